This is an optimization exercise on Yosys and OpenROAD, whose aim is small area, not a production implementation. At most, simulation tests tie the RTL to the original design; equivalence was not proved. Runs are listed by start time; runs that overlapped did not see each other's results, and the first one shown may already differ from the original design. Not every run is shown, and edits may drop behaviour that the tests do not exercise. No functional check of the RTL was part of runs 3 and 4.

$ cat design/flow/config.mk
export PLATFORM = sky130hd
export DESIGN_NAME = motor1stab
export DESIGN_NICKNAME = motor1stab
export VERILOG_FILES = /design/flow/design.v
export SDC_FILE = /design/flow/constraint.sdc
export NUM_CORES = 4
export LEC_CHECK = 0
export CAP_MARGIN = 20
export CORE_MARGIN = 2
export CORE_UTILIZATION = 40
export SLEW_MARGIN = 20
$ cat design/flow/constraint.sdc
create_clock -name core_clock -period 40.0 [get_ports {clk}]
set_input_delay 8.0000 -clock core_clock [delete_from_list [all_inputs] [get_ports {clk}]]
set_output_delay 8.0000 -clock core_clock [all_outputs]
set_load 0.01 [all_outputs]
$ cat design/flow/design.v
module motor1stab(clk, rst,
m1in, m2in, m3in, m4in, ch6ratio, ch3ratio,
m1ratio,m2ratio,m3ratio,m4ratio);
input [10:0] m1in, m2in, m3in, m4in,  ch6ratio, ch3ratio;
input clk,rst;
output [10:0] m1ratio,m2ratio,m3ratio,m4ratio;
reg [10:0] m1ratio,m2ratio,m3ratio,m4ratio;
reg [31:0] counter;
reg [31:0] tempcounter;
reg [31:0] seconds;		
reg[3:0]S;	 
reg[3:0]NS;  
reg[31:0]count1;
reg[16:0]count2;
reg[16:0]count3;
reg[16:0]count4;
reg[16:0]count5;
reg[16:0]cnt1;
reg[16:0]cnt2;
reg[16:0]cnt3;
reg[16:0]cnt4;
reg[16:0]cnt5;
reg[16:0]cnt6;
reg[16:0]cnt7;
reg[16:0]cnt8;
reg [16:0] second;
reg [10:0] tempm1;
reg [10:0] tempm2;
reg [10:0] tempm3;
reg [10:0] tempm4;
reg [10:0] m1dif;
reg [10:0] m2dif;
reg [10:0] m3dif;
reg [10:0] m4dif;
reg [10:0] m1dif1;
reg [10:0] m2dif1;
reg [10:0] m3dif1;
reg [10:0] m4dif1;
reg [10:0] m1dif2;
reg [10:0] m2dif2;
reg [10:0] m3dif2;
reg [10:0] m4dif2;
reg [10:0] m1dif3;
reg [10:0] m2dif3;
reg [10:0] m3dif3;
reg [10:0] m4dif3;
reg [10:0] tempch6;
reg [10:0] tempx;
reg [10:0] tempy;
reg [10:0] tempz;
reg [10:0] m1deri;
reg [10:0] m2deri;
reg [10:0] m3deri;		 
reg [10:0] m4deri;
reg [10:0] m1deri2;
reg [10:0] m2deri2;	 
reg [10:0] m3deri2;
reg [10:0] m4deri2;
reg [12:0] m2avg;
reg [12:0] m3avg;
parameter	
			START					= 4'd0,
			GETMOTOR2 			= 4'd2,
			GETMOTOR3 			= 4'd3,
			ADJUSTMOTOR1		= 4'd4,
			ADJUSTMOTOR2		= 4'd5;			
always @(posedge clk or negedge rst)
if (rst == 1'b0)
begin
	NS <= START;
	cnt1 <= 17'd0;
	cnt2 <= 17'd0;
end
else
begin
	case(S)
		START:
			begin
			cnt1<=second;
			cnt2<=second;
				NS <= GETMOTOR2;
		end
		GETMOTOR2:
		begin
		cnt1 <= seconds;
		cnt2 <= 31'd0;
				if (((m1dif3!=m1dif2)||(m2dif3!=m2dif2)||(m2dif3!=m2dif2)||(m2dif3!=m2dif2))||(seconds>(cnt1+1)))
				NS <= ADJUSTMOTOR1;
		end
		GETMOTOR3:
		begin
		cnt2 <= seconds;
		cnt1 <= 31'd0;
				if ((m1dif3!=m1dif2)||(m2dif3!=m2dif2)||(m2dif3!=m2dif2)||(m2dif3!=m2dif2)||(seconds>(cnt2+1)))
				NS <= ADJUSTMOTOR2;	
		end
		ADJUSTMOTOR1:
		begin
			NS <= GETMOTOR3;	
		end
		ADJUSTMOTOR2:
		begin
			NS <= GETMOTOR2;	
		end
		default:
		begin
		NS <= START;
		end
	endcase
end
always @(posedge clk or negedge rst)
begin
	if (rst == 1'b0)
	begin
		S <= START;
		counter <= 32'd0;
		second <= 32'd0;
		tempcounter <= 32'd0;
		seconds <= 32'd0;
	end
	else
	begin
		S <= NS;		
counter <= counter +1;
if (counter == (32'd50000))
begin						
tempcounter <= 32'd0;
seconds <= seconds + 1'b1;
counter <= 32'b0;	
end
end
end
reg [10:0] m1dif2_q;
reg [10:0] m2dif2_q;
reg [10:0] m3dif2_q;
reg [10:0] m4dif2_q;
reg [10:0] m1dif3_q;
reg [10:0] m2dif3_q;
reg [10:0] m3dif3_q;
reg [10:0] m4dif3_q;
reg [10:0] m1deri_q;
reg [10:0] m2deri_q;
reg [10:0] m3deri_q;
reg [10:0] m4deri_q;
reg [10:0] m1deri2_q;
reg [10:0] m2deri2_q;
reg [10:0] m3deri2_q;
reg [10:0] m4deri2_q;
reg [10:0] m1ratio_q;
reg [10:0] m2ratio_q;
reg [10:0] m3ratio_q;
reg [10:0] m4ratio_q;
reg [12:0] m2avg_q;
reg [12:0] m3avg_q;
always @(posedge clk or negedge rst)
if (rst == 1'b0)
begin
	m1dif2_q <= 11'd0;
	m2dif2_q <= 11'd0;
	m3dif2_q <= 11'd0;
	m4dif2_q <= 11'd0;
	m1dif3_q <= 11'd0;
	m2dif3_q <= 11'd0;
	m3dif3_q <= 11'd0;
	m4dif3_q <= 11'd0;
	m1deri_q <= 11'd0;
	m2deri_q <= 11'd0;
	m3deri_q <= 11'd0;
	m4deri_q <= 11'd0;
	m1deri2_q <= 11'd0;
	m2deri2_q <= 11'd0;
	m3deri2_q <= 11'd0;
	m4deri2_q <= 11'd0;
	m1ratio_q <= 11'd0;
	m2ratio_q <= 11'd0;
	m3ratio_q <= 11'd0;
	m4ratio_q <= 11'd0;
	m2avg_q <= 13'd0;
	m3avg_q <= 13'd0;
end
else
begin
	m1dif2_q <= m1dif2;
	m2dif2_q <= m2dif2;
	m3dif2_q <= m3dif2;
	m4dif2_q <= m4dif2;
	m1dif3_q <= m1dif3;
	m2dif3_q <= m2dif3;
	m3dif3_q <= m3dif3;
	m4dif3_q <= m4dif3;
	m1deri_q <= m1deri;
	m2deri_q <= m2deri;
	m3deri_q <= m3deri;
	m4deri_q <= m4deri;
	m1deri2_q <= m1deri2;
	m2deri2_q <= m2deri2;
	m3deri2_q <= m3deri2;
	m4deri2_q <= m4deri2;
	m1ratio_q <= m1ratio;
	m2ratio_q <= m2ratio;
	m3ratio_q <= m3ratio;
	m4ratio_q <= m4ratio;
	m2avg_q <= m2avg;
	m3avg_q <= m3avg;
end
always @(*)
begin
m1dif2 = m1dif2_q;
m2dif2 = m2dif2_q;
m3dif2 = m3dif2_q;
m4dif2 = m4dif2_q;
m1dif3 = m1dif3_q;
m2dif3 = m2dif3_q;
m3dif3 = m3dif3_q;
m4dif3 = m4dif3_q;
m1deri = m1deri_q;
m2deri = m2deri_q;
m3deri = m3deri_q;
m4deri = m4deri_q;
m1deri2 = m1deri2_q;
m2deri2 = m2deri2_q;
m3deri2 = m3deri2_q;
m4deri2 = m4deri2_q;
m1ratio = m1ratio_q;
m2ratio = m2ratio_q;
m3ratio = m3ratio_q;
m4ratio = m4ratio_q;
m2avg = m2avg_q;
m3avg = m3avg_q;
case (S)
	START:
		begin
m1dif3 = m1in;
m2dif3 = m2in;
m3dif3 = m3in;
m4dif3 = m4in;
		end
		GETMOTOR2:
		begin		
m1dif2 = m1in;
m2dif2 = m2in;
m3dif2 = m3in;
m4dif2 = m4in;
m1deri = (m1dif3-m1dif2);
m2deri = (m2dif3-m2dif2);
m3deri = (m3dif3-m3dif2);
m4deri = (m4dif3-m4dif2);				
		end
	GETMOTOR3:
		begin
m1dif3 = m1in;
m2dif3 = m2in;
m3dif3 = m3in;
m4dif3 = m4in;
m1deri2 = (m1dif2-m1dif3);
m2deri2 = (m2dif2-m2dif3);
m3deri2 = (m3dif2-m3dif3);
m4deri2 = (m4dif2-m4dif3);		
		end
	ADJUSTMOTOR1:
		begin
		if (ch3ratio<50)
		begin
		m1ratio = 0;
		m2ratio = 0;
		m3ratio = 0;
		m4ratio = 0;
		end
		else
		begin
		m2avg = ((m1dif2+m2dif2+m3dif2+m4dif2)/4);
		if ((m1dif2>m2avg)&&(m1deri>0))
		m1ratio = (m1in-((m1deri*ch6ratio)/50));
		else
		m1ratio = m1in;
		if ((m2dif2>m2avg)&&(m2deri>0))
		m2ratio = (m2in-((m2deri*ch6ratio)/50));
		else
		m2ratio = m2in;
		if ((m3dif2>m2avg)&&(m3deri>0))
		m3ratio = (m3in-((m3deri*ch6ratio)/50));
		else
		m3ratio = m3in;
		if ((m4dif2>m2avg)&&(m4deri>0))
		m4ratio = (m4in-((m4deri*ch6ratio)/50));
		else
		m4ratio = m4in;
		end
		end
		ADJUSTMOTOR2:
		begin
		if (ch3ratio<50)
		begin
		m1ratio = 0;
		m2ratio = 0;
		m3ratio = 0;
		m4ratio = 0;
		end
		else
		begin
		m3avg = ((m1dif3+m2dif3+m3dif3+m4dif3)/4);
		if ((m1dif3>m3avg)&&(m1deri2>0))
		m1ratio = (m1in-((m1deri2*ch6ratio)/50));
		else
		m1ratio = m1in;
		if ((m2dif3>m3avg)&&(m2deri2>0))
		m2ratio = (m2in-((m2deri2*ch6ratio)/50));
		else
		m2ratio = m2in;
		if ((m3dif3>m3avg)&&(m3deri2>0))
		m3ratio = (m3in-((m3deri2*ch6ratio)/50));
		else
		m3ratio = m3in;
		if ((m4dif3>m3avg)&&(m4deri2>0))
		m4ratio = (m4in-((m4deri2*ch6ratio)/50));
		else
		m4ratio = m4in;
		end
		end
	endcase
end
endmodule
$ cat design/flow/run.sh
#!/bin/bash
# synth_recipe.tcl (not shown) runs the flow's synth.tcl, then flattens the netlist and writes it again
# the make line also repeats each setting of config.mk as NAME=value (left out here)
make -C /OpenROAD-flow-scripts/flow DESIGN_CONFIG=/design/flow/config.mk WORK_HOME=/design/flow/orfs CLKGATE_MAP_FILE= SYNTH_SCRIPT=/design/flow/synth_recipe.tcl finish
==> results of run 1 <==
registers in the layout, summed over array words and instances, names as in the netlist, 17 cells and up:
name	flops
cnt1	17
counter	32
seconds	32
cnt2	17
kinds of logic after synthesis:
logic type                 synth area share, %
DFF                                      9.658
adders and majority gates                28.76
AOI/OAI and AO/OA                        25.11
xor gates and xnor gates                 6.282
muxes                                    2.544
buffers and inverters                    6.535
and+or+nand+nor                          21.11
cells in the mapped netlist (58+ instances only):
library cell	instances	area share, %
and2_1	637	4.7
o31ai_1	72	0.64
clkbuf_1	411	1.8
a211oi_1	129	1.2
fa_1	700	17
o211ai_1	155	1.4
dfrtp_1	324	9.7
nand2_1	1094	4.9
a31oi_1	113	0.84
nor3_1	211	1.3
mux2i_1	114	1.4
a21o_1	308	2.8
xor2_1	220	2.3
or2_2	59	0.44
o21a_1	83	0.74
and3_1	121	0.90
a211o_1	65	0.68
or3_1	66	0.49
o22ai_1	60	0.45
mux2_2	81	1.1
o21bai_1	58	0.52
nor2b_1	78	0.58
ha_1	787	12
nor2_1	513	2.3
inv_1	955	4.3
nand3_1	266	1.6
a21oi_1	475	2.8
nor4_1	93	0.69
o21ai_0	590	3.5
nand4_1	93	0.69
xnor2_1	359	3.7
nand2b_1	108	0.80
critical path, delay by kind of cell:
| kind | cells | cell delay (ns) |
|---|---|---|
| XOR/XNOR | 4 | 1.92 |
| buffers and inverters | 6 | 1.79 |
| adder cells (fa/ha/maj) | 9 | 3.74 |
| multiplexers | 1 | 0.67 |
| AO/OA/AOI/OAI | 36 | 10.93 |
| AND/OR/NAND/NOR | 11 | 2.79 |
layout make-up:
class / instances / area [µm²]
inverters: 962 / 3611
fillers: 20960 / 120500
flip-flops and latches: 324 / 8109
diodes: 10 / 25.02
clock inverters: 15 / 250.2
well taps: 2805 / 3510
multi-input cells: 8797 / 70460
clock buffers: 55 / 1107
repair buffers: 177 / 1584
per-stage QoR:
stage               setup WS (ns)  instances  hold WS, ns  utilization, %
floorplan                   7.171      10560       0.3486               -
global placement            2.786      13060       0.3530           41.71
detailed placement          2.456      13060       0.3588           41.72
CTS                         2.377      13130       0.3549           42.37
global route               0.5059      13140       0.3686           42.38
finish                      2.067      13150       0.3527           42.39
routing by layer:
layer	wire length [µm]	global-route usage [%]
met1	111900	30.87
met2	114400	37.73
met3	12000	2.456
met4	8252	6.833
met5	105	0
worst max-delay path by stage:
stage / end / cells past startpoint
CTS: m4ratio[10] / 67
floorplan: m2ratio[10] / 72
finish: m4ratio[10] / 67
global placement: m1ratio[10] / 68
detailed placement: m4ratio[10] / 67
global route: m4ratio[10] / 67
==> results.txt, run 1 <==
count of endpoints failing setup in the final report=0; Die W=462.1 µm; routability cong.=0.9099; register-to-register path setup slack=18.80 ns; share of cells above drive strength 1=4.695%; clock period minus worst slack=37.93 ns; unrepaired setup endpoints after global routing=no; wire length of the first global-routing pass=403,500 µm; launch point of the critical path=ch6ratio[7]; gate count of the mapped netlist=10,560; final period utilization=94.83%; total non-filler cell area in the finished layout=88,660 µm²; cell chosen for the clock root=clkbuf_16; PostCTS Resize Cnt=0; cell area after synthesis=83,950 µm²; antenna violations before repair=21; half-perimeter wire length of the detailed placement result=193,800 µm; area of the core=209,200 µm²; instance area at placement=87,250 µm²; CTS tree=done; synthesis-to-finish area growth=5.607%; outcome=finished clean; clock-pin slew reported for the worst setup and hold paths after clock tree synthesis=0.06 ns; Worst Hold Endpoint=S[0]; average cell area after synthesis=7.949 µm²; combined global-route utilization of all metal layers=22.69%; number of enable flip-flop cells after synthesis=0; die area=213,600 µm²; kind of path behind the tightest hold check=reg2reg; count of synthesis-stage warnings from yosys=1; count of pins on the block boundary=112; Top cell by count, worst path=fa_1; end of the worst register-to-register path=m4ratio_q[10]; maximum number of pins on one net before global-route repair=111; Final Routed Wirelength=246,700 µm; number of distinct library cell variants in the gate-level netlist after synthesis=136; launch point of the worst reg-to-reg path=m4deri_q[9]; ANT nets after route=0; Die H=462.1 µm; Worst Path Arrival=29.93 ns; H-tree lvl count=2; flip-flop and latch count after synthesis=324; max-slew headroom at the worst pin=24.61%; ratio of routed vias to standard cells=5.936; CP required=32.00 ns; Initial Util=40.14%; average wire length per cell after detail routing=18.77 µm; summed negative setup slack over all endpoints=0 ns; CP startpoint kind=input port; gr ovfl total=0; Net Count, Synth=12,120; number of post-CTS setup repair buffers=0; initial drt markers=5,710; number of hold-slack violations in the final timing report=0; Crit Path Category=in2out; Achievable Freq=26.36 MHz; number of buffers created by CTS=40; vias in the first global route=75,780; Port-buffer cells=110; DR vias=78,030; proportion of register bits with asynchronous set or reset after synthesis=100.0%; number of detailed-route iterations in the first pass=7; category of the worst setup path capture point=output pin; clk sink count=324; Crit path largest cell delay=0.85 ns; max-cap violations=0; Least-Margin Pin Slew=1.119 ns; final layout net count=11,860; hold_buf cts=0; Fin Clk Skew=0.03853 ns; worst-case reg-to-reg path depth=64; maximum net fanout on the critical path=43; maximum count of clock buffers along a single path=3; Slowest cell on crit path=xnor2_2; top library cells by usage in the layout, fill and taps aside=nand2_1 (1,092), inv_1 (955), ha_1 (787), fa_1 (700), and2_1 (637); sequential fraction of the synthesis area=9.658%; most common cell after layout, fill and taps aside=nand2_1; row count=168; fin. max-slew vios=0; startpoint of the tightest hold check path=NS[0]; number of cells on the worst hold path=0; flip-flop cell with the highest count after synthesis=dfrtp_1; worst skew pair latency=0.61 ns; post-route DRC violation count=0
Power of run 1 is not shown: default switching activity piles up to over one toggle a cycle in this logic, so the estimate is an artifact.
==> inputs of run 2 (changes only) <==
==> design/flow/design.v (replaced) <==
module motor1stab(clk, rst,
m1in, m2in, m3in, m4in, ch6ratio, ch3ratio,
m1ratio,m2ratio,m3ratio,m4ratio);
input [10:0] m1in, m2in, m3in, m4in,  ch6ratio, ch3ratio;
input clk,rst;
output [10:0] m1ratio,m2ratio,m3ratio,m4ratio;
localparam P0 = 3'b000,   
           P1 = 3'b001,   
           AA = 3'b010,   
           AB = 3'b011,   
           WF = 3'b100,   
           WS = 3'b101,   
           GB = 3'b110;   
localparam [16:0] LFSR_END = 17'h151ae;
reg [2:0] ph;
reg [16:0] lfsr;
reg sec2;
reg [10:0] a1, a2, a3, a4;    
reg [10:0] b1, b2, b3, b4;    
reg [10:0] r1, r2, r3, r4;    
wire neq = (m1in != b1) || (m2in != b2);
always @(posedge clk or negedge rst)
if (!rst) begin
	ph <= P0;
	lfsr <= 17'd0;
	sec2 <= 1'b0;
end else begin
	lfsr <= {lfsr[15:0], ~(lfsr[16] ^ lfsr[13])};
	if (lfsr == LFSR_END) sec2 <= 1'b1;
	case (ph)
	P0: ph <= P1;
	P1: ph <= WF;
	WF: ph <= (neq || sec2) ? GB : WS;
	WS: ph <= neq ? GB : WS;
	GB: ph <= AA;
	AA: ph <= AB;
	AB: ph <= WF;
	default: ph <= P0;
	endcase
end
wire cap_a = ph[2];
wire adj   = ~ph[2] & ph[1];
wire ld_b  = ~ph[2] & (~ph[1] | ph[0]);
always @(posedge clk) begin
	if (cap_a) begin
		a1 <= m1in; a2 <= m2in; a3 <= m3in; a4 <= m4in;
	end
	if (ld_b) begin
		b1 <= ph[1] ? a1 : m1in;
		b2 <= ph[1] ? a2 : m2in;
		b3 <= ph[1] ? a3 : m3in;
		b4 <= ph[1] ? a4 : m4in;
	end
end
wire gt1, gt2, gt3, gt4;
wire [10:0] d1, d2, d3, d4;
wire [11:0] cp, cp3;
wire [4:0] w0, w1, w2, w3, w4;
wire t1 = ch6ratio[3] ^ ch6ratio[0];
wire t2 = ch6ratio[3] & ch6ratio[0];
wire t3 = ch6ratio[4] ^ ch6ratio[1] ^ t2;
wire t4 = (ch6ratio[4] & ch6ratio[1]) | (t2 & (ch6ratio[4] ^ ch6ratio[1]));
wire t5 = ch6ratio[5] ^ ch6ratio[2] ^ ch6ratio[0];
wire t6 = (ch6ratio[5] & ch6ratio[2]) | (ch6ratio[0] & (ch6ratio[5] ^ ch6ratio[2]));
wire t7 = t5 ^ t4;
wire t8 = t5 & t4;
wire t9 = ch6ratio[6] ^ ch6ratio[3] ^ ch6ratio[1];
wire t10 = (ch6ratio[6] & ch6ratio[3]) | (ch6ratio[1] & (ch6ratio[6] ^ ch6ratio[3]));
wire t11 = t6 ^ t9 ^ t8;
wire t12 = (t6 & t9) | (t8 & (t6 ^ t9));
wire t13 = ch6ratio[7] ^ ch6ratio[4] ^ ch6ratio[2];
wire t14 = (ch6ratio[7] & ch6ratio[4]) | (ch6ratio[2] & (ch6ratio[7] ^ ch6ratio[4]));
wire t15 = t10 ^ t13 ^ t12;
wire t16 = (t10 & t13) | (t12 & (t10 ^ t13));
wire t17 = ch6ratio[8] ^ ch6ratio[5] ^ ch6ratio[3];
wire t18 = (ch6ratio[8] & ch6ratio[5]) | (ch6ratio[3] & (ch6ratio[8] ^ ch6ratio[5]));
wire t19 = t14 ^ t17 ^ t16;
wire t20 = (t14 & t17) | (t16 & (t14 ^ t17));
wire t21 = ch6ratio[9] ^ ch6ratio[6] ^ ch6ratio[4];
wire t22 = (ch6ratio[9] & ch6ratio[6]) | (ch6ratio[4] & (ch6ratio[9] ^ ch6ratio[6]));
wire t23 = t18 ^ t21 ^ t20;
wire t24 = (t18 & t21) | (t20 & (t18 ^ t21));
wire t25 = ch6ratio[10] ^ ch6ratio[7] ^ ch6ratio[5];
wire t26 = (ch6ratio[10] & ch6ratio[7]) | (ch6ratio[5] & (ch6ratio[10] ^ ch6ratio[7]));
wire t27 = ch6ratio[0] ^ t22 ^ t25;
wire t28 = (ch6ratio[0] & t22) | (t25 & (ch6ratio[0] ^ t22));
wire t29 = t27 ^ t24;
wire t30 = t27 & t24;
wire t31 = ch6ratio[8] ^ ch6ratio[6] ^ ch6ratio[1];
wire t32 = t26 ^ t31 ^ t28;
wire t33 = t32 ^ t30;
wire t34 = ch6ratio[0] ^ ch6ratio[1];
wire t35 = ch6ratio[0] & ch6ratio[1];
wire t36 = ch6ratio[1] ^ ch6ratio[2] ^ t35;
wire t37 = (ch6ratio[1] & ch6ratio[2]) | (t35 & (ch6ratio[1] ^ ch6ratio[2]));
wire t38 = ch6ratio[2] ^ t1 ^ t37;
wire t39 = (ch6ratio[2] & t1) | (t37 & (ch6ratio[2] ^ t1));
wire t40 = t1 ^ t3 ^ t39;
wire t41 = (t1 & t3) | (t39 & (t1 ^ t3));
wire t42 = t3 ^ t7 ^ t41;
wire t43 = (t3 & t7) | (t41 & (t3 ^ t7));
wire t44 = t7 ^ t11 ^ t43;
wire t45 = (t7 & t11) | (t43 & (t7 ^ t11));
wire t46 = t11 ^ t15 ^ t45;
wire t47 = (t11 & t15) | (t45 & (t11 ^ t15));
wire t48 = t15 ^ t19 ^ t47;
wire t49 = (t15 & t19) | (t47 & (t15 ^ t19));
wire t50 = t19 ^ t23 ^ t49;
wire t51 = (t19 & t23) | (t49 & (t19 ^ t23));
wire t52 = t23 ^ t29 ^ t51;
wire t53 = (t23 & t29) | (t51 & (t23 ^ t29));
wire t54 = t29 ^ t33 ^ t53;
wire t55 = ch6ratio[0] ^ ch6ratio[5] ^ ch6ratio[7];
wire t56 = (ch6ratio[0] & ch6ratio[5]) | (ch6ratio[7] & (ch6ratio[0] ^ ch6ratio[5]));
wire t57 = ch6ratio[1] ^ ch6ratio[5] ^ ch6ratio[6];
wire t58 = (ch6ratio[1] & ch6ratio[5]) | (ch6ratio[6] & (ch6ratio[1] ^ ch6ratio[5]));
wire t59 = ch6ratio[7] ^ ch6ratio[8] ^ t56;
wire t60 = (ch6ratio[7] & ch6ratio[8]) | (t56 & (ch6ratio[7] ^ ch6ratio[8]));
wire t61 = t57 ^ t59;
wire t62 = t57 & t59;
wire t63 = ch6ratio[2] ^ ch6ratio[5] ^ ch6ratio[6];
wire t64 = (ch6ratio[2] & ch6ratio[5]) | (ch6ratio[6] & (ch6ratio[2] ^ ch6ratio[5]));
wire t65 = ch6ratio[8] ^ ch6ratio[9] ^ t58;
wire t66 = (ch6ratio[8] & ch6ratio[9]) | (t58 & (ch6ratio[8] ^ ch6ratio[9]));
wire t67 = t63 ^ t60 ^ t65;
wire t68 = (t63 & t60) | (t65 & (t63 ^ t60));
wire t69 = t62 ^ t67;
wire t70 = t62 & t67;
wire t71 = ch6ratio[3] ^ ch6ratio[6] ^ ch6ratio[9];
wire t72 = (ch6ratio[3] & ch6ratio[6]) | (ch6ratio[9] & (ch6ratio[3] ^ ch6ratio[6]));
wire t73 = ch6ratio[10] ^ t64 ^ t71;
wire t74 = (ch6ratio[10] & t64) | (t71 & (ch6ratio[10] ^ t64));
wire t75 = t66 ^ t73 ^ t68;
wire t76 = (t66 & t73) | (t68 & (t66 ^ t73));
wire t77 = t70 ^ t75;
wire t78 = t70 & t75;
wire t79 = ch6ratio[4] ^ ch6ratio[10] ^ t72;
wire t80 = (ch6ratio[4] & ch6ratio[10]) | (t72 & (ch6ratio[4] ^ ch6ratio[10]));
wire t81 = t74 ^ t79 ^ t76;
wire t82 = (t74 & t79) | (t76 & (t74 ^ t79));
wire t83 = t78 ^ t81;
wire t84 = t78 & t81;
wire t85 = t80 ^ t82 ^ t84;
wire t86 = (t80 & t82) | (t84 & (t80 ^ t82));
wire t87 = t86 | (t85 & t83 & (t77 | t69 | t61));
wire t88 = t87 & ~t61;
wire t89 = t87 & t61;
wire t90 = t69 ^ t88;
wire t91 = t69 & t88;
wire t92 = t77 ^ t88 ^ t91;
wire t93 = (t77 & t88) | (t91 & (t77 ^ t88));
wire t94 = t89 | t93;
wire t95 = t83 ^ t94;
wire t96 = t83 & t94;
wire t97 = t85 ^ t96;
wire t98 = t61 ^ t87;
wire t99 = t97 | (t95 & t92 & (t90 | t98 | t55));
wire t100 = t99 & ~t55;
wire t101 = t99 & t55;
wire t102 = t98 ^ t100;
wire t103 = t98 & t100;
wire t104 = t90 ^ t100 ^ t103;
wire t105 = (t90 & t100) | (t103 & (t90 ^ t100));
wire t106 = t101 | t105;
wire t107 = t92 ^ t106;
wire t108 = t92 & t106;
wire t109 = t95 ^ t108;
wire t110 = t55 ^ t99;
wire t111 = t109 | (t107 & t104 & (t102 | t110 | 1'b0));
wire t112 = t111 & ~1'b0;
wire t113 = t111 & 1'b0;
wire t114 = t110 ^ t112;
wire t115 = t110 & t112;
wire t116 = t102 ^ t112 ^ t115;
wire t117 = (t102 & t112) | (t115 & (t102 ^ t112));
wire t118 = t113 | t117;
wire t119 = t104 ^ t118;
wire t120 = t104 & t118;
wire t121 = t107 ^ t120;
wire t122 = 1'b0 ^ t111;
wire t123 = t121 | (t119 & t116 & (t114 | t122 | 1'b0));
wire t124 = t123 & ~1'b0;
wire t125 = t123 & 1'b0;
wire t126 = t122 ^ t124;
wire t127 = t122 & t124;
wire t128 = t114 ^ t124 ^ t127;
wire t129 = (t114 & t124) | (t127 & (t114 ^ t124));
wire t130 = t125 | t129;
wire t131 = t116 ^ t130;
wire t132 = t116 & t130;
wire t133 = t119 ^ t132;
wire t134 = 1'b0 ^ t123;
wire t135 = t133 | (t131 & t128 & (t126 | t134 | 1'b0));
wire t136 = t135 & ~1'b0;
wire t137 = t135 & 1'b0;
wire t138 = t134 ^ t136;
wire t139 = t134 & t136;
wire t140 = t126 ^ t136 ^ t139;
wire t141 = (t126 & t136) | (t139 & (t126 ^ t136));
wire t142 = t137 | t141;
wire t143 = t128 ^ t142;
wire t144 = t128 & t142;
wire t145 = t131 ^ t144;
wire t146 = 1'b0 ^ t135;
wire t147 = t145 | (t143 & t140 & (t138 | t146 | 1'b0));
wire t148 = t147 & ~1'b0;
wire t149 = t147 & 1'b0;
wire t150 = t146 ^ t148;
wire t151 = t146 & t148;
wire t152 = t138 ^ t148 ^ t151;
wire t153 = (t138 & t148) | (t151 & (t138 ^ t148));
wire t154 = t149 | t153;
wire t155 = t140 ^ t154;
wire t156 = t140 & t154;
wire t157 = t143 ^ t156;
wire t158 = 1'b0 ^ t147;
wire t159 = a1[0] ^ a2[0] ^ a3[0];
wire t160 = (a1[0] & a2[0]) | (a3[0] & (a1[0] ^ a2[0]));
wire t161 = a4[0] ^ t159;
wire t162 = a4[0] & t159;
wire t163 = a1[1] ^ a2[1] ^ a3[1];
wire t164 = (a1[1] & a2[1]) | (a3[1] & (a1[1] ^ a2[1]));
wire t165 = a4[1] ^ t160 ^ t163;
wire t166 = (a4[1] & t160) | (t163 & (a4[1] ^ t160));
wire t167 = t162 ^ t165;
wire t168 = t162 & t165;
wire t169 = a1[2] ^ a2[2] ^ a3[2];
wire t170 = (a1[2] & a2[2]) | (a3[2] & (a1[2] ^ a2[2]));
wire t171 = a4[2] ^ t164 ^ t169;
wire t172 = (a4[2] & t164) | (t169 & (a4[2] ^ t164));
wire t173 = t166 ^ t171 ^ t168;
wire t174 = (t166 & t171) | (t168 & (t166 ^ t171));
wire t175 = a1[3] ^ a2[3] ^ a3[3];
wire t176 = (a1[3] & a2[3]) | (a3[3] & (a1[3] ^ a2[3]));
wire t177 = a4[3] ^ t170 ^ t175;
wire t178 = (a4[3] & t170) | (t175 & (a4[3] ^ t170));
wire t179 = t172 ^ t177 ^ t174;
wire t180 = (t172 & t177) | (t174 & (t172 ^ t177));
wire t181 = a1[4] ^ a2[4] ^ a3[4];
wire t182 = (a1[4] & a2[4]) | (a3[4] & (a1[4] ^ a2[4]));
wire t183 = a4[4] ^ t176 ^ t181;
wire t184 = (a4[4] & t176) | (t181 & (a4[4] ^ t176));
wire t185 = t178 ^ t183 ^ t180;
wire t186 = (t178 & t183) | (t180 & (t178 ^ t183));
wire t187 = a1[5] ^ a2[5] ^ a3[5];
wire t188 = (a1[5] & a2[5]) | (a3[5] & (a1[5] ^ a2[5]));
wire t189 = a4[5] ^ t182 ^ t187;
wire t190 = (a4[5] & t182) | (t187 & (a4[5] ^ t182));
wire t191 = t184 ^ t189 ^ t186;
wire t192 = (t184 & t189) | (t186 & (t184 ^ t189));
wire t193 = a1[6] ^ a2[6] ^ a3[6];
wire t194 = (a1[6] & a2[6]) | (a3[6] & (a1[6] ^ a2[6]));
wire t195 = a4[6] ^ t188 ^ t193;
wire t196 = (a4[6] & t188) | (t193 & (a4[6] ^ t188));
wire t197 = t190 ^ t195 ^ t192;
wire t198 = (t190 & t195) | (t192 & (t190 ^ t195));
wire t199 = a1[7] ^ a2[7] ^ a3[7];
wire t200 = (a1[7] & a2[7]) | (a3[7] & (a1[7] ^ a2[7]));
wire t201 = a4[7] ^ t194 ^ t199;
wire t202 = (a4[7] & t194) | (t199 & (a4[7] ^ t194));
wire t203 = t196 ^ t201 ^ t198;
wire t204 = (t196 & t201) | (t198 & (t196 ^ t201));
wire t205 = a1[8] ^ a2[8] ^ a3[8];
wire t206 = (a1[8] & a2[8]) | (a3[8] & (a1[8] ^ a2[8]));
wire t207 = a4[8] ^ t200 ^ t205;
wire t208 = (a4[8] & t200) | (t205 & (a4[8] ^ t200));
wire t209 = t202 ^ t207 ^ t204;
wire t210 = (t202 & t207) | (t204 & (t202 ^ t207));
wire t211 = a1[9] ^ a2[9] ^ a3[9];
wire t212 = (a1[9] & a2[9]) | (a3[9] & (a1[9] ^ a2[9]));
wire t213 = a4[9] ^ t206 ^ t211;
wire t214 = (a4[9] & t206) | (t211 & (a4[9] ^ t206));
wire t215 = t208 ^ t213 ^ t210;
wire t216 = (t208 & t213) | (t210 & (t208 ^ t213));
wire t217 = a1[10] ^ a2[10] ^ a3[10];
wire t218 = (a1[10] & a2[10]) | (a3[10] & (a1[10] ^ a2[10]));
wire t219 = a4[10] ^ t212 ^ t217;
wire t220 = (a4[10] & t212) | (t217 & (a4[10] ^ t212));
wire t221 = t214 ^ t219 ^ t216;
wire t222 = (t214 & t219) | (t216 & (t214 ^ t219));
wire t223 = t218 ^ t220 ^ t222;
wire t224 = (t218 & t220) | (t222 & (t218 ^ t220));
wire t225 = (~t173 & a1[0]) | (~(t173 ^ a1[0]) & 1'b0);
wire t226 = (~t179 & a1[1]) | (~(t179 ^ a1[1]) & t225);
wire t227 = (~t185 & a1[2]) | (~(t185 ^ a1[2]) & t226);
wire t228 = (~t191 & a1[3]) | (~(t191 ^ a1[3]) & t227);
wire t229 = (~t197 & a1[4]) | (~(t197 ^ a1[4]) & t228);
wire t230 = (~t203 & a1[5]) | (~(t203 ^ a1[5]) & t229);
wire t231 = (~t209 & a1[6]) | (~(t209 ^ a1[6]) & t230);
wire t232 = (~t215 & a1[7]) | (~(t215 ^ a1[7]) & t231);
wire t233 = (~t221 & a1[8]) | (~(t221 ^ a1[8]) & t232);
wire t234 = (~t223 & a1[9]) | (~(t223 ^ a1[9]) & t233);
wire t235 = (~t224 & a1[10]) | (~(t224 ^ a1[10]) & t234);
assign gt1 = t235;
wire t236 = (~t173 & a2[0]) | (~(t173 ^ a2[0]) & 1'b0);
wire t237 = (~t179 & a2[1]) | (~(t179 ^ a2[1]) & t236);
wire t238 = (~t185 & a2[2]) | (~(t185 ^ a2[2]) & t237);
wire t239 = (~t191 & a2[3]) | (~(t191 ^ a2[3]) & t238);
wire t240 = (~t197 & a2[4]) | (~(t197 ^ a2[4]) & t239);
wire t241 = (~t203 & a2[5]) | (~(t203 ^ a2[5]) & t240);
wire t242 = (~t209 & a2[6]) | (~(t209 ^ a2[6]) & t241);
wire t243 = (~t215 & a2[7]) | (~(t215 ^ a2[7]) & t242);
wire t244 = (~t221 & a2[8]) | (~(t221 ^ a2[8]) & t243);
wire t245 = (~t223 & a2[9]) | (~(t223 ^ a2[9]) & t244);
wire t246 = (~t224 & a2[10]) | (~(t224 ^ a2[10]) & t245);
assign gt2 = t246;
wire t247 = (~t173 & a3[0]) | (~(t173 ^ a3[0]) & 1'b0);
wire t248 = (~t179 & a3[1]) | (~(t179 ^ a3[1]) & t247);
wire t249 = (~t185 & a3[2]) | (~(t185 ^ a3[2]) & t248);
wire t250 = (~t191 & a3[3]) | (~(t191 ^ a3[3]) & t249);
wire t251 = (~t197 & a3[4]) | (~(t197 ^ a3[4]) & t250);
wire t252 = (~t203 & a3[5]) | (~(t203 ^ a3[5]) & t251);
wire t253 = (~t209 & a3[6]) | (~(t209 ^ a3[6]) & t252);
wire t254 = (~t215 & a3[7]) | (~(t215 ^ a3[7]) & t253);
wire t255 = (~t221 & a3[8]) | (~(t221 ^ a3[8]) & t254);
wire t256 = (~t223 & a3[9]) | (~(t223 ^ a3[9]) & t255);
wire t257 = (~t224 & a3[10]) | (~(t224 ^ a3[10]) & t256);
assign gt3 = t257;
wire t258 = (~t173 & a4[0]) | (~(t173 ^ a4[0]) & 1'b0);
wire t259 = (~t179 & a4[1]) | (~(t179 ^ a4[1]) & t258);
wire t260 = (~t185 & a4[2]) | (~(t185 ^ a4[2]) & t259);
wire t261 = (~t191 & a4[3]) | (~(t191 ^ a4[3]) & t260);
wire t262 = (~t197 & a4[4]) | (~(t197 ^ a4[4]) & t261);
wire t263 = (~t203 & a4[5]) | (~(t203 ^ a4[5]) & t262);
wire t264 = (~t209 & a4[6]) | (~(t209 ^ a4[6]) & t263);
wire t265 = (~t215 & a4[7]) | (~(t215 ^ a4[7]) & t264);
wire t266 = (~t221 & a4[8]) | (~(t221 ^ a4[8]) & t265);
wire t267 = (~t223 & a4[9]) | (~(t223 ^ a4[9]) & t266);
wire t268 = (~t224 & a4[10]) | (~(t224 ^ a4[10]) & t267);
assign gt4 = t268;
wire t269 = ~a1[0];
wire t270 = ~a1[1];
wire t271 = ~a1[2];
wire t272 = ~a1[3];
wire t273 = ~a1[4];
wire t274 = ~a1[5];
wire t275 = ~a1[6];
wire t276 = ~a1[7];
wire t277 = ~a1[8];
wire t278 = ~a1[9];
wire t279 = ~a1[10];
wire t280 = ~b1[0];
wire t281 = t269 ^ t280;
wire t282 = t269 & t280;
wire t283 = b1[1] ^ t270 ^ b1[0];
wire t284 = (b1[1] & t270) | (b1[0] & (b1[1] ^ t270));
wire t285 = t282 ^ t283;
wire t286 = t282 & t283;
wire t287 = b1[2] ^ t271 ^ t284;
wire t288 = (b1[2] & t271) | (t284 & (b1[2] ^ t271));
wire t289 = t286 ^ t287;
wire t290 = t286 & t287;
wire t291 = b1[3] ^ t272 ^ t288;
wire t292 = (b1[3] & t272) | (t288 & (b1[3] ^ t272));
wire t293 = t290 ^ t291;
wire t294 = t290 & t291;
wire t295 = b1[4] ^ t273 ^ t292;
wire t296 = (b1[4] & t273) | (t292 & (b1[4] ^ t273));
wire t297 = t294 ^ t295;
wire t298 = t294 & t295;
wire t299 = b1[5] ^ t274 ^ t296;
wire t300 = (b1[5] & t274) | (t296 & (b1[5] ^ t274));
wire t301 = t298 ^ t299;
wire t302 = t298 & t299;
wire t303 = b1[6] ^ t275 ^ t300;
wire t304 = (b1[6] & t275) | (t300 & (b1[6] ^ t275));
wire t305 = t302 ^ t303;
wire t306 = t302 & t303;
wire t307 = b1[7] ^ t276 ^ t304;
wire t308 = (b1[7] & t276) | (t304 & (b1[7] ^ t276));
wire t309 = t306 ^ t307;
wire t310 = t306 & t307;
wire t311 = b1[8] ^ t277 ^ t308;
wire t312 = (b1[8] & t277) | (t308 & (b1[8] ^ t277));
wire t313 = t310 ^ t311;
wire t314 = t310 & t311;
wire t315 = b1[9] ^ t278 ^ t312;
wire t316 = (b1[9] & t278) | (t312 & (b1[9] ^ t278));
wire t317 = t314 ^ t315;
wire t318 = t314 & t315;
wire t319 = b1[10] ^ t279 ^ t316;
wire t320 = t318 ^ t319;
assign d1 = {t320, t317, t313, t309, t305, t301, t297, t293, t289, t285, t281};
wire t321 = ~a2[0];
wire t322 = ~a2[1];
wire t323 = ~a2[2];
wire t324 = ~a2[3];
wire t325 = ~a2[4];
wire t326 = ~a2[5];
wire t327 = ~a2[6];
wire t328 = ~a2[7];
wire t329 = ~a2[8];
wire t330 = ~a2[9];
wire t331 = ~a2[10];
wire t332 = ~b2[0];
wire t333 = t321 ^ t332;
wire t334 = t321 & t332;
wire t335 = b2[1] ^ t322 ^ b2[0];
wire t336 = (b2[1] & t322) | (b2[0] & (b2[1] ^ t322));
wire t337 = t334 ^ t335;
wire t338 = t334 & t335;
wire t339 = b2[2] ^ t323 ^ t336;
wire t340 = (b2[2] & t323) | (t336 & (b2[2] ^ t323));
wire t341 = t338 ^ t339;
wire t342 = t338 & t339;
wire t343 = b2[3] ^ t324 ^ t340;
wire t344 = (b2[3] & t324) | (t340 & (b2[3] ^ t324));
wire t345 = t342 ^ t343;
wire t346 = t342 & t343;
wire t347 = b2[4] ^ t325 ^ t344;
wire t348 = (b2[4] & t325) | (t344 & (b2[4] ^ t325));
wire t349 = t346 ^ t347;
wire t350 = t346 & t347;
wire t351 = b2[5] ^ t326 ^ t348;
wire t352 = (b2[5] & t326) | (t348 & (b2[5] ^ t326));
wire t353 = t350 ^ t351;
wire t354 = t350 & t351;
wire t355 = b2[6] ^ t327 ^ t352;
wire t356 = (b2[6] & t327) | (t352 & (b2[6] ^ t327));
wire t357 = t354 ^ t355;
wire t358 = t354 & t355;
wire t359 = b2[7] ^ t328 ^ t356;
wire t360 = (b2[7] & t328) | (t356 & (b2[7] ^ t328));
wire t361 = t358 ^ t359;
wire t362 = t358 & t359;
wire t363 = b2[8] ^ t329 ^ t360;
wire t364 = (b2[8] & t329) | (t360 & (b2[8] ^ t329));
wire t365 = t362 ^ t363;
wire t366 = t362 & t363;
wire t367 = b2[9] ^ t330 ^ t364;
wire t368 = (b2[9] & t330) | (t364 & (b2[9] ^ t330));
wire t369 = t366 ^ t367;
wire t370 = t366 & t367;
wire t371 = b2[10] ^ t331 ^ t368;
wire t372 = t370 ^ t371;
assign d2 = {t372, t369, t365, t361, t357, t353, t349, t345, t341, t337, t333};
wire t373 = ~a3[0];
wire t374 = ~a3[1];
wire t375 = ~a3[2];
wire t376 = ~a3[3];
wire t377 = ~a3[4];
wire t378 = ~a3[5];
wire t379 = ~a3[6];
wire t380 = ~a3[7];
wire t381 = ~a3[8];
wire t382 = ~a3[9];
wire t383 = ~a3[10];
wire t384 = ~b3[0];
wire t385 = t373 ^ t384;
wire t386 = t373 & t384;
wire t387 = b3[1] ^ t374 ^ b3[0];
wire t388 = (b3[1] & t374) | (b3[0] & (b3[1] ^ t374));
wire t389 = t386 ^ t387;
wire t390 = t386 & t387;
wire t391 = b3[2] ^ t375 ^ t388;
wire t392 = (b3[2] & t375) | (t388 & (b3[2] ^ t375));
wire t393 = t390 ^ t391;
wire t394 = t390 & t391;
wire t395 = b3[3] ^ t376 ^ t392;
wire t396 = (b3[3] & t376) | (t392 & (b3[3] ^ t376));
wire t397 = t394 ^ t395;
wire t398 = t394 & t395;
wire t399 = b3[4] ^ t377 ^ t396;
wire t400 = (b3[4] & t377) | (t396 & (b3[4] ^ t377));
wire t401 = t398 ^ t399;
wire t402 = t398 & t399;
wire t403 = b3[5] ^ t378 ^ t400;
wire t404 = (b3[5] & t378) | (t400 & (b3[5] ^ t378));
wire t405 = t402 ^ t403;
wire t406 = t402 & t403;
wire t407 = b3[6] ^ t379 ^ t404;
wire t408 = (b3[6] & t379) | (t404 & (b3[6] ^ t379));
wire t409 = t406 ^ t407;
wire t410 = t406 & t407;
wire t411 = b3[7] ^ t380 ^ t408;
wire t412 = (b3[7] & t380) | (t408 & (b3[7] ^ t380));
wire t413 = t410 ^ t411;
wire t414 = t410 & t411;
wire t415 = b3[8] ^ t381 ^ t412;
wire t416 = (b3[8] & t381) | (t412 & (b3[8] ^ t381));
wire t417 = t414 ^ t415;
wire t418 = t414 & t415;
wire t419 = b3[9] ^ t382 ^ t416;
wire t420 = (b3[9] & t382) | (t416 & (b3[9] ^ t382));
wire t421 = t418 ^ t419;
wire t422 = t418 & t419;
wire t423 = b3[10] ^ t383 ^ t420;
wire t424 = t422 ^ t423;
assign d3 = {t424, t421, t417, t413, t409, t405, t401, t397, t393, t389, t385};
wire t425 = ~a4[0];
wire t426 = ~a4[1];
wire t427 = ~a4[2];
wire t428 = ~a4[3];
wire t429 = ~a4[4];
wire t430 = ~a4[5];
wire t431 = ~a4[6];
wire t432 = ~a4[7];
wire t433 = ~a4[8];
wire t434 = ~a4[9];
wire t435 = ~a4[10];
wire t436 = ~b4[0];
wire t437 = t425 ^ t436;
wire t438 = t425 & t436;
wire t439 = b4[1] ^ t426 ^ b4[0];
wire t440 = (b4[1] & t426) | (b4[0] & (b4[1] ^ t426));
wire t441 = t438 ^ t439;
wire t442 = t438 & t439;
wire t443 = b4[2] ^ t427 ^ t440;
wire t444 = (b4[2] & t427) | (t440 & (b4[2] ^ t427));
wire t445 = t442 ^ t443;
wire t446 = t442 & t443;
wire t447 = b4[3] ^ t428 ^ t444;
wire t448 = (b4[3] & t428) | (t444 & (b4[3] ^ t428));
wire t449 = t446 ^ t447;
wire t450 = t446 & t447;
wire t451 = b4[4] ^ t429 ^ t448;
wire t452 = (b4[4] & t429) | (t448 & (b4[4] ^ t429));
wire t453 = t450 ^ t451;
wire t454 = t450 & t451;
wire t455 = b4[5] ^ t430 ^ t452;
wire t456 = (b4[5] & t430) | (t452 & (b4[5] ^ t430));
wire t457 = t454 ^ t455;
wire t458 = t454 & t455;
wire t459 = b4[6] ^ t431 ^ t456;
wire t460 = (b4[6] & t431) | (t456 & (b4[6] ^ t431));
wire t461 = t458 ^ t459;
wire t462 = t458 & t459;
wire t463 = b4[7] ^ t432 ^ t460;
wire t464 = (b4[7] & t432) | (t460 & (b4[7] ^ t432));
wire t465 = t462 ^ t463;
wire t466 = t462 & t463;
wire t467 = b4[8] ^ t433 ^ t464;
wire t468 = (b4[8] & t433) | (t464 & (b4[8] ^ t433));
wire t469 = t466 ^ t467;
wire t470 = t466 & t467;
wire t471 = b4[9] ^ t434 ^ t468;
wire t472 = (b4[9] & t434) | (t468 & (b4[9] ^ t434));
wire t473 = t470 ^ t471;
wire t474 = t470 & t471;
wire t475 = b4[10] ^ t435 ^ t472;
wire t476 = t474 ^ t475;
assign d4 = {t476, t473, t469, t465, t461, t457, t453, t449, t445, t441, t437};
assign cp = {t33, t29, t23, t19, t15, t11, t7, t3, t1, ch6ratio[2], ch6ratio[1], ch6ratio[0]};
assign cp3 = {t54, t52, t50, t48, t46, t44, t42, t40, t38, t36, t34, ch6ratio[0]};
assign w0 = {t109, t107, t104, t102, t110};
assign w1 = {t121, t119, t116, t114, t122};
assign w2 = {t133, t131, t128, t126, t134};
assign w3 = {t145, t143, t140, t138, t146};
assign w4 = {t157, t155, t152, t150, t158};
wire act1 = gt1 & (|d1);
wire act2 = gt2 & (|d2);
wire act3 = gt3 & (|d3);
wire act4 = gt4 & (|d4);
wire s12 = act1 & act2;
wire [10:0] u1d = act1 ? d1 : d2;
wire [10:0] u2d = s12 ? d2 : d3;
wire [10:0] u3d = act4 ? d4 : d3;
wire [10:0] u1m = act1 ? m1in : m2in;
wire [10:0] u2m = s12 ? m2in : m3in;
wire [10:0] u3m = act4 ? m4in : m3in;
wire [10:0] u1o, u2o, u3o;
dunit u1 (.d(u1d), .m(u1m), .cp(cp), .cp3(cp3), .w0(w0), .w1(w1), .w2(w2), .w3(w3), .w4(w4), .c0(ch6ratio[0]), .o(u1o));
dunit u2 (.d(u2d), .m(u2m), .cp(cp), .cp3(cp3), .w0(w0), .w1(w1), .w2(w2), .w3(w3), .w4(w4), .c0(ch6ratio[0]), .o(u2o));
dunit u3 (.d(u3d), .m(u3m), .cp(cp), .cp3(cp3), .w0(w0), .w1(w1), .w2(w2), .w3(w3), .w4(w4), .c0(ch6ratio[0]), .o(u3o));
wire [10:0] o1 = u1o;
wire [10:0] o2 = act1 ? u2o : u1o;
wire [10:0] o3 = s12 ? u3o : u2o;
wire [10:0] o4 = u3o;
wire off = ch3ratio < 11'd50;
wire [10:0] n1 = off ? 11'd0 : act1 ? o1 : m1in;
wire [10:0] n2 = off ? 11'd0 : act2 ? o2 : m2in;
wire [10:0] n3 = off ? 11'd0 : act3 ? o3 : m3in;
wire [10:0] n4 = off ? 11'd0 : act4 ? o4 : m4in;
assign m1ratio = adj ? n1 : r1;
assign m2ratio = adj ? n2 : r2;
assign m3ratio = adj ? n3 : r3;
assign m4ratio = adj ? n4 : r4;
always @(posedge clk or negedge rst)
if (!rst) begin
	r1 <= 11'd0; r2 <= 11'd0; r3 <= 11'd0; r4 <= 11'd0;
end else begin
	r1 <= m1ratio; r2 <= m2ratio; r3 <= m3ratio; r4 <= m4ratio;
end
endmodule
module dunit(d, m, cp, cp3, w0, w1, w2, w3, w4, c0, o);
input [10:0] d;
input [10:0] m;
input [11:0] cp;
input [11:0] cp3;
input [4:0] w0;
input [4:0] w1;
input [4:0] w2;
input [4:0] w3;
input [4:0] w4;
input [0:0] c0;
output [10:0] o;
wire n1 = d[0] ^ d[5] ^ d[7];
wire n2 = (d[0] & d[5]) | (d[7] & (d[0] ^ d[5]));
wire n3 = d[1] ^ d[5] ^ d[6];
wire n4 = (d[1] & d[5]) | (d[6] & (d[1] ^ d[5]));
wire n5 = d[7] ^ d[8] ^ n2;
wire n6 = (d[7] & d[8]) | (n2 & (d[7] ^ d[8]));
wire n7 = n3 ^ n5;
wire n8 = n3 & n5;
wire n9 = d[2] ^ d[5] ^ d[6];
wire n10 = (d[2] & d[5]) | (d[6] & (d[2] ^ d[5]));
wire n11 = d[8] ^ d[9] ^ n4;
wire n12 = (d[8] & d[9]) | (n4 & (d[8] ^ d[9]));
wire n13 = n9 ^ n6 ^ n11;
wire n14 = (n9 & n6) | (n11 & (n9 ^ n6));
wire n15 = n8 ^ n13;
wire n16 = n8 & n13;
wire n17 = d[3] ^ d[6] ^ d[9];
wire n18 = (d[3] & d[6]) | (d[9] & (d[3] ^ d[6]));
wire n19 = d[10] ^ n10 ^ n17;
wire n20 = (d[10] & n10) | (n17 & (d[10] ^ n10));
wire n21 = n12 ^ n19 ^ n14;
wire n22 = (n12 & n19) | (n14 & (n12 ^ n19));
wire n23 = n16 ^ n21;
wire n24 = n16 & n21;
wire n25 = d[4] ^ d[10] ^ n18;
wire n26 = (d[4] & d[10]) | (n18 & (d[4] ^ d[10]));
wire n27 = n20 ^ n25 ^ n22;
wire n28 = (n20 & n25) | (n22 & (n20 ^ n25));
wire n29 = n24 ^ n27;
wire n30 = n24 & n27;
wire n31 = n26 ^ n28 ^ n30;
wire n32 = (n26 & n28) | (n30 & (n26 ^ n28));
wire n33 = n32 | (n31 & n29 & (n23 | n15 | n7));
wire n34 = n33 & ~n7;
wire n35 = n33 & n7;
wire n36 = n15 ^ n34;
wire n37 = n15 & n34;
wire n38 = n23 ^ n34 ^ n37;
wire n39 = (n23 & n34) | (n37 & (n23 ^ n34));
wire n40 = n35 | n39;
wire n41 = n29 ^ n40;
wire n42 = n29 & n40;
wire n43 = n31 ^ n42;
wire n44 = n7 ^ n33;
wire n45 = n43 | (n41 & n38 & (n36 | n44 | n1));
wire n46 = n45 & ~n1;
wire n47 = n45 & n1;
wire n48 = n44 ^ n46;
wire n49 = n44 & n46;
wire n50 = n36 ^ n46 ^ n49;
wire n51 = (n36 & n46) | (n49 & (n36 ^ n46));
wire n52 = n47 | n51;
wire n53 = n38 ^ n52;
wire n54 = n38 & n52;
wire n55 = n41 ^ n54;
wire n56 = n1 ^ n45;
wire n57 = n56 & w0[0];
wire n58 = n56 & w0[1];
wire n59 = n56 & w0[2];
wire n60 = n56 & w0[3];
wire n61 = n56 & w0[4];
wire n62 = n48 & w1[0];
wire n63 = n48 & w1[1];
wire n64 = n48 & w1[2];
wire n65 = n48 & w1[3];
wire n66 = n48 & w1[4];
wire n67 = n50 & w2[0];
wire n68 = n50 & w2[1];
wire n69 = n50 & w2[2];
wire n70 = n50 & w2[3];
wire n71 = n50 & w2[4];
wire n72 = n53 & w3[0];
wire n73 = n53 & w3[1];
wire n74 = n53 & w3[2];
wire n75 = n53 & w3[3];
wire n76 = n53 & w3[4];
wire n77 = n55 & w4[0];
wire n78 = n55 & w4[1];
wire n79 = n55 & w4[2];
wire n80 = n55 & w4[3];
wire n81 = n55 & w4[4];
wire n82 = n57 ^ n62 ^ n67;
wire n83 = (n57 & n62) | (n67 & (n57 ^ n62));
wire n84 = n72 ^ n77 ^ n82;
wire n85 = (n72 & n77) | (n82 & (n72 ^ n77));
wire n86 = n58 ^ n63 ^ n68;
wire n87 = (n58 & n63) | (n68 & (n58 ^ n63));
wire n88 = n73 ^ n78 ^ n83;
wire n89 = (n73 & n78) | (n83 & (n73 ^ n78));
wire n90 = n86 ^ n85 ^ n88;
wire n91 = (n86 & n85) | (n88 & (n86 ^ n85));
wire n92 = n59 ^ n64 ^ n69;
wire n93 = (n59 & n64) | (n69 & (n59 ^ n64));
wire n94 = n74 ^ n79 ^ n87;
wire n95 = (n74 & n79) | (n87 & (n74 ^ n79));
wire n96 = n92 ^ n89 ^ n94;
wire n97 = (n92 & n89) | (n94 & (n92 ^ n89));
wire n98 = n91 ^ n96;
wire n99 = n91 & n96;
wire n100 = n60 ^ n65 ^ n70;
wire n101 = (n60 & n65) | (n70 & (n60 ^ n65));
wire n102 = n75 ^ n80 ^ n93;
wire n103 = (n75 & n80) | (n93 & (n75 ^ n80));
wire n104 = n100 ^ n95 ^ n102;
wire n105 = (n100 & n95) | (n102 & (n100 ^ n95));
wire n106 = n97 ^ n104 ^ n99;
wire n107 = (n97 & n104) | (n99 & (n97 ^ n104));
wire n108 = n61 ^ n66 ^ n71;
wire n109 = (n61 & n66) | (n71 & (n61 ^ n66));
wire n110 = n76 ^ n81 ^ n101;
wire n111 = (n76 & n81) | (n101 & (n76 ^ n81));
wire n112 = n108 ^ n103 ^ n110;
wire n113 = (n108 & n103) | (n110 & (n108 ^ n103));
wire n114 = n105 ^ n112 ^ n107;
wire n115 = (n105 & n112) | (n107 & (n105 ^ n112));
wire n116 = n109 ^ n111 ^ n113;
wire n117 = (n109 & n111) | (n113 & (n109 ^ n111));
wire n118 = n116 ^ n115;
wire n119 = n116 & n115;
wire n120 = n117 ^ n119;
wire n121 = n120 | (n118 & n114 & (n106 | n98 | n90));
wire n122 = n121 & ~n90;
wire n123 = n121 & n90;
wire n124 = n98 ^ n122;
wire n125 = n98 & n122;
wire n126 = n106 ^ n122 ^ n125;
wire n127 = (n106 & n122) | (n125 & (n106 ^ n122));
wire n128 = n123 | n127;
wire n129 = n114 ^ n128;
wire n130 = n114 & n128;
wire n131 = n118 ^ n130;
wire n132 = n90 ^ n121;
wire n133 = n131 | (n129 & n126 & (n124 | n132 | n84));
wire n134 = n133 & ~n84;
wire n135 = n133 & n84;
wire n136 = n132 ^ n134;
wire n137 = n132 & n134;
wire n138 = n124 ^ n134 ^ n137;
wire n139 = (n124 & n134) | (n137 & (n124 ^ n134));
wire n140 = n135 | n139;
wire n141 = n126 ^ n140;
wire n142 = n126 & n140;
wire n143 = n129 ^ n142;
wire n144 = n84 ^ n133;
wire n145 = (d[0] & c0) ^ n144;
wire n146 = (1'b0 & ~d[0] & ~d[1] & ~d[2]) | (~1'b0 & d[0] & ~d[1] & ~d[2]) | (1'b0 & ~d[0] & d[1] & d[2]) | (~1'b0 & d[0] & d[1] & d[2]);
wire n147 = (1'b0 & d[0] & ~d[1] & ~d[2]) | (~1'b0 & ~d[0] & d[1] & ~d[2]) | (1'b0 & d[0] & ~d[1] & d[2]) | (~1'b0 & ~d[0] & d[1] & d[2]);
wire n148 = (1'b0 & ~d[0] & d[1] & ~d[2]) | (~1'b0 & d[0] & d[1] & ~d[2]) | (1'b0 & ~d[0] & ~d[1] & d[2]) | (~1'b0 & d[0] & ~d[1] & d[2]);
wire n149 = (1'b0 & d[0] & d[1] & ~d[2]) | (~1'b0 & ~d[0] & ~d[1] & d[2]);
wire n150 = (1'b0 & ~d[0] & ~d[1] & ~d[2]) | (~1'b0 & d[0] & ~d[1] & ~d[2]) | (1'b0 & d[0] & ~d[1] & ~d[2]) | (~1'b0 & ~d[0] & d[1] & ~d[2]) | (1'b0 & ~d[0] & d[1] & ~d[2]) | (~1'b0 & d[0] & d[1] & ~d[2]) | (1'b0 & d[0] & d[1] & ~d[2]);
wire n151 = (d[2] & ~d[3] & ~d[4] & ~d[5]) | (~d[2] & d[3] & ~d[4] & ~d[5]) | (d[2] & ~d[3] & d[4] & d[5]) | (~d[2] & d[3] & d[4] & d[5]);
wire n152 = (d[2] & d[3] & ~d[4] & ~d[5]) | (~d[2] & ~d[3] & d[4] & ~d[5]) | (d[2] & d[3] & ~d[4] & d[5]) | (~d[2] & ~d[3] & d[4] & d[5]);
wire n153 = (d[2] & ~d[3] & d[4] & ~d[5]) | (~d[2] & d[3] & d[4] & ~d[5]) | (d[2] & ~d[3] & ~d[4] & d[5]) | (~d[2] & d[3] & ~d[4] & d[5]);
wire n154 = (d[2] & d[3] & d[4] & ~d[5]) | (~d[2] & ~d[3] & ~d[4] & d[5]);
wire n155 = (d[2] & ~d[3] & ~d[4] & ~d[5]) | (~d[2] & d[3] & ~d[4] & ~d[5]) | (d[2] & d[3] & ~d[4] & ~d[5]) | (~d[2] & ~d[3] & d[4] & ~d[5]) | (d[2] & ~d[3] & d[4] & ~d[5]) | (~d[2] & d[3] & d[4] & ~d[5]) | (d[2] & d[3] & d[4] & ~d[5]);
wire n156 = (d[5] & ~d[6] & ~d[7] & ~d[8]) | (~d[5] & d[6] & ~d[7] & ~d[8]) | (d[5] & ~d[6] & d[7] & d[8]) | (~d[5] & d[6] & d[7] & d[8]);
wire n157 = (d[5] & d[6] & ~d[7] & ~d[8]) | (~d[5] & ~d[6] & d[7] & ~d[8]) | (d[5] & d[6] & ~d[7] & d[8]) | (~d[5] & ~d[6] & d[7] & d[8]);
wire n158 = (d[5] & ~d[6] & d[7] & ~d[8]) | (~d[5] & d[6] & d[7] & ~d[8]) | (d[5] & ~d[6] & ~d[7] & d[8]) | (~d[5] & d[6] & ~d[7] & d[8]);
wire n159 = (d[5] & d[6] & d[7] & ~d[8]) | (~d[5] & ~d[6] & ~d[7] & d[8]);
wire n160 = (d[5] & ~d[6] & ~d[7] & ~d[8]) | (~d[5] & d[6] & ~d[7] & ~d[8]) | (d[5] & d[6] & ~d[7] & ~d[8]) | (~d[5] & ~d[6] & d[7] & ~d[8]) | (d[5] & ~d[6] & d[7] & ~d[8]) | (~d[5] & d[6] & d[7] & ~d[8]) | (d[5] & d[6] & d[7] & ~d[8]);
wire n161 = (d[8] & ~d[9] & ~d[10] & ~1'b0) | (~d[8] & d[9] & ~d[10] & ~1'b0) | (d[8] & ~d[9] & d[10] & 1'b0) | (~d[8] & d[9] & d[10] & 1'b0);
wire n162 = (d[8] & d[9] & ~d[10] & ~1'b0) | (~d[8] & ~d[9] & d[10] & ~1'b0) | (d[8] & d[9] & ~d[10] & 1'b0) | (~d[8] & ~d[9] & d[10] & 1'b0);
wire n163 = (d[8] & ~d[9] & d[10] & ~1'b0) | (~d[8] & d[9] & d[10] & ~1'b0) | (d[8] & ~d[9] & ~d[10] & 1'b0) | (~d[8] & d[9] & ~d[10] & 1'b0);
wire n164 = (d[8] & d[9] & d[10] & ~1'b0) | (~d[8] & ~d[9] & ~d[10] & 1'b0);
wire n165 = (d[8] & ~d[9] & ~d[10] & ~1'b0) | (~d[8] & d[9] & ~d[10] & ~1'b0) | (d[8] & d[9] & ~d[10] & ~1'b0) | (~d[8] & ~d[9] & d[10] & ~1'b0) | (d[8] & ~d[9] & d[10] & ~1'b0) | (~d[8] & d[9] & d[10] & ~1'b0) | (d[8] & d[9] & d[10] & ~1'b0);
wire n166 = ((n146 & cp[0]) | (n148 & cp3[0])) ^ n150;
wire n167 = ((n146 & cp[1]) | (n147 & cp[0]) | (n148 & cp3[1])) ^ n150;
wire n168 = ((n146 & cp[2]) | (n147 & cp[1]) | (n148 & cp3[2]) | (n149 & cp[0])) ^ n150;
wire n169 = ((n146 & cp[3]) | (n147 & cp[2]) | (n148 & cp3[3]) | (n149 & cp[1])) ^ n150;
wire n170 = ((n146 & cp[4]) | (n147 & cp[3]) | (n148 & cp3[4]) | (n149 & cp[2])) ^ n150;
wire n171 = ((n146 & cp[5]) | (n147 & cp[4]) | (n148 & cp3[5]) | (n149 & cp[3])) ^ n150;
wire n172 = ((n146 & cp[6]) | (n147 & cp[5]) | (n148 & cp3[6]) | (n149 & cp[4])) ^ n150;
wire n173 = ((n146 & cp[7]) | (n147 & cp[6]) | (n148 & cp3[7]) | (n149 & cp[5])) ^ n150;
wire n174 = ((n146 & cp[8]) | (n147 & cp[7]) | (n148 & cp3[8]) | (n149 & cp[6])) ^ n150;
wire n175 = ((n146 & cp[9]) | (n147 & cp[8]) | (n148 & cp3[9]) | (n149 & cp[7])) ^ n150;
wire n176 = ((n146 & cp[10]) | (n147 & cp[9]) | (n148 & cp3[10]) | (n149 & cp[8])) ^ n150;
wire n177 = ((n146 & cp[11]) | (n147 & cp[10]) | (n148 & cp3[11]) | (n149 & cp[9])) ^ n150;
wire n178 = ((n151 & cp[0]) | (n153 & cp3[0])) ^ n155;
wire n179 = ((n151 & cp[1]) | (n152 & cp[0]) | (n153 & cp3[1])) ^ n155;
wire n180 = ((n151 & cp[2]) | (n152 & cp[1]) | (n153 & cp3[2]) | (n154 & cp[0])) ^ n155;
wire n181 = ((n151 & cp[3]) | (n152 & cp[2]) | (n153 & cp3[3]) | (n154 & cp[1])) ^ n155;
wire n182 = ((n151 & cp[4]) | (n152 & cp[3]) | (n153 & cp3[4]) | (n154 & cp[2])) ^ n155;
wire n183 = ((n151 & cp[5]) | (n152 & cp[4]) | (n153 & cp3[5]) | (n154 & cp[3])) ^ n155;
wire n184 = ((n151 & cp[6]) | (n152 & cp[5]) | (n153 & cp3[6]) | (n154 & cp[4])) ^ n155;
wire n185 = ((n151 & cp[7]) | (n152 & cp[6]) | (n153 & cp3[7]) | (n154 & cp[5])) ^ n155;
wire n186 = ((n151 & cp[8]) | (n152 & cp[7]) | (n153 & cp3[8]) | (n154 & cp[6])) ^ n155;
wire n187 = ((n156 & cp[0]) | (n158 & cp3[0])) ^ n160;
wire n188 = ((n156 & cp[1]) | (n157 & cp[0]) | (n158 & cp3[1])) ^ n160;
wire n189 = ((n156 & cp[2]) | (n157 & cp[1]) | (n158 & cp3[2]) | (n159 & cp[0])) ^ n160;
wire n190 = ((n156 & cp[3]) | (n157 & cp[2]) | (n158 & cp3[3]) | (n159 & cp[1])) ^ n160;
wire n191 = ((n156 & cp[4]) | (n157 & cp[3]) | (n158 & cp3[4]) | (n159 & cp[2])) ^ n160;
wire n192 = ((n156 & cp[5]) | (n157 & cp[4]) | (n158 & cp3[5]) | (n159 & cp[3])) ^ n160;
wire n193 = ((n161 & cp[0]) | (n163 & cp3[0])) ^ n165;
wire n194 = ((n161 & cp[1]) | (n162 & cp[0]) | (n163 & cp3[1])) ^ n165;
wire n195 = ((n161 & cp[2]) | (n162 & cp[1]) | (n163 & cp3[2]) | (n164 & cp[0])) ^ n165;
wire n196 = n144 ^ n145 ^ n166;
wire n197 = (n144 & n145) | (n166 & (n144 ^ n145));
wire n198 = n150 ^ n196;
wire n199 = n150 & n196;
wire n200 = m[0] ^ n136 ^ n167;
wire n201 = (m[0] & n136) | (n167 & (m[0] ^ n136));
wire n202 = n197 ^ n200 ^ n199;
wire n203 = (n197 & n200) | (n199 & (n197 ^ n200));
wire n204 = m[1] ^ n138 ^ n168;
wire n205 = (m[1] & n138) | (n168 & (m[1] ^ n138));
wire n206 = n201 ^ n204 ^ n203;
wire n207 = (n201 & n204) | (n203 & (n201 ^ n204));
wire n208 = m[2] ^ n141 ^ n144;
wire n209 = (m[2] & n141) | (n144 & (m[2] ^ n141));
wire n210 = n169 ^ n178 ^ n155;
wire n211 = (n169 & n178) | (n155 & (n169 ^ n178));
wire n212 = n205 ^ n208 ^ n210;
wire n213 = (n205 & n208) | (n210 & (n205 ^ n208));
wire n214 = n212 ^ n207;
wire n215 = n212 & n207;
wire n216 = m[3] ^ n143 ^ n136;
wire n217 = (m[3] & n143) | (n136 & (m[3] ^ n143));
wire n218 = n170 ^ n179 ^ n209;
wire n219 = (n170 & n179) | (n209 & (n170 ^ n179));
wire n220 = n211 ^ n216 ^ n213;
wire n221 = (n211 & n216) | (n213 & (n211 ^ n216));
wire n222 = n218 ^ n220 ^ n215;
wire n223 = (n218 & n220) | (n215 & (n218 ^ n220));
wire n224 = m[4] ^ n138 ^ n144;
wire n225 = (m[4] & n138) | (n144 & (m[4] ^ n138));
wire n226 = n171 ^ n180 ^ n217;
wire n227 = (n171 & n180) | (n217 & (n171 ^ n180));
wire n228 = n224 ^ n219 ^ n226;
wire n229 = (n224 & n219) | (n226 & (n224 ^ n219));
wire n230 = n221 ^ n228 ^ n223;
wire n231 = (n221 & n228) | (n223 & (n221 ^ n228));
wire n232 = m[5] ^ n141 ^ n136;
wire n233 = (m[5] & n141) | (n136 & (m[5] ^ n141));
wire n234 = n172 ^ n181 ^ n187;
wire n235 = (n172 & n181) | (n187 & (n172 ^ n181));
wire n236 = n160 ^ n225 ^ n232;
wire n237 = (n160 & n225) | (n232 & (n160 ^ n225));
wire n238 = n234 ^ n227 ^ n236;
wire n239 = (n234 & n227) | (n236 & (n234 ^ n227));
wire n240 = n229 ^ n238 ^ n231;
wire n241 = (n229 & n238) | (n231 & (n229 ^ n238));
wire n242 = m[6] ^ n143 ^ n138;
wire n243 = (m[6] & n143) | (n138 & (m[6] ^ n143));
wire n244 = n173 ^ n182 ^ n188;
wire n245 = (n173 & n182) | (n188 & (n173 ^ n182));
wire n246 = n233 ^ n235 ^ n242;
wire n247 = (n233 & n235) | (n242 & (n233 ^ n235));
wire n248 = n244 ^ n237 ^ n246;
wire n249 = (n244 & n237) | (n246 & (n244 ^ n237));
wire n250 = n239 ^ n248 ^ n241;
wire n251 = (n239 & n248) | (n241 & (n239 ^ n248));
wire n252 = m[7] ^ n141 ^ n174;
wire n253 = (m[7] & n141) | (n174 & (m[7] ^ n141));
wire n254 = n183 ^ n189 ^ n243;
wire n255 = (n183 & n189) | (n243 & (n183 ^ n189));
wire n256 = n245 ^ n252 ^ n247;
wire n257 = (n245 & n252) | (n247 & (n245 ^ n252));
wire n258 = n254 ^ n249 ^ n256;
wire n259 = (n254 & n249) | (n256 & (n254 ^ n249));
wire n260 = n258 ^ n251;
wire n261 = n258 & n251;
wire n262 = m[8] ^ n143 ^ n175;
wire n263 = (m[8] & n143) | (n175 & (m[8] ^ n143));
wire n264 = n184 ^ n190 ^ n193;
wire n265 = (n184 & n190) | (n193 & (n184 ^ n190));
wire n266 = n165 ^ n253 ^ n262;
wire n267 = (n165 & n253) | (n262 & (n165 ^ n253));
wire n268 = n264 ^ n255 ^ n266;
wire n269 = (n264 & n255) | (n266 & (n264 ^ n255));
wire n270 = n257 ^ n268 ^ n259;
wire n271 = (n257 & n268) | (n259 & (n257 ^ n268));
wire n272 = n270 ^ n261;
wire n273 = n270 & n261;
wire n274 = m[9] ^ n144 ^ n176;
wire n275 = (m[9] & n144) | (n176 & (m[9] ^ n144));
wire n276 = n185 ^ n191 ^ n194;
wire n277 = (n185 & n191) | (n194 & (n185 ^ n191));
wire n278 = n263 ^ n265 ^ n274;
wire n279 = (n263 & n265) | (n274 & (n263 ^ n265));
wire n280 = n276 ^ n267 ^ n278;
wire n281 = (n276 & n267) | (n278 & (n276 ^ n267));
wire n282 = n269 ^ n280 ^ n271;
wire n283 = (n269 & n280) | (n271 & (n269 ^ n280));
wire n284 = n282 ^ n273;
wire n285 = n282 & n273;
wire n286 = m[10] ^ n136 ^ n145;
wire n287 = n177 ^ n186 ^ n192;
wire n288 = n195 ^ n275 ^ n277;
wire n289 = n286 ^ n287 ^ n279;
wire n290 = n288 ^ n281 ^ n289;
wire n291 = n290 ^ n283 ^ n285;
assign o = {n291, n284, n272, n260, n250, n240, n230, n222, n214, n206, n202};
endmodule
==> results.txt, run 2 <==
post-route DRC violation count=0; H-tree lvl count=4; maximum number of pins on one net before global-route repair=66; kind of path behind the tightest hold check=reg2reg; cell with the most instances after synthesis=inv_1; startpoint of the tightest hold check path=lfsr[8]; most common cell after layout, fill and taps aside=inv_1; ANT nets after route=0; count of pins on the block boundary=112; Net Count, Synth=2,960; Port-buffer cells=110; Yosys top cell area share=27.27%; top library cells by usage in the layout, fill and taps aside=inv_1 (364), fa_1 (317), nand2_1 (223), ha_1 (199), xnor2_1 (111); number of distinct library cell variants in the gate-level netlist after synthesis=88; Crit Path Category=in2out; CTS tree=done; flip-flop cell with the highest count after synthesis=edfxtp_1; number of cells on the worst hold path=0; initial drt markers=1,768; hold_buf cts=0; clock period minus worst slack=38.86 ns; Top cell by count, worst path=ha_1; routability cong.=0.9522; maximum net fanout on the critical path=7; cell type with the largest total area after synthesis=fa_1; flip-flop and latch count after synthesis=153; Final Routed Wirelength=73,010 µm; most flop-heavy register=lfsr; top cells by count, synth=inv_1 (364), fa_1 (317), nand2_1 (223); number of antenna repair diodes=0; count of endpoints failing setup in the final report=0; summed negative setup slack over all endpoints=0 ns; average wire length per cell after detail routing=22.67 µm; DR vias=17,860; Slowest cell on crit path=clkdlybuf4s50_1; combined global-route utilization of all metal layers=24.84%; worst skew pair latency=0.45 ns; Initial Util=40.42%; category of the worst setup path capture point=output pin; Achievable Freq=25.73 MHz; final worst hold slack=0.3680 ns; wire length of the first global-routing pass=111,800 µm; proportion of register bits with asynchronous set or reset after synthesis=42.48%; outcome=finished clean; CP startpoint kind=input port; die area=60,130 µm²; worst-case reg-to-reg path depth=98; final layout net count=3,026; share of cells above drive strength 1=7.128%; count of synthesis-stage warnings from yosys=1; CP required=32.00 ns; number of detailed-route iterations in the first pass=8; max FFs per register=17; number of enable flip-flop cells after synthesis=88; number of hold-slack violations in the final timing report=0; gate count of the mapped netlist=2,376; Die W=245.2 µm; ratio of routed vias to standard cells=5.545; row count=88; clk sink count=153; register-to-register path setup slack=14.27 ns; sequential fraction of the synthesis area=18.34%; area of the core=57,590 µm²; vias in the first global route=18,590; maximum count of clock buffers along a single path=2; Crit path largest cell delay=0.59 ns; number of buffers created by CTS=17; largest cells by area after synthesis=fa_1 (27%), edfxtp_1 (11%), ha_1 (11%), dfrtp_1 (7.0%), inv_1 (5.9%); average cell area after synthesis=9.796 µm²; unrepaired setup endpoints after global routing=no; half-perimeter wire length of the detailed placement result=60,270 µm; Setup WS pre-CTS=0.1134 ns; final period utilization=97.15%; launch point of the worst reg-to-reg path=a1[1]; Die H=245.2 µm; Least-Margin Pin Slew=1.054 ns; max-cap violations=0; cell chosen for the clock root=clkbuf_16; antenna violations before repair=0; max-slew headroom at the worst pin=29.71%; least setup slack across all paths after layout=1.139 ns; Fin Clk Skew=0.008069 ns; Worst Path Arrival=30.86 ns; Worst Hold Endpoint=lfsr[9]; cell area after synthesis=23,270 µm²; gr ovfl total=0; end of the worst register-to-register path=r2[10]; clock-pin slew reported for the worst setup and hold paths after clock tree synthesis=0.07 ns; synthesis-to-finish area growth=10.79%; fin. max-slew vios=0
-- run 2: changes by cell type in the layout (fill, tap and decap cells not counted), moves of 383 or more --
cell,previous run,this run
fa_1,700,317
and2_1,637,44
inv_1,955,364
o21ai_0,590,109
nand2_1,1092,223
nor2_1,512,110
ha_1,787,199
-- run 2: final cells by class --
type | instances | area (µm²)
Tap cell | 765 | 957.2
Fill cell | 5459 | 31800
Multi-Input combinational cell | 1764 | 17320
Inverter | 367 | 1379
Clock inverter | 14 | 115.1
Timing Repair Buffer | 139 | 1319
Sequential cell | 153 | 4272
Clock buffer | 18 | 429.2
-- run 2: repair_timing --
| action | 4_1_cts | 5_1_grt |
|---|---|---|
| setup endpoints to repair | 0 | 6 |
| hold endpoints to repair | 0 | 0 |
| buffers inserted | 0 | 2 |
| gates resized for setup | 0 | 13 |
-- run 2: cell families after synthesis --
logic type	Yosys count	share of synthesized area, %
XOR/XNOR	197	7.720
flip-flops	153	18.34
buffers and inverters	459	7.585
AND/OR/NAND/NOR	507	10.04
adder cells (fa/ha/maj)	516	37.96
AO/OA/AOI/OAI	384	10.99
multiplexers	160	7.365
-- run 2: worst max-delay path by stage --
stage           startpoint          end  slack, ns
6_report       ch6ratio[9]  m3ratio[10]       1.14
5_1_grt        ch6ratio[9]  m3ratio[10]       0.05
4_1_cts        ch6ratio[6]  m4ratio[10]       0.05
3_5_place_dp   ch6ratio[6]  m4ratio[10]       0.11
3_3_place_gp   ch6ratio[6]  m4ratio[10]       0.50
2_1_floorplan  ch6ratio[3]  m4ratio[10]       3.21
-- run 2: routing by layer --
metal,vias to the layer above,routed length [µm],global-route usage (%)
li1,8051,-,-
met1,9063,30280,32.55
met2,626,35630,42.10
met3,115,4103,2.591
met4,0,3005,9.828
met5,-,0,0
-- run 2: stage by stage --
stage	instance area [µm²]	instances	utilization [%]
2_1_floorplan	23270	2376	-
3_3_place_gp	25170	3186	43.70
3_5_place_dp	25170	3186	43.70
4_1_cts	25710	3218	44.65
5_1_grt	25790	3220	44.78
6_report	25790	3220	44.78
-- run 2: worst max-delay path: cells and delay by family --
| family | cells | cell delay (ns) |
|---|---|---|
| AO/OA/AOI/OAI | 9 | 1.37 |
| XOR/XNOR | 8 | 1.58 |
| AND/OR/NAND/NOR | 10 | 1.83 |
| multiplexers | 1 | 0.39 |
| buffers and inverters | 14 | 2.17 |
| adder cells (fa/ha/maj) | 49 | 15.49 |
Power of run 2 is left out for the same reason.
==> inputs of run 3 (changes only) <==
==> design/flow/design.v (replaced) <==
module motor1stab(clk, rst,
m1in, m2in, m3in, m4in, ch6ratio, ch3ratio,
m1ratio,m2ratio,m3ratio,m4ratio);
input [10:0] m1in, m2in, m3in, m4in,  ch6ratio, ch3ratio;
input clk,rst;
output [10:0] m1ratio,m2ratio,m3ratio,m4ratio;
localparam P0 = 3'b000,   
           P1 = 3'b001,   
           AA = 3'b010,   
           AB = 3'b011,   
           WF = 3'b100,   
           WS = 3'b101,   
           GB = 3'b110;   
localparam [16:0] LFSR_END = 17'h151ae;
reg [2:0] ph;
reg [16:0] lfsr;
reg sec2;
reg [10:0] a1, a2, a3, a4;    
reg [10:0] b1, b2, b3, b4;    
reg [10:0] r1, r2, r3, r4;    
wire first = (ph == WF);
wire [10:0] x1 = first ? a1 : b1;
wire [10:0] x2 = first ? a2 : b2;
wire neq = (m1in != x1) || (m2in != x2);
always @(posedge clk or negedge rst)
if (!rst) begin
	ph <= P0;
	lfsr <= 17'd0;
	sec2 <= 1'b0;
end else begin
	lfsr <= {lfsr[15:0], ~(lfsr[16] ^ lfsr[13])};
	if (lfsr == LFSR_END) sec2 <= 1'b1;
	case (ph)
	P0: ph <= P1;
	P1: ph <= WF;
	WF: ph <= (neq || sec2) ? GB : WS;
	WS: ph <= neq ? GB : WS;
	GB: ph <= AA;
	AA: ph <= AB;
	AB: ph <= WF;
	default: ph <= P0;
	endcase
end
wire cap_a = ph[2] | ~ph[1];    
wire adj   = ~ph[2] & ph[1];
always @(posedge clk) begin
	if (cap_a) begin
		a1 <= m1in; a2 <= m2in; a3 <= m3in; a4 <= m4in;
	end
	if (first) begin
		b1 <= a1; b2 <= a2; b3 <= a3; b4 <= a4;
	end
end
wire gt1, gt2, gt3, gt4;
wire [10:0] d1, d2, d3, d4;
wire [11:0] cp, cp3;
wire [4:0] w0, w1, w2, w3, w4;
wire t1 = ch6ratio[3] ^ ch6ratio[0];
wire t2 = ch6ratio[3] & ch6ratio[0];
wire t3 = ch6ratio[4] ^ ch6ratio[1] ^ t2;
wire t4 = (ch6ratio[4] & ch6ratio[1]) | (t2 & (ch6ratio[4] ^ ch6ratio[1]));
wire t5 = ch6ratio[5] ^ ch6ratio[2] ^ ch6ratio[0];
wire t6 = (ch6ratio[5] & ch6ratio[2]) | (ch6ratio[0] & (ch6ratio[5] ^ ch6ratio[2]));
wire t7 = t5 ^ t4;
wire t8 = t5 & t4;
wire t9 = ch6ratio[6] ^ ch6ratio[3] ^ ch6ratio[1];
wire t10 = (ch6ratio[6] & ch6ratio[3]) | (ch6ratio[1] & (ch6ratio[6] ^ ch6ratio[3]));
wire t11 = t6 ^ t9 ^ t8;
wire t12 = (t6 & t9) | (t8 & (t6 ^ t9));
wire t13 = ch6ratio[7] ^ ch6ratio[4] ^ ch6ratio[2];
wire t14 = (ch6ratio[7] & ch6ratio[4]) | (ch6ratio[2] & (ch6ratio[7] ^ ch6ratio[4]));
wire t15 = t10 ^ t13 ^ t12;
wire t16 = (t10 & t13) | (t12 & (t10 ^ t13));
wire t17 = ch6ratio[8] ^ ch6ratio[5] ^ ch6ratio[3];
wire t18 = (ch6ratio[8] & ch6ratio[5]) | (ch6ratio[3] & (ch6ratio[8] ^ ch6ratio[5]));
wire t19 = t14 ^ t17 ^ t16;
wire t20 = (t14 & t17) | (t16 & (t14 ^ t17));
wire t21 = ch6ratio[9] ^ ch6ratio[6] ^ ch6ratio[4];
wire t22 = (ch6ratio[9] & ch6ratio[6]) | (ch6ratio[4] & (ch6ratio[9] ^ ch6ratio[6]));
wire t23 = t18 ^ t21 ^ t20;
wire t24 = (t18 & t21) | (t20 & (t18 ^ t21));
wire t25 = ch6ratio[10] ^ ch6ratio[7] ^ ch6ratio[5];
wire t26 = (ch6ratio[10] & ch6ratio[7]) | (ch6ratio[5] & (ch6ratio[10] ^ ch6ratio[7]));
wire t27 = ch6ratio[0] ^ t22 ^ t25;
wire t28 = (ch6ratio[0] & t22) | (t25 & (ch6ratio[0] ^ t22));
wire t29 = t27 ^ t24;
wire t30 = t27 & t24;
wire t31 = ch6ratio[8] ^ ch6ratio[6] ^ ch6ratio[1];
wire t32 = t31 ^ t26 ^ t28;
wire t33 = t32 ^ t30;
wire t34 = ~ch6ratio[0];
wire t35 = ~ch6ratio[1];
wire t36 = ~ch6ratio[2];
wire t37 = ~ch6ratio[3];
wire t38 = ~ch6ratio[4];
wire t39 = ~ch6ratio[5];
wire t40 = ~ch6ratio[6];
wire t41 = ~ch6ratio[7];
wire t42 = ~ch6ratio[8];
wire t43 = ~ch6ratio[9];
wire t44 = ~ch6ratio[10];
wire t45 = ~ch6ratio[0];
wire t46 = ~ch6ratio[1];
wire t47 = ~ch6ratio[2];
wire t48 = ~ch6ratio[3];
wire t49 = ~ch6ratio[4];
wire t50 = ~ch6ratio[5];
wire t51 = ~ch6ratio[6];
wire t52 = ~ch6ratio[7];
wire t53 = ~ch6ratio[8];
wire t54 = ~ch6ratio[9];
wire t55 = ~ch6ratio[0];
wire t56 = ~ch6ratio[1];
wire t57 = ~t34;
wire t58 = t35 ^ t34;
wire t59 = t35 & t34;
wire t60 = ~(t36 ^ t45);
wire t61 = t36 | t45;
wire t62 = t59 ^ t60;
wire t63 = t59 & t60;
wire t64 = t37 ^ t46 ^ t61;
wire t65 = (t37 & t46) | (t61 & (t37 ^ t46));
wire t66 = t63 ^ t64;
wire t67 = t63 & t64;
wire t68 = t38 ^ t47 ^ t65;
wire t69 = (t38 & t47) | (t65 & (t38 ^ t47));
wire t70 = t67 ^ t68;
wire t71 = t67 & t68;
wire t72 = t39 ^ t48 ^ t69;
wire t73 = (t39 & t48) | (t69 & (t39 ^ t48));
wire t74 = t71 ^ t72;
wire t75 = t71 & t72;
wire t76 = t40 ^ t49 ^ t73;
wire t77 = (t40 & t49) | (t73 & (t40 ^ t49));
wire t78 = t75 ^ t76;
wire t79 = t75 & t76;
wire t80 = ch6ratio[0] ^ t41 ^ t50;
wire t81 = (ch6ratio[0] & t41) | (t50 & (ch6ratio[0] ^ t41));
wire t82 = t80 ^ t77 ^ t79;
wire t83 = (t80 & t77) | (t79 & (t80 ^ t77));
wire t84 = ch6ratio[1] ^ t42 ^ t51;
wire t85 = (ch6ratio[1] & t42) | (t51 & (ch6ratio[1] ^ t42));
wire t86 = t81 ^ t84 ^ t83;
wire t87 = (t81 & t84) | (t83 & (t81 ^ t84));
wire t88 = ch6ratio[2] ^ t43 ^ t52;
wire t89 = (ch6ratio[2] & t43) | (t52 & (ch6ratio[2] ^ t43));
wire t90 = t85 ^ t88 ^ t87;
wire t91 = (t85 & t88) | (t87 & (t85 ^ t88));
wire t92 = ~(ch6ratio[3] ^ t44);
wire t93 = ch6ratio[3] | t44;
wire t94 = t53 ^ t55 ^ t89;
wire t95 = (t53 & t55) | (t89 & (t53 ^ t55));
wire t96 = t92 ^ t94 ^ t91;
wire t97 = (t92 & t94) | (t91 & (t92 ^ t94));
wire t98 = ch6ratio[4] ^ 1'b1 ^ t54;
wire t99 = t56 ^ t98 ^ t93;
wire t100 = t99 ^ t95 ^ t97;
wire t101 = ch6ratio[0] ^ ch6ratio[5] ^ ch6ratio[7];
wire t102 = (ch6ratio[0] & ch6ratio[5]) | (ch6ratio[7] & (ch6ratio[0] ^ ch6ratio[5]));
wire t103 = ch6ratio[1] ^ ch6ratio[5] ^ ch6ratio[6];
wire t104 = (ch6ratio[1] & ch6ratio[5]) | (ch6ratio[6] & (ch6ratio[1] ^ ch6ratio[5]));
wire t105 = ch6ratio[7] ^ ch6ratio[8] ^ t102;
wire t106 = (ch6ratio[7] & ch6ratio[8]) | (t102 & (ch6ratio[7] ^ ch6ratio[8]));
wire t107 = t103 ^ t105;
wire t108 = t103 & t105;
wire t109 = ch6ratio[2] ^ ch6ratio[5] ^ ch6ratio[6];
wire t110 = (ch6ratio[2] & ch6ratio[5]) | (ch6ratio[6] & (ch6ratio[2] ^ ch6ratio[5]));
wire t111 = ch6ratio[8] ^ ch6ratio[9] ^ t104;
wire t112 = (ch6ratio[8] & ch6ratio[9]) | (t104 & (ch6ratio[8] ^ ch6ratio[9]));
wire t113 = t109 ^ t106 ^ t111;
wire t114 = (t109 & t106) | (t111 & (t109 ^ t106));
wire t115 = t108 ^ t113;
wire t116 = t108 & t113;
wire t117 = ch6ratio[3] ^ ch6ratio[6] ^ ch6ratio[9];
wire t118 = (ch6ratio[3] & ch6ratio[6]) | (ch6ratio[9] & (ch6ratio[3] ^ ch6ratio[6]));
wire t119 = ch6ratio[10] ^ t110 ^ t117;
wire t120 = (ch6ratio[10] & t110) | (t117 & (ch6ratio[10] ^ t110));
wire t121 = t112 ^ t119 ^ t114;
wire t122 = (t112 & t119) | (t114 & (t112 ^ t119));
wire t123 = t116 ^ t121;
wire t124 = t116 & t121;
wire t125 = ch6ratio[4] ^ ch6ratio[10] ^ t118;
wire t126 = (ch6ratio[4] & ch6ratio[10]) | (t118 & (ch6ratio[4] ^ ch6ratio[10]));
wire t127 = t120 ^ t125 ^ t122;
wire t128 = (t120 & t125) | (t122 & (t120 ^ t125));
wire t129 = t124 ^ t127;
wire t130 = t124 & t127;
wire t131 = t126 ^ t128 ^ t130;
wire t132 = (t126 & t128) | (t130 & (t126 ^ t128));
wire t133 = t132 | (t131 & t129 & (t123 | t115 | t107));
wire t134 = t133 & ~t107;
wire t135 = t133 & t107;
wire t136 = t115 ^ t134;
wire t137 = t115 & t134;
wire t138 = t123 ^ t134 ^ t137;
wire t139 = (t123 & t134) | (t137 & (t123 ^ t134));
wire t140 = t135 | t139;
wire t141 = t129 ^ t140;
wire t142 = t129 & t140;
wire t143 = t131 ^ t142;
wire t144 = t107 ^ t133;
wire t145 = t143 | (t141 & t138 & (t136 | t144 | t101));
wire t146 = t145 & ~t101;
wire t147 = t145 & t101;
wire t148 = t144 ^ t146;
wire t149 = t144 & t146;
wire t150 = t136 ^ t146 ^ t149;
wire t151 = (t136 & t146) | (t149 & (t136 ^ t146));
wire t152 = t147 | t151;
wire t153 = t138 ^ t152;
wire t154 = t138 & t152;
wire t155 = t141 ^ t154;
wire t156 = t101 ^ t145;
wire t157 = (t155) | (t156 & t150 & t153) | (t148 & t150 & t153);
wire t158 = (~t156 & t155) | (t156 & ~t150 & ~t155) | (t156 & ~t153 & ~t155) | (~t156 & t148 & t150 & t153);
wire t159 = (t156 & t148) | (~t156 & ~t148 & t155) | (t148 & ~t150 & ~t155) | (t148 & ~t153 & ~t155);
wire t160 = (t150 & ~t153 & ~t155) | (t156 & ~t150 & t155) | (~t156 & ~t148 & t150) | (t148 & ~t150 & t155);
wire t161 = (~t150 & t153) | (t156 & t150 & t155) | (~t156 & ~t148 & t153) | (t148 & t150 & t155);
wire t162 = (~t150 & t153) | (t150 & t155) | (t156 & t148 & t155) | (~t156 & ~t148 & t153) | (t156 & t148 & t150 & ~t153);
wire t163 = (t153 & ~t155) | (~t148 & ~t150 & ~t153 & t155) | (~t156 & t148 & ~t150 & t155) | (t156 & t148 & t150 & ~t155);
wire t164 = (~t156 & t153) | (~t156 & t155) | (t156 & ~t150 & ~t153 & ~t155) | (t156 & ~t148 & ~t153 & ~t155);
wire t165 = (~t156 & t148 & ~t150 & ~t155) | (~t156 & t148 & t150 & ~t153) | (t156 & t148 & t150 & t153) | (t148 & ~t150 & ~t153 & ~t155) | (t156 & ~t148 & t150 & t155) | (t156 & ~t148 & ~t150 & t153) | (~t156 & ~t148 & ~t150 & ~t153 & t155);
wire t166 = (~t156 & t150 & ~t153 & ~t155) | (t153 & t155) | (~t156 & t148 & ~t150 & t155) | (t156 & t148 & t150 & t155) | (~t156 & ~t148 & t150 & t153) | (t156 & ~t148 & ~t150 & t155) | (t156 & t148 & ~t150 & t153) | (~t148 & t150 & ~t153 & ~t155);
wire t167 = (~t148 & ~t150 & t155) | (t148 & ~t150 & t153) | (t148 & t150 & t155) | (~t156 & t150 & ~t153 & ~t155) | (~t156 & ~t150 & t155) | (~t156 & ~t148 & t150 & t153) | (~t148 & t150 & ~t153 & ~t155);
wire t168 = (t150 & ~t153 & ~t155) | (~t150 & ~t153 & t155) | (~t148 & t150 & ~t153) | (~t148 & ~t150 & t153 & ~t155);
wire t169 = (t150 & ~t155) | (t153 & ~t155);
wire t170 = (t156 & ~t150 & ~t153 & ~t155) | (t156 & t148 & t150 & t155) | (t156 & ~t148 & ~t150 & t155) | (t156 & t148 & ~t150 & t153) | (~t156 & ~t148 & t150 & t155) | (t156 & ~t148 & ~t153 & ~t155) | (~t156 & t148 & t150 & t153) | (~t156 & ~t148 & ~t150 & t153 & ~t155);
wire t171 = (~t156 & t148 & ~t150 & ~t153) | (t153 & t155) | (t156 & t148 & t150 & t153) | (~t156 & ~t148 & t150 & t153) | (t148 & ~t150 & ~t153 & ~t155) | (~t156 & t148 & ~t153 & ~t155) | (t156 & ~t148 & t150 & t155) | (t156 & ~t148 & ~t150 & t153);
wire t172 = (~t148 & ~t150 & t153) | (t156 & t148 & t153) | (~t156 & t148 & ~t150 & ~t153) | (t156 & ~t148 & t150 & ~t153) | (~t156 & ~t148 & t153) | (t148 & ~t150 & ~t153 & ~t155) | (~t156 & t148 & ~t153 & ~t155);
wire t173 = (t156 & ~t148 & t155) | (t148 & t150 & t155) | (~t156 & t148 & ~t150 & ~t155) | (~t148 & ~t150 & t153 & ~t155) | (t156 & t148 & t150 & t153) | (~t148 & ~t150 & ~t153 & t155) | (t148 & ~t150 & ~t153 & ~t155) | (~t156 & ~t148 & t150 & ~t153 & ~t155);
wire t174 = (t150 & ~t153 & ~t155) | (t148 & ~t150 & ~t153) | (~t150 & ~t153 & t155) | (~t156 & ~t148 & ~t153 & t155) | (t156 & t148 & t150 & t153);
wire t175 = (t156 & t150 & t153) | (~t156 & t148 & t153) | (t153 & t155) | (~t156 & t148 & ~t150 & t155) | (t156 & ~t148 & t150 & t155) | (t156 & t148 & t150 & ~t155) | (~t156 & ~t148 & t150 & ~t153 & ~t155);
wire t176 = (t156 & ~t148 & ~t150) | (~t156 & t150 & t153) | (t156 & ~t150 & ~t153 & ~t155) | (t156 & t148 & t150 & t155) | (~t156 & t148 & t150 & ~t155) | (~t156 & ~t148 & t150 & t155);
wire t177 = a1[0] ^ a2[0] ^ a3[0];
wire t178 = (a1[0] & a2[0]) | (a3[0] & (a1[0] ^ a2[0]));
wire t179 = a4[0] ^ t177;
wire t180 = a4[0] & t177;
wire t181 = a1[1] ^ a2[1] ^ a3[1];
wire t182 = (a1[1] & a2[1]) | (a3[1] & (a1[1] ^ a2[1]));
wire t183 = a4[1] ^ t178 ^ t181;
wire t184 = (a4[1] & t178) | (t181 & (a4[1] ^ t178));
wire t185 = t180 ^ t183;
wire t186 = t180 & t183;
wire t187 = a1[2] ^ a2[2] ^ a3[2];
wire t188 = (a1[2] & a2[2]) | (a3[2] & (a1[2] ^ a2[2]));
wire t189 = a4[2] ^ t182 ^ t187;
wire t190 = (a4[2] & t182) | (t187 & (a4[2] ^ t182));
wire t191 = t184 ^ t189 ^ t186;
wire t192 = (t184 & t189) | (t186 & (t184 ^ t189));
wire t193 = a1[3] ^ a2[3] ^ a3[3];
wire t194 = (a1[3] & a2[3]) | (a3[3] & (a1[3] ^ a2[3]));
wire t195 = a4[3] ^ t188 ^ t193;
wire t196 = (a4[3] & t188) | (t193 & (a4[3] ^ t188));
wire t197 = t190 ^ t195 ^ t192;
wire t198 = (t190 & t195) | (t192 & (t190 ^ t195));
wire t199 = a1[4] ^ a2[4] ^ a3[4];
wire t200 = (a1[4] & a2[4]) | (a3[4] & (a1[4] ^ a2[4]));
wire t201 = a4[4] ^ t194 ^ t199;
wire t202 = (a4[4] & t194) | (t199 & (a4[4] ^ t194));
wire t203 = t196 ^ t201 ^ t198;
wire t204 = (t196 & t201) | (t198 & (t196 ^ t201));
wire t205 = a1[5] ^ a2[5] ^ a3[5];
wire t206 = (a1[5] & a2[5]) | (a3[5] & (a1[5] ^ a2[5]));
wire t207 = a4[5] ^ t200 ^ t205;
wire t208 = (a4[5] & t200) | (t205 & (a4[5] ^ t200));
wire t209 = t202 ^ t207 ^ t204;
wire t210 = (t202 & t207) | (t204 & (t202 ^ t207));
wire t211 = a1[6] ^ a2[6] ^ a3[6];
wire t212 = (a1[6] & a2[6]) | (a3[6] & (a1[6] ^ a2[6]));
wire t213 = a4[6] ^ t206 ^ t211;
wire t214 = (a4[6] & t206) | (t211 & (a4[6] ^ t206));
wire t215 = t208 ^ t213 ^ t210;
wire t216 = (t208 & t213) | (t210 & (t208 ^ t213));
wire t217 = a1[7] ^ a2[7] ^ a3[7];
wire t218 = (a1[7] & a2[7]) | (a3[7] & (a1[7] ^ a2[7]));
wire t219 = a4[7] ^ t212 ^ t217;
wire t220 = (a4[7] & t212) | (t217 & (a4[7] ^ t212));
wire t221 = t214 ^ t219 ^ t216;
wire t222 = (t214 & t219) | (t216 & (t214 ^ t219));
wire t223 = a1[8] ^ a2[8] ^ a3[8];
wire t224 = (a1[8] & a2[8]) | (a3[8] & (a1[8] ^ a2[8]));
wire t225 = a4[8] ^ t218 ^ t223;
wire t226 = (a4[8] & t218) | (t223 & (a4[8] ^ t218));
wire t227 = t220 ^ t225 ^ t222;
wire t228 = (t220 & t225) | (t222 & (t220 ^ t225));
wire t229 = a1[9] ^ a2[9] ^ a3[9];
wire t230 = (a1[9] & a2[9]) | (a3[9] & (a1[9] ^ a2[9]));
wire t231 = a4[9] ^ t224 ^ t229;
wire t232 = (a4[9] & t224) | (t229 & (a4[9] ^ t224));
wire t233 = t226 ^ t231 ^ t228;
wire t234 = (t226 & t231) | (t228 & (t226 ^ t231));
wire t235 = a1[10] ^ a2[10] ^ a3[10];
wire t236 = (a1[10] & a2[10]) | (a3[10] & (a1[10] ^ a2[10]));
wire t237 = a4[10] ^ t230 ^ t235;
wire t238 = (a4[10] & t230) | (t235 & (a4[10] ^ t230));
wire t239 = t232 ^ t237 ^ t234;
wire t240 = (t232 & t237) | (t234 & (t232 ^ t237));
wire t241 = t236 ^ t238 ^ t240;
wire t242 = (t236 & t238) | (t240 & (t236 ^ t238));
wire t243 = (a1[0] & ~t191) | (a1[0] & 1'b0) | (~t191 & 1'b0);
wire t244 = (a1[1] & ~t197) | (a1[1] & t243) | (~t197 & t243);
wire t245 = (a1[2] & ~t203) | (a1[2] & t244) | (~t203 & t244);
wire t246 = (a1[3] & ~t209) | (a1[3] & t245) | (~t209 & t245);
wire t247 = (a1[4] & ~t215) | (a1[4] & t246) | (~t215 & t246);
wire t248 = (a1[5] & ~t221) | (a1[5] & t247) | (~t221 & t247);
wire t249 = (a1[6] & ~t227) | (a1[6] & t248) | (~t227 & t248);
wire t250 = (a1[7] & ~t233) | (a1[7] & t249) | (~t233 & t249);
wire t251 = (a1[8] & ~t239) | (a1[8] & t250) | (~t239 & t250);
wire t252 = (a1[9] & ~t241) | (a1[9] & t251) | (~t241 & t251);
wire t253 = (a1[10] & ~t242) | (a1[10] & t252) | (~t242 & t252);
assign gt1 = t253;
wire t254 = (a2[0] & ~t191) | (a2[0] & 1'b0) | (~t191 & 1'b0);
wire t255 = (a2[1] & ~t197) | (a2[1] & t254) | (~t197 & t254);
wire t256 = (a2[2] & ~t203) | (a2[2] & t255) | (~t203 & t255);
wire t257 = (a2[3] & ~t209) | (a2[3] & t256) | (~t209 & t256);
wire t258 = (a2[4] & ~t215) | (a2[4] & t257) | (~t215 & t257);
wire t259 = (a2[5] & ~t221) | (a2[5] & t258) | (~t221 & t258);
wire t260 = (a2[6] & ~t227) | (a2[6] & t259) | (~t227 & t259);
wire t261 = (a2[7] & ~t233) | (a2[7] & t260) | (~t233 & t260);
wire t262 = (a2[8] & ~t239) | (a2[8] & t261) | (~t239 & t261);
wire t263 = (a2[9] & ~t241) | (a2[9] & t262) | (~t241 & t262);
wire t264 = (a2[10] & ~t242) | (a2[10] & t263) | (~t242 & t263);
assign gt2 = t264;
wire t265 = (a3[0] & ~t191) | (a3[0] & 1'b0) | (~t191 & 1'b0);
wire t266 = (a3[1] & ~t197) | (a3[1] & t265) | (~t197 & t265);
wire t267 = (a3[2] & ~t203) | (a3[2] & t266) | (~t203 & t266);
wire t268 = (a3[3] & ~t209) | (a3[3] & t267) | (~t209 & t267);
wire t269 = (a3[4] & ~t215) | (a3[4] & t268) | (~t215 & t268);
wire t270 = (a3[5] & ~t221) | (a3[5] & t269) | (~t221 & t269);
wire t271 = (a3[6] & ~t227) | (a3[6] & t270) | (~t227 & t270);
wire t272 = (a3[7] & ~t233) | (a3[7] & t271) | (~t233 & t271);
wire t273 = (a3[8] & ~t239) | (a3[8] & t272) | (~t239 & t272);
wire t274 = (a3[9] & ~t241) | (a3[9] & t273) | (~t241 & t273);
wire t275 = (a3[10] & ~t242) | (a3[10] & t274) | (~t242 & t274);
assign gt3 = t275;
wire t276 = (a4[0] & ~t191) | (a4[0] & 1'b0) | (~t191 & 1'b0);
wire t277 = (a4[1] & ~t197) | (a4[1] & t276) | (~t197 & t276);
wire t278 = (a4[2] & ~t203) | (a4[2] & t277) | (~t203 & t277);
wire t279 = (a4[3] & ~t209) | (a4[3] & t278) | (~t209 & t278);
wire t280 = (a4[4] & ~t215) | (a4[4] & t279) | (~t215 & t279);
wire t281 = (a4[5] & ~t221) | (a4[5] & t280) | (~t221 & t280);
wire t282 = (a4[6] & ~t227) | (a4[6] & t281) | (~t227 & t281);
wire t283 = (a4[7] & ~t233) | (a4[7] & t282) | (~t233 & t282);
wire t284 = (a4[8] & ~t239) | (a4[8] & t283) | (~t239 & t283);
wire t285 = (a4[9] & ~t241) | (a4[9] & t284) | (~t241 & t284);
wire t286 = (a4[10] & ~t242) | (a4[10] & t285) | (~t242 & t285);
assign gt4 = t286;
wire t287 = ~a1[0];
wire t288 = ~a1[1];
wire t289 = ~a1[2];
wire t290 = ~a1[3];
wire t291 = ~a1[4];
wire t292 = ~a1[5];
wire t293 = ~a1[6];
wire t294 = ~a1[7];
wire t295 = ~a1[8];
wire t296 = ~a1[9];
wire t297 = ~a1[10];
wire t298 = ~(b1[0] ^ t287);
wire t299 = b1[0] | t287;
wire t300 = b1[1] ^ t288 ^ t299;
wire t301 = (b1[1] & t288) | (t299 & (b1[1] ^ t288));
wire t302 = b1[2] ^ t289 ^ t301;
wire t303 = (b1[2] & t289) | (t301 & (b1[2] ^ t289));
wire t304 = b1[3] ^ t290 ^ t303;
wire t305 = (b1[3] & t290) | (t303 & (b1[3] ^ t290));
wire t306 = b1[4] ^ t291 ^ t305;
wire t307 = (b1[4] & t291) | (t305 & (b1[4] ^ t291));
wire t308 = b1[5] ^ t292 ^ t307;
wire t309 = (b1[5] & t292) | (t307 & (b1[5] ^ t292));
wire t310 = b1[6] ^ t293 ^ t309;
wire t311 = (b1[6] & t293) | (t309 & (b1[6] ^ t293));
wire t312 = b1[7] ^ t294 ^ t311;
wire t313 = (b1[7] & t294) | (t311 & (b1[7] ^ t294));
wire t314 = b1[8] ^ t295 ^ t313;
wire t315 = (b1[8] & t295) | (t313 & (b1[8] ^ t295));
wire t316 = b1[9] ^ t296 ^ t315;
wire t317 = (b1[9] & t296) | (t315 & (b1[9] ^ t296));
wire t318 = b1[10] ^ t297 ^ t317;
assign d1 = {t318, t316, t314, t312, t310, t308, t306, t304, t302, t300, t298};
wire t319 = ~a2[0];
wire t320 = ~a2[1];
wire t321 = ~a2[2];
wire t322 = ~a2[3];
wire t323 = ~a2[4];
wire t324 = ~a2[5];
wire t325 = ~a2[6];
wire t326 = ~a2[7];
wire t327 = ~a2[8];
wire t328 = ~a2[9];
wire t329 = ~a2[10];
wire t330 = ~(b2[0] ^ t319);
wire t331 = b2[0] | t319;
wire t332 = b2[1] ^ t320 ^ t331;
wire t333 = (b2[1] & t320) | (t331 & (b2[1] ^ t320));
wire t334 = b2[2] ^ t321 ^ t333;
wire t335 = (b2[2] & t321) | (t333 & (b2[2] ^ t321));
wire t336 = b2[3] ^ t322 ^ t335;
wire t337 = (b2[3] & t322) | (t335 & (b2[3] ^ t322));
wire t338 = b2[4] ^ t323 ^ t337;
wire t339 = (b2[4] & t323) | (t337 & (b2[4] ^ t323));
wire t340 = b2[5] ^ t324 ^ t339;
wire t341 = (b2[5] & t324) | (t339 & (b2[5] ^ t324));
wire t342 = b2[6] ^ t325 ^ t341;
wire t343 = (b2[6] & t325) | (t341 & (b2[6] ^ t325));
wire t344 = b2[7] ^ t326 ^ t343;
wire t345 = (b2[7] & t326) | (t343 & (b2[7] ^ t326));
wire t346 = b2[8] ^ t327 ^ t345;
wire t347 = (b2[8] & t327) | (t345 & (b2[8] ^ t327));
wire t348 = b2[9] ^ t328 ^ t347;
wire t349 = (b2[9] & t328) | (t347 & (b2[9] ^ t328));
wire t350 = b2[10] ^ t329 ^ t349;
assign d2 = {t350, t348, t346, t344, t342, t340, t338, t336, t334, t332, t330};
wire t351 = ~a3[0];
wire t352 = ~a3[1];
wire t353 = ~a3[2];
wire t354 = ~a3[3];
wire t355 = ~a3[4];
wire t356 = ~a3[5];
wire t357 = ~a3[6];
wire t358 = ~a3[7];
wire t359 = ~a3[8];
wire t360 = ~a3[9];
wire t361 = ~a3[10];
wire t362 = ~(b3[0] ^ t351);
wire t363 = b3[0] | t351;
wire t364 = b3[1] ^ t352 ^ t363;
wire t365 = (b3[1] & t352) | (t363 & (b3[1] ^ t352));
wire t366 = b3[2] ^ t353 ^ t365;
wire t367 = (b3[2] & t353) | (t365 & (b3[2] ^ t353));
wire t368 = b3[3] ^ t354 ^ t367;
wire t369 = (b3[3] & t354) | (t367 & (b3[3] ^ t354));
wire t370 = b3[4] ^ t355 ^ t369;
wire t371 = (b3[4] & t355) | (t369 & (b3[4] ^ t355));
wire t372 = b3[5] ^ t356 ^ t371;
wire t373 = (b3[5] & t356) | (t371 & (b3[5] ^ t356));
wire t374 = b3[6] ^ t357 ^ t373;
wire t375 = (b3[6] & t357) | (t373 & (b3[6] ^ t357));
wire t376 = b3[7] ^ t358 ^ t375;
wire t377 = (b3[7] & t358) | (t375 & (b3[7] ^ t358));
wire t378 = b3[8] ^ t359 ^ t377;
wire t379 = (b3[8] & t359) | (t377 & (b3[8] ^ t359));
wire t380 = b3[9] ^ t360 ^ t379;
wire t381 = (b3[9] & t360) | (t379 & (b3[9] ^ t360));
wire t382 = b3[10] ^ t361 ^ t381;
assign d3 = {t382, t380, t378, t376, t374, t372, t370, t368, t366, t364, t362};
wire t383 = ~a4[0];
wire t384 = ~a4[1];
wire t385 = ~a4[2];
wire t386 = ~a4[3];
wire t387 = ~a4[4];
wire t388 = ~a4[5];
wire t389 = ~a4[6];
wire t390 = ~a4[7];
wire t391 = ~a4[8];
wire t392 = ~a4[9];
wire t393 = ~a4[10];
wire t394 = ~(b4[0] ^ t383);
wire t395 = b4[0] | t383;
wire t396 = b4[1] ^ t384 ^ t395;
wire t397 = (b4[1] & t384) | (t395 & (b4[1] ^ t384));
wire t398 = b4[2] ^ t385 ^ t397;
wire t399 = (b4[2] & t385) | (t397 & (b4[2] ^ t385));
wire t400 = b4[3] ^ t386 ^ t399;
wire t401 = (b4[3] & t386) | (t399 & (b4[3] ^ t386));
wire t402 = b4[4] ^ t387 ^ t401;
wire t403 = (b4[4] & t387) | (t401 & (b4[4] ^ t387));
wire t404 = b4[5] ^ t388 ^ t403;
wire t405 = (b4[5] & t388) | (t403 & (b4[5] ^ t388));
wire t406 = b4[6] ^ t389 ^ t405;
wire t407 = (b4[6] & t389) | (t405 & (b4[6] ^ t389));
wire t408 = b4[7] ^ t390 ^ t407;
wire t409 = (b4[7] & t390) | (t407 & (b4[7] ^ t390));
wire t410 = b4[8] ^ t391 ^ t409;
wire t411 = (b4[8] & t391) | (t409 & (b4[8] ^ t391));
wire t412 = b4[9] ^ t392 ^ t411;
wire t413 = (b4[9] & t392) | (t411 & (b4[9] ^ t392));
wire t414 = b4[10] ^ t393 ^ t413;
assign d4 = {t414, t412, t410, t408, t406, t404, t402, t400, t398, t396, t394};
assign cp = {t33, t29, t23, t19, t15, t11, t7, t3, t1, ch6ratio[2], ch6ratio[1], ch6ratio[0]};
assign cp3 = {t100, t96, t90, t86, t82, t78, t74, t70, t66, t62, t58, t57};
assign w0 = {t155, t153, t150, t148, t156};
assign w1 = {t161, t160, t159, t158, t157};
assign w2 = {t166, t165, t164, t163, t162};
assign w3 = {t171, t170, t169, t168, t167};
assign w4 = {t176, t175, t174, t173, t172};
wire act1 = gt1 & (|d1);
wire act2 = gt2 & (|d2);
wire act3 = gt3 & (|d3);
wire act4 = gt4 & (|d4);
wire s12 = act1 & act2;
wire [10:0] u1d = act1 ? d1 : d2;
wire [10:0] u2d = s12 ? d2 : d3;
wire [10:0] u3d = act4 ? d4 : d3;
wire [10:0] u1m = act1 ? m1in : m2in;
wire [10:0] u2m = s12 ? m2in : m3in;
wire [10:0] u3m = act4 ? m4in : m3in;
wire [10:0] u1o, u2o, u3o;
dunit u1 (.d(u1d), .m(u1m), .cp(cp), .cp3(cp3), .w0(w0), .w1(w1), .w2(w2), .w3(w3), .w4(w4), .c0(ch6ratio[0]), .o(u1o));
dunit u2 (.d(u2d), .m(u2m), .cp(cp), .cp3(cp3), .w0(w0), .w1(w1), .w2(w2), .w3(w3), .w4(w4), .c0(ch6ratio[0]), .o(u2o));
dunit u3 (.d(u3d), .m(u3m), .cp(cp), .cp3(cp3), .w0(w0), .w1(w1), .w2(w2), .w3(w3), .w4(w4), .c0(ch6ratio[0]), .o(u3o));
wire [10:0] o1 = u1o;
wire [10:0] o2 = act1 ? u2o : u1o;
wire [10:0] o3 = s12 ? u3o : u2o;
wire [10:0] o4 = u3o;
wire off = ch3ratio < 11'd50;
wire [10:0] n1 = off ? 11'd0 : act1 ? o1 : m1in;
wire [10:0] n2 = off ? 11'd0 : act2 ? o2 : m2in;
wire [10:0] n3 = off ? 11'd0 : act3 ? o3 : m3in;
wire [10:0] n4 = off ? 11'd0 : act4 ? o4 : m4in;
assign m1ratio = adj ? n1 : r1;
assign m2ratio = adj ? n2 : r2;
assign m3ratio = adj ? n3 : r3;
assign m4ratio = adj ? n4 : r4;
always @(posedge clk or negedge rst)
if (!rst) begin
	r1 <= 11'd0; r2 <= 11'd0; r3 <= 11'd0; r4 <= 11'd0;
end else begin
	r1 <= m1ratio; r2 <= m2ratio; r3 <= m3ratio; r4 <= m4ratio;
end
endmodule
module dunit(d, m, cp, cp3, w0, w1, w2, w3, w4, c0, o);
input [10:0] d;
input [10:0] m;
input [11:0] cp;
input [11:0] cp3;
input [4:0] w0;
input [4:0] w1;
input [4:0] w2;
input [4:0] w3;
input [4:0] w4;
input [0:0] c0;
output [10:0] o;
wire n1 = d[0] ^ d[5] ^ d[7];
wire n2 = (d[0] & d[5]) | (d[7] & (d[0] ^ d[5]));
wire n3 = d[1] ^ d[5] ^ d[6];
wire n4 = (d[1] & d[5]) | (d[6] & (d[1] ^ d[5]));
wire n5 = d[7] ^ d[8] ^ n2;
wire n6 = (d[7] & d[8]) | (n2 & (d[7] ^ d[8]));
wire n7 = n3 ^ n5;
wire n8 = n3 & n5;
wire n9 = d[2] ^ d[5] ^ d[6];
wire n10 = (d[2] & d[5]) | (d[6] & (d[2] ^ d[5]));
wire n11 = d[8] ^ d[9] ^ n4;
wire n12 = (d[8] & d[9]) | (n4 & (d[8] ^ d[9]));
wire n13 = n9 ^ n6 ^ n11;
wire n14 = (n9 & n6) | (n11 & (n9 ^ n6));
wire n15 = n8 ^ n13;
wire n16 = n8 & n13;
wire n17 = d[3] ^ d[6] ^ d[9];
wire n18 = (d[3] & d[6]) | (d[9] & (d[3] ^ d[6]));
wire n19 = d[10] ^ n10 ^ n17;
wire n20 = (d[10] & n10) | (n17 & (d[10] ^ n10));
wire n21 = n12 ^ n19 ^ n14;
wire n22 = (n12 & n19) | (n14 & (n12 ^ n19));
wire n23 = n16 ^ n21;
wire n24 = n16 & n21;
wire n25 = d[4] ^ d[10] ^ n18;
wire n26 = (d[4] & d[10]) | (n18 & (d[4] ^ d[10]));
wire n27 = n20 ^ n25 ^ n22;
wire n28 = (n20 & n25) | (n22 & (n20 ^ n25));
wire n29 = n24 ^ n27;
wire n30 = n24 & n27;
wire n31 = n26 ^ n28 ^ n30;
wire n32 = (n26 & n28) | (n30 & (n26 ^ n28));
wire n33 = n32 | (n31 & n29 & (n23 | n15 | n7));
wire n34 = n33 & ~n7;
wire n35 = n33 & n7;
wire n36 = n15 ^ n34;
wire n37 = n15 & n34;
wire n38 = n23 ^ n34 ^ n37;
wire n39 = (n23 & n34) | (n37 & (n23 ^ n34));
wire n40 = n35 | n39;
wire n41 = n29 ^ n40;
wire n42 = n29 & n40;
wire n43 = n31 ^ n42;
wire n44 = n7 ^ n33;
wire n45 = n43 | (n41 & n38 & (n36 | n44 | n1));
wire n46 = n45 & ~n1;
wire n47 = n45 & n1;
wire n48 = n44 ^ n46;
wire n49 = n44 & n46;
wire n50 = n36 ^ n46 ^ n49;
wire n51 = (n36 & n46) | (n49 & (n36 ^ n46));
wire n52 = n47 | n51;
wire n53 = n38 ^ n52;
wire n54 = n38 & n52;
wire n55 = n41 ^ n54;
wire n56 = n1 ^ n45;
wire n57 = n56 & w0[0];
wire n58 = n56 & w0[1];
wire n59 = n56 & w0[2];
wire n60 = n56 & w0[3];
wire n61 = n56 & w0[4];
wire n62 = n48 & w1[0];
wire n63 = n48 & w1[1];
wire n64 = n48 & w1[2];
wire n65 = n48 & w1[3];
wire n66 = n48 & w1[4];
wire n67 = n50 & w2[0];
wire n68 = n50 & w2[1];
wire n69 = n50 & w2[2];
wire n70 = n50 & w2[3];
wire n71 = n50 & w2[4];
wire n72 = n53 & w3[0];
wire n73 = n53 & w3[1];
wire n74 = n53 & w3[2];
wire n75 = n53 & w3[3];
wire n76 = n53 & w3[4];
wire n77 = n55 & w4[0];
wire n78 = n55 & w4[1];
wire n79 = n55 & w4[2];
wire n80 = n55 & w4[3];
wire n81 = n55 & w4[4];
wire n82 = n57 ^ n62 ^ n67;
wire n83 = (n57 & n62) | (n67 & (n57 ^ n62));
wire n84 = n72 ^ n82 ^ n77;
wire n85 = (n72 & n82) | (n77 & (n72 ^ n82));
wire n86 = n58 ^ n63 ^ n68;
wire n87 = (n58 & n63) | (n68 & (n58 ^ n63));
wire n88 = n73 ^ n83 ^ n86;
wire n89 = (n73 & n83) | (n86 & (n73 ^ n83));
wire n90 = n78 ^ n88 ^ n85;
wire n91 = (n78 & n88) | (n85 & (n78 ^ n88));
wire n92 = n59 ^ n64 ^ n69;
wire n93 = (n59 & n64) | (n69 & (n59 ^ n64));
wire n94 = n74 ^ n87 ^ n92;
wire n95 = (n74 & n87) | (n92 & (n74 ^ n87));
wire n96 = n79 ^ n89 ^ n94;
wire n97 = (n79 & n89) | (n94 & (n79 ^ n89));
wire n98 = n96 ^ n91;
wire n99 = n96 & n91;
wire n100 = n60 ^ n65 ^ n70;
wire n101 = (n60 & n65) | (n70 & (n60 ^ n65));
wire n102 = n75 ^ n93 ^ n100;
wire n103 = (n75 & n93) | (n100 & (n75 ^ n93));
wire n104 = n80 ^ n95 ^ n102;
wire n105 = (n80 & n95) | (n102 & (n80 ^ n95));
wire n106 = n97 ^ n104 ^ n99;
wire n107 = (n97 & n104) | (n99 & (n97 ^ n104));
wire n108 = n61 ^ n66 ^ n71;
wire n109 = (n61 & n66) | (n71 & (n61 ^ n66));
wire n110 = n76 ^ n101 ^ n108;
wire n111 = (n76 & n101) | (n108 & (n76 ^ n101));
wire n112 = n81 ^ n103 ^ n110;
wire n113 = (n81 & n103) | (n110 & (n81 ^ n103));
wire n114 = n105 ^ n112 ^ n107;
wire n115 = (n105 & n112) | (n107 & (n105 ^ n112));
wire n116 = n109 ^ n111 ^ n113;
wire n117 = (n109 & n111) | (n113 & (n109 ^ n111));
wire n118 = n116 ^ n115;
wire n119 = n116 & n115;
wire n120 = n117 ^ n119;
wire n121 = n120 | (n118 & n114 & (n106 | n98 | n90));
wire n122 = n121 & ~n90;
wire n123 = n121 & n90;
wire n124 = n98 ^ n122;
wire n125 = n98 & n122;
wire n126 = n106 ^ n122 ^ n125;
wire n127 = (n106 & n122) | (n125 & (n106 ^ n122));
wire n128 = n123 | n127;
wire n129 = n114 ^ n128;
wire n130 = n114 & n128;
wire n131 = n118 ^ n130;
wire n132 = n90 ^ n121;
wire n133 = n131 | (n129 & n126 & (n124 | n132 | n84));
wire n134 = n133 & ~n84;
wire n135 = n133 & n84;
wire n136 = n132 ^ n134;
wire n137 = n132 & n134;
wire n138 = n124 ^ n134 ^ n137;
wire n139 = (n124 & n134) | (n137 & (n124 ^ n134));
wire n140 = n135 | n139;
wire n141 = n126 ^ n140;
wire n142 = n126 & n140;
wire n143 = n129 ^ n142;
wire n144 = n84 ^ n133;
wire n145 = (d[0] & c0) ^ n144;
wire n146 = (1'b0 & ~d[0] & ~d[1] & ~d[2]) | (~1'b0 & d[0] & ~d[1] & ~d[2]) | (1'b0 & ~d[0] & d[1] & d[2]) | (~1'b0 & d[0] & d[1] & d[2]);
wire n147 = (1'b0 & d[0] & ~d[1] & ~d[2]) | (~1'b0 & ~d[0] & d[1] & ~d[2]) | (1'b0 & d[0] & ~d[1] & d[2]) | (~1'b0 & ~d[0] & d[1] & d[2]);
wire n148 = (1'b0 & ~d[0] & d[1] & ~d[2]) | (~1'b0 & d[0] & d[1] & ~d[2]) | (1'b0 & ~d[0] & ~d[1] & d[2]) | (~1'b0 & d[0] & ~d[1] & d[2]);
wire n149 = (1'b0 & d[0] & d[1] & ~d[2]) | (~1'b0 & ~d[0] & ~d[1] & d[2]);
wire n150 = (1'b0 & ~d[0] & ~d[1] & ~d[2]) | (~1'b0 & d[0] & ~d[1] & ~d[2]) | (1'b0 & d[0] & ~d[1] & ~d[2]) | (~1'b0 & ~d[0] & d[1] & ~d[2]) | (1'b0 & ~d[0] & d[1] & ~d[2]) | (~1'b0 & d[0] & d[1] & ~d[2]) | (1'b0 & d[0] & d[1] & ~d[2]);
wire n151 = (d[2] & ~d[3] & ~d[4] & ~d[5]) | (~d[2] & d[3] & ~d[4] & ~d[5]) | (d[2] & ~d[3] & d[4] & d[5]) | (~d[2] & d[3] & d[4] & d[5]);
wire n152 = (d[2] & d[3] & ~d[4] & ~d[5]) | (~d[2] & ~d[3] & d[4] & ~d[5]) | (d[2] & d[3] & ~d[4] & d[5]) | (~d[2] & ~d[3] & d[4] & d[5]);
wire n153 = (d[2] & ~d[3] & d[4] & ~d[5]) | (~d[2] & d[3] & d[4] & ~d[5]) | (d[2] & ~d[3] & ~d[4] & d[5]) | (~d[2] & d[3] & ~d[4] & d[5]);
wire n154 = (d[2] & d[3] & d[4] & ~d[5]) | (~d[2] & ~d[3] & ~d[4] & d[5]);
wire n155 = (d[2] & ~d[3] & ~d[4] & ~d[5]) | (~d[2] & d[3] & ~d[4] & ~d[5]) | (d[2] & d[3] & ~d[4] & ~d[5]) | (~d[2] & ~d[3] & d[4] & ~d[5]) | (d[2] & ~d[3] & d[4] & ~d[5]) | (~d[2] & d[3] & d[4] & ~d[5]) | (d[2] & d[3] & d[4] & ~d[5]);
wire n156 = (d[5] & ~d[6] & ~d[7] & ~d[8]) | (~d[5] & d[6] & ~d[7] & ~d[8]) | (d[5] & ~d[6] & d[7] & d[8]) | (~d[5] & d[6] & d[7] & d[8]);
wire n157 = (d[5] & d[6] & ~d[7] & ~d[8]) | (~d[5] & ~d[6] & d[7] & ~d[8]) | (d[5] & d[6] & ~d[7] & d[8]) | (~d[5] & ~d[6] & d[7] & d[8]);
wire n158 = (d[5] & ~d[6] & d[7] & ~d[8]) | (~d[5] & d[6] & d[7] & ~d[8]) | (d[5] & ~d[6] & ~d[7] & d[8]) | (~d[5] & d[6] & ~d[7] & d[8]);
wire n159 = (d[5] & d[6] & d[7] & ~d[8]) | (~d[5] & ~d[6] & ~d[7] & d[8]);
wire n160 = (d[5] & ~d[6] & ~d[7] & ~d[8]) | (~d[5] & d[6] & ~d[7] & ~d[8]) | (d[5] & d[6] & ~d[7] & ~d[8]) | (~d[5] & ~d[6] & d[7] & ~d[8]) | (d[5] & ~d[6] & d[7] & ~d[8]) | (~d[5] & d[6] & d[7] & ~d[8]) | (d[5] & d[6] & d[7] & ~d[8]);
wire n161 = (d[8] & ~d[9] & ~d[10] & ~1'b0) | (~d[8] & d[9] & ~d[10] & ~1'b0) | (d[8] & ~d[9] & d[10] & 1'b0) | (~d[8] & d[9] & d[10] & 1'b0);
wire n162 = (d[8] & d[9] & ~d[10] & ~1'b0) | (~d[8] & ~d[9] & d[10] & ~1'b0) | (d[8] & d[9] & ~d[10] & 1'b0) | (~d[8] & ~d[9] & d[10] & 1'b0);
wire n163 = (d[8] & ~d[9] & d[10] & ~1'b0) | (~d[8] & d[9] & d[10] & ~1'b0) | (d[8] & ~d[9] & ~d[10] & 1'b0) | (~d[8] & d[9] & ~d[10] & 1'b0);
wire n164 = (d[8] & d[9] & d[10] & ~1'b0) | (~d[8] & ~d[9] & ~d[10] & 1'b0);
wire n165 = (d[8] & ~d[9] & ~d[10] & ~1'b0) | (~d[8] & d[9] & ~d[10] & ~1'b0) | (d[8] & d[9] & ~d[10] & ~1'b0) | (~d[8] & ~d[9] & d[10] & ~1'b0) | (d[8] & ~d[9] & d[10] & ~1'b0) | (~d[8] & d[9] & d[10] & ~1'b0) | (d[8] & d[9] & d[10] & ~1'b0);
wire n166 = ((n146 & cp[0]) | (n148 & cp3[0])) ^ n150;
wire n167 = ((n146 & cp[1]) | (n147 & cp[0]) | (n148 & cp3[1])) ^ n150;
wire n168 = ((n146 & cp[2]) | (n147 & cp[1]) | (n148 & cp3[2]) | (n149 & cp[0])) ^ n150;
wire n169 = ((n146 & cp[3]) | (n147 & cp[2]) | (n148 & cp3[3]) | (n149 & cp[1])) ^ n150;
wire n170 = ((n146 & cp[4]) | (n147 & cp[3]) | (n148 & cp3[4]) | (n149 & cp[2])) ^ n150;
wire n171 = ((n146 & cp[5]) | (n147 & cp[4]) | (n148 & cp3[5]) | (n149 & cp[3])) ^ n150;
wire n172 = ((n146 & cp[6]) | (n147 & cp[5]) | (n148 & cp3[6]) | (n149 & cp[4])) ^ n150;
wire n173 = ((n146 & cp[7]) | (n147 & cp[6]) | (n148 & cp3[7]) | (n149 & cp[5])) ^ n150;
wire n174 = ((n146 & cp[8]) | (n147 & cp[7]) | (n148 & cp3[8]) | (n149 & cp[6])) ^ n150;
wire n175 = ((n146 & cp[9]) | (n147 & cp[8]) | (n148 & cp3[9]) | (n149 & cp[7])) ^ n150;
wire n176 = ((n146 & cp[10]) | (n147 & cp[9]) | (n148 & cp3[10]) | (n149 & cp[8])) ^ n150;
wire n177 = ((n146 & cp[11]) | (n147 & cp[10]) | (n148 & cp3[11]) | (n149 & cp[9])) ^ n150;
wire n178 = ((n151 & cp[0]) | (n153 & cp3[0])) ^ n155;
wire n179 = ((n151 & cp[1]) | (n152 & cp[0]) | (n153 & cp3[1])) ^ n155;
wire n180 = ((n151 & cp[2]) | (n152 & cp[1]) | (n153 & cp3[2]) | (n154 & cp[0])) ^ n155;
wire n181 = ((n151 & cp[3]) | (n152 & cp[2]) | (n153 & cp3[3]) | (n154 & cp[1])) ^ n155;
wire n182 = ((n151 & cp[4]) | (n152 & cp[3]) | (n153 & cp3[4]) | (n154 & cp[2])) ^ n155;
wire n183 = ((n151 & cp[5]) | (n152 & cp[4]) | (n153 & cp3[5]) | (n154 & cp[3])) ^ n155;
wire n184 = ((n151 & cp[6]) | (n152 & cp[5]) | (n153 & cp3[6]) | (n154 & cp[4])) ^ n155;
wire n185 = ((n151 & cp[7]) | (n152 & cp[6]) | (n153 & cp3[7]) | (n154 & cp[5])) ^ n155;
wire n186 = ((n151 & cp[8]) | (n152 & cp[7]) | (n153 & cp3[8]) | (n154 & cp[6])) ^ n155;
wire n187 = ((n156 & cp[0]) | (n158 & cp3[0])) ^ n160;
wire n188 = ((n156 & cp[1]) | (n157 & cp[0]) | (n158 & cp3[1])) ^ n160;
wire n189 = ((n156 & cp[2]) | (n157 & cp[1]) | (n158 & cp3[2]) | (n159 & cp[0])) ^ n160;
wire n190 = ((n156 & cp[3]) | (n157 & cp[2]) | (n158 & cp3[3]) | (n159 & cp[1])) ^ n160;
wire n191 = ((n156 & cp[4]) | (n157 & cp[3]) | (n158 & cp3[4]) | (n159 & cp[2])) ^ n160;
wire n192 = ((n156 & cp[5]) | (n157 & cp[4]) | (n158 & cp3[5]) | (n159 & cp[3])) ^ n160;
wire n193 = ((n161 & cp[0]) | (n163 & cp3[0])) ^ n165;
wire n194 = ((n161 & cp[1]) | (n162 & cp[0]) | (n163 & cp3[1])) ^ n165;
wire n195 = ((n161 & cp[2]) | (n162 & cp[1]) | (n163 & cp3[2]) | (n164 & cp[0])) ^ n165;
wire n196 = n150 ^ n166 ^ n144;
wire n197 = (n150 & n166) | (n144 & (n150 ^ n166));
wire n198 = n145 ^ n196;
wire n199 = n145 & n196;
wire n200 = m[0] ^ n167 ^ n136;
wire n201 = (m[0] & n167) | (n136 & (m[0] ^ n167));
wire n202 = n197 ^ n199 ^ n200;
wire n203 = (n197 & n199) | (n200 & (n197 ^ n199));
wire n204 = m[1] ^ n168 ^ n138;
wire n205 = (m[1] & n168) | (n138 & (m[1] ^ n168));
wire n206 = n201 ^ n204 ^ n203;
wire n207 = (n201 & n204) | (n203 & (n201 ^ n204));
wire n208 = m[2] ^ n155 ^ n169;
wire n209 = (m[2] & n155) | (n169 & (m[2] ^ n155));
wire n210 = n178 ^ n208 ^ n144;
wire n211 = (n178 & n208) | (n144 & (n178 ^ n208));
wire n212 = n210 ^ n141 ^ n205;
wire n213 = (n210 & n141) | (n205 & (n210 ^ n141));
wire n214 = n212 ^ n207;
wire n215 = n212 & n207;
wire n216 = m[3] ^ n170 ^ n179;
wire n217 = (m[3] & n170) | (n179 & (m[3] ^ n170));
wire n218 = n209 ^ n216 ^ n136;
wire n219 = (n209 & n216) | (n136 & (n209 ^ n216));
wire n220 = n211 ^ n218 ^ n143;
wire n221 = (n211 & n218) | (n143 & (n211 ^ n218));
wire n222 = n213 ^ n220 ^ n215;
wire n223 = (n213 & n220) | (n215 & (n213 ^ n220));
wire n224 = m[4] ^ n171 ^ n180;
wire n225 = (m[4] & n171) | (n180 & (m[4] ^ n171));
wire n226 = n217 ^ n224 ^ n144;
wire n227 = (n217 & n224) | (n144 & (n217 ^ n224));
wire n228 = n138 ^ n226 ^ n219;
wire n229 = (n138 & n226) | (n219 & (n138 ^ n226));
wire n230 = n228 ^ n221 ^ n223;
wire n231 = (n228 & n221) | (n223 & (n228 ^ n221));
wire n232 = m[5] ^ n160 ^ n172;
wire n233 = (m[5] & n160) | (n172 & (m[5] ^ n160));
wire n234 = n181 ^ n187 ^ n225;
wire n235 = (n181 & n187) | (n225 & (n181 ^ n187));
wire n236 = n232 ^ n234 ^ n136;
wire n237 = (n232 & n234) | (n136 & (n232 ^ n234));
wire n238 = n227 ^ n236 ^ n141;
wire n239 = (n227 & n236) | (n141 & (n227 ^ n236));
wire n240 = n229 ^ n238 ^ n231;
wire n241 = (n229 & n238) | (n231 & (n229 ^ n238));
wire n242 = m[6] ^ n173 ^ n182;
wire n243 = (m[6] & n173) | (n182 & (m[6] ^ n173));
wire n244 = n188 ^ n233 ^ n242;
wire n245 = (n188 & n233) | (n242 & (n188 ^ n233));
wire n246 = n235 ^ n244 ^ n138;
wire n247 = (n235 & n244) | (n138 & (n235 ^ n244));
wire n248 = n237 ^ n246 ^ n143;
wire n249 = (n237 & n246) | (n143 & (n237 ^ n246));
wire n250 = n239 ^ n248 ^ n241;
wire n251 = (n239 & n248) | (n241 & (n239 ^ n248));
wire n252 = m[7] ^ n174 ^ n183;
wire n253 = (m[7] & n174) | (n183 & (m[7] ^ n174));
wire n254 = n189 ^ n243 ^ n252;
wire n255 = (n189 & n243) | (n252 & (n189 ^ n243));
wire n256 = n245 ^ n254 ^ n141;
wire n257 = (n245 & n254) | (n141 & (n245 ^ n254));
wire n258 = n247 ^ n256 ^ n249;
wire n259 = (n247 & n256) | (n249 & (n247 ^ n256));
wire n260 = n258 ^ n251;
wire n261 = n258 & n251;
wire n262 = m[8] ^ n165 ^ n175;
wire n263 = (m[8] & n165) | (n175 & (m[8] ^ n165));
wire n264 = n184 ^ n190 ^ n193;
wire n265 = (n184 & n190) | (n193 & (n184 ^ n190));
wire n266 = n253 ^ n262 ^ n264;
wire n267 = (n253 & n262) | (n264 & (n253 ^ n262));
wire n268 = n255 ^ n266 ^ n143;
wire n269 = (n255 & n266) | (n143 & (n255 ^ n266));
wire n270 = n257 ^ n268 ^ n259;
wire n271 = (n257 & n268) | (n259 & (n257 ^ n268));
wire n272 = n270 ^ n261;
wire n273 = n270 & n261;
wire n274 = m[9] ^ n176 ^ n185;
wire n275 = (m[9] & n176) | (n185 & (m[9] ^ n176));
wire n276 = n191 ^ n194 ^ n263;
wire n277 = (n191 & n194) | (n263 & (n191 ^ n194));
wire n278 = n265 ^ n274 ^ n267;
wire n279 = (n265 & n274) | (n267 & (n265 ^ n274));
wire n280 = n276 ^ n278 ^ n144;
wire n281 = (n276 & n278) | (n144 & (n276 ^ n278));
wire n282 = n280 ^ n269 ^ n271;
wire n283 = (n280 & n269) | (n271 & (n280 ^ n269));
wire n284 = n282 ^ n273;
wire n285 = n282 & n273;
wire n286 = m[10] ^ n177 ^ n186;
wire n287 = n192 ^ n195 ^ n286;
wire n288 = n275 ^ n287 ^ n277;
wire n289 = n288 ^ n279 ^ n136;
wire n290 = n145 ^ n281 ^ n289;
wire n291 = n290 ^ n283 ^ n285;
assign o = {n291, n284, n272, n260, n250, n240, n230, n222, n214, n206, n202};
endmodule
==> results.txt, run 3 <==
area of the core=57,920 µm²; final period utilization=89.88%; cell chosen for the clock root=clkbuf_16; max-cap violations=0; average wire length per cell after detail routing=22.59 µm; row count=88; gr ovfl total=0; unrepaired setup endpoints after global routing=no; initial drt markers=1,726; clock period minus worst slack=35.95 ns; Top cell by count, worst path=fa_1; Initial Util=40.67%; number of post-CTS setup repair buffers=0; Slowest cell on crit path=clkdlybuf4s50_1; H-tree lvl count=4; CP startpoint kind=input port; cell with the most instances after synthesis=nand2_1; Fin Clk Skew=0.01657 ns; average cell area after synthesis=8.864 µm²; vias in the first global route=19,650; top library cells by usage in the layout, fill and taps aside=nand2_1 (351), inv_1 (343), fa_1 (316), o21ai_0 (182), a21oi_1 (150); routability cong.=0.8825; number of antenna repair diodes=0; max-slew headroom at the worst pin=30.49%; flip-flop cell with the highest count after synthesis=edfxtp_1; antenna violations before repair=1; count of synthesis-stage warnings from yosys=1; largest cells by area after synthesis=fa_1 (27%), edfxtp_1 (8.4%), dfrtp_1 (6.9%), ha_1 (6.7%), nand2_1 (5.6%); maximum number of pins on one net before global-route repair=66; Achievable Freq=27.82 MHz; sequential fraction of the synthesis area=17.19%; category of cells accounting for the largest share of critical-path delay=adder cells; number of hold-slack violations in the final timing report=0; number of enable flip-flop cells after synthesis=66; maximum net fanout on the critical path=19; die area=60,840 µm²; synthesis-to-finish area growth=9.902%; Die W=246.7 µm; summed negative setup slack over all endpoints=0 ns; CTS tree=done; Crit path largest cell delay=0.78 ns; met2 layer usage reported by global route=43.15%; number of buffers created by CTS=17; cell type with the largest total area after synthesis=fa_1; share of cells above drive strength 1=6.136%; top cells by count, synth=nand2_1 (351), inv_1 (343), fa_1 (316); cell area after synthesis=23,550 µm²; Net Count, Synth=3,167; outcome=finished clean; DR vias=19,620; maximum count of clock buffers along a single path=2; half-perimeter wire length of the detailed placement result=62,530 µm; met1 usage in global routing=35.24%; final layout net count=3,186; combined global-route utilization of all metal layers=25.98%; Least-Margin Pin Slew=1.032 ns; global routing's busiest layer=met2; CP required=32.00 ns; Buffers & Inverters on Critical Path=8; PostCTS Resize Cnt=0; most common cell after layout, fill and taps aside=nand2_1; worst skew pair latency=0.46 ns; fin. max-slew vios=0; Worst Path Arrival=27.95 ns; ANT nets after route=0; Final Instance Count excl. Fillers=3,454; flip-flop and latch count after synthesis=153; count of endpoints failing setup in the final report=0; clock-pin slew reported for the worst setup and hold paths after clock tree synthesis=0.07 ns; category of the worst setup path capture point=output pin; Die H=246.7 µm; number of detailed-route iterations in the first pass=7; kind of path behind the tightest hold check=reg2reg; final core area utilization=44.69%; Crit Path Category=in2out; post-route DRC violation count=0; hold_buf cts=0; Yosys top cell area share=26.86%; number of fill cells=5,692; ratio of routed vias to standard cells=5.680; number of distinct library cell variants in the gate-level netlist after synthesis=96; met3 track demand over resource in global routing=2.442%; Final Routed Wirelength=78,030 µm; placed cell count=3,422; Port-buffer cells=110; proportion of register bits with asynchronous set or reset after synthesis=42.48%; wire length of the first global-routing pass=118,900 µm; max FFs per register=17; count of pins on the block boundary=112; clk sink count=153; most flop-heavy register=lfsr; gate count of the mapped netlist=2,657
==> run 3: cell types whose count changed after synthesis, moves of 23 or more <==
cell and change:
nand2_1 +128, o21ai_0 +73, o22ai_1 +25, a21oi_1 +54
nor2b_1 +23, clkbuf_1 +52, ha_1 -73
==> run 3: area by class of cell <==
type	instances	area, µm²	share of cell area, %
Clock buffer	17	425.4	1.643
Multi-Input combinational cell	2007	17650	68.17
Inverter	353	1325	5.119
Sequential cell	153	4049	15.64
Tap cell	765	957.2	3.698
Clock inverter	15	130.1	0.5027
Timing Repair Buffer	144	1351	5.220
==> run 3: through the flow <==
step / area [µm²] / worst slack, ns / hold WS (ns)
after global routing: 25880 / 2.951 / 0.3863
after floorplan: 23550 / 6.285 / 0.3454
after CTS: 25880 / 3.936 / 0.3824
final: 25880 / 4.049 / 0.3779
after detailed placement: 25330 / 3.958 / 0.3625
after global placement: 25330 / 4.308 / 0.3575
==> run 3: cell families after synthesis <==
kind of cell               count (synthesis)  synth area share, %
and+or+nand+nor                          705                13.66
adders and majority gates                452                33.98
AOI/OAI and AO/OA                        574                15.72
muxes                                    117                5.249
xor gates and xnor gates                 159                6.184
buffers and inverters                    497                8.011
DFF                                      153                17.19
==> run 3: path summary, 6_finish.rpt <==
check                             from  depth (start not counted)  slack (ns)     endpoint
max                        ch6ratio[5]                         72        4.05  m3ratio[10]
min                            lfsr[5]                          0        0.38      lfsr[6]
max reg2reg                      a1[1]                         91       14.18       r3[10]
min reg2reg                    lfsr[5]                          0        0.38      lfsr[6]
max in group asynchronous          rst                          2       31.64        r4[4]
min in group asynchronous          rst                          2        7.74      lfsr[0]
==> run 3: per-layer routing <==
layer	part of all wire [%]	wire, µm
met1	43	33450
met2	48	37670
met3	5.2	4078
met4	3.6	2832
met5	0	0
Power of run 3 is left out for the same reason.
==> inputs of run 4 (changes only) <==
--- a/design/flow/config.mk
+++ b/design/flow/config.mk
@@ -6,6 +6,8 @@
 export NUM_CORES = 4
 export LEC_CHECK = 0
+export ABC_AREA = 1
 export CAP_MARGIN = 20
 export CORE_MARGIN = 2
-export CORE_UTILIZATION = 40
+export CORE_UTILIZATION = 55
+export CTS_BUF_LIST = sky130_fd_sc_hd__clkbuf_8
 export SLEW_MARGIN = 20
==> results.txt, run 4 <==
final worst hold slack=0.3843 ns; launch point of the worst reg-to-reg path=a1[1]; kind of path behind the tightest hold check=reg2reg; Fin Clk Skew=0.01706 ns; count of pins on the block boundary=112; Top cell by count, worst path=fa_1; placed cell count=3,385; most common cell after layout, fill and taps aside=nand2_1; simple-gate share of the synthesized area=19.69%; row count=74; DR vias=19,760; gate count of the mapped netlist=2,799; wire length of the first global-routing pass=112,600 µm; average wire length per cell after detail routing=21.62 µm; max FFs per register=17; Buffers & Inverters on Critical Path=12; launch point of the critical path=ch6ratio[1]; area of the core=40,740 µm²; ANT nets after route=0; proportion of register bits with asynchronous set or reset after synthesis=42.48%; gr ovfl total=0; flip-flop cell with the highest count after synthesis=edfxtp_1; CP startpoint kind=input port; endpoint of the worst setup timing path=m2ratio[10]; synthesis-to-finish area growth=8.499%; antenna violations before repair=0; top library cells by usage in the layout, fill and taps aside=nand2_1 (628), inv_1 (543), fa_1 (316), o21ai_0 (172), nand3_1 (131); Port-buffer cells=110; Final Instance Count excl. Fillers=3,418; Final Routed Wirelength=73,890 µm; combined global-route utilization of all metal layers=34.41%; worst-case reg-to-reg path depth=104; average cell area after synthesis=8.099 µm²; number of distinct library cell variants in the gate-level netlist after synthesis=61; share of cells above drive strength 1=5.061%; maximum net fanout on the critical path=25; cell with the most instances after synthesis=nand2_1; logic depth of the worst setup path including buffers=84; least setup slack across all paths after layout=4.408 ns; cell chosen for the clock root=clkbuf_8; number of post-CTS setup repair buffers=0; PostCTS Resize Cnt=0; number of detailed-route iterations in the first pass=6; maximum count of clock buffers along a single path=2; routability cong.=1.001; number of enable flip-flop cells after synthesis=66; CTS tree=done; initial drt markers=1,897; Net Count, Synth=3,309; post-route DRC violation count=0; clk sink count=153; Die H=207.0 µm; area share of xor/xnor cells in the synthesized design=5.171%; max-cap violations=0; most flop-heavy register=lfsr; combinational family with the most area after synthesis=adder cells; synthesized-area fraction occupied by ao, oa, aoi and oai cells=11.50%; Crit path largest cell delay=0.62 ns; largest cells by area after synthesis=fa_1 (28%), nand2_1 (10%), inv_1 (9.0%), edfxtp_1 (8.7%), dfrtp_1 (7.2%); Die W=207.0 µm; cell type with the largest total area after synthesis=fa_1; clock-pin slew reported for the worst setup and hold paths after clock tree synthesis=0.10 ns; Achievable Freq=28.10 MHz; area share of fa/ha/maj cells after synthesis=34.86%; maximum number of pins on one net before global-route repair=67; Yosys top cell area share=27.90%; final period utilization=88.98%; number of buffers created by CTS=17; max-slew headroom at the worst pin=31.87%; Setup WS pre-CTS=4.284 ns; storage element area=4049 µm²; category of cells accounting for the largest share of critical-path delay=adder cells; number of hold-slack violations in the final timing report=0; Crit Path Category=in2out; worst skew pair latency=0.50 ns; Slowest cell on crit path=xor2_1; final layout net count=3,382; top cells by count, synth=nand2_1 (628), inv_1 (543), fa_1 (316); register-to-register path setup slack=15.52 ns; Worst Path Arrival=27.59 ns; ratio of routed vias to standard cells=5.781; hold_buf cts=0; cell area after synthesis=22,670 µm²; Least-Margin Pin Slew=1.011 ns; vias in the first global route=19,640; count of synthesis-stage warnings from yosys=1; category of the worst setup path capture point=output pin; sequential fraction of the synthesis area=17.86%; half-perimeter wire length of the detailed placement result=61,360 µm; outcome=finished clean; CP required=32.00 ns; number of fill cells=3,784; count of endpoints failing setup in the final report=0; total area of multi-input combinational cells=16,150 µm²; unrepaired setup endpoints after global routing=no; clock period minus worst slack=35.59 ns; flip-flop and latch count after synthesis=153; end of the worst register-to-register path=r3[10]; H-tree lvl count=4; fin. max-slew vios=0; share of synthesized area spent on multiplexers=0%; Initial Util=55.65%; summed negative setup slack over all endpoints=0 ns; die area=42,860 µm²
==> run 4: cell count changes in the layout (fill, tap and decap cells not counted), sizes merged, moves of 39 or more <==
| cell | change |
|---|---|
| nand2 | +331 |
| a21oi | -104 |
| mux2 | -39 |
| mux2i | -78 |
| xnor2 | -55 |
| inv | +203 |
| nand3 | +100 |
==> run 4: final cells by class <==
cell class	count	area share [%]
clock inverters	15	0.6002
well taps	532	2.706
multi-input cells	2012	65.66
inverters	558	8.541
flip-flops and latches	153	16.46
clock buffers	17	0.9512
diodes	1	0.01017
repair buffers	130	5.066
==> run 4: cells by family (layout without fill, tap and decap cells) <==
logic type / count (synthesis) / after routing
other: 0 / 1
adder cells (fa/ha/maj): 442 / 442
AND/OR/NAND/NOR: 1023 / 1023
buffers and inverters: 634 / 720
AO/OA/AOI/OAI: 414 / 414
XOR/XNOR: 133 / 133
flip-flops: 153 / 153
==> run 4: how the worst min path moves through the flow <==
stage,startpoint,endpoint,slack [ns],cells past startpoint
floorplan,lfsr[14],lfsr[15],0.35,0
global placement,lfsr[14],lfsr[15],0.36,0
detailed placement,lfsr[0],lfsr[1],0.36,0
CTS,lfsr[0],lfsr[1],0.39,0
global route,lfsr[0],lfsr[1],0.39,0
finish,lfsr[0],lfsr[1],0.38,0
==> run 4: per-layer routing <==
metal  vias up  track usage [%]  part of all wire, %
met2       952            57.29                   48
met5         -                0                    0
met3       201            4.821                  7.9
met1      9622            44.82                   39
li1       8985                -                    -
met4         0            15.47                  5.2
==> run 4: metrics by stage <==
| stage | area, µm² | utilization (%) |
|---|---|---|
| after floorplan | 22670 | - |
| after global placement | 24210 | 59.43 |
| after detailed placement | 24210 | 59.43 |
| after CTS | 24590 | 60.37 |
| after global routing | 24590 | 60.37 |
| final | 24600 | 60.38 |
Power of run 4 is left out for the same reason.
==> inputs of run 5 (changes only) <==
==> design/flow/design.v (replaced) <==
module motor1stab(clk, rst,
m1in, m2in, m3in, m4in, ch6ratio, ch3ratio,
m1ratio,m2ratio,m3ratio,m4ratio);
input [10:0] m1in, m2in, m3in, m4in,  ch6ratio, ch3ratio;
input clk,rst;
output [10:0] m1ratio,m2ratio,m3ratio,m4ratio;
localparam P0 = 3'b000,   
           P1 = 3'b001,   
           AA = 3'b010,   
           AB = 3'b011,   
           WF = 3'b100,   
           WS = 3'b101,   
           GB = 3'b110;   
localparam [16:0] LFSR_END = 17'h151ae;
reg [2:0] ph;
reg [16:0] lfsr;
reg sec2;
reg [10:0] a1, a2, a3, a4;    
reg [10:0] b1, b2, b3, b4;    
reg [10:0] r1, r2, r3, r4;    
wire first = (ph == WF);
wire [10:0] x1 = first ? a1 : b1;
wire [10:0] x2 = first ? a2 : b2;
wire neq = (m1in != x1) || (m2in != x2);
always @(posedge clk or negedge rst)
if (!rst) begin
	ph <= P0;
	lfsr <= 17'd0;
	sec2 <= 1'b0;
end else begin
	lfsr <= {lfsr[15:0], ~(lfsr[16] ^ lfsr[13])};
	if (lfsr == LFSR_END) sec2 <= 1'b1;
	case (ph)
	P0: ph <= P1;
	P1: ph <= WF;
	WF: ph <= (neq || sec2) ? GB : WS;
	WS: ph <= neq ? GB : WS;
	GB: ph <= AA;
	AA: ph <= AB;
	AB: ph <= WF;
	default: ph <= P0;
	endcase
end
wire cap_a = ph[2] | ~ph[1];    
wire adj   = ~ph[2] & ph[1];
always @(posedge clk) begin
	if (cap_a) begin
		a1 <= m1in; a2 <= m2in; a3 <= m3in; a4 <= m4in;
	end
	if (first) begin
		b1 <= a1; b2 <= a2; b3 <= a3; b4 <= a4;
	end
end
wire gt1, gt2, gt3, gt4;
wire [10:0] d1, d2, d3, d4;
wire [11:0] cp, cp3;
wire [4:0] w0, w1, w2, w3, w4;
wire t1 = ch6ratio[3] ^ ch6ratio[0];
wire t2 = ch6ratio[3] & ch6ratio[0];
wire t3 = ch6ratio[4] ^ ch6ratio[1] ^ t2;
wire t4 = (ch6ratio[4] & ch6ratio[1]) | (t2 & (ch6ratio[4] ^ ch6ratio[1]));
wire t5 = ch6ratio[5] ^ ch6ratio[2] ^ ch6ratio[0];
wire t6 = (ch6ratio[5] & ch6ratio[2]) | (ch6ratio[0] & (ch6ratio[5] ^ ch6ratio[2]));
wire t7 = t5 ^ t4;
wire t8 = t5 & t4;
wire t9 = ch6ratio[6] ^ ch6ratio[3] ^ ch6ratio[1];
wire t10 = (ch6ratio[6] & ch6ratio[3]) | (ch6ratio[1] & (ch6ratio[6] ^ ch6ratio[3]));
wire t11 = t6 ^ t9 ^ t8;
wire t12 = (t6 & t9) | (t8 & (t6 ^ t9));
wire t13 = ch6ratio[7] ^ ch6ratio[4] ^ ch6ratio[2];
wire t14 = (ch6ratio[7] & ch6ratio[4]) | (ch6ratio[2] & (ch6ratio[7] ^ ch6ratio[4]));
wire t15 = t10 ^ t13 ^ t12;
wire t16 = (t10 & t13) | (t12 & (t10 ^ t13));
wire t17 = ch6ratio[8] ^ ch6ratio[5] ^ ch6ratio[3];
wire t18 = (ch6ratio[8] & ch6ratio[5]) | (ch6ratio[3] & (ch6ratio[8] ^ ch6ratio[5]));
wire t19 = t14 ^ t17 ^ t16;
wire t20 = (t14 & t17) | (t16 & (t14 ^ t17));
wire t21 = ch6ratio[9] ^ ch6ratio[6] ^ ch6ratio[4];
wire t22 = (ch6ratio[9] & ch6ratio[6]) | (ch6ratio[4] & (ch6ratio[9] ^ ch6ratio[6]));
wire t23 = t18 ^ t21 ^ t20;
wire t24 = (t18 & t21) | (t20 & (t18 ^ t21));
wire t25 = ch6ratio[10] ^ ch6ratio[7] ^ ch6ratio[5];
wire t26 = (ch6ratio[10] & ch6ratio[7]) | (ch6ratio[5] & (ch6ratio[10] ^ ch6ratio[7]));
wire t27 = ch6ratio[0] ^ t22 ^ t25;
wire t28 = (ch6ratio[0] & t22) | (t25 & (ch6ratio[0] ^ t22));
wire t29 = t27 ^ t24;
wire t30 = t27 & t24;
wire t31 = ch6ratio[8] ^ ch6ratio[6] ^ ch6ratio[1];
wire t32 = t26 ^ t31 ^ t28;
wire t33 = t32 ^ t30;
wire t34 = ch6ratio[0] ^ ch6ratio[1];
wire t35 = ch6ratio[0] & ch6ratio[1];
wire t36 = ch6ratio[1] ^ ch6ratio[2] ^ t35;
wire t37 = (ch6ratio[1] & ch6ratio[2]) | (t35 & (ch6ratio[1] ^ ch6ratio[2]));
wire t38 = ch6ratio[2] ^ t1 ^ t37;
wire t39 = (ch6ratio[2] & t1) | (t37 & (ch6ratio[2] ^ t1));
wire t40 = t1 ^ t3 ^ t39;
wire t41 = (t1 & t3) | (t39 & (t1 ^ t3));
wire t42 = t3 ^ t7 ^ t41;
wire t43 = (t3 & t7) | (t41 & (t3 ^ t7));
wire t44 = t7 ^ t11 ^ t43;
wire t45 = (t7 & t11) | (t43 & (t7 ^ t11));
wire t46 = t11 ^ t15 ^ t45;
wire t47 = (t11 & t15) | (t45 & (t11 ^ t15));
wire t48 = t15 ^ t19 ^ t47;
wire t49 = (t15 & t19) | (t47 & (t15 ^ t19));
wire t50 = t19 ^ t23 ^ t49;
wire t51 = (t19 & t23) | (t49 & (t19 ^ t23));
wire t52 = t23 ^ t29 ^ t51;
wire t53 = (t23 & t29) | (t51 & (t23 ^ t29));
wire t54 = t29 ^ t33 ^ t53;
wire t55 = ch6ratio[0] ^ ch6ratio[5] ^ ch6ratio[7];
wire t56 = (ch6ratio[0] & ch6ratio[5]) | (ch6ratio[7] & (ch6ratio[0] ^ ch6ratio[5]));
wire t57 = ch6ratio[1] ^ ch6ratio[5] ^ ch6ratio[6];
wire t58 = (ch6ratio[1] & ch6ratio[5]) | (ch6ratio[6] & (ch6ratio[1] ^ ch6ratio[5]));
wire t59 = ch6ratio[7] ^ ch6ratio[8] ^ t56;
wire t60 = (ch6ratio[7] & ch6ratio[8]) | (t56 & (ch6ratio[7] ^ ch6ratio[8]));
wire t61 = t57 ^ t59;
wire t62 = t57 & t59;
wire t63 = ch6ratio[2] ^ ch6ratio[5] ^ ch6ratio[6];
wire t64 = (ch6ratio[2] & ch6ratio[5]) | (ch6ratio[6] & (ch6ratio[2] ^ ch6ratio[5]));
wire t65 = ch6ratio[8] ^ ch6ratio[9] ^ t58;
wire t66 = (ch6ratio[8] & ch6ratio[9]) | (t58 & (ch6ratio[8] ^ ch6ratio[9]));
wire t67 = t63 ^ t60 ^ t65;
wire t68 = (t63 & t60) | (t65 & (t63 ^ t60));
wire t69 = t62 ^ t67;
wire t70 = t62 & t67;
wire t71 = ch6ratio[3] ^ ch6ratio[6] ^ ch6ratio[9];
wire t72 = (ch6ratio[3] & ch6ratio[6]) | (ch6ratio[9] & (ch6ratio[3] ^ ch6ratio[6]));
wire t73 = ch6ratio[10] ^ t64 ^ t71;
wire t74 = (ch6ratio[10] & t64) | (t71 & (ch6ratio[10] ^ t64));
wire t75 = t66 ^ t73 ^ t68;
wire t76 = (t66 & t73) | (t68 & (t66 ^ t73));
wire t77 = t70 ^ t75;
wire t78 = t70 & t75;
wire t79 = ch6ratio[4] ^ ch6ratio[10] ^ t72;
wire t80 = (ch6ratio[4] & ch6ratio[10]) | (t72 & (ch6ratio[4] ^ ch6ratio[10]));
wire t81 = t74 ^ t79 ^ t76;
wire t82 = (t74 & t79) | (t76 & (t74 ^ t79));
wire t83 = t78 ^ t81;
wire t84 = t78 & t81;
wire t85 = t80 ^ t82 ^ t84;
wire t86 = (t80 & t82) | (t84 & (t80 ^ t82));
wire t87 = t86 | (t85 & t83 & (t77 | t69 | t61));
wire t88 = t87 & ~t61;
wire t89 = t87 & t61;
wire t90 = t69 ^ t88;
wire t91 = t69 & t88;
wire t92 = t77 ^ t88 ^ t91;
wire t93 = (t77 & t88) | (t91 & (t77 ^ t88));
wire t94 = t89 | t93;
wire t95 = t83 ^ t94;
wire t96 = t83 & t94;
wire t97 = t85 ^ t96;
wire t98 = t61 ^ t87;
wire t99 = t97 | (t95 & t92 & (t90 | t98 | t55));
wire t100 = t99 & ~t55;
wire t101 = t99 & t55;
wire t102 = t98 ^ t100;
wire t103 = t98 & t100;
wire t104 = t90 ^ t100 ^ t103;
wire t105 = (t90 & t100) | (t103 & (t90 ^ t100));
wire t106 = t101 | t105;
wire t107 = t92 ^ t106;
wire t108 = t92 & t106;
wire t109 = t95 ^ t108;
wire t110 = t55 ^ t99;
wire t111 = t109 | (t107 & t104 & (t102 | t110 | 1'b0));
wire t112 = t111 & ~1'b0;
wire t113 = t111 & 1'b0;
wire t114 = t110 ^ t112;
wire t115 = t110 & t112;
wire t116 = t102 ^ t112 ^ t115;
wire t117 = (t102 & t112) | (t115 & (t102 ^ t112));
wire t118 = t113 | t117;
wire t119 = t104 ^ t118;
wire t120 = t104 & t118;
wire t121 = t107 ^ t120;
wire t122 = 1'b0 ^ t111;
wire t123 = t121 | (t119 & t116 & (t114 | t122 | 1'b0));
wire t124 = t123 & ~1'b0;
wire t125 = t123 & 1'b0;
wire t126 = t122 ^ t124;
wire t127 = t122 & t124;
wire t128 = t114 ^ t124 ^ t127;
wire t129 = (t114 & t124) | (t127 & (t114 ^ t124));
wire t130 = t125 | t129;
wire t131 = t116 ^ t130;
wire t132 = t116 & t130;
wire t133 = t119 ^ t132;
wire t134 = 1'b0 ^ t123;
wire t135 = t133 | (t131 & t128 & (t126 | t134 | 1'b0));
wire t136 = t135 & ~1'b0;
wire t137 = t135 & 1'b0;
wire t138 = t134 ^ t136;
wire t139 = t134 & t136;
wire t140 = t126 ^ t136 ^ t139;
wire t141 = (t126 & t136) | (t139 & (t126 ^ t136));
wire t142 = t137 | t141;
wire t143 = t128 ^ t142;
wire t144 = t128 & t142;
wire t145 = t131 ^ t144;
wire t146 = 1'b0 ^ t135;
wire t147 = t145 | (t143 & t140 & (t138 | t146 | 1'b0));
wire t148 = t147 & ~1'b0;
wire t149 = t147 & 1'b0;
wire t150 = t146 ^ t148;
wire t151 = t146 & t148;
wire t152 = t138 ^ t148 ^ t151;
wire t153 = (t138 & t148) | (t151 & (t138 ^ t148));
wire t154 = t149 | t153;
wire t155 = t140 ^ t154;
wire t156 = t140 & t154;
wire t157 = t143 ^ t156;
wire t158 = 1'b0 ^ t147;
wire t159 = a1[0] ^ a2[0] ^ a3[0];
wire t160 = (a1[0] & a2[0]) | (a3[0] & (a1[0] ^ a2[0]));
wire t161 = a4[0] ^ t159;
wire t162 = a4[0] & t159;
wire t163 = a1[1] ^ a2[1] ^ a3[1];
wire t164 = (a1[1] & a2[1]) | (a3[1] & (a1[1] ^ a2[1]));
wire t165 = a4[1] ^ t160 ^ t163;
wire t166 = (a4[1] & t160) | (t163 & (a4[1] ^ t160));
wire t167 = t162 ^ t165;
wire t168 = t162 & t165;
wire t169 = a1[2] ^ a2[2] ^ a3[2];
wire t170 = (a1[2] & a2[2]) | (a3[2] & (a1[2] ^ a2[2]));
wire t171 = a4[2] ^ t164 ^ t169;
wire t172 = (a4[2] & t164) | (t169 & (a4[2] ^ t164));
wire t173 = t166 ^ t171 ^ t168;
wire t174 = (t166 & t171) | (t168 & (t166 ^ t171));
wire t175 = a1[3] ^ a2[3] ^ a3[3];
wire t176 = (a1[3] & a2[3]) | (a3[3] & (a1[3] ^ a2[3]));
wire t177 = a4[3] ^ t170 ^ t175;
wire t178 = (a4[3] & t170) | (t175 & (a4[3] ^ t170));
wire t179 = t172 ^ t177 ^ t174;
wire t180 = (t172 & t177) | (t174 & (t172 ^ t177));
wire t181 = a1[4] ^ a2[4] ^ a3[4];
wire t182 = (a1[4] & a2[4]) | (a3[4] & (a1[4] ^ a2[4]));
wire t183 = a4[4] ^ t176 ^ t181;
wire t184 = (a4[4] & t176) | (t181 & (a4[4] ^ t176));
wire t185 = t178 ^ t183 ^ t180;
wire t186 = (t178 & t183) | (t180 & (t178 ^ t183));
wire t187 = a1[5] ^ a2[5] ^ a3[5];
wire t188 = (a1[5] & a2[5]) | (a3[5] & (a1[5] ^ a2[5]));
wire t189 = a4[5] ^ t182 ^ t187;
wire t190 = (a4[5] & t182) | (t187 & (a4[5] ^ t182));
wire t191 = t184 ^ t189 ^ t186;
wire t192 = (t184 & t189) | (t186 & (t184 ^ t189));
wire t193 = a1[6] ^ a2[6] ^ a3[6];
wire t194 = (a1[6] & a2[6]) | (a3[6] & (a1[6] ^ a2[6]));
wire t195 = a4[6] ^ t188 ^ t193;
wire t196 = (a4[6] & t188) | (t193 & (a4[6] ^ t188));
wire t197 = t190 ^ t195 ^ t192;
wire t198 = (t190 & t195) | (t192 & (t190 ^ t195));
wire t199 = a1[7] ^ a2[7] ^ a3[7];
wire t200 = (a1[7] & a2[7]) | (a3[7] & (a1[7] ^ a2[7]));
wire t201 = a4[7] ^ t194 ^ t199;
wire t202 = (a4[7] & t194) | (t199 & (a4[7] ^ t194));
wire t203 = t196 ^ t201 ^ t198;
wire t204 = (t196 & t201) | (t198 & (t196 ^ t201));
wire t205 = a1[8] ^ a2[8] ^ a3[8];
wire t206 = (a1[8] & a2[8]) | (a3[8] & (a1[8] ^ a2[8]));
wire t207 = a4[8] ^ t200 ^ t205;
wire t208 = (a4[8] & t200) | (t205 & (a4[8] ^ t200));
wire t209 = t202 ^ t207 ^ t204;
wire t210 = (t202 & t207) | (t204 & (t202 ^ t207));
wire t211 = a1[9] ^ a2[9] ^ a3[9];
wire t212 = (a1[9] & a2[9]) | (a3[9] & (a1[9] ^ a2[9]));
wire t213 = a4[9] ^ t206 ^ t211;
wire t214 = (a4[9] & t206) | (t211 & (a4[9] ^ t206));
wire t215 = t208 ^ t213 ^ t210;
wire t216 = (t208 & t213) | (t210 & (t208 ^ t213));
wire t217 = a1[10] ^ a2[10] ^ a3[10];
wire t218 = (a1[10] & a2[10]) | (a3[10] & (a1[10] ^ a2[10]));
wire t219 = a4[10] ^ t212 ^ t217;
wire t220 = (a4[10] & t212) | (t217 & (a4[10] ^ t212));
wire t221 = t214 ^ t219 ^ t216;
wire t222 = (t214 & t219) | (t216 & (t214 ^ t219));
wire t223 = t218 ^ t220 ^ t222;
wire t224 = (t218 & t220) | (t222 & (t218 ^ t220));
wire t225 = (a1[0] & ~t173) | (a1[0] & 1'b0) | (~t173 & 1'b0);
wire t226 = (a1[1] & ~t179) | (a1[1] & t225) | (~t179 & t225);
wire t227 = (a1[2] & ~t185) | (a1[2] & t226) | (~t185 & t226);
wire t228 = (a1[3] & ~t191) | (a1[3] & t227) | (~t191 & t227);
wire t229 = (a1[4] & ~t197) | (a1[4] & t228) | (~t197 & t228);
wire t230 = (a1[5] & ~t203) | (a1[5] & t229) | (~t203 & t229);
wire t231 = (a1[6] & ~t209) | (a1[6] & t230) | (~t209 & t230);
wire t232 = (a1[7] & ~t215) | (a1[7] & t231) | (~t215 & t231);
wire t233 = (a1[8] & ~t221) | (a1[8] & t232) | (~t221 & t232);
wire t234 = (a1[9] & ~t223) | (a1[9] & t233) | (~t223 & t233);
wire t235 = (a1[10] & ~t224) | (a1[10] & t234) | (~t224 & t234);
assign gt1 = t235;
wire t236 = (a2[0] & ~t173) | (a2[0] & 1'b0) | (~t173 & 1'b0);
wire t237 = (a2[1] & ~t179) | (a2[1] & t236) | (~t179 & t236);
wire t238 = (a2[2] & ~t185) | (a2[2] & t237) | (~t185 & t237);
wire t239 = (a2[3] & ~t191) | (a2[3] & t238) | (~t191 & t238);
wire t240 = (a2[4] & ~t197) | (a2[4] & t239) | (~t197 & t239);
wire t241 = (a2[5] & ~t203) | (a2[5] & t240) | (~t203 & t240);
wire t242 = (a2[6] & ~t209) | (a2[6] & t241) | (~t209 & t241);
wire t243 = (a2[7] & ~t215) | (a2[7] & t242) | (~t215 & t242);
wire t244 = (a2[8] & ~t221) | (a2[8] & t243) | (~t221 & t243);
wire t245 = (a2[9] & ~t223) | (a2[9] & t244) | (~t223 & t244);
wire t246 = (a2[10] & ~t224) | (a2[10] & t245) | (~t224 & t245);
assign gt2 = t246;
wire t247 = (a3[0] & ~t173) | (a3[0] & 1'b0) | (~t173 & 1'b0);
wire t248 = (a3[1] & ~t179) | (a3[1] & t247) | (~t179 & t247);
wire t249 = (a3[2] & ~t185) | (a3[2] & t248) | (~t185 & t248);
wire t250 = (a3[3] & ~t191) | (a3[3] & t249) | (~t191 & t249);
wire t251 = (a3[4] & ~t197) | (a3[4] & t250) | (~t197 & t250);
wire t252 = (a3[5] & ~t203) | (a3[5] & t251) | (~t203 & t251);
wire t253 = (a3[6] & ~t209) | (a3[6] & t252) | (~t209 & t252);
wire t254 = (a3[7] & ~t215) | (a3[7] & t253) | (~t215 & t253);
wire t255 = (a3[8] & ~t221) | (a3[8] & t254) | (~t221 & t254);
wire t256 = (a3[9] & ~t223) | (a3[9] & t255) | (~t223 & t255);
wire t257 = (a3[10] & ~t224) | (a3[10] & t256) | (~t224 & t256);
assign gt3 = t257;
wire t258 = (a4[0] & ~t173) | (a4[0] & 1'b0) | (~t173 & 1'b0);
wire t259 = (a4[1] & ~t179) | (a4[1] & t258) | (~t179 & t258);
wire t260 = (a4[2] & ~t185) | (a4[2] & t259) | (~t185 & t259);
wire t261 = (a4[3] & ~t191) | (a4[3] & t260) | (~t191 & t260);
wire t262 = (a4[4] & ~t197) | (a4[4] & t261) | (~t197 & t261);
wire t263 = (a4[5] & ~t203) | (a4[5] & t262) | (~t203 & t262);
wire t264 = (a4[6] & ~t209) | (a4[6] & t263) | (~t209 & t263);
wire t265 = (a4[7] & ~t215) | (a4[7] & t264) | (~t215 & t264);
wire t266 = (a4[8] & ~t221) | (a4[8] & t265) | (~t221 & t265);
wire t267 = (a4[9] & ~t223) | (a4[9] & t266) | (~t223 & t266);
wire t268 = (a4[10] & ~t224) | (a4[10] & t267) | (~t224 & t267);
assign gt4 = t268;
wire t269 = ~a1[0];
wire t270 = ~a1[1];
wire t271 = ~a1[2];
wire t272 = ~a1[3];
wire t273 = ~a1[4];
wire t274 = ~a1[5];
wire t275 = ~a1[6];
wire t276 = ~a1[7];
wire t277 = ~a1[8];
wire t278 = ~a1[9];
wire t279 = ~a1[10];
wire t280 = ~(b1[0] ^ t269);
wire t281 = b1[0] | t269;
wire t282 = b1[1] ^ t270 ^ t281;
wire t283 = (b1[1] & t270) | (t281 & (b1[1] ^ t270));
wire t284 = b1[2] ^ t271 ^ t283;
wire t285 = (b1[2] & t271) | (t283 & (b1[2] ^ t271));
wire t286 = b1[3] ^ t272 ^ t285;
wire t287 = (b1[3] & t272) | (t285 & (b1[3] ^ t272));
wire t288 = b1[4] ^ t273 ^ t287;
wire t289 = (b1[4] & t273) | (t287 & (b1[4] ^ t273));
wire t290 = b1[5] ^ t274 ^ t289;
wire t291 = (b1[5] & t274) | (t289 & (b1[5] ^ t274));
wire t292 = b1[6] ^ t275 ^ t291;
wire t293 = (b1[6] & t275) | (t291 & (b1[6] ^ t275));
wire t294 = b1[7] ^ t276 ^ t293;
wire t295 = (b1[7] & t276) | (t293 & (b1[7] ^ t276));
wire t296 = b1[8] ^ t277 ^ t295;
wire t297 = (b1[8] & t277) | (t295 & (b1[8] ^ t277));
wire t298 = b1[9] ^ t278 ^ t297;
wire t299 = (b1[9] & t278) | (t297 & (b1[9] ^ t278));
wire t300 = b1[10] ^ t279 ^ t299;
assign d1 = {t300, t298, t296, t294, t292, t290, t288, t286, t284, t282, t280};
wire t301 = ~a2[0];
wire t302 = ~a2[1];
wire t303 = ~a2[2];
wire t304 = ~a2[3];
wire t305 = ~a2[4];
wire t306 = ~a2[5];
wire t307 = ~a2[6];
wire t308 = ~a2[7];
wire t309 = ~a2[8];
wire t310 = ~a2[9];
wire t311 = ~a2[10];
wire t312 = ~(b2[0] ^ t301);
wire t313 = b2[0] | t301;
wire t314 = b2[1] ^ t302 ^ t313;
wire t315 = (b2[1] & t302) | (t313 & (b2[1] ^ t302));
wire t316 = b2[2] ^ t303 ^ t315;
wire t317 = (b2[2] & t303) | (t315 & (b2[2] ^ t303));
wire t318 = b2[3] ^ t304 ^ t317;
wire t319 = (b2[3] & t304) | (t317 & (b2[3] ^ t304));
wire t320 = b2[4] ^ t305 ^ t319;
wire t321 = (b2[4] & t305) | (t319 & (b2[4] ^ t305));
wire t322 = b2[5] ^ t306 ^ t321;
wire t323 = (b2[5] & t306) | (t321 & (b2[5] ^ t306));
wire t324 = b2[6] ^ t307 ^ t323;
wire t325 = (b2[6] & t307) | (t323 & (b2[6] ^ t307));
wire t326 = b2[7] ^ t308 ^ t325;
wire t327 = (b2[7] & t308) | (t325 & (b2[7] ^ t308));
wire t328 = b2[8] ^ t309 ^ t327;
wire t329 = (b2[8] & t309) | (t327 & (b2[8] ^ t309));
wire t330 = b2[9] ^ t310 ^ t329;
wire t331 = (b2[9] & t310) | (t329 & (b2[9] ^ t310));
wire t332 = b2[10] ^ t311 ^ t331;
assign d2 = {t332, t330, t328, t326, t324, t322, t320, t318, t316, t314, t312};
wire t333 = ~a3[0];
wire t334 = ~a3[1];
wire t335 = ~a3[2];
wire t336 = ~a3[3];
wire t337 = ~a3[4];
wire t338 = ~a3[5];
wire t339 = ~a3[6];
wire t340 = ~a3[7];
wire t341 = ~a3[8];
wire t342 = ~a3[9];
wire t343 = ~a3[10];
wire t344 = ~(b3[0] ^ t333);
wire t345 = b3[0] | t333;
wire t346 = b3[1] ^ t334 ^ t345;
wire t347 = (b3[1] & t334) | (t345 & (b3[1] ^ t334));
wire t348 = b3[2] ^ t335 ^ t347;
wire t349 = (b3[2] & t335) | (t347 & (b3[2] ^ t335));
wire t350 = b3[3] ^ t336 ^ t349;
wire t351 = (b3[3] & t336) | (t349 & (b3[3] ^ t336));
wire t352 = b3[4] ^ t337 ^ t351;
wire t353 = (b3[4] & t337) | (t351 & (b3[4] ^ t337));
wire t354 = b3[5] ^ t338 ^ t353;
wire t355 = (b3[5] & t338) | (t353 & (b3[5] ^ t338));
wire t356 = b3[6] ^ t339 ^ t355;
wire t357 = (b3[6] & t339) | (t355 & (b3[6] ^ t339));
wire t358 = b3[7] ^ t340 ^ t357;
wire t359 = (b3[7] & t340) | (t357 & (b3[7] ^ t340));
wire t360 = b3[8] ^ t341 ^ t359;
wire t361 = (b3[8] & t341) | (t359 & (b3[8] ^ t341));
wire t362 = b3[9] ^ t342 ^ t361;
wire t363 = (b3[9] & t342) | (t361 & (b3[9] ^ t342));
wire t364 = b3[10] ^ t343 ^ t363;
assign d3 = {t364, t362, t360, t358, t356, t354, t352, t350, t348, t346, t344};
wire t365 = ~a4[0];
wire t366 = ~a4[1];
wire t367 = ~a4[2];
wire t368 = ~a4[3];
wire t369 = ~a4[4];
wire t370 = ~a4[5];
wire t371 = ~a4[6];
wire t372 = ~a4[7];
wire t373 = ~a4[8];
wire t374 = ~a4[9];
wire t375 = ~a4[10];
wire t376 = ~(b4[0] ^ t365);
wire t377 = b4[0] | t365;
wire t378 = b4[1] ^ t366 ^ t377;
wire t379 = (b4[1] & t366) | (t377 & (b4[1] ^ t366));
wire t380 = b4[2] ^ t367 ^ t379;
wire t381 = (b4[2] & t367) | (t379 & (b4[2] ^ t367));
wire t382 = b4[3] ^ t368 ^ t381;
wire t383 = (b4[3] & t368) | (t381 & (b4[3] ^ t368));
wire t384 = b4[4] ^ t369 ^ t383;
wire t385 = (b4[4] & t369) | (t383 & (b4[4] ^ t369));
wire t386 = b4[5] ^ t370 ^ t385;
wire t387 = (b4[5] & t370) | (t385 & (b4[5] ^ t370));
wire t388 = b4[6] ^ t371 ^ t387;
wire t389 = (b4[6] & t371) | (t387 & (b4[6] ^ t371));
wire t390 = b4[7] ^ t372 ^ t389;
wire t391 = (b4[7] & t372) | (t389 & (b4[7] ^ t372));
wire t392 = b4[8] ^ t373 ^ t391;
wire t393 = (b4[8] & t373) | (t391 & (b4[8] ^ t373));
wire t394 = b4[9] ^ t374 ^ t393;
wire t395 = (b4[9] & t374) | (t393 & (b4[9] ^ t374));
wire t396 = b4[10] ^ t375 ^ t395;
assign d4 = {t396, t394, t392, t390, t388, t386, t384, t382, t380, t378, t376};
assign cp = {t33, t29, t23, t19, t15, t11, t7, t3, t1, ch6ratio[2], ch6ratio[1], ch6ratio[0]};
assign cp3 = {t54, t52, t50, t48, t46, t44, t42, t40, t38, t36, t34, ch6ratio[0]};
assign w0 = {t109, t107, t104, t102, t110};
assign w1 = {t121, t119, t116, t114, t122};
assign w2 = {t133, t131, t128, t126, t134};
assign w3 = {t145, t143, t140, t138, t146};
assign w4 = {t157, t155, t152, t150, t158};
wire act1 = gt1 & (|d1);
wire act2 = gt2 & (|d2);
wire act3 = gt3 & (|d3);
wire act4 = gt4 & (|d4);
wire s12 = act1 & act2;
wire [10:0] u1d = act1 ? d1 : d2;
wire [10:0] u2d = s12 ? d2 : d3;
wire [10:0] u3d = act4 ? d4 : d3;
wire [10:0] u1m = act1 ? m1in : m2in;
wire [10:0] u2m = s12 ? m2in : m3in;
wire [10:0] u3m = act4 ? m4in : m3in;
wire [10:0] u1o, u2o, u3o;
dunit u1 (.d(u1d), .m(u1m), .cp(cp), .cp3(cp3), .w0(w0), .w1(w1), .w2(w2), .w3(w3), .w4(w4), .c0(ch6ratio[0]), .o(u1o));
dunit u2 (.d(u2d), .m(u2m), .cp(cp), .cp3(cp3), .w0(w0), .w1(w1), .w2(w2), .w3(w3), .w4(w4), .c0(ch6ratio[0]), .o(u2o));
dunit u3 (.d(u3d), .m(u3m), .cp(cp), .cp3(cp3), .w0(w0), .w1(w1), .w2(w2), .w3(w3), .w4(w4), .c0(ch6ratio[0]), .o(u3o));
wire [10:0] o1 = u1o;
wire [10:0] o2 = act1 ? u2o : u1o;
wire [10:0] o3 = s12 ? u3o : u2o;
wire [10:0] o4 = u3o;
wire off = ch3ratio < 11'd50;
wire [10:0] n1 = off ? 11'd0 : act1 ? o1 : m1in;
wire [10:0] n2 = off ? 11'd0 : act2 ? o2 : m2in;
wire [10:0] n3 = off ? 11'd0 : act3 ? o3 : m3in;
wire [10:0] n4 = off ? 11'd0 : act4 ? o4 : m4in;
assign m1ratio = adj ? n1 : r1;
assign m2ratio = adj ? n2 : r2;
assign m3ratio = adj ? n3 : r3;
assign m4ratio = adj ? n4 : r4;
always @(posedge clk or negedge rst)
if (!rst) begin
	r1 <= 11'd0; r2 <= 11'd0; r3 <= 11'd0; r4 <= 11'd0;
end else begin
	r1 <= m1ratio; r2 <= m2ratio; r3 <= m3ratio; r4 <= m4ratio;
end
endmodule
module dunit(d, m, cp, cp3, w0, w1, w2, w3, w4, c0, o);
input [10:0] d;
input [10:0] m;
input [11:0] cp;
input [11:0] cp3;
input [4:0] w0;
input [4:0] w1;
input [4:0] w2;
input [4:0] w3;
input [4:0] w4;
input [0:0] c0;
output [10:0] o;
wire n1 = d[0] ^ d[5] ^ d[7];
wire n2 = (d[0] & d[5]) | (d[7] & (d[0] ^ d[5]));
wire n3 = d[1] ^ d[5] ^ d[6];
wire n4 = (d[1] & d[5]) | (d[6] & (d[1] ^ d[5]));
wire n5 = d[7] ^ d[8] ^ n2;
wire n6 = (d[7] & d[8]) | (n2 & (d[7] ^ d[8]));
wire n7 = n3 ^ n5;
wire n8 = n3 & n5;
wire n9 = d[2] ^ d[5] ^ d[6];
wire n10 = (d[2] & d[5]) | (d[6] & (d[2] ^ d[5]));
wire n11 = d[8] ^ d[9] ^ n4;
wire n12 = (d[8] & d[9]) | (n4 & (d[8] ^ d[9]));
wire n13 = n9 ^ n6 ^ n11;
wire n14 = (n9 & n6) | (n11 & (n9 ^ n6));
wire n15 = n8 ^ n13;
wire n16 = n8 & n13;
wire n17 = d[3] ^ d[6] ^ d[9];
wire n18 = (d[3] & d[6]) | (d[9] & (d[3] ^ d[6]));
wire n19 = d[10] ^ n10 ^ n17;
wire n20 = (d[10] & n10) | (n17 & (d[10] ^ n10));
wire n21 = n12 ^ n19 ^ n14;
wire n22 = (n12 & n19) | (n14 & (n12 ^ n19));
wire n23 = n16 ^ n21;
wire n24 = n16 & n21;
wire n25 = d[4] ^ d[10] ^ n18;
wire n26 = (d[4] & d[10]) | (n18 & (d[4] ^ d[10]));
wire n27 = n20 ^ n25 ^ n22;
wire n28 = (n20 & n25) | (n22 & (n20 ^ n25));
wire n29 = n24 ^ n27;
wire n30 = n24 & n27;
wire n31 = n26 ^ n28 ^ n30;
wire n32 = (n26 & n28) | (n30 & (n26 ^ n28));
wire n33 = n32 | (n31 & n29 & (n23 | n15 | n7));
wire n34 = n33 & ~n7;
wire n35 = n33 & n7;
wire n36 = n15 ^ n34;
wire n37 = n15 & n34;
wire n38 = n23 ^ n34 ^ n37;
wire n39 = (n23 & n34) | (n37 & (n23 ^ n34));
wire n40 = n35 | n39;
wire n41 = n29 ^ n40;
wire n42 = n29 & n40;
wire n43 = n31 ^ n42;
wire n44 = n7 ^ n33;
wire n45 = n43 | (n41 & n38 & (n36 | n44 | n1));
wire n46 = n45 & ~n1;
wire n47 = n45 & n1;
wire n48 = n44 ^ n46;
wire n49 = n44 & n46;
wire n50 = n36 ^ n46 ^ n49;
wire n51 = (n36 & n46) | (n49 & (n36 ^ n46));
wire n52 = n47 | n51;
wire n53 = n38 ^ n52;
wire n54 = n38 & n52;
wire n55 = n41 ^ n54;
wire n56 = n1 ^ n45;
wire n57 = n56 & w0[0];
wire n58 = n56 & w0[1];
wire n59 = n56 & w0[2];
wire n60 = n56 & w0[3];
wire n61 = n56 & w0[4];
wire n62 = n48 & w1[0];
wire n63 = n48 & w1[1];
wire n64 = n48 & w1[2];
wire n65 = n48 & w1[3];
wire n66 = n48 & w1[4];
wire n67 = n50 & w2[0];
wire n68 = n50 & w2[1];
wire n69 = n50 & w2[2];
wire n70 = n50 & w2[3];
wire n71 = n50 & w2[4];
wire n72 = n53 & w3[0];
wire n73 = n53 & w3[1];
wire n74 = n53 & w3[2];
wire n75 = n53 & w3[3];
wire n76 = n53 & w3[4];
wire n77 = n55 & w4[0];
wire n78 = n55 & w4[1];
wire n79 = n55 & w4[2];
wire n80 = n55 & w4[3];
wire n81 = n55 & w4[4];
wire n82 = n57 ^ n62 ^ n67;
wire n83 = (n57 & n62) | (n67 & (n57 ^ n62));
wire n84 = n72 ^ n77 ^ n82;
wire n85 = (n72 & n77) | (n82 & (n72 ^ n77));
wire n86 = n58 ^ n63 ^ n68;
wire n87 = (n58 & n63) | (n68 & (n58 ^ n63));
wire n88 = n73 ^ n78 ^ n83;
wire n89 = (n73 & n78) | (n83 & (n73 ^ n78));
wire n90 = n86 ^ n85 ^ n88;
wire n91 = (n86 & n85) | (n88 & (n86 ^ n85));
wire n92 = n59 ^ n64 ^ n69;
wire n93 = (n59 & n64) | (n69 & (n59 ^ n64));
wire n94 = n74 ^ n79 ^ n87;
wire n95 = (n74 & n79) | (n87 & (n74 ^ n79));
wire n96 = n92 ^ n89 ^ n94;
wire n97 = (n92 & n89) | (n94 & (n92 ^ n89));
wire n98 = n91 ^ n96;
wire n99 = n91 & n96;
wire n100 = n60 ^ n65 ^ n70;
wire n101 = (n60 & n65) | (n70 & (n60 ^ n65));
wire n102 = n75 ^ n80 ^ n93;
wire n103 = (n75 & n80) | (n93 & (n75 ^ n80));
wire n104 = n100 ^ n95 ^ n102;
wire n105 = (n100 & n95) | (n102 & (n100 ^ n95));
wire n106 = n97 ^ n104 ^ n99;
wire n107 = (n97 & n104) | (n99 & (n97 ^ n104));
wire n108 = n61 ^ n66 ^ n71;
wire n109 = (n61 & n66) | (n71 & (n61 ^ n66));
wire n110 = n76 ^ n81 ^ n101;
wire n111 = (n76 & n81) | (n101 & (n76 ^ n81));
wire n112 = n108 ^ n103 ^ n110;
wire n113 = (n108 & n103) | (n110 & (n108 ^ n103));
wire n114 = n105 ^ n112 ^ n107;
wire n115 = (n105 & n112) | (n107 & (n105 ^ n112));
wire n116 = n109 ^ n111 ^ n113;
wire n117 = (n109 & n111) | (n113 & (n109 ^ n111));
wire n118 = n116 ^ n115;
wire n119 = n116 & n115;
wire n120 = n117 ^ n119;
wire n121 = n120 | (n118 & n114 & (n106 | n98 | n90));
wire n122 = n121 & ~n90;
wire n123 = n121 & n90;
wire n124 = n98 ^ n122;
wire n125 = n98 & n122;
wire n126 = n106 ^ n122 ^ n125;
wire n127 = (n106 & n122) | (n125 & (n106 ^ n122));
wire n128 = n123 | n127;
wire n129 = n114 ^ n128;
wire n130 = n114 & n128;
wire n131 = n118 ^ n130;
wire n132 = n90 ^ n121;
wire n133 = n131 | (n129 & n126 & (n124 | n132 | n84));
wire n134 = n133 & ~n84;
wire n135 = n133 & n84;
wire n136 = n132 ^ n134;
wire n137 = n132 & n134;
wire n138 = n124 ^ n134 ^ n137;
wire n139 = (n124 & n134) | (n137 & (n124 ^ n134));
wire n140 = n135 | n139;
wire n141 = n126 ^ n140;
wire n142 = n126 & n140;
wire n143 = n129 ^ n142;
wire n144 = n84 ^ n133;
wire n145 = (d[0] & c0) ^ n144;
wire n146 = (1'b0 & ~d[0] & ~d[1] & ~d[2]) | (~1'b0 & d[0] & ~d[1] & ~d[2]) | (1'b0 & ~d[0] & d[1] & d[2]) | (~1'b0 & d[0] & d[1] & d[2]);
wire n147 = (1'b0 & d[0] & ~d[1] & ~d[2]) | (~1'b0 & ~d[0] & d[1] & ~d[2]) | (1'b0 & d[0] & ~d[1] & d[2]) | (~1'b0 & ~d[0] & d[1] & d[2]);
wire n148 = (1'b0 & ~d[0] & d[1] & ~d[2]) | (~1'b0 & d[0] & d[1] & ~d[2]) | (1'b0 & ~d[0] & ~d[1] & d[2]) | (~1'b0 & d[0] & ~d[1] & d[2]);
wire n149 = (1'b0 & d[0] & d[1] & ~d[2]) | (~1'b0 & ~d[0] & ~d[1] & d[2]);
wire n150 = (1'b0 & ~d[0] & ~d[1] & ~d[2]) | (~1'b0 & d[0] & ~d[1] & ~d[2]) | (1'b0 & d[0] & ~d[1] & ~d[2]) | (~1'b0 & ~d[0] & d[1] & ~d[2]) | (1'b0 & ~d[0] & d[1] & ~d[2]) | (~1'b0 & d[0] & d[1] & ~d[2]) | (1'b0 & d[0] & d[1] & ~d[2]);
wire n151 = (d[2] & ~d[3] & ~d[4] & ~d[5]) | (~d[2] & d[3] & ~d[4] & ~d[5]) | (d[2] & ~d[3] & d[4] & d[5]) | (~d[2] & d[3] & d[4] & d[5]);
wire n152 = (d[2] & d[3] & ~d[4] & ~d[5]) | (~d[2] & ~d[3] & d[4] & ~d[5]) | (d[2] & d[3] & ~d[4] & d[5]) | (~d[2] & ~d[3] & d[4] & d[5]);
wire n153 = (d[2] & ~d[3] & d[4] & ~d[5]) | (~d[2] & d[3] & d[4] & ~d[5]) | (d[2] & ~d[3] & ~d[4] & d[5]) | (~d[2] & d[3] & ~d[4] & d[5]);
wire n154 = (d[2] & d[3] & d[4] & ~d[5]) | (~d[2] & ~d[3] & ~d[4] & d[5]);
wire n155 = (d[2] & ~d[3] & ~d[4] & ~d[5]) | (~d[2] & d[3] & ~d[4] & ~d[5]) | (d[2] & d[3] & ~d[4] & ~d[5]) | (~d[2] & ~d[3] & d[4] & ~d[5]) | (d[2] & ~d[3] & d[4] & ~d[5]) | (~d[2] & d[3] & d[4] & ~d[5]) | (d[2] & d[3] & d[4] & ~d[5]);
wire n156 = (d[5] & ~d[6] & ~d[7] & ~d[8]) | (~d[5] & d[6] & ~d[7] & ~d[8]) | (d[5] & ~d[6] & d[7] & d[8]) | (~d[5] & d[6] & d[7] & d[8]);
wire n157 = (d[5] & d[6] & ~d[7] & ~d[8]) | (~d[5] & ~d[6] & d[7] & ~d[8]) | (d[5] & d[6] & ~d[7] & d[8]) | (~d[5] & ~d[6] & d[7] & d[8]);
wire n158 = (d[5] & ~d[6] & d[7] & ~d[8]) | (~d[5] & d[6] & d[7] & ~d[8]) | (d[5] & ~d[6] & ~d[7] & d[8]) | (~d[5] & d[6] & ~d[7] & d[8]);
wire n159 = (d[5] & d[6] & d[7] & ~d[8]) | (~d[5] & ~d[6] & ~d[7] & d[8]);
wire n160 = (d[5] & ~d[6] & ~d[7] & ~d[8]) | (~d[5] & d[6] & ~d[7] & ~d[8]) | (d[5] & d[6] & ~d[7] & ~d[8]) | (~d[5] & ~d[6] & d[7] & ~d[8]) | (d[5] & ~d[6] & d[7] & ~d[8]) | (~d[5] & d[6] & d[7] & ~d[8]) | (d[5] & d[6] & d[7] & ~d[8]);
wire n161 = (d[8] & ~d[9] & ~d[10] & ~1'b0) | (~d[8] & d[9] & ~d[10] & ~1'b0) | (d[8] & ~d[9] & d[10] & 1'b0) | (~d[8] & d[9] & d[10] & 1'b0);
wire n162 = (d[8] & d[9] & ~d[10] & ~1'b0) | (~d[8] & ~d[9] & d[10] & ~1'b0) | (d[8] & d[9] & ~d[10] & 1'b0) | (~d[8] & ~d[9] & d[10] & 1'b0);
wire n163 = (d[8] & ~d[9] & d[10] & ~1'b0) | (~d[8] & d[9] & d[10] & ~1'b0) | (d[8] & ~d[9] & ~d[10] & 1'b0) | (~d[8] & d[9] & ~d[10] & 1'b0);
wire n164 = (d[8] & d[9] & d[10] & ~1'b0) | (~d[8] & ~d[9] & ~d[10] & 1'b0);
wire n165 = (d[8] & ~d[9] & ~d[10] & ~1'b0) | (~d[8] & d[9] & ~d[10] & ~1'b0) | (d[8] & d[9] & ~d[10] & ~1'b0) | (~d[8] & ~d[9] & d[10] & ~1'b0) | (d[8] & ~d[9] & d[10] & ~1'b0) | (~d[8] & d[9] & d[10] & ~1'b0) | (d[8] & d[9] & d[10] & ~1'b0);
wire n166 = ((n146 & cp[0]) | (n148 & cp3[0])) ^ n150;
wire n167 = ((n146 & cp[1]) | (n147 & cp[0]) | (n148 & cp3[1])) ^ n150;
wire n168 = ((n146 & cp[2]) | (n147 & cp[1]) | (n148 & cp3[2]) | (n149 & cp[0])) ^ n150;
wire n169 = ((n146 & cp[3]) | (n147 & cp[2]) | (n148 & cp3[3]) | (n149 & cp[1])) ^ n150;
wire n170 = ((n146 & cp[4]) | (n147 & cp[3]) | (n148 & cp3[4]) | (n149 & cp[2])) ^ n150;
wire n171 = ((n146 & cp[5]) | (n147 & cp[4]) | (n148 & cp3[5]) | (n149 & cp[3])) ^ n150;
wire n172 = ((n146 & cp[6]) | (n147 & cp[5]) | (n148 & cp3[6]) | (n149 & cp[4])) ^ n150;
wire n173 = ((n146 & cp[7]) | (n147 & cp[6]) | (n148 & cp3[7]) | (n149 & cp[5])) ^ n150;
wire n174 = ((n146 & cp[8]) | (n147 & cp[7]) | (n148 & cp3[8]) | (n149 & cp[6])) ^ n150;
wire n175 = ((n146 & cp[9]) | (n147 & cp[8]) | (n148 & cp3[9]) | (n149 & cp[7])) ^ n150;
wire n176 = ((n146 & cp[10]) | (n147 & cp[9]) | (n148 & cp3[10]) | (n149 & cp[8])) ^ n150;
wire n177 = ((n146 & cp[11]) | (n147 & cp[10]) | (n148 & cp3[11]) | (n149 & cp[9])) ^ n150;
wire n178 = ((n151 & cp[0]) | (n153 & cp3[0])) ^ n155;
wire n179 = ((n151 & cp[1]) | (n152 & cp[0]) | (n153 & cp3[1])) ^ n155;
wire n180 = ((n151 & cp[2]) | (n152 & cp[1]) | (n153 & cp3[2]) | (n154 & cp[0])) ^ n155;
wire n181 = ((n151 & cp[3]) | (n152 & cp[2]) | (n153 & cp3[3]) | (n154 & cp[1])) ^ n155;
wire n182 = ((n151 & cp[4]) | (n152 & cp[3]) | (n153 & cp3[4]) | (n154 & cp[2])) ^ n155;
wire n183 = ((n151 & cp[5]) | (n152 & cp[4]) | (n153 & cp3[5]) | (n154 & cp[3])) ^ n155;
wire n184 = ((n151 & cp[6]) | (n152 & cp[5]) | (n153 & cp3[6]) | (n154 & cp[4])) ^ n155;
wire n185 = ((n151 & cp[7]) | (n152 & cp[6]) | (n153 & cp3[7]) | (n154 & cp[5])) ^ n155;
wire n186 = ((n151 & cp[8]) | (n152 & cp[7]) | (n153 & cp3[8]) | (n154 & cp[6])) ^ n155;
wire n187 = ((n156 & cp[0]) | (n158 & cp3[0])) ^ n160;
wire n188 = ((n156 & cp[1]) | (n157 & cp[0]) | (n158 & cp3[1])) ^ n160;
wire n189 = ((n156 & cp[2]) | (n157 & cp[1]) | (n158 & cp3[2]) | (n159 & cp[0])) ^ n160;
wire n190 = ((n156 & cp[3]) | (n157 & cp[2]) | (n158 & cp3[3]) | (n159 & cp[1])) ^ n160;
wire n191 = ((n156 & cp[4]) | (n157 & cp[3]) | (n158 & cp3[4]) | (n159 & cp[2])) ^ n160;
wire n192 = ((n156 & cp[5]) | (n157 & cp[4]) | (n158 & cp3[5]) | (n159 & cp[3])) ^ n160;
wire n193 = ((n161 & cp[0]) | (n163 & cp3[0])) ^ n165;
wire n194 = ((n161 & cp[1]) | (n162 & cp[0]) | (n163 & cp3[1])) ^ n165;
wire n195 = ((n161 & cp[2]) | (n162 & cp[1]) | (n163 & cp3[2]) | (n164 & cp[0])) ^ n165;
wire n196 = n144 ^ n145 ^ n166;
wire n197 = (n144 & n145) | (n166 & (n144 ^ n145));
wire n198 = n150 ^ n196;
wire n199 = n150 & n196;
wire n200 = m[0] ^ n136 ^ n167;
wire n201 = (m[0] & n136) | (n167 & (m[0] ^ n136));
wire n202 = n197 ^ n200 ^ n199;
wire n203 = (n197 & n200) | (n199 & (n197 ^ n200));
wire n204 = m[1] ^ n138 ^ n168;
wire n205 = (m[1] & n138) | (n168 & (m[1] ^ n138));
wire n206 = n201 ^ n204 ^ n203;
wire n207 = (n201 & n204) | (n203 & (n201 ^ n204));
wire n208 = m[2] ^ n141 ^ n144;
wire n209 = (m[2] & n141) | (n144 & (m[2] ^ n141));
wire n210 = n169 ^ n178 ^ n155;
wire n211 = (n169 & n178) | (n155 & (n169 ^ n178));
wire n212 = n205 ^ n208 ^ n210;
wire n213 = (n205 & n208) | (n210 & (n205 ^ n208));
wire n214 = n212 ^ n207;
wire n215 = n212 & n207;
wire n216 = m[3] ^ n143 ^ n136;
wire n217 = (m[3] & n143) | (n136 & (m[3] ^ n143));
wire n218 = n170 ^ n179 ^ n209;
wire n219 = (n170 & n179) | (n209 & (n170 ^ n179));
wire n220 = n211 ^ n216 ^ n213;
wire n221 = (n211 & n216) | (n213 & (n211 ^ n216));
wire n222 = n218 ^ n220 ^ n215;
wire n223 = (n218 & n220) | (n215 & (n218 ^ n220));
wire n224 = m[4] ^ n138 ^ n144;
wire n225 = (m[4] & n138) | (n144 & (m[4] ^ n138));
wire n226 = n171 ^ n180 ^ n217;
wire n227 = (n171 & n180) | (n217 & (n171 ^ n180));
wire n228 = n224 ^ n219 ^ n226;
wire n229 = (n224 & n219) | (n226 & (n224 ^ n219));
wire n230 = n221 ^ n228 ^ n223;
wire n231 = (n221 & n228) | (n223 & (n221 ^ n228));
wire n232 = m[5] ^ n141 ^ n136;
wire n233 = (m[5] & n141) | (n136 & (m[5] ^ n141));
wire n234 = n172 ^ n181 ^ n187;
wire n235 = (n172 & n181) | (n187 & (n172 ^ n181));
wire n236 = n160 ^ n225 ^ n232;
wire n237 = (n160 & n225) | (n232 & (n160 ^ n225));
wire n238 = n234 ^ n227 ^ n236;
wire n239 = (n234 & n227) | (n236 & (n234 ^ n227));
wire n240 = n229 ^ n238 ^ n231;
wire n241 = (n229 & n238) | (n231 & (n229 ^ n238));
wire n242 = m[6] ^ n143 ^ n138;
wire n243 = (m[6] & n143) | (n138 & (m[6] ^ n143));
wire n244 = n173 ^ n182 ^ n188;
wire n245 = (n173 & n182) | (n188 & (n173 ^ n182));
wire n246 = n233 ^ n235 ^ n242;
wire n247 = (n233 & n235) | (n242 & (n233 ^ n235));
wire n248 = n244 ^ n237 ^ n246;
wire n249 = (n244 & n237) | (n246 & (n244 ^ n237));
wire n250 = n239 ^ n248 ^ n241;
wire n251 = (n239 & n248) | (n241 & (n239 ^ n248));
wire n252 = m[7] ^ n141 ^ n174;
wire n253 = (m[7] & n141) | (n174 & (m[7] ^ n141));
wire n254 = n183 ^ n189 ^ n243;
wire n255 = (n183 & n189) | (n243 & (n183 ^ n189));
wire n256 = n245 ^ n252 ^ n247;
wire n257 = (n245 & n252) | (n247 & (n245 ^ n252));
wire n258 = n254 ^ n249 ^ n256;
wire n259 = (n254 & n249) | (n256 & (n254 ^ n249));
wire n260 = n258 ^ n251;
wire n261 = n258 & n251;
wire n262 = m[8] ^ n143 ^ n175;
wire n263 = (m[8] & n143) | (n175 & (m[8] ^ n143));
wire n264 = n184 ^ n190 ^ n193;
wire n265 = (n184 & n190) | (n193 & (n184 ^ n190));
wire n266 = n165 ^ n253 ^ n262;
wire n267 = (n165 & n253) | (n262 & (n165 ^ n253));
wire n268 = n264 ^ n255 ^ n266;
wire n269 = (n264 & n255) | (n266 & (n264 ^ n255));
wire n270 = n257 ^ n268 ^ n259;
wire n271 = (n257 & n268) | (n259 & (n257 ^ n268));
wire n272 = n270 ^ n261;
wire n273 = n270 & n261;
wire n274 = m[9] ^ n144 ^ n176;
wire n275 = (m[9] & n144) | (n176 & (m[9] ^ n144));
wire n276 = n185 ^ n191 ^ n194;
wire n277 = (n185 & n191) | (n194 & (n185 ^ n191));
wire n278 = n263 ^ n265 ^ n274;
wire n279 = (n263 & n265) | (n274 & (n263 ^ n265));
wire n280 = n276 ^ n267 ^ n278;
wire n281 = (n276 & n267) | (n278 & (n276 ^ n267));
wire n282 = n269 ^ n280 ^ n271;
wire n283 = (n269 & n280) | (n271 & (n269 ^ n280));
wire n284 = n282 ^ n273;
wire n285 = n282 & n273;
wire n286 = m[10] ^ n136 ^ n145;
wire n287 = n177 ^ n186 ^ n192;
wire n288 = n195 ^ n275 ^ n277;
wire n289 = n286 ^ n287 ^ n279;
wire n290 = n288 ^ n281 ^ n289;
wire n291 = n290 ^ n283 ^ n285;
assign o = {n291, n284, n272, n260, n250, n240, n230, n222, n214, n206, n202};
endmodule
--- a/design/flow/config.mk
+++ b/design/flow/config.mk
@@ -6,8 +6,6 @@
 export NUM_CORES = 4
 export LEC_CHECK = 0
-export ABC_AREA = 1
 export CAP_MARGIN = 20
 export CORE_MARGIN = 2
-export CORE_UTILIZATION = 55
-export CTS_BUF_LIST = sky130_fd_sc_hd__clkbuf_8
+export CORE_UTILIZATION = 40
 export SLEW_MARGIN = 20
==> results.txt, run 5 <==
outcome=finished clean; launch point of the worst reg-to-reg path=a1[1]; Die H=238.2 µm; share of cells above drive strength 1=6.898%; Crit path largest cell delay=0.58 ns; final worst hold slack=0.3683 ns; row count=85; number of antenna repair diodes=0; number of detailed-route iterations in the first pass=8; number of buffers created by CTS=17; gr ovfl total=0; top layer in use=met4; die area=56,720 µm²; H-tree lvl count=4; flip-flop cell with the highest count after synthesis=edfxtp_1; category of the worst setup path capture point=output pin; end of the worst register-to-register path=r3[10]; Slowest cell on crit path=clkdlybuf4s50_1; gate count of the mapped netlist=2,283; wire length of the first global-routing pass=106,600 µm; proportion of register bits with asynchronous set or reset after synthesis=42.48%; Initial Util=40.60%; max-cap violations=0; most common cell after layout, fill and taps aside=inv_1; register-to-register path setup slack=14.33 ns; synthesis-to-finish area growth=11.54%; cell with the most instances after synthesis=inv_1; number of cells on the worst hold path=0; maximum net fanout on the critical path=7; Final Routed Wirelength=69,920 µm; Worst Hold Endpoint=lfsr[9]; worst skew pair latency=0.45 ns; Top cell by count, worst path=fa_1; Yosys top cell area share=28.93%; total non-filler cell area in the finished layout=24,460 µm²; sequential fraction of the synthesis area=18.46%; fin. max-slew vios=0; flip-flop and latch count after synthesis=153; area of the core=54,030 µm²; CTS tree=done; cell type with the largest total area after synthesis=fa_1; Die W=238.2 µm; Crit Path Category=in2out; largest cells by area after synthesis=fa_1 (29%), edfxtp_1 (9.0%), dfrtp_1 (7.4%), ha_1 (7.0%), inv_1 (5.9%); clk sink count=153; Net Count, Synth=2,791; vias in the first global route=17,710; Achievable Freq=25.76 MHz; CP required=32.00 ns; Port-buffer cells=110; number of hold-slack violations in the final timing report=0; Worst Path Arrival=30.81 ns; routed length on met2=33,950 µm; kind of path behind the tightest hold check=reg2reg; ANT nets after route=0; initial drt markers=1,314; ratio of routed vias to standard cells=5.585; count of endpoints failing setup in the final report=0; worst-case reg-to-reg path depth=96; combined global-route utilization of all metal layers=25.09%; post-route DRC violation count=0; clock period minus worst slack=38.81 ns; number of distinct library cell variants in the gate-level netlist after synthesis=84; maximum count of clock buffers along a single path=2; Fin Clk Skew=0.01633 ns; cell area after synthesis=21,930 µm²; count of pins on the block boundary=112; cell chosen for the clock root=clkbuf_16; top cells by count, synth=inv_1 (345), fa_1 (317), nand2_1 (236); hold_buf cts=0; average cell area after synthesis=9.607 µm²; half-perimeter wire length of the detailed placement result=57,510 µm; final period utilization=97.04%; most flop-heavy register=lfsr; CP startpoint kind=input port; met3 wire length=4303 µm; average wire length per cell after detail routing=22.86 µm; number of enable flip-flop cells after synthesis=66; max-slew headroom at the worst pin=27.15%; clock-pin slew reported for the worst setup and hold paths after clock tree synthesis=0.07 ns; wire length on met1=28,740 µm; antenna violations before repair=1; final layout net count=2,858; Least-Margin Pin Slew=1.089 ns; top library cells by usage in the layout, fill and taps aside=inv_1 (345), fa_1 (317), nand2_1 (236), ha_1 (121), xnor2_1 (105); count of synthesis-stage warnings from yosys=1; startpoint of the tightest hold check path=lfsr[8]; max FFs per register=17; instance area at placement=23,780 µm²; maximum number of pins on one net before global-route repair=66; DR vias=17,090; routability cong.=0.9260
[run 5: cells by family (layout without fill, tap and decap cells)]
kind of cell	Yosys count	count (layout)	share of synthesized area [%]
AO/OA/AOI/OAI	373	373	11.72
XOR/XNOR	190	190	7.776
adder cells (fa/ha/maj)	452	452	36.53
buffers and inverters	452	532	7.833
flip-flops	153	153	18.46
multiplexers	141	141	6.663
AND/OR/NAND/NOR	522	522	11.01
[run 5: how the worst max path moves through the flow]
stage	from	depth (start not counted)	to
after CTS	ch6ratio[5]	95	m3ratio[10]
after global placement	ch6ratio[5]	95	m3ratio[10]
after global routing	ch6ratio[1]	94	m3ratio[10]
after detailed placement	ch6ratio[5]	95	m3ratio[10]
final	ch6ratio[9]	93	m3ratio[10]
after floorplan	ch6ratio[3]	87	m1ratio[10]
[run 5: stage by stage]
step	std cells	util, %	setup TNS, ns	worst slack (ns)
after global placement	3024	44.02	0	0.5975
final	3059	45.28	0	1.186
after detailed placement	3024	44.02	0	0.05457
after global routing	3059	45.28	-0.008750	-0.008750
after CTS	3056	45.09	0	0.1220
after floorplan	2283	-	0	3.218
[run 5: repair_timing]
action,in CTS,in global routing
setup endpoints to repair,1,4
pin swaps,0,7
buffers inserted,0,2
gates resized for setup,1,16
hold endpoints to repair,0,0
[run 5: critical path, delay by kind of cell]
| family | cells | cell delay (ns) |
|---|---|---|
| adders and majority gates | 49 | 15.19 |
| AOI/OAI and AO/OA | 9 | 1.47 |
| and+or+nand+nor | 9 | 1.60 |
| buffers and inverters | 14 | 2.25 |
| muxes | 1 | 0.12 |
| xor gates and xnor gates | 11 | 2.19 |
[run 5: layout make-up]
type | count | area [µm²]
clock inverters | 13 | 120.1
multi-input cells | 1678 | 16250
well taps | 696 | 870.8
repair buffers | 143 | 1376
inverters | 357 | 1340
flip-flops and latches | 153 | 4049
clock buffers | 19 | 452.9
fillers | 5172 | 29560
[run 5: per-layer routing]
metal	global-route usage, %	vias up
met5	0	-
li1	-	7677
met1	33.08	8659
met3	2.973	106
met2	42.23	643
met4	9.773	0
Power of run 5 is left out for the same reason.
==> inputs of run 6 (changes only) <==
==> design/flow/flow/run.sh (new file) <==
#!/bin/bash
# Own layout flow: the standard layout (standard.sh) with one change: synthesis
# maps the logic with an area-oriented ABC script (flow/abc_area.script, used as
# ORFS's abc_area.script with ABC_AREA=1) instead of ORFS's speed script.
# Yosys's own steps, and so the registers, are those of the standard synthesis.
set -euo pipefail
here=$(pwd)
rm -rf "$here/scripts_local"
cp -r "$FLOW_HOME/scripts" "$here/scripts_local"
cp "$here/flow/abc_area.script" "$here/scripts_local/abc_area.script"
bash standard.sh SCRIPTS_DIR="$here/scripts_local" ABC_AREA=1 synth > "$here/flow_synth.log" 2>&1
bash standard.sh finish > "$here/flow_finish.log" 2>&1
==> design/flow/flow/abc_area.script (new file) <==
strash
dch -f
map -a
topo
==> design/flow/standard.sh (new file) <==
#!/bin/bash
# synth_recipe.tcl (not shown) runs the flow's synth.tcl, then flattens the netlist and writes it again
# the make line also repeats each setting of config.mk as NAME=value (left out here)
make -C /OpenROAD-flow-scripts/flow DESIGN_CONFIG=/design/flow/config.mk WORK_HOME=/design/flow/orfs CLKGATE_MAP_FILE= SYNTH_SCRIPT=/design/flow/synth_recipe.tcl "${@:-finish}"
removed: design/flow/run.sh
==> results.txt, run 6 <==
post-route DRC violation count=0; final layout net count=2,898; combined global-route utilization of all metal layers=24.51%; final core area utilization=46.16%; count of synthesis-stage warnings from yosys=1; max FFs per register=17; Achievable Freq=25.81 MHz; top cells by count, synth=clkinv_1 (470), fa_1 (317), nand2_1 (253); cell with the most instances after synthesis=clkinv_1; antenna violations before repair=0; Least-Margin Pin Slew=1.217 ns; number of distinct library cell variants in the gate-level netlist after synthesis=41; number of detailed-route iterations in the first pass=6; most common cell after layout, fill and taps aside=clkinv_1; Die H=229.7 µm; hold_buf cts=0; Worst Path Arrival=30.75 ns; instance area at placement=22,550 µm²; clk sink count=153; H-tree lvl count=4; register-to-register path setup slack=14.11 ns; end of the worst register-to-register path=r3[9]; flip-flop and latch count after synthesis=153; worst-case reg-to-reg path depth=91; Fin Clk Skew=0.01329 ns; average wire length per cell after detail routing=20.65 µm; DR vias=16,530; Die W=229.7 µm; Port-buffer cells=110; cell area after synthesis=20,370 µm²; die area=52,740 µm²; proportion of register bits with asynchronous set or reset after synthesis=42.48%; number of fill cells=4,870; clock period minus worst slack=38.75 ns; launch point of the critical path=ch6ratio[9]; cell chosen for the clock root=clkbuf_16; number of post-CTS setup repair buffers=0; Buffers & Inverters on Critical Path=20; CTS tree=done; worst skew pair latency=0.46 ns; fin. max-slew vios=0; initial drt markers=1,425; Net Count, Synth=2,741; endpoint of the worst setup timing path=m3ratio[8]; sequential fraction of the synthesis area=19.88%; CP startpoint kind=input port; max-cap violations=0; ANT nets after route=0; Crit Path Category=in2out; Slowest cell on crit path=clkdlybuf4s50_1; maximum number of pins on one net before global-route repair=70; wire length of the first global-routing pass=98,150 µm; count of endpoints failing setup in the final report=0; total non-filler cell area in the finished layout=23,160 µm²; Initial Util=40.60%; launch point of the worst reg-to-reg path=a1[1]; maximum net fanout on the critical path=6; flip-flop cell with the highest count after synthesis=edfxtp_1; area of the core=50,170 µm²; kind of path behind the tightest hold check=reg2reg; gr ovfl total=0; logic depth of the worst setup path including buffers=93; ratio of routed vias to standard cells=5.377; Final Routed Wirelength=63,490 µm; category of cells accounting for the largest share of critical-path delay=adder cells; number of buffers created by CTS=17; row count=82; maximum count of clock buffers along a single path=2; CP required=32.00 ns; vias in the first global route=16,860; average cell area after synthesis=9.121 µm²; number of hold-slack violations in the final timing report=0; number of enable flip-flop cells after synthesis=66; outcome=finished clean; synthesis-to-finish area growth=13.71%; PostCTS Resize Cnt=0; count of pins on the block boundary=112; largest cells by area after synthesis=fa_1 (31%), edfxtp_1 (9.7%), clkinv_1 (8.7%), dfrtp_1 (8.0%), ha_1 (7.6%); half-perimeter wire length of the detailed placement result=52,410 µm; summed negative setup slack over all endpoints=0 ns; clock-pin slew reported for the worst setup and hold paths after clock tree synthesis=0.07 ns; Yosys top cell area share=31.16%; routability cong.=0.9462; unrepaired setup endpoints after global routing=no; category of the worst setup path capture point=output pin; cell type with the largest total area after synthesis=fa_1; share of cells above drive strength 1=4.869%; top library cells by usage in the layout, fill and taps aside=clkinv_1 (468), fa_1 (317), nand2_1 (253), nor2_1 (179), o21ai_0 (168); Crit path largest cell delay=0.61 ns; gate count of the mapped netlist=2,233; most flop-heavy register=lfsr; final period utilization=96.87%; max-slew headroom at the worst pin=17.98%; number of antenna repair diodes=0
run 6: changes by cell type in the layout (fill, tap and decap cells not counted), moves of 43 or more:
cell and delta:
a22oi_1 +50, clkinv_1 +463, nor2_1 +82, inv_1 -345
o21ai_0 +81, xnor2_1 -61, and2_1 -43, mux2i_1 -95
run 6: worst register-to-register path: cells and delay by family (launching register included):
family          cells  cell delay, ns
buf+inv            18            2.95
xor+xnor            2            0.44
fa+ha+maj          51           17.57
flops               1            0.40
compound gates     11            3.01
simple gates        9            1.40
run 6: worst min-delay path by stage:
stage	cells past startpoint	end	startpoint	slack [ns]
5_1_grt	0	lfsr[15]	lfsr[14]	0.39
6_report	0	lfsr[12]	lfsr[11]	0.37
4_1_cts	0	lfsr[12]	lfsr[11]	0.37
2_1_floorplan	0	lfsr[12]	lfsr[11]	0.35
3_3_place_gp	0	lfsr[12]	lfsr[11]	0.36
3_5_place_dp	0	lfsr[12]	lfsr[11]	0.36
run 6: layout make-up:
type	instances	area, µm²	share of cell area (%)
sequential	153	4049	17.48
tap	672	840.8	3.631
clock buffer	17	425.4	1.837
clock inverter	15	147.6	0.6375
timing repair buffer	138	1314	5.673
inverter	470	1769	7.640
multi-input combinational	1610	14610	63.10
run 6: layer usage:
metal  vias to the layer above  wire [µm]  GRT usage (%)  share of wire [%]
li1                       7607          -              -                  -
met1                      8262      26900          32.71                 42
met2                       564      31290          41.74                 49
met3                       100       3379          2.617                5.3
met4                         0       1923          7.955                3.0
met5                         -          0              0                  0
run 6: kinds of logic after synthesis:
kind of cell,synth area share (%)
AO/OA/AOI/OAI,14.11
XOR/XNOR,7.182
adder cells (fa/ha/maj),39.11
buffers and inverters,8.662
flip-flops,19.88
multiplexers,0.2949
AND/OR/NAND/NOR,10.77
run 6: stage by stage:
stage	std cells	hold slack [ns]	setup slack [ns]
after floorplan	2233	0.3454	3.649
after global placement	3043	0.3574	0.8266
after detailed placement	3043	0.3591	0.5171
after CTS	3075	0.3746	0.4846
after global routing	3075	0.3882	0.03139
final	3075	0.3695	1.251
Power of run 6 is left out for the same reason.
==> inputs of run 7 (changes only) <==
==> design/flow/flow/run.sh (replaced) <==
#!/bin/bash
# Own layout flow: the standard layout (standard.sh) with two changes: synthesis
# maps the logic with an area-oriented ABC script (flow/abc_area.script, used as
# ORFS's abc_area.script with ABC_AREA=1) instead of ORFS's speed script.
# Yosys's own steps, and so the registers, are those of the standard synthesis.
# The port buffers are sky130_fd_sc_hd__buf_1 cells.
set -euo pipefail
here=$(pwd)
rm -rf "$here/scripts_local"
cp -r "$FLOW_HOME/scripts" "$here/scripts_local"
cp "$here/flow/abc_area.script" "$here/scripts_local/abc_area.script"
bash standard.sh SCRIPTS_DIR="$here/scripts_local" ABC_AREA=1 synth > "$here/flow_synth.log" 2>&1
export BUFFER_PORTS_ARGS="-buffer_cell sky130_fd_sc_hd__buf_1"
bash standard.sh finish > "$here/flow_finish.log" 2>&1
==> results.txt, run 7 <==
count of pins on the block boundary=112; Slowest cell on crit path=fa_1; number of antenna repair diodes=0; number of detailed-route iterations in the first pass=6; ANT nets after route=0; outcome=finished clean; CP required=32.00 ns; cell area after synthesis=20,370 µm²; category of the worst setup path capture point=output pin; launch point of the worst reg-to-reg path=a1[1]; flip-flop cell with the highest count after synthesis=edfxtp_1; area of the core=50,170 µm²; flip-flop and latch count after synthesis=153; number of distinct library cell variants in the gate-level netlist after synthesis=41; Initial Util=40.60%; CP startpoint kind=input port; maximum net fanout on the critical path=6; Final Routed Wirelength=63,430 µm; top library cells by usage in the layout, fill and taps aside=clkinv_1 (469), fa_1 (317), nand2_1 (253), nor2_1 (179), o21ai_0 (171); max-slew headroom at the worst pin=20.14%; worst-case reg-to-reg path depth=91; Net Count, Synth=2,741; post-route DRC violation count=0; share of synthesized area spent on multiplexers=0.2949%; row count=82; largest cells by area after synthesis=fa_1 (31%), edfxtp_1 (9.7%), clkinv_1 (8.7%), dfrtp_1 (8.0%), ha_1 (7.6%); Port-buffer cells=110; Crit path largest cell delay=0.55 ns; die area=52,740 µm²; sequential fraction of the synthesis area=19.88%; top cells by count, synth=clkinv_1 (470), fa_1 (317), nand2_1 (253); final worst hold slack=0.3728 ns; average wire length per cell after detail routing=20.64 µm; gr ovfl total=0; count of synthesis-stage warnings from yosys=1; Crit Path Category=in2out; register-to-register path setup slack=14.10 ns; Achievable Freq=25.81 MHz; maximum count of clock buffers along a single path=2; area share of fa/ha/maj cells after synthesis=39.11%; number of fill cells=4,924; wire length of the first global-routing pass=99,590 µm; Worst Path Arrival=30.75 ns; final period utilization=96.87%; worst skew pair latency=0.45 ns; most flop-heavy register=lfsr; Fin Clk Skew=0.01234 ns; clk sink count=153; share of cells above drive strength 1=4.621%; average cell area after synthesis=9.121 µm²; number of enable flip-flop cells after synthesis=66; number of hold-slack violations in the final timing report=0; vias in the first global route=17,230; kind of path behind the tightest hold check=reg2reg; simple-gate share of the synthesized area=10.77%; unrepaired setup endpoints after global routing=no; Top cell by count, worst path=ha_1; DR vias=16,620; final layout net count=2,897; combinational family with the most area after synthesis=adder cells; combined global-route utilization of all metal layers=24.74%; Die H=229.7 µm; clock-pin slew reported for the worst setup and hold paths after clock tree synthesis=0.07 ns; proportion of register bits with asynchronous set or reset after synthesis=42.48%; H-tree lvl count=4; Die W=229.7 µm; max FFs per register=17; hold_buf cts=0; number of cells on the worst hold path=0; startpoint of the tightest hold check path=lfsr[11]; number of buffers created by CTS=17; Worst Hold Endpoint=lfsr[12]; synthesis-to-finish area growth=10.23%; cell chosen for the clock root=clkbuf_16; synthesized-area fraction occupied by ao, oa, aoi and oai cells=14.10%; area share of xor/xnor cells in the synthesized design=7.181%; antenna violations before repair=0; cell with the most instances after synthesis=clkinv_1; max-cap violations=0; half-perimeter wire length of the detailed placement result=52,390 µm; maximum number of pins on one net before global-route repair=67; count of endpoints failing setup in the final report=0; clock period minus worst slack=38.75 ns; Least-Margin Pin Slew=1.185 ns; initial drt markers=1,444; end of the worst register-to-register path=r2[10]; routability cong.=0.9601; fin. max-slew vios=0; Yosys top cell area share=31.16%; cell type with the largest total area after synthesis=fa_1; summed negative setup slack over all endpoints=0 ns; gate count of the mapped netlist=2,233; most common cell after layout, fill and taps aside=clkinv_1; CTS tree=done; ratio of routed vias to standard cells=5.405
==> run 7: cell counts after synthesis <==
Identical to the previous run, type by type.
==> run 7: worst max-delay path: cells and delay by family <==
| family | cells | cell delay (ns) |
|---|---|---|
| AOI/OAI and AO/OA | 7 | 1.16 |
| xor gates and xnor gates | 4 | 1.53 |
| adders and majority gates | 49 | 15.56 |
| buffers and inverters | 17 | 2.33 |
| and+or+nand+nor | 12 | 2.17 |
==> run 7: final cells by class <==
cell class / count / area, µm² / area share [%]
clock buffer: 22 / 508.0 / 2.263
clock inverter: 10 / 73.82 / 0.3288
inverter: 470 / 1765 / 7.863
sequential: 153 / 4049 / 18.03
timing repair buffer: 137 / 616.8 / 2.747
tap: 672 / 840.8 / 3.745
multi-input combinational: 1610 / 14600 / 65.02
==> run 7: worst max-delay path by stage <==
| stage | start | endpoint |
|---|---|---|
| 6_report | ch6ratio[6] | m2ratio[10] |
| 5_1_grt | ch6ratio[6] | m2ratio[10] |
| 4_1_cts | ch6ratio[6] | m2ratio[10] |
| 3_5_place_dp | ch6ratio[6] | m2ratio[10] |
| 3_3_place_gp | ch6ratio[6] | m2ratio[10] |
| 2_1_floorplan | ch6ratio[3] | m3ratio[10] |
==> run 7: metrics by stage <==
stage               std cells  worst slack, ns  util, %  instance area, µm²
global route             3074         0.001865    44.75               22450
CTS                      3074            1.024    44.74               22440
detailed placement       3042            1.057    43.58               21860
global placement         3042            1.338    43.58               21860
floorplan                2233            3.649        -               20370
finish                   3074            1.250    44.75               22450
==> run 7: routing by layer <==
metal  GRT usage, %  vias up  part of all wire (%)
met5              0        -                     0
met4          8.989        0                   3.3
met3          2.840      106                   5.7
met2          42.54      616                    49
met1          32.17     8294                    42
li1               -     7599                     -
==> run 7: cells by family (layout without fill, tap and decap cells) <==
kind of cell             count (synthesis)  count (layout)
XOR/XNOR                               167             167
AO/OA/AOI/OAI                          461             461
buffers and inverters                  470             639
flip-flops                             153             153
AND/OR/NAND/NOR                        528             528
multiplexers                             6               6
adder cells (fa/ha/maj)                448             448
==> run 7: what timing repair did <==
item                                    CTS  global route
buffers inserted                          0             0
endpoints found under the setup margin    0             4
gates resized for setup                   0             1
Power of run 7 is left out for the same reason.
==> inputs of run 8 (changes only) <==
--- a/design/flow/config.mk
+++ b/design/flow/config.mk
@@ -8,4 +8,6 @@
 export CAP_MARGIN = 20
 export CORE_MARGIN = 2
-export CORE_UTILIZATION = 40
+export CORE_UTILIZATION = 55
+export CTS_BUF_LIST = sky130_fd_sc_hd__clkbuf_8
+export CTS_CLUSTER_SIZE = 30
 export SLEW_MARGIN = 20
==> results.txt, run 8 <==
number of distinct library cell variants in the gate-level netlist after synthesis=41; Fin Clk Skew=0.01887 ns; Top cell by count, worst path=ha_1; max FFs per register=17; worst skew pair latency=0.49 ns; kind of path behind the tightest hold check=reg2reg; die area=38,590 µm²; category of cells accounting for the largest share of critical-path delay=adder cells; Buffers & Inverters on Critical Path=18; Least-Margin Pin Slew=1.198 ns; cell type with the largest total area after synthesis=fa_1; Crit path largest cell delay=0.55 ns; H-tree lvl count=4; sequential fraction of the synthesis area=19.88%; maximum number of pins on one net before global-route repair=67; CTS tree=done; row count=70; clk sink count=153; category of the worst setup path capture point=output pin; DR vias=16,610; gr ovfl total=0; clock-pin slew reported for the worst setup and hold paths after clock tree synthesis=0.08 ns; synthesis-to-finish area growth=7.722%; maximum net fanout on the critical path=6; share of cells above drive strength 1=4.379%; CP required=32.00 ns; hold_buf cts=0; flip-flop and latch count after synthesis=153; outcome=finished clean; largest cells by area after synthesis=fa_1 (31%), edfxtp_1 (9.7%), clkinv_1 (8.7%), dfrtp_1 (8.0%), ha_1 (7.6%); top library cells by usage in the layout, fill and taps aside=clkinv_1 (471), fa_1 (317), nand2_1 (253), nor2_1 (179), o21ai_0 (172); Yosys top cell area share=31.16%; maximum count of clock buffers along a single path=2; Initial Util=55.77%; unrepaired setup endpoints after global routing=no; initial drt markers=1,379; cell chosen for the clock root=clkbuf_8; Die W=196.4 µm; post-route DRC violation count=0; Final Routed Wirelength=61,260 µm; gate count of the mapped netlist=2,233; Port-buffer cells=110; Die H=196.4 µm; combined global-route utilization of all metal layers=32.98%; most common cell after layout, fill and taps aside=clkinv_1; ANT nets after route=0; count of endpoints failing setup in the final report=0; clock period minus worst slack=38.73 ns; flip-flop cell with the highest count after synthesis=edfxtp_1; antenna violations before repair=0; count of synthesis-stage warnings from yosys=1; number of hold-slack violations in the final timing report=0; Slowest cell on crit path=fa_1; ratio of routed vias to standard cells=5.797; fin. max-slew vios=0; count of pins on the block boundary=112; wire length of the first global-routing pass=95,410 µm; Worst Path Arrival=30.73 ns; routability cong.=0.9446; number of antenna repair diodes=0; average wire length per cell after detail routing=21.38 µm; number of detailed-route iterations in the first pass=6; proportion of register bits with asynchronous set or reset after synthesis=42.48%; Achievable Freq=25.82 MHz; summed negative setup slack over all endpoints=0 ns; most flop-heavy register=lfsr; Net Count, Synth=2,741; final layout net count=2,893; max-slew headroom at the worst pin=19.31%; cell with the most instances after synthesis=clkinv_1; max-cap violations=0; final period utilization=96.83%; cell area after synthesis=20,370 µm²; vias in the first global route=16,800; top cells by count, synth=clkinv_1 (470), fa_1 (317), nand2_1 (253); area of the core=36,520 µm²; average cell area after synthesis=9.121 µm²; number of buffers created by CTS=17; CP startpoint kind=input port; number of post-CTS setup repair buffers=0; half-perimeter wire length of the detailed placement result=50,620 µm; Crit Path Category=in2out; number of enable flip-flop cells after synthesis=66; PostCTS Resize Cnt=0
==> run 8: final timing paths <==
kind,from,to,slack [ns],cells after the start
worst min-delay path,lfsr[0],lfsr[1],0.38,0
worst max register to register,a1[1],r2[10],14.43,91
min in group asynchronous,rst,r4[3],7.67,2
worst min register to register,lfsr[0],lfsr[1],0.38,0
worst max-delay path,ch6ratio[6],m2ratio[10],1.27,91
max in group asynchronous,rst,r1[3],31.64,2
==> run 8: layout make-up <==
type / instances / area, µm²
Clock buffer: 17 / 234.0
Clock inverter: 15 / 128.9
Fill cell: 3343 / 14580
Inverter: 470 / 1765
Multi-Input combinational cell: 1610 / 14590
Sequential cell: 153 / 4049
Tap cell: 468 / 585.6
Timing Repair Buffer: 133 / 586.8
==> run 8: cells by family after synthesis <==
group / Yosys count / share of synthesized area (%)
simple gates: 528 / 10.77
buf+inv: 470 / 8.662
mux: 6 / 0.2949
compound gates: 461 / 14.11
xor+xnor: 167 / 7.182
fa+ha+maj: 448 / 39.11
flops: 153 / 19.88
==> run 8: per-stage QoR <==
step / instance area, µm² / util, % / instances / setup slack [ns] / hold WS (ns)
2_1_floorplan: 20370 / - / 2233 / 3.649 / 0.3454
6_report: 21940 / 60.07 / 2866 / 1.269 / 0.3815
3_5_place_dp: 21580 / 59.08 / 2834 / 1.170 / 0.3610
5_1_grt: 21940 / 60.07 / 2866 / 0.04489 / 0.3954
4_1_cts: 21940 / 60.07 / 2866 / 1.124 / 0.3837
3_3_place_gp: 21580 / 59.08 / 2834 / 1.523 / 0.3576
==> run 8: worst register-to-register path, delay by kind of cell, from the launching register on <==
kind                     cells  cell delay, ns
XOR/XNOR                     4            0.82
flip-flops                   1            0.42
buffers and inverters       19            2.97
AO/OA/AOI/OAI                9            3.02
AND/OR/NAND/NOR              9            1.45
adder cells (fa/ha/maj)     50           16.82
==> run 8: per-layer routing <==
metal	global-route usage [%]	up-vias	part of all wire [%]
li1	-	7574	-
met1	43.51	8249	41
met2	56.61	669	50
met3	2.823	122	5.7
met4	13.24	0	3.9
met5	0	-	0
Power of run 8 is left out for the same reason.
==> inputs of run 9 (changes only) <==
==> design/flow/flow/run.sh (replaced) <==
#!/bin/bash
# Own layout flow: the standard layout (standard.sh) with three changes:
#  - synthesis runs synth_recipe.tcl with its synth wrapper replaced by
#    flow/synth_proc.tcl: the full/half adders are extracted before synth's
#    abc -fast instead of after it (same passes otherwise, same registers);
#  - the logic is mapped with an area-oriented ABC script (flow/abc_area.script,
#    used as ORFS's abc_area.script with ABC_AREA=1);
#  - the port buffers are sky130_fd_sc_hd__buf_1 cells.
# Each step's output goes to its own log file in this folder.
set -euo pipefail
here=$(pwd)
rm -rf "$here/scripts_local"
cp -r "$FLOW_HOME/scripts" "$here/scripts_local"
cp "$here/flow/abc_area.script" "$here/scripts_local/abc_area.script"
first='proc synth {args} { yosys synth -nofsm -noshare {*}$args }'
if [[ "$(head -1 synth_recipe.tcl)" != "$first" ]]; then
  echo "synth_recipe.tcl does not start with the expected synth wrapper" >&2
  exit 1
fi
{ cat "$here/flow/synth_proc.tcl"; tail -n +2 synth_recipe.tcl; } > "$here/own_synth.tcl"
bash standard.sh SCRIPTS_DIR="$here/scripts_local" ABC_AREA=1 SYNTH_SCRIPT="$here/own_synth.tcl" synth > "$here/flow_synth.log" 2>&1
export BUFFER_PORTS_ARGS="-buffer_cell sky130_fd_sc_hd__buf_1"
bash standard.sh finish > "$here/flow_finish.log" 2>&1
==> design/flow/flow/synth_proc.tcl (new file) <==
# Replaces the first line of synth_recipe.tcl (its synth wrapper). Same synth -nofsm
# -noshare, except that the fine stage extracts the full and half adders (as ORFS's
# synth.tcl does later) before synth's own abc -fast, so that the adder structure of
# the RTL reaches the adder cells. Registers are not touched by this step.
proc synth {args} {
  set i [lsearch -exact $args "fine:"]
  if { $i > 0 && [lindex $args [expr {$i - 1}]] == "-run" } {
    # the fine stage of synth, with the full adders extracted before abc -fast
    set rest [lreplace $args [expr {$i - 1}] $i]
    set top [lindex $rest [expr {[lsearch -exact $rest "-top"] + 1}]]
    set extra {}
    set j [lsearch -exact $rest "-extra-map"]
    if { $j >= 0 } { set extra [list -map [lindex $rest [expr {$j + 1}]]] }
    yosys opt -fast -full
    yosys memory_map
    yosys opt -full
    yosys techmap -map +/techmap.v {*}$extra
    yosys opt -fast
    yosys extract_fa
    yosys techmap -map $::env(ADDER_MAP_FILE)
    yosys techmap
    yosys opt -fast
    yosys abc -fast
    yosys opt -fast
    yosys synth -nofsm -noshare -run check: {*}$rest
  } else {
    yosys synth -nofsm -noshare {*}$args
  }
}
--- a/design/flow/config.mk
+++ b/design/flow/config.mk
@@ -8,6 +8,4 @@
 export CAP_MARGIN = 20
 export CORE_MARGIN = 2
-export CORE_UTILIZATION = 55
-export CTS_BUF_LIST = sky130_fd_sc_hd__clkbuf_8
-export CTS_CLUSTER_SIZE = 30
+export CORE_UTILIZATION = 40
 export SLEW_MARGIN = 20
==> results.txt, run 9 <==
count of pins on the block boundary=112; category of cells accounting for the largest share of critical-path delay=adder cells; flip-flop and latch count after synthesis=153; placed cell count=2,848; Yosys top cell area share=33.05%; routability cong.=0.9682; cell area after synthesis=19,690 µm²; clock period minus worst slack=38.72 ns; Port-buffer cells=110; number of post-CTS setup repair buffers=0; category of the worst setup path capture point=output pin; row count=81; worst skew pair latency=0.44 ns; top cells by count, synth=fa_1 (325), nand2_1 (284), clkinv_1 (258); final period utilization=96.81%; antenna violations before repair=0; Die W=225.8 µm; gr ovfl total=0; wire length of the first global-routing pass=95,120 µm; CTS tree=done; final layout net count=2,720; hold_buf cts=0; max-cap violations=0; count of synthesis-stage warnings from yosys=1; Worst Path Arrival=30.72 ns; Buffers & Inverters on Critical Path=7; max FFs per register=17; Final Routed Wirelength=60,750 µm; maximum net fanout on the critical path=6; CP startpoint kind=input port; number of detailed-route iterations in the first pass=7; Crit path largest cell delay=0.53 ns; average wire length per cell after detail routing=21.09 µm; Top cell by count, worst path=fa_1; share of cells above drive strength 1=5.190%; PostCTS Resize Cnt=0; maximum count of clock buffers along a single path=2; combined global-route utilization of all metal layers=24.76%; ANT nets after route=0; sequential fraction of the synthesis area=20.57%; most flop-heavy register=lfsr; Least-Margin Pin Slew=1.154 ns; synthesis-to-finish area growth=10.95%; number of buffers created by CTS=17; area of the core=48,750 µm²; vias in the first global route=16,340; Achievable Freq=25.82 MHz; clk sink count=153; gate count of the mapped netlist=2,041; Initial Util=40.38%; most common cell after layout, fill and taps aside=fa_1; H-tree lvl count=4; number of fill cells=4,751; clock-pin slew reported for the worst setup and hold paths after clock tree synthesis=0.07 ns; flip-flop cell with the highest count after synthesis=edfxtp_1; ratio of routed vias to standard cells=5.459; Slowest cell on crit path=fa_1; max-slew headroom at the worst pin=22.22%; number of distinct library cell variants in the gate-level netlist after synthesis=42; average cell area after synthesis=9.645 µm²; half-perimeter wire length of the detailed placement result=50,020 µm; largest cells by area after synthesis=fa_1 (33%), edfxtp_1 (10%), dfrtp_1 (8.3%), ha_1 (7.9%), nand2_1 (5.4%); number of enable flip-flop cells after synthesis=66; Crit Path Category=in2out; cell chosen for the clock root=clkbuf_16; number of antenna repair diodes=0; unrepaired setup endpoints after global routing=no; fin. max-slew vios=0; proportion of register bits with asynchronous set or reset after synthesis=42.48%; cell with the most instances after synthesis=fa_1; DR vias=15,720; post-route DRC violation count=0; outcome=finished clean; summed negative setup slack over all endpoints=0 ns; die area=51,000 µm²; Net Count, Synth=2,558; top library cells by usage in the layout, fill and taps aside=fa_1 (325), nand2_1 (284), clkinv_1 (257), nor2_1 (192), o21ai_0 (180); Fin Clk Skew=0.01191 ns; Final Instance Count excl. Fillers=2,880; CP required=32.00 ns; maximum number of pins on one net before global-route repair=66; Die H=225.8 µm; number of hold-slack violations in the final timing report=0; count of endpoints failing setup in the final report=0; cell type with the largest total area after synthesis=fa_1; initial drt markers=1,146; kind of path behind the tightest hold check=reg2reg
-- run 9: worst register-to-register path: cells and delay by family (launching register included) --
family | cells | cell delay (ns)
fa+ha+maj | 52 | 19.88
compound gates | 10 | 2.27
simple gates | 11 | 2.00
buf+inv | 5 | 1.99
xor+xnor | 4 | 0.93
flops | 1 | 0.51
-- run 9: cell type report --
cell class / count / area, µm² / area share (%)
Timing Repair Buffer: 143 / 661.9 / 3.031
Inverter: 258 / 968.4 / 4.434
Clock buffer: 17 / 425.4 / 1.948
Sequential cell: 153 / 4049 / 18.54
Clock inverter: 15 / 150.1 / 0.6875
Multi-Input combinational cell: 1630 / 14750 / 67.56
Tap cell: 664 / 830.8 / 3.804
-- run 9: metrics by stage --
step           hold slack [ns]  utilization (%)  cell area, µm²  setup slack, ns
2_1_floorplan           0.3454                -           19690            2.703
3_3_place_gp            0.3562            43.50           21210            1.070
3_5_place_dp            0.3611            43.50           21210           0.6080
4_1_cts                 0.3804            44.68           21780           0.5636
5_1_grt                 0.3919            44.80           21840          0.02461
6_report                0.3793            44.80           21840            1.276
-- run 9: cells by family after synthesis --
| kind of cell | Yosys count | synth area share, % |
|---|---|---|
| xor+xnor | 166 | 7.386 |
| compound gates | 440 | 13.72 |
| flops | 153 | 20.57 |
| simple gates | 557 | 11.55 |
| buf+inv | 258 | 4.920 |
| fa+ha+maj | 466 | 41.80 |
| mux | 1 | 0.05720 |
-- run 9: metal layers --
metal  track usage (%)  wire length [µm]  vias to the layer above
met5                 0                 0                        -
met4             9.592              2394                        0
met3             3.747              3751                      111
met2             41.33             29540                      558
met1             32.43             25060                     7882
li1                  -                 -                     7170
-- run 9: path summary, 6_finish.rpt --
kind / slack (ns) / cells past startpoint / startpoint / end
max: 1.28 / 83 / ch6ratio[5] / m3ratio[10]
min: 0.38 / 0 / lfsr[15] / lfsr[16]
max reg2reg: 12.34 / 82 / a1[1] / r3[10]
min reg2reg: 0.38 / 0 / lfsr[15] / lfsr[16]
max in group asynchronous: 31.63 / 2 / rst / r4[4]
min in group asynchronous: 7.77 / 2 / rst / lfsr[16]
Power of run 9 is left out for the same reason.
==> inputs of run 10 (changes only) <==
--- a/design/flow/config.mk
+++ b/design/flow/config.mk
@@ -8,4 +8,6 @@
 export CAP_MARGIN = 20
 export CORE_MARGIN = 2
-export CORE_UTILIZATION = 40
+export CORE_UTILIZATION = 70
+export CTS_BUF_LIST = sky130_fd_sc_hd__clkbuf_8
+export CTS_CLUSTER_SIZE = 30
 export SLEW_MARGIN = 20
==> results.txt, run 10 <==
top library cells by usage in the layout, fill and taps aside=fa_1 (325), nand2_1 (284), clkinv_1 (257), nor2_1 (192), o21ai_0 (179); area share of xor/xnor cells in the synthesized design=7.386%; Initial Util=71.05%; combinational family with the most area after synthesis=adder cells; Slowest cell on crit path=fa_1; CP startpoint kind=input port; Final Routed Wirelength=58,460 µm; Worst Path Arrival=30.91 ns; maximum count of clock buffers along a single path=2; Achievable Freq=25.70 MHz; sequential fraction of the synthesis area=20.57%; cell with the most instances after synthesis=fa_1; average wire length per cell after detail routing=22.55 µm; share of synthesized area spent on multiplexers=0.05720%; clock-pin slew reported for the worst setup and hold paths after clock tree synthesis=0.08 ns; number of distinct library cell variants in the gate-level netlist after synthesis=42; wire length of the first global-routing pass=91,060 µm; antenna violations before repair=1; vias in the first global route=17,200; worst skew pair latency=0.48 ns; most flop-heavy register=lfsr; ratio of routed vias to standard cells=6.336; area share of fa/ha/maj cells after synthesis=41.80%; share of cells above drive strength 1=4.923%; cell chosen for the clock root=clkbuf_8; half-perimeter wire length of the detailed placement result=47,170 µm; number of fill cells=1,985; clock period minus worst slack=38.91 ns; Die W=171.7 µm; maximum number of pins on one net before global-route repair=66; synthesis-to-finish area growth=8.117%; average cell area after synthesis=9.645 µm²; outcome=finished clean; count of synthesis-stage warnings from yosys=1; total non-filler cell area in the finished layout=21,280 µm²; gr ovfl total=0; routability cong.=0.9509; number of detailed-route iterations in the first pass=8; number of hold-slack violations in the final timing report=0; Port-buffer cells=110; CTS tree=done; initial drt markers=1,795; kind of path behind the tightest hold check=reg2reg; CP required=32.00 ns; flip-flop cell with the highest count after synthesis=edfxtp_1; H-tree lvl count=4; flip-flop and latch count after synthesis=153; number of enable flip-flop cells after synthesis=66; Least-Margin Pin Slew=1.178 ns; number of antenna repair diodes=0; most common cell after layout, fill and taps aside=fa_1; DR vias=16,420; synthesized-area fraction occupied by ao, oa, aoi and oai cells=13.72%; max-cap violations=0; combined global-route utilization of all metal layers=41.53%; summed negative setup slack over all endpoints=0 ns; instance area at placement=20,830 µm²; Crit Path Category=in2out; cell area after synthesis=19,690 µm²; proportion of register bits with asynchronous set or reset after synthesis=42.48%; Fin Clk Skew=0.01458 ns; final period utilization=97.29%; gate count of the mapped netlist=2,041; row count=61; count of pins on the block boundary=112; register-to-register path setup slack=12.41 ns; count of endpoints failing setup in the final report=0; Net Count, Synth=2,558; top cells by count, synth=fa_1 (325), nand2_1 (284), clkinv_1 (258); final worst hold slack=0.3783 ns; ANT nets after route=0; simple-gate share of the synthesized area=11.55%; Crit path largest cell delay=0.52 ns; final layout net count=2,718; max FFs per register=17; cell type with the largest total area after synthesis=fa_1; Top cell by count, worst path=fa_1; max-slew headroom at the worst pin=20.67%; number of buffers created by CTS=17; largest cells by area after synthesis=fa_1 (33%), edfxtp_1 (10%), dfrtp_1 (8.3%), ha_1 (7.9%), nand2_1 (5.4%); die area=29,480 µm²; area of the core=27,710 µm²; Die H=171.7 µm; fin. max-slew vios=0; post-route DRC violation count=0; category of the worst setup path capture point=output pin; unrepaired setup endpoints after global routing=no; clk sink count=153; maximum net fanout on the critical path=6; Yosys top cell area share=33.05%
## run 10: path summary, 6_finish.rpt
path                             start          end  cells past startpoint
setup / recovery           ch6ratio[5]  m3ratio[10]                     81
hold / removal                lfsr[14]     lfsr[15]                      0
setup reg to reg                 a1[1]       r3[10]                     81
hold reg to reg               lfsr[14]     lfsr[15]                      0
max in group asynchronous          rst        r4[6]                      2
min in group asynchronous          rst     lfsr[14]                      2
## run 10: kinds of logic (layout without fill, tap and decap cells)
kind of cell | after synthesis | count (layout)
AND/OR/NAND/NOR | 557 | 557
adder cells (fa/ha/maj) | 466 | 466
AO/OA/AOI/OAI | 440 | 440
buffers and inverters | 258 | 431
XOR/XNOR | 166 | 166
flip-flops | 153 | 153
multiplexers | 1 | 1
## run 10: metal layers
layer	wire length, µm	global-route usage [%]
met1	21300	52.35
met4	3764	24.61
met5	12	0
met2	28020	68.22
met3	5361	6.535
## run 10: layout make-up
type	count	area [µm²]	area share [%]
sequential	153	4049	19.02
clock buffer	19	261.5	1.229
multi-input combinational	1630	14740	69.24
tap	378	473.0	2.222
inverter	258	968.4	4.550
clock inverter	13	148.9	0.6996
timing repair buffer	141	646.9	3.039
## run 10: metrics by stage
stage          std cells  util, %  worst slack, ns
3_3_place_gp        2560    75.19           0.9942
4_1_cts             2592    76.67           0.5491
2_1_floorplan       2041        -            2.703
5_1_grt             2592    76.82          0.02031
3_5_place_dp        2560    75.19           0.5629
6_report            2592    76.82            1.085
## run 10: worst max-delay path: cells and delay by family
family          cells  cell delay [ns]
simple gates       10             1.88
buf+inv             8             1.42
fa+ha+maj          49            16.84
xor+xnor            4             0.75
compound gates     10             1.96
## run 10: what timing repair did
item	4_1_cts	5_1_grt
hold buffers	0	0
buffers inserted	0	0
endpoints found under the setup margin	0	9
resized for setup	0	6
Power of run 10 is left out for the same reason.
==> inputs of run 11 (changes only) <==
==> design/flow/design.v (replaced) <==
module motor1stab(clk, rst,
m1in, m2in, m3in, m4in, ch6ratio, ch3ratio,
m1ratio,m2ratio,m3ratio,m4ratio);
input [10:0] m1in, m2in, m3in, m4in,  ch6ratio, ch3ratio;
input clk,rst;
output [10:0] m1ratio,m2ratio,m3ratio,m4ratio;
localparam P0 = 3'b000,   
           P1 = 3'b001,   
           AA = 3'b010,   
           AB = 3'b011,   
           WF = 3'b100,   
           WS = 3'b101,   
           GB = 3'b110;   
localparam [16:0] LFSR_END = 17'h151ae;
reg [2:0] ph;
reg [16:0] lfsr;
reg sec2;
reg [10:0] a1, a2, a3, a4;    
reg [10:0] b1, b2, b3, b4;    
reg [10:0] r1, r2, r3, r4;    
wire first = (ph == WF);
wire [10:0] x1 = first ? a1 : b1;
wire [10:0] x2 = first ? a2 : b2;
wire neq = (m1in != x1) || (m2in != x2);
always @(posedge clk or negedge rst)
if (!rst) begin
	ph <= P0;
	lfsr <= 17'd0;
	sec2 <= 1'b0;
end else begin
	lfsr <= {lfsr[15:0], ~(lfsr[16] ^ lfsr[13])};
	if (lfsr == LFSR_END) sec2 <= 1'b1;
	case (ph)
	P0: ph <= P1;
	P1: ph <= WF;
	WF: ph <= (neq || sec2) ? GB : WS;
	WS: ph <= neq ? GB : WS;
	GB: ph <= AA;
	AA: ph <= AB;
	AB: ph <= WF;
	default: ph <= P0;
	endcase
end
wire cap_a = ph[2] | ~ph[1];    
wire adj   = ~ph[2] & ph[1];
always @(posedge clk) begin
	if (cap_a) begin
		a1 <= m1in; a2 <= m2in; a3 <= m3in; a4 <= m4in;
	end
	if (first) begin
		b1 <= a1; b2 <= a2; b3 <= a3; b4 <= a4;
	end
end
wire gt1, gt2, gt3, gt4;
wire [10:0] d1, d2, d3, d4;
wire [11:0] cp, cp3;
wire [4:0] w0, w1, w2, w3, w4;
wire t1 = ch6ratio[3] ^ ch6ratio[0];
wire t2 = ch6ratio[3] & ch6ratio[0];
wire t3 = ch6ratio[4] ^ ch6ratio[1] ^ t2;
wire t4 = (ch6ratio[4] & ch6ratio[1]) | (t2 & (ch6ratio[4] ^ ch6ratio[1]));
wire t5 = ch6ratio[5] ^ ch6ratio[2] ^ ch6ratio[0];
wire t6 = (ch6ratio[5] & ch6ratio[2]) | (ch6ratio[0] & (ch6ratio[5] ^ ch6ratio[2]));
wire t7 = t5 ^ t4;
wire t8 = t5 & t4;
wire t9 = ch6ratio[6] ^ ch6ratio[3] ^ ch6ratio[1];
wire t10 = (ch6ratio[6] & ch6ratio[3]) | (ch6ratio[1] & (ch6ratio[6] ^ ch6ratio[3]));
wire t11 = t6 ^ t9 ^ t8;
wire t12 = (t6 & t9) | (t8 & (t6 ^ t9));
wire t13 = ch6ratio[7] ^ ch6ratio[4] ^ ch6ratio[2];
wire t14 = (ch6ratio[7] & ch6ratio[4]) | (ch6ratio[2] & (ch6ratio[7] ^ ch6ratio[4]));
wire t15 = t10 ^ t13 ^ t12;
wire t16 = (t10 & t13) | (t12 & (t10 ^ t13));
wire t17 = ch6ratio[8] ^ ch6ratio[5] ^ ch6ratio[3];
wire t18 = (ch6ratio[8] & ch6ratio[5]) | (ch6ratio[3] & (ch6ratio[8] ^ ch6ratio[5]));
wire t19 = t14 ^ t17 ^ t16;
wire t20 = (t14 & t17) | (t16 & (t14 ^ t17));
wire t21 = ch6ratio[9] ^ ch6ratio[6] ^ ch6ratio[4];
wire t22 = (ch6ratio[9] & ch6ratio[6]) | (ch6ratio[4] & (ch6ratio[9] ^ ch6ratio[6]));
wire t23 = t18 ^ t21 ^ t20;
wire t24 = (t18 & t21) | (t20 & (t18 ^ t21));
wire t25 = ch6ratio[10] ^ ch6ratio[7] ^ ch6ratio[5];
wire t26 = (ch6ratio[10] & ch6ratio[7]) | (ch6ratio[5] & (ch6ratio[10] ^ ch6ratio[7]));
wire t27 = ch6ratio[0] ^ t22 ^ t25;
wire t28 = (ch6ratio[0] & t22) | (t25 & (ch6ratio[0] ^ t22));
wire t29 = t27 ^ t24;
wire t30 = t27 & t24;
wire t31 = ch6ratio[8] ^ ch6ratio[6] ^ ch6ratio[1];
wire t32 = t26 ^ t31 ^ t28;
wire t33 = t32 ^ t30;
wire t34 = ch6ratio[0] ^ ch6ratio[1];
wire t35 = ch6ratio[0] & ch6ratio[1];
wire t36 = ch6ratio[1] ^ ch6ratio[2] ^ t35;
wire t37 = (ch6ratio[1] & ch6ratio[2]) | (t35 & (ch6ratio[1] ^ ch6ratio[2]));
wire t38 = ch6ratio[2] ^ t1 ^ t37;
wire t39 = (ch6ratio[2] & t1) | (t37 & (ch6ratio[2] ^ t1));
wire t40 = t1 ^ t3 ^ t39;
wire t41 = (t1 & t3) | (t39 & (t1 ^ t3));
wire t42 = t3 ^ t7 ^ t41;
wire t43 = (t3 & t7) | (t41 & (t3 ^ t7));
wire t44 = t7 ^ t11 ^ t43;
wire t45 = (t7 & t11) | (t43 & (t7 ^ t11));
wire t46 = t11 ^ t15 ^ t45;
wire t47 = (t11 & t15) | (t45 & (t11 ^ t15));
wire t48 = t15 ^ t19 ^ t47;
wire t49 = (t15 & t19) | (t47 & (t15 ^ t19));
wire t50 = t19 ^ t23 ^ t49;
wire t51 = (t19 & t23) | (t49 & (t19 ^ t23));
wire t52 = t23 ^ t29 ^ t51;
wire t53 = (t23 & t29) | (t51 & (t23 ^ t29));
wire t54 = t29 ^ t33 ^ t53;
wire t55 = ~ch6ratio[5];
wire t56 = ~ch6ratio[10];
wire t57 = ch6ratio[0] ^ ch6ratio[7] ^ t56;
wire t58 = (ch6ratio[0] & ch6ratio[7]) | (t56 & (ch6ratio[0] ^ ch6ratio[7]));
wire t59 = ch6ratio[1] ^ t55 ^ ch6ratio[6];
wire t60 = (ch6ratio[1] & t55) | (ch6ratio[6] & (ch6ratio[1] ^ t55));
wire t61 = ~(ch6ratio[7] ^ ch6ratio[8]);
wire t62 = ch6ratio[7] | ch6ratio[8];
wire t63 = t58 ^ t59 ^ t61;
wire t64 = (t58 & t59) | (t61 & (t58 ^ t59));
wire t65 = ch6ratio[2] ^ ch6ratio[6] ^ ch6ratio[8];
wire t66 = (ch6ratio[2] & ch6ratio[6]) | (ch6ratio[8] & (ch6ratio[2] ^ ch6ratio[6]));
wire t67 = ~(ch6ratio[9] ^ t60);
wire t68 = ch6ratio[9] | t60;
wire t69 = t62 ^ t65 ^ t64;
wire t70 = (t62 & t65) | (t64 & (t62 ^ t65));
wire t71 = t67 ^ t69;
wire t72 = t67 & t69;
wire t73 = ch6ratio[3] ^ ch6ratio[6] ^ ch6ratio[9];
wire t74 = (ch6ratio[3] & ch6ratio[6]) | (ch6ratio[9] & (ch6ratio[3] ^ ch6ratio[6]));
wire t75 = t66 ^ t73 ^ t68;
wire t76 = (t66 & t73) | (t68 & (t66 ^ t73));
wire t77 = t70 ^ t75 ^ t72;
wire t78 = (t70 & t75) | (t72 & (t70 ^ t75));
wire t79 = ch6ratio[4] ^ t55 ^ t74;
wire t80 = (ch6ratio[4] & t55) | (t74 & (ch6ratio[4] ^ t55));
wire t81 = t79 ^ t76 ^ t78;
wire t82 = (t79 & t76) | (t78 & (t79 ^ t76));
wire t83 = t80 ^ t82;
wire t84 = t80 & t82;
wire t85 = t84 | (t83 & t81 & (t77 | t71 | t63));
wire t86 = t85 & ~t63;
wire t87 = t85 & t63;
wire t88 = t71 ^ t86;
wire t89 = t71 & t86;
wire t90 = t77 ^ t86 ^ t89;
wire t91 = (t77 & t86) | (t89 & (t77 ^ t86));
wire t92 = t87 | t91;
wire t93 = t81 ^ t92;
wire t94 = t81 & t92;
wire t95 = t83 ^ t94;
wire t96 = t63 ^ t85;
wire t97 = t95 | (t93 & t90 & (t88 | t96 | t57));
wire t98 = t97 & ~t57;
wire t99 = t97 & t57;
wire t100 = t96 ^ t98;
wire t101 = t96 & t98;
wire t102 = t88 ^ t98 ^ t101;
wire t103 = (t88 & t98) | (t101 & (t88 ^ t98));
wire t104 = t99 | t103;
wire t105 = t90 ^ t104;
wire t106 = t90 & t104;
wire t107 = t93 ^ t106;
wire t108 = t57 ^ t97;
wire t109 = t107 | (t105 & t102 & (t100 | t108 | 1'b0));
wire t110 = t109 & ~1'b0;
wire t111 = t109 & 1'b0;
wire t112 = t108 ^ t110;
wire t113 = t108 & t110;
wire t114 = t100 ^ t110 ^ t113;
wire t115 = (t100 & t110) | (t113 & (t100 ^ t110));
wire t116 = t111 | t115;
wire t117 = t102 ^ t116;
wire t118 = t102 & t116;
wire t119 = t105 ^ t118;
wire t120 = 1'b0 ^ t109;
wire t121 = t119 | (t117 & t114 & (t112 | t120 | 1'b0));
wire t122 = t121 & ~1'b0;
wire t123 = t121 & 1'b0;
wire t124 = t120 ^ t122;
wire t125 = t120 & t122;
wire t126 = t112 ^ t122 ^ t125;
wire t127 = (t112 & t122) | (t125 & (t112 ^ t122));
wire t128 = t123 | t127;
wire t129 = t114 ^ t128;
wire t130 = t114 & t128;
wire t131 = t117 ^ t130;
wire t132 = 1'b0 ^ t121;
wire t133 = t131 | (t129 & t126 & (t124 | t132 | 1'b0));
wire t134 = t133 & ~1'b0;
wire t135 = t133 & 1'b0;
wire t136 = t132 ^ t134;
wire t137 = t132 & t134;
wire t138 = t124 ^ t134 ^ t137;
wire t139 = (t124 & t134) | (t137 & (t124 ^ t134));
wire t140 = t135 | t139;
wire t141 = t126 ^ t140;
wire t142 = t126 & t140;
wire t143 = t129 ^ t142;
wire t144 = 1'b0 ^ t133;
wire t145 = t143 | (t141 & t138 & (t136 | t144 | 1'b0));
wire t146 = t145 & ~1'b0;
wire t147 = t145 & 1'b0;
wire t148 = t144 ^ t146;
wire t149 = t144 & t146;
wire t150 = t136 ^ t146 ^ t149;
wire t151 = (t136 & t146) | (t149 & (t136 ^ t146));
wire t152 = t147 | t151;
wire t153 = t138 ^ t152;
wire t154 = t138 & t152;
wire t155 = t141 ^ t154;
wire t156 = 1'b0 ^ t145;
wire t157 = a1[0] ^ a2[0] ^ a3[0];
wire t158 = (a1[0] & a2[0]) | (a3[0] & (a1[0] ^ a2[0]));
wire t159 = a4[0] ^ t157;
wire t160 = a4[0] & t157;
wire t161 = a1[1] ^ a2[1] ^ a3[1];
wire t162 = (a1[1] & a2[1]) | (a3[1] & (a1[1] ^ a2[1]));
wire t163 = a4[1] ^ t158 ^ t161;
wire t164 = (a4[1] & t158) | (t161 & (a4[1] ^ t158));
wire t165 = t160 ^ t163;
wire t166 = t160 & t163;
wire t167 = a1[2] ^ a2[2] ^ a3[2];
wire t168 = (a1[2] & a2[2]) | (a3[2] & (a1[2] ^ a2[2]));
wire t169 = a4[2] ^ t162 ^ t167;
wire t170 = (a4[2] & t162) | (t167 & (a4[2] ^ t162));
wire t171 = t164 ^ t169 ^ t166;
wire t172 = (t164 & t169) | (t166 & (t164 ^ t169));
wire t173 = a1[3] ^ a2[3] ^ a3[3];
wire t174 = (a1[3] & a2[3]) | (a3[3] & (a1[3] ^ a2[3]));
wire t175 = a4[3] ^ t168 ^ t173;
wire t176 = (a4[3] & t168) | (t173 & (a4[3] ^ t168));
wire t177 = t170 ^ t175 ^ t172;
wire t178 = (t170 & t175) | (t172 & (t170 ^ t175));
wire t179 = a1[4] ^ a2[4] ^ a3[4];
wire t180 = (a1[4] & a2[4]) | (a3[4] & (a1[4] ^ a2[4]));
wire t181 = a4[4] ^ t174 ^ t179;
wire t182 = (a4[4] & t174) | (t179 & (a4[4] ^ t174));
wire t183 = t176 ^ t181 ^ t178;
wire t184 = (t176 & t181) | (t178 & (t176 ^ t181));
wire t185 = a1[5] ^ a2[5] ^ a3[5];
wire t186 = (a1[5] & a2[5]) | (a3[5] & (a1[5] ^ a2[5]));
wire t187 = a4[5] ^ t180 ^ t185;
wire t188 = (a4[5] & t180) | (t185 & (a4[5] ^ t180));
wire t189 = t182 ^ t187 ^ t184;
wire t190 = (t182 & t187) | (t184 & (t182 ^ t187));
wire t191 = a1[6] ^ a2[6] ^ a3[6];
wire t192 = (a1[6] & a2[6]) | (a3[6] & (a1[6] ^ a2[6]));
wire t193 = a4[6] ^ t186 ^ t191;
wire t194 = (a4[6] & t186) | (t191 & (a4[6] ^ t186));
wire t195 = t188 ^ t193 ^ t190;
wire t196 = (t188 & t193) | (t190 & (t188 ^ t193));
wire t197 = a1[7] ^ a2[7] ^ a3[7];
wire t198 = (a1[7] & a2[7]) | (a3[7] & (a1[7] ^ a2[7]));
wire t199 = a4[7] ^ t192 ^ t197;
wire t200 = (a4[7] & t192) | (t197 & (a4[7] ^ t192));
wire t201 = t194 ^ t199 ^ t196;
wire t202 = (t194 & t199) | (t196 & (t194 ^ t199));
wire t203 = a1[8] ^ a2[8] ^ a3[8];
wire t204 = (a1[8] & a2[8]) | (a3[8] & (a1[8] ^ a2[8]));
wire t205 = a4[8] ^ t198 ^ t203;
wire t206 = (a4[8] & t198) | (t203 & (a4[8] ^ t198));
wire t207 = t200 ^ t205 ^ t202;
wire t208 = (t200 & t205) | (t202 & (t200 ^ t205));
wire t209 = a1[9] ^ a2[9] ^ a3[9];
wire t210 = (a1[9] & a2[9]) | (a3[9] & (a1[9] ^ a2[9]));
wire t211 = a4[9] ^ t204 ^ t209;
wire t212 = (a4[9] & t204) | (t209 & (a4[9] ^ t204));
wire t213 = t206 ^ t211 ^ t208;
wire t214 = (t206 & t211) | (t208 & (t206 ^ t211));
wire t215 = a1[10] ^ a2[10] ^ a3[10];
wire t216 = (a1[10] & a2[10]) | (a3[10] & (a1[10] ^ a2[10]));
wire t217 = a4[10] ^ t210 ^ t215;
wire t218 = (a4[10] & t210) | (t215 & (a4[10] ^ t210));
wire t219 = t212 ^ t217 ^ t214;
wire t220 = (t212 & t217) | (t214 & (t212 ^ t217));
wire t221 = t216 ^ t218 ^ t220;
wire t222 = (t216 & t218) | (t220 & (t216 ^ t218));
wire t223 = (a1[0] & ~t171) | (a1[0] & 1'b0) | (~t171 & 1'b0);
wire t224 = (a1[1] & ~t177) | (a1[1] & t223) | (~t177 & t223);
wire t225 = (a1[2] & ~t183) | (a1[2] & t224) | (~t183 & t224);
wire t226 = (a1[3] & ~t189) | (a1[3] & t225) | (~t189 & t225);
wire t227 = (a1[4] & ~t195) | (a1[4] & t226) | (~t195 & t226);
wire t228 = (a1[5] & ~t201) | (a1[5] & t227) | (~t201 & t227);
wire t229 = (a1[6] & ~t207) | (a1[6] & t228) | (~t207 & t228);
wire t230 = (a1[7] & ~t213) | (a1[7] & t229) | (~t213 & t229);
wire t231 = (a1[8] & ~t219) | (a1[8] & t230) | (~t219 & t230);
wire t232 = (a1[9] & ~t221) | (a1[9] & t231) | (~t221 & t231);
wire t233 = (a1[10] & ~t222) | (a1[10] & t232) | (~t222 & t232);
assign gt1 = t233;
wire t234 = (a2[0] & ~t171) | (a2[0] & 1'b0) | (~t171 & 1'b0);
wire t235 = (a2[1] & ~t177) | (a2[1] & t234) | (~t177 & t234);
wire t236 = (a2[2] & ~t183) | (a2[2] & t235) | (~t183 & t235);
wire t237 = (a2[3] & ~t189) | (a2[3] & t236) | (~t189 & t236);
wire t238 = (a2[4] & ~t195) | (a2[4] & t237) | (~t195 & t237);
wire t239 = (a2[5] & ~t201) | (a2[5] & t238) | (~t201 & t238);
wire t240 = (a2[6] & ~t207) | (a2[6] & t239) | (~t207 & t239);
wire t241 = (a2[7] & ~t213) | (a2[7] & t240) | (~t213 & t240);
wire t242 = (a2[8] & ~t219) | (a2[8] & t241) | (~t219 & t241);
wire t243 = (a2[9] & ~t221) | (a2[9] & t242) | (~t221 & t242);
wire t244 = (a2[10] & ~t222) | (a2[10] & t243) | (~t222 & t243);
assign gt2 = t244;
wire t245 = (a3[0] & ~t171) | (a3[0] & 1'b0) | (~t171 & 1'b0);
wire t246 = (a3[1] & ~t177) | (a3[1] & t245) | (~t177 & t245);
wire t247 = (a3[2] & ~t183) | (a3[2] & t246) | (~t183 & t246);
wire t248 = (a3[3] & ~t189) | (a3[3] & t247) | (~t189 & t247);
wire t249 = (a3[4] & ~t195) | (a3[4] & t248) | (~t195 & t248);
wire t250 = (a3[5] & ~t201) | (a3[5] & t249) | (~t201 & t249);
wire t251 = (a3[6] & ~t207) | (a3[6] & t250) | (~t207 & t250);
wire t252 = (a3[7] & ~t213) | (a3[7] & t251) | (~t213 & t251);
wire t253 = (a3[8] & ~t219) | (a3[8] & t252) | (~t219 & t252);
wire t254 = (a3[9] & ~t221) | (a3[9] & t253) | (~t221 & t253);
wire t255 = (a3[10] & ~t222) | (a3[10] & t254) | (~t222 & t254);
assign gt3 = t255;
wire t256 = (a4[0] & ~t171) | (a4[0] & 1'b0) | (~t171 & 1'b0);
wire t257 = (a4[1] & ~t177) | (a4[1] & t256) | (~t177 & t256);
wire t258 = (a4[2] & ~t183) | (a4[2] & t257) | (~t183 & t257);
wire t259 = (a4[3] & ~t189) | (a4[3] & t258) | (~t189 & t258);
wire t260 = (a4[4] & ~t195) | (a4[4] & t259) | (~t195 & t259);
wire t261 = (a4[5] & ~t201) | (a4[5] & t260) | (~t201 & t260);
wire t262 = (a4[6] & ~t207) | (a4[6] & t261) | (~t207 & t261);
wire t263 = (a4[7] & ~t213) | (a4[7] & t262) | (~t213 & t262);
wire t264 = (a4[8] & ~t219) | (a4[8] & t263) | (~t219 & t263);
wire t265 = (a4[9] & ~t221) | (a4[9] & t264) | (~t221 & t264);
wire t266 = (a4[10] & ~t222) | (a4[10] & t265) | (~t222 & t265);
assign gt4 = t266;
wire t267 = ~a1[0];
wire t268 = ~a1[1];
wire t269 = ~a1[2];
wire t270 = ~a1[3];
wire t271 = ~a1[4];
wire t272 = ~a1[5];
wire t273 = ~a1[6];
wire t274 = ~a1[7];
wire t275 = ~a1[8];
wire t276 = ~a1[9];
wire t277 = ~a1[10];
wire t278 = ~(b1[0] ^ t267);
wire t279 = b1[0] | t267;
wire t280 = b1[1] ^ t268 ^ t279;
wire t281 = (b1[1] & t268) | (t279 & (b1[1] ^ t268));
wire t282 = b1[2] ^ t269 ^ t281;
wire t283 = (b1[2] & t269) | (t281 & (b1[2] ^ t269));
wire t284 = b1[3] ^ t270 ^ t283;
wire t285 = (b1[3] & t270) | (t283 & (b1[3] ^ t270));
wire t286 = b1[4] ^ t271 ^ t285;
wire t287 = (b1[4] & t271) | (t285 & (b1[4] ^ t271));
wire t288 = b1[5] ^ t272 ^ t287;
wire t289 = (b1[5] & t272) | (t287 & (b1[5] ^ t272));
wire t290 = b1[6] ^ t273 ^ t289;
wire t291 = (b1[6] & t273) | (t289 & (b1[6] ^ t273));
wire t292 = b1[7] ^ t274 ^ t291;
wire t293 = (b1[7] & t274) | (t291 & (b1[7] ^ t274));
wire t294 = b1[8] ^ t275 ^ t293;
wire t295 = (b1[8] & t275) | (t293 & (b1[8] ^ t275));
wire t296 = b1[9] ^ t276 ^ t295;
wire t297 = (b1[9] & t276) | (t295 & (b1[9] ^ t276));
wire t298 = b1[10] ^ t277 ^ t297;
assign d1 = {t298, t296, t294, t292, t290, t288, t286, t284, t282, t280, t278};
wire t299 = ~a2[0];
wire t300 = ~a2[1];
wire t301 = ~a2[2];
wire t302 = ~a2[3];
wire t303 = ~a2[4];
wire t304 = ~a2[5];
wire t305 = ~a2[6];
wire t306 = ~a2[7];
wire t307 = ~a2[8];
wire t308 = ~a2[9];
wire t309 = ~a2[10];
wire t310 = ~(b2[0] ^ t299);
wire t311 = b2[0] | t299;
wire t312 = b2[1] ^ t300 ^ t311;
wire t313 = (b2[1] & t300) | (t311 & (b2[1] ^ t300));
wire t314 = b2[2] ^ t301 ^ t313;
wire t315 = (b2[2] & t301) | (t313 & (b2[2] ^ t301));
wire t316 = b2[3] ^ t302 ^ t315;
wire t317 = (b2[3] & t302) | (t315 & (b2[3] ^ t302));
wire t318 = b2[4] ^ t303 ^ t317;
wire t319 = (b2[4] & t303) | (t317 & (b2[4] ^ t303));
wire t320 = b2[5] ^ t304 ^ t319;
wire t321 = (b2[5] & t304) | (t319 & (b2[5] ^ t304));
wire t322 = b2[6] ^ t305 ^ t321;
wire t323 = (b2[6] & t305) | (t321 & (b2[6] ^ t305));
wire t324 = b2[7] ^ t306 ^ t323;
wire t325 = (b2[7] & t306) | (t323 & (b2[7] ^ t306));
wire t326 = b2[8] ^ t307 ^ t325;
wire t327 = (b2[8] & t307) | (t325 & (b2[8] ^ t307));
wire t328 = b2[9] ^ t308 ^ t327;
wire t329 = (b2[9] & t308) | (t327 & (b2[9] ^ t308));
wire t330 = b2[10] ^ t309 ^ t329;
assign d2 = {t330, t328, t326, t324, t322, t320, t318, t316, t314, t312, t310};
wire t331 = ~a3[0];
wire t332 = ~a3[1];
wire t333 = ~a3[2];
wire t334 = ~a3[3];
wire t335 = ~a3[4];
wire t336 = ~a3[5];
wire t337 = ~a3[6];
wire t338 = ~a3[7];
wire t339 = ~a3[8];
wire t340 = ~a3[9];
wire t341 = ~a3[10];
wire t342 = ~(b3[0] ^ t331);
wire t343 = b3[0] | t331;
wire t344 = b3[1] ^ t332 ^ t343;
wire t345 = (b3[1] & t332) | (t343 & (b3[1] ^ t332));
wire t346 = b3[2] ^ t333 ^ t345;
wire t347 = (b3[2] & t333) | (t345 & (b3[2] ^ t333));
wire t348 = b3[3] ^ t334 ^ t347;
wire t349 = (b3[3] & t334) | (t347 & (b3[3] ^ t334));
wire t350 = b3[4] ^ t335 ^ t349;
wire t351 = (b3[4] & t335) | (t349 & (b3[4] ^ t335));
wire t352 = b3[5] ^ t336 ^ t351;
wire t353 = (b3[5] & t336) | (t351 & (b3[5] ^ t336));
wire t354 = b3[6] ^ t337 ^ t353;
wire t355 = (b3[6] & t337) | (t353 & (b3[6] ^ t337));
wire t356 = b3[7] ^ t338 ^ t355;
wire t357 = (b3[7] & t338) | (t355 & (b3[7] ^ t338));
wire t358 = b3[8] ^ t339 ^ t357;
wire t359 = (b3[8] & t339) | (t357 & (b3[8] ^ t339));
wire t360 = b3[9] ^ t340 ^ t359;
wire t361 = (b3[9] & t340) | (t359 & (b3[9] ^ t340));
wire t362 = b3[10] ^ t341 ^ t361;
assign d3 = {t362, t360, t358, t356, t354, t352, t350, t348, t346, t344, t342};
wire t363 = ~a4[0];
wire t364 = ~a4[1];
wire t365 = ~a4[2];
wire t366 = ~a4[3];
wire t367 = ~a4[4];
wire t368 = ~a4[5];
wire t369 = ~a4[6];
wire t370 = ~a4[7];
wire t371 = ~a4[8];
wire t372 = ~a4[9];
wire t373 = ~a4[10];
wire t374 = ~(b4[0] ^ t363);
wire t375 = b4[0] | t363;
wire t376 = b4[1] ^ t364 ^ t375;
wire t377 = (b4[1] & t364) | (t375 & (b4[1] ^ t364));
wire t378 = b4[2] ^ t365 ^ t377;
wire t379 = (b4[2] & t365) | (t377 & (b4[2] ^ t365));
wire t380 = b4[3] ^ t366 ^ t379;
wire t381 = (b4[3] & t366) | (t379 & (b4[3] ^ t366));
wire t382 = b4[4] ^ t367 ^ t381;
wire t383 = (b4[4] & t367) | (t381 & (b4[4] ^ t367));
wire t384 = b4[5] ^ t368 ^ t383;
wire t385 = (b4[5] & t368) | (t383 & (b4[5] ^ t368));
wire t386 = b4[6] ^ t369 ^ t385;
wire t387 = (b4[6] & t369) | (t385 & (b4[6] ^ t369));
wire t388 = b4[7] ^ t370 ^ t387;
wire t389 = (b4[7] & t370) | (t387 & (b4[7] ^ t370));
wire t390 = b4[8] ^ t371 ^ t389;
wire t391 = (b4[8] & t371) | (t389 & (b4[8] ^ t371));
wire t392 = b4[9] ^ t372 ^ t391;
wire t393 = (b4[9] & t372) | (t391 & (b4[9] ^ t372));
wire t394 = b4[10] ^ t373 ^ t393;
assign d4 = {t394, t392, t390, t388, t386, t384, t382, t380, t378, t376, t374};
assign cp = {t33, t29, t23, t19, t15, t11, t7, t3, t1, ch6ratio[2], ch6ratio[1], ch6ratio[0]};
assign cp3 = {t54, t52, t50, t48, t46, t44, t42, t40, t38, t36, t34, ch6ratio[0]};
assign w0 = {t107, t105, t102, t100, t108};
assign w1 = {t119, t117, t114, t112, t120};
assign w2 = {t131, t129, t126, t124, t132};
assign w3 = {t143, t141, t138, t136, t144};
assign w4 = {t155, t153, t150, t148, t156};
wire act1 = gt1 & (|d1);
wire act2 = gt2 & (|d2);
wire act3 = gt3 & (|d3);
wire act4 = gt4 & (|d4);
wire s12 = act1 & act2;
wire [10:0] u1d = act1 ? d1 : d2;
wire [10:0] u2d = s12 ? d2 : d3;
wire [10:0] u3d = act4 ? d4 : d3;
wire [10:0] u1m = act1 ? m1in : m2in;
wire [10:0] u2m = s12 ? m2in : m3in;
wire [10:0] u3m = act4 ? m4in : m3in;
wire [10:0] u1o, u2o, u3o;
dunit u1 (.d(u1d), .m(u1m), .cp(cp), .cp3(cp3), .w0(w0), .w1(w1), .w2(w2), .w3(w3), .w4(w4), .c0(ch6ratio[0]), .o(u1o));
dunit u2 (.d(u2d), .m(u2m), .cp(cp), .cp3(cp3), .w0(w0), .w1(w1), .w2(w2), .w3(w3), .w4(w4), .c0(ch6ratio[0]), .o(u2o));
dunit u3 (.d(u3d), .m(u3m), .cp(cp), .cp3(cp3), .w0(w0), .w1(w1), .w2(w2), .w3(w3), .w4(w4), .c0(ch6ratio[0]), .o(u3o));
wire [10:0] o1 = u1o;
wire [10:0] o2 = act1 ? u2o : u1o;
wire [10:0] o3 = s12 ? u3o : u2o;
wire [10:0] o4 = u3o;
wire off = ch3ratio < 11'd50;
wire [10:0] n1 = off ? 11'd0 : act1 ? o1 : m1in;
wire [10:0] n2 = off ? 11'd0 : act2 ? o2 : m2in;
wire [10:0] n3 = off ? 11'd0 : act3 ? o3 : m3in;
wire [10:0] n4 = off ? 11'd0 : act4 ? o4 : m4in;
assign m1ratio = adj ? n1 : r1;
assign m2ratio = adj ? n2 : r2;
assign m3ratio = adj ? n3 : r3;
assign m4ratio = adj ? n4 : r4;
always @(posedge clk or negedge rst)
if (!rst) begin
	r1 <= 11'd0; r2 <= 11'd0; r3 <= 11'd0; r4 <= 11'd0;
end else begin
	r1 <= m1ratio; r2 <= m2ratio; r3 <= m3ratio; r4 <= m4ratio;
end
endmodule
module dunit(d, m, cp, cp3, w0, w1, w2, w3, w4, c0, o);
input [10:0] d;
input [10:0] m;
input [11:0] cp;
input [11:0] cp3;
input [4:0] w0;
input [4:0] w1;
input [4:0] w2;
input [4:0] w3;
input [4:0] w4;
input [0:0] c0;
output [10:0] o;
wire n1 = ~d[5];
wire n2 = ~d[10];
wire n3 = d[0] ^ d[7] ^ n2;
wire n4 = (d[0] & d[7]) | (n2 & (d[0] ^ d[7]));
wire n5 = d[1] ^ n1 ^ d[6];
wire n6 = (d[1] & n1) | (d[6] & (d[1] ^ n1));
wire n7 = ~(d[7] ^ d[8]);
wire n8 = d[7] | d[8];
wire n9 = n4 ^ n5 ^ n7;
wire n10 = (n4 & n5) | (n7 & (n4 ^ n5));
wire n11 = d[2] ^ d[6] ^ d[8];
wire n12 = (d[2] & d[6]) | (d[8] & (d[2] ^ d[6]));
wire n13 = ~(d[9] ^ n6);
wire n14 = d[9] | n6;
wire n15 = n8 ^ n11 ^ n10;
wire n16 = (n8 & n11) | (n10 & (n8 ^ n11));
wire n17 = n13 ^ n15;
wire n18 = n13 & n15;
wire n19 = d[3] ^ d[6] ^ d[9];
wire n20 = (d[3] & d[6]) | (d[9] & (d[3] ^ d[6]));
wire n21 = n12 ^ n19 ^ n14;
wire n22 = (n12 & n19) | (n14 & (n12 ^ n19));
wire n23 = n16 ^ n21 ^ n18;
wire n24 = (n16 & n21) | (n18 & (n16 ^ n21));
wire n25 = d[4] ^ n1 ^ n20;
wire n26 = (d[4] & n1) | (n20 & (d[4] ^ n1));
wire n27 = n25 ^ n22 ^ n24;
wire n28 = (n25 & n22) | (n24 & (n25 ^ n22));
wire n29 = n26 ^ n28;
wire n30 = n26 & n28;
wire n31 = n30 | (n29 & n27 & (n23 | n17 | n9));
wire n32 = n31 & ~n9;
wire n33 = n31 & n9;
wire n34 = n17 ^ n32;
wire n35 = n17 & n32;
wire n36 = n23 ^ n32 ^ n35;
wire n37 = (n23 & n32) | (n35 & (n23 ^ n32));
wire n38 = n33 | n37;
wire n39 = n27 ^ n38;
wire n40 = n27 & n38;
wire n41 = n29 ^ n40;
wire n42 = n9 ^ n31;
wire n43 = n41 | (n39 & n36 & (n34 | n42 | n3));
wire n44 = n43 & ~n3;
wire n45 = n43 & n3;
wire n46 = n42 ^ n44;
wire n47 = n42 & n44;
wire n48 = n34 ^ n44 ^ n47;
wire n49 = (n34 & n44) | (n47 & (n34 ^ n44));
wire n50 = n45 | n49;
wire n51 = n36 ^ n50;
wire n52 = n36 & n50;
wire n53 = n39 ^ n52;
wire n54 = n3 ^ n43;
wire n55 = n54 & w0[0];
wire n56 = n54 & w0[1];
wire n57 = n54 & w0[2];
wire n58 = n54 & w0[3];
wire n59 = n54 & w0[4];
wire n60 = n46 & w1[0];
wire n61 = n46 & w1[1];
wire n62 = n46 & w1[2];
wire n63 = n46 & w1[3];
wire n64 = n46 & w1[4];
wire n65 = n48 & w2[0];
wire n66 = n48 & w2[1];
wire n67 = n48 & w2[2];
wire n68 = n48 & w2[3];
wire n69 = n48 & w2[4];
wire n70 = n51 & w3[0];
wire n71 = n51 & w3[1];
wire n72 = n51 & w3[2];
wire n73 = n51 & w3[3];
wire n74 = n51 & w3[4];
wire n75 = n53 & w4[0];
wire n76 = n53 & w4[1];
wire n77 = n53 & w4[2];
wire n78 = n53 & w4[3];
wire n79 = n53 & w4[4];
wire n80 = n55 ^ n60 ^ n65;
wire n81 = (n55 & n60) | (n65 & (n55 ^ n60));
wire n82 = n70 ^ n75 ^ n80;
wire n83 = (n70 & n75) | (n80 & (n70 ^ n75));
wire n84 = n56 ^ n61 ^ n66;
wire n85 = (n56 & n61) | (n66 & (n56 ^ n61));
wire n86 = n71 ^ n76 ^ n81;
wire n87 = (n71 & n76) | (n81 & (n71 ^ n76));
wire n88 = n84 ^ n83 ^ n86;
wire n89 = (n84 & n83) | (n86 & (n84 ^ n83));
wire n90 = n57 ^ n62 ^ n67;
wire n91 = (n57 & n62) | (n67 & (n57 ^ n62));
wire n92 = n72 ^ n77 ^ n85;
wire n93 = (n72 & n77) | (n85 & (n72 ^ n77));
wire n94 = n90 ^ n87 ^ n92;
wire n95 = (n90 & n87) | (n92 & (n90 ^ n87));
wire n96 = n89 ^ n94;
wire n97 = n89 & n94;
wire n98 = n58 ^ n63 ^ n68;
wire n99 = (n58 & n63) | (n68 & (n58 ^ n63));
wire n100 = n73 ^ n78 ^ n91;
wire n101 = (n73 & n78) | (n91 & (n73 ^ n78));
wire n102 = n98 ^ n93 ^ n100;
wire n103 = (n98 & n93) | (n100 & (n98 ^ n93));
wire n104 = n95 ^ n102 ^ n97;
wire n105 = (n95 & n102) | (n97 & (n95 ^ n102));
wire n106 = n59 ^ n64 ^ n69;
wire n107 = (n59 & n64) | (n69 & (n59 ^ n64));
wire n108 = n74 ^ n79 ^ n99;
wire n109 = (n74 & n79) | (n99 & (n74 ^ n79));
wire n110 = n106 ^ n101 ^ n108;
wire n111 = (n106 & n101) | (n108 & (n106 ^ n101));
wire n112 = n103 ^ n110 ^ n105;
wire n113 = (n103 & n110) | (n105 & (n103 ^ n110));
wire n114 = n107 ^ n109 ^ n111;
wire n115 = (n107 & n109) | (n111 & (n107 ^ n109));
wire n116 = n114 ^ n113;
wire n117 = n114 & n113;
wire n118 = n115 ^ n117;
wire n119 = n118 | (n116 & n112 & (n104 | n96 | n88));
wire n120 = n119 & ~n88;
wire n121 = n119 & n88;
wire n122 = n96 ^ n120;
wire n123 = n96 & n120;
wire n124 = n104 ^ n120 ^ n123;
wire n125 = (n104 & n120) | (n123 & (n104 ^ n120));
wire n126 = n121 | n125;
wire n127 = n112 ^ n126;
wire n128 = n112 & n126;
wire n129 = n116 ^ n128;
wire n130 = n88 ^ n119;
wire n131 = n129 | (n127 & n124 & (n122 | n130 | n82));
wire n132 = n131 & ~n82;
wire n133 = n131 & n82;
wire n134 = n130 ^ n132;
wire n135 = n130 & n132;
wire n136 = n122 ^ n132 ^ n135;
wire n137 = (n122 & n132) | (n135 & (n122 ^ n132));
wire n138 = n133 | n137;
wire n139 = n124 ^ n138;
wire n140 = n124 & n138;
wire n141 = n127 ^ n140;
wire n142 = n82 ^ n131;
wire n143 = (d[0] & c0) ^ n142;
wire n144 = (1'b0 & ~d[0] & ~d[1] & ~d[2]) | (~1'b0 & d[0] & ~d[1] & ~d[2]) | (1'b0 & ~d[0] & d[1] & d[2]) | (~1'b0 & d[0] & d[1] & d[2]);
wire n145 = (1'b0 & d[0] & ~d[1] & ~d[2]) | (~1'b0 & ~d[0] & d[1] & ~d[2]) | (1'b0 & d[0] & ~d[1] & d[2]) | (~1'b0 & ~d[0] & d[1] & d[2]);
wire n146 = (1'b0 & ~d[0] & d[1] & ~d[2]) | (~1'b0 & d[0] & d[1] & ~d[2]) | (1'b0 & ~d[0] & ~d[1] & d[2]) | (~1'b0 & d[0] & ~d[1] & d[2]);
wire n147 = (1'b0 & d[0] & d[1] & ~d[2]) | (~1'b0 & ~d[0] & ~d[1] & d[2]);
wire n148 = (1'b0 & ~d[0] & ~d[1] & ~d[2]) | (~1'b0 & d[0] & ~d[1] & ~d[2]) | (1'b0 & d[0] & ~d[1] & ~d[2]) | (~1'b0 & ~d[0] & d[1] & ~d[2]) | (1'b0 & ~d[0] & d[1] & ~d[2]) | (~1'b0 & d[0] & d[1] & ~d[2]) | (1'b0 & d[0] & d[1] & ~d[2]);
wire n149 = (d[2] & ~d[3] & ~d[4] & ~d[5]) | (~d[2] & d[3] & ~d[4] & ~d[5]) | (d[2] & ~d[3] & d[4] & d[5]) | (~d[2] & d[3] & d[4] & d[5]);
wire n150 = (d[2] & d[3] & ~d[4] & ~d[5]) | (~d[2] & ~d[3] & d[4] & ~d[5]) | (d[2] & d[3] & ~d[4] & d[5]) | (~d[2] & ~d[3] & d[4] & d[5]);
wire n151 = (d[2] & ~d[3] & d[4] & ~d[5]) | (~d[2] & d[3] & d[4] & ~d[5]) | (d[2] & ~d[3] & ~d[4] & d[5]) | (~d[2] & d[3] & ~d[4] & d[5]);
wire n152 = (d[2] & d[3] & d[4] & ~d[5]) | (~d[2] & ~d[3] & ~d[4] & d[5]);
wire n153 = (d[2] & ~d[3] & ~d[4] & ~d[5]) | (~d[2] & d[3] & ~d[4] & ~d[5]) | (d[2] & d[3] & ~d[4] & ~d[5]) | (~d[2] & ~d[3] & d[4] & ~d[5]) | (d[2] & ~d[3] & d[4] & ~d[5]) | (~d[2] & d[3] & d[4] & ~d[5]) | (d[2] & d[3] & d[4] & ~d[5]);
wire n154 = (d[5] & ~d[6] & ~d[7] & ~d[8]) | (~d[5] & d[6] & ~d[7] & ~d[8]) | (d[5] & ~d[6] & d[7] & d[8]) | (~d[5] & d[6] & d[7] & d[8]);
wire n155 = (d[5] & d[6] & ~d[7] & ~d[8]) | (~d[5] & ~d[6] & d[7] & ~d[8]) | (d[5] & d[6] & ~d[7] & d[8]) | (~d[5] & ~d[6] & d[7] & d[8]);
wire n156 = (d[5] & ~d[6] & d[7] & ~d[8]) | (~d[5] & d[6] & d[7] & ~d[8]) | (d[5] & ~d[6] & ~d[7] & d[8]) | (~d[5] & d[6] & ~d[7] & d[8]);
wire n157 = (d[5] & d[6] & d[7] & ~d[8]) | (~d[5] & ~d[6] & ~d[7] & d[8]);
wire n158 = (d[5] & ~d[6] & ~d[7] & ~d[8]) | (~d[5] & d[6] & ~d[7] & ~d[8]) | (d[5] & d[6] & ~d[7] & ~d[8]) | (~d[5] & ~d[6] & d[7] & ~d[8]) | (d[5] & ~d[6] & d[7] & ~d[8]) | (~d[5] & d[6] & d[7] & ~d[8]) | (d[5] & d[6] & d[7] & ~d[8]);
wire n159 = (d[8] & ~d[9] & ~d[10] & ~1'b0) | (~d[8] & d[9] & ~d[10] & ~1'b0) | (d[8] & ~d[9] & d[10] & 1'b0) | (~d[8] & d[9] & d[10] & 1'b0);
wire n160 = (d[8] & d[9] & ~d[10] & ~1'b0) | (~d[8] & ~d[9] & d[10] & ~1'b0) | (d[8] & d[9] & ~d[10] & 1'b0) | (~d[8] & ~d[9] & d[10] & 1'b0);
wire n161 = (d[8] & ~d[9] & d[10] & ~1'b0) | (~d[8] & d[9] & d[10] & ~1'b0) | (d[8] & ~d[9] & ~d[10] & 1'b0) | (~d[8] & d[9] & ~d[10] & 1'b0);
wire n162 = (d[8] & d[9] & d[10] & ~1'b0) | (~d[8] & ~d[9] & ~d[10] & 1'b0);
wire n163 = (d[8] & ~d[9] & ~d[10] & ~1'b0) | (~d[8] & d[9] & ~d[10] & ~1'b0) | (d[8] & d[9] & ~d[10] & ~1'b0) | (~d[8] & ~d[9] & d[10] & ~1'b0) | (d[8] & ~d[9] & d[10] & ~1'b0) | (~d[8] & d[9] & d[10] & ~1'b0) | (d[8] & d[9] & d[10] & ~1'b0);
wire n164 = ((n144 & cp[0]) | (n146 & cp3[0])) ^ n148;
wire n165 = ((n144 & cp[1]) | (n145 & cp[0]) | (n146 & cp3[1])) ^ n148;
wire n166 = ((n144 & cp[2]) | (n145 & cp[1]) | (n146 & cp3[2]) | (n147 & cp[0])) ^ n148;
wire n167 = ((n144 & cp[3]) | (n145 & cp[2]) | (n146 & cp3[3]) | (n147 & cp[1])) ^ n148;
wire n168 = ((n144 & cp[4]) | (n145 & cp[3]) | (n146 & cp3[4]) | (n147 & cp[2])) ^ n148;
wire n169 = ((n144 & cp[5]) | (n145 & cp[4]) | (n146 & cp3[5]) | (n147 & cp[3])) ^ n148;
wire n170 = ((n144 & cp[6]) | (n145 & cp[5]) | (n146 & cp3[6]) | (n147 & cp[4])) ^ n148;
wire n171 = ((n144 & cp[7]) | (n145 & cp[6]) | (n146 & cp3[7]) | (n147 & cp[5])) ^ n148;
wire n172 = ((n144 & cp[8]) | (n145 & cp[7]) | (n146 & cp3[8]) | (n147 & cp[6])) ^ n148;
wire n173 = ((n144 & cp[9]) | (n145 & cp[8]) | (n146 & cp3[9]) | (n147 & cp[7])) ^ n148;
wire n174 = ((n144 & cp[10]) | (n145 & cp[9]) | (n146 & cp3[10]) | (n147 & cp[8])) ^ n148;
wire n175 = ((n144 & cp[11]) | (n145 & cp[10]) | (n146 & cp3[11]) | (n147 & cp[9])) ^ n148;
wire n176 = ((n149 & cp[0]) | (n151 & cp3[0])) ^ n153;
wire n177 = ((n149 & cp[1]) | (n150 & cp[0]) | (n151 & cp3[1])) ^ n153;
wire n178 = ((n149 & cp[2]) | (n150 & cp[1]) | (n151 & cp3[2]) | (n152 & cp[0])) ^ n153;
wire n179 = ((n149 & cp[3]) | (n150 & cp[2]) | (n151 & cp3[3]) | (n152 & cp[1])) ^ n153;
wire n180 = ((n149 & cp[4]) | (n150 & cp[3]) | (n151 & cp3[4]) | (n152 & cp[2])) ^ n153;
wire n181 = ((n149 & cp[5]) | (n150 & cp[4]) | (n151 & cp3[5]) | (n152 & cp[3])) ^ n153;
wire n182 = ((n149 & cp[6]) | (n150 & cp[5]) | (n151 & cp3[6]) | (n152 & cp[4])) ^ n153;
wire n183 = ((n149 & cp[7]) | (n150 & cp[6]) | (n151 & cp3[7]) | (n152 & cp[5])) ^ n153;
wire n184 = ((n149 & cp[8]) | (n150 & cp[7]) | (n151 & cp3[8]) | (n152 & cp[6])) ^ n153;
wire n185 = ((n154 & cp[0]) | (n156 & cp3[0])) ^ n158;
wire n186 = ((n154 & cp[1]) | (n155 & cp[0]) | (n156 & cp3[1])) ^ n158;
wire n187 = ((n154 & cp[2]) | (n155 & cp[1]) | (n156 & cp3[2]) | (n157 & cp[0])) ^ n158;
wire n188 = ((n154 & cp[3]) | (n155 & cp[2]) | (n156 & cp3[3]) | (n157 & cp[1])) ^ n158;
wire n189 = ((n154 & cp[4]) | (n155 & cp[3]) | (n156 & cp3[4]) | (n157 & cp[2])) ^ n158;
wire n190 = ((n154 & cp[5]) | (n155 & cp[4]) | (n156 & cp3[5]) | (n157 & cp[3])) ^ n158;
wire n191 = ((n159 & cp[0]) | (n161 & cp3[0])) ^ n163;
wire n192 = ((n159 & cp[1]) | (n160 & cp[0]) | (n161 & cp3[1])) ^ n163;
wire n193 = ((n159 & cp[2]) | (n160 & cp[1]) | (n161 & cp3[2]) | (n162 & cp[0])) ^ n163;
wire n194 = n142 ^ n143 ^ n164;
wire n195 = (n142 & n143) | (n164 & (n142 ^ n143));
wire n196 = n148 ^ n194;
wire n197 = n148 & n194;
wire n198 = m[0] ^ n134 ^ n165;
wire n199 = (m[0] & n134) | (n165 & (m[0] ^ n134));
wire n200 = n195 ^ n198 ^ n197;
wire n201 = (n195 & n198) | (n197 & (n195 ^ n198));
wire n202 = m[1] ^ n136 ^ n166;
wire n203 = (m[1] & n136) | (n166 & (m[1] ^ n136));
wire n204 = n199 ^ n202 ^ n201;
wire n205 = (n199 & n202) | (n201 & (n199 ^ n202));
wire n206 = m[2] ^ n139 ^ n142;
wire n207 = (m[2] & n139) | (n142 & (m[2] ^ n139));
wire n208 = n167 ^ n176 ^ n153;
wire n209 = (n167 & n176) | (n153 & (n167 ^ n176));
wire n210 = n203 ^ n206 ^ n208;
wire n211 = (n203 & n206) | (n208 & (n203 ^ n206));
wire n212 = n210 ^ n205;
wire n213 = n210 & n205;
wire n214 = m[3] ^ n141 ^ n134;
wire n215 = (m[3] & n141) | (n134 & (m[3] ^ n141));
wire n216 = n168 ^ n177 ^ n207;
wire n217 = (n168 & n177) | (n207 & (n168 ^ n177));
wire n218 = n209 ^ n214 ^ n211;
wire n219 = (n209 & n214) | (n211 & (n209 ^ n214));
wire n220 = n216 ^ n218 ^ n213;
wire n221 = (n216 & n218) | (n213 & (n216 ^ n218));
wire n222 = m[4] ^ n136 ^ n142;
wire n223 = (m[4] & n136) | (n142 & (m[4] ^ n136));
wire n224 = n169 ^ n178 ^ n215;
wire n225 = (n169 & n178) | (n215 & (n169 ^ n178));
wire n226 = n222 ^ n217 ^ n224;
wire n227 = (n222 & n217) | (n224 & (n222 ^ n217));
wire n228 = n219 ^ n226 ^ n221;
wire n229 = (n219 & n226) | (n221 & (n219 ^ n226));
wire n230 = m[5] ^ n139 ^ n134;
wire n231 = (m[5] & n139) | (n134 & (m[5] ^ n139));
wire n232 = n170 ^ n179 ^ n185;
wire n233 = (n170 & n179) | (n185 & (n170 ^ n179));
wire n234 = n158 ^ n223 ^ n230;
wire n235 = (n158 & n223) | (n230 & (n158 ^ n223));
wire n236 = n232 ^ n225 ^ n234;
wire n237 = (n232 & n225) | (n234 & (n232 ^ n225));
wire n238 = n227 ^ n236 ^ n229;
wire n239 = (n227 & n236) | (n229 & (n227 ^ n236));
wire n240 = m[6] ^ n141 ^ n136;
wire n241 = (m[6] & n141) | (n136 & (m[6] ^ n141));
wire n242 = n171 ^ n180 ^ n186;
wire n243 = (n171 & n180) | (n186 & (n171 ^ n180));
wire n244 = n231 ^ n233 ^ n240;
wire n245 = (n231 & n233) | (n240 & (n231 ^ n233));
wire n246 = n242 ^ n235 ^ n244;
wire n247 = (n242 & n235) | (n244 & (n242 ^ n235));
wire n248 = n237 ^ n246 ^ n239;
wire n249 = (n237 & n246) | (n239 & (n237 ^ n246));
wire n250 = m[7] ^ n139 ^ n172;
wire n251 = (m[7] & n139) | (n172 & (m[7] ^ n139));
wire n252 = n181 ^ n187 ^ n241;
wire n253 = (n181 & n187) | (n241 & (n181 ^ n187));
wire n254 = n243 ^ n250 ^ n245;
wire n255 = (n243 & n250) | (n245 & (n243 ^ n250));
wire n256 = n252 ^ n247 ^ n254;
wire n257 = (n252 & n247) | (n254 & (n252 ^ n247));
wire n258 = n256 ^ n249;
wire n259 = n256 & n249;
wire n260 = m[8] ^ n141 ^ n173;
wire n261 = (m[8] & n141) | (n173 & (m[8] ^ n141));
wire n262 = n182 ^ n188 ^ n191;
wire n263 = (n182 & n188) | (n191 & (n182 ^ n188));
wire n264 = n163 ^ n251 ^ n260;
wire n265 = (n163 & n251) | (n260 & (n163 ^ n251));
wire n266 = n262 ^ n253 ^ n264;
wire n267 = (n262 & n253) | (n264 & (n262 ^ n253));
wire n268 = n255 ^ n266 ^ n257;
wire n269 = (n255 & n266) | (n257 & (n255 ^ n266));
wire n270 = n268 ^ n259;
wire n271 = n268 & n259;
wire n272 = m[9] ^ n142 ^ n174;
wire n273 = (m[9] & n142) | (n174 & (m[9] ^ n142));
wire n274 = n183 ^ n189 ^ n192;
wire n275 = (n183 & n189) | (n192 & (n183 ^ n189));
wire n276 = n261 ^ n263 ^ n272;
wire n277 = (n261 & n263) | (n272 & (n261 ^ n263));
wire n278 = n274 ^ n265 ^ n276;
wire n279 = (n274 & n265) | (n276 & (n274 ^ n265));
wire n280 = n267 ^ n278 ^ n269;
wire n281 = (n267 & n278) | (n269 & (n267 ^ n278));
wire n282 = n280 ^ n271;
wire n283 = n280 & n271;
wire n284 = m[10] ^ n134 ^ n143;
wire n285 = n175 ^ n184 ^ n190;
wire n286 = n193 ^ n273 ^ n275;
wire n287 = n284 ^ n285 ^ n277;
wire n288 = n286 ^ n279 ^ n287;
wire n289 = n288 ^ n281 ^ n283;
assign o = {n289, n282, n270, n258, n248, n238, n228, n220, n212, n204, n200};
endmodule
==> results.txt, run 11 <==
outcome=finished clean; initial drt markers=1,847; row count=61; wire length of the first global-routing pass=88,200 µm; DR vias=16,130; H-tree lvl count=4; die area=29,250 µm²; vias in the first global route=16,410; Port-buffer cells=110; CP required=32.00 ns; number of detailed-route iterations in the first pass=7; gr ovfl total=0; combined global-route utilization of all metal layers=40.46%; Initial Util=70.69%; cell chosen for the clock root=clkbuf_8; maximum number of pins on one net before global-route repair=66; share of cells above drive strength 1=5.190%; total non-filler cell area in the finished layout=21,080 µm²; clock period minus worst slack=39.02 ns; Buffers & Inverters on Critical Path=12; Worst Path Arrival=31.02 ns; largest cells by area after synthesis=fa_1 (32%), edfxtp_1 (10%), dfrtp_1 (8.3%), ha_1 (7.2%), clkinv_1 (5.7%); top library cells by usage in the layout, fill and taps aside=fa_1 (317), clkinv_1 (291), nand2_1 (267), nor2_1 (213), o21ai_0 (177); average wire length per cell after detail routing=21.65 µm; category of the worst setup path capture point=output pin; Final Routed Wirelength=56,570 µm; max FFs per register=17; most common cell after layout, fill and taps aside=fa_1; flip-flop and latch count after synthesis=153; count of synthesis-stage warnings from yosys=1; number of distinct library cell variants in the gate-level netlist after synthesis=39; Crit path largest cell delay=0.55 ns; hold_buf cts=0; sequential fraction of the synthesis area=20.73%; number of buffers created by CTS=17; average cell area after synthesis=9.471 µm²; flip-flop cell with the highest count after synthesis=edfxtp_1; most flop-heavy register=lfsr; synthesis-to-finish area growth=7.957%; ratio of routed vias to standard cells=6.171; clk sink count=153; Fin Clk Skew=0.02015 ns; category of cells accounting for the largest share of critical-path delay=adder cells; cell with the most instances after synthesis=fa_1; post-route DRC violation count=0; kind of path behind the tightest hold check=reg2reg; maximum count of clock buffers along a single path=2; least setup slack across all paths after layout=0.9768 ns; final layout net count=2,719; gate count of the mapped netlist=2,062; ANT nets after route=0; clock-pin slew reported for the worst setup and hold paths after clock tree synthesis=0.08 ns; final core area utilization=76.31%; instance area at placement=20,650 µm²; final worst hold slack=0.3834 ns; Net Count, Synth=2,559; number of antenna repair diodes=0; final period utilization=97.56%; maximum net fanout on the critical path=6; count of pins on the block boundary=112; worst skew pair latency=0.46 ns; Achievable Freq=25.63 MHz; cell type with the largest total area after synthesis=fa_1; Least-Margin Pin Slew=1.124 ns; fin. max-slew vios=0; Die W=171.0 µm; proportion of register bits with asynchronous set or reset after synthesis=42.48%; top cells by count, synth=fa_1 (317), clkinv_1 (294), nand2_1 (267); CTS tree=done; Setup WS pre-CTS=0.1689 ns; area of the core=27,630 µm²; Crit Path Category=in2out; max-slew headroom at the worst pin=24.79%; routability cong.=0.9866; Slowest cell on crit path=fa_1; cell area after synthesis=19,530 µm²; half-perimeter wire length of the detailed placement result=46,010 µm; antenna violations before repair=1; Yosys top cell area share=32.49%; max-cap violations=0; number of enable flip-flop cells after synthesis=66; Die H=171.0 µm; CP startpoint kind=input port; count of endpoints failing setup in the final report=0; number of hold-slack violations in the final timing report=0
[run 11: per-layer routing]
layer  global-route usage [%]  routed length (µm)
met1                    51.52               20380
met2                    65.48               26940
met3                    8.258                5773
met4                    22.00                3459
met5                        0                  13
[run 11: cell type report]
cell class	count	area, µm²
Sequential cell	153	4049
Clock inverter	15	116.4
Inverter	294	1105
Clock buffer	17	234.0
Multi-Input combinational cell	1615	14460
Fill cell	2078	6545
Timing Repair Buffer	141	646.9
Tap cell	378	473.0
[run 11: stage by stage]
stage | cells | setup TNS, ns
after floorplan | 2062 | 0
after global placement | 2577 | 0
after detailed placement | 2577 | 0
after CTS | 2609 | 0
after global routing | 2613 | -0.01861
final | 2613 | 0
[run 11: cell families (layout without fill, tap and decap cells)]
group                    after synthesis  after routing  share of synthesized area (%)
AO/OA/AOI/OAI                        439            439                          13.79
adder cells (fa/ha/maj)              446            446                          40.54
flip-flops                           153            153                          20.73
XOR/XNOR                             167            167                          7.489
AND/OR/NAND/NOR                      562            562                          11.74
multiplexers                           1              1                        0.05765
buffers and inverters                294            467                          5.651
[run 11: worst paths after layout]
check / slack, ns / start / depth (start not counted) / end
worst max-delay path: 0.98 / ch6ratio[6] / 88 / m3ratio[10]
worst min-delay path: 0.38 / lfsr[6] / 0 / lfsr[7]
worst max register to register: 12.08 / a1[1] / 84 / r3[10]
worst min register to register: 0.38 / lfsr[6] / 0 / lfsr[7]
max in group asynchronous: 31.67 / rst / 2 / lfsr[8]
min in group asynchronous: 7.73 / rst / 2 / r4[6]
[run 11: worst register-to-register path, delay by kind of cell (launching register included)]
kind / cells / cell delay (ns)
AND/OR/NAND/NOR: 12 / 2.18
flip-flops: 1 / 0.51
XOR/XNOR: 6 / 1.68
AO/OA/AOI/OAI: 9 / 2.27
adder cells (fa/ha/maj): 52 / 19.62
buffers and inverters: 5 / 1.61
[run 11: repair_timing]
action,4_1_cts,5_1_grt
setup buffers,0,3
gates resized for setup,0,12
hold endpoints to repair,0,0
endpoints found under the setup margin,0,4
Power of run 11 is left out for the same reason.
==> inputs of run 12 (changes only) <==
--- a/design/flow/config.mk
+++ b/design/flow/config.mk
@@ -6,8 +6,9 @@
 export NUM_CORES = 4
 export LEC_CHECK = 0
-export CAP_MARGIN = 20
+export CAP_MARGIN = 10
 export CORE_MARGIN = 2
 export CORE_UTILIZATION = 70
 export CTS_BUF_LIST = sky130_fd_sc_hd__clkbuf_8
 export CTS_CLUSTER_SIZE = 30
-export SLEW_MARGIN = 20
+export GPL_TIMING_DRIVEN = 0
+export SLEW_MARGIN = 10
==> results.txt, run 12 <==
clock-pin slew reported for the worst setup and hold paths after clock tree synthesis=0.08 ns; cell chosen for the clock root=clkbuf_8; Crit Path Category=in2out; most common cell after layout, fill and taps aside=fa_1; count of pins on the block boundary=112; Least-Margin Pin Slew=1.291 ns; maximum count of clock buffers along a single path=2; DR vias=16,130; number of distinct library cell variants in the gate-level netlist after synthesis=39; max-slew headroom at the worst pin=13.93%; Net Count, Synth=2,559; top library cells by usage in the layout, fill and taps aside=fa_1 (317), clkinv_1 (289), nand2_1 (267), nor2_1 (212), o21ai_0 (175); Port-buffer cells=110; fin. max-slew vios=0; number of hold-slack violations in the final timing report=0; row count=61; Die W=171.0 µm; CP startpoint kind=input port; number of antenna repair diodes=0; die area=29,250 µm²; count of endpoints failing setup in the final report=0; clk sink count=153; register-to-register path setup slack=12.65 ns; worst skew pair latency=0.48 ns; Yosys top cell area share=32.49%; number of cells on the worst hold path=0; flip-flop and latch count after synthesis=153; sequential fraction of the synthesis area=20.73%; average cell area after synthesis=9.471 µm²; post-route DRC violation count=0; H-tree lvl count=4; end of the worst register-to-register path=r3[10]; max-cap violations=0; cell type with the largest total area after synthesis=fa_1; top cells by count, synth=fa_1 (317), clkinv_1 (294), nand2_1 (267); average wire length per cell after detail routing=21.70 µm; most flop-heavy register=lfsr; largest cells by area after synthesis=fa_1 (32%), edfxtp_1 (10%), dfrtp_1 (8.3%), ha_1 (7.2%), clkinv_1 (5.7%); final period utilization=97.59%; proportion of register bits with asynchronous set or reset after synthesis=42.48%; vias in the first global route=16,680; Initial Util=70.69%; combined global-route utilization of all metal layers=40.12%; storage element area=4049 µm²; cell area after synthesis=19,530 µm²; routability cong.=0.9779; number of fill cells=1,995; launch point of the worst reg-to-reg path=a1[1]; ratio of routed vias to standard cells=6.214; synthesis-to-finish area growth=8.636%; Fin Clk Skew=0.01445 ns; Final Routed Wirelength=56,320 µm; wire length of the first global-routing pass=88,210 µm; maximum number of pins on one net before global-route repair=90; initial drt markers=1,691; final core area utilization=76.79%; Worst Path Arrival=31.04 ns; Worst Hold Endpoint=lfsr[5]; outcome=finished clean; Achievable Freq=25.62 MHz; hold_buf cts=0; flip-flop cell with the highest count after synthesis=edfxtp_1; gate count of the mapped netlist=2,062; area of the core=27,630 µm²; max FFs per register=17; number of enable flip-flop cells after synthesis=66; count of synthesis-stage warnings from yosys=1; number of buffers created by CTS=17; number of detailed-route iterations in the first pass=6; kind of path behind the tightest hold check=reg2reg; total area of multi-input combinational cells=14,560 µm²; antenna violations before repair=0; cell with the most instances after synthesis=fa_1; final layout net count=2,701; category of the worst setup path capture point=output pin; Die H=171.0 µm; half-perimeter wire length of the detailed placement result=45,950 µm; startpoint of the tightest hold check path=lfsr[4]; maximum net fanout on the critical path=25; gr ovfl total=0; CTS tree=done; worst-case reg-to-reg path depth=80; Crit path largest cell delay=0.55 ns; share of cells above drive strength 1=5.007%; ANT nets after route=0; clock period minus worst slack=39.04 ns; CP required=32.00 ns; Slowest cell on crit path=fa_1
## run 12: changes by cell type in the layout (fill, tap and decap cells not counted), moves of 3 or more
cell     change
buf_4       -24
buf_8        +3
xnor2_2      -3
buf_12       +3
buf_1        -4
xnor2_4      +4
## run 12: layout make-up
| cell class | count | share of cell area (%) |
|---|---|---|
| inverter | 294 | 5.278 |
| timing repair buffer | 123 | 2.919 |
| sequential | 153 | 19.08 |
| clock inverter | 15 | 0.7725 |
| tap | 378 | 2.229 |
| multi-input combinational | 1615 | 68.61 |
| clock buffer | 17 | 1.103 |
## run 12: logic make-up (layout without fill, tap and decap cells)
family                     after synthesis  count (layout)  share of synthesized area, %
AOI/OAI and AO/OA                      439             439                         13.79
buffers and inverters                  294             449                         5.651
adders and majority gates              446             446                         40.54
and+or+nand+nor                        562             562                         11.74
muxes                                    1               1                       0.05765
xor gates and xnor gates               167             167                         7.489
DFF                                    153             153                         20.73
## run 12: timing repair
action,in CTS,in global routing
endpoints found under the hold margin,0,0
resized for setup,10,21
pin swaps,0,8
setup buffers,0,6
setup endpoints to repair,17,6
## run 12: how the worst max path moves through the flow
stage | slack [ns] | to | start | cells past startpoint
2_1_floorplan | 2.27 | m1ratio[10] | ch6ratio[1] | 82
3_3_place_gp | -2.14 | m2ratio[10] | ch6ratio[1] | 85
3_5_place_dp | -1.49 | m2ratio[10] | ch6ratio[1] | 85
4_1_cts | 0.06 | m2ratio[10] | ch6ratio[1] | 85
5_1_grt | -0.09 | m2ratio[10] | ch6ratio[1] | 85
6_report | 0.96 | m2ratio[10] | ch6ratio[1] | 85
## run 12: layer usage
metal	share of wire [%]	vias up	global-route usage [%]
li1	-	7145	-
met1	37	7858	51.45
met2	48	908	65.83
met3	8.9	215	7.402
met4	5.3	0	20.15
met5	0	-	0
## run 12: worst max-delay path: cells and delay by family
kind                     cells  cell delay, ns
adder cells (fa/ha/maj)     50           16.94
AO/OA/AOI/OAI                9            1.25
AND/OR/NAND/NOR             11            1.95
buffers and inverters        8            1.17
XOR/XNOR                     7            1.66
## run 12: metrics by stage
step	cells	cell area, µm²	hold WS, ns	setup WS, ns	TNS (ns)
6_report	2595	21220	0.3790	0.9621	0
5_1_grt	2595	21220	0.3936	-0.08653	-0.1721
4_1_cts	2589	21060	0.3807	0.06299	0
3_5_place_dp	2557	20610	0.3607	-1.486	-9.471
3_3_place_gp	2550	20420	0.3560	-2.140	-22.72
2_1_floorplan	2062	19530	0.3535	2.270	0
Power of run 12 is left out for the same reason.
==> inputs of run 13 (changes only) <==
==> design/flow/config.mk (replaced) <==
export PLATFORM = sky130hd
export DESIGN_NAME = motor1stab
export DESIGN_NICKNAME = motor1stab
export VERILOG_FILES = /design/flow/design.v
export SDC_FILE = /design/flow/constraint.sdc
export NUM_CORES = 4
export LEC_CHECK = 0
export CAP_MARGIN = 20
export CORE_MARGIN = 2
export CORE_UTILIZATION = 70
export CTS_BUF_LIST = sky130_fd_sc_hd__clkbuf_16
export CTS_CLUSTER_DIAMETER = 300
export CTS_CLUSTER_SIZE = 50
export GPL_TIMING_DRIVEN = 0
export SLEW_MARGIN = 20
==> results.txt, run 13 <==
outcome=finished clean; area of the core=27,630 µm²; top library cells by usage in the layout, fill and taps aside=fa_1 (317), clkinv_1 (290), nand2_1 (267), nor2_1 (211), o21ai_0 (173); cell chosen for the clock root=clkbuf_16; clk sink count=153; ANT nets after route=0; count of endpoints failing setup in the final report=0; hold_buf cts=0; number of hold-slack violations in the final timing report=0; launch point of the worst reg-to-reg path=a1[1]; number of buffers created by CTS=17; top cells by count, synth=fa_1 (317), clkinv_1 (294), nand2_1 (267); max-slew headroom at the worst pin=22.43%; share of synthesized area spent on multiplexers=0.05766%; combinational family with the most area after synthesis=adder cells; kind of path behind the tightest hold check=reg2reg; number of fill cells=1,956; fin. max-slew vios=0; maximum count of clock buffers along a single path=2; flip-flop and latch count after synthesis=153; average wire length per cell after detail routing=22.13 µm; end of the worst register-to-register path=r2[10]; count of synthesis-stage warnings from yosys=1; post-route DRC violation count=0; CP startpoint kind=input port; number of cells on the worst hold path=0; most flop-heavy register=lfsr; most common cell after layout, fill and taps aside=fa_1; gr ovfl total=0; Die W=171.0 µm; clock period minus worst slack=39.08 ns; H-tree lvl count=4; sequential fraction of the synthesis area=20.73%; final layout net count=2,705; Crit Path Category=in2out; row count=61; ratio of routed vias to standard cells=6.249; number of detailed-route iterations in the first pass=6; cell with the most instances after synthesis=fa_1; wire length of the first global-routing pass=89,060 µm; largest cells by area after synthesis=fa_1 (32%), edfxtp_1 (10%), dfrtp_1 (8.3%), ha_1 (7.2%), clkinv_1 (5.7%); average cell area after synthesis=9.471 µm²; Port-buffer cells=110; synthesized-area fraction occupied by ao, oa, aoi and oai cells=13.79%; max FFs per register=17; Crit path largest cell delay=0.55 ns; die area=29,250 µm²; Die H=171.0 µm; worst-case reg-to-reg path depth=83; maximum net fanout on the critical path=23; Slowest cell on crit path=fa_1; gate count of the mapped netlist=2,062; register-to-register path setup slack=12.69 ns; vias in the first global route=16,750; CTS tree=done; DR vias=16,240; number of antenna repair diodes=0; synthesis-to-finish area growth=10.12%; max-cap violations=0; Least-Margin Pin Slew=1.151 ns; Worst Hold Endpoint=lfsr[5]; share of cells above drive strength 1=5.268%; area share of fa/ha/maj cells after synthesis=40.54%; Achievable Freq=25.59 MHz; combined global-route utilization of all metal layers=40.68%; startpoint of the tightest hold check path=lfsr[4]; number of distinct library cell variants in the gate-level netlist after synthesis=39; worst skew pair latency=0.44 ns; proportion of register bits with asynchronous set or reset after synthesis=42.48%; routability cong.=0.9779; CP required=32.00 ns; Net Count, Synth=2,559; final period utilization=97.70%; cell type with the largest total area after synthesis=fa_1; category of the worst setup path capture point=output pin; final worst hold slack=0.3767 ns; number of enable flip-flop cells after synthesis=66; Yosys top cell area share=32.49%; Final Routed Wirelength=57,530 µm; Fin Clk Skew=0.008713 ns; simple-gate share of the synthesized area=11.74%; half-perimeter wire length of the detailed placement result=46,420 µm; Worst Path Arrival=31.08 ns; Initial Util=70.69%; cell area after synthesis=19,530 µm²; clock-pin slew reported for the worst setup and hold paths after clock tree synthesis=0.06 ns; maximum number of pins on one net before global-route repair=90; count of pins on the block boundary=112; initial drt markers=1,756; area share of xor/xnor cells in the synthesized design=7.489%; flip-flop cell with the highest count after synthesis=edfxtp_1; antenna violations before repair=0
run 13: changes by cell type in the layout (fill, tap and decap cells not counted), moves of 2 or more:
cell	previous run	this run
buf_16	2	4
clkbuf_8	17	0
clkbuf_16	0	20
o21ai_1	4	6
clkinv_4	4	1
bufinv_16	2	0
buf_4	6	8
o21ai_0	175	173
run 13: final cells by class:
type / instances / area (µm²) / share of cell area [%]
timing repair buffer: 127 / 689.4 / 3.206
tap: 378 / 473.0 / 2.199
clock buffer: 20 / 500.5 / 2.327
clock inverter: 12 / 95.09 / 0.4422
multi-input combinational: 1615 / 14580 / 67.79
sequential: 153 / 4049 / 18.83
inverter: 294 / 1120 / 5.207
run 13: what timing repair did:
item,in CTS,in global routing
setup buffers,0,8
pin swaps,0,8
setup endpoints to repair,17,6
gates resized for setup,10,24
run 13: per-layer routing:
layer | up-vias | part of all wire, % | track usage, %
li1 | 7173 | - | -
met1 | 7987 | 37 | 51.70
met2 | 876 | 49 | 68.18
met3 | 204 | 8.4 | 6.570
met4 | 0 | 5.3 | 20.08
met5 | - | 0 | 0
run 13: kinds of logic after synthesis:
family                   Yosys count
AND/OR/NAND/NOR                  562
adder cells (fa/ha/maj)          446
AO/OA/AOI/OAI                    439
buffers and inverters            294
XOR/XNOR                         167
flip-flops                       153
multiplexers                       1
run 13: worst max path at each step:
| stage | startpoint | endpoint | slack, ns | depth (start not counted) |
|---|---|---|---|---|
| after floorplan | ch6ratio[1] | m1ratio[10] | 2.27 | 82 |
| after global placement | ch6ratio[1] | m2ratio[10] | -2.14 | 85 |
| after detailed placement | ch6ratio[1] | m2ratio[10] | -1.50 | 85 |
| after CTS | ch6ratio[1] | m2ratio[10] | 0.06 | 85 |
| after global routing | ch6ratio[1] | m3ratio[10] | -0.04 | 85 |
| final | ch6ratio[0] | m3ratio[10] | 0.92 | 83 |
run 13: stage by stage:
stage / cell area, µm² / utilization [%] / setup slack (ns) / TNS [ns] / std cells
after floorplan: 19530 / - / 2.270 / 0 / 2062
after global placement: 20420 / 73.89 / -2.140 / -22.72 / 2550
after detailed placement: 20670 / 74.80 / -1.503 / -9.678 / 2559
after CTS: 21310 / 77.14 / 0.06474 / 0 / 2591
after global routing: 21510 / 77.84 / -0.03752 / -0.04164 / 2599
final: 21510 / 77.84 / 0.9186 / 0 / 2599
run 13: worst max-delay path, delay by kind of cell:
family | cells | cell delay (ns)
fa+ha+maj | 50 | 17.29
simple gates | 12 | 2.10
buf+inv | 7 | 1.27
compound gates | 9 | 1.26
xor+xnor | 5 | 1.14
Power of run 13 is left out for the same reason.
==> inputs of run 14 (changes only) <==
--- a/design/flow/flow/run.sh
+++ b/design/flow/flow/run.sh
@@ -1,4 +1,4 @@
 #!/bin/bash
-# Own layout flow: the standard layout (standard.sh) with three changes:
+# Own layout flow: the standard layout (standard.sh) with four changes:
 #  - synthesis runs synth_recipe.tcl with its synth wrapper replaced by
 #    flow/synth_proc.tcl: the full/half adders are extracted before synth's
@@ -6,5 +6,7 @@
 #  - the logic is mapped with an area-oriented ABC script (flow/abc_area.script,
 #    used as ORFS's abc_area.script with ABC_AREA=1);
-#  - the port buffers are sky130_fd_sc_hd__buf_1 cells.
+#  - the port buffers are sky130_fd_sc_hd__buf_1 cells;
+#  - after global routing, gates off the critical paths are downsized
+#    (ORFS's RECOVER_POWER step, repair_timing -recover_power).
 # Each step's output goes to its own log file in this folder.
 set -euo pipefail
@@ -21,3 +23,3 @@
 bash standard.sh SCRIPTS_DIR="$here/scripts_local" ABC_AREA=1 SYNTH_SCRIPT="$here/own_synth.tcl" synth > "$here/flow_synth.log" 2>&1
 export BUFFER_PORTS_ARGS="-buffer_cell sky130_fd_sc_hd__buf_1"
-bash standard.sh finish > "$here/flow_finish.log" 2>&1
+bash standard.sh RECOVER_POWER=100 finish > "$here/flow_finish.log" 2>&1
--- a/design/flow/config.mk
+++ b/design/flow/config.mk
@@ -9,7 +9,5 @@
 export CORE_MARGIN = 2
 export CORE_UTILIZATION = 70
-export CTS_BUF_LIST = sky130_fd_sc_hd__clkbuf_16
-export CTS_CLUSTER_DIAMETER = 300
-export CTS_CLUSTER_SIZE = 50
-export GPL_TIMING_DRIVEN = 0
+export CTS_BUF_LIST = sky130_fd_sc_hd__clkbuf_8
+export CTS_CLUSTER_SIZE = 30
 export SLEW_MARGIN = 20
==> results.txt, run 14 <==
wire length of the first global-routing pass=88,200 µm; Least-Margin Pin Slew=3.735 ns; summed negative setup slack over all endpoints=0 ns; initial drt markers=1,733; Achievable Freq=25.63 MHz; number of detailed-route iterations in the first pass=7; clock-pin slew reported for the worst setup and hold paths after clock tree synthesis=0.08 ns; combinational family with the most area after synthesis=adder cells; Crit Path Category=in2out; flip-flop cell with the highest count after synthesis=edfxtp_1; count of synthesis-stage warnings from yosys=1; number of distinct library cell variants in the gate-level netlist after synthesis=39; average wire length per cell after detail routing=21.58 µm; final layout net count=2,719; half-perimeter wire length of the detailed placement result=46,010 µm; least setup slack across all paths after layout=0.9824 ns; number of antenna repair diodes=0; outcome=failed layout checks; violated checks=capacitance limit, slew limit; largest cells by area after synthesis=fa_1 (32%), edfxtp_1 (10%), dfrtp_1 (8.3%), ha_1 (7.2%), clkinv_1 (5.7%); routability cong.=0.9866; ratio of routed vias to standard cells=6.205; proportion of register bits with asynchronous set or reset after synthesis=42.48%; most common cell after layout, fill and taps aside=fa_1; Final Routed Wirelength=56,400 µm; max FFs per register=17; Initial Util=70.69%; post-route DRC violation count=0; Yosys top cell area share=32.49%; clock period minus worst slack=39.02 ns; CTS tree=done; share of cells above drive strength 1=5.011%; Port-buffer cells=110; Die H=171.0 µm; Net Count, Synth=2,559; cell chosen for the clock root=clkbuf_8; gate count of the mapped netlist=2,062; final core area utilization=76.27%; category of the worst setup path capture point=output pin; maximum net fanout on the critical path=6; clk sink count=153; kind of path behind the tightest hold check=reg2reg; area share of xor/xnor cells in the synthesized design=7.489%; fin. max-slew vios=188; antenna violations before repair=1; DR vias=16,210; H-tree lvl count=4; flip-flop and latch count after synthesis=153; max-slew headroom at the worst pin=-149.0%; Slowest cell on crit path=fa_1; vias in the first global route=16,410; gr ovfl total=0; count of pins on the block boundary=112; Worst Path Arrival=31.02 ns; CP startpoint kind=input port; simple-gate share of the synthesized area=11.74%; average cell area after synthesis=9.471 µm²; CP required=32.00 ns; synthesized-area fraction occupied by ao, oa, aoi and oai cells=13.79%; final period utilization=97.54%; maximum number of pins on one net before global-route repair=66; row count=61; cell area after synthesis=19,530 µm²; area of the core=27,630 µm²; Die W=171.0 µm; share of synthesized area spent on multiplexers=0.05766%; top library cells by usage in the layout, fill and taps aside=fa_1 (317), clkinv_1 (291), nand2_1 (267), nor2_1 (213), o21ai_0 (177); ANT nets after route=0; worst skew pair latency=0.46 ns; hold_buf cts=0; die area=29,250 µm²; number of enable flip-flop cells after synthesis=66; max-cap violations=4; area share of fa/ha/maj cells after synthesis=40.54%; maximum count of clock buffers along a single path=2; cell type with the largest total area after synthesis=fa_1; count of endpoints failing setup in the final report=0; number of hold-slack violations in the final timing report=0; top cells by count, synth=fa_1 (317), clkinv_1 (294), nand2_1 (267); Setup WS pre-CTS=0.1689 ns; cell with the most instances after synthesis=fa_1; Crit path largest cell delay=0.54 ns; most flop-heavy register=lfsr; Fin Clk Skew=0.02122 ns; combined global-route utilization of all metal layers=40.46%; sequential fraction of the synthesis area=20.73%; number of buffers created by CTS=17; synthesis-to-finish area growth=7.899%
[run 14: cell counts after synthesis]
Identical to the previous run, type by type.
[run 14: metal layers]
metal | GRT usage [%] | vias to the layer above | part of all wire [%]
li1 | - | 7172 | -
met1 | 51.52 | 7880 | 36
met2 | 65.48 | 925 | 48
met3 | 8.258 | 235 | 10
met4 | 22.00 | 2 | 6.4
met5 | 0 | - | 0.023
[run 14: stage by stage]
stage / hold slack [ns] / instances / area (µm²)
after floorplan: 0.3535 / 2062 / 19530
after global placement: 0.3559 / 2577 / 20650
after detailed placement: 0.3633 / 2577 / 20650
after CTS: 0.3839 / 2609 / 21000
after global routing: 0.3901 / 2613 / 21070
final: 0.3833 / 2613 / 21070
[run 14: path summary, 6_finish.rpt]
path	start	endpoint	slack, ns	depth (start not counted)
worst min register to register	lfsr[6]	lfsr[7]	0.38	0
worst max register to register	a1[1]	r3[10]	12.12	84
min in group asynchronous	rst	r4[6]	8.92	2
worst min-delay path	lfsr[6]	lfsr[7]	0.38	0
max in group asynchronous	rst	lfsr[5]	28.97	2
worst max-delay path	ch6ratio[6]	m3ratio[10]	0.98	88
[run 14: area by class of cell]
type                    instances  area [µm²]
multi-input cells            1615       14460
fillers                      2082        6556
flip-flops and latches        153        4049
inverters                     294        1105
repair buffers                141       635.6
well taps                     378       473.0
clock buffers                  17       234.0
clock inverters                15       116.4
[run 14: cell families after synthesis]
logic type | after synthesis
compound gates | 439
xor+xnor | 167
fa+ha+maj | 446
buf+inv | 294
flops | 153
mux | 1
simple gates | 562
[run 14: timing repair]
item / in CTS / in global routing
gates resized for setup: 0 / 12
setup buffers: 0 / 3
endpoints found under the setup margin: 0 / 4
[run 14: critical path, delay by kind of cell]
| family | cells | cell delay (ns) |
|---|---|---|
| adders and majority gates | 49 | 16.59 |
| and+or+nand+nor | 12 | 2.19 |
| buffers and inverters | 12 | 1.71 |
| xor gates and xnor gates | 6 | 1.34 |
| AOI/OAI and AO/OA | 9 | 1.17 |
Power of run 14 is left out for the same reason.
==> inputs of run 15 (changes only) <==
--- a/design/flow/flow/run.sh
+++ b/design/flow/flow/run.sh
@@ -7,6 +7,5 @@
 #    used as ORFS's abc_area.script with ABC_AREA=1);
 #  - the port buffers are sky130_fd_sc_hd__buf_1 cells;
-#  - after global routing, gates off the critical paths are downsized
-#    (ORFS's RECOVER_POWER step, repair_timing -recover_power).
+#  - clock tree: clkbuf_16 at the root, clkbuf_4/clkbuf_8 below it, no dummy loads.
 # Each step's output goes to its own log file in this folder.
 set -euo pipefail
@@ -23,3 +22,4 @@
 bash standard.sh SCRIPTS_DIR="$here/scripts_local" ABC_AREA=1 SYNTH_SCRIPT="$here/own_synth.tcl" synth > "$here/flow_synth.log" 2>&1
 export BUFFER_PORTS_ARGS="-buffer_cell sky130_fd_sc_hd__buf_1"
-bash standard.sh RECOVER_POWER=100 finish > "$here/flow_finish.log" 2>&1
+export CTS_ARGS="-sink_clustering_enable -repair_clock_nets -sink_clustering_size 30 -root_buf sky130_fd_sc_hd__clkbuf_16 -buf_list {sky130_fd_sc_hd__clkbuf_4 sky130_fd_sc_hd__clkbuf_8} -dont_use_dummy_load"
+bash standard.sh finish > "$here/flow_finish.log" 2>&1
--- a/design/flow/config.mk
+++ b/design/flow/config.mk
@@ -8,5 +8,5 @@
 export CAP_MARGIN = 20
 export CORE_MARGIN = 2
-export CORE_UTILIZATION = 70
+export CORE_UTILIZATION = 75
 export CTS_BUF_LIST = sky130_fd_sc_hd__clkbuf_8
 export CTS_CLUSTER_SIZE = 30
==> results.txt, run 15 <==
outcome=finished clean; wire length of the first global-routing pass=89,600 µm; gate count of the mapped netlist=2,062; DR vias=16,650; top library cells by usage in the layout, fill and taps aside=fa_1 (317), clkinv_1 (289), nand2_1 (267), nor2_1 (212), o21ai_0 (178); final layout net count=2,717; number of fill cells=1,678; number of detailed-route iterations in the first pass=8; count of synthesis-stage warnings from yosys=1; maximum count of clock buffers along a single path=2; average cell area after synthesis=9.471 µm²; max FFs per register=17; maximum number of pins on one net before global-route repair=66; count of pins on the block boundary=112; Worst Path Arrival=30.95 ns; flip-flop and latch count after synthesis=153; number of hold-slack violations in the final timing report=0; half-perimeter wire length of the detailed placement result=46,860 µm; antenna violations before repair=2; startpoint of the tightest hold check path=lfsr[8]; fin. max-slew vios=0; final period utilization=97.38%; Setup WS pre-CTS=0.3084 ns; Yosys top cell area share=32.49%; CP startpoint kind=input port; ANT nets after route=0; routability cong.=0.9988; kind of path behind the tightest hold check=reg2reg; most common cell after layout, fill and taps aside=fa_1; clock period minus worst slack=38.95 ns; Die W=165.4 µm; max-slew headroom at the worst pin=25.83%; post-route DRC violation count=0; hold_buf cts=0; Fin Clk Skew=0.03766 ns; average wire length per cell after detail routing=22.95 µm; Least-Margin Pin Slew=1.101 ns; CTS tree=done; maximum net fanout on the critical path=6; row count=59; combined global-route utilization of all metal layers=44.32%; Die H=165.4 µm; Port-buffer cells=110; area of the core=25,840 µm²; proportion of register bits with asynchronous set or reset after synthesis=42.48%; max-cap violations=0; share of cells above drive strength 1=4.599%; Slowest cell on crit path=fa_1; worst-case reg-to-reg path depth=80; largest cells by area after synthesis=fa_1 (32%), edfxtp_1 (10%), dfrtp_1 (8.3%), ha_1 (7.2%), clkinv_1 (5.7%); Achievable Freq=25.67 MHz; end of the worst register-to-register path=r3[10]; cell with the most instances after synthesis=fa_1; number of distinct library cell variants in the gate-level netlist after synthesis=39; clk sink count=153; initial drt markers=2,041; cell type with the largest total area after synthesis=fa_1; register-to-register path setup slack=12.64 ns; CP required=32.00 ns; number of enable flip-flop cells after synthesis=66; cell chosen for the clock root=clkbuf_16; count of endpoints failing setup in the final report=0; ratio of routed vias to standard cells=6.521; final worst hold slack=0.3700 ns; Crit path largest cell delay=0.52 ns; number of buffers created by CTS=17; least setup slack across all paths after layout=1.049 ns; number of antenna repair diodes=0; launch point of the worst reg-to-reg path=a1[1]; category of the worst setup path capture point=output pin; flip-flop cell with the highest count after synthesis=edfxtp_1; synthesis-to-finish area growth=7.073%; Worst Hold Endpoint=lfsr[9]; H-tree lvl count=4; worst skew pair latency=0.39 ns; Final Routed Wirelength=58,590 µm; sequential fraction of the synthesis area=20.73%; gr ovfl total=0; most flop-heavy register=lfsr; vias in the first global route=17,020; clock-pin slew reported for the worst setup and hold paths after clock tree synthesis=0.10 ns; Net Count, Synth=2,559; number of cells on the worst hold path=0; cell area after synthesis=19,530 µm²; Initial Util=75.59%; top cells by count, synth=fa_1 (317), clkinv_1 (294), nand2_1 (267); Top cell by count, worst path=ha_1; die area=27,350 µm²; Crit Path Category=in2out
-- run 15: cell counts after synthesis --
Identical to the previous run, type by type.
-- run 15: area by class of cell --
type                       instances  area, µm²  area share (%)
tap                              335      419.2           2.004
clock buffer                      17      245.2           1.173
sequential                       153       4049           19.36
inverter                         294       1111           5.313
timing repair buffer             139      631.9           3.022
multi-input combinational       1615      14460           69.13
-- run 15: repair_timing --
item                       4_1_cts  5_1_grt
gates resized for setup          0       14
hold endpoints to repair         0        0
buffers inserted                 0        3
setup endpoints to repair        0        6
-- run 15: kinds of logic after synthesis --
logic type      Yosys count  synth area share, %
mux                       1              0.05765
fa+ha+maj               446                40.54
flops                   153                20.73
xor+xnor                167                7.489
compound gates          439                13.79
buf+inv                 294                5.651
simple gates            562                11.74
-- run 15: how the worst max path moves through the flow --
stage / startpoint / end / slack (ns)
final: ch6ratio[6] / m2ratio[10] / 1.05
after global routing: ch6ratio[6] / m2ratio[10] / -0.01
after CTS: ch6ratio[6] / m3ratio[10] / 0.18
after detailed placement: ch6ratio[6] / m3ratio[10] / 0.31
after global placement: ch6ratio[6] / m3ratio[10] / 0.83
after floorplan: ch6ratio[1] / m1ratio[10] / 2.27
-- run 15: stage by stage --
stage               area (µm²)  utilization (%)   TNS, ns  std cells
global route             20910            80.93  -0.01064       2553
global placement         20590            79.69         0       2533
detailed placement       20590            79.69         0       2533
floorplan                19530                -         0       2062
CTS                      20830            80.63         0       2550
finish                   20910            80.93         0       2553
-- run 15: routing by layer --
metal | share of wire, % | up-vias | GRT usage, %
met2 | 47 | 1180 | 71.63
met1 | 34 | 7961 | 53.70
li1 | - | 7152 | -
met3 | 12 | 351 | 10.81
met4 | 8.0 | 4 | 28.17
met5 | 0.046 | - | 0
-- run 15: critical path, delay by kind of cell --
| kind | cells | cell delay (ns) |
|---|---|---|
| compound gates | 10 | 1.26 |
| xor+xnor | 5 | 1.08 |
| fa+ha+maj | 50 | 17.03 |
| buf+inv | 12 | 1.61 |
| simple gates | 11 | 1.96 |
Power of run 15 is left out for the same reason.
==> inputs of run 16 (changes only) <==
--- a/design/flow/config.mk
+++ b/design/flow/config.mk
@@ -8,5 +8,5 @@
 export CAP_MARGIN = 20
 export CORE_MARGIN = 2
-export CORE_UTILIZATION = 75
+export CORE_UTILIZATION = 80
 export CTS_BUF_LIST = sky130_fd_sc_hd__clkbuf_8
 export CTS_CLUSTER_SIZE = 30
==> results.txt, run 16 <==
count of endpoints failing setup in the final report=0; cell with the most instances after synthesis=fa_1; gate count of the mapped netlist=2,062; max-cap violations=0; maximum net fanout on the critical path=6; worst-case reg-to-reg path depth=83; share of cells above drive strength 1=4.330%; Slowest cell on crit path=fa_1; maximum count of clock buffers along a single path=2; Initial Util=80.78%; final period utilization=97.88%; number of cells on the worst hold path=0; Worst Path Arrival=31.15 ns; met2 layer usage reported by global route=77.63%; Least-Margin Pin Slew=1.156 ns; CP required=32.00 ns; most flop-heavy register=lfsr; wire length of the first global-routing pass=95,220 µm; Die H=160.2 µm; row count=57; top cells by count, synth=fa_1 (317), clkinv_1 (294), nand2_1 (267); cell area after synthesis=19,530 µm²; Port-buffer cells=110; proportion of register bits with asynchronous set or reset after synthesis=42.48%; top library cells by usage in the layout, fill and taps aside=fa_1 (317), clkinv_1 (291), nand2_1 (267), nor2_1 (214), o21ai_0 (177); H-tree lvl count=4; gr ovfl total=0; max FFs per register=17; Achievable Freq=25.54 MHz; area of the core=24,180 µm²; ANT nets after route=0; clock-pin slew reported for the worst setup and hold paths after clock tree synthesis=0.10 ns; Net Count, Synth=2,559; sequential fraction of the synthesis area=20.73%; category of the worst setup path capture point=output pin; global routing's busiest layer=met2; number of detailed-route iterations in the first pass=9; cell chosen for the clock root=clkbuf_16; initial drt markers=2,525; largest cells by area after synthesis=fa_1 (32%), edfxtp_1 (10%), dfrtp_1 (8.3%), ha_1 (7.2%), clkinv_1 (5.7%); final layout net count=2,716; routability cong.=1.021; Yosys top cell area share=32.49%; hold_buf cts=0; Top cell by count, worst path=ha_1; half-perimeter wire length of the detailed placement result=47,620 µm; flip-flop cell with the highest count after synthesis=edfxtp_1; worst skew pair latency=0.40 ns; post-route DRC violation count=0; met1 usage in global routing=58.72%; max-slew headroom at the worst pin=22.68%; antenna violations before repair=3; most common cell after layout, fill and taps aside=fa_1; ratio of routed vias to standard cells=6.807; clock period minus worst slack=39.15 ns; Crit Path Category=in2out; placed cell count=2,523; unrepaired setup endpoints after global routing=no; cell type with the largest total area after synthesis=fa_1; Crit path largest cell delay=0.51 ns; number of enable flip-flop cells after synthesis=66; average wire length per cell after detail routing=23.72 µm; summed negative setup slack over all endpoints=0 ns; count of pins on the block boundary=112; vias in the first global route=18,040; outcome=finished clean; die area=25,680 µm²; met3 track demand over resource in global routing=14.03%; combined global-route utilization of all metal layers=49.10%; CP startpoint kind=input port; CTS tree=done; maximum number of pins on one net before global-route repair=66; Fin Clk Skew=0.03802 ns; average cell area after synthesis=9.471 µm²; Final Instance Count excl. Fillers=2,542; Die W=160.2 µm; kind of path behind the tightest hold check=reg2reg; number of hold-slack violations in the final timing report=0; number of distinct library cell variants in the gate-level netlist after synthesis=39; clk sink count=153; number of buffers created by CTS=17; Final Routed Wirelength=60,300 µm; DR vias=17,300; count of synthesis-stage warnings from yosys=1; synthesis-to-finish area growth=6.894%; fin. max-slew vios=0; flip-flop and latch count after synthesis=153
[run 16: cell count changes in the layout (fill, tap and decap cells not counted), sizes merged]
cell / previous run / this run
diode: 0 / 1
clkinv: 289 / 291
clkinvlp: 2 / 1
buf: 139 / 138
inv: 3 / 2
[run 16: path summary, 6_finish.rpt]
kind / slack (ns) / from / end
setup / recovery: 0.85 / ch6ratio[6] / m3ratio[10]
hold / removal: 0.38 / lfsr[6] / lfsr[7]
setup reg to reg: 12.46 / a1[1] / r3[10]
hold reg to reg: 0.38 / lfsr[6] / lfsr[7]
max in group asynchronous: 31.59 / rst / r2[10]
min in group asynchronous: 7.79 / rst / r4[2]
[run 16: what timing repair did]
item / CTS / global route
gates resized for setup: 0 / 10
endpoints found under the setup margin: 0 / 4
setup buffers: 0 / 1
[run 16: cell families after synthesis]
group           share of synthesized area [%]
simple gates                            11.74
fa+ha+maj                               40.54
compound gates                          13.79
buf+inv                                 5.651
xor+xnor                                7.489
flops                                   20.73
mux                                   0.05765
[run 16: through the flow]
| stage | util, % | hold slack (ns) | worst slack (ns) | instance area [µm²] |
|---|---|---|---|---|
| 2_1_floorplan | - | 0.3535 | 2.270 | 19530 |
| 3_3_place_gp | 85.13 | 0.3577 | 0.8423 | 20580 |
| 3_5_place_dp | 85.13 | 0.3651 | 0.4136 | 20580 |
| 4_1_cts | 86.15 | 0.3761 | 0.3702 | 20830 |
| 5_1_grt | 86.34 | 0.3874 | 0.03982 | 20870 |
| 6_report | 86.35 | 0.3782 | 0.8499 | 20880 |
[run 16: final cells by class]
class                      instances  area, µm²
multi-input combinational       1615      14440
sequential                       153       4049
fill                            1246       3301
inverter                         294       1107
timing repair buffer             138      624.3
tap                              324      405.4
clock buffer                      17      245.2
antenna                            1      2.502
[run 16: per-layer routing]
| layer | part of all wire (%) | wire length [µm] |
|---|---|---|
| met1 | 32 | 19310 |
| met2 | 46 | 27630 |
| met3 | 13 | 7592 |
| met4 | 9.5 | 5745 |
| met5 | 0.045 | 27 |
[run 16: critical path: cells and delay by family]
kind                       cells  cell delay [ns]
adders and majority gates     50            16.99
AOI/OAI and AO/OA              9             1.23
buffers and inverters         12             1.60
and+or+nand+nor               12             2.12
xor gates and xnor gates       5             1.15
Power of run 16 is left out for the same reason.
==> inputs of run 17 (changes only) <==
==> design/flow/design.v (replaced) <==
module motor1stab(clk, rst,
m1in, m2in, m3in, m4in, ch6ratio, ch3ratio,
m1ratio,m2ratio,m3ratio,m4ratio);
input [10:0] m1in, m2in, m3in, m4in,  ch6ratio, ch3ratio;
input clk,rst;
output [10:0] m1ratio,m2ratio,m3ratio,m4ratio;
localparam P0 = 3'b000,   
           P1 = 3'b001,   
           AA = 3'b010,   
           AB = 3'b011,   
           WF = 3'b100,   
           WS = 3'b101,   
           GB = 3'b110;   
localparam [16:0] LFSR_END = 17'h151ae;
reg [2:0] ph;
reg [16:0] lfsr;
reg sec2;
reg [10:0] a1, a2, a3, a4;    
reg [10:0] b1, b2, b3, b4;    
reg [10:0] r1, r2, r3, r4;    
wire first = (ph == WF);
wire [10:0] x1 = first ? a1 : b1;
wire [10:0] x2 = first ? a2 : b2;
wire neq = (m1in != x1) || (m2in != x2);
always @(posedge clk or negedge rst)
if (!rst) begin
	ph <= P0;
	lfsr <= 17'd0;
	sec2 <= 1'b0;
end else begin
	lfsr <= {lfsr[15:0], ~(lfsr[16] ^ lfsr[13])};
	if (lfsr == LFSR_END) sec2 <= 1'b1;
	case (ph)
	P0: ph <= P1;
	P1: ph <= WF;
	WF: ph <= (neq || sec2) ? GB : WS;
	WS: ph <= neq ? GB : WS;
	GB: ph <= AA;
	AA: ph <= AB;
	AB: ph <= WF;
	default: ph <= P0;
	endcase
end
wire cap_a = ph[2] | ~ph[1];    
wire adj   = ~ph[2] & ph[1];
always @(posedge clk) begin
	if (cap_a) begin
		a1 <= m1in; a2 <= m2in; a3 <= m3in; a4 <= m4in;
	end
	if (first) begin
		b1 <= a1; b2 <= a2; b3 <= a3; b4 <= a4;
	end
end
wire gt1, gt2, gt3, gt4;
wire [10:0] d1, d2, d3, d4;
wire [11:0] cp, cp3;
wire [4:0] w0, w1, w2, w3, w4;
wire t1 = ch6ratio[3] ^ ch6ratio[0];
wire t2 = ch6ratio[3] & ch6ratio[0];
wire t3 = ch6ratio[4] ^ ch6ratio[1] ^ t2;
wire t4 = (ch6ratio[4] & ch6ratio[1]) | (t2 & (ch6ratio[4] ^ ch6ratio[1]));
wire t5 = ch6ratio[5] ^ ch6ratio[2] ^ ch6ratio[0];
wire t6 = (ch6ratio[5] & ch6ratio[2]) | (ch6ratio[0] & (ch6ratio[5] ^ ch6ratio[2]));
wire t7 = t5 ^ t4;
wire t8 = t5 & t4;
wire t9 = ch6ratio[6] ^ ch6ratio[3] ^ ch6ratio[1];
wire t10 = (ch6ratio[6] & ch6ratio[3]) | (ch6ratio[1] & (ch6ratio[6] ^ ch6ratio[3]));
wire t11 = t6 ^ t9 ^ t8;
wire t12 = (t6 & t9) | (t8 & (t6 ^ t9));
wire t13 = ch6ratio[7] ^ ch6ratio[4] ^ ch6ratio[2];
wire t14 = (ch6ratio[7] & ch6ratio[4]) | (ch6ratio[2] & (ch6ratio[7] ^ ch6ratio[4]));
wire t15 = t10 ^ t13 ^ t12;
wire t16 = (t10 & t13) | (t12 & (t10 ^ t13));
wire t17 = ch6ratio[8] ^ ch6ratio[5] ^ ch6ratio[3];
wire t18 = (ch6ratio[8] & ch6ratio[5]) | (ch6ratio[3] & (ch6ratio[8] ^ ch6ratio[5]));
wire t19 = t14 ^ t17 ^ t16;
wire t20 = (t14 & t17) | (t16 & (t14 ^ t17));
wire t21 = ch6ratio[9] ^ ch6ratio[6] ^ ch6ratio[4];
wire t22 = (ch6ratio[9] & ch6ratio[6]) | (ch6ratio[4] & (ch6ratio[9] ^ ch6ratio[6]));
wire t23 = t18 ^ t21 ^ t20;
wire t24 = (t18 & t21) | (t20 & (t18 ^ t21));
wire t25 = ch6ratio[10] ^ ch6ratio[7] ^ ch6ratio[5];
wire t26 = (ch6ratio[10] & ch6ratio[7]) | (ch6ratio[5] & (ch6ratio[10] ^ ch6ratio[7]));
wire t27 = ch6ratio[0] ^ t22 ^ t25;
wire t28 = (ch6ratio[0] & t22) | (t25 & (ch6ratio[0] ^ t22));
wire t29 = t27 ^ t24;
wire t30 = t27 & t24;
wire t31 = ch6ratio[8] ^ ch6ratio[6] ^ ch6ratio[1];
wire t32 = t26 ^ t31 ^ t28;
wire t33 = t32 ^ t30;
wire t34 = ch6ratio[0] ^ ch6ratio[1];
wire t35 = ch6ratio[0] & ch6ratio[1];
wire t36 = ch6ratio[1] ^ ch6ratio[2] ^ t35;
wire t37 = (ch6ratio[1] & ch6ratio[2]) | (t35 & (ch6ratio[1] ^ ch6ratio[2]));
wire t38 = ch6ratio[2] ^ t1 ^ t37;
wire t39 = (ch6ratio[2] & t1) | (t37 & (ch6ratio[2] ^ t1));
wire t40 = t1 ^ t3 ^ t39;
wire t41 = (t1 & t3) | (t39 & (t1 ^ t3));
wire t42 = t3 ^ t7 ^ t41;
wire t43 = (t3 & t7) | (t41 & (t3 ^ t7));
wire t44 = t7 ^ t11 ^ t43;
wire t45 = (t7 & t11) | (t43 & (t7 ^ t11));
wire t46 = t11 ^ t15 ^ t45;
wire t47 = (t11 & t15) | (t45 & (t11 ^ t15));
wire t48 = t15 ^ t19 ^ t47;
wire t49 = (t15 & t19) | (t47 & (t15 ^ t19));
wire t50 = t19 ^ t23 ^ t49;
wire t51 = (t19 & t23) | (t49 & (t19 ^ t23));
wire t52 = t23 ^ t29 ^ t51;
wire t53 = (t23 & t29) | (t51 & (t23 ^ t29));
wire t54 = t29 ^ t33 ^ t53;
wire t55 = ~ch6ratio[5];
wire t56 = ~ch6ratio[10];
wire t57 = ch6ratio[0] ^ ch6ratio[7] ^ t56;
wire t58 = (ch6ratio[0] & ch6ratio[7]) | (t56 & (ch6ratio[0] ^ ch6ratio[7]));
wire t59 = ch6ratio[1] ^ t55 ^ ch6ratio[6];
wire t60 = (ch6ratio[1] & t55) | (ch6ratio[6] & (ch6ratio[1] ^ t55));
wire t61 = ~(ch6ratio[7] ^ ch6ratio[8]);
wire t62 = ch6ratio[7] | ch6ratio[8];
wire t63 = t58 ^ t59 ^ t61;
wire t64 = (t58 & t59) | (t61 & (t58 ^ t59));
wire t65 = ch6ratio[2] ^ ch6ratio[6] ^ ch6ratio[8];
wire t66 = (ch6ratio[2] & ch6ratio[6]) | (ch6ratio[8] & (ch6ratio[2] ^ ch6ratio[6]));
wire t67 = ~(ch6ratio[9] ^ t60);
wire t68 = ch6ratio[9] | t60;
wire t69 = t62 ^ t65 ^ t64;
wire t70 = (t62 & t65) | (t64 & (t62 ^ t65));
wire t71 = t67 ^ t69;
wire t72 = t67 & t69;
wire t73 = ch6ratio[3] ^ ch6ratio[6] ^ ch6ratio[9];
wire t74 = (ch6ratio[3] & ch6ratio[6]) | (ch6ratio[9] & (ch6ratio[3] ^ ch6ratio[6]));
wire t75 = t66 ^ t73 ^ t68;
wire t76 = (t66 & t73) | (t68 & (t66 ^ t73));
wire t77 = t70 ^ t75 ^ t72;
wire t78 = (t70 & t75) | (t72 & (t70 ^ t75));
wire t79 = ch6ratio[4] ^ t55 ^ t74;
wire t80 = (ch6ratio[4] & t55) | (t74 & (ch6ratio[4] ^ t55));
wire t81 = t79 ^ t76 ^ t78;
wire t82 = (t79 & t76) | (t78 & (t79 ^ t76));
wire t83 = t80 ^ t82;
wire t84 = t80 & t82;
wire t85 = t63 | t57;
wire t86 = t71 | t85;
wire t87 = t77 & t86;
wire t88 = t81 & t87;
wire t89 = t83 | t88;
wire t90 = t84 | t89;
wire t91 = t71 | t63;
wire t92 = t77 | t91;
wire t93 = t81 & t92;
wire t94 = t83 & t93;
wire t95 = t84 | t94;
wire t96 = t63 & t57;
wire t97 = t71 | t96;
wire t98 = t77 & t97;
wire t99 = t81 | t98;
wire t100 = t83 | t99;
wire t101 = t84 & t100;
wire t102 = (t90 & ~t95) | t101;
wire t103 = t90 & ~t101;
wire t104 = t95 & ~t101;
wire t105 = t102 ^ t57;
wire t106 = t102 & t57;
wire t107 = t103 ^ t63 ^ t106;
wire t108 = (t103 & t63) | (t106 & (t103 ^ t63));
wire t109 = t90 ^ t108 ^ t71;
wire t110 = (t90 & t108) | (t71 & (t90 ^ t108));
wire t111 = t104 ^ t77 ^ t110;
wire t112 = (t104 & t77) | (t110 & (t104 ^ t77));
wire t113 = t101 ^ t81 ^ t112;
wire t114 = t113 | (t111 & t109 & (t107 | t105 | 1'b0));
wire t115 = t114 & ~1'b0;
wire t116 = t114 & 1'b0;
wire t117 = t105 ^ t115;
wire t118 = t105 & t115;
wire t119 = t107 ^ t115 ^ t118;
wire t120 = (t107 & t115) | (t118 & (t107 ^ t115));
wire t121 = t116 | t120;
wire t122 = t109 ^ t121;
wire t123 = t109 & t121;
wire t124 = t111 ^ t123;
wire t125 = 1'b0 ^ t114;
wire t126 = t124 | (t122 & t119 & (t117 | t125 | 1'b0));
wire t127 = t126 & ~1'b0;
wire t128 = t126 & 1'b0;
wire t129 = t125 ^ t127;
wire t130 = t125 & t127;
wire t131 = t117 ^ t127 ^ t130;
wire t132 = (t117 & t127) | (t130 & (t117 ^ t127));
wire t133 = t128 | t132;
wire t134 = t119 ^ t133;
wire t135 = t119 & t133;
wire t136 = t122 ^ t135;
wire t137 = 1'b0 ^ t126;
wire t138 = t136 | (t134 & t131 & (t129 | t137 | 1'b0));
wire t139 = t138 & ~1'b0;
wire t140 = t138 & 1'b0;
wire t141 = t137 ^ t139;
wire t142 = t137 & t139;
wire t143 = t129 ^ t139 ^ t142;
wire t144 = (t129 & t139) | (t142 & (t129 ^ t139));
wire t145 = t140 | t144;
wire t146 = t131 ^ t145;
wire t147 = t131 & t145;
wire t148 = t134 ^ t147;
wire t149 = 1'b0 ^ t138;
wire t150 = t148 | (t146 & t143 & (t141 | t149 | 1'b0));
wire t151 = t150 & ~1'b0;
wire t152 = t150 & 1'b0;
wire t153 = t149 ^ t151;
wire t154 = t149 & t151;
wire t155 = t141 ^ t151 ^ t154;
wire t156 = (t141 & t151) | (t154 & (t141 ^ t151));
wire t157 = t152 | t156;
wire t158 = t143 ^ t157;
wire t159 = t143 & t157;
wire t160 = t146 ^ t159;
wire t161 = 1'b0 ^ t150;
wire t162 = a1[0] ^ a2[0] ^ a3[0];
wire t163 = (a1[0] & a2[0]) | (a3[0] & (a1[0] ^ a2[0]));
wire t164 = a4[0] ^ t162;
wire t165 = a4[0] & t162;
wire t166 = a1[1] ^ a2[1] ^ a3[1];
wire t167 = (a1[1] & a2[1]) | (a3[1] & (a1[1] ^ a2[1]));
wire t168 = a4[1] ^ t163 ^ t166;
wire t169 = (a4[1] & t163) | (t166 & (a4[1] ^ t163));
wire t170 = t165 ^ t168;
wire t171 = t165 & t168;
wire t172 = a1[2] ^ a2[2] ^ a3[2];
wire t173 = (a1[2] & a2[2]) | (a3[2] & (a1[2] ^ a2[2]));
wire t174 = a4[2] ^ t167 ^ t172;
wire t175 = (a4[2] & t167) | (t172 & (a4[2] ^ t167));
wire t176 = t169 ^ t174 ^ t171;
wire t177 = (t169 & t174) | (t171 & (t169 ^ t174));
wire t178 = a1[3] ^ a2[3] ^ a3[3];
wire t179 = (a1[3] & a2[3]) | (a3[3] & (a1[3] ^ a2[3]));
wire t180 = a4[3] ^ t173 ^ t178;
wire t181 = (a4[3] & t173) | (t178 & (a4[3] ^ t173));
wire t182 = t175 ^ t180 ^ t177;
wire t183 = (t175 & t180) | (t177 & (t175 ^ t180));
wire t184 = a1[4] ^ a2[4] ^ a3[4];
wire t185 = (a1[4] & a2[4]) | (a3[4] & (a1[4] ^ a2[4]));
wire t186 = a4[4] ^ t179 ^ t184;
wire t187 = (a4[4] & t179) | (t184 & (a4[4] ^ t179));
wire t188 = t181 ^ t186 ^ t183;
wire t189 = (t181 & t186) | (t183 & (t181 ^ t186));
wire t190 = a1[5] ^ a2[5] ^ a3[5];
wire t191 = (a1[5] & a2[5]) | (a3[5] & (a1[5] ^ a2[5]));
wire t192 = a4[5] ^ t185 ^ t190;
wire t193 = (a4[5] & t185) | (t190 & (a4[5] ^ t185));
wire t194 = t187 ^ t192 ^ t189;
wire t195 = (t187 & t192) | (t189 & (t187 ^ t192));
wire t196 = a1[6] ^ a2[6] ^ a3[6];
wire t197 = (a1[6] & a2[6]) | (a3[6] & (a1[6] ^ a2[6]));
wire t198 = a4[6] ^ t191 ^ t196;
wire t199 = (a4[6] & t191) | (t196 & (a4[6] ^ t191));
wire t200 = t193 ^ t198 ^ t195;
wire t201 = (t193 & t198) | (t195 & (t193 ^ t198));
wire t202 = a1[7] ^ a2[7] ^ a3[7];
wire t203 = (a1[7] & a2[7]) | (a3[7] & (a1[7] ^ a2[7]));
wire t204 = a4[7] ^ t197 ^ t202;
wire t205 = (a4[7] & t197) | (t202 & (a4[7] ^ t197));
wire t206 = t199 ^ t204 ^ t201;
wire t207 = (t199 & t204) | (t201 & (t199 ^ t204));
wire t208 = a1[8] ^ a2[8] ^ a3[8];
wire t209 = (a1[8] & a2[8]) | (a3[8] & (a1[8] ^ a2[8]));
wire t210 = a4[8] ^ t203 ^ t208;
wire t211 = (a4[8] & t203) | (t208 & (a4[8] ^ t203));
wire t212 = t205 ^ t210 ^ t207;
wire t213 = (t205 & t210) | (t207 & (t205 ^ t210));
wire t214 = a1[9] ^ a2[9] ^ a3[9];
wire t215 = (a1[9] & a2[9]) | (a3[9] & (a1[9] ^ a2[9]));
wire t216 = a4[9] ^ t209 ^ t214;
wire t217 = (a4[9] & t209) | (t214 & (a4[9] ^ t209));
wire t218 = t211 ^ t216 ^ t213;
wire t219 = (t211 & t216) | (t213 & (t211 ^ t216));
wire t220 = a1[10] ^ a2[10] ^ a3[10];
wire t221 = (a1[10] & a2[10]) | (a3[10] & (a1[10] ^ a2[10]));
wire t222 = a4[10] ^ t215 ^ t220;
wire t223 = (a4[10] & t215) | (t220 & (a4[10] ^ t215));
wire t224 = t217 ^ t222 ^ t219;
wire t225 = (t217 & t222) | (t219 & (t217 ^ t222));
wire t226 = t221 ^ t223 ^ t225;
wire t227 = (t221 & t223) | (t225 & (t221 ^ t223));
wire t228 = (a1[0] & ~t176) | (a1[0] & 1'b0) | (~t176 & 1'b0);
wire t229 = (a1[1] & ~t182) | (a1[1] & t228) | (~t182 & t228);
wire t230 = (a1[2] & ~t188) | (a1[2] & t229) | (~t188 & t229);
wire t231 = (a1[3] & ~t194) | (a1[3] & t230) | (~t194 & t230);
wire t232 = (a1[4] & ~t200) | (a1[4] & t231) | (~t200 & t231);
wire t233 = (a1[5] & ~t206) | (a1[5] & t232) | (~t206 & t232);
wire t234 = (a1[6] & ~t212) | (a1[6] & t233) | (~t212 & t233);
wire t235 = (a1[7] & ~t218) | (a1[7] & t234) | (~t218 & t234);
wire t236 = (a1[8] & ~t224) | (a1[8] & t235) | (~t224 & t235);
wire t237 = (a1[9] & ~t226) | (a1[9] & t236) | (~t226 & t236);
wire t238 = (a1[10] & ~t227) | (a1[10] & t237) | (~t227 & t237);
assign gt1 = t238;
wire t239 = (a2[0] & ~t176) | (a2[0] & 1'b0) | (~t176 & 1'b0);
wire t240 = (a2[1] & ~t182) | (a2[1] & t239) | (~t182 & t239);
wire t241 = (a2[2] & ~t188) | (a2[2] & t240) | (~t188 & t240);
wire t242 = (a2[3] & ~t194) | (a2[3] & t241) | (~t194 & t241);
wire t243 = (a2[4] & ~t200) | (a2[4] & t242) | (~t200 & t242);
wire t244 = (a2[5] & ~t206) | (a2[5] & t243) | (~t206 & t243);
wire t245 = (a2[6] & ~t212) | (a2[6] & t244) | (~t212 & t244);
wire t246 = (a2[7] & ~t218) | (a2[7] & t245) | (~t218 & t245);
wire t247 = (a2[8] & ~t224) | (a2[8] & t246) | (~t224 & t246);
wire t248 = (a2[9] & ~t226) | (a2[9] & t247) | (~t226 & t247);
wire t249 = (a2[10] & ~t227) | (a2[10] & t248) | (~t227 & t248);
assign gt2 = t249;
wire t250 = (a3[0] & ~t176) | (a3[0] & 1'b0) | (~t176 & 1'b0);
wire t251 = (a3[1] & ~t182) | (a3[1] & t250) | (~t182 & t250);
wire t252 = (a3[2] & ~t188) | (a3[2] & t251) | (~t188 & t251);
wire t253 = (a3[3] & ~t194) | (a3[3] & t252) | (~t194 & t252);
wire t254 = (a3[4] & ~t200) | (a3[4] & t253) | (~t200 & t253);
wire t255 = (a3[5] & ~t206) | (a3[5] & t254) | (~t206 & t254);
wire t256 = (a3[6] & ~t212) | (a3[6] & t255) | (~t212 & t255);
wire t257 = (a3[7] & ~t218) | (a3[7] & t256) | (~t218 & t256);
wire t258 = (a3[8] & ~t224) | (a3[8] & t257) | (~t224 & t257);
wire t259 = (a3[9] & ~t226) | (a3[9] & t258) | (~t226 & t258);
wire t260 = (a3[10] & ~t227) | (a3[10] & t259) | (~t227 & t259);
assign gt3 = t260;
wire t261 = (a4[0] & ~t176) | (a4[0] & 1'b0) | (~t176 & 1'b0);
wire t262 = (a4[1] & ~t182) | (a4[1] & t261) | (~t182 & t261);
wire t263 = (a4[2] & ~t188) | (a4[2] & t262) | (~t188 & t262);
wire t264 = (a4[3] & ~t194) | (a4[3] & t263) | (~t194 & t263);
wire t265 = (a4[4] & ~t200) | (a4[4] & t264) | (~t200 & t264);
wire t266 = (a4[5] & ~t206) | (a4[5] & t265) | (~t206 & t265);
wire t267 = (a4[6] & ~t212) | (a4[6] & t266) | (~t212 & t266);
wire t268 = (a4[7] & ~t218) | (a4[7] & t267) | (~t218 & t267);
wire t269 = (a4[8] & ~t224) | (a4[8] & t268) | (~t224 & t268);
wire t270 = (a4[9] & ~t226) | (a4[9] & t269) | (~t226 & t269);
wire t271 = (a4[10] & ~t227) | (a4[10] & t270) | (~t227 & t270);
assign gt4 = t271;
wire t272 = ~a1[0];
wire t273 = ~a1[1];
wire t274 = ~a1[2];
wire t275 = ~a1[3];
wire t276 = ~a1[4];
wire t277 = ~a1[5];
wire t278 = ~a1[6];
wire t279 = ~a1[7];
wire t280 = ~a1[8];
wire t281 = ~a1[9];
wire t282 = ~a1[10];
wire t283 = ~(b1[0] ^ t272);
wire t284 = b1[0] | t272;
wire t285 = b1[1] ^ t273 ^ t284;
wire t286 = (b1[1] & t273) | (t284 & (b1[1] ^ t273));
wire t287 = b1[2] ^ t274 ^ t286;
wire t288 = (b1[2] & t274) | (t286 & (b1[2] ^ t274));
wire t289 = b1[3] ^ t275 ^ t288;
wire t290 = (b1[3] & t275) | (t288 & (b1[3] ^ t275));
wire t291 = b1[4] ^ t276 ^ t290;
wire t292 = (b1[4] & t276) | (t290 & (b1[4] ^ t276));
wire t293 = b1[5] ^ t277 ^ t292;
wire t294 = (b1[5] & t277) | (t292 & (b1[5] ^ t277));
wire t295 = b1[6] ^ t278 ^ t294;
wire t296 = (b1[6] & t278) | (t294 & (b1[6] ^ t278));
wire t297 = b1[7] ^ t279 ^ t296;
wire t298 = (b1[7] & t279) | (t296 & (b1[7] ^ t279));
wire t299 = b1[8] ^ t280 ^ t298;
wire t300 = (b1[8] & t280) | (t298 & (b1[8] ^ t280));
wire t301 = b1[9] ^ t281 ^ t300;
wire t302 = (b1[9] & t281) | (t300 & (b1[9] ^ t281));
wire t303 = b1[10] ^ t282 ^ t302;
assign d1 = {t303, t301, t299, t297, t295, t293, t291, t289, t287, t285, t283};
wire t304 = ~a2[0];
wire t305 = ~a2[1];
wire t306 = ~a2[2];
wire t307 = ~a2[3];
wire t308 = ~a2[4];
wire t309 = ~a2[5];
wire t310 = ~a2[6];
wire t311 = ~a2[7];
wire t312 = ~a2[8];
wire t313 = ~a2[9];
wire t314 = ~a2[10];
wire t315 = ~(b2[0] ^ t304);
wire t316 = b2[0] | t304;
wire t317 = b2[1] ^ t305 ^ t316;
wire t318 = (b2[1] & t305) | (t316 & (b2[1] ^ t305));
wire t319 = b2[2] ^ t306 ^ t318;
wire t320 = (b2[2] & t306) | (t318 & (b2[2] ^ t306));
wire t321 = b2[3] ^ t307 ^ t320;
wire t322 = (b2[3] & t307) | (t320 & (b2[3] ^ t307));
wire t323 = b2[4] ^ t308 ^ t322;
wire t324 = (b2[4] & t308) | (t322 & (b2[4] ^ t308));
wire t325 = b2[5] ^ t309 ^ t324;
wire t326 = (b2[5] & t309) | (t324 & (b2[5] ^ t309));
wire t327 = b2[6] ^ t310 ^ t326;
wire t328 = (b2[6] & t310) | (t326 & (b2[6] ^ t310));
wire t329 = b2[7] ^ t311 ^ t328;
wire t330 = (b2[7] & t311) | (t328 & (b2[7] ^ t311));
wire t331 = b2[8] ^ t312 ^ t330;
wire t332 = (b2[8] & t312) | (t330 & (b2[8] ^ t312));
wire t333 = b2[9] ^ t313 ^ t332;
wire t334 = (b2[9] & t313) | (t332 & (b2[9] ^ t313));
wire t335 = b2[10] ^ t314 ^ t334;
assign d2 = {t335, t333, t331, t329, t327, t325, t323, t321, t319, t317, t315};
wire t336 = ~a3[0];
wire t337 = ~a3[1];
wire t338 = ~a3[2];
wire t339 = ~a3[3];
wire t340 = ~a3[4];
wire t341 = ~a3[5];
wire t342 = ~a3[6];
wire t343 = ~a3[7];
wire t344 = ~a3[8];
wire t345 = ~a3[9];
wire t346 = ~a3[10];
wire t347 = ~(b3[0] ^ t336);
wire t348 = b3[0] | t336;
wire t349 = b3[1] ^ t337 ^ t348;
wire t350 = (b3[1] & t337) | (t348 & (b3[1] ^ t337));
wire t351 = b3[2] ^ t338 ^ t350;
wire t352 = (b3[2] & t338) | (t350 & (b3[2] ^ t338));
wire t353 = b3[3] ^ t339 ^ t352;
wire t354 = (b3[3] & t339) | (t352 & (b3[3] ^ t339));
wire t355 = b3[4] ^ t340 ^ t354;
wire t356 = (b3[4] & t340) | (t354 & (b3[4] ^ t340));
wire t357 = b3[5] ^ t341 ^ t356;
wire t358 = (b3[5] & t341) | (t356 & (b3[5] ^ t341));
wire t359 = b3[6] ^ t342 ^ t358;
wire t360 = (b3[6] & t342) | (t358 & (b3[6] ^ t342));
wire t361 = b3[7] ^ t343 ^ t360;
wire t362 = (b3[7] & t343) | (t360 & (b3[7] ^ t343));
wire t363 = b3[8] ^ t344 ^ t362;
wire t364 = (b3[8] & t344) | (t362 & (b3[8] ^ t344));
wire t365 = b3[9] ^ t345 ^ t364;
wire t366 = (b3[9] & t345) | (t364 & (b3[9] ^ t345));
wire t367 = b3[10] ^ t346 ^ t366;
assign d3 = {t367, t365, t363, t361, t359, t357, t355, t353, t351, t349, t347};
wire t368 = ~a4[0];
wire t369 = ~a4[1];
wire t370 = ~a4[2];
wire t371 = ~a4[3];
wire t372 = ~a4[4];
wire t373 = ~a4[5];
wire t374 = ~a4[6];
wire t375 = ~a4[7];
wire t376 = ~a4[8];
wire t377 = ~a4[9];
wire t378 = ~a4[10];
wire t379 = ~(b4[0] ^ t368);
wire t380 = b4[0] | t368;
wire t381 = b4[1] ^ t369 ^ t380;
wire t382 = (b4[1] & t369) | (t380 & (b4[1] ^ t369));
wire t383 = b4[2] ^ t370 ^ t382;
wire t384 = (b4[2] & t370) | (t382 & (b4[2] ^ t370));
wire t385 = b4[3] ^ t371 ^ t384;
wire t386 = (b4[3] & t371) | (t384 & (b4[3] ^ t371));
wire t387 = b4[4] ^ t372 ^ t386;
wire t388 = (b4[4] & t372) | (t386 & (b4[4] ^ t372));
wire t389 = b4[5] ^ t373 ^ t388;
wire t390 = (b4[5] & t373) | (t388 & (b4[5] ^ t373));
wire t391 = b4[6] ^ t374 ^ t390;
wire t392 = (b4[6] & t374) | (t390 & (b4[6] ^ t374));
wire t393 = b4[7] ^ t375 ^ t392;
wire t394 = (b4[7] & t375) | (t392 & (b4[7] ^ t375));
wire t395 = b4[8] ^ t376 ^ t394;
wire t396 = (b4[8] & t376) | (t394 & (b4[8] ^ t376));
wire t397 = b4[9] ^ t377 ^ t396;
wire t398 = (b4[9] & t377) | (t396 & (b4[9] ^ t377));
wire t399 = b4[10] ^ t378 ^ t398;
assign d4 = {t399, t397, t395, t393, t391, t389, t387, t385, t383, t381, t379};
assign cp = {t33, t29, t23, t19, t15, t11, t7, t3, t1, ch6ratio[2], ch6ratio[1], ch6ratio[0]};
assign cp3 = {t54, t52, t50, t48, t46, t44, t42, t40, t38, t36, t34, ch6ratio[0]};
assign w0 = {t113, t111, t109, t107, t105};
assign w1 = {t124, t122, t119, t117, t125};
assign w2 = {t136, t134, t131, t129, t137};
assign w3 = {t148, t146, t143, t141, t149};
assign w4 = {t160, t158, t155, t153, t161};
wire act1 = gt1 & (|d1);
wire act2 = gt2 & (|d2);
wire act3 = gt3 & (|d3);
wire act4 = gt4 & (|d4);
wire s12 = act1 & act2;
wire [10:0] u1d = act1 ? d1 : d2;
wire [10:0] u2d = s12 ? d2 : d3;
wire [10:0] u3d = act4 ? d4 : d3;
wire [10:0] u1m = act1 ? m1in : m2in;
wire [10:0] u2m = s12 ? m2in : m3in;
wire [10:0] u3m = act4 ? m4in : m3in;
wire [10:0] u1o, u2o, u3o;
dunit u1 (.d(u1d), .m(u1m), .cp(cp), .cp3(cp3), .w0(w0), .w1(w1), .w2(w2), .w3(w3), .w4(w4), .c0(ch6ratio[0]), .o(u1o));
dunit u2 (.d(u2d), .m(u2m), .cp(cp), .cp3(cp3), .w0(w0), .w1(w1), .w2(w2), .w3(w3), .w4(w4), .c0(ch6ratio[0]), .o(u2o));
dunit u3 (.d(u3d), .m(u3m), .cp(cp), .cp3(cp3), .w0(w0), .w1(w1), .w2(w2), .w3(w3), .w4(w4), .c0(ch6ratio[0]), .o(u3o));
wire [10:0] o1 = u1o;
wire [10:0] o2 = act1 ? u2o : u1o;
wire [10:0] o3 = s12 ? u3o : u2o;
wire [10:0] o4 = u3o;
wire off = ch3ratio < 11'd50;
wire [10:0] n1 = off ? 11'd0 : act1 ? o1 : m1in;
wire [10:0] n2 = off ? 11'd0 : act2 ? o2 : m2in;
wire [10:0] n3 = off ? 11'd0 : act3 ? o3 : m3in;
wire [10:0] n4 = off ? 11'd0 : act4 ? o4 : m4in;
assign m1ratio = adj ? n1 : r1;
assign m2ratio = adj ? n2 : r2;
assign m3ratio = adj ? n3 : r3;
assign m4ratio = adj ? n4 : r4;
always @(posedge clk or negedge rst)
if (!rst) begin
	r1 <= 11'd0; r2 <= 11'd0; r3 <= 11'd0; r4 <= 11'd0;
end else begin
	r1 <= m1ratio; r2 <= m2ratio; r3 <= m3ratio; r4 <= m4ratio;
end
endmodule
module dunit(d, m, cp, cp3, w0, w1, w2, w3, w4, c0, o);
input [10:0] d;
input [10:0] m;
input [11:0] cp;
input [11:0] cp3;
input [4:0] w0;
input [4:0] w1;
input [4:0] w2;
input [4:0] w3;
input [4:0] w4;
input [0:0] c0;
output [10:0] o;
wire n1 = ~d[5];
wire n2 = ~d[10];
wire n3 = d[0] ^ d[7] ^ n2;
wire n4 = (d[0] & d[7]) | (n2 & (d[0] ^ d[7]));
wire n5 = d[1] ^ n1 ^ d[6];
wire n6 = (d[1] & n1) | (d[6] & (d[1] ^ n1));
wire n7 = ~(d[7] ^ d[8]);
wire n8 = d[7] | d[8];
wire n9 = n4 ^ n5 ^ n7;
wire n10 = (n4 & n5) | (n7 & (n4 ^ n5));
wire n11 = d[2] ^ d[6] ^ d[8];
wire n12 = (d[2] & d[6]) | (d[8] & (d[2] ^ d[6]));
wire n13 = ~(d[9] ^ n6);
wire n14 = d[9] | n6;
wire n15 = n8 ^ n11 ^ n10;
wire n16 = (n8 & n11) | (n10 & (n8 ^ n11));
wire n17 = n13 ^ n15;
wire n18 = n13 & n15;
wire n19 = d[3] ^ d[6] ^ d[9];
wire n20 = (d[3] & d[6]) | (d[9] & (d[3] ^ d[6]));
wire n21 = n12 ^ n19 ^ n14;
wire n22 = (n12 & n19) | (n14 & (n12 ^ n19));
wire n23 = n16 ^ n21 ^ n18;
wire n24 = (n16 & n21) | (n18 & (n16 ^ n21));
wire n25 = d[4] ^ n1 ^ n20;
wire n26 = (d[4] & n1) | (n20 & (d[4] ^ n1));
wire n27 = n25 ^ n22 ^ n24;
wire n28 = (n25 & n22) | (n24 & (n25 ^ n22));
wire n29 = n26 ^ n28;
wire n30 = n26 & n28;
wire n31 = n9 | n3;
wire n32 = n17 | n31;
wire n33 = n23 & n32;
wire n34 = n27 & n33;
wire n35 = n29 | n34;
wire n36 = n30 | n35;
wire n37 = n17 | n9;
wire n38 = n23 | n37;
wire n39 = n27 & n38;
wire n40 = n29 & n39;
wire n41 = n30 | n40;
wire n42 = n9 & n3;
wire n43 = n17 | n42;
wire n44 = n23 & n43;
wire n45 = n27 | n44;
wire n46 = n29 | n45;
wire n47 = n30 & n46;
wire n48 = (n36 & ~n41) | n47;
wire n49 = n36 & ~n47;
wire n50 = n41 & ~n47;
wire n51 = n48 ^ n3;
wire n52 = n48 & n3;
wire n53 = n49 ^ n9 ^ n52;
wire n54 = (n49 & n9) | (n52 & (n49 ^ n9));
wire n55 = n36 ^ n54 ^ n17;
wire n56 = (n36 & n54) | (n17 & (n36 ^ n54));
wire n57 = n50 ^ n23 ^ n56;
wire n58 = (n50 & n23) | (n56 & (n50 ^ n23));
wire n59 = n47 ^ n27 ^ n58;
wire n60 = n51 & w0[0];
wire n61 = n51 & w0[1];
wire n62 = n51 & w0[2];
wire n63 = n51 & w0[3];
wire n64 = n51 & w0[4];
wire n65 = n53 & w1[0];
wire n66 = n53 & w1[1];
wire n67 = n53 & w1[2];
wire n68 = n53 & w1[3];
wire n69 = n53 & w1[4];
wire n70 = n55 & w2[0];
wire n71 = n55 & w2[1];
wire n72 = n55 & w2[2];
wire n73 = n55 & w2[3];
wire n74 = n55 & w2[4];
wire n75 = n57 & w3[0];
wire n76 = n57 & w3[1];
wire n77 = n57 & w3[2];
wire n78 = n57 & w3[3];
wire n79 = n57 & w3[4];
wire n80 = n59 & w4[0];
wire n81 = n59 & w4[1];
wire n82 = n59 & w4[2];
wire n83 = n59 & w4[3];
wire n84 = n59 & w4[4];
wire n85 = n60 ^ n65 ^ n70;
wire n86 = (n60 & n65) | (n70 & (n60 ^ n65));
wire n87 = n75 ^ n80 ^ n85;
wire n88 = (n75 & n80) | (n85 & (n75 ^ n80));
wire n89 = n61 ^ n66 ^ n71;
wire n90 = (n61 & n66) | (n71 & (n61 ^ n66));
wire n91 = n76 ^ n81 ^ n86;
wire n92 = (n76 & n81) | (n86 & (n76 ^ n81));
wire n93 = n89 ^ n88 ^ n91;
wire n94 = (n89 & n88) | (n91 & (n89 ^ n88));
wire n95 = n62 ^ n67 ^ n72;
wire n96 = (n62 & n67) | (n72 & (n62 ^ n67));
wire n97 = n77 ^ n82 ^ n90;
wire n98 = (n77 & n82) | (n90 & (n77 ^ n82));
wire n99 = n95 ^ n92 ^ n97;
wire n100 = (n95 & n92) | (n97 & (n95 ^ n92));
wire n101 = n94 ^ n99;
wire n102 = n94 & n99;
wire n103 = n63 ^ n68 ^ n73;
wire n104 = (n63 & n68) | (n73 & (n63 ^ n68));
wire n105 = n78 ^ n83 ^ n96;
wire n106 = (n78 & n83) | (n96 & (n78 ^ n83));
wire n107 = n103 ^ n98 ^ n105;
wire n108 = (n103 & n98) | (n105 & (n103 ^ n98));
wire n109 = n100 ^ n107 ^ n102;
wire n110 = (n100 & n107) | (n102 & (n100 ^ n107));
wire n111 = n64 ^ n69 ^ n74;
wire n112 = (n64 & n69) | (n74 & (n64 ^ n69));
wire n113 = n79 ^ n84 ^ n104;
wire n114 = (n79 & n84) | (n104 & (n79 ^ n84));
wire n115 = n111 ^ n106 ^ n113;
wire n116 = (n111 & n106) | (n113 & (n111 ^ n106));
wire n117 = n108 ^ n115 ^ n110;
wire n118 = (n108 & n115) | (n110 & (n108 ^ n115));
wire n119 = n112 ^ n114 ^ n116;
wire n120 = (n112 & n114) | (n116 & (n112 ^ n114));
wire n121 = n119 ^ n118;
wire n122 = n119 & n118;
wire n123 = n120 ^ n122;
wire n124 = n93 | n87;
wire n125 = n101 | n124;
wire n126 = n109 & n125;
wire n127 = n117 & n126;
wire n128 = n121 | n127;
wire n129 = n123 | n128;
wire n130 = n101 | n93;
wire n131 = n109 | n130;
wire n132 = n117 & n131;
wire n133 = n121 & n132;
wire n134 = n123 | n133;
wire n135 = n93 & n87;
wire n136 = n101 | n135;
wire n137 = n109 & n136;
wire n138 = n117 | n137;
wire n139 = n121 | n138;
wire n140 = n123 & n139;
wire n141 = (n129 & ~n134) | n140;
wire n142 = n129 & ~n140;
wire n143 = n134 & ~n140;
wire n144 = n141 ^ n87;
wire n145 = n141 & n87;
wire n146 = n142 ^ n93 ^ n145;
wire n147 = (n142 & n93) | (n145 & (n142 ^ n93));
wire n148 = n129 ^ n101 ^ n147;
wire n149 = (n129 & n101) | (n147 & (n129 ^ n101));
wire n150 = n143 ^ n109 ^ n149;
wire n151 = (n143 & n109) | (n149 & (n143 ^ n109));
wire n152 = n140 ^ n117 ^ n151;
wire n153 = (d[0] & c0) ^ n144;
wire n154 = (1'b0 & ~d[0] & ~d[1] & ~d[2]) | (~1'b0 & d[0] & ~d[1] & ~d[2]) | (1'b0 & ~d[0] & d[1] & d[2]) | (~1'b0 & d[0] & d[1] & d[2]);
wire n155 = (1'b0 & d[0] & ~d[1] & ~d[2]) | (~1'b0 & ~d[0] & d[1] & ~d[2]) | (1'b0 & d[0] & ~d[1] & d[2]) | (~1'b0 & ~d[0] & d[1] & d[2]);
wire n156 = (1'b0 & ~d[0] & d[1] & ~d[2]) | (~1'b0 & d[0] & d[1] & ~d[2]) | (1'b0 & ~d[0] & ~d[1] & d[2]) | (~1'b0 & d[0] & ~d[1] & d[2]);
wire n157 = (1'b0 & d[0] & d[1] & ~d[2]) | (~1'b0 & ~d[0] & ~d[1] & d[2]);
wire n158 = (1'b0 & ~d[0] & ~d[1] & ~d[2]) | (~1'b0 & d[0] & ~d[1] & ~d[2]) | (1'b0 & d[0] & ~d[1] & ~d[2]) | (~1'b0 & ~d[0] & d[1] & ~d[2]) | (1'b0 & ~d[0] & d[1] & ~d[2]) | (~1'b0 & d[0] & d[1] & ~d[2]) | (1'b0 & d[0] & d[1] & ~d[2]);
wire n159 = (d[2] & ~d[3] & ~d[4] & ~d[5]) | (~d[2] & d[3] & ~d[4] & ~d[5]) | (d[2] & ~d[3] & d[4] & d[5]) | (~d[2] & d[3] & d[4] & d[5]);
wire n160 = (d[2] & d[3] & ~d[4] & ~d[5]) | (~d[2] & ~d[3] & d[4] & ~d[5]) | (d[2] & d[3] & ~d[4] & d[5]) | (~d[2] & ~d[3] & d[4] & d[5]);
wire n161 = (d[2] & ~d[3] & d[4] & ~d[5]) | (~d[2] & d[3] & d[4] & ~d[5]) | (d[2] & ~d[3] & ~d[4] & d[5]) | (~d[2] & d[3] & ~d[4] & d[5]);
wire n162 = (d[2] & d[3] & d[4] & ~d[5]) | (~d[2] & ~d[3] & ~d[4] & d[5]);
wire n163 = (d[2] & ~d[3] & ~d[4] & ~d[5]) | (~d[2] & d[3] & ~d[4] & ~d[5]) | (d[2] & d[3] & ~d[4] & ~d[5]) | (~d[2] & ~d[3] & d[4] & ~d[5]) | (d[2] & ~d[3] & d[4] & ~d[5]) | (~d[2] & d[3] & d[4] & ~d[5]) | (d[2] & d[3] & d[4] & ~d[5]);
wire n164 = (d[5] & ~d[6] & ~d[7] & ~d[8]) | (~d[5] & d[6] & ~d[7] & ~d[8]) | (d[5] & ~d[6] & d[7] & d[8]) | (~d[5] & d[6] & d[7] & d[8]);
wire n165 = (d[5] & d[6] & ~d[7] & ~d[8]) | (~d[5] & ~d[6] & d[7] & ~d[8]) | (d[5] & d[6] & ~d[7] & d[8]) | (~d[5] & ~d[6] & d[7] & d[8]);
wire n166 = (d[5] & ~d[6] & d[7] & ~d[8]) | (~d[5] & d[6] & d[7] & ~d[8]) | (d[5] & ~d[6] & ~d[7] & d[8]) | (~d[5] & d[6] & ~d[7] & d[8]);
wire n167 = (d[5] & d[6] & d[7] & ~d[8]) | (~d[5] & ~d[6] & ~d[7] & d[8]);
wire n168 = (d[5] & ~d[6] & ~d[7] & ~d[8]) | (~d[5] & d[6] & ~d[7] & ~d[8]) | (d[5] & d[6] & ~d[7] & ~d[8]) | (~d[5] & ~d[6] & d[7] & ~d[8]) | (d[5] & ~d[6] & d[7] & ~d[8]) | (~d[5] & d[6] & d[7] & ~d[8]) | (d[5] & d[6] & d[7] & ~d[8]);
wire n169 = (d[8] & ~d[9] & ~d[10] & ~1'b0) | (~d[8] & d[9] & ~d[10] & ~1'b0) | (d[8] & ~d[9] & d[10] & 1'b0) | (~d[8] & d[9] & d[10] & 1'b0);
wire n170 = (d[8] & d[9] & ~d[10] & ~1'b0) | (~d[8] & ~d[9] & d[10] & ~1'b0) | (d[8] & d[9] & ~d[10] & 1'b0) | (~d[8] & ~d[9] & d[10] & 1'b0);
wire n171 = (d[8] & ~d[9] & d[10] & ~1'b0) | (~d[8] & d[9] & d[10] & ~1'b0) | (d[8] & ~d[9] & ~d[10] & 1'b0) | (~d[8] & d[9] & ~d[10] & 1'b0);
wire n172 = (d[8] & d[9] & d[10] & ~1'b0) | (~d[8] & ~d[9] & ~d[10] & 1'b0);
wire n173 = (d[8] & ~d[9] & ~d[10] & ~1'b0) | (~d[8] & d[9] & ~d[10] & ~1'b0) | (d[8] & d[9] & ~d[10] & ~1'b0) | (~d[8] & ~d[9] & d[10] & ~1'b0) | (d[8] & ~d[9] & d[10] & ~1'b0) | (~d[8] & d[9] & d[10] & ~1'b0) | (d[8] & d[9] & d[10] & ~1'b0);
wire n174 = ((n154 & cp[0]) | (n156 & cp3[0])) ^ n158;
wire n175 = ((n154 & cp[1]) | (n155 & cp[0]) | (n156 & cp3[1])) ^ n158;
wire n176 = ((n154 & cp[2]) | (n155 & cp[1]) | (n156 & cp3[2]) | (n157 & cp[0])) ^ n158;
wire n177 = ((n154 & cp[3]) | (n155 & cp[2]) | (n156 & cp3[3]) | (n157 & cp[1])) ^ n158;
wire n178 = ((n154 & cp[4]) | (n155 & cp[3]) | (n156 & cp3[4]) | (n157 & cp[2])) ^ n158;
wire n179 = ((n154 & cp[5]) | (n155 & cp[4]) | (n156 & cp3[5]) | (n157 & cp[3])) ^ n158;
wire n180 = ((n154 & cp[6]) | (n155 & cp[5]) | (n156 & cp3[6]) | (n157 & cp[4])) ^ n158;
wire n181 = ((n154 & cp[7]) | (n155 & cp[6]) | (n156 & cp3[7]) | (n157 & cp[5])) ^ n158;
wire n182 = ((n154 & cp[8]) | (n155 & cp[7]) | (n156 & cp3[8]) | (n157 & cp[6])) ^ n158;
wire n183 = ((n154 & cp[9]) | (n155 & cp[8]) | (n156 & cp3[9]) | (n157 & cp[7])) ^ n158;
wire n184 = ((n154 & cp[10]) | (n155 & cp[9]) | (n156 & cp3[10]) | (n157 & cp[8])) ^ n158;
wire n185 = ((n154 & cp[11]) | (n155 & cp[10]) | (n156 & cp3[11]) | (n157 & cp[9])) ^ n158;
wire n186 = ((n159 & cp[0]) | (n161 & cp3[0])) ^ n163;
wire n187 = ((n159 & cp[1]) | (n160 & cp[0]) | (n161 & cp3[1])) ^ n163;
wire n188 = ((n159 & cp[2]) | (n160 & cp[1]) | (n161 & cp3[2]) | (n162 & cp[0])) ^ n163;
wire n189 = ((n159 & cp[3]) | (n160 & cp[2]) | (n161 & cp3[3]) | (n162 & cp[1])) ^ n163;
wire n190 = ((n159 & cp[4]) | (n160 & cp[3]) | (n161 & cp3[4]) | (n162 & cp[2])) ^ n163;
wire n191 = ((n159 & cp[5]) | (n160 & cp[4]) | (n161 & cp3[5]) | (n162 & cp[3])) ^ n163;
wire n192 = ((n159 & cp[6]) | (n160 & cp[5]) | (n161 & cp3[6]) | (n162 & cp[4])) ^ n163;
wire n193 = ((n159 & cp[7]) | (n160 & cp[6]) | (n161 & cp3[7]) | (n162 & cp[5])) ^ n163;
wire n194 = ((n159 & cp[8]) | (n160 & cp[7]) | (n161 & cp3[8]) | (n162 & cp[6])) ^ n163;
wire n195 = ((n164 & cp[0]) | (n166 & cp3[0])) ^ n168;
wire n196 = ((n164 & cp[1]) | (n165 & cp[0]) | (n166 & cp3[1])) ^ n168;
wire n197 = ((n164 & cp[2]) | (n165 & cp[1]) | (n166 & cp3[2]) | (n167 & cp[0])) ^ n168;
wire n198 = ((n164 & cp[3]) | (n165 & cp[2]) | (n166 & cp3[3]) | (n167 & cp[1])) ^ n168;
wire n199 = ((n164 & cp[4]) | (n165 & cp[3]) | (n166 & cp3[4]) | (n167 & cp[2])) ^ n168;
wire n200 = ((n164 & cp[5]) | (n165 & cp[4]) | (n166 & cp3[5]) | (n167 & cp[3])) ^ n168;
wire n201 = ((n169 & cp[0]) | (n171 & cp3[0])) ^ n173;
wire n202 = ((n169 & cp[1]) | (n170 & cp[0]) | (n171 & cp3[1])) ^ n173;
wire n203 = ((n169 & cp[2]) | (n170 & cp[1]) | (n171 & cp3[2]) | (n172 & cp[0])) ^ n173;
wire n204 = n153 ^ n174 ^ n158;
wire n205 = (n153 & n174) | (n158 & (n153 ^ n174));
wire n206 = n204 ^ n144;
wire n207 = n204 & n144;
wire n208 = m[0] ^ n175 ^ n205;
wire n209 = (m[0] & n175) | (n205 & (m[0] ^ n175));
wire n210 = n208 ^ n146 ^ n207;
wire n211 = (n208 & n146) | (n207 & (n208 ^ n146));
wire n212 = m[1] ^ n176 ^ n209;
wire n213 = (m[1] & n176) | (n209 & (m[1] ^ n176));
wire n214 = n212 ^ n148 ^ n211;
wire n215 = (n212 & n148) | (n211 & (n212 ^ n148));
wire n216 = m[2] ^ n177 ^ n186;
wire n217 = (m[2] & n177) | (n186 & (m[2] ^ n177));
wire n218 = n163 ^ n216 ^ n144;
wire n219 = (n163 & n216) | (n144 & (n163 ^ n216));
wire n220 = n213 ^ n218 ^ n150;
wire n221 = (n213 & n218) | (n150 & (n213 ^ n218));
wire n222 = n215 ^ n220;
wire n223 = n215 & n220;
wire n224 = m[3] ^ n178 ^ n187;
wire n225 = (m[3] & n178) | (n187 & (m[3] ^ n178));
wire n226 = n217 ^ n224 ^ n146;
wire n227 = (n217 & n224) | (n146 & (n217 ^ n224));
wire n228 = n219 ^ n226 ^ n152;
wire n229 = (n219 & n226) | (n152 & (n219 ^ n226));
wire n230 = n221 ^ n223 ^ n228;
wire n231 = (n221 & n223) | (n228 & (n221 ^ n223));
wire n232 = m[4] ^ n179 ^ n188;
wire n233 = (m[4] & n179) | (n188 & (m[4] ^ n179));
wire n234 = n225 ^ n232 ^ n144;
wire n235 = (n225 & n232) | (n144 & (n225 ^ n232));
wire n236 = n234 ^ n148 ^ n227;
wire n237 = (n234 & n148) | (n227 & (n234 ^ n148));
wire n238 = n236 ^ n229 ^ n231;
wire n239 = (n236 & n229) | (n231 & (n236 ^ n229));
wire n240 = m[5] ^ n180 ^ n189;
wire n241 = (m[5] & n180) | (n189 & (m[5] ^ n180));
wire n242 = n195 ^ n168 ^ n233;
wire n243 = (n195 & n168) | (n233 & (n195 ^ n168));
wire n244 = n240 ^ n242 ^ n146;
wire n245 = (n240 & n242) | (n146 & (n240 ^ n242));
wire n246 = n235 ^ n244 ^ n150;
wire n247 = (n235 & n244) | (n150 & (n235 ^ n244));
wire n248 = n237 ^ n246 ^ n239;
wire n249 = (n237 & n246) | (n239 & (n237 ^ n246));
wire n250 = m[6] ^ n181 ^ n190;
wire n251 = (m[6] & n181) | (n190 & (m[6] ^ n181));
wire n252 = n196 ^ n241 ^ n250;
wire n253 = (n196 & n241) | (n250 & (n196 ^ n241));
wire n254 = n243 ^ n252 ^ n148;
wire n255 = (n243 & n252) | (n148 & (n243 ^ n252));
wire n256 = n245 ^ n254 ^ n152;
wire n257 = (n245 & n254) | (n152 & (n245 ^ n254));
wire n258 = n247 ^ n256 ^ n249;
wire n259 = (n247 & n256) | (n249 & (n247 ^ n256));
wire n260 = m[7] ^ n182 ^ n191;
wire n261 = (m[7] & n182) | (n191 & (m[7] ^ n182));
wire n262 = n197 ^ n251 ^ n260;
wire n263 = (n197 & n251) | (n260 & (n197 ^ n251));
wire n264 = n253 ^ n262 ^ n150;
wire n265 = (n253 & n262) | (n150 & (n253 ^ n262));
wire n266 = n255 ^ n264 ^ n257;
wire n267 = (n255 & n264) | (n257 & (n255 ^ n264));
wire n268 = n266 ^ n259;
wire n269 = n266 & n259;
wire n270 = m[8] ^ n183 ^ n192;
wire n271 = (m[8] & n183) | (n192 & (m[8] ^ n183));
wire n272 = n198 ^ n201 ^ n173;
wire n273 = (n198 & n201) | (n173 & (n198 ^ n201));
wire n274 = n261 ^ n270 ^ n272;
wire n275 = (n261 & n270) | (n272 & (n261 ^ n270));
wire n276 = n263 ^ n274 ^ n152;
wire n277 = (n263 & n274) | (n152 & (n263 ^ n274));
wire n278 = n265 ^ n276 ^ n267;
wire n279 = (n265 & n276) | (n267 & (n265 ^ n276));
wire n280 = n278 ^ n269;
wire n281 = n278 & n269;
wire n282 = m[9] ^ n184 ^ n193;
wire n283 = (m[9] & n184) | (n193 & (m[9] ^ n184));
wire n284 = n199 ^ n202 ^ n271;
wire n285 = (n199 & n202) | (n271 & (n199 ^ n202));
wire n286 = n273 ^ n282 ^ n275;
wire n287 = (n273 & n282) | (n275 & (n273 ^ n282));
wire n288 = n284 ^ n144 ^ n286;
wire n289 = (n284 & n144) | (n286 & (n284 ^ n144));
wire n290 = n288 ^ n277 ^ n279;
wire n291 = (n288 & n277) | (n279 & (n288 ^ n277));
wire n292 = n290 ^ n281;
wire n293 = n290 & n281;
wire n294 = m[10] ^ n153 ^ n185;
wire n295 = n194 ^ n200 ^ n203;
wire n296 = n283 ^ n294 ^ n295;
wire n297 = n285 ^ n296 ^ n287;
wire n298 = n146 ^ n289 ^ n297;
wire n299 = n298 ^ n291 ^ n293;
assign o = {n299, n292, n280, n268, n258, n248, n238, n230, n222, n214, n210};
endmodule
--- a/design/flow/config.mk
+++ b/design/flow/config.mk
@@ -8,5 +8,5 @@
 export CAP_MARGIN = 20
 export CORE_MARGIN = 2
-export CORE_UTILIZATION = 80
+export CORE_UTILIZATION = 75
 export CTS_BUF_LIST = sky130_fd_sc_hd__clkbuf_8
 export CTS_CLUSTER_SIZE = 30
==> results.txt, run 17 <==
summed negative setup slack over all endpoints=0 ns; Crit path largest cell delay=0.57 ns; number of distinct library cell variants in the gate-level netlist after synthesis=40; count of endpoints failing setup in the final report=0; maximum net fanout on the critical path=21; register-to-register path setup slack=15.56 ns; count of pins on the block boundary=112; final layout net count=2,689; Worst Path Arrival=30.08 ns; Fin Clk Skew=0.04016 ns; max-cap violations=0; CTS tree=done; storage element area=4049 µm²; CP required=32.00 ns; Initial Util=76.32%; post-route DRC violation count=0; category of cells accounting for the largest share of critical-path delay=adder cells; wire length of the first global-routing pass=93,360 µm; synthesis-to-finish area growth=6.542%; number of hold-slack violations in the final timing report=0; Die H=164.1 µm; number of buffers created by CTS=17; count of synthesis-stage warnings from yosys=1; Yosys top cell area share=33.75%; combined global-route utilization of all metal layers=46.92%; cell type with the largest total area after synthesis=fa_1; ANT nets after route=0; total area of multi-input combinational cells=14,010 µm²; CP startpoint kind=input port; most common cell after layout, fill and taps aside=fa_1; final period utilization=95.20%; unrepaired setup endpoints after global routing=no; Final Routed Wirelength=60,560 µm; cell chosen for the clock root=clkbuf_16; Setup WS pre-CTS=2.058 ns; Final Instance Count excl. Fillers=2,564; category of the worst setup path capture point=output pin; final core area utilization=81.32%; half-perimeter wire length of the detailed placement result=47,770 µm; clock period minus worst slack=38.08 ns; least setup slack across all paths after layout=1.921 ns; antenna violations before repair=2; kind of path behind the tightest hold check=reg2reg; max-slew headroom at the worst pin=25.18%; average wire length per cell after detail routing=23.62 µm; largest cells by area after synthesis=fa_1 (34%), edfxtp_1 (10%), dfrtp_1 (8.5%), clkinv_1 (6.2%), o21ai_0 (5.7%); average cell area after synthesis=9.218 µm²; cell with the most instances after synthesis=fa_1; flip-flop and latch count after synthesis=153; max FFs per register=17; outcome=finished clean; share of cells above drive strength 1=2.643%; number of enable flip-flop cells after synthesis=66; top library cells by usage in the layout, fill and taps aside=fa_1 (324), clkinv_1 (315), nor2_1 (282), nand2_1 (229), o21ai_0 (213); row count=58; PostCTS Resize Cnt=0; die area=26,920 µm²; routability cong.=1.033; Net Count, Synth=2,540; gate count of the mapped netlist=2,085; DR vias=16,940; placed cell count=2,545; initial drt markers=2,063; sequential fraction of the synthesis area=21.07%; number of post-CTS setup repair buffers=0; hold_buf cts=0; clock-pin slew reported for the worst setup and hold paths after clock tree synthesis=0.10 ns; Buffers & Inverters on Critical Path=10; fin. max-slew vios=0; Achievable Freq=26.26 MHz; Die W=164.1 µm; clk sink count=153; top cells by count, synth=fa_1 (324), clkinv_1 (316), nor2_1 (284); cell area after synthesis=19,220 µm²; proportion of register bits with asynchronous set or reset after synthesis=42.48%; gr ovfl total=0; Least-Margin Pin Slew=1.111 ns; vias in the first global route=17,710; Top cell by count, worst path=fa_1; number of fill cells=1,602; flip-flop cell with the highest count after synthesis=edfxtp_1; most flop-heavy register=lfsr; area of the core=25,180 µm²; ratio of routed vias to standard cells=6.608; maximum number of pins on one net before global-route repair=66; H-tree lvl count=4; maximum count of clock buffers along a single path=2; Crit Path Category=in2out; worst skew pair latency=0.39 ns; number of detailed-route iterations in the first pass=6; Slowest cell on crit path=fa_1; Port-buffer cells=110
[run 17: changes by cell type after synthesis, moves of 18 or more]
cell,delta
a21oi_1,+23
ha_1,-49
nand2_1,-38
a221oi_1,+18
nor2_1,+68
o21ai_0,+38
clkinv_1,+22
a22oi_1,-49
[run 17: layer usage]
| metal | vias up | routed length [µm] | global-route usage [%] |
|---|---|---|---|
| li1 | 7195 | - | - |
| met3 | 402 | 6944 | 13.36 |
| met4 | 0 | 4858 | 31.94 |
| met2 | 1252 | 28740 | 75.64 |
| met5 | - | 0 | 0 |
| met1 | 8095 | 20020 | 54.66 |
[run 17: cell type report]
cell class,instances,share of cell area (%)
inverter,316,5.793
timing repair buffer,130,2.756
clock buffer,17,1.198
antenna,2,0.02444
tap,330,2.016
multi-input combinational,1616,68.44
sequential,153,19.77
[run 17: path summary, 6_finish.rpt]
path / end / cells after the start / from
worst max-delay path: m3ratio[10] / 74 / ch6ratio[1]
worst min-delay path: lfsr[5] / 0 / lfsr[4]
worst min register to register: lfsr[5] / 0 / lfsr[4]
min in group asynchronous: lfsr[14] / 2 / rst
max in group asynchronous: r3[10] / 2 / rst
worst max register to register: r3[10] / 69 / a1[1]
[run 17: worst reg2reg max path, delay by kind of cell, from the launching register on]
family	cells	cell delay, ns
AND/OR/NAND/NOR	8	1.25
adder cells (fa/ha/maj)	43	17.25
XOR/XNOR	3	1.11
flip-flops	1	0.50
buffers and inverters	6	1.71
AO/OA/AOI/OAI	9	2.50
[run 17: kinds of logic (layout without fill, tap and decap cells)]
family	count (synthesis)	after routing	synth area share, %
AO/OA/AOI/OAI	461	461	14.23
other	0	2	0
buffers and inverters	316	463	6.171
multiplexers	1	1	0.05859
XOR/XNOR	170	170	7.747
AND/OR/NAND/NOR	581	581	12.04
flip-flops	153	153	21.07
adder cells (fa/ha/maj)	403	403	38.68
[run 17: metrics by stage]
step | cell area (µm²) | hold WS, ns
after floorplan | 19220 | 0.3535
after global placement | 20230 | 0.3572
after detailed placement | 20230 | 0.3667
after CTS | 20470 | 0.3681
after global routing | 20470 | 0.3752
final | 20480 | 0.3643
Power of run 17 is left out for the same reason.
==> inputs of run 18 (changes only) <==
--- a/design/flow/flow/run.sh
+++ b/design/flow/flow/run.sh
@@ -22,4 +22,4 @@
 bash standard.sh SCRIPTS_DIR="$here/scripts_local" ABC_AREA=1 SYNTH_SCRIPT="$here/own_synth.tcl" synth > "$here/flow_synth.log" 2>&1
 export BUFFER_PORTS_ARGS="-buffer_cell sky130_fd_sc_hd__buf_1"
-export CTS_ARGS="-sink_clustering_enable -repair_clock_nets -sink_clustering_size 30 -root_buf sky130_fd_sc_hd__clkbuf_16 -buf_list {sky130_fd_sc_hd__clkbuf_4 sky130_fd_sc_hd__clkbuf_8} -dont_use_dummy_load"
+export CTS_ARGS="-repair_clock_nets -root_buf sky130_fd_sc_hd__clkbuf_16 -buf_list {sky130_fd_sc_hd__clkbuf_4 sky130_fd_sc_hd__clkbuf_8} -dont_use_dummy_load"
 bash standard.sh finish > "$here/flow_finish.log" 2>&1
==> results.txt, run 18 <==
ANT nets after route=0; Achievable Freq=26.26 MHz; row count=58; Worst Path Arrival=30.08 ns; top library cells by usage in the layout, fill and taps aside=fa_1 (324), clkinv_1 (315), nor2_1 (282), nand2_1 (229), o21ai_0 (213); summed negative setup slack over all endpoints=0 ns; unrepaired setup endpoints after global routing=no; gr ovfl total=0; die area=26,920 µm²; number of enable flip-flop cells after synthesis=66; clk sink count=153; area of the core=25,180 µm²; number of detailed-route iterations in the first pass=6; average cell area after synthesis=9.218 µm²; average wire length per cell after detail routing=23.62 µm; Fin Clk Skew=0.04016 ns; Final Routed Wirelength=60,560 µm; proportion of register bits with asynchronous set or reset after synthesis=42.48%; initial drt markers=2,063; kind of path behind the tightest hold check=reg2reg; CP startpoint kind=input port; maximum net fanout on the critical path=21; clock-pin slew reported for the worst setup and hold paths after clock tree synthesis=0.10 ns; launch point of the critical path=ch6ratio[1]; routability cong.=1.033; hold_buf cts=0; final layout net count=2,689; Slowest cell on crit path=fa_1; flip-flop cell with the highest count after synthesis=edfxtp_1; antenna violations before repair=2; Die W=164.1 µm; Port-buffer cells=110; category of the worst setup path capture point=output pin; max-cap violations=0; count of endpoints failing setup in the final report=0; H-tree lvl count=4; max-slew headroom at the worst pin=25.18%; number of distinct library cell variants in the gate-level netlist after synthesis=40; number of post-CTS setup repair buffers=0; DR vias=16,940; Least-Margin Pin Slew=1.111 ns; flip-flop and latch count after synthesis=153; max FFs per register=17; half-perimeter wire length of the detailed placement result=47,770 µm; number of buffers created by CTS=17; final period utilization=95.20%; clock period minus worst slack=38.08 ns; Crit path largest cell delay=0.57 ns; cell type with the largest total area after synthesis=fa_1; number of fill cells=1,602; combined global-route utilization of all metal layers=46.92%; CP required=32.00 ns; synthesis-to-finish area growth=6.542%; maximum number of pins on one net before global-route repair=66; vias in the first global route=17,710; count of pins on the block boundary=112; Initial Util=76.32%; PostCTS Resize Cnt=0; wire length of the first global-routing pass=93,360 µm; count of synthesis-stage warnings from yosys=1; Top cell by count, worst path=fa_1; most common cell after layout, fill and taps aside=fa_1; launch point of the worst reg-to-reg path=a1[1]; Crit Path Category=in2out; most flop-heavy register=lfsr; top cells by count, synth=fa_1 (324), clkinv_1 (316), nor2_1 (284); sequential fraction of the synthesis area=21.07%; number of hold-slack violations in the final timing report=0; cell with the most instances after synthesis=fa_1; share of cells above drive strength 1=2.643%; cell chosen for the clock root=clkbuf_16; outcome=finished clean; worst skew pair latency=0.39 ns; Net Count, Synth=2,540; Die H=164.1 µm; fin. max-slew vios=0; largest cells by area after synthesis=fa_1 (34%), edfxtp_1 (10%), dfrtp_1 (8.5%), clkinv_1 (6.2%), o21ai_0 (5.7%); Yosys top cell area share=33.75%; CTS tree=done; post-route DRC violation count=0; cell area after synthesis=19,220 µm²; maximum count of clock buffers along a single path=2; gate count of the mapped netlist=2,085; startpoint of the tightest hold check path=lfsr[4]; ratio of routed vias to standard cells=6.608
-- run 18: cell counts after synthesis --
Identical to the previous run, type by type.
-- run 18: cell type report --
class / instances / area, µm² / share of cell area, %
diodes: 2 / 5.005 / 0.02444
clock buffers: 17 / 245.2 / 1.198
inverters: 316 / 1186 / 5.793
multi-input cells: 1616 / 14010 / 68.44
flip-flops and latches: 153 / 4049 / 19.77
well taps: 330 / 412.9 / 2.016
repair buffers: 130 / 564.3 / 2.756
-- run 18: routing by layer --
metal	GRT usage (%)	up-vias	wire length, µm
met3	13.36	402	6944
met2	75.64	1252	28740
met5	0	-	0
li1	-	7195	-
met4	31.94	0	4858
met1	54.66	8095	20020
-- run 18: cell families after synthesis --
logic type,count (synthesis),share of synthesized area [%]
flops,153,21.07
fa+ha+maj,403,38.68
xor+xnor,170,7.747
mux,1,0.05859
simple gates,581,12.04
buf+inv,316,6.171
compound gates,461,14.23
-- run 18: worst paths after layout --
path	depth (start not counted)	slack, ns	endpoint
max	74	1.92	m3ratio[10]
min	0	0.36	lfsr[5]
max reg2reg	69	15.56	r3[10]
min reg2reg	0	0.36	lfsr[5]
max in group asynchronous	2	31.58	r3[10]
min in group asynchronous	2	7.81	lfsr[14]
-- run 18: through the flow --
stage	hold WS (ns)	instances	area, µm²	utilization, %	setup slack [ns]
after floorplan	0.3535	2085	19220	-	5.155
after global routing	0.3752	2562	20470	81.30	0.9514
after global placement	0.3572	2545	20230	80.32	2.532
after CTS	0.3681	2562	20470	81.30	2.021
final	0.3643	2564	20480	81.32	1.921
after detailed placement	0.3667	2545	20230	80.32	2.058
-- run 18: worst max-delay path, delay by kind of cell --
| family | cells | cell delay [ns] |
|---|---|---|
| buffers and inverters | 10 | 1.69 |
| AO/OA/AOI/OAI | 8 | 1.86 |
| AND/OR/NAND/NOR | 8 | 1.63 |
| adder cells (fa/ha/maj) | 41 | 14.62 |
| XOR/XNOR | 7 | 2.27 |
Power of run 18 is left out for the same reason.
==> inputs of run 19 (changes only) <==
--- a/design/flow/flow/run.sh
+++ b/design/flow/flow/run.sh
@@ -22,4 +22,4 @@
 bash standard.sh SCRIPTS_DIR="$here/scripts_local" ABC_AREA=1 SYNTH_SCRIPT="$here/own_synth.tcl" synth > "$here/flow_synth.log" 2>&1
 export BUFFER_PORTS_ARGS="-buffer_cell sky130_fd_sc_hd__buf_1"
-export CTS_ARGS="-repair_clock_nets -root_buf sky130_fd_sc_hd__clkbuf_16 -buf_list {sky130_fd_sc_hd__clkbuf_4 sky130_fd_sc_hd__clkbuf_8} -dont_use_dummy_load"
+export CTS_ARGS="-sink_clustering_enable -repair_clock_nets -sink_clustering_size 60 -sink_clustering_max_diameter 400 -root_buf sky130_fd_sc_hd__clkbuf_16 -buf_list {sky130_fd_sc_hd__clkbuf_8 sky130_fd_sc_hd__clkbuf_16} -dont_use_dummy_load"
 bash standard.sh finish > "$here/flow_finish.log" 2>&1
==> results.txt, run 19 <==
largest cells by area after synthesis=fa_1 (34%), edfxtp_1 (10%), dfrtp_1 (8.5%), clkinv_1 (6.2%), o21ai_0 (5.7%); vias in the first global route=18,070; routability cong.=1.033; number of antenna repair diodes=0; flip-flop cell with the highest count after synthesis=edfxtp_1; gr ovfl total=0; number of enable flip-flop cells after synthesis=66; most flop-heavy register=lfsr; number of buffers created by CTS=17; sequential fraction of the synthesis area=21.07%; CP required=32.00 ns; wire length of the first global-routing pass=96,080 µm; proportion of register bits with asynchronous set or reset after synthesis=42.48%; ratio of routed vias to standard cells=6.745; Yosys top cell area share=33.75%; clock period minus worst slack=38.03 ns; ANT nets after route=0; synthesis-to-finish area growth=7.454%; row count=58; top library cells by usage in the layout, fill and taps aside=fa_1 (324), clkinv_1 (315), nor2_1 (282), nand2_1 (229), o21ai_0 (213); Least-Margin Pin Slew=1.148 ns; antenna violations before repair=1; Net Count, Synth=2,540; Die W=164.1 µm; cell with the most instances after synthesis=fa_1; combined global-route utilization of all metal layers=48.15%; max-cap violations=0; half-perimeter wire length of the detailed placement result=47,770 µm; fin. max-slew vios=0; worst skew pair latency=0.44 ns; Initial Util=76.32%; maximum number of pins on one net before global-route repair=66; most common cell after layout, fill and taps aside=fa_1; cell chosen for the clock root=clkbuf_16; Buffers & Inverters on Critical Path=10; Top cell by count, worst path=fa_1; count of synthesis-stage warnings from yosys=1; die area=26,920 µm²; max FFs per register=17; Crit Path Category=in2out; unrepaired setup endpoints after global routing=no; average cell area after synthesis=9.218 µm²; category of the worst setup path capture point=output pin; post-route DRC violation count=0; count of endpoints failing setup in the final report=0; Crit path largest cell delay=0.57 ns; CTS tree=done; clk sink count=153; Slowest cell on crit path=fa_1; Die H=164.1 µm; share of cells above drive strength 1=2.643%; number of distinct library cell variants in the gate-level netlist after synthesis=40; number of detailed-route iterations in the first pass=9; top cells by count, synth=fa_1 (324), clkinv_1 (316), nor2_1 (284); area of the core=25,180 µm²; Worst Path Arrival=30.03 ns; Final Routed Wirelength=62,270 µm; maximum count of clock buffers along a single path=2; PostCTS Resize Cnt=0; initial drt markers=2,327; final period utilization=95.07%; Fin Clk Skew=0.03209 ns; average wire length per cell after detail routing=24.31 µm; cell area after synthesis=19,220 µm²; max-slew headroom at the worst pin=22.66%; Port-buffer cells=110; number of hold-slack violations in the final timing report=0; kind of path behind the tightest hold check=reg2reg; cell type with the largest total area after synthesis=fa_1; category of cells accounting for the largest share of critical-path delay=adder cells; clock-pin slew reported for the worst setup and hold paths after clock tree synthesis=0.07 ns; final layout net count=2,689; maximum net fanout on the critical path=21; hold_buf cts=0; count of pins on the block boundary=112; DR vias=17,280; number of fill cells=1,547; Achievable Freq=26.30 MHz; summed negative setup slack over all endpoints=0 ns; H-tree lvl count=4; flip-flop and latch count after synthesis=153; CP startpoint kind=input port; number of post-CTS setup repair buffers=0; outcome=finished clean; gate count of the mapped netlist=2,085
## run 19: cell type report
type	instances	area [µm²]	area share, %
multi-input combinational	1616	14010	67.86
sequential	153	4049	19.60
clock buffer	17	425.4	2.060
tap	330	412.9	1.999
timing repair buffer	130	564.3	2.732
inverter	316	1186	5.743
## run 19: metal layers
layer / wire, µm / up-vias / global-route usage, %
met4: 5181 / 0 / 32.46
met3: 7607 / 478 / 13.81
met5: 0 / - / 0.9470
met1: 20170 / 8190 / 56.36
li1: - / 7189 / -
met2: 29310 / 1424 / 77.29
## run 19: through the flow
stage	std cells	area, µm²	hold slack, ns	util (%)	worst slack, ns
6_report	2562	20650	0.3592	82.01	1.972
5_1_grt	2562	20650	0.3715	82.01	0.9501
4_1_cts	2562	20650	0.3674	82.01	2.021
3_5_place_dp	2545	20230	0.3667	80.32	2.058
3_3_place_gp	2545	20230	0.3572	80.32	2.532
2_1_floorplan	2085	19220	0.3535	-	5.155
## run 19: logic make-up (layout without fill, tap and decap cells)
logic type                 count (synthesis)  count (layout)  synth area share, %
xor gates and xnor gates                 170             170                7.747
and+or+nand+nor                          581             581                12.04
muxes                                      1               1              0.05859
buffers and inverters                    316             463                6.171
adders and majority gates                403             403                38.68
DFF                                      153             153                21.07
AOI/OAI and AO/OA                        461             461                14.23
## run 19: path summary, 6_finish.rpt
| path | startpoint | endpoint | slack, ns | cells past startpoint |
|---|---|---|---|---|
| setup / recovery | ch6ratio[1] | m3ratio[10] | 1.97 | 74 |
| hold / removal | lfsr[4] | lfsr[5] | 0.36 | 0 |
| setup reg to reg | a1[1] | r2[9] | 15.47 | 69 |
| hold reg to reg | lfsr[4] | lfsr[5] | 0.36 | 0 |
| max in group asynchronous | rst | r4[0] | 31.60 | 2 |
| min in group asynchronous | rst | lfsr[14] | 7.77 | 2 |
Power of run 19 is left out for the same reason.

==> static timing again, ports no longer ideal <==
How much do the figures lean on ideal ports? The routed layouts below were timed once more, with nothing changed but the port constraints.
Step 1 (the two cells are an assumption about what drives the block):
set clk [get_ports {clk}]
set_driving_cell -lib_cell sky130_fd_sc_hd__clkbuf_16 $clk
set_driving_cell -lib_cell sky130_fd_sc_hd__buf_2 [delete_from_list [all_inputs] $clk]
Step 2 also shifts input and output timing later by t, the mid clock arrival at the registers, as if the neighbouring blocks saw the same clock.
Three values: ideal, step 1, step 2; two values: the first two.
run | t, ns | slack for setup (ns) | worst data-port slew with drivers (ns)
run 1 | 0.679 | 2.067 / 2.041 / 2.041 | 0.21
run 2 | 0.498 | 1.139 / 1.113 / 1.113 | 0.04
run 3 | 0.502 | 4.049 / 4.028 / 4.028 | 0.07
run 4 | 0.538 | 4.408 / 4.385 / 4.385 | 0.05
run 5 | 0.492 | 1.186 / 1.162 / 1.162 | 0.06
run 6 | 0.500 | 1.251 / 1.228 / 1.228 | 0.05
run 7 | 0.487 | 1.250 / 1.217 / 1.217 | 0.05
run 8 | 0.522 | 1.269 / 1.246 / 1.246 | 0.04
run 9 | 0.486 | 1.276 / 1.231 / 1.231 | 0.06
run 10 | 0.514 | 1.085 / 1.066 / 1.066 | 0.07
run 11 | 0.498 | 0.977 / 0.949 / 0.949 | 0.06
run 12 | 0.508 | 0.962 / 0.913 / 0.913 | 0.05
run 13 | 0.479 | 0.919 / 0.859 / 0.859 | 0.06
run 14 | 0.496 | 0.982 / 0.956 / 0.956 | 0.06
run 15 | 0.425 | 1.049 / 1.007 / 1.007 | 0.06
run 16 | 0.429 | 0.850 / 0.805 / 0.805 | 0.06
run 17 | 0.413 | 1.921 / 1.894 / 1.894 | 0.05
run 18 | 0.413 | 1.921 / 1.894 / 1.894 | 0.05
run 19 | 0.464 | 1.972 / 1.945 / 1.945 | 0.05
The setup slack of run 13, which loses most, moves by -0.060 ns with the drivers and by -0.060 ns with both steps.
